Background: an optimization exercise with open tools, aiming at small area, a short achievable clock period and few clock cycles per item. Do not read the settings as production practice. At most, simulation tests tie the RTL to the original design; equivalence was not proved. Order is by start time. A run may have started before the one above it ended, and the first run may already hold edits. The series may have gaps, and a smaller design here may also do less where the tests do not look. For runs 2 to 22, 29 to 42, 50 to 52, 54, 57, 58, 68, 71, 82 to 84, 87 to 89, 91, 93, 109, 111 to 117, 126 to 128, 136 and 137, only the layout was checked, not whether the RTL still works. In runs 101, 102, 104 to 108, 110 and 113 to 137 the design's own scripts or RTL, not TritonCTS, make the clock network. The clock port is modelled as an ideal driver, which makes a skipped or thinned clock tree look cheaper than it is; a real chip needs a root buffer or a tree. Power figures rest on the tool's default switching activity, not on a simulated workload.

### design.v
`timescale 1ns / 1ps
module prng (
	input clk,     
	input rst,   
	input [31:0] seed,  
	input start,
	input cont,
	output reg done,
	output reg [31:0] rand_num
);
reg [3:0] state; 
reg [15:0] param_a;
reg [31:0] param_m;
reg [31:0] quot;
reg [31:0] rem;
reg [31:0] y;
reg [31:0] z;
reg [31:0] q;
reg [31:0] r;
reg [31:0] m1;
reg [31:0] m2;
reg [31:0] sub_res;
reg [31:0] int_seed;  
reg [31:0] div_y;
reg [31:0] div_x;
wire [31:0] div_q;
wire [31:0] div_r;
reg div_start;
wire div_done;
reg [31:0] sub_a;
reg [31:0] sub_b;
reg [31:0] sub_out;
reg [31:0] mult_in_a;
reg [31:0] mult_in_b;
reg mult_enable;
wire mult_done;
wire [31:0] mult_out;
div div0 (
	.clk	(clk),
	.rst	(rst),
    .en	(div_start),
    .y	(div_y),
    .x	(div_x),
    .q	(div_q),
    .r	(div_r),
    .done	(div_done)
);
mult #(32) mult0 (
	.data_multiplicand(mult_in_a),
	.data_multiplier(mult_in_b),
	.data_result(mult_out),
	.ctrl_enable(mult_enable),
	.ctrl_done(mult_done),
	.rst(rst),
	.clk(clk)
	);
always @(posedge clk) begin
	if(rst) begin
		q <= 0;
		r <= 0;
		y <= 0;
		z <= 0;
		state <= 0;
		done <= 0;
		int_seed <= 0;
		param_a <= 16'h41a7;  
		param_m <= {{1'b0},{31{1'b1}}};  
		quot <= 127773;
		rem <= 2836;
		div_start <= 0;
		mult_enable <= 0;
	end else begin
		if (div_start == 1) div_start <= 0;
		 if (state == 0) begin   
		 	if (start == 1 && done == 0) begin
		 	  int_seed <= seed;
				div_start <= 1;  
				div_y <= param_m;
				div_x <= param_a;
		 		state <=1;
		 	end 
      else if (start == 0) done <= 0;
		 end
		 if (state == 1) begin 
		 	if (div_done == 1) begin
				q <= div_q;
				r <= div_r;
		 		state <= 2;
		 		div_start <= 1;
				div_y <= int_seed;  
				div_x <= div_q;  
		 	end
		 end
		 if (state == 2) begin 
		 	if (div_done == 1) begin
		 		state <= 3;
				z <= div_q;
				y <= div_r;
				mult_in_a <= param_a;
				mult_in_b <= div_r;
				mult_enable <= 1;
		 	end
		 end
		 if (state == 3) begin
		 	if (mult_done == 1) begin
			 	state <= 4;
			 	mult_enable <= 0;
				m1 <= mult_out;
			end
		 end
		 if (state == 4) begin
				state <= 5;
				mult_enable <= 1;
				mult_in_a <= div_q;
				mult_in_b <= r;
		 end
		 if (state == 5) begin 
		 	if (mult_done == 1) begin
				m2 <= mult_out;
				state <= 6;
				mult_enable <= 0;
			end
		 end
		 if (state == 6) begin 
			state <= 7;
			sub_res <= $signed(m1) - $signed(m2);
		 end
		 if (state == 7) begin 
			state <= 8;
			div_y <= sub_res;
			div_x <= param_m;
	 		div_start <= 1;
		 end
		 if (state == 8) begin 
		 	if (div_done == 1) begin
				rand_num <= div_r;
		 		state <= 0;
        	done <= 1;
		 	end
		 end
	end
end
endmodule
`timescale 1ns / 1ps
module div(
    input clk,
    input rst,
    input en,
    input [31:0] y,
    input [31:0] x,
    output reg [31:0] q,
    output reg [31:0] r,
    output reg done
    );
reg [31:0] orig_x;  
reg [2:0]  state;  
reg [31:0] dividend;  
reg [31:0] divisor;  
reg [5:0] m;  
reg [5:0] n;  
reg [4:0] i;  
reg [4:0] i2;  
reg [31:0] tmp_q;
reg [31:0] tmp2;
reg [4:0] tmp3;
reg trivial;
always @(posedge clk) begin : proc_divide
	if(rst) begin
		state <= 3;
		tmp2 <= 1;
		done <= 0;
	end else if(en) begin  
		state <= 0;
		done <= 0;
		dividend <= y;
		divisor <= x;
		orig_x <= x;
		tmp_q <= 0;
		r <= 0;
		trivial <= 0;
    i <= 0;
		for (i2 = 0; i2 < 31; i2 = i2 +1) begin
		  	if (y[i2] == 1) begin
		  		m <= i2;
		  	end
		  	if (x[i2] == 1) begin
		  		n <= i2;
		  	end
		end
	end else begin
		if (state == 0) begin 
			done <= 0;
			tmp3 <= $signed(m) - $signed(n);
			if ($signed($signed(m) - $signed(n)) < 0) begin
				state <= 3;
			end
			else state <= 1;
			tmp2 <= 0;
		end
		if (state == 1) begin 
			i <= i + 1;
			if (i >= (m - n)) begin
				state <= 2;
			end
			if ($signed(dividend) > 0) begin
				dividend <= dividend - (divisor << (m - n - i));
				tmp_q <= tmp_q + (1 << (m - n - i));
			end else begin
				dividend <= dividend + (divisor << (m - n - i));
				tmp_q <= tmp_q - (1 << (m - n - i));
			end
		end
		if (state == 2) begin 
			if ($signed(dividend) >= $signed(divisor)) begin
				dividend <= ($signed(dividend) - $signed(divisor));
				tmp_q <= ($signed(tmp_q) + 1);
			end
			if ($signed(dividend) < 0) begin
				dividend <= ($signed(dividend) + $signed(divisor));
				tmp_q <= ($signed(tmp_q) - 1);
			end
			state <= 3;
		end
		if (state == 3) begin 
			r <= dividend;
			q <= tmp_q;
			if (tmp2 == 0) begin
				done <= 1;
				tmp2 <= 1;
			end
			else done <= 0;
			state <= 3;  
		end
	end
end
endmodule
`timescale 1ns / 1ps
module mult#(
	parameter in_width = 4,
	parameter out_width = in_width*2)
	(
    input [in_width-1:0] data_multiplicand,
    input [in_width-1:0] data_multiplier,
    output reg [in_width-1:0] data_result,
    input ctrl_enable,
    output reg ctrl_done,
    input rst,
    input clk
    );
	reg [in_width-1:0] a;
	reg [in_width-1:0] b;
	reg [1:0] state;
	integer accum,i,j;
	reg[out_width-1:0] pp;
always @(posedge clk) begin : proc_mult
	if (rst == 1) begin
		state <= 0;
		ctrl_done <= 0;
	end else begin
		if (state == 0) begin
			if(ctrl_enable == 1) begin 
				state <= 1;
			end
		end
		if (state == 1) begin
			a <= data_multiplicand;
			b <= data_multiplier;
			ctrl_done <= 0;
			state <= 2;
			i <= 0;
			accum <= 0;
		end
		if(state == 2) begin
			if (i > 31) begin
				state <= 3;
			end else begin
				if (a[i] != 0) begin
					accum <= accum + (b<<i);
				end
				i <= i + 1;
			end
		end
		if(state == 3) begin
			data_result <= accum[31:0];
			if (ctrl_enable == 0) begin
				state <= 0;
				ctrl_done <= 0;
			end else begin
				ctrl_done <= 1;
			end
		end
	end
end
endmodule
### run.sh
#!/bin/bash
# synth_recipe.tcl (not shown) runs the flow's synth.tcl, then flattens the netlist and writes it again
# the make line also repeats each setting of config.mk as NAME=value (left out here)
make -C /OpenROAD-flow-scripts/flow DESIGN_CONFIG=/design/flow/config.mk WORK_HOME=/design/flow/orfs CLKGATE_MAP_FILE= SYNTH_SCRIPT=/design/flow/synth_recipe.tcl finish
### config.mk
export PLATFORM = sky130hd
export DESIGN_NAME = prng
export DESIGN_NICKNAME = prng
export VERILOG_FILES = /design/flow/design.v
export SDC_FILE = /design/flow/constraint.sdc
export NUM_CORES = 8
export LEC_CHECK = 0
export CAP_MARGIN = 20
export CORE_MARGIN = 2
export CORE_UTILIZATION = 40
export SLEW_MARGIN = 20
### constraint.sdc
create_clock -name core_clock -period 9.0 [get_ports {clk}]
set_input_delay 1.8000 -clock core_clock [delete_from_list [all_inputs] [get_ports {clk}]]
set_output_delay 1.8000 -clock core_clock [all_outputs]
set_load 0.01 [all_outputs]
==> summary.txt, run 1 <==
Run status
  • Outcome: complete, no violations

Clock network
  • Clock tree buffer depth: 3
  • Post-CTS Hold Buffers: 0
  • Worst-path clk slew: around 60 ps
  • Number of H-tree levels: 3
  • Count of buffers added by post-CTS timing repair for setup: 0
  • TritonCTS clock tree: done
  • CTS Buf Count: 80
  • Library cell used as clock root buffer: sky130_fd_sc_hd__clkbuf_16
  • Sinks on the clock net: 701
  • Number of gates resized after cts: 0
  • Later-pin clock latency in the skew report: about 670 ps

Global routing
  • Initial antenna violation count: 7
  • Total routing usage reported by global routing: 23.9%
  • Total congestion overflow: 0
  • Maximum number of pins on one net before global-route repair: 77
  • Wire length of the first global-routing pass: between 200000 and 250000 um
  • Via count of the first global-routing pass: about 32000

Critical path
  • Critical-path maximum fanout: 15
  • Crit path kind: reg2reg
  • Data arrival at the endpoint of the critical path: approximately 8500 ps
  • Peak per-stage delay on the critical path: about 500 ps
  • Worst reg2reg path startpoint: div0.n[0]
  • Critical Path Slowest Stage Cell: sky130_fd_sc_hd__o21ai_0
  • Critical path required time: between 9000 and 10000 ps
  • Critical Path Source Type: flop
  • Startpoint of the worst setup timing path: div0.n[0]
  • Sort of element at the end of the critical path: flop

Floorplan
  • Floorplan row count: 120
  • Full die area: around 110000 sq um
  • Die Span Y: between 300 and 400 um
  • Starting density of the core: just over 40%
  • Core Region: about 110000 sq um
  • Die width: 334 um
  • Count of boundary I/O pins: between 60 and 70

Cells and area
  • Core occupancy in the finished layout: 44.8%
  • Area Overhead vs Synth: 10.6%
  • Share of final-layout standard cells stronger than drive strength 1: around 8%
  • Layout net count: roughly 4600

Placed design
  • GPL Wtd Cong: approximately 0.96
  • Count of buffers inserted at the top-level ports: 67
  • HPWL after detailed placement: around 97000 um

Yosys
  • Share of the yosys chip area belonging to registers: 45.9%
  • Most used standard cell by instance count after synthesis: sky130_fd_sc_hd__edfxtp_1
  • Post-synth top cells: sky130_fd_sc_hd__edfxtp_1, sky130_fd_sc_hd__nand2_1, sky130_fd_sc_hd__a21oi_1, sky130_fd_sc_hd__nor2_1, sky130_fd_sc_hd__o21ai_0
  • Cells taking the most area after synthesis: sky130_fd_sc_hd__edfxtp_1, sky130_fd_sc_hd__ha_1, sky130_fd_sc_hd__dfxtp_1
  • Synth Area per Inst: about 9.9 sq um
  • Flops & latches, synth: 701
  • Top cell type by total area after synthesis: sky130_fd_sc_hd__edfxtp_1
  • Post-synth net total: about 4700
  • Synthesized instance count: ~4400
  • Count of synthesis-stage warnings from yosys: 3
  • Synth top area share: between 40% and 50%
  • Proportion of register bits with asynchronous set or reset after synthesis: 0%
  • Synthesized area: roughly 43000 sq um
  • Number of flops mapped to enable cells by yosys: ~590
  • Unique masters post-synth: 98
  • Dominant synthesized flop cell: sky130_fd_sc_hd__edfxtp_1

Detailed routing
  • Avg WL per Cell: about 23 um
  • Antenna-violating nets left: 0
  • Number of DRC markers in iteration 0: between 3000 and 4000
  • Drt drc: 0
  • Detailed-route wire length: 136000 um
  • Detailed-route vias per instance: between 5 and 6
  • Via count: approximately 35000
  • Initial DRT Pass Iterations: 5

Min path
  • Startpoint of the most critical hold path: mult_in_b[11]
  • Type of the most critical hold path: reg2reg

Pwr
  • Peak ir drop on the vdd network: about 120 uV
  • Power density normalized to cell area: 211 nW/um^2
  • Leak Pwr: about 17 nW

Timing
  • Final setup fails: 0
  • Final count of hold timing violations: 0
  • Final period utilization: between 90 and 100%
  • Maximum operating frequency: approximately 120 MHz
  • Worst max-slew margin expressed relative to the limit: between 20% and 30%
  • Max-slew violation total from the final report: 0
  • Final critical path time including I/O delays and setup: ~8100 ps
  • Total negative slack for setup checks: 0 ps
  • Worst clock skew on the final layout: roughly 44 ps
  • RSZ-0062 raised after global routing: no
  • Transition at the pin with the smallest max-transition slack: between 1000 and 1500 ps

Run
  • Count of max-cap constraint violations: 0
## worst max-delay path, delay by kind of cell (launching register included)
family / cells / cell delay [ps]
adders and majority gates: 5 / 1660
muxes: 1 / 350
AOI/OAI and AO/OA: 13 / 3360
DFF: 1 / 370
and+or+nand+nor: 9 / 1320
xor gates and xnor gates: 3 / 460
buffers and inverters: 2 / 320
## final cells by class
type,instances,area (sq um)
antenna,1,2.50
clock inverter,43,339
tap,1403,1760
fill,10056,59300
multi-input combinational,3272,21900
timing repair buffer,137,1200
sequential,701,20000
clock buffer,105,2200
inverter,180,683
## power by group
part           total (mW)  switching, mW  leakage (nW)  internal [mW]
clock network        3.18           1.39          1.24           1.80
logic                2.98           1.81          9.78           1.17
registers            3.99          0.293          6.36           3.70
## routing by layer
| layer | wire [um] | track usage (%) |
|---|---|---|
| met5 | 13 | 0 |
| met4 | 4920 | 8.72 |
| met3 | 10500 | 3.54 |
| met2 | 58700 | 35.6 |
| met1 | 61600 | 35.0 |
## final timing paths
path / depth (start not counted) / slack (ps) / to
max: 33 / 870 / div0.dividend[29]
min: 0 / 400 / mult0.b[11]
max reg2reg: 33 / 870 / div0.dividend[29]
min reg2reg: 0 / 400 / mult0.b[11]
## cells by family (layout without fill, tap and decap cells)
logic type / count (synthesis) / count (layout) / share of synthesized area (%)
AO/OA/AOI/OAI: 1226 / 1226 / 17.7
XOR/XNOR: 241 / 241 / 4.86
adder cells (fa/ha/maj): 218 / 218 / 6.41
buffers and inverters: 432 / 465 / 3.90
flip-flops: 701 / 701 / 45.9
multiplexers: 155 / 155 / 5.66
other: 0 / 1 / 0
AND/OR/NAND/NOR: 1432 / 1432 / 15.6
## through the flow
stage	area (sq um)	cells	hold slack (ps)	power (mW)	setup WS [ps]
floorplan	43500	4405	400	6.12	1720
global placement	45500	5692	402	6.94	1080
detailed placement	45500	5692	405	6.95	999
CTS	48100	5840	405	10.2	950
global route	48100	5841	415	10.6	234
finish	48100	5842	404	10.2	873
## layout by cell type (no fill, tap or decap), drive strengths merged, types with 58 or more instances in the layout
| master | instances |
|---|---|
| nor2b | 58 |
| dfxtp | 110 |
| and2 | 72 |
| nand3 | 128 |
| xor2 | 95 |
| clkbuf | 105 |
| ha | 210 |
| o21ai | 280 |
| edfxtp | 591 |
| a21o | 62 |
| buf | 71 |
| clkdlybuf4s50 | 66 |
| nand2 | 468 |
| nor2 | 342 |
| nor3 | 109 |
| o22ai | 81 |
| xnor2 | 146 |
| mux4 | 65 |
| inv | 187 |
| a21oi | 373 |
Testbench counts, summed over its fixed seeds: cycles 259,963, items 2,048.
==> run 2, diff against run 1 <==
==> design.v (replaced) <==
`timescale 1ns / 1ps
module prng (
	input clk,     
	input rst,   
	input [31:0] seed,
	input start,
	input cont,
	output reg done,
	output [31:0] rand_num
);
reg        busy;       
reg  [2:0] cnt;        
reg [30:0] acc;        
wire [30:0] acc8 = {acc[27:0], acc[30:28]};
wire [31:0] sum  = {1'b0, acc8} + {1'b0, ~acc};
wire [30:0] acc7 = sum[30:0] + {30'd0, sum[31]};
assign rand_num = {1'b0, acc};
always @(posedge clk) begin
	if (rst) begin
		busy <= 1'b0;
		done <= 1'b0;
		cnt  <= 3'd0;
	end else if (busy) begin
		cnt <= cnt + 3'd1;
		if (cnt == 3'd4) begin
			busy <= 1'b0;
			done <= 1'b1;
		end
	end else if (done) begin
		if (!start) done <= 1'b0;
	end else if (start) begin
		busy <= 1'b1;
		cnt  <= 3'd0;
	end
end
always @(posedge clk) begin
	if (busy)
		acc <= acc7;
	else if (!done)
		acc <= seed[30:0];
end
endmodule
==> summary.txt, run 2 <==
Timing
  • Worst clock skew on the final layout: 6.41 ps (was 43.7 ps)
  • Hold slack: 526 ps (was 404 ps)
  • Worst setup slack after layout: 3760 ps (was 873 ps)

Run status
  • Outcome: complete, no violations (unchanged)

Yosys
  • Post-synth top cells: sky130_fd_sc_hd__nor2_1, sky130_fd_sc_hd__a21oi_1, sky130_fd_sc_hd__nand2_1, sky130_fd_sc_hd__inv_1, sky130_fd_sc_hd__ha_1 (was sky130_fd_sc_hd__edfxtp_1, sky130_fd_sc_hd__nand2_1, sky130_fd_sc_hd__a21oi_1, sky130_fd_sc_hd__nor2_1, sky130_fd_sc_hd__o21ai_0)
  • Synth top area share: 22.0% (was 40.8%)
  • Post-synthesis mux area share: 1.80% (was 5.66%)
  • Flops & latches, synth: 36 (was 701)
  • Complex-gate fraction of the synthesized area: 23.9% (was 17.7%)

Placed design
  • GPL Wtd Cong: 0.895 (was 0.959)

Global routing
  • Wire length of the first global-routing pass: 19600 um (was 204000 um)
  • Initial antenna violation count: 0 (was 7)
  • Maximum number of pins on one net before global-route repair: 60 (was 77)

Critical path
  • Count of cells along the worst register-to-register path: 19 (was 33)
  • Worst reg2reg path startpoint: acc[1] (was div0.n[0])
  • Destination of the critical timing path: acc[28] (was div0.dividend[29])
  • Peak per-stage delay on the critical path: 700 ps (was 500 ps)

Clock network
  • Number of H-tree levels: 2 (was 3)

Cells and area
  • Layout net count: 663 (was 4626)
  • Area Overhead vs Synth: 19.9% (was 10.6%)
  • Post-route cell area: 5080 sq um (was 48100 sq um)
  • Commonest non-fill, non-tap cell in the layout: sky130_fd_sc_hd__clkdlybuf4s50_1 (was sky130_fd_sc_hd__edfxtp_1)

Floorplan
  • Die width: 107 um (was 334 um)
run 2: cell count changes after synthesis, sizes merged, moves of 136 or more:
cell    before  now
a21oi      373   51
o21ai      280   23
clkbuf     194   17
edfxtp     591   31
nor2       342   57
inv        180   44
nand2      468   45
ha         210   36
run 2: critical path: cells and delay by family, from the launching register on:
kind	cells	cell delay [ps]
adders and majority gates	3	850
AOI/OAI and AO/OA	9	1530
and+or+nand+nor	7	2220
DFF	1	490
run 2: cell type report:
class / count / area [sq um] / share of cell area, %
Tap cell: 136 / 170 / 3.35
Inverter: 44 / 165 / 3.25
Clock inverter: 2 / 12.5 / 0.246
Sequential cell: 36 / 1030 / 20.3
Multi-Input combinational cell: 436 / 2940 / 57.9
Timing Repair Buffer: 67 / 666 / 13.1
Clock buffer: 6 / 93.8 / 1.85
run 2: metal layers:
metal  up-vias  wire length, um  track usage [%]
li1       2081                -                -
met1      1894             5670             28.4
met2       101             5500             35.7
met3        20              456             3.22
met4         0              223             5.57
met5         -                0                0
Power of run 2 is not shown: the default activity estimate is doubtful for this run.
--- run 3: outline of the changes from run 2 ---
design.v: 42 -> 87 lines; modules unchanged: 0
  prng: edited, 41 -> 86 lines, not shown
==> summary.txt, run 3 <==
Run status
  • Outcome: complete, no violations (unchanged)

Detailed routing
  • Avg WL per Cell: 12.6 um (was 16.3 um)
  • Via count: 2763 (was 4096)
  • Number of DRC markers in iteration 0: 97 (was 205)
  • Drt drc: 0 (unchanged)

Cells and area
  • Number of inserted diodes: 0 (unchanged)
  • Layout net count: 501 (was 663)
  • Area Overhead vs Synth: 28.4% (was 19.9%)
  • Share of final-layout standard cells stronger than drive strength 1: 3.94% (was 4.91%)

Timing
  • Final setup fails: 0 (unchanged)
  • Maximum operating frequency: 297 MHz (was 191 MHz)
  • Total negative slack for setup checks: 0 ps (unchanged)

Global routing
  • Total routing usage reported by global routing: 17.5% (was 21.2%)
  • Maximum number of pins on one net before global-route repair: 64 (was 60)
  • Global-route track usage on met2: 29.6% (was 35.7%)

Clock network
  • Library cell used as clock root buffer: sky130_fd_sc_hd__clkbuf_8 (unchanged)
  • Later-pin clock latency in the skew report: 290 ps (was 300 ps)
  • Sinks on the clock net: 36 (unchanged)

Yosys
  • Unique masters post-synth: 56 (was 74)
  • Synthesized area: 2920 sq um (was 4240 sq um)
  • Synth Area per Inst: 7.89 sq um (was 7.88 sq um)
  • Cells taking the most area after synthesis: sky130_fd_sc_hd__dfxtp_1, sky130_fd_sc_hd__ha_1, sky130_fd_sc_hd__nor2b_1 (was sky130_fd_sc_hd__edfxtp_1, sky130_fd_sc_hd__ha_1, sky130_fd_sc_hd__a21oi_1)
  • Proportion of register bits with asynchronous set or reset after synthesis: 0% (unchanged)
  • Count of synthesis-stage warnings from yosys: 1 (unchanged)

Pwr
  • Combinational-cell power consumption: between 0.3 and 0.4 mW
  • Sequential group power: approximately 0.22 mW
  • Switching part of the total power: between 30 and 40%
  • Leak Pwr: roughly 1.5 nW
  • Power consumption: roughly 0.68 mW

Placed design
  • DP Area: 3660 sq um (was 4970 sq um)

Floorplan
  • Full die area: 8000 sq um (was 11400 sq um)
  • Starting density of the core: 40.7% (was 41.1%)

Min path
  • Type of the most critical hold path: reg2reg (unchanged)

Critical path
  • Crit path kind: reg2reg (unchanged)
run 3: layout make-up:
cell class	count	area (sq um)
fill	695	3420
multi-input combinational	311	2120
sequential	36	722
timing repair buffer	66	658
tap	99	124
clock buffer	8	90.1
inverter	11	41.3
run 3: logic make-up (layout without fill, tap and decap cells):
| kind of cell | after synthesis | count (layout) | synth area share (%) |
|---|---|---|---|
| compound gates | 107 | 107 | 22.9 |
| xor+xnor | 27 | 27 | 8.10 |
| fa+ha+maj | 34 | 34 | 14.8 |
| buf+inv | 23 | 85 | 3.13 |
| flops | 36 | 36 | 24.7 |
| mux | 3 | 3 | 1.11 |
| other cells | 1 | 1 | 0.128 |
| simple gates | 139 | 139 | 25.1 |
run 3: worst max-delay path: cells and delay by family (launching register included):
kind / cells / cell delay, ps
compound gates: 5 / 1290
fa+ha+maj: 1 / 300
flops: 1 / 740
simple gates: 4 / 920
==> run 4, diff against run 3 <==
--- a/config.mk
+++ b/config.mk
@@ -10,2 +10,2 @@
 export CORE_UTILIZATION = 40
-export SLEW_MARGIN = 20
+export SLEW_MARGIN = 70
==> summary.txt, run 4 <==
Yosys
  • Count of synthesis-stage warnings from yosys: 1 (unchanged)
  • Number of flops mapped to enable cells by yosys: 0 (unchanged)
  • Synthesized area: 2920 sq um (unchanged)
  • Xor and xnor fraction of the mapped netlist area: 8.10% (unchanged)
  • Post-synth net total: 440 (unchanged)
  • Simple-gate share of the synthesized area: 25.1% (unchanged)
  • Share of the yosys chip area belonging to registers: 24.7% (unchanged)

Floorplan
  • Full die area: 8000 sq um (unchanged)
  • Count of boundary I/O pins: 69 (unchanged)

Cells and area
  • Non-filler instance count after layout: 531 (unchanged)
  • Area Overhead vs Synth: 30.3% (was 28.4%)
  • Layout net count: 501 (unchanged)
  • Multi-input combinational cell area: 2160 sq um (was 2120 sq um)
  • Commonest non-fill, non-tap cell in the layout: sky130_fd_sc_hd__clkdlybuf4s50_1 (unchanged)

Detailed routing
  • Antenna-violating nets left: 0 (unchanged)
  • Met1 Routed Length: 3510 um (was 3400 um)
  • Detailed-route wire length: 6870 um (was 6710 um)

Timing
  • Final setup fails: 0 (unchanged)

Pwr
  • Power Internal: 0.428 mW (was 0.424 mW)
  • Combinational-cell power consumption: 0.351 mW (was 0.342 mW)
  • Comb power frac: 50.9% (was 50.1%)
  • Switching power of the nets: 0.262 mW (was 0.258 mW)

Run status
  • Outcome: complete, no violations (unchanged)

Critical path
  • Peak per-stage delay on the critical path: 580 ps (was 740 ps)
  • Worst reg2reg endpoint: acc[19] (was acc[15])
  • Crit path kind: reg2reg (unchanged)
  • Worst reg2reg setup slack: 5830 ps (was 5630 ps)
  • Critical-path maximum fanout: 40 (unchanged)

Clock network
  • Count of buffers added by post-CTS timing repair for setup: 0 (unchanged)
  • Sinks on the clock net: 36 (unchanged)

Min path
  • Worst hold endpoint: cnt[2] (unchanged)
  • Hold Path Stages: 2 (unchanged)

Placed design
  • Count of buffers inserted at the top-level ports: 65 (unchanged)
  • Post-placement worst setup slack: 5870 ps (was 5680 ps)
==> run 4: cell types whose count changed in the layout (fill, tap and decap cells not counted), sizes merged <==
cell,before,now
buf,1,0
clkbuf,8,9
==> run 4: worst min-delay path, delay by kind of cell, from the launching register on <==
| family | cells | cell delay [ps] |
|---|---|---|
| compound gates | 2 | 130 |
| flops | 1 | 320 |
==> run 4: final cells by class <==
type                            count  area share, %
Clock buffer                        8           2.37
Multi-Input combinational cell    311           56.8
Timing Repair Buffer               66           17.5
Tap cell                           99           3.26
Sequential cell                    36           19.0
Inverter                           11           1.09
==> run 4: worst max path at each step <==
stage | start | to | slack (ps) | cells after the start
2_1_floorplan | busy | acc[19] | 5910 | 12
3_3_place_gp | busy | acc[30] | 5270 | 10
3_5_place_dp | busy | acc[19] | 5870 | 10
4_1_cts | busy | acc[19] | 5860 | 10
5_1_grt | busy | acc[19] | 5570 | 10
6_report | busy | acc[19] | 5830 | 10
==> run 5, diff against run 4 <==
--- a/design.v
+++ b/design.v
@@ -14,3 +14,3 @@
 wire [30:0] a = acc;
-wire [30:0] b = ~{acc[2:0], acc[30:3]} & {31{busy}};
+wire [30:0] b = ~{acc[2:0], acc[30:3]};
 wire [30:0] g0 = a & b;
@@ -81,5 +81,5 @@
 always @(posedge clk) begin
-	if (busy || done)
+	if (busy)
 		acc <= sum;
-	else
+	else if (!done)
 		acc <= {seed[15:0], seed[30:16]};
--- a/config.mk
+++ b/config.mk
@@ -10,2 +10,2 @@
 export CORE_UTILIZATION = 40
-export SLEW_MARGIN = 70
+export SLEW_MARGIN = 20
==> summary.txt, run 5 <==
Run status
  • Outcome: complete, no violations (unchanged)

Detailed routing
  • Avg WL per Cell: 14.2 um (was 12.9 um)
  • Met2 WL: 3400 um (was 3090 um)
  • Max Used Layer: met4 (unchanged)

Placed design
  • HPWL after detailed placement: 5570 um (was 5170 um)
  • Number of cells in the design after placement: 507 (was 523)

Yosys
  • Cells taking the most area after synthesis: sky130_fd_sc_hd__edfxtp_1, sky130_fd_sc_hd__ha_1, sky130_fd_sc_hd__inv_1 (was sky130_fd_sc_hd__dfxtp_1, sky130_fd_sc_hd__ha_1, sky130_fd_sc_hd__nor2b_1)
  • Synth top area share: 28.7% (was 24.7%)
  • Share of the yosys chip area belonging to registers: 31.8% (was 24.7%)
  • Proportion of register bits with asynchronous set or reset after synthesis: 0% (unchanged)
  • Post-synth net total: 416 (was 440)

Cells and area
  • Register Area: 1030 sq um (was 724 sq um)
  • Area Overhead vs Synth: 26.2% (was 30.3%)
  • Layout net count: 482 (was 501)
  • Post-route cell area: 4090 sq um (was 3800 sq um)

Critical path
  • Critical Path Source Type: flop (unchanged)
  • Worst path buffer plus inverter count: 1 (was 0)
  • Kind of cell with the highest combined delay on the critical path: buffers and inverters (was compound AO/OA/AOI/OAI gates)
  • Worst reg2reg setup slack: 5930 ps (was 5830 ps)

Global routing
  • Global-route track usage on met2: 29.3% (was 29.8%)

Floorplan
  • Full die area: 8840 sq um (was 8000 sq um)
  • Tap cell count: 102 (was 99)

Clock network
  • TritonCTS clock tree: done (unchanged)
==> run 5: cell count changes after synthesis, moves of 8 or more <==
cell / delta
sky130_fd_sc_hd__dfxtp_1: -31
sky130_fd_sc_hd__edfxtp_1: +31
sky130_fd_sc_hd__inv_1: +37
sky130_fd_sc_hd__mux2_2: +13
sky130_fd_sc_hd__nand2_1: -22
sky130_fd_sc_hd__nor2_1: +8
sky130_fd_sc_hd__nor2b_1: -31
sky130_fd_sc_hd__o21ai_0: -15
sky130_fd_sc_hd__xor2_1: -8
==> run 5: logic make-up after synthesis <==
kind of cell	share of synthesized area (%)
buffers and inverters	6.64
DFF	31.8
muxes	5.83
other	0.116
xor gates and xnor gates	4.86
AOI/OAI and AO/OA	22.4
and+or+nand+nor	15.0
adders and majority gates	13.3
==> run 5: path summary, 6_finish.rpt <==
path,endpoint,start
min reg2reg,cnt[2],cnt[2]
min,cnt[2],cnt[2]
max reg2reg,acc[1],acc[3]
max,rand_num[3],acc[3]
Power of run 5 is not shown: the default activity estimate is doubtful for this run.
==> run 6, diff against run 5 <==
--- a/design.v
+++ b/design.v
@@ -14,3 +14,5 @@
 wire [30:0] a = acc;
-wire [30:0] b = ~{acc[2:0], acc[30:3]};
+reg [3:0] en;
+wire [30:0] en_bits = {{7{en[3]}}, {8{en[2]}}, {8{en[1]}}, {8{en[0]}}};
+wire [30:0] b = ~{acc[2:0], acc[30:3]} & en_bits;
 wire [30:0] g0 = a & b;
@@ -64,2 +66,3 @@
 	if (rst) begin
+		en   <= 4'd0;
 		busy <= 1'b0;
@@ -70,2 +73,3 @@
 		if (cnt == 3'd4) begin
+			en   <= 4'd0;
 			busy <= 1'b0;
@@ -76,2 +80,3 @@
 	end else if (start) begin
+		en   <= 4'hf;
 		busy <= 1'b1;
@@ -81,5 +86,5 @@
 always @(posedge clk) begin
-	if (busy)
+	if (busy || done)
 		acc <= sum;
-	else if (!done)
+	else
 		acc <= {seed[15:0], seed[30:16]};
==> summary.txt, run 6 <==
Floorplan
  • Die Span Y: 90.0 um (was 94.0 um)
  • Tap cell count: 99 (was 102)
  • Floorplan row count: 31 (was 32)
  • Full die area: 8100 sq um (was 8840 sq um)

Timing
  • Final critical path time including I/O delays and setup: 3490 ps (was 3090 ps)
  • Hold slack: 498 ps (was 507 ps)
  • Worst max-slew margin expressed relative to the limit: 43.8% (was 45.8%)
  • Final count of hold timing violations: 0 (unchanged)

Pwr
  • Leak Pwr: 1.56 nW
  • Sequential group power: about 0.22 mW
  • Power consumption: about 0.66 mW
  • Combinational-cell power consumption: around 0.3 mW

Clock network
  • CTS Buf Count: 5 (unchanged)
  • Library cell used as clock root buffer: sky130_fd_sc_hd__clkbuf_8 (unchanged)
  • Worst-path clk slew: 80 ps (was 70 ps)

Detailed routing
  • Sum of met3 wire segment lengths after detailed routing: 343 um (was 315 um)
  • Avg WL per Cell: 13.1 um (was 14.2 um)

Yosys
  • Synthesized instance count: 375 (was 346)
  • Post-synth net total: 445 (was 416)
  • Adder-cell share of the synthesized area: 14.6% (was 13.3%)

Min path
  • Type of the most critical hold path: reg2reg (unchanged)
  • Worst hold endpoint: cnt[2] (unchanged)

Run status
  • Outcome: complete, no violations (unchanged)

Critical path
  • Critical Path Source Type: flop (unchanged)
  • Count of cells along the worst register-to-register path: 10 (unchanged)
  • Critical path required time: 9180 ps (was 7200 ps)
  • Data arrival at the endpoint of the critical path: 3680 ps (was 1290 ps)

Cells and area
  • Non-filler instance count after layout: 536 (was 515)
  • Number of sequential storage elements: 37 (was 36)
  • Relative area of non-clock buffer cells in the final design: 17.3% (was 16.3%)
  • Register Area: 741 sq um (was 1030 sq um)

Global routing
  • Global-route track usage on met2: 27.6% (was 29.3%)
  • Total congestion overflow: 0 (unchanged)
  • Initial antenna violation count: 0 (unchanged)
run 6: cell count changes in the layout (fill, tap and decap cells not counted), sizes merged, moves of 8 or more:
cell	delta
inv	-38
dfxtp	+32
nor2b	+32
edfxtp	-31
nand2	+22
o21ai	+21
mux2	-13
xor2	+8
run 6: worst max-delay path by stage:
stage / endpoint / slack (ps)
2_1_floorplan: acc[19] / 6170
3_3_place_gp: acc[30] / 5510
3_5_place_dp: acc[30] / 5500
4_1_cts: acc[30] / 5490
5_1_grt: acc[15] / 5220
6_report: acc[19] / 5510
run 6: worst max-delay path: cells and delay by family, from the launching register on:
| family | cells | cell delay (ps) |
|---|---|---|
| AND/OR/NAND/NOR | 1 | 220 |
| flip-flops | 1 | 870 |
| XOR/XNOR | 1 | 140 |
| multiplexers | 1 | 250 |
| AO/OA/AOI/OAI | 6 | 1590 |
| adder cells (fa/ha/maj) | 1 | 300 |
==> run 7, diff against run 6 <==
--- a/design.v
+++ b/design.v
@@ -14,5 +14,3 @@
 wire [30:0] a = acc;
-reg [3:0] en;
-wire [30:0] en_bits = {{7{en[3]}}, {8{en[2]}}, {8{en[1]}}, {8{en[0]}}};
-wire [30:0] b = ~{acc[2:0], acc[30:3]} & en_bits;
+wire [30:0] b = ~{acc[2:0], acc[30:3]} & {31{busy}};
 wire [30:0] g0 = a & b;
@@ -66,3 +64,2 @@
 	if (rst) begin
-		en   <= 4'd0;
 		busy <= 1'b0;
@@ -73,3 +70,2 @@
 		if (cnt == 3'd4) begin
-			en   <= 4'd0;
 			busy <= 1'b0;
@@ -80,3 +76,2 @@
 	end else if (start) begin
-		en   <= 4'hf;
 		busy <= 1'b1;
--- a/config.mk
+++ b/config.mk
@@ -7,2 +7,3 @@
 export LEC_CHECK = 0
+export ABC_AREA = 1
 export CAP_MARGIN = 20
==> summary.txt, run 7 <==
Cells and area
  • Highest-count cells in the layout ignoring fill and taps: sky130_fd_sc_hd__nand2_1, sky130_fd_sc_hd__inv_1, sky130_fd_sc_hd__nor2_1 (was sky130_fd_sc_hd__clkdlybuf4s50_1, sky130_fd_sc_hd__nand2_1, sky130_fd_sc_hd__dfxtp_1)
  • Number of inserted diodes: 0 (unchanged)

Placed design
  • GPL Wtd Cong: 0.845 (was 0.791)
  • DP Area: 4180 sq um (was 3700 sq um)

Clock network
  • CTS Buf Count: 5 (unchanged)
  • Sinks on the clock net: 36 (was 37)

Yosys
  • Cells taking the most area after synthesis: sky130_fd_sc_hd__nand2_1, sky130_fd_sc_hd__dfxtp_1, sky130_fd_sc_hd__ha_1 (was sky130_fd_sc_hd__dfxtp_1, sky130_fd_sc_hd__ha_1, sky130_fd_sc_hd__nor2b_1)
  • Simple-gate share of the synthesized area: 45.5% (was 25.7%)
  • Number of flops mapped to enable cells by yosys: 0 (unchanged)
  • Unique masters post-synth: 35 (was 56)
  • Post-synth net total: 661 (was 445)

Critical path
  • Worst path buffer plus inverter count: 4 (was 0)
  • Sort of element at the end of the critical path: flop (unchanged)

Detailed routing
  • Max Used Layer: met4 (unchanged)
  • Drt drc: 0 (unchanged)

Global routing
  • GR Util met3: 3.24% (was 4.19%)

Run status
  • Outcome: complete, no violations (unchanged)

Floorplan
  • Full die area: 9450 sq um (was 8100 sq um)
  • Count of boundary I/O pins: 69 (unchanged)

Timing
  • Final period utilization: 42.1% (was 38.8%)

Pwr
  • Comb power frac: 46.2% (was 46.8%)
  • Largest power group: combinational cells (unchanged)
  • Power density normalized to cell area: 179 nW/um^2 (was 173 nW/um^2)
-- run 7: through the flow --
stage / hold slack [ps] / worst slack (ps)
global route: 532 / 4810
global placement: 469 / 5030
floorplan: 450 / 6210
CTS: 489 / 5010
finish: 488 / 5210
detailed placement: 477 / 5030
-- run 7: cell type report --
type	count	area [sq um]
clock buffer	5	68.8
clock inverter	3	90.1
fill	874	4190
inverter	75	282
multi-input combinational	467	2390
sequential	36	721
tap	108	135
timing repair buffer	67	673
-- run 7: path summary, 6_finish.rpt --
| path | startpoint | endpoint | slack [ps] | depth (start not counted) |
|---|---|---|---|---|
| worst min register to register | cnt[1] | cnt[1] | 490 | 2 |
| worst max-delay path | busy | acc[1] | 5210 | 16 |
| worst max register to register | busy | acc[1] | 5210 | 16 |
| worst min-delay path | cnt[1] | cnt[1] | 490 | 2 |
-- run 7: logic make-up after synthesis --
logic type      after synthesis
compound gates               63
buf+inv                      88
fa+ha+maj                    34
flops                        36
other cells                   1
simple gates                367
xor+xnor                      2
==> run 8, diff against run 7 <==
--- a/config.mk
+++ b/config.mk
@@ -11,2 +11,2 @@
 export CORE_UTILIZATION = 40
-export SLEW_MARGIN = 20
+export SLEW_MARGIN = 70
==> summary.txt, run 8 <==
Cells and area
  • Relative area of non-clock buffer cells in the final design: 15.4% (about the same)
  • Number of clock buffers in the layout: 6 (was 5)
  • Cell group occupying the most layout area: multi-input gates (unchanged)
  • Post-route cell area: 4310 sq um (was 4360 sq um)
  • Number of multi-input logic gates: 467 (unchanged)
  • Number of signal-net buffers in the layout: 66 (was 67)

Timing
  • Final critical path time including I/O delays and setup: 3240 ps (was 3790 ps)
  • RSZ-0062 raised after global routing: no (unchanged)
  • Maximum operating frequency: 308 MHz (was 264 MHz)
  • Worst setup slack after layout: 5760 ps (was 5210 ps)
  • Max-slew violation total from the final report: 0 (unchanged)
  • Worst clock skew on the final layout: 6.54 ps (was 9.35 ps)

Critical path
  • Startpoint of the worst setup timing path: busy (unchanged)
  • Count of cells along the worst register-to-register path: 15 (was 16)
  • Crit. path cell count: 15 (was 16)
  • Sort of element at the end of the critical path: flop (unchanged)

Global routing
  • Total routing usage reported by global routing: 19.2% (was 19.4%)
  • GRT met1 Usage: 24.2% (was 24.6%)
  • Via count of the first global-routing pass: 3556 (was 3585)

Yosys
  • Most used standard cell by instance count after synthesis: sky130_fd_sc_hd__nand2_1 (unchanged)
  • Synth top area share: 21.6% (unchanged)
  • Flops & latches, synth: 36 (unchanged)

Run status
  • Outcome: complete, no violations (unchanged)

Pwr
  • Power density normalized to cell area: 166 nW/um^2 (was 179 nW/um^2)
  • Power Internal: 0.418 mW (was 0.474 mW)
  • Clock group share of total power: 20.3% (was 26.9%)
  • Leak Pwr: 2.31 nW (was 2.33 nW)

Floorplan
  • Core Region: 8550 sq um (unchanged)
  • Starting density of the core: 40.6% (unchanged)
  • Die width: 97.2 um (unchanged)

Placed design
  • Number of cells in the design after placement: 752 (unchanged)
  • DP Area: 4190 sq um (was 4180 sq um)

Clock network
  • Number of H-tree levels: 2 (unchanged)

Detailed routing
  • Detailed-route vias per instance: 4.88 (was 4.93)
[run 8: cell types whose count changed in the layout (fill, tap and decap cells not counted)]
| cell | delta |
|---|---|
| sky130_fd_sc_hd__clkinv_4 | +1 |
| sky130_fd_sc_hd__buf_8 | -1 |
| sky130_fd_sc_hd__bufinv_16 | -2 |
| sky130_fd_sc_hd__clkbuf_1 | +1 |
| sky130_fd_sc_hd__buf_6 | +1 |
| sky130_fd_sc_hd__nand2_8 | +1 |
| sky130_fd_sc_hd__inv_4 | +1 |
| sky130_fd_sc_hd__clkinv_1 | -2 |
| sky130_fd_sc_hd__clkinv_2 | +1 |
| sky130_fd_sc_hd__buf_4 | -1 |
| sky130_fd_sc_hd__nand2_4 | -1 |
[run 8: kinds of logic (layout without fill, tap and decap cells)]
group	Yosys count	count (layout)	share of synthesized area, %
other cells	1	1	0.108
compound gates	63	63	10.0
buf+inv	88	149	10.6
flops	36	36	20.7
fa+ha+maj	34	34	12.5
xor+xnor	2	2	0.504
simple gates	367	367	45.5
==> run 9, diff against run 8 <==
--- a/config.mk
+++ b/config.mk
@@ -7,3 +7,2 @@
 export LEC_CHECK = 0
-export ABC_AREA = 1
 export CAP_MARGIN = 20
@@ -11,2 +10,2 @@
 export CORE_UTILIZATION = 40
-export SLEW_MARGIN = 70
+export SLEW_MARGIN = 85
==> summary.txt, run 9 <==
Yosys
  • Synth Area per Inst: 7.89 sq um (was 5.88 sq um)
  • Cells taking the most area after synthesis: sky130_fd_sc_hd__dfxtp_1, sky130_fd_sc_hd__ha_1, sky130_fd_sc_hd__nor2b_1 (was sky130_fd_sc_hd__nand2_1, sky130_fd_sc_hd__dfxtp_1, sky130_fd_sc_hd__ha_1)
  • Top cell type by total area after synthesis: sky130_fd_sc_hd__dfxtp_1 (was sky130_fd_sc_hd__nand2_1)
  • Most used standard cell by instance count after synthesis: sky130_fd_sc_hd__nand2_1 (unchanged)

Global routing
  • Via count of the first global-routing pass: 2836 (was 3556)

Run status
  • Outcome: complete, no violations (unchanged)

Floorplan
  • Full die area: 8000 sq um (was 9450 sq um)
  • Floorplan row count: 31 (was 34)
  • Tap cell count: 99 (was 108)

Pwr
  • Power density normalized to cell area: 179 nW/um^2 (was 166 nW/um^2)
  • Leak Pwr: 1.74 nW (was 2.31 nW)

Timing
  • Total negative slack for setup checks: 0 ps (unchanged)
  • Worst setup slack after layout: 1710 ps (was 5760 ps)
  • RSZ-0062 raised after global routing: no (unchanged)

Critical path
  • Peak per-stage delay on the critical path: 560 ps (was 410 ps)
  • Worst reg2reg setup slack: 1710 ps (was 5760 ps)
  • Critical Path Source Type: flop (unchanged)

Cells and area
  • Flip-flop and latch share of the layout cell area: 16.2% (was 16.7%)
  • Proportion of cell area spent on the clock network: 1.62% (was 2.50%)

Placed design
  • HPWL after detailed placement: 5890 um (was 6620 um)

Detailed routing
  • Max Used Layer: met4 (unchanged)

Min path
  • Startpoint of the most critical hold path: cnt[2] (was cnt[1])
  • Worst hold endpoint: cnt[2] (was cnt[1])
[run 9: cell count changes in the layout (fill, tap and decap cells not counted), sizes merged, moves of 13 or more]
cell	change
a21oi	-20
nand3	-43
nor2b	+33
o21ai	+34
inv	-63
clkdlybuf4s50	+27
nor2	-63
nand2	-177
xor2	+13
[run 9: layer usage]
metal | vias up | global-route usage, %
met1 | 1395 | 25.9
li1 | 1527 | -
met5 | - | 0
met2 | 63 | 33.3
met4 | 0 | 5.02
met3 | 10 | 3.60
[run 9: worst min-delay path: cells and delay by family, from the launching register on]
family	cells	cell delay (ps)
compound gates	2	130
flops	1	320
[run 9: kinds of logic (layout without fill, tap and decap cells)]
group                    Yosys count  in the layout  share of synthesized area (%)
multiplexers                       3              3                           1.11
other                              1              1                          0.128
adder cells (fa/ha/maj)           34             34                           14.8
AND/OR/NAND/NOR                  139            139                           25.1
AO/OA/AOI/OAI                    107            107                           22.9
flip-flops                        36             36                           24.7
XOR/XNOR                          27             27                           8.10
buffers and inverters             23            122                           3.13
==> run 10, diff against run 9 <==
--- a/design.v
+++ b/design.v
@@ -14,3 +14,3 @@
 wire [30:0] a = acc;
-wire [30:0] b = ~{acc[2:0], acc[30:3]} & {31{busy}};
+wire [30:0] b = ~{acc[2:0], acc[30:3]};
 wire [30:0] g0 = a & b;
@@ -81,5 +81,5 @@
 always @(posedge clk) begin
-	if (busy || done)
+	if (busy)
 		acc <= sum;
-	else
+	else if (!done)
 		acc <= {seed[15:0], seed[30:16]};
--- a/config.mk
+++ b/config.mk
@@ -7,2 +7,3 @@
 export LEC_CHECK = 0
+export ABC_AREA = 1
 export CAP_MARGIN = 20
@@ -10,2 +11,2 @@
 export CORE_UTILIZATION = 40
-export SLEW_MARGIN = 85
+export SLEW_MARGIN = 20
==> summary.txt, run 10 <==
Run status
  • Outcome: complete, no violations (unchanged)

Yosys
  • Dominant combinational cell family by area after synthesis: simple AND/OR/NAND/NOR gates (unchanged)
  • Synthesized instance count: 587 (was 370)
  • Synth Area per Inst: 6.31 sq um (was 7.89 sq um)
  • Count of synthesis-stage warnings from yosys: 1 (unchanged)
  • Post-synth top cells: sky130_fd_sc_hd__nand2_1, sky130_fd_sc_hd__inv_1, sky130_fd_sc_hd__nand3_1, sky130_fd_sc_hd__a21oi_1, sky130_fd_sc_hd__nor2_1 (was sky130_fd_sc_hd__nand2_1, sky130_fd_sc_hd__dfxtp_1, sky130_fd_sc_hd__ha_1, sky130_fd_sc_hd__nor2b_1, sky130_fd_sc_hd__o21ai_0)
  • Flops & latches, synth: 36 (unchanged)

Timing
  • Max-slew violation total from the final report: 0 (unchanged)
  • Hold slack: 494 ps (was 502 ps)
  • RSZ-0062 raised after global routing: no (unchanged)
  • Final count of hold timing violations: 0 (unchanged)

Run
  • Count of max-cap constraint violations: 0 (unchanged)

Clock network
  • Library cell used as clock root buffer: sky130_fd_sc_hd__clkbuf_8 (unchanged)
  • Count of buffers added by post-CTS timing repair for setup: 0 (unchanged)
  • CTS Buf Count: 5 (unchanged)

Critical path
  • Critical Path Source Type: flop (unchanged)
  • Data arrival at the endpoint of the critical path: 1300 ps (was 7480 ps)
  • Destination of the critical timing path: rand_num[3] (was acc[29])
  • Critical path required time: 7200 ps (was 9190 ps)

Detailed routing
  • Drt drc: 0 (unchanged)
  • Initial DRT Pass Iterations: 5 (was 4)

Floorplan
  • Core Region: 9110 sq um (was 7180 sq um)
  • Die width: 100 um (was 89.4 um)
run 10: cell types whose count changed after synthesis, moves of 20 or more:
cell,previous run,this run
sky130_fd_sc_hd__nand2_1,46,209
sky130_fd_sc_hd__inv_1,11,93
sky130_fd_sc_hd__nand3_1,10,56
sky130_fd_sc_hd__nor2b_1,33,0
sky130_fd_sc_hd__dfxtp_1,36,5
sky130_fd_sc_hd__edfxtp_1,0,31
sky130_fd_sc_hd__nor2_1,13,41
sky130_fd_sc_hd__o21ai_0,30,3
sky130_fd_sc_hd__a21oi_1,26,46
run 10: cell type report:
class | instances | area [sq um]
Multi-Input combinational cell | 435 | 2210
Clock buffer | 8 | 90.1
Inverter | 104 | 390
Fill cell | 959 | 4570
Tap cell | 111 | 139
Sequential cell | 36 | 1030
Timing Repair Buffer | 68 | 673
run 10: per-layer routing:
metal  share of wire [%]  track usage [%]
met5                   0                0
met3                 4.1             2.99
met2                  45             32.7
met4                 1.1             4.43
met1                  49             26.5
Power of run 10 is not shown: the default activity estimate is doubtful for this run.
==> run 11, diff against run 10 <==
--- a/design.v
+++ b/design.v
@@ -14,3 +14,3 @@
 wire [30:0] a = acc;
-wire [30:0] b = ~{acc[2:0], acc[30:3]};
+wire [30:0] b = ~{acc[2:0], acc[30:3]} & {31{busy}};
 wire [30:0] g0 = a & b;
@@ -81,5 +81,5 @@
 always @(posedge clk) begin
-	if (busy)
+	if (busy || done)
 		acc <= sum;
-	else if (!done)
+	else
 		acc <= {seed[15:0], seed[30:16]};
==> flow/run.sh (new file) <==
#!/bin/bash
# The standard layout, with the port buffers made of plain buffers
# (sky130_fd_sc_hd__buf_2) instead of the cell buffer_ports picks by itself.
set -euo pipefail
export BUFFER_PORTS_ARGS="-buffer_cell sky130_fd_sc_hd__buf_2"
bash standard.sh > standard.log 2>&1
==> standard.sh (new file) <==
#!/bin/bash
# synth_recipe.tcl (not shown) runs the flow's synth.tcl, then flattens the netlist and writes it again
# the make line also repeats each setting of config.mk as NAME=value (left out here)
make -C /OpenROAD-flow-scripts/flow DESIGN_CONFIG=/design/flow/config.mk WORK_HOME=/design/flow/orfs CLKGATE_MAP_FILE= SYNTH_SCRIPT=/design/flow/synth_recipe.tcl "${@:-finish}"
--- a/config.mk
+++ b/config.mk
@@ -7,3 +7,2 @@
 export LEC_CHECK = 0
-export ABC_AREA = 1
 export CAP_MARGIN = 20
@@ -11,2 +10,2 @@
 export CORE_UTILIZATION = 40
-export SLEW_MARGIN = 20
+export SLEW_MARGIN = 70
removed: run.sh
==> summary.txt, run 11 <==
Run status
  • Outcome: complete, no violations (unchanged)

Yosys
  • Xor and xnor fraction of the mapped netlist area: 8.10% (was 0.236%)
  • Synth Area per Inst: 7.89 sq um (was 6.31 sq um)
  • Cells taking the most area after synthesis: sky130_fd_sc_hd__dfxtp_1, sky130_fd_sc_hd__ha_1, sky130_fd_sc_hd__nor2b_1 (was sky130_fd_sc_hd__edfxtp_1, sky130_fd_sc_hd__nand2_1, sky130_fd_sc_hd__ha_1)
  • Synth top area share: 24.7% (was 25.1%)
  • Unique masters post-synth: 56 (was 34)
  • Synthesized instance count: 370 (was 587)

Cells and area
  • Core occupancy in the finished layout: 48.5% (was 49.8%)
  • Commonest non-fill, non-tap cell in the layout: sky130_fd_sc_hd__buf_2 (was sky130_fd_sc_hd__nand2_1)
  • Highest-count cells in the layout ignoring fill and taps: sky130_fd_sc_hd__buf_2, sky130_fd_sc_hd__nand2_1, sky130_fd_sc_hd__dfxtp_1 (was sky130_fd_sc_hd__nand2_1, sky130_fd_sc_hd__inv_1, sky130_fd_sc_hd__clkdlybuf4s50_1)

Detailed routing
  • Drt drc: 0 (unchanged)
  • Met2 WL: 2920 um (was 4260 um)

Timing
  • Maximum operating frequency: 318 MHz (was 322 MHz)

Pwr
  • Power density normalized to cell area: around 190 nW/um^2

Critical path
  • Sort of element at the end of the critical path: flop (was output pin)
  • Critical-path maximum fanout: 40 (was 4)
  • Worst path buffer plus inverter count: 0 (was 1)

Floorplan
  • Count of boundary I/O pins: 69 (unchanged)

Placed design
  • GPL Wtd Cong: 0.840 (was 0.854)
  • Count of buffers inserted at the top-level ports: 65 (unchanged)

Global routing
  • Total congestion overflow: 0 (unchanged)

Clock network
  • Later-pin clock latency in the skew report: 300 ps (about the same)
  • Post-CTS Hold Buffers: 0 (unchanged)
==> run 11: metrics by stage <==
step                      setup WS (ps)  total power, mW  hold slack (ps)
after global placement             5280            0.527              471
after detailed placement           5870            0.532              486
after CTS                          5840            0.680              500
after floorplan                    5910            0.447              451
after global routing               5680            0.731              522
final                              5860            0.674              502
==> run 11: path summary, 6_finish.rpt <==
check	to	slack, ps	cells after the start
worst max-delay path	acc[19]	5860	10
worst min-delay path	cnt[2]	500	2
worst max register to register	acc[19]	5860	10
worst min register to register	cnt[2]	500	2
==> run 11: area by class of cell <==
cell class,count,area (sq um)
Fill cell,706,3690
Tap cell,99,124
Inverter,11,41.3
Sequential cell,36,724
Multi-Input combinational cell,311,2140
Clock inverter,3,42.5
Timing Repair Buffer,66,337
Clock buffer,5,68.8
==> run 11: power breakdown <==
part	internal (mW)	total [mW]	switching, mW
combinational	0.141	0.312	0.170
clock	0.0820	0.145	0.0630
sequential	0.188	0.218	0.0296
total	0.411	0.674	0.263
==> run 12, diff against run 11 <==
--- a/flow/run.sh
+++ b/flow/run.sh
@@ -5,2 +5,3 @@
 export BUFFER_PORTS_ARGS="-buffer_cell sky130_fd_sc_hd__buf_2"
+export SETUP_SLACK_MARGIN=6.4
 bash standard.sh > standard.log 2>&1
==> summary.txt, run 12 <==
Clock network
  • Post-CTS Hold Buffers: 0 (unchanged)

Critical path
  • Critical-path maximum fanout: 10 (was 40)
  • Kind of cell with the highest combined delay on the critical path: compound AO/OA/AOI/OAI gates (unchanged)
  • Sort of element at the end of the critical path: flop (unchanged)
  • Worst reg2reg path startpoint: busy (unchanged)
  • Worst path buffer plus inverter count: 2 (was 0)

Pwr
  • Power Internal: 0.577 mW (was 0.411 mW)
  • Share of total power in sequential cells: 25.2% (was 32.3%)
  • Leak Pwr: 2.09 nW (was 1.56 nW)

Yosys
  • Share of the yosys chip area belonging to registers: 24.7% (unchanged)
  • Proportion of register bits with asynchronous set or reset after synthesis: 0% (unchanged)
  • Unique masters post-synth: 56 (unchanged)

Timing
  • Maximum operating frequency: 349 MHz (was 318 MHz)
  • Final critical path time including I/O delays and setup: 2870 ps (was 3140 ps)

Run status
  • Outcome: complete, no violations (unchanged)

Placed design
  • Count of buffers inserted at the top-level ports: 65 (unchanged)
  • GPL Wtd Cong: 0.834 (was 0.840)

Cells and area
  • Layout net count: 571 (was 501)
  • Share of final-layout standard cells stronger than drive strength 1: 55.4% (was 20.1%)
  • Highest-count cells in the layout ignoring fill and taps: sky130_fd_sc_hd__buf_4, sky130_fd_sc_hd__nand2_1, sky130_fd_sc_hd__buf_2 (was sky130_fd_sc_hd__buf_2, sky130_fd_sc_hd__nand2_1, sky130_fd_sc_hd__dfxtp_1)

Floorplan
  • Core Region: 7180 sq um (unchanged)

Detailed routing
  • Antenna-violating nets left: 0 (unchanged)

Global routing
  • Total congestion overflow: 0 (unchanged)
==> run 12: power groups by stage <==
stage               logic (mW)  clock network, mW  registers, mW
floorplan                0.229                  0          0.225
global placement         0.310                  0          0.222
detailed placement       0.319                  0          0.222
CTS                      0.439              0.150          0.224
global route             0.597              0.159          0.240
finish                   0.552              0.147          0.236
==> run 12: cell type report <==
class	instances	area, sq um	share of cell area [%]
multi-input combinational	311	2760	55.8
sequential	36	800	16.2
clock inverter	3	42.5	0.861
timing repair buffer	136	1110	22.4
tap	99	124	2.51
clock buffer	5	68.8	1.39
inverter	11	41.3	0.836
==> run 12: cells by family after synthesis <==
kind of cell,after synthesis,share of synthesized area (%)
fa+ha+maj,34,14.8
xor+xnor,27,8.10
mux,3,1.11
buf+inv,23,3.13
simple gates,139,25.1
compound gates,107,22.9
flops,36,24.7
other cells,1,0.128
==> run 12: stage by stage <==
step	setup WS [ps]	hold slack, ps
after floorplan	6140	451
after global placement	5690	471
after detailed placement	5950	477
after CTS	6150	494
after global routing	5980	521
final	6130	495
==> run 13, diff against run 12 <==
--- a/flow/run.sh
+++ b/flow/run.sh
@@ -5,3 +5,3 @@
 export BUFFER_PORTS_ARGS="-buffer_cell sky130_fd_sc_hd__buf_2"
-export SETUP_SLACK_MARGIN=6.4
+export SETUP_SLACK_MARGIN=6.0
 bash standard.sh > standard.log 2>&1
==> summary.txt, run 13 <==
Run status
  • Outcome: complete, no violations (unchanged)

Pwr
  • Power consumption: 0.690 mW (was 0.935 mW)

Floorplan
  • Floorplan row count: 31 (unchanged)
  • Starting density of the core: 40.7% (unchanged)

Yosys
  • Proportion of register bits with asynchronous set or reset after synthesis: 0% (unchanged)
  • Xor and xnor fraction of the mapped netlist area: 8.10% (unchanged)
  • Top cell type by total area after synthesis: sky130_fd_sc_hd__dfxtp_1 (unchanged)
  • Synth Area per Inst: 7.89 sq um (unchanged)

Critical path
  • Critical path required time: 9180 ps (was 9170 ps)
  • Crit path kind: reg2reg (unchanged)
  • Destination of the critical timing path: acc[19] (was acc[3])
  • Critical-path maximum fanout: 6 (was 10)
  • Worst reg2reg endpoint: acc[19] (was acc[3])

Timing
  • Worst clock skew on the final layout: 2.40 ps (was 9.57 ps)
  • Final setup fails: 0 (unchanged)
  • Total negative slack for setup checks: 0 ps (unchanged)
  • Final count of hold timing violations: 0 (unchanged)
  • Final period utilization: 32.4% (was 31.8%)

Cells and area
  • Highest-count cells in the layout ignoring fill and taps: sky130_fd_sc_hd__buf_2, sky130_fd_sc_hd__nand2_1, sky130_fd_sc_hd__dfxtp_1 (was sky130_fd_sc_hd__buf_4, sky130_fd_sc_hd__nand2_1, sky130_fd_sc_hd__buf_2)
  • Non-filler instance count after layout: 544 (was 601)

Detailed routing
  • Detailed-route wire length: 7260 um (was 9210 um)
  • Max Used Layer: met4 (unchanged)

Placed design
  • Post-placement worst setup slack: 5870 ps (was 5950 ps)
[run 13: changes by cell type in the layout (fill, tap and decap cells not counted), sizes merged]
cell      delta
buf         -56
clkbuf       +2
bufinv       -1
clkinv       -1
clkinvlp     -1
[run 13: final cells by class]
type | instances | area, sq um
Clock buffer | 8 | 90.1
Fill cell | 719 | 3470
Inverter | 11 | 41.3
Multi-Input combinational cell | 311 | 2270
Sequential cell | 36 | 724
Tap cell | 99 | 124
Timing Repair Buffer | 79 | 454
[run 13: report_power, final]
part | internal [mW] | switching, mW | leakage, nW | total [mW]
Combinational | 0.163 | 0.190 | 1.29 | 0.353
Sequential | 0.188 | 0.0282 | 0.303 | 0.216
Clock | 0.0625 | 0.0588 | 0.0455 | 0.121
[run 13: what timing repair did]
| action | in CTS | in global routing |
|---|---|---|
| gates resized for setup | 7 | 26 |
| setup buffers | 5 | 8 |
| gates cloned | 0 | 0 |
| pin swaps | 2 | 14 |
| endpoints found under the setup margin | 9 | 11 |
==> run 14, diff against run 13 <==
--- a/design.v
+++ b/design.v
@@ -14,3 +14,3 @@
 wire [30:0] a = acc;
-wire [30:0] b = ~{acc[2:0], acc[30:3]} & {31{busy}};
+wire [30:0] b = ~{acc[2:0], acc[30:3]};
 wire [30:0] g0 = a & b;
@@ -81,5 +81,5 @@
 always @(posedge clk) begin
-	if (busy || done)
+	if (busy)
 		acc <= sum;
-	else
+	else if (!done)
 		acc <= {seed[15:0], seed[30:16]};
--- a/flow/run.sh
+++ b/flow/run.sh
@@ -5,3 +5,3 @@
 export BUFFER_PORTS_ARGS="-buffer_cell sky130_fd_sc_hd__buf_2"
-export SETUP_SLACK_MARGIN=6.0
+
 bash standard.sh > standard.log 2>&1
==> summary.txt, run 14 <==
Yosys
  • Simple-gate share of the synthesized area: 15.0% (was 25.1%)
  • Share of the yosys chip area belonging to registers: 31.8% (was 24.7%)
  • Unique masters post-synth: 66 (was 56)

Floorplan
  • Starting density of the core: 41.5% (was 40.7%)
  • Core Region: 7810 sq um (was 7180 sq um)

Critical path
  • Peak per-stage delay on the critical path: 480 ps (was 380 ps)
  • Critical Path Slowest Stage Cell: sky130_fd_sc_hd__edfxtp_1 (was sky130_fd_sc_hd__dfxtp_4)
  • Worst path buffer plus inverter count: 1 (unchanged)
  • Critical Path Source Type: flop (unchanged)
  • Data arrival at the endpoint of the critical path: 3120 ps (was 3100 ps)
  • Worst reg2reg setup slack: 5920 ps (was 6080 ps)

Timing
  • Final period utilization: 34.2% (was 32.4%)
  • Final critical path time including I/O delays and setup: 3080 ps (was 2920 ps)
  • Maximum operating frequency: 325 MHz (was 343 MHz)
  • Final setup fails: 0 (unchanged)

Placed design
  • GPL Wtd Cong: 0.860 (was 0.839)
  • Count of buffers inserted at the top-level ports: 65 (unchanged)

Detailed routing
  • Avg WL per Cell: 14.1 um (was 13.3 um)

Global routing
  • Global-route track usage on met2: 28.3% (was 29.5%)
  • Total routing usage reported by global routing: 16.6% (was 17.9%)

Clock network
  • CTS Buf Count: 5 (unchanged)
  • Count of buffers added by post-CTS timing repair for setup: 0 (was 5)

Run status
  • Outcome: complete, no violations (unchanged)
-- run 14: per-stage QoR --
stage | instance area, sq um | cells | setup WS, ps | utilization (%) | hold WS, ps
final | 3800 | 515 | 5920 | 48.6 | 491
after global routing | 3800 | 515 | 5720 | 48.6 | 530
after CTS | 3780 | 515 | 5910 | 48.5 | 497
after detailed placement | 3690 | 507 | 5930 | 47.3 | 483
after global placement | 3680 | 507 | 5940 | 47.1 | 476
after floorplan | 3240 | 346 | 6180 | - | 451
-- run 14: layout make-up --
cell class	count	area (sq um)	share of cell area (%)
timing repair buffer	67	344	9.06
tap	102	128	3.36
clock buffer	8	90.1	2.37
inverter	48	183	4.81
sequential	36	1030	27.2
multi-input combinational	254	2020	53.2
-- run 14: worst min-delay path by stage --
stage                  end  slack, ps  cells after the start
finish              cnt[2]        490                      2
global route          done        530                      2
CTS                 cnt[2]        500                      2
detailed placement  cnt[2]        480                      2
global placement    cnt[2]        480                      2
floorplan           cnt[2]        450                      2
Power of run 14 is not shown: the default activity estimate is doubtful for this run.
==> run 15, diff against run 14 <==
--- a/flow/run.sh
+++ b/flow/run.sh
@@ -5,3 +5,3 @@
 export BUFFER_PORTS_ARGS="-buffer_cell sky130_fd_sc_hd__buf_2"
-
+export SETUP_SLACK_MARGIN=6.4
 bash standard.sh > standard.log 2>&1
==> summary.txt, run 15 <==
Run status
  • Outcome: complete, no violations (unchanged)

Clock network
  • Later-pin clock latency in the skew report: 290 ps (about the same)
  • Clock tree buffer depth: 2 (unchanged)

Cells and area
  • Highest-count cells in the layout ignoring fill and taps: sky130_fd_sc_hd__buf_2, sky130_fd_sc_hd__buf_4, sky130_fd_sc_hd__inv_1 (was sky130_fd_sc_hd__buf_2, sky130_fd_sc_hd__inv_1, sky130_fd_sc_hd__ha_1)
  • Number of inserted diodes: 0 (unchanged)
  • Relative area of non-clock buffer cells in the final design: 15.7% (was 9.06%)
  • Non-filler instance count after layout: 561 (was 515)
  • Share of cell area taken by multi-input logic gates: 54.1% (was 53.2%)
  • Number of fill cells in the layout: 687 (was 784)

Global routing
  • GR Util met3: 3.05% (was 2.89%)
  • Total congestion overflow: 0 (unchanged)
  • Global-route track usage on met2: 32.8% (was 28.3%)

Yosys
  • Synth Area per Inst: 9.37 sq um (unchanged)
  • Synthesized area: 3240 sq um (unchanged)
  • Post-synth net total: 416 (unchanged)
  • Top cell type by total area after synthesis: sky130_fd_sc_hd__edfxtp_1 (unchanged)

Critical path
  • Critical Path Source Type: flop (unchanged)
  • Critical-path maximum fanout: 3 (was 8)
  • Kind of cell with the highest combined delay on the critical path: flip-flops (was compound AO/OA/AOI/OAI gates)

Timing
  • RSZ-0062 raised after global routing: yes (was no)

Floorplan
  • Count of boundary I/O pins: 69 (unchanged)
  • Starting density of the core: 41.5% (unchanged)
  • Floorplan row count: 32 (unchanged)
## run 15: cell count changes in the layout (fill, tap and decap cells not counted), moves of 4 or more
cell,before,now
sky130_fd_sc_hd__o21ai_0,15,7
sky130_fd_sc_hd__o21ai_2,2,7
sky130_fd_sc_hd__buf_4,1,38
sky130_fd_sc_hd__a21oi_4,0,6
sky130_fd_sc_hd__inv_1,47,37
sky130_fd_sc_hd__buf_2,65,61
sky130_fd_sc_hd__ha_1,33,8
sky130_fd_sc_hd__buf_6,1,14
sky130_fd_sc_hd__inv_2,0,10
sky130_fd_sc_hd__ha_4,0,22
sky130_fd_sc_hd__a21oi_1,20,15
## run 15: kinds of logic after synthesis
| family | count (synthesis) | share of synthesized area [%] |
|---|---|---|
| AOI/OAI and AO/OA | 93 | 22.4 |
| and+or+nand+nor | 91 | 15.0 |
| buffers and inverters | 56 | 6.64 |
| DFF | 36 | 31.8 |
| adders and majority gates | 34 | 13.3 |
| xor gates and xnor gates | 18 | 4.86 |
| muxes | 17 | 5.83 |
| other | 1 | 0.116 |
Power of run 15 is not shown: the default activity estimate is doubtful for this run.
--- run 16: outline of the changes from run 15 ---
design.v: 87 -> 227 lines; modules unchanged: 0
  prng: edited, 86 -> 226 lines, shown in part
==> module prng, changes in run 16, first 19 of 241 lines <==
@@ -13,48 +13,188 @@
 wire [30:0] a = acc;
-wire [30:0] b = ~{acc[2:0], acc[30:3]};
+wire [30:0] b = ~{acc[2:0], acc[30:3]} & {31{busy}};
 wire [30:0] g0 = a & b;
 wire [30:0] p0 = a ^ b;
-wire [30:0] g1, p1, g2, p2, g3, p3, g4, p4, g5, p5;
-genvar i;
-generate
-	for (i = 0; i < 31; i = i + 1) begin : pfx
-		if (i & 1) begin
-			assign g1[i] = g0[i] | p0[i] & g0[i-1];
-			assign p1[i] = p0[i] & p0[i-1];
-		end else begin
-			assign g1[i] = g0[i];
-			assign p1[i] = p0[i];
-		end
-		if (i & 2) begin
-			assign g2[i] = g1[i] | p1[i] & g1[(i & ~3) + 1];
--- a/flow/run.sh
+++ b/flow/run.sh
@@ -5,3 +5,3 @@
 export BUFFER_PORTS_ARGS="-buffer_cell sky130_fd_sc_hd__buf_2"
-export SETUP_SLACK_MARGIN=6.4
+
 bash standard.sh > standard.log 2>&1
==> summary.txt, run 16 <==
Critical path
  • Critical Path Source Type: flop (unchanged)
  • Worst reg2reg endpoint: acc[19] (was acc[28])
  • Crit. path cell count: 11 (was 2)
  • Critical Path Slowest Stage Cell: sky130_fd_sc_hd__dfxtp_2 (was sky130_fd_sc_hd__edfxtp_1)

Clock network
  • Worst-path clk slew: 80 ps (about the same)
  • CTS Buf Count: 5 (unchanged)

Yosys
  • Number of flops mapped to enable cells by yosys: 0 (was 31)

Cells and area
  • Non-filler instance count after layout: 534 (was 561)
  • Commonest non-fill, non-tap cell in the layout: sky130_fd_sc_hd__buf_2 (unchanged)
  • Number of sequential storage elements: 36 (unchanged)
  • Number of inverters outside the clock class in the layout: 11 (was 48)
  • Relative area of non-clock buffer cells in the final design: 10.2% (was 15.7%)

Timing
  • Worst setup slack after layout: 5760 ps (was 6200 ps)

Floorplan
  • Floorplan row count: 31 (was 32)
  • Count of boundary I/O pins: 69 (unchanged)

Pwr
  • Switching power of the nets: 0.261 mW
  • Sequential group power: around 0.22 mW

Run status
  • Outcome: complete, no violations (unchanged)

Placed design
  • Count of buffers inserted at the top-level ports: 65 (unchanged)

Global routing
  • Wire length of the first global-routing pass: 10800 um (was 13500 um)

Min path
  • Hold Path Stages: 2 (unchanged)
  • Type of the most critical hold path: reg2reg (unchanged)

Run
  • Count of max-cap constraint violations: 0 (unchanged)
run 16: cell types whose count changed after synthesis, moves of 13 or more:
cell	change
sky130_fd_sc_hd__dfxtp_1	+31
sky130_fd_sc_hd__edfxtp_1	-31
sky130_fd_sc_hd__inv_1	-37
sky130_fd_sc_hd__mux2_2	-13
sky130_fd_sc_hd__nand2_1	+22
sky130_fd_sc_hd__nor2b_1	+31
sky130_fd_sc_hd__o21ai_0	+15
run 16: kinds of logic (layout without fill, tap and decap cells):
logic type / Yosys count / in the layout / synth area share (%)
compound gates: 107 / 107 / 22.9
xor+xnor: 27 / 27 / 8.10
fa+ha+maj: 34 / 34 / 14.8
buf+inv: 23 / 88 / 3.13
flops: 36 / 36 / 24.7
mux: 3 / 3 / 1.11
other cells: 1 / 1 / 0.128
simple gates: 139 / 139 / 25.1
run 16: tightest hold or removal path: cells and delay by family (launching register included):
| family | cells | cell delay, ps |
|---|---|---|
| DFF | 1 | 320 |
| AOI/OAI and AO/OA | 2 | 130 |
--- run 17: outline of the changes from run 16 ---
design.v: 227 -> 186 lines; modules unchanged: 0
  prng: edited, 226 -> 185 lines, not shown
==> summary.txt, run 17 <==
Yosys
  • Proportion of register bits with asynchronous set or reset after synthesis: 0% (unchanged)
  • Synthesized area: 2780 sq um (was 2920 sq um)
  • Synth top area share: 26.0% (was 24.7%)
  • Post-synth net total: 406 (was 440)
  • Most used standard cell by instance count after synthesis: sky130_fd_sc_hd__nand2_1 (unchanged)
  • Flops & latches, synth: 36 (unchanged)

Pwr
  • Power consumption: 0.635 mW (was 0.656 mW)
  • Combinational-cell power consumption: 0.290 mW (was 0.318 mW)
  • Switching power of the nets: 0.242 mW (was 0.261 mW)
  • Leak Pwr: 1.56 nW (about the same)

Floorplan
  • Die Span Y: 87.3 um (was 89.4 um)

Placed design
  • Count of buffers inserted at the top-level ports: 65 (unchanged)
  • Number of cells in the design after placement: 469 (was 526)

Cells and area
  • Number of inserted diodes: 0 (unchanged)
  • Register Area: 722 sq um (unchanged)
  • Number of sequential storage elements: 36 (unchanged)

Detailed routing
  • Via count: 2461 (was 2748)
  • Antenna-violating nets left: 0 (unchanged)

Timing
  • Maximum operating frequency: 262 MHz (was 308 MHz)
  • Final count of hold timing violations: 0 (unchanged)

Critical path
  • Worst reg2reg endpoint: acc[8] (was acc[19])
  • Worst reg2reg path startpoint: busy (unchanged)
  • Startpoint of the worst setup timing path: busy (unchanged)
  • Critical-path maximum fanout: 27 (was 23)

Clock network
  • CTS Buf Count: 5 (unchanged)
  • Count of buffers added by post-CTS timing repair for setup: 0 (unchanged)
  • Clock tree buffer depth: 2 (unchanged)

Min path
  • Hold Path Stages: 2 (unchanged)
  • Startpoint of the most critical hold path: cnt[2] (unchanged)

Global routing
  • Total congestion overflow: 0 (unchanged)
  • Maximum number of pins on one net before global-route repair: 30 (unchanged)
  • Total routing usage reported by global routing: 16.0% (was 16.9%)

Run
  • Count of max-cap constraint violations: 0 (unchanged)

Run status
  • Outcome: complete, no violations (unchanged)
## run 17: cell count changes in the layout (fill, tap and decap cells not counted), sizes merged, moves of 3 or more
cell	previous run	this run
o21ai	42	36
fa	1	4
nand2	46	39
mux2	2	5
a31o	0	3
nor2	14	8
nor3	8	0
o2111ai	0	3
xor2	15	12
a21oi	26	23
## run 17: stage by stage
stage,hold WS [ps],cell area (sq um)
CTS,498,3270
global route,531,3300
finish,499,3300
detailed placement,487,3180
global placement,470,3160
floorplan,451,2780
## run 17: cells by family (layout without fill, tap and decap cells)
family,after synthesis,count (layout),synth area share [%]
AO/OA/AOI/OAI,95,95,21.4
XOR/XNOR,25,25,7.89
adder cells (fa/ha/maj),37,37,17.8
buffers and inverters,22,86,3.43
flip-flops,36,36,26.0
multiplexers,6,6,2.39
other,1,1,0.135
AND/OR/NAND/NOR,111,111,21.1
## run 17: layer usage
metal | track usage, % | share of wire [%]
met1 | 21.7 | 50
met3 | 2.84 | 3.5
met2 | 26.0 | 46
met4 | 4.20 | 0.63
met5 | 0 | 0
--- run 18: outline of the changes from run 17 ---
design.v: 186 -> 236 lines; modules unchanged: 0
  prng: edited, 185 -> 235 lines, shown in part
==> module prng as of run 18, first 29 of 235 lines <==
module prng (
	input clk,     
	input rst,   
	input [31:0] seed,
	input start,
	input cont,
	output reg done,
	output [31:0] rand_num
);
reg        busy;       
reg  [2:0] cnt;        
reg [30:0] acc;        
reg        nd;         
wire [30:0] a = acc;
wire [30:0] b = ~{acc[2:0], acc[30:3]} & {{15{nd}}, {16{busy}}};
wire [30:0] g0 = a & b;
wire [30:0] p0 = a ^ b;
wire sg0_1 = g0[1] | p0[1] & g0[0];
wire sp0_1 = p0[1] & p0[0];
wire sg0_3 = g0[3] | p0[3] & g0[2];
wire sp0_3 = p0[3] & p0[2];
wire sg0_5 = g0[5] | p0[5] & g0[4];
wire sp0_5 = p0[5] & p0[4];
wire sg0_7 = g0[7] | p0[7] & g0[6];
wire sp0_7 = p0[7] & p0[6];
wire sg0_9 = g0[9] | p0[9] & g0[8];
wire sp0_9 = p0[9] & p0[8];
wire sg0_11 = g0[11] | p0[11] & g0[10];
wire sp0_11 = p0[11] & p0[10];
==> summary.txt, run 18 <==
Detailed routing
  • Detailed-route vias per instance: 5.38 (was 5.16)
  • Drt drc: 0 (unchanged)

Critical path
  • Destination of the critical timing path: acc[14] (was acc[8])
  • Critical path required time: 9180 ps (about the same)
  • Count of cells along the worst register-to-register path: 10 (was 13)
  • Critical-path maximum fanout: 26 (was 27)

Min path
  • Type of the most critical hold path: reg2reg (unchanged)
  • Startpoint of the most critical hold path: cnt[2] (unchanged)

Pwr
  • Switching power of the nets: 0.509 mW (was 0.242 mW)
  • Power consumption: 1.12 mW (was 0.635 mW)
  • Power density normalized to cell area: 314 nW/um^2 (was 193 nW/um^2)

Yosys
  • Cells taking the most area after synthesis: sky130_fd_sc_hd__dfxtp_1, sky130_fd_sc_hd__ha_1, sky130_fd_sc_hd__nor2b_1 (unchanged)
  • Post-synth net total: 453 (was 406)
  • Simple-gate share of the synthesized area: 27.5% (was 21.1%)

Clock network
  • Count of buffers added by post-CTS timing repair for setup: 0 (unchanged)
  • Library cell used as clock root buffer: sky130_fd_sc_hd__clkbuf_8 (unchanged)
  • Clock tree buffer depth: 2 (unchanged)
  • Sinks on the clock net: 37 (was 36)

Global routing
  • Layer carrying the most global-route usage: met2 (unchanged)

Floorplan
  • Count of boundary I/O pins: 69 (unchanged)

Timing
  • Total negative slack for setup checks: 0 ps (unchanged)
  • Final setup fails: 0 (unchanged)

Run status
  • Outcome: complete, no violations (unchanged)
## run 18: changes by cell type after synthesis, moves of 4 or more
cell	delta
sky130_fd_sc_hd__a21oi_1	+17
sky130_fd_sc_hd__mux2_2	-5
sky130_fd_sc_hd__nand2_1	-7
sky130_fd_sc_hd__nand4_1	+9
sky130_fd_sc_hd__nor2_1	+30
sky130_fd_sc_hd__nor3_1	+10
sky130_fd_sc_hd__o211ai_1	+6
sky130_fd_sc_hd__o21ai_0	-9
sky130_fd_sc_hd__o21ai_1	-4
sky130_fd_sc_hd__o31ai_1	+8
sky130_fd_sc_hd__xor2_1	-10
## run 18: final cells by class
| class | count | area [sq um] |
|---|---|---|
| Tap cell | 99 | 124 |
| Fill cell | 754 | 3670 |
| Multi-Input combinational cell | 323 | 2210 |
| Clock buffer | 5 | 68.8 |
| Inverter | 9 | 33.8 |
| Timing Repair Buffer | 67 | 337 |
| Clock inverter | 3 | 65.1 |
| Sequential cell | 37 | 746 |
==> run 19, diff against run 18 <==
--- a/design.v
+++ b/design.v
@@ -13,5 +13,4 @@
 reg [30:0] acc;        
-reg        nd;         
 wire [30:0] a = acc;
-wire [30:0] b = ~{acc[2:0], acc[30:3]} & {{15{nd}}, {16{busy}}};
+wire [30:0] b = ~{acc[2:0], acc[30:3]};
 wire [30:0] g0 = a & b;
@@ -222,13 +221,5 @@
 always @(posedge clk) begin
-	if (rst)
-		nd <= 1'b1;
-	else if (busy && cnt == 3'd4)
-		nd <= 1'b0;
-	else if (done && !start)
-		nd <= 1'b1;
-end
-always @(posedge clk) begin
-	if (busy || done)
+	if (busy)
 		acc <= sum;
-	else
+	else if (!done)
 		acc <= {seed[15:0], seed[30:16]};
==> summary.txt, run 19 <==
Cells and area
  • Number of inverters outside the clock class in the layout: 48 (was 9)
  • Share of cell area taken by multi-input logic gates: 53.2% (was 61.7%)
  • Highest-count cells in the layout ignoring fill and taps: sky130_fd_sc_hd__buf_2, sky130_fd_sc_hd__inv_1, sky130_fd_sc_hd__ha_1 (was sky130_fd_sc_hd__buf_2, sky130_fd_sc_hd__a21oi_1, sky130_fd_sc_hd__nor2_1)

Placed design
  • Count of buffers inserted at the top-level ports: 65 (unchanged)
  • Post-placement worst setup slack: 5930 ps (was 5680 ps)
  • HPWL after detailed placement: 5520 um (was 5720 um)

Yosys
  • Simple-gate share of the synthesized area: 15.0% (was 27.5%)
  • Dominant synthesized flop cell: sky130_fd_sc_hd__edfxtp_1 (was sky130_fd_sc_hd__dfxtp_1)
  • Proportion of register bits with asynchronous set or reset after synthesis: 0% (unchanged)
  • Count of synthesis-stage warnings from yosys: 1 (unchanged)
  • Complex-gate fraction of the synthesized area: 22.4% (was 25.8%)
  • Post-synth net total: 416 (was 453)

Run status
  • Outcome: complete, no violations (unchanged)

Global routing
  • Initial antenna violation count: 0 (unchanged)
  • Maximum number of pins on one net before global-route repair: 43 (was 35)
  • GRT met1 Usage: 22.3% (was 24.6%)

Detailed routing
  • Avg WL per Cell: 14.1 um (was 13.7 um)
  • Detailed-route vias per instance: 5.29 (was 5.38)
  • Met2 WL: 3470 um (was 3430 um)

Floorplan
  • Starting density of the core: 41.5% (about the same)
  • Core Region: 7810 sq um (was 7250 sq um)

Clock network
  • Clock tree buffer depth: 2 (unchanged)
  • Number of H-tree levels: 2 (unchanged)
==> run 19: cell families after synthesis <==
| logic type | Yosys count |
|---|---|
| flops | 36 |
| fa+ha+maj | 34 |
| buf+inv | 56 |
| compound gates | 93 |
| simple gates | 91 |
| xor+xnor | 18 |
| mux | 17 |
| other cells | 1 |
==> run 19: worst max-delay path by stage <==
stage | from | to | slack, ps
after detailed placement | acc[3] | acc[1] | 5930
after floorplan | acc[3] | acc[15] | 6180
final | acc[3] | acc[1] | 5920
after global placement | acc[3] | acc[1] | 5940
after CTS | acc[3] | acc[1] | 5910
after global routing | acc[3] | acc[1] | 5720
==> run 19: stage by stage <==
| stage | area (sq um) | hold WS (ps) |
|---|---|---|
| floorplan | 3240 | 451 |
| global placement | 3680 | 476 |
| detailed placement | 3690 | 483 |
| CTS | 3780 | 497 |
| global route | 3800 | 530 |
| finish | 3800 | 491 |
Power of run 19 is not shown: the default activity estimate is doubtful for this run.
--- run 20: outline of the changes from run 19 ---
design.v: 227 -> 195 lines; modules unchanged: 0
  prng: edited, 226 -> 194 lines, not shown
==> summary.txt, run 20 <==
Cells and area
  • Share of cell area taken by multi-input logic gates: 59.7% (was 53.2%)
  • Layout net count: 473 (was 482)
  • Number of fill cells in the layout: 709 (was 784)
  • Core occupancy in the finished layout: 49.0% (was 48.6%)

Yosys
  • Synth top area share: 26.3% (was 28.7%)
  • Proportion of register bits with asynchronous set or reset after synthesis: 0% (unchanged)
  • Most used standard cell by instance count after synthesis: sky130_fd_sc_hd__nand2_1 (was sky130_fd_sc_hd__inv_1)
  • Top cell type by total area after synthesis: sky130_fd_sc_hd__dfxtp_1 (was sky130_fd_sc_hd__edfxtp_1)
  • Count of synthesis-stage warnings from yosys: 1 (unchanged)
  • Number of flops mapped to enable cells by yosys: 0 (was 31)
  • Synthesized area: 2810 sq um (was 3240 sq um)

Detailed routing
  • Antenna-violating nets left: 0 (unchanged)
  • Detailed-route wire length: 6080 um (was 7270 um)
  • Met2 WL: 2810 um (was 3470 um)
  • Met1 Routed Length: 2950 um (was 3420 um)

Clock network
  • TritonCTS clock tree: done (unchanged)
  • Count of buffers added by post-CTS timing repair for setup: 0 (unchanged)
  • Number of gates resized after cts: 0 (unchanged)

Critical path
  • Worst path buffer plus inverter count: 2 (was 1)
  • Critical-path maximum fanout: 26 (was 8)
  • Critical Path Slowest Stage Cell: sky130_fd_sc_hd__dfxtp_4 (was sky130_fd_sc_hd__edfxtp_1)
  • Worst reg2reg path startpoint: busy (was acc[3])
  • Worst reg2reg endpoint: acc[8] (was acc[1])

Global routing
  • Wire length of the first global-routing pass: 10600 um (was 11900 um)
  • Layer carrying the most global-route usage: met2 (unchanged)
  • Initial antenna violation count: 0 (unchanged)
  • GR Util met3: 3.39% (was 2.89%)

Timing
  • Final critical path time including I/O delays and setup: 3610 ps (was 3080 ps)
  • Final setup fails: 0 (unchanged)

Run status
  • Outcome: complete, no violations (unchanged)

Floorplan
  • Floorplan row count: 30 (was 32)
  • Starting density of the core: 41.4% (was 41.5%)

Pwr
  • Clock group share of total power: roughly 10%
  • Comb power frac: 65.4%
-- run 20: kinds of logic (layout without fill, tap and decap cells) --
family                   Yosys count  after routing  synth area share [%]
other                              1              1                 0.133
XOR/XNOR                          25             25                  7.79
flip-flops                        37             37                  26.3
multiplexers                       6              6                  2.36
buffers and inverters             22             86                  3.38
adder cells (fa/ha/maj)           37             37                  17.5
AO/OA/AOI/OAI                     97             97                  21.5
AND/OR/NAND/NOR                  112            112                  20.9
-- run 20: power groups by stage --
stage	combinational (mW)	clock, mW	sequential, mW
after floorplan	0.543	0	0.292
after global placement	0.716	0	0.283
after detailed placement	0.728	0	0.283
after CTS	0.732	0.118	0.280
after global routing	0.855	0.125	0.287
final	0.736	0.112	0.277
-- run 20: through the flow --
stage | instances | cell area [sq um]
final | 497 | 3330
after global routing | 497 | 3330
after CTS | 495 | 3300
after detailed placement | 487 | 3220
after global placement | 487 | 3210
after floorplan | 337 | 2810
--- run 21: outline of the changes from run 20 ---
design.v: 195 -> 205 lines; modules unchanged: 0
  prng: edited, 194 -> 204 lines, not shown
==> summary.txt, run 21 <==
Run status
  • Outcome: complete, no violations (unchanged)

Yosys
  • Most used standard cell by instance count after synthesis: sky130_fd_sc_hd__nand2_1 (unchanged)
  • Share of the yosys chip area belonging to registers: 26.3% (about the same)
  • Dominant synthesized flop cell: sky130_fd_sc_hd__dfxtp_1 (unchanged)
  • Synth Area per Inst: 8.19 sq um (was 8.34 sq um)
  • Top cell type by total area after synthesis: sky130_fd_sc_hd__dfxtp_1 (unchanged)

Pwr
  • Leak Pwr: 1.61 nW (was 1.53 nW)
  • Power consumption: 0.694 mW (was 1.12 mW)
  • Largest power group: combinational cells (unchanged)

Clock network
  • CTS Buf Count: 5 (unchanged)
  • Count of buffers added by post-CTS timing repair for setup: 0 (unchanged)
  • Number of gates resized after cts: 0 (unchanged)
  • Post-CTS Hold Buffers: 0 (unchanged)
  • Library cell used as clock root buffer: sky130_fd_sc_hd__clkbuf_8 (unchanged)

Detailed routing
  • Max Used Layer: met4 (unchanged)
  • Initial DRT Pass Iterations: 4 (unchanged)
  • Antenna-violating nets left: 0 (unchanged)

Floorplan
  • Count of boundary I/O pins: 69 (unchanged)
  • Die width: 91.3 um (was 87.8 um)
  • Tap cell count: 99 (was 96)

Global routing
  • Total congestion overflow: 0 (unchanged)
  • Maximum number of pins on one net before global-route repair: 30 (was 58)
  • Total routing usage reported by global routing: 17.0% (was 16.8%)

Critical path
  • Critical-path maximum fanout: 9 (was 26)
  • Peak per-stage delay on the critical path: 430 ps (was 490 ps)

Cells and area
  • Number of signal-net buffers in the layout: 68 (unchanged)
  • Number of sequential storage elements: 40 (was 37)
  • Relative area of non-clock buffer cells in the final design: 9.68% (was 10.8%)
  • Number of clock buffers in the layout: 5 (was 8)
  • Number of fill cells in the layout: 732 (was 709)

Timing
  • Total negative slack for setup checks: 0 ps (unchanged)
  • Maximum operating frequency: 325 MHz (was 277 MHz)

Placed design
  • HPWL after detailed placement: 5740 um (was 4790 um)
  • Number of cells in the design after placement: 530 (was 487)
-- run 21: changes by cell type in the layout (fill, tap and decap cells not counted), moves of 4 or more --
cell                      before  now
sky130_fd_sc_hd__o21ai_0      29   34
sky130_fd_sc_hd__a21oi_1      22   32
sky130_fd_sc_hd__mux2_2        5    9
sky130_fd_sc_hd__or2_2         4    0
sky130_fd_sc_hd__nor2_1        7   22
sky130_fd_sc_hd__nor3_1        1    5
sky130_fd_sc_hd__nand2_1      39   49
sky130_fd_sc_hd__dfxtp_1      35   40
sky130_fd_sc_hd__fa_1          4    8
sky130_fd_sc_hd__xor2_1       12    7
-- run 21: worst paths after layout --
kind	startpoint	to	cells past startpoint	slack, ps
max	en[1]	acc[28]	11	5920
min	cnt[2]	cnt[2]	2	530
max reg2reg	en[1]	acc[28]	11	5920
min reg2reg	cnt[2]	cnt[2]	2	530
-- run 21: metal layers --
layer,vias up,track usage (%)
met2,53,28.6
met4,0,4.17
li1,1442,-
met5,-,0
met3,7,2.74
met1,1248,22.8
--- run 22: outline of the changes from run 21 ---
design.v: 205 -> 240 lines; modules unchanged: 0
  prng: edited, 204 -> 239 lines, not shown
==> summary.txt, run 22 <==
Cells and area
  • Highest-count cells in the layout ignoring fill and taps: sky130_fd_sc_hd__buf_2, sky130_fd_sc_hd__nand2_1, sky130_fd_sc_hd__dfxtp_1 (unchanged)
  • Commonest non-fill, non-tap cell in the layout: sky130_fd_sc_hd__buf_2 (unchanged)

Timing
  • Final count of hold timing violations: 0 (unchanged)
  • Hold slack: 526 ps (about the same)
  • Max-slew violation total from the final report: 0 (unchanged)
  • Final critical path time including I/O delays and setup: 3070 ps (was 3080 ps)

Pwr
  • Clock group share of total power: 19.5% (was 22.4%)
  • Sequential group power: 0.233 mW (was 0.242 mW)
  • Power Internal: 0.394 mW (was 0.428 mW)
  • Comb power frac: 44.4% (was 42.7%)
  • Switching part of the total power: 39.0% (was 38.4%)
  • Power density normalized to cell area: 177 nW/um^2 (was 193 nW/um^2)

Critical path
  • Worst reg2reg setup slack: 5930 ps (was 5920 ps)
  • Critical path required time: 9190 ps (was 9200 ps)

Min path
  • Worst hold endpoint: cnt[2] (unchanged)
  • Hold Path Stages: 2 (unchanged)

Placed design
  • GPL Wtd Cong: 0.789 (was 0.859)

Run status
  • Outcome: complete, no violations (unchanged)

Clock network
  • Later-pin clock latency in the skew report: 290 ps (was 310 ps)

Yosys
  • Post-synth net total: 461 (was 449)
  • Number of flops mapped to enable cells by yosys: 0 (unchanged)

Global routing
  • Via count of the first global-routing pass: 2724 (was 2546)

Detailed routing
  • Drt drc: 0 (unchanged)
-- run 22: kinds of logic (layout without fill, tap and decap cells) --
logic type	after synthesis	after routing	share of synthesized area, %
and+or+nand+nor	151	151	24.6
AOI/OAI and AO/OA	115	115	24.7
DFF	40	40	25.8
adders and majority gates	34	34	13.9
buffers and inverters	24	87	3.30
xor gates and xnor gates	23	23	6.49
muxes	3	3	1.05
other	1	1	0.121
-- run 22: final cells by class --
type	count	area, sq um
fillers	819	3960
multi-input cells	327	2240
flip-flops and latches	40	802
repair buffers	66	339
well taps	102	128
clock buffers	6	82.6
inverters	13	48.8
clock inverters	2	10.0
-- run 22: routing by layer --
metal  global-route usage (%)  wire length [um]
met3                     3.53               256
met1                     24.6              3660
met5                        0                 0
met4                     4.73                82
met2                     30.0              3380
-- run 22: through the flow --
step | setup WS (ps) | cell area, sq um
floorplan | 6340 | 3110
global placement | 5980 | 3520
detailed placement | 5980 | 3520
CTS | 5970 | 3610
global route | 5710 | 3650
finish | 5930 | 3650
--- run 23: outline of the changes from run 22 ---
design.v: 240 -> 192 lines; modules unchanged: 0
  prng: edited, 239 -> 191 lines, not shown
==> summary.txt, run 23 <==
Critical path
  • Sort of element at the end of the critical path: flop (unchanged)
  • Kind of cell with the highest combined delay on the critical path: compound AO/OA/AOI/OAI gates (unchanged)

Clock network
  • Post-CTS Hold Buffers: 0 (unchanged)
  • Worst-path clk slew: 70 ps (was 80 ps)

Global routing
  • Global-route track usage on met2: 27.1% (was 30.0%)
  • Layer carrying the most global-route usage: met2 (unchanged)
  • GRT met1 Usage: 23.9% (was 24.6%)

Run status
  • Outcome: complete, no violations (unchanged)

Yosys
  • Synth top area share: 24.6% (was 25.8%)
  • Complex-gate fraction of the synthesized area: 20.9% (was 24.7%)
  • Dominant synthesized flop cell: sky130_fd_sc_hd__dfxtp_1 (unchanged)
  • Dominant combinational cell family by area after synthesis: simple AND/OR/NAND/NOR gates (was compound AO/OA/AOI/OAI gates)
  • Simple-gate share of the synthesized area: 21.5% (was 24.6%)

Pwr
  • Peak ir drop on the vdd network: 120 uV (was 63.6 uV)
  • Leak Pwr: 1.56 nW (about the same)

Cells and area
  • Non-filler instance count after layout: 519 (was 556)
  • Core occupancy in the finished layout: 48.4% (was 47.9%)
  • Area Overhead vs Synth: 18.7% (was 17.4%)

Detailed routing
  • Max Used Layer: met4 (unchanged)
  • Detailed-route vias per instance: 5.11 (was 5.24)

Timing
  • Worst clock skew on the final layout: 1.15 ps (was 3.93 ps)
  • Hold slack: 497 ps (was 526 ps)

Floorplan
  • Die Span Y: 89.5 um (was 92.1 um)
[run 23: layout make-up]
class                           instances  share of cell area (%)
Sequential cell                        36                    20.9
Clock buffer                            5                    1.98
Inverter                               12                    1.30
Tap cell                               99                    3.57
Timing Repair Buffer                   66                    9.69
Clock inverter                          3                    1.23
Multi-Input combinational cell        298                    61.4
[run 23: worst paths after layout]
path / from / endpoint / cells after the start
worst max register to register: busy / acc[20] / 9
worst max-delay path: busy / acc[20] / 9
worst min register to register: cnt[2] / cnt[2] / 2
worst min-delay path: cnt[2] / cnt[2] / 2
[run 23: tightest hold or removal path, cell delays in order, from the launching register on]
cell	delay [ps]
sky130_fd_sc_hd__dfxtp_1	320
sky130_fd_sc_hd__o21ai_0	70
sky130_fd_sc_hd__a21oi_1	60
[run 23: power breakdown]
part | internal (mW) | total (mW) | switching, mW
Clock | 0.0820 | 0.144 | 0.0624
Combinational | 0.157 | 0.350 | 0.193
Sequential | 0.191 | 0.228 | 0.0362
Total | 0.430 | 0.721 | 0.291
Testbench counts for the RTL of run 23, summed over its fixed seeds: cycles 18,432, items 2,048.
==> run 24, diff against run 23 <==
==> run.sh (new file) <==
#!/bin/bash
# synth_recipe.tcl (not shown) runs the flow's synth.tcl, then flattens the netlist and writes it again
# the make line also repeats each setting of config.mk as NAME=value (left out here)
make -C /OpenROAD-flow-scripts/flow DESIGN_CONFIG=/design/flow/config.mk WORK_HOME=/design/flow/orfs CLKGATE_MAP_FILE= SYNTH_SCRIPT=/design/flow/synth_recipe.tcl finish
removed: flow/run.sh
removed: standard.sh
==> summary.txt, run 24 <==
Cells and area
  • Commonest non-fill, non-tap cell in the layout: sky130_fd_sc_hd__clkdlybuf4s50_1 (was sky130_fd_sc_hd__buf_2)
  • Number of fill cells in the layout: 703 (was 743)
  • Layout net count: 496 (unchanged)
  • Core occupancy in the finished layout: 52.6% (was 48.4%)

Floorplan
  • Die width: 89.5 um (unchanged)

Critical path
  • Critical path required time: 7200 ps (was 9190 ps)
  • Worst reg2reg setup slack: 5960 ps (was 5950 ps)
  • Peak per-stage delay on the critical path: 570 ps (about the same)

Detailed routing
  • Detailed-route vias per instance: 5.17 (was 5.11)
  • Detailed-route wire length: 6770 um (was 6550 um)

Yosys
  • Share of the yosys chip area belonging to registers: 24.6% (unchanged)
  • Adder-cell share of the synthesized area: 19.6% (unchanged)
  • Dominant combinational cell family by area after synthesis: simple AND/OR/NAND/NOR gates (unchanged)
  • Complex-gate fraction of the synthesized area: 20.9% (unchanged)

Clock network
  • Sinks on the clock net: 36 (unchanged)
  • Post-CTS Hold Buffers: 0 (unchanged)
  • Number of gates resized after cts: 0 (unchanged)

Pwr
  • Power density normalized to cell area: 194 nW/um^2 (was 208 nW/um^2)
  • Power Internal: 0.437 mW (was 0.430 mW)
  • Power consumption: 0.732 mW (was 0.721 mW)

Timing
  • Maximum operating frequency: 323 MHz (was 328 MHz)

Run status
  • Outcome: complete, no violations (unchanged)

Placed design
  • Post-placement worst setup slack: 5960 ps (about the same)
run 24: metal layers:
| metal | vias up | global-route usage, % |
|---|---|---|
| met5 | - | 0 |
| met4 | 0 | 4.34 |
| met3 | 5 | 4.34 |
| met2 | 64 | 28.7 |
| met1 | 1240 | 23.4 |
| li1 | 1374 | - |
run 24: cells by family after synthesis:
| logic type | Yosys count |
|---|---|
| AOI/OAI and AO/OA | 94 |
| buffers and inverters | 22 |
| DFF | 36 |
| other | 1 |
| muxes | 9 |
| xor gates and xnor gates | 23 |
| and+or+nand+nor | 130 |
| adders and majority gates | 41 |
run 24: final cells by class:
class                           count  area [sq um]  share of cell area, %
Sequential cell                    36           724                   19.2
Tap cell                           99           124                   3.28
Multi-Input combinational cell    298          2130                   56.5
Clock buffer                        5          68.8                   1.82
Clock inverter                      3          18.8                  0.498
Inverter                           12          45.0                   1.19
Timing Repair Buffer               66           662                   17.5
==> run 25, diff against run 24 <==
==> flow/run.sh (new file) <==
#!/bin/bash
# The standard layout, with the port buffers made of plain buffers
# (sky130_fd_sc_hd__buf_1) instead of the cell buffer_ports picks by itself.
set -euo pipefail
export BUFFER_PORTS_ARGS="-buffer_cell sky130_fd_sc_hd__buf_1"

bash standard.sh > standard.log 2>&1
==> standard.sh (new file) <==
#!/bin/bash
# synth_recipe.tcl (not shown) runs the flow's synth.tcl, then flattens the netlist and writes it again
# the make line also repeats each setting of config.mk as NAME=value (left out here)
make -C /OpenROAD-flow-scripts/flow DESIGN_CONFIG=/design/flow/config.mk WORK_HOME=/design/flow/orfs CLKGATE_MAP_FILE= SYNTH_SCRIPT=/design/flow/synth_recipe.tcl "${@:-finish}"
removed: run.sh
==> summary.txt, run 25 <==
Yosys
  • Synth top area share: 24.6% (unchanged)
  • Count of synthesis-stage warnings from yosys: 1 (unchanged)
  • Dominant synthesized flop cell: sky130_fd_sc_hd__dfxtp_1 (unchanged)
  • Dominant combinational cell family by area after synthesis: simple AND/OR/NAND/NOR gates (unchanged)
  • Proportion of register bits with asynchronous set or reset after synthesis: 0% (unchanged)
  • Number of flops mapped to enable cells by yosys: 0 (unchanged)
  • Complex-gate fraction of the synthesized area: 20.9% (unchanged)
  • Post-synth net total: 433 (unchanged)

Detailed routing
  • Initial DRT Pass Iterations: 4 (unchanged)
  • Drt drc: 0 (unchanged)

Timing
  • Maximum operating frequency: 328 MHz (was 323 MHz)
  • Total negative slack for setup checks: 0 ps (unchanged)
  • Final period utilization: 33.8% (was 34.4%)

Floorplan
  • Die width: 89.5 um (unchanged)
  • Die Span Y: 89.5 um (unchanged)

Run status
  • Outcome: complete, no violations (unchanged)

Pwr
  • Power density normalized to cell area: 223 nW/um^2 (was 194 nW/um^2)
  • Comb power frac: 44.1% (was 52.9%)
  • Largest power group: combinational cells (unchanged)

Global routing
  • Via count of the first global-routing pass: 2467 (was 2459)
  • Layer carrying the most global-route usage: met2 (unchanged)

Run
  • Count of max-cap constraint violations: 0 (unchanged)

Critical path
  • Sort of element at the end of the critical path: flop (was output pin)
[run 25: cell counts after synthesis]
Identical to the previous run, type by type.
[run 25: per-stage QoR]
step                instances  power, mW  hold WS, ps  setup WS [ps]  util [%]
floorplan                 356      0.484          451           6060         -
global placement          511      0.568          473           5420      45.5
detailed placement        511      0.570          489           5970      45.6
CTS                       519      0.775          499           5940      47.8
global route              519      0.838          515           5730      47.9
finish                    519      0.767          494           5960      47.9
[run 25: area by class of cell]
cell class / count / share of cell area [%]
Tap cell: 99 / 3.60
Sequential cell: 36 / 21.1
Clock inverter: 3 / 2.62
Inverter: 12 / 1.31
Timing Repair Buffer: 66 / 7.43
Clock buffer: 5 / 2.00
Multi-Input combinational cell: 298 / 62.0
[run 25: path summary, 6_finish.rpt]
check | from | end | slack [ps] | cells after the start
min | cnt[2] | cnt[2] | 490 | 2
max reg2reg | busy | acc[20] | 5960 | 9
min reg2reg | cnt[2] | cnt[2] | 490 | 2
max | busy | acc[20] | 5960 | 9
==> run 26, diff against run 25 <==
==> flow/run.sh (replaced) <==
#!/bin/bash
# The standard layout, with the port buffers made of plain buffers
# (sky130_fd_sc_hd__buf_2) instead of the cell buffer_ports picks by itself.
set -euo pipefail
export BUFFER_PORTS_ARGS="-buffer_cell sky130_fd_sc_hd__buf_2"

bash standard.sh > standard.log 2>&1
--- a/config.mk
+++ b/config.mk
@@ -9,3 +9,3 @@
 export CORE_MARGIN = 2
-export CORE_UTILIZATION = 40
+export CORE_UTILIZATION = 65
 export SLEW_MARGIN = 70
==> summary.txt, run 26 <==
Global routing
  • GR Util met3: 5.56% (was 2.95%)
  • Via count of the first global-routing pass: 2577 (was 2467)
  • GRT met1 Usage: 34.0% (was 23.6%)
  • Initial antenna violation count: 0 (unchanged)
  • Total congestion overflow: 0 (unchanged)
  • Maximum number of pins on one net before global-route repair: 55 (unchanged)

Critical path
  • Critical Path Slowest Stage Cell: sky130_fd_sc_hd__dfxtp_4 (unchanged)
  • Data arrival at the endpoint of the critical path: 3260 ps (was 3230 ps)
  • Crit path kind: reg2reg (unchanged)
  • Critical Path Source Type: flop (unchanged)

Clock network
  • Clock tree buffer depth: 2 (unchanged)
  • Worst-path clk slew: 70 ps (was 80 ps)
  • Post-CTS Hold Buffers: 0 (unchanged)
  • Number of gates resized after cts: 0 (unchanged)
  • Count of buffers added by post-CTS timing repair for setup: 0 (unchanged)

Yosys
  • Top cell type by total area after synthesis: sky130_fd_sc_hd__dfxtp_1 (unchanged)
  • Post-synthesis mux area share: 3.42% (unchanged)
  • Unique masters post-synth: 49 (unchanged)
  • Most used standard cell by instance count after synthesis: sky130_fd_sc_hd__nand2_1 (unchanged)
  • Synth Area per Inst: 8.22 sq um (unchanged)
  • Adder-cell share of the synthesized area: 19.6% (unchanged)
  • Number of flops mapped to enable cells by yosys: 0 (unchanged)

Detailed routing
  • Drt drc: 0 (unchanged)
  • Initial DRT Pass Iterations: 4 (unchanged)
  • Number of DRC markers in iteration 0: 117 (was 42)

Cells and area
  • Number of inserted diodes: 0 (unchanged)
  • Share of final-layout standard cells stronger than drive strength 1: 22.4% (was 6.90%)
  • Layout net count: 496 (unchanged)

Pwr
  • Leak Pwr: 1.55 nW (was 1.40 nW)

Timing
  • Final critical path time including I/O delays and setup: 3080 ps (was 3040 ps)
  • Hold slack: 497 ps (was 494 ps)
  • Final period utilization: 34.2% (was 33.8%)
  • Max-slew violation total from the final report: 0 (unchanged)

Run status
  • Outcome: complete, no violations (unchanged)
## run 26: final timing paths
check	startpoint	endpoint	slack [ps]
max	busy	acc[20]	5920
min	cnt[2]	cnt[2]	500
max reg2reg	busy	acc[20]	5920
min reg2reg	cnt[2]	cnt[2]	500
## run 26: final cells by class
type	instances	area, sq um
inverter	12	45.0
multi-input combinational	298	2130
timing repair buffer	66	337
fill	346	961
sequential	36	724
tap	52	65.1
clock inverter	2	10.0
clock buffer	6	82.6
## run 26: through the flow
step	std cells	util [%]	total power [mW]	setup slack (ps)	area, sq um
after floorplan	356	-	0.484	6060	2930
after global placement	464	75.5	0.567	5410	3290
after detailed placement	464	75.7	0.578	5980	3300
after CTS	472	77.8	0.702	5950	3390
after global routing	472	77.9	0.757	5780	3390
final	472	77.9	0.699	5920	3390
## run 26: report_power, final
part,total (mW),internal (mW),switching (mW),leakage [nW]
Clock,0.122,0.0611,0.0608,0.0510
Combinational,0.351,0.156,0.195,1.20
Sequential,0.226,0.191,0.0349,0.303
==> run 27, diff against run 26 <==
--- a/config.mk
+++ b/config.mk
@@ -9,3 +9,3 @@
 export CORE_MARGIN = 2
-export CORE_UTILIZATION = 65
-export SLEW_MARGIN = 70
+export CORE_UTILIZATION = 40
+export SLEW_MARGIN = 50
==> summary.txt, run 27 <==
Pwr
  • Sequential group power: 0.227 mW (was 0.226 mW)
  • Largest power group: combinational cells (unchanged)
  • Peak ir drop on the vdd network: 80.0 uV (was 138 uV)
  • Switching part of the total power: 40.4% (was 41.6%)
  • Switching power of the nets: 0.291 mW (was 0.290 mW)

Global routing
  • GRT met1 Usage: 24.0% (was 34.0%)
  • GR Util met3: 3.69% (was 5.56%)
  • Total congestion overflow: 0 (unchanged)

Critical path
  • Critical path required time: 9190 ps (about the same)
  • Crit. path cell count: 9 (unchanged)
  • Worst path buffer plus inverter count: 0 (unchanged)
  • Critical-path maximum fanout: 40 (unchanged)
  • Worst reg2reg path startpoint: busy (unchanged)
  • Critical Path Source Type: flop (unchanged)

Run status
  • Outcome: complete, no violations (unchanged)

Cells and area
  • Share of final-layout standard cells stronger than drive strength 1: 22.1% (was 22.4%)
  • Area Overhead vs Synth: 18.3% (was 16.0%)
  • Multi-input combinational cell area: 2130 sq um (about the same)

Detailed routing
  • Met1 Routed Length: 3270 um (was 2930 um)
  • Sum of met3 wire segment lengths after detailed routing: 268 um (was 304 um)
  • Via count: 2636 (was 2688)
  • Number of DRC markers in iteration 0: 59 (was 117)

Floorplan
  • Count of boundary I/O pins: 69 (unchanged)
  • Floorplan row count: 31 (was 24)

Placed design
  • HPWL after detailed placement: 5240 um (was 4970 um)
  • Post-placement worst setup slack: 5790 ps (was 5980 ps)

Timing
  • Final setup fails: 0 (unchanged)
  • Final critical path time including I/O delays and setup: 3230 ps (was 3080 ps)
  • Hold slack: 497 ps (about the same)
  • Final period utilization: 35.9% (was 34.2%)
  • RSZ-0062 raised after global routing: no (unchanged)

Clock network
  • Number of gates resized after cts: 0 (unchanged)
  • Count of buffers added by post-CTS timing repair for setup: 0 (unchanged)

Yosys
  • Post-synth top cells: sky130_fd_sc_hd__nand2_1, sky130_fd_sc_hd__dfxtp_1, sky130_fd_sc_hd__ha_1, sky130_fd_sc_hd__nor2b_1, sky130_fd_sc_hd__a21oi_1 (unchanged)
## run 27: cell count changes in the layout (fill, tap and decap cells not counted), sizes merged
cell	delta
clkbuf	-1
bufinv	+1
clkinvlp	+1
clkinv	-1
## run 27: area by class of cell
| cell class | instances | share of cell area (%) |
|---|---|---|
| Multi-Input combinational cell | 298 | 61.4 |
| Sequential cell | 36 | 20.9 |
| Timing Repair Buffer | 66 | 9.62 |
| Tap cell | 99 | 3.58 |
| Clock buffer | 5 | 1.99 |
| Inverter | 12 | 1.30 |
| Clock inverter | 3 | 1.23 |
## run 27: kinds of logic after synthesis
family	count (synthesis)	share of synthesized area [%]
and+or+nand+nor	130	21.5
DFF	36	24.6
adders and majority gates	41	19.6
AOI/OAI and AO/OA	94	20.9
muxes	9	3.42
other	1	0.128
buffers and inverters	22	2.95
xor gates and xnor gates	23	6.89
==> run 28, diff against run 27 <==
--- a/config.mk
+++ b/config.mk
@@ -10,2 +10,3 @@
 export CORE_UTILIZATION = 40
-export SLEW_MARGIN = 50
+export PLACE_DENSITY = 0.85
+export SLEW_MARGIN = 70
==> summary.txt, run 28 <==
Run status
  • Outcome: complete, no violations (unchanged)

Cells and area
  • Relative area of non-clock buffer cells in the final design: 9.76% (was 9.62%)
  • Number of multi-input logic gates: 298 (unchanged)
  • Non-filler instance count after layout: 519 (unchanged)
  • Core occupancy in the finished layout: 48.1% (was 48.2%)
  • Highest-count cells in the layout ignoring fill and taps: sky130_fd_sc_hd__buf_2, sky130_fd_sc_hd__nand2_1, sky130_fd_sc_hd__dfxtp_1 (unchanged)

Global routing
  • GRT met1 Usage: 22.1% (was 24.0%)

Critical path
  • Sort of element at the end of the critical path: flop (unchanged)
  • Critical-path maximum fanout: 40 (unchanged)

Pwr
  • Combinational-cell power consumption: 0.353 mW (was 0.348 mW)
  • Power consumption: 0.703 mW (was 0.720 mW)
  • Switching part of the total power: 41.8% (was 40.4%)

Yosys
  • Post-synth top cells: sky130_fd_sc_hd__nand2_1, sky130_fd_sc_hd__dfxtp_1, sky130_fd_sc_hd__ha_1, sky130_fd_sc_hd__nor2b_1, sky130_fd_sc_hd__a21oi_1 (unchanged)
  • Top cell type by total area after synthesis: sky130_fd_sc_hd__dfxtp_1 (unchanged)
  • Unique masters post-synth: 49 (unchanged)
  • Cells taking the most area after synthesis: sky130_fd_sc_hd__dfxtp_1, sky130_fd_sc_hd__ha_1, sky130_fd_sc_hd__nor2b_1 (unchanged)

Timing
  • Hold slack: 501 ps (was 497 ps)
  • Maximum operating frequency: 326 MHz (was 309 MHz)
  • Total negative slack for setup checks: 0 ps (unchanged)

Detailed routing
  • Antenna-violating nets left: 0 (unchanged)

Placed design
  • HPWL after detailed placement: 5520 um (was 5240 um)

Clock network
  • Count of buffers added by post-CTS timing repair for setup: 0 (unchanged)
  • Number of H-tree levels: 2 (unchanged)
-- run 28: kinds of logic after synthesis --
| group | after synthesis | share of synthesized area (%) |
|---|---|---|
| AND/OR/NAND/NOR | 130 | 21.5 |
| AO/OA/AOI/OAI | 94 | 20.9 |
| adder cells (fa/ha/maj) | 41 | 19.6 |
| flip-flops | 36 | 24.6 |
| XOR/XNOR | 23 | 6.89 |
| buffers and inverters | 22 | 2.95 |
| multiplexers | 9 | 3.42 |
| other | 1 | 0.128 |
-- run 28: worst paths after layout --
| kind | startpoint | to | slack (ps) | depth (start not counted) |
|---|---|---|---|---|
| setup / recovery | busy | acc[20] | 5940 | 9 |
| hold / removal | cnt[2] | cnt[2] | 500 | 2 |
| setup reg to reg | busy | acc[20] | 5940 | 9 |
| hold reg to reg | cnt[2] | cnt[2] | 500 | 2 |
==> run 29, diff against run 28 <==
--- a/design.v
+++ b/design.v
@@ -165,3 +165,4 @@
 assign c[30] = b7g0_29 | b7p0_29 & cin7;
-wire [30:0] sum = p0 ^ c;
+wire [30:0] x = (busy || done) ? p0 : {seed[15:0], seed[30:16]};
+wire [30:0] d = x ^ c;
 assign rand_num = {1'b0, acc};
@@ -185,8 +186,4 @@
 end
-always @(posedge clk) begin
-	if (busy || done)
-		acc <= sum;
-	else
-		acc <= {seed[15:0], seed[30:16]};
-end
+always @(posedge clk)
+	acc <= d;
 endmodule
==> flow/run.sh (replaced) <==
#!/bin/bash
# The standard layout, with the port buffers made of plain buffers
# (sky130_fd_sc_hd__buf_1) instead of the cell buffer_ports picks by itself.
set -euo pipefail
export BUFFER_PORTS_ARGS="-buffer_cell sky130_fd_sc_hd__buf_1"

bash standard.sh > standard.log 2>&1
--- a/config.mk
+++ b/config.mk
@@ -10,3 +10,2 @@
 export CORE_UTILIZATION = 40
-export PLACE_DENSITY = 0.85
 export SLEW_MARGIN = 70
==> summary.txt, run 29 <==
Detailed routing
  • Avg WL per Cell: 14.1 um (was 13.4 um)
  • Antenna-violating nets left: 0 (unchanged)
  • Number of DRC markers in iteration 0: 124 (was 120)

Yosys
  • Share of the yosys chip area belonging to registers: 23.9% (was 24.6%)
  • Most used standard cell by instance count after synthesis: sky130_fd_sc_hd__dfxtp_1 (was sky130_fd_sc_hd__nand2_1)
  • Proportion of register bits with asynchronous set or reset after synthesis: 0% (unchanged)
  • Xor and xnor fraction of the mapped netlist area: 7.56% (was 6.89%)
  • Flops & latches, synth: 36 (unchanged)

Timing
  • Final period utilization: 32.4% (was 34.0%)
  • Worst clock skew on the final layout: 8.59 ps (was 6.10 ps)
  • Worst setup slack after layout: 6080 ps (was 5940 ps)
  • Final count of hold timing violations: 0 (unchanged)

Cells and area
  • Number of sequential storage elements: 36 (unchanged)
  • Share of final-layout standard cells stronger than drive strength 1: 9.49% (was 21.9%)
  • Share of cell area taken by multi-input logic gates: 64.3% (was 61.7%)
  • Layout net count: 479 (was 496)

Clock network
  • Worst-path clk slew: 80 ps (was 70 ps)
  • Sinks on the clock net: 36 (unchanged)
  • Later-pin clock latency in the skew report: 290 ps (about the same)

Pwr
  • Peak ir drop on the vdd network: 130 uV (was 74.7 uV)

Critical path
  • Worst reg2reg endpoint: acc[11] (was acc[20])

Placed design
  • Post-placement worst setup slack: 6030 ps (was 5960 ps)
  • HPWL after detailed placement: 5620 um (was 5520 um)

Floorplan
  • Die width: 90.8 um (was 89.5 um)
  • Floorplan row count: 31 (unchanged)
  • Tap cell count: 99 (unchanged)
  • Full die area: 8240 sq um (was 8010 sq um)
  • Count of boundary I/O pins: 69 (unchanged)

Global routing
  • Wire length of the first global-routing pass: 12000 um (was 11500 um)
  • Total congestion overflow: 0 (unchanged)
  • Layer carrying the most global-route usage: met2 (unchanged)
  • Global-route track usage on met2: 28.8% (was 32.5%)

Run
  • Count of max-cap constraint violations: 0 (unchanged)

Run status
  • Outcome: complete, no violations (unchanged)
run 29: through the flow:
step / cells / cell area, sq um / utilization, %
floorplan: 343 / 3010 / -
global placement: 500 / 3360 / 46.3
detailed placement: 501 / 3380 / 46.6
CTS: 509 / 3470 / 47.9
global route: 510 / 3500 / 48.2
finish: 510 / 3500 / 48.2
run 29: where the power goes:
part | switching [mW] | internal (mW)
combinational | 0.425 | 0.299
sequential | 0.0710 | 0.239
clock | 0.0621 | 0.0612
total | 0.558 | 0.599
run 29: cells by family (layout without fill, tap and decap cells):
logic type	count (synthesis)	after routing
adders and majority gates	33	33
DFF	36	36
xor gates and xnor gates	26	26
buffers and inverters	19	87
and+or+nand+nor	107	107
muxes	33	33
AOI/OAI and AO/OA	88	88
other	1	1
run 29: worst max-delay path by stage:
stage,start,end,depth (start not counted)
CTS,busy,acc[3],10
finish,busy,acc[11],10
global placement,busy,acc[11],10
detailed placement,busy,acc[3],10
global route,busy,acc[11],10
floorplan,seed[12],acc[27],4
--- run 30: outline of the changes from run 29 ---
design.v: 189 -> 224 lines; modules unchanged: 0
  prng: edited, 188 -> 223 lines, shown in part
==> module prng as of run 30, first 29 of 223 lines <==
module prng (
	input clk,     
	input rst,   
	input [31:0] seed,
	input start,
	input cont,
	output reg done,
	output [31:0] rand_num
);
reg        busy;       
reg  [2:0] cnt;        
reg [30:0] acc;        
wire [30:0] a = acc;
wire [30:0] b = ~{acc[2:0], acc[30:3]} & {31{busy}};
wire [30:0] g0 = a & b;
wire [30:0] p0 = a ^ b;
wire sg0_1 = g0[1] | p0[1] & g0[0];
wire sp0_1 = p0[1] & p0[0];
wire sg0_3 = g0[3] | p0[3] & g0[2];
wire sp0_3 = p0[3] & p0[2];
wire sg0_5 = g0[5] | p0[5] & g0[4];
wire sp0_5 = p0[5] & p0[4];
wire sg0_7 = g0[7] | p0[7] & g0[6];
wire sp0_7 = p0[7] & p0[6];
wire sg0_9 = g0[9] | p0[9] & g0[8];
wire sp0_9 = p0[9] & p0[8];
wire sg0_11 = g0[11] | p0[11] & g0[10];
wire sp0_11 = p0[11] & p0[10];
wire sg0_13 = g0[13] | p0[13] & g0[12];
==> summary.txt, run 30 <==
Run status
  • Outcome: complete, no violations (unchanged)

Critical path
  • Worst reg2reg setup slack: 5780 ps (was 6080 ps)
  • Worst reg2reg endpoint: acc[23] (was acc[11])
  • Worst reg2reg path startpoint: busy (unchanged)

Min path
  • Hold Path Stages: 2 (unchanged)
  • Startpoint of the most critical hold path: cnt[2] (unchanged)
  • Type of the most critical hold path: reg2reg (unchanged)

Clock network
  • Library cell used as clock root buffer: sky130_fd_sc_hd__clkbuf_8 (unchanged)
  • Number of H-tree levels: 2 (unchanged)
  • Sinks on the clock net: 36 (unchanged)
  • Count of buffers added by post-CTS timing repair for setup: 0 (unchanged)

Timing
  • Final critical path time including I/O delays and setup: 3220 ps (was 2920 ps)
  • Final setup fails: 0 (unchanged)

Cells and area
  • Number of fill cells in the layout: 703 (was 738)
  • Commonest non-fill, non-tap cell in the layout: sky130_fd_sc_hd__buf_1 (unchanged)
  • Highest-count cells in the layout ignoring fill and taps: sky130_fd_sc_hd__buf_1, sky130_fd_sc_hd__dfxtp_1, sky130_fd_sc_hd__nor2b_1 (was sky130_fd_sc_hd__buf_1, sky130_fd_sc_hd__dfxtp_1, sky130_fd_sc_hd__ha_1)

Yosys
  • Flops & latches, synth: 36 (unchanged)
  • Post-synth top cells: sky130_fd_sc_hd__dfxtp_1, sky130_fd_sc_hd__nor2b_1, sky130_fd_sc_hd__ha_1, sky130_fd_sc_hd__mux2i_1, sky130_fd_sc_hd__a21oi_1 (was sky130_fd_sc_hd__dfxtp_1, sky130_fd_sc_hd__ha_1, sky130_fd_sc_hd__nor2b_1, sky130_fd_sc_hd__a21oi_1, sky130_fd_sc_hd__mux2i_1)

Floorplan
  • Starting density of the core: 40.9% (was 41.5%)

Global routing
  • GRT met1 Usage: 22.3% (was 23.3%)

Pwr
  • Comb power frac: 58.1% (was 62.6%)
  • Share of total power in sequential cells: 28.3% (was 26.8%)

Detailed routing
  • Detailed-route wire length: 6050 um (was 7200 um)
run 30: cell count changes in the layout (fill, tap and decap cells not counted), moves of 5 or more:
cell,delta
sky130_fd_sc_hd__and2_1,-6
sky130_fd_sc_hd__mux2_2,-5
sky130_fd_sc_hd__o21ai_0,-6
sky130_fd_sc_hd__xnor2_1,+5
sky130_fd_sc_hd__nor2_1,-10
sky130_fd_sc_hd__a21o_1,+6
run 30: logic make-up (layout without fill, tap and decap cells):
group	count (synthesis)	count (layout)
xor gates and xnor gates	31	31
AOI/OAI and AO/OA	68	68
muxes	32	32
adders and majority gates	33	33
DFF	36	36
and+or+nand+nor	77	77
other	1	1
buffers and inverters	16	83
run 30: cell type report:
cell class	count	share of cell area [%]
well taps	80	3.14
repair buffers	67	8.25
flip-flops and latches	36	22.6
multi-input cells	242	61.5
clock inverters	3	1.34
clock buffers	5	2.16
inverters	8	0.943
--- run 31: outline of the changes from run 30 ---
design.v: 224 -> 183 lines; modules unchanged: 0
  prng: edited, 223 -> 182 lines, not shown
==> summary.txt, run 31 <==
Run status
  • Outcome: complete, no violations (unchanged)

Cells and area
  • Register Area: 721 sq um (unchanged)
  • Commonest non-fill, non-tap cell in the layout: sky130_fd_sc_hd__buf_1 (unchanged)
  • Layout net count: 449 (was 429)
  • Highest-count cells in the layout ignoring fill and taps: sky130_fd_sc_hd__buf_1, sky130_fd_sc_hd__dfxtp_1, sky130_fd_sc_hd__ha_1 (was sky130_fd_sc_hd__buf_1, sky130_fd_sc_hd__dfxtp_1, sky130_fd_sc_hd__nor2b_1)

Detailed routing
  • Number of DRC markers in iteration 0: 57 (was 60)

Placed design
  • Count of buffers inserted at the top-level ports: 65 (unchanged)
  • GPL Wtd Cong: 0.811 (was 0.808)

Yosys
  • Synth Area per Inst: 9.00 sq um (was 9.29 sq um)
  • Synthesized area: 2800 sq um (was 2730 sq um)
  • Unique masters post-synth: 48 (was 44)

Floorplan
  • Die Span Y: 87.6 um (was 86.6 um)

Critical path
  • Data arrival at the endpoint of the critical path: 3690 ps (was 3450 ps)
  • Critical Path Source Type: flop (unchanged)
  • Count of cells along the worst register-to-register path: 12 (unchanged)
  • Crit path kind: reg2reg (unchanged)
  • Worst reg2reg endpoint: acc[6] (was acc[23])

Global routing
  • Total routing usage reported by global routing: 17.1% (was 16.8%)
  • Via count of the first global-routing pass: 2332 (was 2300)

Clock network
  • Sinks on the clock net: 36 (unchanged)

Min path
  • Worst hold endpoint: cnt[2] (was done)
  • Hold Path Stages: 2 (unchanged)

Timing
  • Maximum operating frequency: 289 MHz (was 311 MHz)
[run 31: power by group]
part,internal (mW),leakage [nW],switching (mW)
Clock,0.0527,0.0410,0.0584
Sequential,0.241,0.302,0.0680
Combinational,0.291,1.07,0.378
[run 31: area by class of cell]
class,instances,area share (%)
Clock buffer,6,2.23
Clock inverter,1,0.154
Inverter,8,0.922
Multi-Input combinational cell,259,62.5
Sequential cell,36,22.1
Tap cell,96,3.69
Timing Repair Buffer,70,8.41
[run 31: routing by layer]
metal / track usage (%) / wire length, um / up-vias
met5: 0 / 0 / -
li1: - / - / 1285
met2: 27.4 / 2840 / 48
met4: 5.87 / 127 / 0
met3: 3.39 / 234 / 11
met1: 22.9 / 3070 / 1093
[run 31: worst register-to-register path: cells and delay by family, from the launching register on]
family | cells | cell delay, ps
xor gates and xnor gates | 1 | 150
AOI/OAI and AO/OA | 4 | 1180
DFF | 1 | 530
adders and majority gates | 1 | 300
buffers and inverters | 2 | 510
and+or+nand+nor | 4 | 720
--- run 32: outline of the changes from run 31 ---
design.v: 183 -> 202 lines; modules unchanged: 0
  prng: edited, 182 -> 201 lines, not shown
==> summary.txt, run 32 <==
Yosys
  • Post-synth net total: 419 (was 380)
  • Most used standard cell by instance count after synthesis: sky130_fd_sc_hd__dfxtp_1 (unchanged)
  • Dominant combinational cell family by area after synthesis: compound AO/OA/AOI/OAI gates (unchanged)
  • Unique masters post-synth: 54 (was 48)
  • Synth Area per Inst: 8.90 sq um (was 9.00 sq um)
  • Simple-gate share of the synthesized area: 20.1% (was 17.3%)
  • Dominant synthesized flop cell: sky130_fd_sc_hd__dfxtp_1 (unchanged)

Global routing
  • Maximum number of pins on one net before global-route repair: 33 (was 32)
  • Total routing usage reported by global routing: 17.6% (was 17.1%)
  • Via count of the first global-routing pass: 2606 (was 2332)

Critical path
  • Worst path buffer plus inverter count: 1 (was 2)
  • Critical Path Slowest Stage Cell: sky130_fd_sc_hd__dfxtp_1 (unchanged)
  • Worst reg2reg setup slack: 6370 ps (was 5540 ps)

Timing
  • Max-slew violation total from the final report: 0 (unchanged)
  • Final count of hold timing violations: 0 (unchanged)

Run status
  • Outcome: complete, no violations (unchanged)

Clock network
  • Count of buffers added by post-CTS timing repair for setup: 0 (unchanged)
  • Sinks on the clock net: 40 (was 36)

Floorplan
  • Core Region: 7650 sq um (was 6790 sq um)

Detailed routing
  • Number of DRC markers in iteration 0: 119 (was 57)
  • Via count: 2791 (was 2437)

Cells and area
  • Number of fill cells in the layout: 783 (was 694)

Placed design
  • HPWL after detailed placement: 5780 um (was 5030 um)
[run 32: worst max-delay path by stage]
stage | from | end | slack (ps)
floorplan | seed[12] | acc[27] | 6240
global placement | seed[12] | acc[27] | 6120
detailed placement | seed[12] | acc[27] | 6110
CTS | done | done | 6290
global route | en[2] | acc[30] | 6140
finish | done | done | 6310
[run 32: cell type report]
type,count,area share [%]
Multi-Input combinational cell,297,63.2
Sequential cell,40,22.0
Timing Repair Buffer,68,7.34
Tap cell,102,3.51
Clock buffer,5,1.89
Clock inverter,3,1.31
Inverter,7,0.723
[run 32: power breakdown]
group / switching (mW) / internal (mW)
logic: 0.377 / 0.267
clock network: 0.0712 / 0.0837
registers: 0.0747 / 0.257
total: 0.523 / 0.607
[run 32: routing by layer]
metal	wire length (um)	global-route usage, %	vias up
met5	0	0	-
met4	29	2.61	0
met3	375	5.09	2
met2	3230	27.0	58
met1	3750	25.1	1289
li1	-	-	1442
--- run 33: outline of the changes from run 32 ---
design.v: 202 -> 237 lines; modules unchanged: 0
  prng: edited, 201 -> 236 lines, not shown
==> summary.txt, run 33 <==
Timing
  • Final critical path time including I/O delays and setup: 2970 ps (was 2690 ps)

Pwr
  • Share of total power in sequential cells: 31.5% (was 29.3%)
  • Largest power group: combinational cells (unchanged)

Yosys
  • Proportion of register bits with asynchronous set or reset after synthesis: 0% (unchanged)
  • Dominant synthesized flop cell: sky130_fd_sc_hd__dfxtp_1 (unchanged)
  • Adder-cell share of the synthesized area: 14.0% (was 13.2%)
  • Synth top area share: 27.1% (was 25.7%)

Global routing
  • GRT met1 Usage: 22.9% (was 25.1%)
  • GR Util met3: 3.44% (was 5.09%)
  • Initial antenna violation count: 0 (unchanged)

Detailed routing
  • Max Used Layer: met4 (unchanged)

Cells and area
  • Layout net count: 469 (was 488)
  • Area Overhead vs Synth: 16.0% (was 16.5%)
  • Commonest non-fill, non-tap cell in the layout: sky130_fd_sc_hd__buf_1 (unchanged)

Critical path
  • Critical path required time: 9190 ps (was 7200 ps)
  • Peak per-stage delay on the critical path: 450 ps (was 420 ps)
  • Critical-path maximum fanout: 9 (was 4)

Placed design
  • HPWL after detailed placement: 5410 um (was 5780 um)
  • Count of buffers inserted at the top-level ports: 65 (unchanged)

Floorplan
  • Full die area: 8090 sq um (was 8510 sq um)
  • Core Region: 7210 sq um (was 7650 sq um)

Clock network
  • Number of gates resized after cts: 0 (unchanged)

Run status
  • Outcome: complete, no violations (unchanged)
-- run 33: cell types whose count changed after synthesis, moves of 5 or more --
cell	previous run	this run
sky130_fd_sc_hd__and2_1	7	1
sky130_fd_sc_hd__nand3_1	9	4
sky130_fd_sc_hd__nor2_1	14	9
sky130_fd_sc_hd__o21ai_1	7	1
-- run 33: worst paths after layout --
check	slack, ps	endpoint	from	cells after the start
setup / recovery	6030	acc[11]	en[1]	10
hold / removal	520	en[1]	cnt[2]	1
setup reg to reg	6030	acc[11]	en[1]	10
hold reg to reg	520	en[1]	cnt[2]	1
-- run 33: layout make-up --
cell class | instances | area, sq um
Fill cell | 758 | 3790
Multi-Input combinational cell | 276 | 2120
Sequential cell | 40 | 801
Timing Repair Buffer | 66 | 251
Tap cell | 99 | 124
Clock buffer | 6 | 82.6
Inverter | 11 | 41.3
Clock inverter | 2 | 10.0
--- run 34: outline of the changes from run 33 ---
design.v: 237 -> 164 lines; modules unchanged: 0
  prng: edited, 236 -> 163 lines, not shown
==> summary.txt, run 34 <==
Global routing
  • Initial antenna violation count: 0 (unchanged)
  • Layer carrying the most global-route usage: met2 (unchanged)
  • GR Util met3: 3.14% (was 3.44%)
  • Total congestion overflow: 0 (unchanged)
  • GRT met1 Usage: 22.0% (was 22.9%)
  • Global-route track usage on met2: 28.6% (was 29.0%)

Placed design
  • Number of cells in the design after placement: 481 (was 492)

Cells and area
  • Number of inverters outside the clock class in the layout: 9 (was 11)
  • Area Overhead vs Synth: 19.3% (was 16.0%)
  • Register Area: 722 sq um (was 801 sq um)

Yosys
  • Adder-cell share of the synthesized area: 14.3% (was 14.0%)
  • Post-synth top cells: sky130_fd_sc_hd__dfxtp_1, sky130_fd_sc_hd__ha_1, sky130_fd_sc_hd__nor2b_1, sky130_fd_sc_hd__mux2i_1, sky130_fd_sc_hd__a21oi_1 (was sky130_fd_sc_hd__dfxtp_1, sky130_fd_sc_hd__nor2b_1, sky130_fd_sc_hd__ha_1, sky130_fd_sc_hd__a21oi_1, sky130_fd_sc_hd__mux2i_1)
  • Unique masters post-synth: 54 (was 53)
  • Post-synthesis mux area share: 11.6% (was 10.9%)

Timing
  • Final critical path time including I/O delays and setup: 3390 ps (was 2970 ps)
  • Worst clock skew on the final layout: 2.72 ps (was 7.98 ps)
  • Total negative slack for setup checks: 0 ps (unchanged)

Critical path
  • Critical Path Source Type: flop (unchanged)
  • Critical-path maximum fanout: 27 (was 9)

Detailed routing
  • Detailed-route wire length: 6700 um (was 7010 um)
  • Detailed-route vias per instance: 5.35 (was 5.25)

Clock network
  • Later-pin clock latency in the skew report: 290 ps (was 300 ps)

Run status
  • Outcome: complete, no violations (unchanged)
-- run 34: cell count changes in the layout (fill, tap and decap cells not counted), sizes merged, moves of 4 or more --
cell,before,now
nand2,18,7
a211o,0,5
o21a,1,5
and3,6,1
o21ai,14,10
nand3,4,8
dfxtp,40,36
xnor2,14,10
a21oi,35,27
-- run 34: critical path, stage by stage (launching register included) --
cell	delay, ps
sky130_fd_sc_hd__dfxtp_2	490
sky130_fd_sc_hd__buf_4	320
sky130_fd_sc_hd__nor2b_1	170
sky130_fd_sc_hd__ha_1	280
sky130_fd_sc_hd__a211o_1	290
sky130_fd_sc_hd__a21oi_2	280
sky130_fd_sc_hd__a211o_1	210
sky130_fd_sc_hd__nand3b_1	130
sky130_fd_sc_hd__a21oi_2	280
sky130_fd_sc_hd__o221ai_1	260
sky130_fd_sc_hd__a2111oi_0	470
sky130_fd_sc_hd__nor3_1	90
==> run 35, diff against run 34 <==
==> design.v: back to that of run 32 <==
--- a/config.mk
+++ b/config.mk
@@ -10,2 +10,4 @@
 export CORE_UTILIZATION = 40
+export CTS_CLUSTER_DIAMETER = 200
+export CTS_CLUSTER_SIZE = 50
 export SLEW_MARGIN = 70
==> summary.txt, run 35 <==
Cells and area
  • Core occupancy in the finished layout: 47.5% (was 48.4%)
  • Cell group occupying the most layout area: multi-input gates (unchanged)
  • Highest-count cells in the layout ignoring fill and taps: sky130_fd_sc_hd__buf_1, sky130_fd_sc_hd__dfxtp_1, sky130_fd_sc_hd__a21oi_1, sky130_fd_sc_hd__ha_1, sky130_fd_sc_hd__nor2b_1 (was sky130_fd_sc_hd__buf_1, sky130_fd_sc_hd__dfxtp_1, sky130_fd_sc_hd__nor2b_1, sky130_fd_sc_hd__ha_1, sky130_fd_sc_hd__mux2i_1)
  • Share of cell area taken by multi-input logic gates: 63.2% (was 62.3%)
  • Number of multi-input logic gates: 297 (was 270)
  • Number of clock buffers in the layout: 5 (unchanged)

Timing
  • RSZ-0062 raised after global routing: no (unchanged)

Yosys
  • Post-synth net total: 419 (was 392)
  • Number of flops mapped to enable cells by yosys: 0 (unchanged)
  • Synthesized instance count: 350 (was 323)
  • Synth Area per Inst: 8.90 sq um (was 8.96 sq um)
  • Share of the yosys chip area belonging to registers: 25.7% (was 24.9%)

Pwr
  • Power Internal: 0.607 mW (was 0.664 mW)
  • Switching power of the nets: 0.523 mW (was 0.519 mW)

Placed design
  • Number of cells in the design after placement: 512 (was 481)

Global routing
  • Global-route track usage on met2: 27.0% (was 28.6%)
  • Wire length of the first global-routing pass: 12200 um (was 10700 um)

Floorplan
  • Die Span Y: 92.3 um (was 89.0 um)
  • Floorplan row count: 32 (was 31)

Detailed routing
  • Detailed-route vias per instance: 5.35 (about the same)

Min path
  • Type of the most critical hold path: reg2reg (unchanged)

Clock network
  • Library cell used as clock root buffer: sky130_fd_sc_hd__clkbuf_8 (unchanged)

Run status
  • Outcome: complete, no violations (unchanged)
==> run 35: power groups by stage <==
stage / Clock [mW] / Combinational [mW] / Sequential (mW)
final: 0.155 / 0.644 / 0.331
after global routing: 0.170 / 0.723 / 0.342
after CTS: 0.161 / 0.630 / 0.332
after detailed placement: 0 / 0.627 / 0.337
after global placement: 0 / 0.614 / 0.337
after floorplan: 0 / 0.442 / 0.349
==> run 35: per-layer routing <==
layer / vias to the layer above / wire length (um)
li1: 1442 / -
met1: 1289 / 3750
met2: 58 / 3230
met3: 2 / 375
met4: 0 / 29
met5: - / 0
==> run 35: cell families after synthesis <==
| group | share of synthesized area (%) |
|---|---|
| fa+ha+maj | 13.2 |
| buf+inv | 2.01 |
| flops | 25.7 |
| simple gates | 20.1 |
| mux | 10.4 |
| other cells | 0.120 |
| compound gates | 20.8 |
| xor+xnor | 7.59 |
==> run 36, diff against run 35 <==
--- a/config.mk
+++ b/config.mk
@@ -10,2 +10,3 @@
 export CORE_UTILIZATION = 40
+export CTS_BUF_LIST = sky130_fd_sc_hd__clkbuf_16
 export CTS_CLUSTER_DIAMETER = 200
==> summary.txt, run 36 <==
Detailed routing
  • Met2 WL: 3190 um (was 3230 um)
  • Detailed-route vias per instance: 5.36 (was 5.35)
  • Antenna-violating nets left: 0 (unchanged)

Timing
  • Maximum operating frequency: 374 MHz (was 371 MHz)
  • Final period utilization: 29.7% (was 29.9%)
  • Worst setup slack after layout: 6320 ps (was 6310 ps)

Floorplan
  • Full die area: 8510 sq um (unchanged)

Critical path
  • Peak per-stage delay on the critical path: 410 ps (was 420 ps)
  • Startpoint of the worst setup timing path: done (unchanged)
  • Worst reg2reg path startpoint: en[2] (was en[0])
  • Count of cells along the worst register-to-register path: 9 (unchanged)

Yosys
  • Synth Area per Inst: 8.90 sq um (unchanged)
  • Number of flops mapped to enable cells by yosys: 0 (unchanged)
  • Unique masters post-synth: 54 (unchanged)

Cells and area
  • Number of signal-net buffers in the layout: 68 (unchanged)
  • Share of final-layout standard cells stronger than drive strength 1: 10.7% (unchanged)
  • Relative area of non-clock buffer cells in the final design: 7.23% (was 7.34%)
  • Post-route cell area: 3690 sq um (was 3630 sq um)
  • Commonest non-fill, non-tap cell in the layout: sky130_fd_sc_hd__buf_1 (unchanged)

Pwr
  • Power density normalized to cell area: 322 nW/um^2 (was 311 nW/um^2)

Run status
  • Outcome: complete, no violations (unchanged)

Clock network
  • Post-CTS Hold Buffers: 0 (unchanged)
  • Clock tree buffer depth: 2 (unchanged)
==> run 36: cell counts after synthesis <==
No cell type changed its count.
==> run 36: power groups by stage <==
stage / logic (mW) / clock network (mW) / registers, mW
after detailed placement: 0.627 / 0 / 0.337
after floorplan: 0.442 / 0 / 0.349
after CTS: 0.633 / 0.217 / 0.332
after global placement: 0.614 / 0 / 0.337
final: 0.645 / 0.211 / 0.332
after global routing: 0.724 / 0.225 / 0.342
==> run 36: worst min-delay path by stage <==
stage | startpoint | endpoint | slack, ps | depth (start not counted)
6_report | cnt[2] | cnt[2] | 500 | 2
2_1_floorplan | cnt[2] | cnt[2] | 470 | 2
4_1_cts | cnt[2] | cnt[2] | 510 | 2
3_3_place_gp | cnt[2] | cnt[2] | 490 | 2
5_1_grt | cnt[2] | cnt[2] | 530 | 2
3_5_place_dp | cnt[2] | cnt[2] | 500 | 2
==> run 37, diff against run 36 <==
--- a/config.mk
+++ b/config.mk
@@ -11,4 +11,2 @@
 export CTS_BUF_LIST = sky130_fd_sc_hd__clkbuf_16
-export CTS_CLUSTER_DIAMETER = 200
-export CTS_CLUSTER_SIZE = 50
 export SLEW_MARGIN = 70
==> summary.txt, run 37 <==
Run status
  • Outcome: complete, no violations (unchanged)

Yosys
  • Xor and xnor fraction of the mapped netlist area: 7.59% (unchanged)
  • Share of the yosys chip area belonging to registers: 25.7% (unchanged)
  • Simple-gate share of the synthesized area: 20.1% (unchanged)
  • Count of synthesis-stage warnings from yosys: 1 (unchanged)
  • Proportion of register bits with asynchronous set or reset after synthesis: 0% (unchanged)
  • Unique masters post-synth: 54 (unchanged)
  • Dominant combinational cell family by area after synthesis: compound AO/OA/AOI/OAI gates (unchanged)

Clock network
  • TritonCTS clock tree: done (unchanged)
  • Count of buffers added by post-CTS timing repair for setup: 0 (unchanged)

Cells and area
  • Core occupancy in the finished layout: 48.2% (unchanged)
  • Flip-flop and latch share of the layout cell area: 21.7% (unchanged)
  • Number of clock buffers in the layout: 5 (unchanged)
  • Number of inserted diodes: 0 (unchanged)
  • Share of cell area taken by multi-input logic gates: 62.2% (unchanged)
  • Share of final-layout standard cells stronger than drive strength 1: 10.7% (unchanged)

Detailed routing
  • Drt drc: 0 (unchanged)
  • Avg WL per Cell: 14.4 um (unchanged)
  • Antenna-violating nets left: 0 (unchanged)
  • Detailed-route wire length: 7500 um (unchanged)
  • Initial DRT Pass Iterations: 4 (unchanged)

Floorplan
  • Full die area: 8510 sq um (unchanged)
  • Starting density of the core: 40.8% (unchanged)
  • Floorplan row count: 32 (unchanged)

Pwr
  • Clock group share of total power: 17.8% (about the same)
  • Power Internal: 0.656 mW (unchanged)
  • Power consumption: 1.19 mW (unchanged)
  • Power density normalized to cell area: 322 nW/um^2 (unchanged)
  • Leak Pwr: 1.52 nW (unchanged)

Critical path
  • Worst path buffer plus inverter count: 1 (unchanged)
  • Data arrival at the endpoint of the critical path: 880 ps (about the same)

Timing
  • Final critical path time including I/O delays and setup: 2680 ps (unchanged)
  • Hold slack: 502 ps (unchanged)

Global routing
  • GRT met1 Usage: 25.0% (unchanged)
==> run 37: cells by family (layout without fill, tap and decap cells) <==
family                     Yosys count  in the layout
and+or+nand+nor                    111            111
AOI/OAI and AO/OA                   93             93
DFF                                 40             40
buffers and inverters               13             83
xor gates and xnor gates            27             27
adders and majority gates           33             33
other                                1              1
muxes                               32             32
==> run 37: worst min-delay path by stage <==
stage | cells past startpoint | endpoint | slack, ps | from
6_report | 2 | cnt[2] | 500 | cnt[2]
3_5_place_dp | 2 | cnt[2] | 500 | cnt[2]
2_1_floorplan | 2 | cnt[2] | 470 | cnt[2]
5_1_grt | 2 | cnt[2] | 530 | cnt[2]
4_1_cts | 2 | cnt[2] | 510 | cnt[2]
3_3_place_gp | 2 | cnt[2] | 490 | cnt[2]
==> run 37: power groups by stage <==
stage	clock, mW	sequential [mW]	combinational (mW)
final	0.211	0.332	0.645
after global routing	0.225	0.342	0.724
after CTS	0.217	0.332	0.633
after detailed placement	0	0.337	0.627
after global placement	0	0.337	0.614
after floorplan	0	0.349	0.442
==> run 38, diff against run 37 <==
--- a/config.mk
+++ b/config.mk
@@ -10,3 +10,5 @@
 export CORE_UTILIZATION = 40
-export CTS_BUF_LIST = sky130_fd_sc_hd__clkbuf_16
+export CTS_BUF_LIST = sky130_fd_sc_hd__clkbuf_8
+export CTS_CLUSTER_DIAMETER = 100
+export CTS_CLUSTER_SIZE = 30
 export SLEW_MARGIN = 70
==> summary.txt, run 38 <==
Placed design
  • HPWL after detailed placement: 5780 um (unchanged)
  • Number of cells in the design after placement: 512 (unchanged)

Global routing
  • Total congestion overflow: 0 (unchanged)
  • Maximum number of pins on one net before global-route repair: 33 (unchanged)
  • Initial antenna violation count: 0 (unchanged)

Pwr
  • Leak Pwr: 1.49 nW (was 1.52 nW)

Min path
  • Type of the most critical hold path: reg2reg (unchanged)

Critical path
  • Kind of cell with the highest combined delay on the critical path: flip-flops (unchanged)
  • Critical-path maximum fanout: 4 (unchanged)
  • Startpoint of the worst setup timing path: done (unchanged)
  • Destination of the critical timing path: done (unchanged)

Cells and area
  • Proportion of cell area spent on the clock network: 3.20% (was 4.68%)
  • Number of sequential storage elements: 40 (unchanged)
  • Share of final-layout standard cells stronger than drive strength 1: 10.7% (unchanged)
  • Number of clock buffers in the layout: 5 (unchanged)
  • Number of signal-net buffers in the layout: 68 (unchanged)
  • Number of multi-input logic gates: 297 (unchanged)
  • Non-filler instance count after layout: 522 (unchanged)

Timing
  • Max-slew violation total from the final report: 0 (unchanged)
  • Final count of hold timing violations: 0 (unchanged)
  • Maximum operating frequency: 371 MHz (was 374 MHz)
  • Hold slack: 506 ps (was 502 ps)
  • Worst clock skew on the final layout: 11.6 ps (was 5.98 ps)

Detailed routing
  • Initial DRT Pass Iterations: 4 (unchanged)
  • Detailed-route vias per instance: 5.35 (was 5.36)

Floorplan
  • Full die area: 8510 sq um (unchanged)

Clock network
  • Sinks on the clock net: 40 (unchanged)
  • Clock tree buffer depth: 2 (unchanged)
  • CTS Buf Count: 5 (unchanged)
  • Worst-path clk slew: 90 ps (was 70 ps)

Yosys
  • Unique masters post-synth: 54 (unchanged)
  • Top cell type by total area after synthesis: sky130_fd_sc_hd__dfxtp_1 (unchanged)
  • Share of the yosys chip area belonging to registers: 25.7% (unchanged)

Run status
  • Outcome: complete, no violations (unchanged)
==> run 38: power breakdown <==
part / internal (mW) / switching, mW / leakage [nW] / total (mW)
sequential: 0.257 / 0.0747 / 0.336 / 0.331
clock: 0.0837 / 0.0712 / 0.0583 / 0.155
combinational: 0.267 / 0.377 / 1.10 / 0.644
total: 0.607 / 0.523 / 1.49 / 1.13
==> run 38: metal layers <==
| layer | track usage, % | wire length [um] |
|---|---|---|
| met2 | 27.0 | 3230 |
| met3 | 5.09 | 375 |
| met4 | 2.61 | 29 |
| met5 | 0 | 0 |
| met1 | 25.1 | 3750 |
==> run 38: logic make-up after synthesis <==
family | Yosys count | synth area share (%)
xor+xnor | 27 | 7.59
fa+ha+maj | 33 | 13.2
other cells | 1 | 0.120
compound gates | 93 | 20.8
mux | 32 | 10.4
simple gates | 111 | 20.1
buf+inv | 13 | 2.01
flops | 40 | 25.7
--- run 39: outline of the changes from run 38 ---
design.v: 202 -> 98 lines; modules unchanged: 0
  prng: edited, 201 -> 97 lines, shown in part
==> module prng as of run 39, first 22 of 97 lines <==
module prng (
	input clk,     
	input rst,   
	input [31:0] seed,
	input start,
	input cont,
	output reg done,
	output [31:0] rand_num
);
localparam B  = 4;                 
localparam NB = (31 + B - 1) / B;  
reg [30:0] acc;    
reg  [2:0] cnt;    
reg  [3:0] en;     
wire busy = en[0];
assign rand_num = {1'b0, acc};
wire [30:0] en_bits = {{7{en[3]}}, {8{en[2]}}, {8{en[1]}}, {8{en[0]}}};
wire [30:0] b = ~{acc[2:0], acc[30:3]} & en_bits;
wire [30:0] g = acc & b;    
wire [30:0] p = acc ^ b;    
localparam LB = $clog2(B);
wire [30:0] lg [0:LB];
--- a/config.mk
+++ b/config.mk
@@ -10,5 +10,2 @@
 export CORE_UTILIZATION = 40
-export CTS_BUF_LIST = sky130_fd_sc_hd__clkbuf_8
-export CTS_CLUSTER_DIAMETER = 100
-export CTS_CLUSTER_SIZE = 30
 export SLEW_MARGIN = 70
==> summary.txt, run 39 <==
Cells and area
  • Number of signal-net buffers in the layout: 67 (was 68)
  • Share of cell area taken by multi-input logic gates: 63.2% (about the same)
  • Number of inverters outside the clock class in the layout: 10 (was 7)
  • Multi-input combinational cell area: 2270 sq um (was 2290 sq um)
  • Relative area of non-clock buffer cells in the final design: 7.23% (was 7.34%)
  • Core occupancy in the finished layout: 47.3% (was 47.5%)

Min path
  • Type of the most critical hold path: reg2reg (unchanged)

Timing
  • Max-slew violation total from the final report: 0 (unchanged)
  • Worst clock skew on the final layout: 1.82 ps (was 11.6 ps)
  • Hold slack: 507 ps (was 506 ps)

Pwr
  • Switching part of the total power: 46.2% (about the same)
  • Share of total power in sequential cells: 28.7% (was 29.3%)
  • Combinational-cell power consumption: 0.658 mW (was 0.644 mW)

Yosys
  • Unique masters post-synth: 54 (unchanged)
  • Share of the yosys chip area belonging to registers: 25.1% (was 25.7%)
  • Cells taking the most area after synthesis: sky130_fd_sc_hd__dfxtp_1, sky130_fd_sc_hd__ha_1, sky130_fd_sc_hd__mux2i_1 (unchanged)
  • Dominant combinational cell family by area after synthesis: compound AO/OA/AOI/OAI gates (unchanged)
  • Proportion of register bits with asynchronous set or reset after synthesis: 0% (unchanged)
  • Adder-cell share of the synthesized area: 13.3% (was 13.2%)
  • Post-synth net total: 422 (was 419)

Global routing
  • GR Util met3: 3.62% (was 5.09%)
  • Total congestion overflow: 0 (unchanged)

Floorplan
  • Tap cell count: 102 (unchanged)
  • Die width: 92.1 um (was 92.3 um)
  • Starting density of the core: 40.9% (was 40.8%)

Detailed routing
  • Max Used Layer: met4 (unchanged)
  • Via count: 2814 (was 2791)

Critical path
  • Sort of element at the end of the critical path: output pin (unchanged)

Clock network
  • Number of H-tree levels: 2 (unchanged)
  • Post-CTS Hold Buffers: 0 (unchanged)

Placed design
  • HPWL after detailed placement: 5820 um (was 5780 um)
  • Post-placement worst setup slack: 6090 ps (was 6110 ps)

Run status
  • Outcome: complete, no violations (unchanged)

Run
  • Count of max-cap constraint violations: 0 (unchanged)
[run 39: cell count changes in the layout (fill, tap and decap cells not counted), moves of 2 or more]
cell,delta
sky130_fd_sc_hd__nor2_1,+6
sky130_fd_sc_hd__nor2_2,-2
sky130_fd_sc_hd__dfxtp_1,-2
sky130_fd_sc_hd__a21oi_2,-2
sky130_fd_sc_hd__nand3_1,-2
sky130_fd_sc_hd__or2_2,-4
sky130_fd_sc_hd__clkinv_4,-2
sky130_fd_sc_hd__a21o_1,+2
sky130_fd_sc_hd__inv_1,+3
sky130_fd_sc_hd__clkbuf_2,-2
[run 39: worst paths after layout]
check | cells past startpoint | slack, ps | to | start
hold / removal | 2 | 510 | cnt[2] | cnt[2]
setup reg to reg | 8 | 6370 | acc[11] | en[0]
setup / recovery | 1 | 6320 | done | done
hold reg to reg | 2 | 510 | cnt[2] | cnt[2]
==> run 40, diff against run 39 <==
--- a/design.v
+++ b/design.v
@@ -10,3 +10,3 @@
 );
-localparam B  = 4;                 
+localparam B  = 5;                 
 localparam NB = (31 + B - 1) / B;  
==> summary.txt, run 40 <==
Pwr
  • Comb power frac: 60.5% (was 57.7%)

Run status
  • Outcome: complete, no violations (unchanged)

Clock network
  • Count of buffers added by post-CTS timing repair for setup: 0 (unchanged)
  • Clock tree buffer depth: 2 (unchanged)
  • Sinks on the clock net: 39 (unchanged)
  • Post-CTS Hold Buffers: 0 (unchanged)
  • TritonCTS clock tree: done (unchanged)

Cells and area
  • Number of inserted diodes: 0 (unchanged)

Global routing
  • Global-route track usage on met2: 30.7% (was 29.5%)
  • Via count of the first global-routing pass: 2908 (was 2641)
  • Initial antenna violation count: 0 (unchanged)

Detailed routing
  • Max Used Layer: met4 (unchanged)
  • Detailed-route wire length: 7910 um (was 7430 um)
  • Sum of met3 wire segment lengths after detailed routing: 316 um (was 352 um)

Yosys
  • Dominant combinational cell family by area after synthesis: compound AO/OA/AOI/OAI gates (unchanged)
  • Cells taking the most area after synthesis: sky130_fd_sc_hd__dfxtp_1, sky130_fd_sc_hd__ha_1, sky130_fd_sc_hd__mux2i_1 (unchanged)
  • Synth top area share: 24.3% (was 25.1%)
  • Simple-gate share of the synthesized area: 19.9% (was 19.7%)

Critical path
  • Worst reg2reg path startpoint: en[3] (was en[0])
  • Worst reg2reg endpoint: acc[28] (was acc[11])
  • Crit. path cell count: 10 (was 1)

Timing
  • Maximum operating frequency: 328 MHz (was 373 MHz)

Min path
  • Hold Path Stages: 2 (unchanged)
[run 40: changes by cell type in the layout (fill, tap and decap cells not counted), moves of 4 or more]
cell / delta
sky130_fd_sc_hd__or2_2: +4
sky130_fd_sc_hd__o211ai_1: +4
sky130_fd_sc_hd__and2_1: -4
sky130_fd_sc_hd__a211oi_2: +4
[run 40: metrics by stage]
step	area [sq um]	utilization, %	total power [mW]
2_1_floorplan	3210	-	0.819
3_3_place_gp	3560	45.9	0.982
3_5_place_dp	3600	46.3	1.00
4_1_cts	3680	47.4	1.13
5_1_grt	3700	47.7	1.23
6_report	3700	47.7	1.13
[run 40: final cells by class]
cell class,count,area (sq um)
clock buffers,5,68.8
inverters,10,37.5
flip-flops and latches,39,782
repair buffers,68,267
clock inverters,3,15.0
well taps,102,128
fillers,835,4070
multi-input cells,312,2400
==> run 41, diff against run 40 <==
--- a/design.v
+++ b/design.v
@@ -10,3 +10,3 @@
 );
-localparam B  = 5;                 
+localparam B  = 6;                 
 localparam NB = (31 + B - 1) / B;  
==> summary.txt, run 41 <==
Critical path
  • Critical-path maximum fanout: 9 (was 8)
  • Peak per-stage delay on the critical path: 450 ps (was 420 ps)
  • Critical Path Source Type: flop (unchanged)
  • Crit path kind: reg2reg (unchanged)

Placed design
  • GPL Wtd Cong: 0.804 (was 0.819)
  • HPWL after detailed placement: 5690 um (was 6270 um)
  • Post-placement worst setup slack: 5850 ps (was 5950 ps)
  • Count of buffers inserted at the top-level ports: 65 (unchanged)

Floorplan
  • Die Span Y: 91.4 um (was 93.6 um)
  • Tap cell count: 99 (was 102)
  • Floorplan row count: 31 (was 32)
  • Die width: 91.4 um (was 93.6 um)

Yosys
  • Dominant synthesized flop cell: sky130_fd_sc_hd__dfxtp_1 (unchanged)
  • Proportion of register bits with asynchronous set or reset after synthesis: 0% (unchanged)

Run status
  • Outcome: complete, no violations (unchanged)

Pwr
  • Leak Pwr: 1.57 nW (was 1.55 nW)

Global routing
  • Maximum number of pins on one net before global-route repair: 19 (unchanged)
  • Wire length of the first global-routing pass: 12100 um (was 13300 um)

Clock network
  • Library cell used as clock root buffer: sky130_fd_sc_hd__clkbuf_8 (unchanged)
  • Number of H-tree levels: 2 (unchanged)

Detailed routing
  • Max Used Layer: met4 (unchanged)

Timing
  • Final critical path time including I/O delays and setup: 3020 ps (was 3050 ps)

Cells and area
  • Number of fill cells in the layout: 744 (was 835)
[run 41: cell types whose count changed after synthesis, moves of 3 or more]
cell | previous run | this run
sky130_fd_sc_hd__a211oi_2 | 3 | 0
sky130_fd_sc_hd__a21oi_1 | 31 | 23
sky130_fd_sc_hd__and3_1 | 4 | 8
sky130_fd_sc_hd__and4_1 | 1 | 4
sky130_fd_sc_hd__nand3_1 | 9 | 5
sky130_fd_sc_hd__nand4_1 | 1 | 5
sky130_fd_sc_hd__nor3_1 | 10 | 15
sky130_fd_sc_hd__o211ai_1 | 4 | 1
sky130_fd_sc_hd__o21ai_0 | 15 | 11
sky130_fd_sc_hd__o21bai_1 | 5 | 2
sky130_fd_sc_hd__or2_2 | 4 | 1
sky130_fd_sc_hd__xnor2_1 | 8 | 11
[run 41: power breakdown]
| part | internal [mW] | switching (mW) |
|---|---|---|
| Combinational | 0.278 | 0.376 |
| Clock | 0.0701 | 0.0639 |
| Sequential | 0.251 | 0.0769 |
| Total | 0.599 | 0.517 |
==> run 42, diff against run 41 <==
--- a/design.v
+++ b/design.v
@@ -10,3 +10,3 @@
 );
-localparam B  = 6;                 
+localparam B  = 8;                 
 localparam NB = (31 + B - 1) / B;  
==> summary.txt, run 42 <==
Floorplan
  • Die width: 89.0 um (was 91.4 um)
  • Tap cell count: 96 (was 99)
  • Starting density of the core: 41.9% (was 41.7%)
  • Die Span Y: 89.0 um (was 91.4 um)

Clock network
  • Number of H-tree levels: 2 (unchanged)
  • Later-pin clock latency in the skew report: 290 ps (about the same)
  • Sinks on the clock net: 39 (unchanged)
  • Library cell used as clock root buffer: sky130_fd_sc_hd__clkbuf_8 (unchanged)

Yosys
  • Flops & latches, synth: 39 (unchanged)
  • Synthesized area: 2890 sq um (was 3050 sq um)
  • Synth top area share: 27.0% (was 25.6%)
  • Proportion of register bits with asynchronous set or reset after synthesis: 0% (unchanged)

Detailed routing
  • Antenna-violating nets left: 0 (unchanged)
  • Avg WL per Cell: 13.9 um (was 14.2 um)

Cells and area
  • Number of inserted diodes: 0 (unchanged)
  • Number of inverters outside the clock class in the layout: 8 (unchanged)
  • Area Overhead vs Synth: 16.8% (was 17.2%)
  • Layout net count: 461 (was 480)
  • Core occupancy in the finished layout: 48.9% (was 48.8%)
  • Number of clock buffers in the layout: 8 (unchanged)
  • Share of final-layout standard cells stronger than drive strength 1: 6.11% (was 8.50%)

Pwr
  • Total clock network power: 0.135 mW (was 0.134 mW)

Min path
  • Type of the most critical hold path: reg2reg (unchanged)
  • Startpoint of the most critical hold path: cnt[2] (unchanged)
  • Hold Path Stages: 2 (unchanged)

Placed design
  • Count of buffers inserted at the top-level ports: 65 (unchanged)
  • DP Area: 3270 sq um (was 3430 sq um)

Timing
  • RSZ-0062 raised after global routing: no (unchanged)
  • Final critical path time including I/O delays and setup: 2990 ps (was 3020 ps)
  • Max-slew violation total from the final report: 0 (unchanged)

Global routing
  • Total routing usage reported by global routing: 17.7% (about the same)
  • Global-route track usage on met2: 30.7% (was 29.5%)

Critical path
  • Critical path required time: 9180 ps (about the same)

Run status
  • Outcome: complete, no violations (unchanged)
[run 42: cell count changes after synthesis, moves of 4 or more]
cell and delta:
sky130_fd_sc_hd__a21oi_1 +9, sky130_fd_sc_hd__xnor2_1 +8, sky130_fd_sc_hd__nor3_1 -7, sky130_fd_sc_hd__nor2_1 -6, sky130_fd_sc_hd__a21o_1 +4, sky130_fd_sc_hd__and3_1 -4, sky130_fd_sc_hd__mux2_2 -4, sky130_fd_sc_hd__xor2_1 -4
[run 42: metal layers]
layer,wire (um),up-vias
met5,0,-
li1,-,1325
met1,3200,1167
met4,50,0
met2,3220,55
met3,330,4
[run 42: logic make-up after synthesis]
| group | after synthesis | share of synthesized area (%) |
|---|---|---|
| compound gates | 82 | 18.9 |
| xor+xnor | 31 | 9.39 |
| fa+ha+maj | 33 | 14.3 |
| buf+inv | 15 | 2.08 |
| flops | 39 | 27.0 |
| mux | 32 | 11.1 |
| other cells | 1 | 0.130 |
| simple gates | 90 | 17.2 |
==> run 43, diff against run 42 <==
--- a/design.v
+++ b/design.v
@@ -10,3 +10,3 @@
 );
-localparam B  = 8;                 
+localparam B  = 4;                 
 localparam NB = (31 + B - 1) / B;  
@@ -21,3 +21,3 @@
 wire [30:0] p = acc ^ b;    
-localparam LB = $clog2(B);
+localparam LB = (B > 8) ? 4 : (B > 4) ? 3 : (B > 2) ? 2 : (B > 1) ? 1 : 0;   
 wire [30:0] lg [0:LB];
@@ -52,3 +52,3 @@
 endgenerate
-localparam L = $clog2(NB);
+localparam L = (NB > 16) ? 5 : (NB > 8) ? 4 : (NB > 4) ? 3 : (NB > 2) ? 2 : 1;   
 wire [NB-1:0] cg [0:L];
==> summary.txt, run 43 <==
Timing
  • Max-slew violation total from the final report: 0 (unchanged)
  • Maximum operating frequency: 373 MHz (was 335 MHz)
  • Final count of hold timing violations: 0 (unchanged)

Pwr
  • Switching power of the nets: 0.527 mW (was 0.489 mW)
  • Sequential group power: 0.328 mW (about the same)
  • Combinational-cell power consumption: 0.658 mW (was 0.617 mW)
  • Power consumption: 1.14 mW (was 1.08 mW)
  • Leak Pwr: 1.49 nW (was 1.48 nW)
  • Comb power frac: 57.7% (was 57.1%)

Clock network
  • TritonCTS clock tree: done (unchanged)
  • Later-pin clock latency in the skew report: 290 ps (about the same)
  • Library cell used as clock root buffer: sky130_fd_sc_hd__clkbuf_8 (unchanged)
  • Number of H-tree levels: 2 (unchanged)

Yosys
  • Count of synthesis-stage warnings from yosys: 1 (unchanged)
  • Most used standard cell by instance count after synthesis: sky130_fd_sc_hd__dfxtp_1 (unchanged)
  • Flops & latches, synth: 39 (unchanged)
  • Dominant synthesized flop cell: sky130_fd_sc_hd__dfxtp_1 (unchanged)

Placed design
  • DP Area: 3470 sq um (was 3270 sq um)
  • HPWL after detailed placement: 5820 um (was 5380 um)

Critical path
  • Critical-path maximum fanout: 4 (was 9)
  • Data arrival at the endpoint of the critical path: 880 ps (was 3170 ps)
  • Peak per-stage delay on the critical path: 420 ps (was 470 ps)
  • Crit path kind: reg2out (was reg2reg)

Detailed routing
  • Met1 Routed Length: 3550 um (was 3200 um)
  • Max Used Layer: met4 (unchanged)
  • Detailed-route vias per instance: 5.39 (was 5.22)
  • Detailed-route wire length: 7430 um (was 6800 um)

Cells and area
  • Layout net count: 488 (was 461)
  • Share of final-layout standard cells stronger than drive strength 1: 8.81% (was 6.11%)

Floorplan
  • Die Span Y: 92.1 um (was 89.0 um)

Global routing
  • Initial antenna violation count: 0 (unchanged)
  • Wire length of the first global-routing pass: 12400 um (was 11100 um)
  • Global-route track usage on met2: 29.5% (was 30.7%)

Run status
  • Outcome: complete, no violations (unchanged)
[run 43: area by class of cell]
class | instances | area, sq um
clock inverters | 2 | 35.0
multi-input cells | 296 | 2270
flip-flops and latches | 39 | 782
fillers | 811 | 4010
clock buffers | 6 | 82.6
inverters | 10 | 37.5
repair buffers | 67 | 260
well taps | 102 | 128
[run 43: logic make-up (layout without fill, tap and decap cells)]
| family | Yosys count | after routing |
|---|---|---|
| flip-flops | 39 | 39 |
| AND/OR/NAND/NOR | 110 | 110 |
| XOR/XNOR | 26 | 26 |
| AO/OA/AOI/OAI | 93 | 93 |
| multiplexers | 33 | 33 |
| adder cells (fa/ha/maj) | 33 | 33 |
| buffers and inverters | 18 | 85 |
| other | 1 | 1 |
[run 43: path summary, 6_finish.rpt]
check,startpoint,endpoint,slack [ps],cells past startpoint
max,done,done,6320,1
min,cnt[2],cnt[2],510,2
max reg2reg,en[0],acc[11],6370,8
min reg2reg,cnt[2],cnt[2],510,2
Testbench counts for the RTL of run 43, summed over its fixed seeds: cycles 18,432, items 2,048.
==> run 44, diff against run 43 <==
--- a/design.v
+++ b/design.v
@@ -14,7 +14,7 @@
 reg  [2:0] cnt;    
-reg  [3:0] en;     
-wire busy = en[0];
+reg  [3:0] nen;    
+wire busy = !nen[0];
 assign rand_num = {1'b0, acc};
-wire [30:0] en_bits = {{7{en[3]}}, {8{en[2]}}, {8{en[1]}}, {8{en[0]}}};
-wire [30:0] b = ~{acc[2:0], acc[30:3]} & en_bits;
+wire [30:0] nen_bits = {{7{nen[3]}}, {8{nen[2]}}, {8{nen[1]}}, {8{nen[0]}}};
+wire [30:0] b = ~({acc[2:0], acc[30:3]} | nen_bits);
 wire [30:0] g = acc & b;    
@@ -80,3 +80,3 @@
 	if (rst) begin
-		en   <= 4'd0;
+		nen  <= 4'hf;
 		done <= 1'b0;
@@ -85,6 +85,6 @@
 		cnt <= cnt + 3'd1;
-		if (cnt == 3'd4)        en[0] <= 1'b0;
-		if (cnt[2])             en[1] <= 1'b0;
-		if (cnt[2] && !cnt[1])  en[2] <= 1'b0;
-		if (cnt[2] && !cnt[0])  en[3] <= 1'b0;
+		if (cnt == 3'd4)        nen[0] <= 1'b1;
+		if (cnt[2])             nen[1] <= 1'b1;
+		if (cnt[2] && !cnt[1])  nen[2] <= 1'b1;
+		if (cnt[2] && !cnt[0])  nen[3] <= 1'b1;
 		if (cnt == 3'd4)        done  <= 1'b1;
@@ -93,3 +93,3 @@
 	end else if (start) begin
-		en  <= 4'hf;
+		nen <= 4'd0;
 		cnt <= 3'd0;
==> summary.txt, run 44 <==
Clock network
  • Sinks on the clock net: 39 (unchanged)
  • Post-CTS Hold Buffers: 0 (unchanged)
  • TritonCTS clock tree: done (unchanged)

Min path
  • Type of the most critical hold path: reg2reg (unchanged)

Critical path
  • Crit. path cell count: 1 (unchanged)
  • Critical Path Slowest Stage Cell: sky130_fd_sc_hd__dfxtp_1 (unchanged)
  • Critical Path Source Type: flop (unchanged)
  • Count of cells along the worst register-to-register path: 10 (was 8)
  • Cell chain of the critical path: buf_1 (unchanged)

Detailed routing
  • Antenna-violating nets left: 0 (unchanged)
  • Via count: 2768 (was 2814)

Yosys
  • Adder-cell share of the synthesized area: 13.7% (was 13.3%)
  • Post-synth net total: 434 (was 422)
  • Flops & latches, synth: 39 (unchanged)
  • Share of the yosys chip area belonging to registers: 26.0% (was 25.1%)

Placed design
  • HPWL after detailed placement: 5850 um (was 5820 um)
  • GPL Wtd Cong: 0.873 (was 0.860)

Timing
  • Final setup fails: 0 (unchanged)
  • Maximum operating frequency: 373 MHz (about the same)

Floorplan
  • Die width: 90.7 um (was 92.1 um)

Pwr
  • Leak Pwr: 1.43 nW (was 1.49 nW)

Run status
  • Outcome: complete, no violations (unchanged)

Cells and area
  • Relative area of non-clock buffer cells in the final design: 7.70% (was 7.23%)
-- run 44: changes by cell type after synthesis, sizes merged, moves of 3 or more --
cell and change:
a21oi +3, nor2b -31, xnor2 +6, nor2 +39
mux2i -5, clkbuf +3, xor2 -3, nand2 +6
mux2 -3
-- run 44: where the power goes --
group | total, mW | switching, mW | internal, mW | leakage (nW)
combinational | 0.649 | 0.381 | 0.268 | 1.07
clock | 0.124 | 0.0703 | 0.0540 | 0.0402
sequential | 0.329 | 0.0763 | 0.253 | 0.327
total | 1.10 | 0.528 | 0.574 | 1.43
-- run 44: logic make-up (layout without fill, tap and decap cells) --
group,Yosys count,count (layout)
adders and majority gates,33,33
and+or+nand+nor,121,121
xor gates and xnor gates,29,29
DFF,39,39
buffers and inverters,22,86
other,1,1
muxes,25,25
AOI/OAI and AO/OA,95,95
-- run 44: per-layer routing --
metal	share of wire [%]	GRT usage (%)	vias to the layer above
met5	0	0	-
met4	1.2	7.05	0
met3	4.7	2.92	6
met2	45	29.4	70
met1	49	24.9	1251
li1	-	-	1441
Testbench counts for the RTL of run 44, summed over its fixed seeds: cycles 18,432, items 2,048.
==> run 45, diff against run 44 <==
==> flow/run.sh (replaced) <==
#!/bin/bash
# The standard layout with two changes:
#  - the port buffers are plain buffers (sky130_fd_sc_hd__buf_1) instead of the
#    cell buffer_ports picks by itself;
#  - in synthesis, ABC's technology mapping (&nf) may relax delay for area
#    (-R 100). Everything else in the synthesis, registers included, is as in
#    the standard flow.
set -euo pipefail
export BUFFER_PORTS_ARGS="-buffer_cell sky130_fd_sc_hd__buf_1"
cp -r "$FLOW_HOME/scripts" scripts
sed -i 's/^&nf$/\&nf -R 100/' scripts/abc_speed.script
export SCRIPTS_DIR="$PWD/scripts"
bash standard.sh > standard.log 2>&1
==> summary.txt, run 45 <==
Placed design
  • Count of buffers inserted at the top-level ports: 65 (unchanged)
  • Post-placement worst setup slack: 6070 ps (was 6110 ps)
  • Number of cells in the design after placement: 448 (was 518)

Floorplan
  • Count of boundary I/O pins: 69 (unchanged)
  • Core Region: 6390 sq um (was 7250 sq um)

Cells and area
  • Area Overhead vs Synth: 16.4% (was 14.2%)
  • Highest-count cells in the layout ignoring fill and taps: sky130_fd_sc_hd__buf_1, sky130_fd_sc_hd__nor2_1, sky130_fd_sc_hd__dfxtp_1 (unchanged)
  • Layout net count: 447 (was 497)

Run
  • Count of max-cap constraint violations: 0 (unchanged)

Clock network
  • Count of buffers added by post-CTS timing repair for setup: 0 (unchanged)
  • Post-CTS Hold Buffers: 0 (unchanged)

Detailed routing
  • Initial DRT Pass Iterations: 4 (unchanged)
  • Via count: 2415 (was 2768)
  • Drt drc: 0 (unchanged)
  • Number of DRC markers in iteration 0: 96 (was 144)

Pwr
  • Leak Pwr: 1.49 nW (was 1.43 nW)

Yosys
  • Number of flops mapped to enable cells by yosys: 0 (unchanged)
  • Simple-gate share of the synthesized area: 13.5% (was 18.7%)
  • Most used standard cell by instance count after synthesis: sky130_fd_sc_hd__nor2_1 (unchanged)

Run status
  • Outcome: complete, no violations (unchanged)

Global routing
  • Initial antenna violation count: 0 (unchanged)
  • Via count of the first global-routing pass: 2317 (was 2634)

Timing
  • Hold slack: 521 ps (was 502 ps)
## run 45: layer usage
metal / part of all wire, % / vias up / GRT usage, % / routed length, um
met4: 1.3 / 0 / 5.19 / 79
met3: 4.9 / 9 / 2.98 / 306
met2: 44 / 67 / 29.0 / 2760
li1: - / 1234 / - / -
met5: 0 / - / 0 / 0
met1: 50 / 1105 / 23.8 / 3110
## run 45: cells by family after synthesis
group	count (synthesis)
simple gates	85
compound gates	77
flops	39
fa+ha+maj	33
xor+xnor	31
mux	31
buf+inv	14
other cells	1
## run 45: metrics by stage
step	util (%)	cell area, sq um
after floorplan	-	2670
after global placement	46.8	2990
after detailed placement	47.2	3010
after CTS	48.6	3100
after global routing	48.6	3110
final	48.6	3110
## run 45: where the power goes
part	switching, mW	internal [mW]
Combinational	0.323	0.246
Clock	0.0684	0.0540
Sequential	0.0744	0.254
Total	0.465	0.554
==> run 46, diff against run 45 <==
--- a/flow/run.sh
+++ b/flow/run.sh
@@ -5,3 +5,3 @@
 #  - in synthesis, ABC's technology mapping (&nf) may relax delay for area
-#    (-R 100). Everything else in the synthesis, registers included, is as in
+#    (-R 50). Everything else in the synthesis, registers included, is as in
 #    the standard flow.
@@ -10,3 +10,3 @@
 cp -r "$FLOW_HOME/scripts" scripts
-sed -i 's/^&nf$/\&nf -R 100/' scripts/abc_speed.script
+sed -i 's/^&nf$/\&nf -R 50/' scripts/abc_speed.script
 export SCRIPTS_DIR="$PWD/scripts"
==> summary.txt, run 46 <==
Critical path
  • Critical path required time: 9220 ps (was 9240 ps)

Pwr
  • Power consumption: 1.04 mW (was 1.02 mW)
  • Total clock network power: 0.117 mW (was 0.122 mW)
  • Peak ir drop on the vdd network: 136 uV (was 139 uV)
  • Switching power of the nets: 0.481 mW (was 0.465 mW)
  • Comb power frac: 57.3% (was 55.8%)
  • Combinational-cell power consumption: 0.599 mW (was 0.568 mW)

Yosys
  • Unique masters post-synth: 43 (was 32)
  • Proportion of register bits with asynchronous set or reset after synthesis: 0% (unchanged)
  • Top cell type by total area after synthesis: sky130_fd_sc_hd__dfxtp_1 (unchanged)
  • Adder-cell share of the synthesized area: 15.1% (was 15.5%)
  • Post-synth top cells: sky130_fd_sc_hd__dfxtp_1, sky130_fd_sc_hd__nor2_1, sky130_fd_sc_hd__ha_1, sky130_fd_sc_hd__a21oi_1, sky130_fd_sc_hd__mux2i_1 (was sky130_fd_sc_hd__nor2_1, sky130_fd_sc_hd__dfxtp_1, sky130_fd_sc_hd__ha_1, sky130_fd_sc_hd__a21oi_1, sky130_fd_sc_hd__mux2i_1)
  • Synthesized area: 2730 sq um (was 2670 sq um)

Floorplan
  • Core Region: 6680 sq um (was 6390 sq um)
  • Floorplan row count: 30 (was 29)
  • Count of boundary I/O pins: 69 (unchanged)

Detailed routing
  • Initial DRT Pass Iterations: 4 (unchanged)
  • Drt drc: 0 (unchanged)
  • Detailed-route vias per instance: 5.27 (was 5.30)
  • Antenna-violating nets left: 0 (unchanged)

Run status
  • Outcome: complete, no violations (unchanged)

Clock network
  • Number of H-tree levels: 2 (unchanged)

Timing
  • Hold slack: 503 ps (was 521 ps)
## run 46: changes by cell type in the layout (fill, tap and decap cells not counted), sizes merged, moves of 3 or more
| cell | previous run | this run |
|---|---|---|
| nor2 | 46 | 41 |
| o21ai | 18 | 14 |
| a21o | 17 | 14 |
| a21oi | 32 | 35 |
| and4 | 0 | 3 |
| o21bai | 0 | 3 |
## run 46: worst min-delay path, cell delays in order, from the launching register on
cell	delay, ps
sky130_fd_sc_hd__dfxtp_1	330
sky130_fd_sc_hd__nand3_1	70
sky130_fd_sc_hd__a21oi_1	60
## run 46: layer usage
layer	routed length, um	share of wire [%]	global-route usage, %	up-vias
met5	0	0	0	-
li1	-	-	-	1236
met1	3010	48	23.0	1107
met3	276	4.4	3.71	6
met2	2950	47	28.7	53
met4	85	1.3	4.83	0
## run 46: cell type report
class	instances	share of cell area, %
Clock buffer	7	2.43
Clock inverter	1	0.159
Inverter	6	0.716
Multi-Input combinational cell	257	60.6
Sequential cell	39	24.9
Tap cell	80	3.18
Timing Repair Buffer	66	8.11
==> run 47, diff against run 46 <==
--- a/flow/run.sh
+++ b/flow/run.sh
@@ -5,3 +5,3 @@
 #  - in synthesis, ABC's technology mapping (&nf) may relax delay for area
-#    (-R 50). Everything else in the synthesis, registers included, is as in
+#    (-R 15). Everything else in the synthesis, registers included, is as in
 #    the standard flow.
@@ -10,3 +10,3 @@
 cp -r "$FLOW_HOME/scripts" scripts
-sed -i 's/^&nf$/\&nf -R 50/' scripts/abc_speed.script
+sed -i 's/^&nf$/\&nf -R 15/' scripts/abc_speed.script
 export SCRIPTS_DIR="$PWD/scripts"
==> summary.txt, run 47 <==
Pwr
  • Power density normalized to cell area: 324 nW/um^2 (was 332 nW/um^2)

Cells and area
  • Share of cell area taken by multi-input logic gates: 60.7% (was 60.6%)
  • Number of sequential storage elements: 39 (unchanged)
  • Cell group occupying the most layout area: multi-input gates (unchanged)
  • Number of clock buffers in the layout: 6 (was 7)
  • Post-route cell area: 3290 sq um (was 3150 sq um)

Yosys
  • Simple-gate share of the synthesized area: 17.2% (was 14.0%)
  • Number of flops mapped to enable cells by yosys: 0 (unchanged)

Clock network
  • CTS Buf Count: 5 (unchanged)
  • Number of H-tree levels: 2 (unchanged)

Critical path
  • Critical Path Source Type: flop (unchanged)
  • Most frequent cell on the critical path: sky130_fd_sc_hd__a21oi_1

Timing
  • Final setup fails: 0 (unchanged)
  • Worst setup slack after layout: 6320 ps (was 6190 ps)
  • Maximum operating frequency: 373 MHz (was 355 MHz)
  • Worst clock skew on the final layout: 10.9 ps (was 3.94 ps)

Global routing
  • Wire length of the first global-routing pass: 10700 um (was 10600 um)

Run status
  • Outcome: complete, no violations (unchanged)

Placed design
  • HPWL after detailed placement: 5420 um (was 5030 um)
  • Post-placement worst setup slack: 6220 ps (was 6200 ps)

Floorplan
  • Core Region: 6830 sq um (was 6680 sq um)

Detailed routing
  • Avg WL per Cell: 13.5 um (was 13.9 um)
  • Antenna-violating nets left: 0 (unchanged)
[run 47: cell types whose count changed in the layout (fill, tap and decap cells not counted), sizes merged, moves of 4 or more]
| cell | change |
|---|---|
| nor3 | +4 |
| a21oi | +6 |
| nor2 | +6 |
| o21ai | +7 |
| a21o | -10 |
[run 47: path summary, 6_finish.rpt]
| check | start | to | slack [ps] | cells after the start |
|---|---|---|---|---|
| min reg2reg | cnt[1] | cnt[1] | 500 | 2 |
| min | cnt[1] | cnt[1] | 500 | 2 |
| max reg2reg | nen[0] | acc[19] | 6320 | 10 |
| max | nen[0] | acc[19] | 6320 | 10 |
[run 47: per-layer routing]
layer	wire (um)	vias up
met5	0	-
met4	50	0
met3	335	4
met2	3110	61
met1	3230	1153
li1	-	1329
[run 47: report_power, final]
part,internal (mW),switching [mW],total [mW]
sequential,0.254,0.0730,0.327
clock,0.0627,0.0674,0.130
combinational,0.254,0.354,0.608
==> run 48, diff against run 47 <==
--- a/flow/run.sh
+++ b/flow/run.sh
@@ -5,3 +5,3 @@
 #  - in synthesis, ABC's technology mapping (&nf) may relax delay for area
-#    (-R 15). Everything else in the synthesis, registers included, is as in
+#    (-R 25). Everything else in the synthesis, registers included, is as in
 #    the standard flow.
@@ -10,3 +10,3 @@
 cp -r "$FLOW_HOME/scripts" scripts
-sed -i 's/^&nf$/\&nf -R 15/' scripts/abc_speed.script
+sed -i 's/^&nf$/\&nf -R 25/' scripts/abc_speed.script
 export SCRIPTS_DIR="$PWD/scripts"
==> summary.txt, run 48 <==
Run status
  • Outcome: complete, no violations (unchanged)

Detailed routing
  • Detailed-route wire length: 6730 um (unchanged)
  • Avg WL per Cell: 13.5 um (unchanged)
  • Detailed-route vias per instance: 5.11 (unchanged)

Placed design
  • GPL Wtd Cong: 0.820 (unchanged)
  • Number of cells in the design after placement: 490 (unchanged)
  • HPWL after detailed placement: 5420 um (unchanged)
  • DP Area: 3180 sq um (unchanged)
  • Count of buffers inserted at the top-level ports: 65 (unchanged)

Clock network
  • Number of H-tree levels: 2 (unchanged)
  • Count of buffers added by post-CTS timing repair for setup: 0 (unchanged)

Cells and area
  • Number of inverters outside the clock class in the layout: 9 (unchanged)
  • Commonest non-fill, non-tap cell in the layout: sky130_fd_sc_hd__buf_1 (unchanged)
  • Flip-flop and latch share of the layout cell area: 23.8% (unchanged)
  • Register Area: 782 sq um (unchanged)
  • Number of signal-net buffers in the layout: 67 (unchanged)
  • Number of inserted diodes: 0 (unchanged)

Yosys
  • Proportion of register bits with asynchronous set or reset after synthesis: 0% (unchanged)
  • Synth top area share: 27.5% (unchanged)
  • Adder-cell share of the synthesized area: 14.5% (unchanged)
  • Complex-gate fraction of the synthesized area: 18.4% (unchanged)
  • Flops & latches, synth: 39 (unchanged)
  • Post-synthesis mux area share: 9.86% (unchanged)

Critical path
  • Worst reg2reg setup slack: 6320 ps (about the same)
  • Crit path kind: reg2reg (unchanged)
  • Data arrival at the endpoint of the critical path: 2860 ps (about the same)
  • Critical-path maximum fanout: 16 (unchanged)

Timing
  • Final critical path time including I/O delays and setup: 2680 ps (unchanged)

Min path
  • Type of the most critical hold path: reg2reg (unchanged)

Pwr
  • Clock group share of total power: 12.2% (about the same)
  • Peak ir drop on the vdd network: 128 uV (unchanged)
  • Largest power group: combinational cells (unchanged)

Floorplan
  • Starting density of the core: 41.6% (unchanged)
  • Die width: 88.3 um (unchanged)
-- run 48: cell counts after synthesis --
No cell type changed its count.
-- run 48: critical path, delay by kind of cell, from the launching register on --
family	cells	cell delay [ps]
flip-flops	1	500
AO/OA/AOI/OAI	4	770
adder cells (fa/ha/maj)	1	310
AND/OR/NAND/NOR	4	830
XOR/XNOR	1	150
-- run 48: worst paths after layout --
path	to	depth (start not counted)
min reg2reg	cnt[1]	2
max	acc[19]	10
max reg2reg	acc[19]	10
min	cnt[1]	2
-- run 48: cell families after synthesis --
group,after synthesis
AOI/OAI and AO/OA,84
buffers and inverters,18
xor gates and xnor gates,31
DFF,39
other,1
adders and majority gates,33
muxes,28
and+or+nand+nor,102
-- run 48: routing by layer --
metal | part of all wire (%) | global-route usage, % | vias to the layer above
li1 | - | - | 1329
met1 | 48 | 23.3 | 1153
met2 | 46 | 28.4 | 61
met3 | 5.0 | 4.01 | 4
met4 | 0.74 | 4.27 | 0
met5 | 0 | 0 | -
==> run 49, diff against run 48 <==
--- a/flow/run.sh
+++ b/flow/run.sh
@@ -5,3 +5,3 @@
 #  - in synthesis, ABC's technology mapping (&nf) may relax delay for area
-#    (-R 25). Everything else in the synthesis, registers included, is as in
+#    (-R 35). Everything else in the synthesis, registers included, is as in
 #    the standard flow.
@@ -10,3 +10,3 @@
 cp -r "$FLOW_HOME/scripts" scripts
-sed -i 's/^&nf$/\&nf -R 25/' scripts/abc_speed.script
+sed -i 's/^&nf$/\&nf -R 35/' scripts/abc_speed.script
 export SCRIPTS_DIR="$PWD/scripts"
==> summary.txt, run 49 <==
Yosys
  • Number of flops mapped to enable cells by yosys: 0 (unchanged)
  • Top cell type by total area after synthesis: sky130_fd_sc_hd__dfxtp_1 (unchanged)
  • Dominant synthesized flop cell: sky130_fd_sc_hd__dfxtp_1 (unchanged)
  • Synthesized instance count: 310 (was 336)

Cells and area
  • Post-route cell area: 3250 sq um (was 3290 sq um)
  • Non-filler instance count after layout: 456 (was 498)

Critical path
  • Data arrival at the endpoint of the critical path: 3040 ps (was 2860 ps)
  • Kind of cell with the highest combined delay on the critical path: compound AO/OA/AOI/OAI gates (was simple AND/OR/NAND/NOR gates)
  • Critical Path Slowest Stage Cell: sky130_fd_sc_hd__dfxtp_1 (was sky130_fd_sc_hd__dfxtp_2)
  • Peak per-stage delay on the critical path: 550 ps (was 500 ps)

Clock network
  • Worst-path clk slew: 90 ps (was 80 ps)
  • Number of gates resized after cts: 0 (unchanged)
  • Sinks on the clock net: 39 (unchanged)

Pwr
  • Power consumption: 1.13 mW (was 1.06 mW)
  • Power density normalized to cell area: 347 nW/um^2 (was 324 nW/um^2)
  • Peak ir drop on the vdd network: 159 uV (was 128 uV)

Detailed routing
  • Via count: 2435 (was 2547)
  • Detailed-route wire length: 6400 um (was 6730 um)

Floorplan
  • Starting density of the core: 41.1% (was 41.6%)
  • Full die area: 7620 sq um (was 7790 sq um)

Placed design
  • Number of cells in the design after placement: 448 (was 490)
  • Count of buffers inserted at the top-level ports: 65 (unchanged)

Run status
  • Outcome: complete, no violations (unchanged)
[run 49: cell count changes in the layout (fill, tap and decap cells not counted), sizes merged, moves of 4 or more]
cell and change:
a21o +7, nand4 +4, nor3 -4, a21oi -7, o21ai -7, nand2 -6
[run 49: worst max-delay path by stage]
stage	from	endpoint	slack, ps	depth (start not counted)
global placement	nen[2]	acc[11]	6120	11
finish	nen[2]	acc[11]	6150	11
floorplan	nen[0]	acc[19]	6350	12
CTS	nen[1]	acc[11]	6150	11
global route	nen[1]	acc[15]	5920	11
detailed placement	nen[1]	acc[11]	6190	11
[run 49: area by class of cell]
class	count	area, sq um	share of cell area (%)
Tap cell	80	100	3.08
Inverter	8	30.0	0.923
Timing Repair Buffer	66	255	7.84
Clock inverter	3	67.6	2.08
Sequential cell	39	782	24.0
Multi-Input combinational cell	255	1950	59.9
Clock buffer	5	68.8	2.11
==> run 50, diff against run 49 <==
--- a/design.v
+++ b/design.v
@@ -10,3 +10,3 @@
 );
-localparam B  = 4;                 
+localparam B  = 2;                 
 localparam NB = (31 + B - 1) / B;  
--- a/flow/run.sh
+++ b/flow/run.sh
@@ -5,3 +5,3 @@
 #  - in synthesis, ABC's technology mapping (&nf) may relax delay for area
-#    (-R 35). Everything else in the synthesis, registers included, is as in
+#    (-R 20). Everything else in the synthesis, registers included, is as in
 #    the standard flow.
@@ -10,3 +10,3 @@
 cp -r "$FLOW_HOME/scripts" scripts
-sed -i 's/^&nf$/\&nf -R 35/' scripts/abc_speed.script
+sed -i 's/^&nf$/\&nf -R 20/' scripts/abc_speed.script
 export SCRIPTS_DIR="$PWD/scripts"
==> summary.txt, run 50 <==
Timing
  • Hold slack: 497 ps (about the same)
  • Worst clock skew on the final layout: 5.86 ps (was 7.08 ps)
  • Final count of hold timing violations: 0 (unchanged)
  • Max-slew violation total from the final report: 0 (unchanged)

Min path
  • Hold Path Stages: 2 (unchanged)

Cells and area
  • Number of inverters outside the clock class in the layout: 4 (was 8)
  • Number of signal-net buffers in the layout: 69 (was 66)

Global routing
  • Total congestion overflow: 0 (unchanged)
  • Maximum number of pins on one net before global-route repair: 17 (was 34)

Yosys
  • Most used standard cell by instance count after synthesis: sky130_fd_sc_hd__nor2_1 (unchanged)
  • Top cell type by total area after synthesis: sky130_fd_sc_hd__dfxtp_1 (unchanged)
  • Synthesized area: 3140 sq um (was 2780 sq um)
  • Post-synthesis mux area share: 9.89% (was 10.8%)

Clock network
  • Post-CTS Hold Buffers: 0 (unchanged)
  • Count of buffers added by post-CTS timing repair for setup: 0 (unchanged)

Critical path
  • Count of cells along the worst register-to-register path: 9 (was 11)
  • Critical path required time: 7200 ps (was 9190 ps)
  • Cell chain of the critical path: buf_1 (was nor2_1, ha_1, nand4_2, nor2_1, and3_1, a211oi_2, o41ai_4, a21oi_2, o21bai_2, a21oi_1, xor2_1)

Run
  • Count of max-cap constraint violations: 0 (unchanged)

Detailed routing
  • Detailed-route vias per instance: 5.39 (was 5.34)
  • Max Used Layer: met4 (unchanged)

Run status
  • Outcome: complete, no violations (unchanged)

Floorplan
  • Die width: 92.6 um (was 87.3 um)
-- run 50: cell types whose count changed in the layout (fill, tap and decap cells not counted), moves of 4 or more --
| cell | delta |
|---|---|
| sky130_fd_sc_hd__nand2_2 | +5 |
| sky130_fd_sc_hd__inv_1 | -4 |
| sky130_fd_sc_hd__a31o_2 | +8 |
| sky130_fd_sc_hd__nor2_1 | +8 |
| sky130_fd_sc_hd__a21o_1 | -8 |
| sky130_fd_sc_hd__a21oi_2 | +17 |
| sky130_fd_sc_hd__buf_4 | +4 |
| sky130_fd_sc_hd__nand3_1 | +4 |
| sky130_fd_sc_hd__o21ai_1 | +4 |
| sky130_fd_sc_hd__o21ai_2 | +7 |
| sky130_fd_sc_hd__nand2_1 | +10 |
-- run 50: worst max path at each step --
stage | to | cells after the start
floorplan | cnt[2] | 5
global route | done | 1
global placement | cnt[2] | 6
CTS | done | 1
finish | done | 1
detailed placement | cnt[2] | 6
==> run 51, diff against run 50 <==
--- a/design.v
+++ b/design.v
@@ -10,3 +10,3 @@
 );
-localparam B  = 2;                 
+localparam B  = 3;                 
 localparam NB = (31 + B - 1) / B;  
==> summary.txt, run 51 <==
Cells and area
  • Number of multi-input logic gates: 313 (was 309)
  • Proportion of cell area spent on the clock network: 2.60% (was 2.56%)
  • Multi-input combinational cell area: 2250 sq um (was 2330 sq um)
  • Layout net count: 508 (was 497)
  • Number of sequential storage elements: 39 (unchanged)

Timing
  • Worst setup slack after layout: 6030 ps (was 6300 ps)
  • Total negative slack for setup checks: 0 ps (unchanged)
  • RSZ-0062 raised after global routing: no (unchanged)

Pwr
  • Power density normalized to cell area: 322 nW/um^2 (was 346 nW/um^2)
  • Power Internal: 0.591 mW (was 0.611 mW)
  • Largest power group: combinational cells (unchanged)

Detailed routing
  • Detailed-route wire length: 7690 um (was 7940 um)
  • Number of DRC markers in iteration 0: 193 (was 149)

Critical path
  • Critical-path maximum fanout: 9 (was 4)
  • Most frequent cell on the critical path: sky130_fd_sc_hd__a31o_2
  • Cell chain of the critical path: nor2_1, ha_1, nand3_1, nor4_4, o21ai_0, a31o_2, nand2_1, a31o_2, o31ai_1, xor2_1 (was buf_1)
  • Kind of cell with the highest combined delay on the critical path: simple AND/OR/NAND/NOR gates (was flip-flops)
  • Worst reg2reg endpoint: acc[23] (was acc[7])
  • Crit. path cell count: 10 (was 1)
  • Worst reg2reg path startpoint: nen[2] (unchanged)
  • Critical Path Source Type: flop (unchanged)
  • Startpoint of the worst setup timing path: nen[2] (was done)

Global routing
  • Total routing usage reported by global routing: 18.9% (was 19.5%)
  • Maximum number of pins on one net before global-route repair: 17 (unchanged)

Min path
  • Type of the most critical hold path: reg2reg (unchanged)

Clock network
  • Count of buffers added by post-CTS timing repair for setup: 0 (unchanged)
  • TritonCTS clock tree: done (unchanged)
  • Worst-path clk slew: 90 ps (about the same)
  • Sinks on the clock net: 39 (unchanged)

Run status
  • Outcome: complete, no violations (unchanged)

Floorplan
  • Tap cell count: 99 (was 102)

Yosys
  • Complex-gate fraction of the synthesized area: 22.0% (was 25.2%)
  • Count of synthesis-stage warnings from yosys: 1 (unchanged)
  • Synthesized area: 3070 sq um (was 3140 sq um)
-- run 51: cell families (layout without fill, tap and decap cells) --
logic type,after synthesis,after routing
other cells,1,1
mux,27,27
xor+xnor,31,31
fa+ha+maj,33,33
compound gates,100,100
flops,39,39
buf+inv,20,88
simple gates,121,121
-- run 51: how the worst min path moves through the flow --
| stage | from | to | slack (ps) | cells after the start |
|---|---|---|---|---|
| after floorplan | cnt[1] | cnt[1] | 460 | 2 |
| after global placement | cnt[1] | cnt[1] | 490 | 2 |
| after detailed placement | cnt[1] | cnt[1] | 510 | 2 |
| after CTS | cnt[1] | cnt[1] | 520 | 2 |
| after global routing | cnt[1] | cnt[1] | 550 | 2 |
| final | cnt[1] | cnt[1] | 510 | 2 |
-- run 51: metal layers --
metal / global-route usage [%] / vias to the layer above
met3: 3.07 / 11
met4: 5.05 / 0
li1: - / 1482
met1: 25.6 / 1330
met5: 0 / -
met2: 31.0 / 65
==> run 52, diff against run 51 <==
--- a/design.v
+++ b/design.v
@@ -10,3 +10,3 @@
 );
-localparam B  = 3;                 
+localparam B  = 6;                 
 localparam NB = (31 + B - 1) / B;  
==> summary.txt, run 52 <==
Run status
  • Outcome: complete, no violations (unchanged)

Timing
  • Hold slack: 499 ps (was 514 ps)
  • Maximum operating frequency: 333 MHz (was 337 MHz)

Critical path
  • Count of cells along the worst register-to-register path: 11 (was 10)

Yosys
  • Proportion of register bits with asynchronous set or reset after synthesis: 0% (unchanged)
  • Flops & latches, synth: 39 (unchanged)
  • Simple-gate share of the synthesized area: 13.7% (was 18.3%)
  • Post-synthesis mux area share: 10.1% (was 8.81%)
  • Post-synth net total: 386 (was 441)

Min path
  • Hold Path Stages: 2 (unchanged)
  • Type of the most critical hold path: reg2reg (unchanged)

Placed design
  • HPWL after detailed placement: 4910 um (was 6220 um)

Pwr
  • Switching part of the total power: 45.8% (was 48.6%)
  • Power density normalized to cell area: 321 nW/um^2 (was 322 nW/um^2)
  • Combinational-cell power consumption: 0.585 mW (was 0.690 mW)

Cells and area
  • Number of inserted diodes: 0 (unchanged)
  • Highest-count cells in the layout ignoring fill and taps: sky130_fd_sc_hd__buf_1, sky130_fd_sc_hd__nor2_1, sky130_fd_sc_hd__dfxtp_1 (unchanged)
  • Non-filler instance count after layout: 463 (was 539)

Global routing
  • Wire length of the first global-routing pass: 10500 um (was 13000 um)

Clock network
  • Number of gates resized after cts: 0 (unchanged)
  • TritonCTS clock tree: done (unchanged)
  • Post-CTS Hold Buffers: 0 (unchanged)

Detailed routing
  • Via count: 2453 (was 2888)
-- run 52: tightest hold or removal path, stage by stage (launching register included) --
cell and delay (ps):
sky130_fd_sc_hd__dfxtp_1 330, sky130_fd_sc_hd__nand3_1 70, sky130_fd_sc_hd__a21oi_1 60
-- run 52: final cells by class --
class | count | area share [%]
tap | 80 | 3.12
clock buffer | 5 | 2.14
inverter | 10 | 1.17
sequential | 39 | 24.4
timing repair buffer | 66 | 7.95
multi-input combinational | 260 | 60.8
clock inverter | 3 | 0.468
-- run 52: cell families after synthesis --
group	after synthesis
and+or+nand+nor	85
AOI/OAI and AO/OA	82
DFF	39
adders and majority gates	33
xor gates and xnor gates	31
muxes	28
buffers and inverters	18
other	1
-- run 52: routing by layer --
layer	wire [um]	vias to the layer above	share of wire, %
met2	2770	54	45
li1	-	1283	-
met3	276	4	4.5
met1	3070	1112	50
met5	0	-	0
met4	30	0	0.49
==> run 53, diff against run 52 <==
--- a/design.v
+++ b/design.v
@@ -10,3 +10,3 @@
 );
-localparam B  = 6;                 
+localparam B  = 4;                 
 localparam NB = (31 + B - 1) / B;  
==> summary.txt, run 53 <==
Run status
  • Outcome: complete, no violations (unchanged)

Critical path
  • Data arrival at the endpoint of the critical path: 2860 ps (was 3180 ps)
  • Crit path kind: reg2reg (unchanged)
  • Peak per-stage delay on the critical path: 500 ps (was 480 ps)
  • Kind of cell with the highest combined delay on the critical path: simple AND/OR/NAND/NOR gates (was compound AO/OA/AOI/OAI gates)
  • Critical-path maximum fanout: 16 (was 8)

Cells and area
  • Area Overhead vs Synth: 15.8% (was 15.6%)
  • Multi-input combinational cell area: 2000 sq um (was 1950 sq um)
  • Core occupancy in the finished layout: 48.2% (was 47.5%)
  • Non-filler instance count after layout: 498 (was 463)
  • Number of inserted diodes: 0 (unchanged)
  • Number of sequential storage elements: 39 (unchanged)
  • Number of signal-net buffers in the layout: 67 (was 66)
  • Number of multi-input logic gates: 279 (was 260)

Timing
  • Max-slew violation total from the final report: 0 (unchanged)
  • Worst setup slack after layout: 6320 ps (was 6000 ps)
  • RSZ-0062 raised after global routing: no (unchanged)
  • Total negative slack for setup checks: 0 ps (unchanged)
  • Final setup fails: 0 (unchanged)

Yosys
  • Post-synthesis mux area share: 9.86% (was 10.1%)
  • Dominant combinational cell family by area after synthesis: compound AO/OA/AOI/OAI gates (unchanged)
  • Synth top area share: 27.5% (was 28.1%)
  • Count of synthesis-stage warnings from yosys: 1 (unchanged)
  • Dominant synthesized flop cell: sky130_fd_sc_hd__dfxtp_1 (unchanged)
  • Proportion of register bits with asynchronous set or reset after synthesis: 0% (unchanged)
  • Number of flops mapped to enable cells by yosys: 0 (unchanged)

Floorplan
  • Count of boundary I/O pins: 69 (unchanged)
  • Die width: 88.3 um (was 87.3 um)

Clock network
  • Worst-path clk slew: 80 ps (about the same)

Placed design
  • Number of cells in the design after placement: 490 (was 455)

Min path
  • Type of the most critical hold path: reg2reg (unchanged)

Detailed routing
  • Max Used Layer: met4 (unchanged)
  • Drt drc: 0 (unchanged)

Global routing
  • Maximum number of pins on one net before global-route repair: 21 (was 36)
## run 53: metal layers
metal | global-route usage (%) | up-vias
met2 | 28.4 | 61
met5 | 0 | -
met4 | 4.27 | 0
li1 | - | 1329
met3 | 4.01 | 4
met1 | 23.3 | 1153
## run 53: power by group
group | total (mW) | switching [mW] | leakage (nW) | internal (mW)
Sequential | 0.327 | 0.0730 | 0.327 | 0.254
Combinational | 0.608 | 0.354 | 1.05 | 0.254
Clock | 0.130 | 0.0674 | 0.0474 | 0.0627
Total | 1.06 | 0.494 | 1.42 | 0.570
## run 53: worst paths after layout
kind,startpoint,end,slack (ps),cells after the start
worst max register to register,nen[0],acc[19],6320,10
worst min-delay path,cnt[1],cnt[1],500,2
worst max-delay path,nen[0],acc[19],6320,10
worst min register to register,cnt[1],cnt[1],500,2
Testbench counts for the RTL of run 53, summed over its fixed seeds: cycles 18,432, items 2,048.
==> run 54, diff against run 53 <==
--- a/design.v
+++ b/design.v
@@ -10,3 +10,3 @@
 );
-localparam B  = 4;                 
+localparam B  = 8;                 
 localparam NB = (31 + B - 1) / B;  
==> summary.txt, run 54 <==
Yosys
  • Complex-gate fraction of the synthesized area: 18.8% (was 18.4%)
  • Top cell type by total area after synthesis: sky130_fd_sc_hd__dfxtp_1 (unchanged)
  • Post-synth net total: 377 (was 405)
  • Synth top area share: 28.7% (was 27.5%)

Critical path
  • Critical-path maximum fanout: 9 (was 16)
  • Count of cells along the worst register-to-register path: 11 (was 10)
  • Data arrival at the endpoint of the critical path: 3150 ps (was 2860 ps)
  • Critical Path Source Type: flop (unchanged)
  • Worst reg2reg path startpoint: nen[2] (was nen[0])

Cells and area
  • Core occupancy in the finished layout: 46.9% (was 48.2%)
  • Non-filler instance count after layout: 453 (was 498)
  • Commonest non-fill, non-tap cell in the layout: sky130_fd_sc_hd__buf_1 (unchanged)
  • Number of inserted diodes: 0 (unchanged)

Pwr
  • Sequential group power: 0.328 mW (was 0.327 mW)
  • Power density normalized to cell area: 327 nW/um^2 (was 324 nW/um^2)
  • Clock group share of total power: 12.0% (was 12.2%)
  • Power consumption: 1.03 mW (was 1.06 mW)
  • Comb power frac: 56.0% (was 57.1%)
  • Power Internal: 0.561 mW (was 0.570 mW)

Clock network
  • Post-CTS Hold Buffers: 0 (unchanged)

Placed design
  • Post-placement worst setup slack: 6060 ps (was 6220 ps)
  • Number of cells in the design after placement: 446 (was 490)
  • Count of buffers inserted at the top-level ports: 65 (unchanged)

Global routing
  • Initial antenna violation count: 0 (unchanged)
  • Wire length of the first global-routing pass: 10200 um (was 10700 um)

Timing
  • Final critical path time including I/O delays and setup: 2930 ps (was 2680 ps)
  • Worst clock skew on the final layout: 9.74 ps (was 10.9 ps)
  • Hold slack: 502 ps (was 505 ps)

Floorplan
  • Floorplan row count: 30 (unchanged)

Run status
  • Outcome: complete, no violations (unchanged)

Detailed routing
  • Number of DRC markers in iteration 0: 57 (was 58)
  • Detailed-route wire length: 6020 um (was 6730 um)

Min path
  • Startpoint of the most critical hold path: cnt[1] (unchanged)

Run
  • Count of max-cap constraint violations: 0 (unchanged)
run 54: cell type report:
class | instances | area (sq um) | area share (%)
Sequential cell | 39 | 782 | 24.9
Clock inverter | 1 | 5.00 | 0.160
Tap cell | 80 | 100 | 3.19
Clock buffer | 6 | 82.6 | 2.63
Timing Repair Buffer | 66 | 255 | 8.14
Inverter | 8 | 30.0 | 0.958
Multi-Input combinational cell | 253 | 1880 | 60.0
run 54: worst max-delay path, cell delays in order (launching register included):
cell,delay (ps)
sky130_fd_sc_hd__dfxtp_1,540
sky130_fd_sc_hd__nor2_1,110
sky130_fd_sc_hd__ha_1,340
sky130_fd_sc_hd__a21oi_2,200
sky130_fd_sc_hd__o21ai_2,120
sky130_fd_sc_hd__a221oi_4,310
sky130_fd_sc_hd__o21ai_1,120
sky130_fd_sc_hd__a41o_1,330
sky130_fd_sc_hd__a21o_1,230
sky130_fd_sc_hd__a21o_1,210
sky130_fd_sc_hd__a21oi_1,170
sky130_fd_sc_hd__xor2_1,170
==> run 55, diff against run 54 <==
--- a/design.v
+++ b/design.v
@@ -10,3 +10,3 @@
 );
-localparam B  = 8;                 
+localparam B  = 4;                 
 localparam NB = (31 + B - 1) / B;  
--- a/config.mk
+++ b/config.mk
@@ -10,2 +10,2 @@
 export CORE_UTILIZATION = 40
-export SLEW_MARGIN = 70
+export SLEW_MARGIN = 20
==> summary.txt, run 55 <==
Run status
  • Outcome: complete, no violations (unchanged)

Timing
  • Transition at the pin with the smallest max-transition slack: 608 ps
  • Final setup fails: 0 (unchanged)

Pwr
  • Power Internal: 0.569 mW (was 0.561 mW)
  • Power consumption: 1.06 mW (was 1.03 mW)
  • Combinational-cell power consumption: 0.606 mW (was 0.574 mW)

Global routing
  • Via count of the first global-routing pass: 2356 (was 2230)
  • Wire length of the first global-routing pass: 10700 um (was 10200 um)
  • Maximum number of pins on one net before global-route repair: 21 (was 25)

Critical path
  • Count of cells along the worst register-to-register path: 10 (was 11)

Cells and area
  • Commonest non-fill, non-tap cell in the layout: sky130_fd_sc_hd__buf_1 (unchanged)
  • Number of clock buffers in the layout: 6 (unchanged)
  • Core occupancy in the finished layout: 47.9% (was 46.9%)
  • Number of inverters outside the clock class in the layout: 9 (was 8)

Clock network
  • CTS Buf Count: 5 (unchanged)
  • TritonCTS clock tree: done (unchanged)
  • Count of buffers added by post-CTS timing repair for setup: 0 (unchanged)

Min path
  • Type of the most critical hold path: reg2reg (unchanged)

Yosys
  • Dominant combinational cell family by area after synthesis: compound AO/OA/AOI/OAI gates (unchanged)
  • Dominant synthesized flop cell: sky130_fd_sc_hd__dfxtp_1 (unchanged)

Detailed routing
  • Number of DRC markers in iteration 0: 62 (was 57)

Floorplan
  • Die width: 88.3 um (was 86.4 um)
  • Tap cell count: 96 (was 80)
==> run 55: cell types whose count changed after synthesis, sizes merged, moves of 4 or more <==
| cell | previous run | this run |
|---|---|---|
| nor2 | 41 | 47 |
| a21o | 9 | 4 |
| a21oi | 32 | 41 |
| buf | 1 | 5 |
==> run 55: cell families (layout without fill, tap and decap cells) <==
kind of cell / count (synthesis) / after routing
buf+inv: 18 / 83
fa+ha+maj: 33 / 33
simple gates: 102 / 102
compound gates: 84 / 84
xor+xnor: 31 / 31
flops: 39 / 39
mux: 28 / 28
other cells: 1 / 1
==> run 55: worst min path at each step <==
stage	start	to	depth (start not counted)	slack [ps]
finish	cnt[1]	cnt[1]	2	500
global route	cnt[1]	cnt[1]	2	530
CTS	cnt[1]	cnt[1]	2	500
detailed placement	cnt[1]	cnt[1]	2	490
global placement	cnt[1]	cnt[1]	2	480
floorplan	cnt[1]	cnt[1]	2	460
Testbench counts for the RTL of run 55, summed over its fixed seeds: cycles 18,432, items 2,048.
==> run 56, diff against run 55 <==
--- a/config.mk
+++ b/config.mk
@@ -10,2 +10,2 @@
 export CORE_UTILIZATION = 40
-export SLEW_MARGIN = 20
+export SLEW_MARGIN = 50
==> summary.txt, run 56 <==
Yosys
  • Cells taking the most area after synthesis: sky130_fd_sc_hd__dfxtp_1, sky130_fd_sc_hd__ha_1, sky130_fd_sc_hd__mux2i_1 (unchanged)
  • Synthesized instance count: 336 (unchanged)
  • Post-synth net total: 405 (unchanged)
  • Synth top area share: 27.5% (unchanged)

Pwr
  • Clock group share of total power: 12.0% (about the same)
  • Power Internal: 0.569 mW (unchanged)
  • Total clock network power: 0.127 mW (about the same)
  • Share of total power in sequential cells: 30.8% (about the same)

Timing
  • Final count of hold timing violations: 0 (unchanged)
  • Total negative slack for setup checks: 0 ps (unchanged)
  • Maximum operating frequency: 328 MHz (unchanged)
  • Final critical path time including I/O delays and setup: 3050 ps (unchanged)
  • RSZ-0062 raised after global routing: no (unchanged)

Cells and area
  • Number of inserted diodes: 0 (unchanged)
  • Share of cell area taken by multi-input logic gates: 60.7% (unchanged)
  • Flip-flop and latch share of the layout cell area: 23.9% (unchanged)
  • Number of signal-net buffers in the layout: 66 (unchanged)
  • Number of inverters outside the clock class in the layout: 9 (unchanged)

Clock network
  • CTS Buf Count: 5 (unchanged)
  • TritonCTS clock tree: done (unchanged)
  • Clock tree buffer depth: 2 (unchanged)
  • Later-pin clock latency in the skew report: 290 ps (about the same)

Critical path
  • Critical Path Slowest Stage Cell: sky130_fd_sc_hd__dfxtp_1 (unchanged)
  • Kind of cell with the highest combined delay on the critical path: simple AND/OR/NAND/NOR gates (unchanged)
  • Worst reg2reg setup slack: 5950 ps (about the same)
  • Crit path kind: reg2reg (unchanged)
  • Startpoint of the worst setup timing path: nen[0] (unchanged)
  • Cell chain of the critical path: nor2_1, ha_1, nand2_1, nor2_1, a21oi_1, o21ai_1, a2111oi_0, nor3_1, a21oi_1, xor2_1 (unchanged)

Run status
  • Outcome: complete, no violations (unchanged)

Detailed routing
  • Initial DRT Pass Iterations: 6 (unchanged)
  • Detailed-route vias per instance: 5.10 (unchanged)
  • Via count: 2533 (unchanged)

Run
  • Count of max-cap constraint violations: 0 (unchanged)

Floorplan
  • Full die area: 7790 sq um (unchanged)
## run 56: through the flow
stage / utilization [%] / worst slack, ps / area [sq um] / hold WS (ps)
global placement: 46.4 / 6100 / 3170 / 483
finish: 47.9 / 5950 / 3270 / 503
floorplan: - / 6530 / 2840 / 458
detailed placement: 46.4 / 6040 / 3170 / 489
global route: 47.9 / 5740 / 3270 / 532
CTS: 47.9 / 6020 / 3270 / 503
## run 56: logic make-up (layout without fill, tap and decap cells)
| family | Yosys count | in the layout | synth area share (%) |
|---|---|---|---|
| flip-flops | 39 | 39 | 27.5 |
| XOR/XNOR | 31 | 31 | 9.56 |
| other | 1 | 1 | 0.132 |
| AO/OA/AOI/OAI | 84 | 84 | 18.4 |
| multiplexers | 28 | 28 | 9.86 |
| AND/OR/NAND/NOR | 102 | 102 | 17.2 |
| adder cells (fa/ha/maj) | 33 | 33 | 14.5 |
| buffers and inverters | 18 | 83 | 2.91 |
==> run 57, diff against run 56 <==
--- a/design.v
+++ b/design.v
@@ -14,7 +14,6 @@
 reg  [2:0] cnt;    
-reg  [3:0] nen;    
-wire busy = !nen[0];
+reg        nbusy;  
+wire busy = !nbusy;
 assign rand_num = {1'b0, acc};
-wire [30:0] nen_bits = {{7{nen[3]}}, {8{nen[2]}}, {8{nen[1]}}, {8{nen[0]}}};
-wire [30:0] b = ~({acc[2:0], acc[30:3]} | nen_bits);
+wire [30:0] b = ~({acc[2:0], acc[30:3]} | {31{nbusy}});
 wire [30:0] g = acc & b;    
@@ -80,3 +79,3 @@
 	if (rst) begin
-		nen  <= 4'hf;
+		nbusy <= 1'b1;
 		done <= 1'b0;
@@ -85,7 +84,6 @@
 		cnt <= cnt + 3'd1;
-		if (cnt == 3'd4)        nen[0] <= 1'b1;
-		if (cnt[2])             nen[1] <= 1'b1;
-		if (cnt[2] && !cnt[1])  nen[2] <= 1'b1;
-		if (cnt[2] && !cnt[0])  nen[3] <= 1'b1;
-		if (cnt == 3'd4)        done  <= 1'b1;
+		if (cnt == 3'd4) begin
+			nbusy <= 1'b1;
+			done  <= 1'b1;
+		end
 	end else if (done) begin
@@ -93,3 +91,3 @@
 	end else if (start) begin
-		nen <= 4'd0;
+		nbusy <= 1'b0;
 		cnt <= 3'd0;
--- a/config.mk
+++ b/config.mk
@@ -10,2 +10,2 @@
 export CORE_UTILIZATION = 40
-export SLEW_MARGIN = 50
+export SLEW_MARGIN = 70
==> summary.txt, run 57 <==
Run status
  • Outcome: complete, no violations (unchanged)

Critical path
  • Peak per-stage delay on the critical path: 390 ps (was 650 ps)
  • Startpoint of the worst setup timing path: nbusy (was nen[0])

Detailed routing
  • Initial DRT Pass Iterations: 5 (was 6)
  • Met2 WL: 2920 um (was 3060 um)
  • Drt drc: 0 (unchanged)

Yosys
  • Synth Area per Inst: 8.45 sq um (was 8.46 sq um)
  • Number of flops mapped to enable cells by yosys: 0 (unchanged)
  • Top cell type by total area after synthesis: sky130_fd_sc_hd__dfxtp_1 (unchanged)

Placed design
  • DP Area: 3050 sq um (was 3170 sq um)

Clock network
  • Number of H-tree levels: 2 (unchanged)
  • Worst-path clk slew: 80 ps (about the same)

Floorplan
  • Die width: 86.4 um (was 88.3 um)
  • Starting density of the core: 40.6% (was 41.6%)
  • Full die area: 7460 sq um (was 7790 sq um)

Cells and area
  • Post-route cell area: 3160 sq um (was 3270 sq um)
  • Highest-count cells in the layout ignoring fill and taps: sky130_fd_sc_hd__buf_1, sky130_fd_sc_hd__nor2_1, sky130_fd_sc_hd__a21oi_1 (was sky130_fd_sc_hd__buf_1, sky130_fd_sc_hd__nor2_1, sky130_fd_sc_hd__dfxtp_1)
  • Non-filler instance count after layout: 468 (was 497)

Global routing
  • Wire length of the first global-routing pass: 10800 um (was 10700 um)
  • Global-route track usage on met2: 27.6% (was 29.1%)

Pwr
  • Switching power of the nets: 0.515 mW (was 0.491 mW)
  • Power consumption: 1.11 mW (was 1.06 mW)

Min path
  • Hold Path Stages: 2 (unchanged)
[run 57: kinds of logic after synthesis]
logic type               after synthesis  share of synthesized area, %
XOR/XNOR                              30                          9.69
other                                  1                         0.138
multiplexers                          29                          10.8
buffers and inverters                 14                          2.17
AND/OR/NAND/NOR                       99                          17.4
adder cells (fa/ha/maj)               33                          15.2
flip-flops                            36                          26.6
AO/OA/AOI/OAI                         79                          18.0
[run 57: area by class of cell]
| type | instances | share of cell area, % |
|---|---|---|
| Sequential cell | 36 | 22.8 |
| Timing Repair Buffer | 68 | 8.44 |
| Inverter | 6 | 0.713 |
| Tap cell | 80 | 3.17 |
| Multi-Input combinational cell | 271 | 61.8 |
| Clock buffer | 7 | 3.05 |
[run 57: power by group through the flow]
stage | sequential (mW) | combinational, mW | clock, mW
CTS | 0.312 | 0.665 | 0.130
finish | 0.310 | 0.670 | 0.126
detailed placement | 0.316 | 0.663 | 0
floorplan | 0.332 | 0.468 | 0
global route | 0.320 | 0.756 | 0.137
global placement | 0.315 | 0.648 | 0
==> run 58, diff against run 57 <==
--- a/design.v
+++ b/design.v
@@ -14,6 +14,7 @@
 reg  [2:0] cnt;    
-reg        nbusy;  
-wire busy = !nbusy;
+reg  [1:0] nen;    
+wire busy = !nen[0];
 assign rand_num = {1'b0, acc};
-wire [30:0] b = ~({acc[2:0], acc[30:3]} | {31{nbusy}});
+wire [30:0] nen_bits = {{15{nen[1]}}, {16{nen[0]}}};
+wire [30:0] b = ~({acc[2:0], acc[30:3]} | nen_bits);
 wire [30:0] g = acc & b;    
@@ -79,3 +80,3 @@
 	if (rst) begin
-		nbusy <= 1'b1;
+		nen  <= 2'b11;
 		done <= 1'b0;
@@ -84,6 +85,5 @@
 		cnt <= cnt + 3'd1;
-		if (cnt == 3'd4) begin
-			nbusy <= 1'b1;
-			done  <= 1'b1;
-		end
+		if (cnt == 3'd4)        nen[0] <= 1'b1;
+		if (cnt[2])             nen[1] <= 1'b1;
+		if (cnt == 3'd4)        done  <= 1'b1;
 	end else if (done) begin
@@ -91,3 +91,3 @@
 	end else if (start) begin
-		nbusy <= 1'b0;
+		nen <= 2'b00;
 		cnt <= 3'd0;
==> summary.txt, run 58 <==
Run status
  • Outcome: complete, no violations (unchanged)

Timing
  • RSZ-0062 raised after global routing: no (unchanged)
  • Max-slew violation total from the final report: 0 (unchanged)
  • Total negative slack for setup checks: 0 ps (unchanged)

Global routing
  • Wire length of the first global-routing pass: 11600 um (was 10800 um)
  • Maximum number of pins on one net before global-route repair: 35 (was 38)

Cells and area
  • Core occupancy in the finished layout: 48.2% (was 47.3%)
  • Register Area: 746 sq um (was 721 sq um)
  • Number of fill cells in the layout: 693 (was 721)
  • Number of sequential storage elements: 37 (was 36)
  • Number of inverters outside the clock class in the layout: 7 (was 6)
  • Number of multi-input logic gates: 265 (was 271)

Yosys
  • Xor and xnor fraction of the mapped netlist area: 9.27% (was 9.69%)
  • Simple-gate share of the synthesized area: 15.8% (was 17.4%)
  • Adder-cell share of the synthesized area: 15.1% (was 15.2%)
  • Dominant combinational cell family by area after synthesis: compound AO/OA/AOI/OAI gates (unchanged)

Critical path
  • Startpoint of the worst setup timing path: nen[1] (was nbusy)
  • Sort of element at the end of the critical path: flop (unchanged)
  • Worst path buffer plus inverter count: 1 (unchanged)

Floorplan
  • Die Span Y: 86.8 um (was 86.4 um)
  • Starting density of the core: 40.8% (was 40.6%)

Clock network
  • Sinks on the clock net: 37 (was 36)

Detailed routing
  • Avg WL per Cell: 15.4 um (was 14.0 um)
run 58: cell count changes after synthesis, sizes merged, moves of 2 or more:
cell / previous run / this run
nor2: 49 / 41
nand2: 15 / 19
xnor2: 20 / 17
a21oi: 38 / 36
a221o: 1 / 3
and4: 6 / 4
nand4: 5 / 7
xor2: 10 / 12
run 58: power breakdown:
group          leakage (nW)  switching [mW]  internal (mW)
clock                0.0681          0.0635          0.110
sequential            0.311          0.0764          0.245
combinational          1.05           0.390          0.266
run 58: worst max-delay path by stage:
stage,slack [ps],cells after the start,endpoint
detailed placement,6120,10,acc[7]
global placement,5730,9,acc[7]
CTS,6080,10,acc[7]
floorplan,6260,12,acc[19]
finish,6050,10,acc[7]
global route,5890,10,acc[7]
run 58: through the flow:
step	setup WS, ps	area [sq um]	hold slack (ps)	std cells
floorplan	6260	2740	458	317
global placement	5730	3060	482	455
detailed placement	6120	3090	500	455
CTS	6080	3220	517	463
global route	5890	3240	553	464
finish	6050	3240	517	464
==> run 59, diff against run 58 <==
--- a/design.v
+++ b/design.v
@@ -14,6 +14,6 @@
 reg  [2:0] cnt;    
-reg  [1:0] nen;    
+reg  [3:0] nen;    
 wire busy = !nen[0];
 assign rand_num = {1'b0, acc};
-wire [30:0] nen_bits = {{15{nen[1]}}, {16{nen[0]}}};
+wire [30:0] nen_bits = {{7{nen[3]}}, {8{nen[2]}}, {8{nen[1]}}, {8{nen[0]}}};
 wire [30:0] b = ~({acc[2:0], acc[30:3]} | nen_bits);
@@ -80,3 +80,3 @@
 	if (rst) begin
-		nen  <= 2'b11;
+		nen  <= 4'hf;
 		done <= 1'b0;
@@ -87,2 +87,4 @@
 		if (cnt[2])             nen[1] <= 1'b1;
+		if (cnt[2] && !cnt[1])  nen[2] <= 1'b1;
+		if (cnt[2] && !cnt[0])  nen[3] <= 1'b1;
 		if (cnt == 3'd4)        done  <= 1'b1;
@@ -91,3 +93,3 @@
 	end else if (start) begin
-		nen <= 2'b00;
+		nen <= 4'd0;
 		cnt <= 3'd0;
--- a/flow/run.sh
+++ b/flow/run.sh
@@ -5,3 +5,3 @@
 #  - in synthesis, ABC's technology mapping (&nf) may relax delay for area
-#    (-R 20). Everything else in the synthesis, registers included, is as in
+#    (-R 20 -p). Everything else in the synthesis, registers included, is as in
 #    the standard flow.
@@ -10,3 +10,3 @@
 cp -r "$FLOW_HOME/scripts" scripts
-sed -i 's/^&nf$/\&nf -R 20/' scripts/abc_speed.script
+sed -i 's/^&nf$/\&nf -R 20 -p/' scripts/abc_speed.script
 export SCRIPTS_DIR="$PWD/scripts"
==> summary.txt, run 59 <==
Timing
  • Final setup fails: 0 (unchanged)
  • Worst setup slack after layout: 6320 ps (was 6050 ps)

Yosys
  • Number of flops mapped to enable cells by yosys: 0 (unchanged)
  • Synthesized area: 2840 sq um (was 2740 sq um)
  • Flops & latches, synth: 39 (was 37)

Cells and area
  • Share of final-layout standard cells stronger than drive strength 1: 7.71% (was 7.81%)
  • Number of inverters outside the clock class in the layout: 9 (was 7)
  • Area Overhead vs Synth: 15.8% (was 18.0%)
  • Number of signal-net buffers in the layout: 67 (unchanged)
  • Share of cell area taken by multi-input logic gates: 60.7% (was 60.9%)
  • Number of inserted diodes: 0 (unchanged)

Critical path
  • Worst reg2reg path startpoint: nen[0] (was nen[1])
  • Startpoint of the worst setup timing path: nen[0] (was nen[1])
  • Worst reg2reg setup slack: 6320 ps (was 6050 ps)

Placed design
  • Number of cells in the design after placement: 490 (was 455)

Global routing
  • Global-route track usage on met2: 28.4% (was 31.6%)
  • Via count of the first global-routing pass: 2346 (was 2419)

Run status
  • Outcome: complete, no violations (unchanged)

Floorplan
  • Tap cell count: 96 (was 80)

Detailed routing
  • Sum of met3 wire segment lengths after detailed routing: 335 um (was 393 um)
  • Max Used Layer: met4 (unchanged)
  • Drt drc: 0 (unchanged)

Clock network
  • Later-pin clock latency in the skew report: 290 ps (about the same)
-- run 59: changes by cell type in the layout (fill, tap and decap cells not counted), moves of 3 or more --
cell                       previous run  this run
sky130_fd_sc_hd__a21o_1               8         4
sky130_fd_sc_hd__a21oi_1             32        36
sky130_fd_sc_hd__dfxtp_1             35        38
sky130_fd_sc_hd__nand2b_1             2         6
sky130_fd_sc_hd__nand4_1              7         2
sky130_fd_sc_hd__nor2_1              40        44
sky130_fd_sc_hd__nor3_1               1         4
sky130_fd_sc_hd__o21ai_0              3        11
-- run 59: kinds of logic (layout without fill, tap and decap cells) --
| family | count (synthesis) | count (layout) | share of synthesized area, % |
|---|---|---|---|
| and+or+nand+nor | 102 | 102 | 17.2 |
| DFF | 39 | 39 | 27.5 |
| muxes | 28 | 28 | 9.86 |
| other | 1 | 1 | 0.132 |
| xor gates and xnor gates | 31 | 31 | 9.56 |
| buffers and inverters | 18 | 84 | 2.91 |
| adders and majority gates | 33 | 33 | 14.5 |
| AOI/OAI and AO/OA | 84 | 84 | 18.4 |
Testbench counts for the RTL of run 59, summed over its fixed seeds: cycles 18,432, items 2,048.
==> run 60, diff against run 59 <==
--- a/flow/run.sh
+++ b/flow/run.sh
@@ -5,3 +5,3 @@
 #  - in synthesis, ABC's technology mapping (&nf) may relax delay for area
-#    (-R 20 -p). Everything else in the synthesis, registers included, is as in
+#    (-R 20). Everything else in the synthesis, registers included, is as in
 #    the standard flow.
@@ -10,3 +10,4 @@
 cp -r "$FLOW_HOME/scripts" scripts
-sed -i 's/^&nf$/\&nf -R 20 -p/' scripts/abc_speed.script
+sed -i 's/^&nf$/\&nf -R 20/' scripts/abc_speed.script
+sed -i "/^upsize -c$/d" scripts/abc_speed.script
 export SCRIPTS_DIR="$PWD/scripts"
==> summary.txt, run 60 <==
Critical path
  • Sort of element at the end of the critical path: flop (unchanged)
  • Worst reg2reg setup slack: 6030 ps (was 6320 ps)
  • Kind of cell with the highest combined delay on the critical path: compound AO/OA/AOI/OAI gates (was simple AND/OR/NAND/NOR gates)
  • Critical-path maximum fanout: 9 (was 16)
  • Worst reg2reg endpoint: acc[23] (was acc[19])

Placed design
  • Post-placement worst setup slack: 6220 ps (about the same)
  • HPWL after detailed placement: 5280 um (was 5420 um)

Run status
  • Outcome: complete, no violations (unchanged)

Yosys
  • Count of synthesis-stage warnings from yosys: 1 (unchanged)
  • Synth top area share: 28.1% (was 27.5%)
  • Synthesized area: 2780 sq um (was 2840 sq um)
  • Dominant synthesized flop cell: sky130_fd_sc_hd__dfxtp_1 (unchanged)

Clock network
  • Number of H-tree levels: 2 (unchanged)
  • Count of buffers added by post-CTS timing repair for setup: 0 (unchanged)
  • Worst-path clk slew: 90 ps (was 80 ps)
  • Post-CTS Hold Buffers: 0 (unchanged)
  • TritonCTS clock tree: done (unchanged)
  • Clock tree buffer depth: 2 (unchanged)

Pwr
  • Power Internal: 0.555 mW (was 0.570 mW)
  • Power consumption: 1.04 mW (was 1.06 mW)
  • Peak ir drop on the vdd network: 153 uV (was 128 uV)

Cells and area
  • Area Overhead vs Synth: 16.0% (was 15.8%)
  • Core occupancy in the finished layout: 47.6% (was 48.2%)
  • Layout net count: 471 (was 470)

Global routing
  • Layer carrying the most global-route usage: met2 (unchanged)
  • Total congestion overflow: 0 (unchanged)
  • GRT met1 Usage: 24.3% (was 23.3%)

Detailed routing
  • Detailed-route wire length: 6660 um (was 6730 um)
  • Antenna-violating nets left: 0 (unchanged)

Timing
  • Total negative slack for setup checks: 0 ps (unchanged)
  • Final period utilization: 33.1% (was 29.8%)
  • Worst setup slack after layout: 6030 ps (was 6320 ps)

Floorplan
  • Floorplan row count: 30 (unchanged)

Min path
  • Type of the most critical hold path: reg2reg (unchanged)
-- run 60: cell types whose count changed after synthesis, sizes merged --
cell	previous run	this run
buf	5	3
clkbuf	4	6
-- run 60: cells by family after synthesis --
family          count (synthesis)  share of synthesized area [%]
simple gates                  102                           16.9
xor+xnor                       31                           9.78
fa+ha+maj                      33                           14.9
mux                            28                           10.1
flops                          39                           28.1
compound gates                 84                           17.5
buf+inv                        18                           2.66
other cells                     1                          0.135
-- run 60: cell type report --
class                           instances  area (sq um)
Fill cell                             711          3540
Multi-Input combinational cell        279          1940
Sequential cell                        39           782
Timing Repair Buffer                   68           269
Tap cell                               80           100
Clock buffer                            5          68.8
Inverter                                9          33.8
Clock inverter                          3          25.0
-- run 60: per-layer routing --
metal	wire length, um	up-vias
met1	3290	1167
li1	-	1338
met3	255	7
met4	66	0
met5	0	-
met2	3050	51
==> run 61, diff against run 60 <==
--- a/flow/run.sh
+++ b/flow/run.sh
@@ -11,3 +11,3 @@
 sed -i 's/^&nf$/\&nf -R 20/' scripts/abc_speed.script
-sed -i "/^upsize -c$/d" scripts/abc_speed.script
+export SETUP_SLACK_MARGIN=6.45
 export SCRIPTS_DIR="$PWD/scripts"
==> summary.txt, run 61 <==
Critical path
  • Critical path required time: 7200 ps (was 9230 ps)
  • Crit path kind: reg2out (was reg2reg)
  • Count of cells along the worst register-to-register path: 11 (unchanged)
  • Cell chain of the critical path: buf_6 (was nor2_1, ha_1, a21oi_1, o21ai_1, o2bb2ai_1, o31a_1, a221oi_1, clkdlybuf4s25_1, o21bai_1, a21oi_1, xor2_1)

Placed design
  • Post-placement worst setup slack: 6220 ps (about the same)

Pwr
  • Share of total power in sequential cells: 24.1% (was 31.5%)
  • Power density normalized to cell area: 346 nW/um^2 (was 324 nW/um^2)
  • Combinational-cell power consumption: 0.915 mW (was 0.589 mW)
  • Peak ir drop on the vdd network: 158 uV (was 153 uV)

Cells and area
  • Share of final-layout standard cells stronger than drive strength 1: 36.2% (was 3.97%)
  • Number of inserted diodes: 0 (unchanged)

Detailed routing
  • Initial DRT Pass Iterations: 4 (unchanged)

Clock network
  • Later-pin clock latency in the skew report: 300 ps (about the same)
  • Post-CTS Hold Buffers: 0 (unchanged)

Yosys
  • Synth Area per Inst: 8.46 sq um (was 8.26 sq um)
  • Top cell type by total area after synthesis: sky130_fd_sc_hd__dfxtp_1 (unchanged)

Min path
  • Type of the most critical hold path: reg2reg (unchanged)
  • Startpoint of the most critical hold path: cnt[1] (unchanged)

Global routing
  • Layer carrying the most global-route usage: met2 (unchanged)
  • GRT met1 Usage: 24.6% (was 24.3%)
  • Total congestion overflow: 0 (unchanged)

Timing
  • Max-slew violation total from the final report: 0 (unchanged)

Run status
  • Outcome: complete, no violations (unchanged)
## run 61: changes by cell type after synthesis, sizes merged
cell,previous run,this run
buf,3,5
clkbuf,6,4
## run 61: cell type report
| class | count | area, sq um |
|---|---|---|
| Sequential cell | 39 | 836 |
| Tap cell | 96 | 120 |
| Fill cell | 656 | 2850 |
| Clock buffer | 6 | 82.6 |
| Clock inverter | 2 | 16.3 |
| Multi-Input combinational cell | 279 | 2090 |
| Inverter | 9 | 33.8 |
| Timing Repair Buffer | 107 | 800 |
## run 61: cells by family (layout without fill, tap and decap cells)
logic type / count (synthesis) / count (layout) / synth area share [%]
and+or+nand+nor: 102 / 102 / 17.2
other: 1 / 1 / 0.132
adders and majority gates: 33 / 33 / 14.5
AOI/OAI and AO/OA: 84 / 84 / 18.4
muxes: 28 / 28 / 9.86
buffers and inverters: 18 / 124 / 2.91
DFF: 39 / 39 / 27.5
xor gates and xnor gates: 31 / 31 / 9.56
==> run 62, diff against run 61 <==
--- a/flow/run.sh
+++ b/flow/run.sh
@@ -11,3 +11,4 @@
 sed -i 's/^&nf$/\&nf -R 20/' scripts/abc_speed.script
-export SETUP_SLACK_MARGIN=6.45
+export SETUP_SLACK_MARGIN=6.3
+export SETUP_MOVE_SEQUENCE=sizeup,swap
 export SCRIPTS_DIR="$PWD/scripts"
==> summary.txt, run 62 <==
Cells and area
  • Commonest non-fill, non-tap cell in the layout: sky130_fd_sc_hd__buf_1 (was sky130_fd_sc_hd__nor2_1)
  • Register Area: 793 sq um (was 836 sq um)

Yosys
  • Xor and xnor fraction of the mapped netlist area: 9.56% (unchanged)
  • Post-synth top cells: sky130_fd_sc_hd__nor2_1, sky130_fd_sc_hd__dfxtp_1, sky130_fd_sc_hd__a21oi_1, sky130_fd_sc_hd__ha_1, sky130_fd_sc_hd__mux2i_1 (unchanged)
  • Share of the yosys chip area belonging to registers: 27.5% (unchanged)
  • Complex-gate fraction of the synthesized area: 18.4% (unchanged)

Clock network
  • CTS Buf Count: 5 (unchanged)
  • TritonCTS clock tree: done (unchanged)
  • Clock tree buffer depth: 2 (unchanged)
  • Later-pin clock latency in the skew report: 300 ps (about the same)

Pwr
  • Peak ir drop on the vdd network: 130 uV (was 158 uV)

Global routing
  • Total congestion overflow: 0 (unchanged)
  • Maximum number of pins on one net before global-route repair: 21 (unchanged)

Detailed routing
  • Number of DRC markers in iteration 0: 60 (was 62)
  • Antenna-violating nets left: 0 (unchanged)

Timing
  • Final count of hold timing violations: 0 (unchanged)

Floorplan
  • Floorplan row count: 30 (unchanged)
  • Count of boundary I/O pins: 69 (unchanged)
  • Core Region: 6830 sq um (unchanged)

Critical path
  • Critical-path maximum fanout: 3 (was 2)
  • Critical Path Source Type: flop (unchanged)

Run status
  • Outcome: complete, no violations (unchanged)

Placed design
  • DP Area: 3180 sq um (unchanged)
-- run 62: where the power goes --
group	switching, mW	internal, mW	total [mW]
registers	0.0731	0.255	0.328
logic	0.357	0.257	0.614
clock network	0.0687	0.0626	0.131
total	0.499	0.574	1.07
-- run 62: final timing paths --
check,to,from
worst max-delay path,rand_num[22],acc[22]
worst min register to register,cnt[1],cnt[1]
worst min-delay path,cnt[1],cnt[1]
worst max register to register,acc[19],nen[0]
-- run 62: repair_timing --
action,4_1_cts,5_1_grt
endpoints found under the setup margin,2,14
pin swaps,0,1
gates resized for setup,2,12
-- run 62: per-layer routing --
metal  vias up  GRT usage, %  share of wire (%)
met1      1163          23.3                 48
li1       1329             -                  -
met5         -             0                  0
met3         6          4.01                4.8
met4         0          4.27               0.80
met2        53          28.4                 46
-- run 62: area by class of cell --
cell class	instances	area share (%)
clock buffer	6	2.49
sequential	39	23.9
tap	96	3.63
timing repair buffer	67	7.93
multi-input combinational	279	60.5
clock inverter	2	0.491
inverter	9	1.02
==> run 63, diff against run 62 <==
--- a/flow/run.sh
+++ b/flow/run.sh
@@ -11,3 +11,3 @@
 sed -i 's/^&nf$/\&nf -R 20/' scripts/abc_speed.script
-export SETUP_SLACK_MARGIN=6.3
+export SETUP_SLACK_MARGIN=6.45
 export SETUP_MOVE_SEQUENCE=sizeup,swap
==> summary.txt, run 63 <==
Run status
  • Outcome: complete, no violations (unchanged)

Clock network
  • Number of H-tree levels: 2 (unchanged)
  • TritonCTS clock tree: done (unchanged)
  • Post-CTS Hold Buffers: 0 (unchanged)
  • Sinks on the clock net: 39 (unchanged)

Global routing
  • Initial antenna violation count: 0 (unchanged)
  • Total routing usage reported by global routing: 17.8% (was 17.4%)

Pwr
  • Total clock network power: 0.131 mW (about the same)
  • Combinational-cell power consumption: 0.740 mW (was 0.614 mW)
  • Power density normalized to cell area: 336 nW/um^2 (was 324 nW/um^2)
  • Leak Pwr: 1.60 nW (was 1.44 nW)

Detailed routing
  • Detailed-route wire length: 6820 um (was 6730 um)
  • Antenna-violating nets left: 0 (unchanged)

Yosys
  • Top cell type by total area after synthesis: sky130_fd_sc_hd__dfxtp_1 (unchanged)
  • Synthesized instance count: 336 (unchanged)
  • Flops & latches, synth: 39 (unchanged)

Min path
  • Type of the most critical hold path: reg2reg (unchanged)
  • Hold Path Stages: 2 (unchanged)

Cells and area
  • Proportion of cell area spent on the clock network: 2.69% (was 2.98%)
  • Number of multi-input logic gates: 279 (unchanged)
  • Post-route cell area: 3670 sq um (was 3310 sq um)

Critical path
  • Peak per-stage delay on the critical path: 370 ps (was 380 ps)
  • Crit. path cell count: 1 (unchanged)

Floorplan
  • Die width: 88.3 um (unchanged)
  • Starting density of the core: 41.6% (unchanged)
  • Die Span Y: 88.3 um (unchanged)
  • Tap cell count: 96 (unchanged)

Placed design
  • Count of buffers inserted at the top-level ports: 65 (unchanged)
  • Post-placement worst setup slack: 6220 ps (unchanged)
  • DP Area: 3180 sq um (unchanged)

Timing
  • Maximum operating frequency: 387 MHz (was 377 MHz)
  • Max-slew violation total from the final report: 0 (unchanged)
  • Final setup fails: 0 (unchanged)
  • Worst clock skew on the final layout: 9.12 ps (was 12.1 ps)
-- run 63: cell counts after synthesis --
No cell type changed its count.
-- run 63: cells by family (layout without fill, tap and decap cells) --
family          count (synthesis)  count (layout)  synth area share (%)
mux                            28              28                  9.86
xor+xnor                       31              31                  9.56
buf+inv                        18              84                  2.91
flops                          39              39                  27.5
simple gates                  102             102                  17.2
other cells                     1               1                 0.132
fa+ha+maj                      33              33                  14.5
compound gates                 84              84                  18.4
-- run 63: worst max-delay path by stage --
stage / from / to / slack [ps]
after global routing: acc[23] / rand_num[23] / 6390
after detailed placement: nen[0] / acc[19] / 6220
after floorplan: nen[0] / acc[23] / 6530
after CTS: acc[30] / rand_num[30] / 6410
after global placement: nen[0] / acc[19] / 6100
final: acc[30] / rand_num[30] / 6420
-- run 63: metal layers --
metal | GRT usage (%) | part of all wire, %
met1 | 23.7 | 47
met2 | 29.0 | 47
met3 | 4.20 | 5.1
met4 | 4.68 | 1.1
met5 | 0 | 0
==> run 64, diff against run 63 <==
==> flow/run.sh (replaced) <==
#!/bin/bash
# The standard layout (standard.sh) with these changes:
#  - synthesis: ABC's technology mapping (&nf) may relax delay for area
#    (-R 20); everything else, registers included, is as in the standard flow;
#  - the port buffers are plain buffers (buf_1 on inputs, buf_2 on outputs),
#    placed by flow/buffer_ports.tcl instead of ORFS's own buffer_ports call;
#  - timing repair aims for 6.3 ns of setup slack.
set -euo pipefail
cp -r "$FLOW_HOME/scripts" scripts
sed -i 's/^&nf$/\&nf -R 20/' scripts/abc_speed.script
export SCRIPTS_DIR="$PWD/scripts"
export DONT_BUFFER_PORTS=1
export PRE_GLOBAL_PLACE_TCL="$PWD/flow/buffer_ports.tcl"
export SETUP_SLACK_MARGIN=6.3
bash standard.sh > standard.log 2>&1
==> flow/buffer_ports.tcl (new file) <==
# Port buffers: every input and output port gets one, as in the standard flow,
# but of a chosen plain buffer cell rather than the one buffer_ports picks.
buffer_ports -inputs -buffer_cell sky130_fd_sc_hd__buf_1
buffer_ports -outputs -buffer_cell sky130_fd_sc_hd__buf_2
==> summary.txt, run 64 <==
Run status
  • Outcome: complete, no violations (unchanged)

Clock network
  • Post-CTS Hold Buffers: 0 (unchanged)
  • Count of buffers added by post-CTS timing repair for setup: 0 (unchanged)
  • CTS Buf Count: 5 (unchanged)
  • Sinks on the clock net: 39 (unchanged)

Critical path
  • Critical-path maximum fanout: 4 (was 3)
  • Data arrival at the endpoint of the critical path: 760 ps (was 780 ps)
  • Worst reg2reg endpoint: acc[3] (was acc[30])

Floorplan
  • Core Region: 6830 sq um (unchanged)
  • Count of boundary I/O pins: 69 (unchanged)
  • Full die area: 7790 sq um (unchanged)
  • Floorplan row count: 30 (unchanged)
  • Die width: 88.3 um (unchanged)

Yosys
  • Dominant synthesized flop cell: sky130_fd_sc_hd__dfxtp_1 (unchanged)
  • Simple-gate share of the synthesized area: 17.2% (unchanged)
  • Xor and xnor fraction of the mapped netlist area: 9.56% (unchanged)
  • Number of flops mapped to enable cells by yosys: 0 (unchanged)
  • Synth top area share: 27.5% (unchanged)
  • Unique masters post-synth: 47 (unchanged)

Pwr
  • Total clock network power: 0.126 mW (was 0.131 mW)
  • Peak ir drop on the vdd network: 149 uV (was 157 uV)
  • Combinational-cell power consumption: 0.525 mW (was 0.740 mW)
  • Power Internal: 0.537 mW (was 0.702 mW)
  • Largest power group: combinational cells (unchanged)

Global routing
  • Initial antenna violation count: 0 (unchanged)
  • Total routing usage reported by global routing: 17.6% (was 17.8%)

Timing
  • RSZ-0062 raised after global routing: no (was yes)
  • Hold slack: 489 ps (was 501 ps)
  • Worst setup slack after layout: 6440 ps (was 6420 ps)
  • Maximum operating frequency: 391 MHz (was 387 MHz)
  • Final period utilization: 28.4% (was 28.7%)

Placed design
  • HPWL after detailed placement: 5280 um (was 5420 um)

Detailed routing
  • Detailed-route vias per instance: 5.44 (was 5.17)
  • Antenna-violating nets left: 0 (unchanged)
run 64: cell counts after synthesis:
No cell type changed its count.
run 64: logic make-up (layout without fill, tap and decap cells):
group / after synthesis / in the layout
muxes: 28 / 28
DFF: 39 / 39
other: 1 / 1
and+or+nand+nor: 102 / 102
xor gates and xnor gates: 31 / 31
AOI/OAI and AO/OA: 84 / 84
buffers and inverters: 18 / 20
adders and majority gates: 33 / 33
run 64: cell type report:
| class | instances | area (sq um) | share of cell area, % |
|---|---|---|---|
| inverters | 9 | 33.8 | 1.10 |
| multi-input cells | 279 | 2010 | 65.4 |
| well taps | 96 | 120 | 3.91 |
| repair buffers | 3 | 22.5 | 0.733 |
| clock inverters | 3 | 25.0 | 0.815 |
| flip-flops and latches | 39 | 792 | 25.8 |
| clock buffers | 5 | 68.8 | 2.24 |
run 64: routing by layer:
metal | wire [um] | track usage [%]
met5 | 0 | 0
met4 | 57 | 3.99
met3 | 509 | 5.69
met2 | 3090 | 28.2
met1 | 2970 | 23.1
==> run 65, diff against run 64 <==
--- a/flow/run.sh
+++ b/flow/run.sh
@@ -6,3 +6,3 @@
 #    placed by flow/buffer_ports.tcl instead of ORFS's own buffer_ports call;
-#  - timing repair aims for 6.3 ns of setup slack.
+#  - timing repair aims for 6.4 ns of setup slack.
 set -euo pipefail
@@ -13,3 +13,3 @@
 export PRE_GLOBAL_PLACE_TCL="$PWD/flow/buffer_ports.tcl"
-export SETUP_SLACK_MARGIN=6.3
+export SETUP_SLACK_MARGIN=6.4
 bash standard.sh > standard.log 2>&1
==> summary.txt, run 65 <==
Run status
  • Outcome: complete, no violations (unchanged)

Floorplan
  • Full die area: 7790 sq um (unchanged)
  • Die Span Y: 88.3 um (unchanged)
  • Count of boundary I/O pins: 69 (unchanged)
  • Tap cell count: 96 (unchanged)

Placed design
  • Number of cells in the design after placement: 425 (unchanged)
  • HPWL after detailed placement: 5280 um (unchanged)
  • Count of buffers inserted at the top-level ports: 65 (unchanged)

Timing
  • Max-slew violation total from the final report: 0 (unchanged)
  • Maximum operating frequency: 393 MHz (was 391 MHz)
  • Final critical path time including I/O delays and setup: 2540 ps (was 2560 ps)
  • Hold slack: 489 ps (about the same)

Yosys
  • Flops & latches, synth: 39 (unchanged)
  • Most used standard cell by instance count after synthesis: sky130_fd_sc_hd__nor2_1 (unchanged)
  • Count of synthesis-stage warnings from yosys: 1 (unchanged)

Min path
  • Type of the most critical hold path: reg2reg (unchanged)
  • Worst hold endpoint: cnt[1] (unchanged)

Critical path
  • Sort of element at the end of the critical path: output pin (unchanged)
  • Crit path kind: reg2out (unchanged)
  • Critical path required time: 7200 ps (about the same)
  • Worst reg2reg path startpoint: acc[26] (was acc[10])

Detailed routing
  • Detailed-route wire length: 6710 um (was 6630 um)
  • Initial DRT Pass Iterations: 4 (unchanged)

Pwr
  • Comb power frac: 51.6% (was 51.1%)
  • Power consumption: 1.04 mW (was 1.03 mW)
  • Total clock network power: 0.125 mW (was 0.126 mW)
  • Combinational-cell power consumption: 0.536 mW (was 0.525 mW)

Clock network
  • Worst-path clk slew: 90 ps (about the same)

Cells and area
  • Commonest non-fill, non-tap cell in the layout: sky130_fd_sc_hd__nor2_1 (unchanged)
  • Number of sequential storage elements: 39 (unchanged)
  • Cell group occupying the most layout area: multi-input gates (unchanged)
  • Share of cell area taken by multi-input logic gates: 64.9% (was 65.4%)

Run
  • Count of max-cap constraint violations: 0 (unchanged)

Global routing
  • Total routing usage reported by global routing: 17.6% (about the same)
[run 65: what timing repair did]
action	4_1_cts	5_1_grt
setup endpoints to repair	3	8
buffers inserted	0	4
pin swaps	1	5
cloned	0	0
endpoints found under the hold margin	0	0
gates resized for setup	4	17
[run 65: per-layer routing]
layer	global-route usage (%)	routed length, um
met4	3.99	57
met3	5.69	511
met2	28.2	3180
met5	0	0
met1	23.2	2960
[run 65: cells by family (layout without fill, tap and decap cells)]
| family | count (synthesis) | after routing | share of synthesized area, % |
|---|---|---|---|
| flip-flops | 39 | 39 | 27.5 |
| buffers and inverters | 18 | 23 | 2.91 |
| AND/OR/NAND/NOR | 102 | 102 | 17.2 |
| other | 1 | 1 | 0.132 |
| XOR/XNOR | 31 | 31 | 9.56 |
| adder cells (fa/ha/maj) | 33 | 33 | 14.5 |
| multiplexers | 28 | 28 | 9.86 |
| AO/OA/AOI/OAI | 84 | 84 | 18.4 |
==> run 66, diff against run 65 <==
--- a/flow/run.sh
+++ b/flow/run.sh
@@ -4,5 +4,5 @@
 #    (-R 20); everything else, registers included, is as in the standard flow;
-#  - the port buffers are plain buffers (buf_1 on inputs, buf_2 on outputs),
+#  - the port buffers are plain buffers (buf_1 on inputs, buf_1 on outputs),
 #    placed by flow/buffer_ports.tcl instead of ORFS's own buffer_ports call;
-#  - timing repair aims for 6.4 ns of setup slack.
+#  - timing repair aims for 6.3 ns of setup slack.
 set -euo pipefail
@@ -13,3 +13,3 @@
 export PRE_GLOBAL_PLACE_TCL="$PWD/flow/buffer_ports.tcl"
-export SETUP_SLACK_MARGIN=6.4
+export SETUP_SLACK_MARGIN=6.3
 bash standard.sh > standard.log 2>&1
--- a/flow/buffer_ports.tcl
+++ b/flow/buffer_ports.tcl
@@ -3,2 +3,2 @@
 buffer_ports -inputs -buffer_cell sky130_fd_sc_hd__buf_1
-buffer_ports -outputs -buffer_cell sky130_fd_sc_hd__buf_2
+buffer_ports -outputs -buffer_cell sky130_fd_sc_hd__buf_1
==> summary.txt, run 66 <==
Critical path
  • Critical Path Source Type: flop (unchanged)
  • Data arrival at the endpoint of the critical path: 760 ps (was 740 ps)
  • Crit path kind: reg2out (unchanged)

Yosys
  • Post-synth top cells: sky130_fd_sc_hd__nor2_1, sky130_fd_sc_hd__dfxtp_1, sky130_fd_sc_hd__a21oi_1, sky130_fd_sc_hd__ha_1, sky130_fd_sc_hd__mux2i_1 (unchanged)
  • Number of flops mapped to enable cells by yosys: 0 (unchanged)
  • Share of the yosys chip area belonging to registers: 27.5% (unchanged)
  • Count of synthesis-stage warnings from yosys: 1 (unchanged)
  • Synth Area per Inst: 8.46 sq um (unchanged)
  • Proportion of register bits with asynchronous set or reset after synthesis: 0% (unchanged)
  • Flops & latches, synth: 39 (unchanged)

Min path
  • Worst hold endpoint: cnt[1] (unchanged)
  • Type of the most critical hold path: reg2reg (unchanged)

Cells and area
  • Commonest non-fill, non-tap cell in the layout: sky130_fd_sc_hd__nor2_1 (unchanged)

Detailed routing
  • Number of DRC markers in iteration 0: 86 (was 72)
  • Via count: 2359 (was 2391)
  • Antenna-violating nets left: 0 (unchanged)

Run status
  • Outcome: complete, no violations (unchanged)

Timing
  • Worst setup slack after layout: 6440 ps (was 6460 ps)

Global routing
  • Wire length of the first global-routing pass: 10900 um (about the same)

Pwr
  • Largest power group: combinational cells (unchanged)

Placed design
  • Post-placement worst setup slack: 6240 ps (unchanged)
  • Count of buffers inserted at the top-level ports: 65 (unchanged)

Floorplan
  • Floorplan row count: 30 (unchanged)
==> run 66: cell counts after synthesis <==
No cell type changed its count.
==> run 66: cell type report <==
class,count,area share [%]
well taps,96,3.91
multi-input cells,279,65.4
repair buffers,3,0.733
inverters,9,1.10
flip-flops and latches,39,25.8
clock buffers,5,2.24
clock inverters,3,0.815
==> run 66: how the worst max path moves through the flow <==
| stage | end | start | slack [ps] | cells after the start |
|---|---|---|---|---|
| finish | done | done | 6440 | 0 |
| detailed placement | acc[19] | nen[0] | 6240 | 10 |
| global route | acc[23] | nen[0] | 6300 | 10 |
| floorplan | acc[23] | nen[0] | 6530 | 11 |
| global placement | acc[19] | nen[0] | 6110 | 10 |
| CTS | acc[19] | nen[0] | 6330 | 10 |
==> run 66: repair_timing <==
item,4_1_cts,5_1_grt
hold buffers,0,0
resized for setup,1,9
setup endpoints to repair,1,8
pin swaps,0,3
buffers inserted,0,1
==> run 67, diff against run 66 <==
--- a/flow/run.sh
+++ b/flow/run.sh
@@ -4,5 +4,5 @@
 #    (-R 20); everything else, registers included, is as in the standard flow;
-#  - the port buffers are plain buffers (buf_1 on inputs, buf_1 on outputs),
+#  - the port buffers are plain buffers (buf_1 on inputs, buf_2 on outputs),
 #    placed by flow/buffer_ports.tcl instead of ORFS's own buffer_ports call;
-#  - timing repair aims for 6.3 ns of setup slack.
+#  - timing repair aims for 6.35 ns of setup slack.
 set -euo pipefail
@@ -13,3 +13,3 @@
 export PRE_GLOBAL_PLACE_TCL="$PWD/flow/buffer_ports.tcl"
-export SETUP_SLACK_MARGIN=6.3
+export SETUP_SLACK_MARGIN=6.35
 bash standard.sh > standard.log 2>&1
--- a/flow/buffer_ports.tcl
+++ b/flow/buffer_ports.tcl
@@ -3,2 +3,2 @@
 buffer_ports -inputs -buffer_cell sky130_fd_sc_hd__buf_1
-buffer_ports -outputs -buffer_cell sky130_fd_sc_hd__buf_1
+buffer_ports -outputs -buffer_cell sky130_fd_sc_hd__buf_2
==> summary.txt, run 67 <==
Run status
  • Outcome: complete, no violations (unchanged)

Cells and area
  • Core occupancy in the finished layout: 45.3% (was 45.0%)
  • Register Area: 798 sq um (was 792 sq um)
  • Highest-count cells in the layout ignoring fill and taps: sky130_fd_sc_hd__nor2_1, sky130_fd_sc_hd__a21oi_1, sky130_fd_sc_hd__ha_1 (was sky130_fd_sc_hd__nor2_1, sky130_fd_sc_hd__a21oi_1, sky130_fd_sc_hd__dfxtp_1)
  • Multi-input combinational cell area: 2010 sq um (about the same)

Clock network
  • Number of H-tree levels: 2 (unchanged)
  • Later-pin clock latency in the skew report: 300 ps (about the same)

Timing
  • Max-slew violation total from the final report: 0 (unchanged)
  • Final setup fails: 0 (unchanged)
  • Maximum operating frequency: 391 MHz (about the same)
  • Hold slack: 489 ps (about the same)

Global routing
  • Total routing usage reported by global routing: 17.6% (about the same)
  • Initial antenna violation count: 0 (unchanged)
  • Via count of the first global-routing pass: 2290 (was 2289)

Detailed routing
  • Initial DRT Pass Iterations: 6 (was 4)
  • Max Used Layer: met4 (unchanged)
  • Drt drc: 0 (unchanged)
  • Met1 Routed Length: 2970 um (about the same)
  • Antenna-violating nets left: 0 (unchanged)
  • Met2 WL: 3130 um (was 3090 um)

Critical path
  • Crit. path cell count: 0 (unchanged)

Pwr
  • Power Internal: 0.540 mW (was 0.537 mW)
  • Total clock network power: 0.126 mW (about the same)
  • Power consumption: 1.03 mW (about the same)
  • Sequential group power: 0.377 mW (was 0.376 mW)
  • Combinational-cell power consumption: 0.528 mW (was 0.525 mW)

Yosys
  • Flops & latches, synth: 39 (unchanged)
  • Most used standard cell by instance count after synthesis: sky130_fd_sc_hd__nor2_1 (unchanged)
  • Synthesized area: 2840 sq um (unchanged)
  • Dominant synthesized flop cell: sky130_fd_sc_hd__dfxtp_1 (unchanged)
  • Count of synthesis-stage warnings from yosys: 1 (unchanged)
  • Dominant combinational cell family by area after synthesis: compound AO/OA/AOI/OAI gates (unchanged)
  • Synth top area share: 27.5% (unchanged)

Placed design
  • DP Area: 2940 sq um (unchanged)
-- run 67: worst paths after layout --
| check | startpoint | endpoint | slack, ps |
|---|---|---|---|
| worst max-delay path | done | done | 6440 |
| worst min-delay path | cnt[1] | cnt[1] | 490 |
| worst max register to register | acc[30] | acc[15] | 6460 |
| worst min register to register | cnt[1] | cnt[1] | 490 |
-- run 67: repair_timing --
action,CTS,global route
hold endpoints to repair,0,0
gates cloned,0,0
buffers inserted,0,3
gates resized for setup,3,12
pin swaps,1,4
setup endpoints to repair,1,10
-- run 67: final cells by class --
| type | instances | share of cell area, % |
|---|---|---|
| repair buffers | 5 | 1.21 |
| well taps | 96 | 3.88 |
| clock inverters | 3 | 0.808 |
| clock buffers | 5 | 2.22 |
| flip-flops and latches | 39 | 25.8 |
| multi-input cells | 279 | 65.0 |
| inverters | 9 | 1.09 |
==> run 68, diff against run 67 <==
--- a/design.v
+++ b/design.v
@@ -84,8 +84,8 @@
 	end else if (busy) begin
-		cnt <= cnt + 3'd1;
-		if (cnt == 3'd4)        nen[0] <= 1'b1;
-		if (cnt[2])             nen[1] <= 1'b1;
-		if (cnt[2] && !cnt[1])  nen[2] <= 1'b1;
-		if (cnt[2] && !cnt[0])  nen[3] <= 1'b1;
-		if (cnt == 3'd4)        done  <= 1'b1;
+		cnt <= {cnt[1:0], !cnt[2]};
+		if (cnt == 3'b110)                nen[0] <= 1'b1;
+		if (cnt[2] && !cnt[0])            nen[1] <= 1'b1;
+		if (cnt[1] && !cnt[0])            nen[2] <= 1'b1;
+		if (cnt[2] && (cnt[1] ^ cnt[0]))   nen[3] <= 1'b1;
+		if (cnt == 3'b110)                done   <= 1'b1;
 	end else if (done) begin
==> flow/run.sh (replaced) <==
#!/bin/bash
# The standard layout (standard.sh) with these changes:
#  - synthesis: ABC's technology mapping (&nf) may relax delay for area
#    (-R 20); everything else, registers included, is as in the standard flow;
#  - the port buffers are plain buffers (sky130_fd_sc_hd__buf_1) instead of
#    the cell buffer_ports picks by itself;
#  - timing repair aims for 6.3 ns of setup slack.
set -euo pipefail
cp -r "$FLOW_HOME/scripts" scripts
sed -i 's/^&nf$/\&nf -R 20/' scripts/abc_speed.script
export SCRIPTS_DIR="$PWD/scripts"
export BUFFER_PORTS_ARGS="-buffer_cell sky130_fd_sc_hd__buf_1"
export SETUP_SLACK_MARGIN=6.3
bash standard.sh > standard.log 2>&1
removed: flow/buffer_ports.tcl
==> summary.txt, run 68 <==
Timing
  • Final setup fails: 0 (unchanged)
  • Total negative slack for setup checks: 0 ps (unchanged)

Yosys
  • Synthesized instance count: 330 (was 336)
  • Flops & latches, synth: 39 (unchanged)
  • Share of the yosys chip area belonging to registers: 27.9% (was 27.5%)
  • Top cell type by total area after synthesis: sky130_fd_sc_hd__dfxtp_1 (unchanged)
  • Most used standard cell by instance count after synthesis: sky130_fd_sc_hd__nor2_1 (unchanged)
  • Post-synth net total: 398 (was 405)

Floorplan
  • Die Span Y: 87.6 um (was 88.3 um)
  • Core Region: 6790 sq um (was 6830 sq um)
  • Full die area: 7670 sq um (was 7790 sq um)

Clock network
  • Post-CTS Hold Buffers: 0 (unchanged)
  • TritonCTS clock tree: done (unchanged)
  • Number of gates resized after cts: 3 (unchanged)

Global routing
  • Wire length of the first global-routing pass: 11500 um (was 10900 um)

Cells and area
  • Share of final-layout standard cells stronger than drive strength 1: 18.7% (was 13.2%)
  • Commonest non-fill, non-tap cell in the layout: sky130_fd_sc_hd__buf_1 (was sky130_fd_sc_hd__nor2_1)

Critical path
  • Critical path required time: 7200 ps (about the same)
  • Data arrival at the endpoint of the critical path: 890 ps (was 760 ps)
  • Sort of element at the end of the critical path: output pin (unchanged)

Run status
  • Outcome: complete, no violations (unchanged)

Detailed routing
  • Detailed-route wire length: 7390 um (was 6670 um)
  • Detailed-route vias per instance: 5.28 (was 5.40)
[run 68: path summary, 6_finish.rpt]
path                  endpoint    start  slack (ps)  depth (start not counted)
hold / removal          cnt[2]   cnt[1]         490                          2
setup reg to reg        acc[6]   nen[0]        6370                         10
setup / recovery  rand_num[16]  acc[16]        6310                          1
hold reg to reg         cnt[2]   cnt[1]         490                          2
[run 68: cell families after synthesis]
| family | count (synthesis) |
|---|---|
| muxes | 29 |
| and+or+nand+nor | 104 |
| adders and majority gates | 32 |
| xor gates and xnor gates | 30 |
| other | 1 |
| buffers and inverters | 13 |
| AOI/OAI and AO/OA | 82 |
| DFF | 39 |
[run 68: final cells by class]
type	instances	area (sq um)
Fill cell	688	3220
Multi-Input combinational cell	278	2150
Sequential cell	39	806
Timing Repair Buffer	82	393
Tap cell	96	120
Clock buffer	6	82.6
Inverter	5	18.8
Clock inverter	1	5.00
==> run 69, diff against run 68 <==
--- a/design.v
+++ b/design.v
@@ -84,8 +84,8 @@
 	end else if (busy) begin
-		cnt <= {cnt[1:0], !cnt[2]};
-		if (cnt == 3'b110)                nen[0] <= 1'b1;
-		if (cnt[2] && !cnt[0])            nen[1] <= 1'b1;
-		if (cnt[1] && !cnt[0])            nen[2] <= 1'b1;
-		if (cnt[2] && (cnt[1] ^ cnt[0]))   nen[3] <= 1'b1;
-		if (cnt == 3'b110)                done   <= 1'b1;
+		cnt <= cnt + 3'd1;
+		if (cnt == 3'd4)        nen[0] <= 1'b1;
+		if (cnt[2])             nen[1] <= 1'b1;
+		if (cnt[2] && !cnt[1])  nen[2] <= 1'b1;
+		if (cnt[2] && !cnt[0])  nen[3] <= 1'b1;
+		if (cnt == 3'd4)        done  <= 1'b1;
 	end else if (done) begin
--- a/flow/run.sh
+++ b/flow/run.sh
@@ -6,3 +6,3 @@
 #    the cell buffer_ports picks by itself;
-#  - timing repair aims for 6.3 ns of setup slack.
+#  - timing repair aims for 6.2 ns of setup slack.
 set -euo pipefail
@@ -12,3 +12,3 @@
 export BUFFER_PORTS_ARGS="-buffer_cell sky130_fd_sc_hd__buf_1"
-export SETUP_SLACK_MARGIN=6.3
+export SETUP_SLACK_MARGIN=6.2
 bash standard.sh > standard.log 2>&1
==> summary.txt, run 69 <==
Detailed routing
  • Avg WL per Cell: 13.6 um (was 14.6 um)
  • Detailed-route wire length: 6750 um (was 7390 um)
  • Met2 WL: 3130 um (was 3520 um)
  • Detailed-route vias per instance: 5.12 (was 5.28)
  • Met1 Routed Length: 3250 um (was 3500 um)
  • Via count: 2549 (was 2679)

Floorplan
  • Full die area: 7790 sq um (was 7670 sq um)
  • Die width: 88.3 um (was 87.6 um)

Placed design
  • HPWL after detailed placement: 5420 um (was 5400 um)

Yosys
  • Unique masters post-synth: 47 (unchanged)
  • Synthesized instance count: 336 (was 330)
  • Most used standard cell by instance count after synthesis: sky130_fd_sc_hd__nor2_1 (unchanged)
  • Share of the yosys chip area belonging to registers: 27.5% (was 27.9%)

Cells and area
  • Commonest non-fill, non-tap cell in the layout: sky130_fd_sc_hd__buf_1 (unchanged)
  • Highest-count cells in the layout ignoring fill and taps: sky130_fd_sc_hd__buf_1, sky130_fd_sc_hd__nor2_1, sky130_fd_sc_hd__a21oi_1, sky130_fd_sc_hd__dfxtp_1, sky130_fd_sc_hd__ha_1 (was sky130_fd_sc_hd__buf_1, sky130_fd_sc_hd__nor2_1, sky130_fd_sc_hd__a21oi_1)

Clock network
  • Worst-path clk slew: 80 ps (about the same)
  • CTS Buf Count: 5 (unchanged)

Timing
  • Worst clock skew on the final layout: 12.1 ps (was 4.49 ps)
  • Final setup fails: 0 (unchanged)
  • Final critical path time including I/O delays and setup: 2680 ps (was 2690 ps)

Critical path
  • Critical Path Slowest Stage Cell: sky130_fd_sc_hd__dfxtp_1 (unchanged)

Run status
  • Outcome: complete, no violations (unchanged)

Global routing
  • GR Util met3: 4.01% (was 3.49%)
run 69: cells by family after synthesis:
group	count (synthesis)	synth area share, %
flip-flops	39	27.5
multiplexers	28	9.86
AND/OR/NAND/NOR	102	17.2
buffers and inverters	18	2.91
adder cells (fa/ha/maj)	33	14.5
AO/OA/AOI/OAI	84	18.4
other	1	0.132
XOR/XNOR	31	9.56
run 69: area by class of cell:
class	instances	area, sq um	area share [%]
inverters	9	33.8	1.03
clock buffers	6	82.6	2.51
clock inverters	2	16.3	0.494
repair buffers	67	259	7.86
multi-input cells	279	2000	60.6
well taps	96	120	3.65
flip-flops and latches	39	785	23.8
run 69: final timing paths:
check	from	endpoint	slack [ps]	cells past startpoint
max	done	done	6320	1
min	cnt[1]	cnt[1]	500	2
max reg2reg	nen[0]	acc[19]	6380	10
min reg2reg	cnt[1]	cnt[1]	500	2
run 69: timing repair:
action | 4_1_cts | 5_1_grt
resized for setup | 0 | 3
endpoints found under the setup margin | 0 | 3
setup buffers | 0 | 0
Testbench counts for the RTL of run 69, summed over its fixed seeds: cycles 18,432, items 2,048.
==> run 70, diff against run 69 <==
--- a/flow/run.sh
+++ b/flow/run.sh
@@ -6,3 +6,3 @@
 #    the cell buffer_ports picks by itself;
-#  - timing repair aims for 6.2 ns of setup slack.
+#  - timing repair aims for 6.35 ns of setup slack.
 set -euo pipefail
@@ -12,3 +12,3 @@
 export BUFFER_PORTS_ARGS="-buffer_cell sky130_fd_sc_hd__buf_1"
-export SETUP_SLACK_MARGIN=6.2
+export SETUP_SLACK_MARGIN=6.35
 bash standard.sh > standard.log 2>&1
==> summary.txt, run 70 <==
Run status
  • Outcome: complete, no violations (unchanged)

Detailed routing
  • Antenna-violating nets left: 0 (unchanged)
  • Via count: 2559 (was 2549)
  • Number of DRC markers in iteration 0: 64 (was 59)
  • Max Used Layer: met4 (unchanged)
  • Sum of met3 wire segment lengths after detailed routing: 334 um (was 325 um)
  • Initial DRT Pass Iterations: 4 (unchanged)

Pwr
  • Power density normalized to cell area: 325 nW/um^2 (was 324 nW/um^2)

Floorplan
  • Full die area: 7790 sq um (unchanged)
  • Core Region: 6830 sq um (unchanged)
  • Die width: 88.3 um (unchanged)

Cells and area
  • Share of final-layout standard cells stronger than drive strength 1: 23.6% (was 8.21%)
  • Area Overhead vs Synth: 19.3% (was 15.9%)
  • Highest-count cells in the layout ignoring fill and taps: sky130_fd_sc_hd__nor2_1, sky130_fd_sc_hd__buf_1, sky130_fd_sc_hd__a21oi_1 (was sky130_fd_sc_hd__buf_1, sky130_fd_sc_hd__nor2_1, sky130_fd_sc_hd__a21oi_1, sky130_fd_sc_hd__dfxtp_1, sky130_fd_sc_hd__ha_1)

Clock network
  • TritonCTS clock tree: done (unchanged)

Timing
  • Worst clock skew on the final layout: 12.7 ps (was 12.1 ps)

Global routing
  • Layer carrying the most global-route usage: met2 (unchanged)
  • GR Util met3: 4.01% (unchanged)
  • Wire length of the first global-routing pass: 10700 um (unchanged)

Critical path
  • Kind of cell with the highest combined delay on the critical path: flip-flops (unchanged)
  • Worst reg2reg setup slack: 6490 ps (was 6380 ps)
  • Sort of element at the end of the critical path: output pin (unchanged)

Yosys
  • Synthesized instance count: 336 (unchanged)
[run 70: cell counts after synthesis]
No cell type changed its count.
[run 70: worst reg2reg max path, delay by kind of cell (launching register included)]
| family | cells | cell delay [ps] |
|---|---|---|
| fa+ha+maj | 1 | 300 |
| compound gates | 6 | 1360 |
| flops | 1 | 420 |
| xor+xnor | 1 | 150 |
| simple gates | 2 | 220 |
[run 70: cells by family (layout without fill, tap and decap cells)]
family / count (synthesis) / in the layout / share of synthesized area (%)
xor+xnor: 31 / 31 / 9.56
mux: 28 / 28 / 9.86
flops: 39 / 39 / 27.5
fa+ha+maj: 33 / 33 / 14.5
buf+inv: 18 / 85 / 2.91
other cells: 1 / 1 / 0.132
compound gates: 84 / 84 / 18.4
simple gates: 102 / 102 / 17.2
[run 70: power breakdown]
part           switching (mW)  internal (mW)  leakage [nW]
Combinational           0.358          0.273          1.14
Clock                  0.0682         0.0626        0.0474
Sequential             0.0721          0.269         0.329
==> run 71, diff against run 70 <==
--- a/design.v
+++ b/design.v
@@ -84,8 +84,8 @@
 	end else if (busy) begin
-		cnt <= cnt + 3'd1;
-		if (cnt == 3'd4)        nen[0] <= 1'b1;
-		if (cnt[2])             nen[1] <= 1'b1;
-		if (cnt[2] && !cnt[1])  nen[2] <= 1'b1;
-		if (cnt[2] && !cnt[0])  nen[3] <= 1'b1;
-		if (cnt == 3'd4)        done  <= 1'b1;
+		cnt <= {cnt[1:0], !cnt[2]};
+		if (cnt == 3'b110)                nen[0] <= 1'b1;
+		if (cnt[2] && !cnt[0])            nen[1] <= 1'b1;
+		if (cnt[1] && !cnt[0])            nen[2] <= 1'b1;
+		if (cnt[2] && (cnt[1] ^ cnt[0]))   nen[3] <= 1'b1;
+		if (cnt == 3'b110)                done   <= 1'b1;
 	end else if (done) begin
==> summary.txt, run 71 <==
Timing
  • Hold slack: 495 ps (was 501 ps)
  • Final critical path time including I/O delays and setup: 2640 ps (was 2630 ps)

Detailed routing
  • Drt drc: 0 (unchanged)
  • Detailed-route vias per instance: 5.30 (was 5.13)
  • Max Used Layer: met4 (unchanged)
  • Avg WL per Cell: 14.8 um (was 13.5 um)

Run status
  • Outcome: complete, no violations (unchanged)

Pwr
  • Comb power frac: 61.4% (was 57.2%)
  • Largest power group: combinational cells (unchanged)
  • Power density normalized to cell area: 338 nW/um^2 (was 325 nW/um^2)
  • Power consumption: 1.24 mW (was 1.10 mW)
  • Sequential group power: 0.353 mW (was 0.341 mW)

Clock network
  • Clock tree buffer depth: 2 (unchanged)

Critical path
  • Sort of element at the end of the critical path: flop (was output pin)

Yosys
  • Number of flops mapped to enable cells by yosys: 0 (unchanged)
  • Complex-gate fraction of the synthesized area: 18.4% (about the same)

Placed design
  • DP Area: 3140 sq um (was 3180 sq um)
  • Number of cells in the design after placement: 484 (was 490)
  • GPL Wtd Cong: 0.823 (was 0.820)

Global routing
  • Via count of the first global-routing pass: 2418 (was 2348)

Floorplan
  • Die width: 87.6 um (was 88.3 um)
  • Core Region: 6790 sq um (was 6830 sq um)

Cells and area
  • Area Overhead vs Synth: 31.7% (was 19.3%)
## run 71: cell types whose count changed after synthesis, sizes merged, moves of 4 or more
| cell | delta |
|---|---|
| a21o | +4 |
| o21ai | -7 |
| xor2 | -4 |
| a21oi | -4 |
| inv | -4 |
## run 71: layout make-up
cell class,count,area [sq um],area share (%)
clock buffer,6,82.6,2.24
sequential,39,840,22.8
inverter,5,18.8,0.510
tap,96,120,3.27
multi-input combinational,278,2170,58.9
timing repair buffer,84,444,12.1
clock inverter,1,5.00,0.136
## run 71: worst min-delay path by stage
stage	startpoint	end	slack, ps
floorplan	cnt[1]	cnt[2]	440
global placement	cnt[0]	cnt[1]	480
detailed placement	cnt[1]	cnt[2]	490
CTS	cnt[1]	cnt[2]	500
global route	cnt[0]	cnt[1]	530
finish	cnt[0]	cnt[1]	490
## run 71: per-layer routing
metal | GRT usage (%) | up-vias
met5 | 0 | -
met2 | 30.1 | 54
met4 | 4.48 | 0
li1 | - | 1368
met1 | 26.2 | 1266
met3 | 3.49 | 10
==> run 72, diff against run 71 <==
--- a/design.v
+++ b/design.v
@@ -84,8 +84,8 @@
 	end else if (busy) begin
-		cnt <= {cnt[1:0], !cnt[2]};
-		if (cnt == 3'b110)                nen[0] <= 1'b1;
-		if (cnt[2] && !cnt[0])            nen[1] <= 1'b1;
-		if (cnt[1] && !cnt[0])            nen[2] <= 1'b1;
-		if (cnt[2] && (cnt[1] ^ cnt[0]))   nen[3] <= 1'b1;
-		if (cnt == 3'b110)                done   <= 1'b1;
+		cnt <= cnt + 3'd1;
+		if (cnt == 3'd4)        nen[0] <= 1'b1;
+		if (cnt[2])             nen[1] <= 1'b1;
+		if (cnt[2] && !cnt[1])  nen[2] <= 1'b1;
+		if (cnt[2] && !cnt[0])  nen[3] <= 1'b1;
+		if (cnt == 3'd4)        done  <= 1'b1;
 	end else if (done) begin
==> flow/run.sh (replaced) <==
#!/bin/bash
# The standard layout with two changes:
#  - the port buffers are plain buffers (sky130_fd_sc_hd__buf_1) instead of the
#    cell buffer_ports picks by itself;
#  - in synthesis, ABC's technology mapping (&nf) may relax delay for area
#    (-R 20). Everything else in the synthesis, registers included, is as in
#    the standard flow.
set -euo pipefail
export BUFFER_PORTS_ARGS="-buffer_cell sky130_fd_sc_hd__buf_1"
cp -r "$FLOW_HOME/scripts" scripts
sed -i 's/^&nf$/\&nf -R 20/' scripts/abc_speed.script
export SETUP_SLACK_MARGIN=6.3
export SCRIPTS_DIR="$PWD/scripts"
bash standard.sh > standard.log 2>&1
==> summary.txt, run 72 <==
Pwr
  • Share of total power in sequential cells: 30.5% (was 28.4%)
  • Power Internal: 0.574 mW (was 0.688 mW)
  • Power consumption: 1.07 mW (was 1.24 mW)

Yosys
  • Synth Area per Inst: 8.46 sq um (was 8.47 sq um)
  • Dominant synthesized flop cell: sky130_fd_sc_hd__dfxtp_1 (unchanged)
  • Post-synth net total: 405 (was 398)

Cells and area
  • Flip-flop and latch share of the layout cell area: 23.9% (was 22.8%)
  • Number of inverters outside the clock class in the layout: 9 (was 5)
  • Multi-input combinational cell area: 2000 sq um (was 2170 sq um)
  • Number of multi-input logic gates: 279 (was 278)
  • Non-filler instance count after layout: 498 (was 509)
  • Share of final-layout standard cells stronger than drive strength 1: 10.2% (was 30.3%)
  • Number of inserted diodes: 0 (unchanged)
  • Layout net count: 470 (was 481)
  • Number of fill cells in the layout: 713 (was 673)
  • Number of signal-net buffers in the layout: 67 (was 84)

Run status
  • Outcome: complete, no violations (unchanged)

Detailed routing
  • Via count: 2551 (was 2698)
  • Avg WL per Cell: 13.5 um (was 14.8 um)

Clock network
  • CTS Buf Count: 5 (unchanged)
  • Count of buffers added by post-CTS timing repair for setup: 0 (unchanged)
  • Library cell used as clock root buffer: sky130_fd_sc_hd__clkbuf_8 (unchanged)

Timing
  • Final period utilization: 29.4% (was 29.3%)

Placed design
  • DP Area: 3180 sq um (was 3140 sq um)
  • Number of cells in the design after placement: 490 (was 484)

Critical path
  • Critical path required time: 7200 ps (was 9190 ps)
  • Worst path buffer plus inverter count: 1 (was 2)
  • Sort of element at the end of the critical path: output pin (was flop)

Global routing
  • GR Util met3: 4.01% (was 3.49%)
  • Maximum number of pins on one net before global-route repair: 21 (was 35)
  • Via count of the first global-routing pass: 2348 (was 2418)

Min path
  • Type of the most critical hold path: reg2reg (unchanged)

Floorplan
  • Floorplan row count: 30 (unchanged)
  • Full die area: 7790 sq um (was 7670 sq um)
-- run 72: path summary, 6_finish.rpt --
kind              cells after the start      endpoint  startpoint  slack (ps)
hold reg to reg                       2        cnt[1]      cnt[1]         500
hold / removal                        2        cnt[1]      cnt[1]         500
setup / recovery                      1  rand_num[22]     acc[22]        6350
setup reg to reg                     10       acc[19]      nen[0]        6450
-- run 72: cell families (layout without fill, tap and decap cells) --
kind of cell             after synthesis  in the layout  share of synthesized area (%)
XOR/XNOR                              31             31                           9.56
multiplexers                          28             28                           9.86
adder cells (fa/ha/maj)               33             33                           14.5
buffers and inverters                 18             84                           2.91
AO/OA/AOI/OAI                         84             84                           18.4
other                                  1              1                          0.132
flip-flops                            39             39                           27.5
AND/OR/NAND/NOR                      102            102                           17.2
-- run 72: repair_timing --
item | in CTS | in global routing
setup endpoints to repair | 2 | 14
pin swaps | 0 | 1
gates resized for setup | 2 | 12
Testbench counts for the RTL of run 72, summed over its fixed seeds: cycles 18,432, items 2,048.
==> run 73, diff against run 72 <==
==> flow/run.sh (replaced) <==
#!/bin/bash
# The standard layout (standard.sh) with these changes:
#  - synthesis: ABC's technology mapping (&nf) may relax delay for area
#    (-R 20); everything else, registers included, is as in the standard flow;
#  - the port buffers are plain buffers (sky130_fd_sc_hd__buf_1) instead of
#    the cell buffer_ports picks by itself;
#  - timing repair aims for 6.3 ns of setup slack.
set -euo pipefail
cp -r "$FLOW_HOME/scripts" scripts
sed -i 's/^&nf$/\&nf -R 20/' scripts/abc_speed.script
export SCRIPTS_DIR="$PWD/scripts"
export BUFFER_PORTS_ARGS="-buffer_cell sky130_fd_sc_hd__buf_1"
export SETUP_SLACK_MARGIN=6.3
bash standard.sh > standard.log 2>&1
--- a/config.mk
+++ b/config.mk
@@ -7,2 +7,3 @@
 export LEC_CHECK = 0
+export ABC_AREA = 1
 export CAP_MARGIN = 20
==> summary.txt, run 73 <==
Min path
  • Type of the most critical hold path: reg2reg (unchanged)

Critical path
  • Critical-path maximum fanout: 3 (unchanged)
  • Worst reg2reg setup slack: 6940 ps (was 6450 ps)
  • Data arrival at the endpoint of the critical path: 860 ps (was 850 ps)
  • Cell chain of the critical path: buf_1 (unchanged)
  • Sort of element at the end of the critical path: output pin (unchanged)
  • Count of cells along the worst register-to-register path: 15 (was 10)

Yosys
  • Unique masters post-synth: 20 (was 47)
  • Top cell type by total area after synthesis: sky130_fd_sc_hd__dfxtp_1 (unchanged)
  • Complex-gate fraction of the synthesized area: 6.76% (was 18.4%)
  • Synthesized instance count: 591 (was 336)
  • Most used standard cell by instance count after synthesis: sky130_fd_sc_hd__nand2_1 (was sky130_fd_sc_hd__nor2_1)
  • Dominant combinational cell family by area after synthesis: simple AND/OR/NAND/NOR gates (was compound AO/OA/AOI/OAI gates)

Floorplan
  • Die width: 96.7 um (was 88.3 um)

Global routing
  • Global-route track usage on met2: 27.8% (was 28.4%)

Timing
  • Worst clock skew on the final layout: 13.2 ps (was 12.1 ps)
  • Final critical path time including I/O delays and setup: 2660 ps (was 2650 ps)
  • Worst setup slack after layout: 6340 ps (was 6350 ps)

Cells and area
  • Number of inserted diodes: 0 (unchanged)

Placed design
  • Count of buffers inserted at the top-level ports: 65 (unchanged)
  • Post-placement worst setup slack: 6540 ps (was 6220 ps)

Pwr
  • Leak Pwr: 2.17 nW (was 1.44 nW)

Run status
  • Outcome: complete, no violations (unchanged)
run 73: final timing paths:
check	from	end
max	acc[9]	rand_num[9]
min reg2reg	cnt[2]	cnt[2]
max reg2reg	nen[2]	acc[15]
min	cnt[2]	cnt[2]
run 73: final cells by class:
| type | count | area, sq um | area share, % |
|---|---|---|---|
| timing repair buffer | 65 | 251 | 6.46 |
| sequential | 39 | 791 | 20.3 |
| clock inverter | 3 | 20.0 | 0.514 |
| tap | 105 | 131 | 3.37 |
| clock buffer | 5 | 68.8 | 1.77 |
| inverter | 134 | 503 | 12.9 |
| multi-input combinational | 408 | 2130 | 54.7 |
run 73: power by group through the flow:
stage                     Sequential (mW)  Clock, mW  Combinational (mW)
after floorplan                     0.342          0               0.489
after global placement              0.334          0               0.657
after detailed placement            0.333          0               0.671
after CTS                           0.329      0.132               0.674
after global routing                0.344      0.138               0.777
final                               0.332      0.126               0.671
run 73: timing repair:
action	CTS	global route
hold buffers	0	0
endpoints found under the setup margin	0	13
resized for setup	0	13
endpoints found under the hold margin	0	0
==> run 74, diff against run 73 <==
--- a/flow/run.sh
+++ b/flow/run.sh
@@ -6,3 +6,3 @@
 #    the cell buffer_ports picks by itself;
-#  - timing repair aims for 6.3 ns of setup slack.
+#  - timing repair aims for 6.0 ns of setup slack.
 set -euo pipefail
@@ -12,3 +12,3 @@
 export BUFFER_PORTS_ARGS="-buffer_cell sky130_fd_sc_hd__buf_1"
-export SETUP_SLACK_MARGIN=6.3
+export SETUP_SLACK_MARGIN=6.0
 bash standard.sh > standard.log 2>&1
==> summary.txt, run 74 <==
Yosys
  • Xor and xnor fraction of the mapped netlist area: 2.04% (unchanged)
  • Adder-cell share of the synthesized area: 12.0% (unchanged)
  • Synthesized area: 3440 sq um (unchanged)
  • Complex-gate fraction of the synthesized area: 6.76% (unchanged)
  • Post-synth net total: 660 (unchanged)
  • Simple-gate share of the synthesized area: 37.9% (unchanged)
  • Unique masters post-synth: 20 (unchanged)

Cells and area
  • Commonest non-fill, non-tap cell in the layout: sky130_fd_sc_hd__nand2_1 (unchanged)
  • Multi-input combinational cell area: 2130 sq um (unchanged)
  • Non-filler instance count after layout: 759 (unchanged)

Run status
  • Outcome: complete, no violations (unchanged)

Critical path
  • Crit path kind: reg2out (unchanged)

Timing
  • Worst setup slack after layout: 6330 ps (was 6340 ps)
  • Final count of hold timing violations: 0 (unchanged)

Detailed routing
  • Antenna-violating nets left: 0 (unchanged)
  • Initial DRT Pass Iterations: 4 (unchanged)

Global routing
  • GRT met1 Usage: 21.6% (unchanged)
  • GR Util met3: 3.18% (unchanged)
  • Via count of the first global-routing pass: 3111 (unchanged)
  • Total congestion overflow: 0 (unchanged)

Floorplan
  • Full die area: 9360 sq um (unchanged)
  • Die Span Y: 96.7 um (unchanged)

Min path
  • Hold Path Stages: 2 (unchanged)
==> run 74: cell count changes in the layout (fill, tap and decap cells not counted), sizes merged <==
cell | before | now
clkbuf | 11 | 5
buf | 59 | 65
==> run 74: layout make-up <==
type                    instances  share of cell area (%)
clock buffers                   5                    1.77
clock inverters                 3                   0.516
inverters                     134                    13.0
multi-input cells             408                    54.9
flip-flops and latches         39                    20.2
well taps                     105                    3.39
repair buffers                 65                    6.29
==> run 74: worst max-delay path by stage <==
stage	start	end	slack, ps	depth (start not counted)
finish	acc[14]	rand_num[14]	6330	1
global route	acc[14]	rand_num[14]	6280	1
CTS	acc[10]	rand_num[10]	6300	1
detailed placement	start	nen[3]	6540	6
global placement	start	nen[3]	6550	6
floorplan	seed[5]	acc[20]	6680	2
==> run 74: power by group <==
group	total (mW)	internal [mW]	switching, mW
Clock	0.125	0.0541	0.0714
Combinational	0.667	0.244	0.422
Sequential	0.327	0.251	0.0767
Total	1.12	0.549	0.570
==> run 75, diff against run 74 <==
--- a/flow/run.sh
+++ b/flow/run.sh
@@ -6,3 +6,3 @@
 #    the cell buffer_ports picks by itself;
-#  - timing repair aims for 6.0 ns of setup slack.
+#  - timing repair aims for 6.4 ns of setup slack.
 set -euo pipefail
@@ -12,3 +12,3 @@
 export BUFFER_PORTS_ARGS="-buffer_cell sky130_fd_sc_hd__buf_1"
-export SETUP_SLACK_MARGIN=6.0
+export SETUP_SLACK_MARGIN=6.4
 bash standard.sh > standard.log 2>&1
==> summary.txt, run 75 <==
Floorplan
  • Starting density of the core: 41.7% (unchanged)
  • Die Span Y: 96.7 um (unchanged)

Yosys
  • Count of synthesis-stage warnings from yosys: 1 (unchanged)
  • Number of flops mapped to enable cells by yosys: 0 (unchanged)
  • Post-synth top cells: sky130_fd_sc_hd__nand2_1, sky130_fd_sc_hd__inv_1, sky130_fd_sc_hd__nor2_1, sky130_fd_sc_hd__dfxtp_1, sky130_fd_sc_hd__ha_1 (unchanged)
  • Unique masters post-synth: 20 (unchanged)

Timing
  • Final critical path time including I/O delays and setup: 2560 ps (was 2670 ps)
  • Final setup fails: 0 (unchanged)

Critical path
  • Critical-path maximum fanout: 2 (was 3)
  • Kind of cell with the highest combined delay on the critical path: flip-flops (unchanged)
  • Worst reg2reg setup slack: 6900 ps (was 6910 ps)
  • Peak per-stage delay on the critical path: 340 ps (was 380 ps)

Run status
  • Outcome: complete, no violations (unchanged)

Clock network
  • TritonCTS clock tree: done (unchanged)
  • Worst-path clk slew: 90 ps (about the same)

Pwr
  • Leak Pwr: 2.41 nW (was 2.15 nW)
  • Power density normalized to cell area: 302 nW/um^2 (was 289 nW/um^2)

Global routing
  • Total congestion overflow: 0 (unchanged)
  • GR Util met3: 3.18% (unchanged)

Cells and area
  • Non-filler instance count after layout: 790 (was 759)
  • Number of fill cells in the layout: 892 (was 929)
  • Layout net count: 753 (was 722)

Detailed routing
  • Antenna-violating nets left: 0 (unchanged)
run 75: cell counts after synthesis:
No cell type changed its count.
run 75: power groups by stage:
| stage | Clock, mW | Sequential (mW) | Combinational [mW] |
|---|---|---|---|
| after floorplan | 0 | 0.342 | 0.489 |
| after global placement | 0 | 0.334 | 0.657 |
| after detailed placement | 0 | 0.333 | 0.671 |
| after CTS | 0.132 | 0.326 | 0.757 |
| after global routing | 0.139 | 0.325 | 0.957 |
| final | 0.125 | 0.315 | 0.842 |
run 75: final cells by class:
| cell class | instances | area share [%] |
|---|---|---|
| inverter | 134 | 11.8 |
| multi-input combinational | 408 | 50.1 |
| tap | 105 | 3.09 |
| clock inverter | 3 | 0.471 |
| sequential | 39 | 19.4 |
| clock buffer | 5 | 1.62 |
| timing repair buffer | 96 | 13.5 |
run 75: repair_timing:
item                       CTS  global route
resized for setup           64             9
setup endpoints to repair   32            23
setup buffers               14            17
==> run 76, diff against run 75 <==
==> flow/run.sh (replaced) <==
#!/bin/bash
# The standard layout (standard.sh) with these changes:
#  - synthesis: ABC maps the logic with flow/abc.script instead of ORFS's
#    abc_speed.script; everything else, registers included, is as in the
#    standard flow;
#  - the port buffers are plain buffers (sky130_fd_sc_hd__buf_1) instead of
#    the cell buffer_ports picks by itself;
#  - timing repair aims for 6.3 ns of setup slack.
set -euo pipefail
cp -r "$FLOW_HOME/scripts" scripts
cp flow/abc.script scripts/abc_speed.script
export SCRIPTS_DIR="$PWD/scripts"
export BUFFER_PORTS_ARGS="-buffer_cell sky130_fd_sc_hd__buf_1"
export SETUP_SLACK_MARGIN=6.3
bash standard.sh > standard.log 2>&1
==> flow/abc.script (new file) <==
strash
dch
amap
topo
stime -c
buffer -c
upsize -c
dnsize -c
--- a/config.mk
+++ b/config.mk
@@ -7,3 +7,2 @@
 export LEC_CHECK = 0
-export ABC_AREA = 1
 export CAP_MARGIN = 20
==> summary.txt, run 76 <==
Run status
  • Outcome: complete, no violations (unchanged)

Global routing
  • Maximum number of pins on one net before global-route repair: 33 (was 55)
  • GRT met1 Usage: 25.3% (was 22.2%)
  • GR Util met3: 3.51% (was 3.18%)

Cells and area
  • Commonest non-fill, non-tap cell in the layout: sky130_fd_sc_hd__nor2_1 (was sky130_fd_sc_hd__nand2_1)
  • Cell group occupying the most layout area: multi-input gates (unchanged)
  • Number of fill cells in the layout: 696 (was 892)
  • Register Area: 798 sq um (was 822 sq um)

Clock network
  • Post-CTS Hold Buffers: 0 (unchanged)
  • Clock tree buffer depth: 2 (unchanged)

Pwr
  • Total clock network power: 0.178 mW (was 0.125 mW)
  • Combinational-cell power consumption: 0.644 mW (was 0.842 mW)
  • Power consumption: 1.15 mW (was 1.28 mW)
  • Peak ir drop on the vdd network: 133 uV (was 132 uV)

Yosys
  • Synthesized area: 2770 sq um (was 3440 sq um)

Timing
  • Worst clock skew on the final layout: 7.99 ps (was 11.3 ps)
  • Final period utilization: 29.5% (was 28.5%)
  • RSZ-0062 raised after global routing: no (was yes)
  • Final critical path time including I/O delays and setup: 2650 ps (was 2560 ps)

Detailed routing
  • Antenna-violating nets left: 0 (unchanged)
  • Max Used Layer: met4 (unchanged)
  • Via count: 2752 (was 3536)

Placed design
  • DP Area: 3080 sq um (was 3790 sq um)
==> run 76: cell count changes in the layout (fill, tap and decap cells not counted), moves of 17 or more <==
cell                      change
sky130_fd_sc_hd__o22ai_1     +24
sky130_fd_sc_hd__buf_1       +30
sky130_fd_sc_hd__dfxtp_1     +27
sky130_fd_sc_hd__buf_4       -27
sky130_fd_sc_hd__dfxtp_2     -31
sky130_fd_sc_hd__nor2_1      +27
sky130_fd_sc_hd__buf_2       -23
sky130_fd_sc_hd__inv_1      -114
sky130_fd_sc_hd__nand2_1    -183
sky130_fd_sc_hd__o21ai_0     -17
==> run 76: logic make-up after synthesis <==
family	Yosys count	synth area share, %
flops	39	28.2
simple gates	119	17.6
buf+inv	35	4.88
fa+ha+maj	33	14.9
other cells	1	0.135
compound gates	134	34.4
==> run 76: worst paths after layout <==
kind                            startpoint          end
worst max-delay path                acc[4]  rand_num[4]
worst min-delay path                cnt[2]       nen[3]
worst max register to register      nen[2]      acc[27]
worst min register to register      cnt[2]       nen[3]
==> run 77, diff against run 76 <==
==> flow/abc.script (replaced) <==
&get -n
&st
&syn2
&dch
&nf -R 20
&put
buffer -c
topo
stime -c
upsize -c
dnsize -c
==> summary.txt, run 77 <==
Run status
  • Outcome: complete, no violations (unchanged)

Timing
  • Final period utilization: 29.7% (was 29.5%)
  • Hold slack: 525 ps (was 519 ps)
  • Total negative slack for setup checks: 0 ps (unchanged)

Global routing
  • Via count of the first global-routing pass: 2318 (was 2526)
  • GRT met1 Usage: 23.6% (was 25.3%)

Detailed routing
  • Detailed-route wire length: 6400 um (was 7120 um)
  • Avg WL per Cell: 13.7 um (was 14.0 um)

Critical path
  • Critical path required time: 7200 ps (about the same)

Clock network
  • Sinks on the clock net: 39 (unchanged)
  • Clock tree buffer depth: 2 (unchanged)

Placed design
  • Number of cells in the design after placement: 459 (was 496)
  • HPWL after detailed placement: 5110 um (was 5430 um)
  • DP Area: 3070 sq um (was 3080 sq um)

Pwr
  • Share of total power in sequential cells: 29.0% (was 28.3%)
  • Power consumption: 1.14 mW (was 1.15 mW)
  • Switching part of the total power: 45.2% (was 46.6%)
  • Power density normalized to cell area: 349 nW/um^2 (was 350 nW/um^2)
  • Sequential group power: 0.330 mW (was 0.325 mW)

Floorplan
  • Core Region: 6720 sq um (was 6760 sq um)

Yosys
  • Number of flops mapped to enable cells by yosys: 0 (unchanged)
  • Post-synth top cells: sky130_fd_sc_hd__nor2_1, sky130_fd_sc_hd__dfxtp_1, sky130_fd_sc_hd__ha_1, sky130_fd_sc_hd__a21oi_1, sky130_fd_sc_hd__mux2i_1 (was sky130_fd_sc_hd__nor2_1, sky130_fd_sc_hd__dfxtp_1, sky130_fd_sc_hd__a21oi_1, sky130_fd_sc_hd__ha_1)

Cells and area
  • Post-route cell area: 3250 sq um (was 3280 sq um)
-- run 77: cell types whose count changed after synthesis, sizes merged, moves of 9 or more --
cell,previous run,this run
mux2i,0,29
o22ai,24,0
nor2,78,55
xnor2,0,18
xor2,0,13
inv,17,8
o21a,9,0
-- run 77: worst paths after layout --
kind,from,to,slack [ps]
worst min-delay path,cnt[2],cnt[2],520
worst min register to register,cnt[2],cnt[2],520
worst max register to register,nen[2],acc[19],6520
worst max-delay path,acc[1],rand_num[1],6330
-- run 77: repair_timing --
item | in CTS | in global routing
gates resized for setup | 2 | 13
gates cloned | 0 | 0
setup endpoints to repair | 3 | 14
-- run 77: kinds of logic (layout without fill, tap and decap cells) --
kind of cell    after synthesis  count (layout)  synth area share (%)
compound gates               76              76                  18.1
other cells                   1               1                 0.137
fa+ha+maj                    33              33                  15.0
mux                          29              29                  10.6
xor+xnor                     31              31                  9.89
buf+inv                      16              82                  2.46
simple gates                 96              96                  15.4
flops                        39              39                  28.4
==> run 78, diff against run 77 <==
==> flow/abc.script (replaced) <==
&get -n
&st
&dch
&nf -R 20
&st
&syn2
&if -g -K 6
&synch2
&nf -R 20
&put
buffer -c
topo
stime -c
upsize -c
dnsize -c
==> summary.txt, run 78 <==
Min path
  • Startpoint of the most critical hold path: cnt[1] (was cnt[2])
  • Hold Path Stages: 2 (unchanged)

Yosys
  • Count of synthesis-stage warnings from yosys: 1 (unchanged)
  • Proportion of register bits with asynchronous set or reset after synthesis: 0% (unchanged)

Critical path
  • Sort of element at the end of the critical path: output pin (unchanged)
  • Critical Path Slowest Stage Cell: sky130_fd_sc_hd__dfxtp_1 (unchanged)

Pwr
  • Largest power group: combinational cells (unchanged)
  • Peak ir drop on the vdd network: 138 uV (was 136 uV)
  • Switching power of the nets: 0.527 mW (was 0.514 mW)
  • Leak Pwr: 1.51 nW (was 1.47 nW)

Cells and area
  • Non-filler instance count after layout: 503 (was 467)
  • Commonest non-fill, non-tap cell in the layout: sky130_fd_sc_hd__buf_1 (unchanged)
  • Core occupancy in the finished layout: 49.5% (was 48.4%)
  • Number of inverters outside the clock class in the layout: 11 (was 8)
  • Cell group occupying the most layout area: multi-input gates (unchanged)
  • Layout net count: 475 (was 455)
  • Flip-flop and latch share of the layout cell area: 23.6% (was 24.3%)

Global routing
  • Via count of the first global-routing pass: 2403 (was 2318)

Timing
  • Worst setup slack after layout: 6300 ps (was 6330 ps)
  • Maximum operating frequency: 370 MHz (was 374 MHz)
  • Final count of hold timing violations: 0 (unchanged)
  • Final critical path time including I/O delays and setup: 2700 ps (was 2670 ps)

Floorplan
  • Full die area: 7770 sq um (was 7540 sq um)
  • Die Span Y: 88.2 um (was 86.8 um)
  • Floorplan row count: 30 (unchanged)
  • Starting density of the core: 41.5% (was 40.9%)

Clock network
  • Number of H-tree levels: 2 (unchanged)
  • Worst-path clk slew: 80 ps (was 90 ps)
  • Library cell used as clock root buffer: sky130_fd_sc_hd__clkbuf_8 (unchanged)

Detailed routing
  • Avg WL per Cell: 13.8 um (was 13.7 um)
  • Antenna-violating nets left: 0 (unchanged)
  • Max Used Layer: met4 (unchanged)
  • Met2 WL: 3060 um (was 2980 um)

Run status
  • Outcome: complete, no violations (unchanged)
## run 78: changes by cell type in the layout (fill, tap and decap cells not counted), sizes merged, moves of 3 or more
cell / change
a221o: +3
nand2: -4
clkbuf: +3
nor2: +3
inv: +3
o21bai: +4
mux2i: -5
o31ai: -4
## run 78: worst paths after layout
| check | to |
|---|---|
| setup / recovery | rand_num[21] |
| hold / removal | cnt[1] |
| hold reg to reg | cnt[1] |
| setup reg to reg | acc[30] |
## run 78: repair_timing
action / CTS / global route
gates resized for setup: 3 / 15
pin swaps: 1 / 2
buffers inserted: 0 / 2
endpoints found under the setup margin: 5 / 27
## run 78: cells by family after synthesis
group / after synthesis / synth area share [%]
mux: 24 / 8.48
compound gates: 85 / 19.8
simple gates: 107 / 17.0
other cells: 1 / 0.132
xor+xnor: 31 / 9.58
flops: 39 / 27.6
buf+inv: 20 / 2.87
fa+ha+maj: 33 / 14.6
==> run 79, diff against run 78 <==
--- a/flow/run.sh
+++ b/flow/run.sh
@@ -7,3 +7,3 @@
 #    the cell buffer_ports picks by itself;
-#  - timing repair aims for 6.3 ns of setup slack.
+#  - timing repair aims for 0 ns of setup slack.
 set -euo pipefail
@@ -13,3 +13,3 @@
 export BUFFER_PORTS_ARGS="-buffer_cell sky130_fd_sc_hd__buf_1"
-export SETUP_SLACK_MARGIN=6.3
+export SETUP_SLACK_MARGIN=0
 bash standard.sh > standard.log 2>&1
==> flow/abc.script (replaced) <==
&get -n
&st
&syn2
&dch
&nf -R 20
&put
buffer -c
topo
stime -c
upsize -c
dnsize -c
==> summary.txt, run 79 <==
Clock network
  • Sinks on the clock net: 39 (unchanged)
  • CTS Buf Count: 5 (unchanged)
  • Number of H-tree levels: 2 (unchanged)

Pwr
  • Share of total power in sequential cells: 29.2% (was 30.1%)

Timing
  • Final setup fails: 0 (unchanged)
  • Total negative slack for setup checks: 0 ps (unchanged)
  • Worst clock skew on the final layout: 6.85 ps (was 6.06 ps)
  • Final period utilization: 30.0% (about the same)
  • Max-slew violation total from the final report: 0 (unchanged)

Floorplan
  • Die Span Y: 86.8 um (was 88.2 um)
  • Tap cell count: 80 (was 96)

Detailed routing
  • Sum of met3 wire segment lengths after detailed routing: 297 um (was 362 um)
  • Number of DRC markers in iteration 0: 60 (was 68)
  • Max Used Layer: met4 (unchanged)

Yosys
  • Post-synthesis mux area share: 10.6% (was 8.48%)
  • Synthesized instance count: 321 (was 340)
  • Adder-cell share of the synthesized area: 15.0% (was 14.6%)

Global routing
  • Via count of the first global-routing pass: 2318 (was 2403)

Placed design
  • Count of buffers inserted at the top-level ports: 65 (unchanged)
  • GPL Wtd Cong: 0.830 (was 0.865)

Critical path
  • Kind of cell with the highest combined delay on the critical path: flip-flops (unchanged)
  • Data arrival at the endpoint of the critical path: 900 ps (about the same)

Run status
  • Outcome: complete, no violations (unchanged)
run 79: changes by cell type after synthesis, sizes merged, moves of 3 or more:
cell and change:
nor2 -3, o31ai +4, o21bai -4, mux2i +5
a221o -3, inv -3, nand2 +4
run 79: tightest hold or removal path, cell delays in order (launching register included):
cell and delay, ps:
sky130_fd_sc_hd__dfxtp_1 330, sky130_fd_sc_hd__a21oi_1 110, sky130_fd_sc_hd__nor3_1 50
run 79: worst paths after layout:
check,startpoint,end,slack [ps],cells past startpoint
min reg2reg,cnt[2],cnt[2],520,2
min,cnt[2],cnt[2],520,2
max,done,done,6300,1
max reg2reg,nen[1],acc[11],6310,10
run 79: stage by stage:
stage	util [%]	setup slack, ps	std cells	area, sq um
final	47.8	6300	467	3210
after global routing	47.8	6070	467	3210
after CTS	47.7	6230	467	3210
after detailed placement	45.7	6280	459	3070
after global placement	45.6	6320	459	3070
after floorplan	-	6560	321	2750
==> run 80, diff against run 79 <==
--- a/design.v
+++ b/design.v
@@ -75,3 +75,5 @@
 endgenerate
-wire [30:0] x = (busy || done) ? p : {seed[15:0], seed[30:16]};
+wire [3:0]  keep = ~nen | {4{done}};
+wire [30:0] keep_bits = {{7{keep[3]}}, {8{keep[2]}}, {8{keep[1]}}, {8{keep[0]}}};
+wire [30:0] x = (p & keep_bits) | ({seed[15:0], seed[30:16]} & ~keep_bits);
 always @(posedge clk)
==> flow/run.sh (replaced) <==
#!/bin/bash
# The standard layout (standard.sh) with these changes:
#  - synthesis: ABC's technology mapping (&nf) may relax delay for area
#    (-R 20); everything else, registers included, is as in the standard flow;
#  - the port buffers are plain buffers (sky130_fd_sc_hd__buf_1) instead of
#    the cell buffer_ports picks by itself;
#  - timing repair aims for 6.3 ns of setup slack.
set -euo pipefail
cp -r "$FLOW_HOME/scripts" scripts
sed -i 's/^&nf$/\&nf -R 20/' scripts/abc_speed.script
export SCRIPTS_DIR="$PWD/scripts"
export BUFFER_PORTS_ARGS="-buffer_cell sky130_fd_sc_hd__buf_1"
export SETUP_SLACK_MARGIN=6.3
bash standard.sh > standard.log 2>&1
removed: flow/abc.script
==> summary.txt, run 80 <==
Run status
  • Outcome: complete, no violations (unchanged)

Pwr
  • Combinational-cell power consumption: 0.701 mW (was 0.617 mW)
  • Leak Pwr: 1.54 nW (was 1.46 nW)
  • Clock group share of total power: 10.6% (was 16.0%)
  • Switching power of the nets: 0.551 mW (was 0.509 mW)
  • Largest power group: combinational cells (unchanged)
  • Comb power frac: 60.9% (was 54.8%)
  • Switching part of the total power: 47.8% (was 45.2%)
  • Peak ir drop on the vdd network: 139 uV (was 135 uV)

Detailed routing
  • Detailed-route vias per instance: 5.32 (was 5.24)
  • Met2 WL: 3370 um (was 2970 um)
  • Met1 Routed Length: 3450 um (was 3050 um)

Yosys
  • Synth top area share: 27.6% (was 28.4%)
  • Adder-cell share of the synthesized area: 14.6% (was 15.0%)
  • Complex-gate fraction of the synthesized area: 20.4% (was 18.1%)
  • Proportion of register bits with asynchronous set or reset after synthesis: 0% (unchanged)

Floorplan
  • Floorplan row count: 30 (unchanged)
  • Full die area: 7760 sq um (was 7540 sq um)
  • Starting density of the core: 41.4% (was 40.9%)

Cells and area
  • Layout net count: 470 (was 455)
  • Number of inserted diodes: 0 (unchanged)

Clock network
  • TritonCTS clock tree: done (unchanged)
  • Library cell used as clock root buffer: sky130_fd_sc_hd__clkbuf_8 (unchanged)

Timing
  • Max-slew violation total from the final report: 0 (unchanged)
  • Final count of hold timing violations: 0 (unchanged)
  • Total negative slack for setup checks: 0 ps (unchanged)

Critical path
  • Peak per-stage delay on the critical path: 390 ps (was 430 ps)
  • Kind of cell with the highest combined delay on the critical path: flip-flops (unchanged)
  • Critical Path Slowest Stage Cell: sky130_fd_sc_hd__dfxtp_1 (unchanged)
  • Critical Path Source Type: flop (unchanged)

Global routing
  • Initial antenna violation count: 0 (unchanged)
  • Maximum number of pins on one net before global-route repair: 14 (was 35)

Placed design
  • Count of buffers inserted at the top-level ports: 65 (unchanged)
  • GPL Wtd Cong: 0.845 (was 0.830)
run 80: cell types whose count changed after synthesis, sizes merged, moves of 4 or more:
cell | previous run | this run
a31o | 6 | 2
o31ai | 8 | 3
nor2b | 0 | 4
nor2 | 55 | 40
and4 | 0 | 4
a221o | 0 | 5
run 80: final cells by class:
| type | count | area, sq um | area share [%] |
|---|---|---|---|
| repair buffers | 77 | 332 | 9.44 |
| inverters | 7 | 26.3 | 0.748 |
| multi-input cells | 271 | 2140 | 61.0 |
| flip-flops and latches | 39 | 805 | 22.9 |
| well taps | 96 | 120 | 3.42 |
| clock buffers | 5 | 68.8 | 1.96 |
| clock inverters | 3 | 20.0 | 0.570 |
run 80: final timing paths:
path / from / endpoint / cells after the start
worst min-delay path: cnt[1] / cnt[1] / 2
worst min register to register: cnt[1] / cnt[1] / 2
worst max register to register: nen[1] / acc[7] / 10
worst max-delay path: acc[22] / rand_num[22] / 1
Testbench counts for the RTL of run 80, summed over its fixed seeds: cycles 18,432, items 2,048.
==> run 81, diff against run 80 <==
==> flow/run.sh (replaced) <==
#!/bin/bash
# The standard layout (standard.sh) with these changes:
#  - synthesis: ABC maps the logic with flow/abc.script instead of ORFS's
#    abc_speed.script; everything else, registers included, is as in the
#    standard flow;
#  - the port buffers are plain buffers (sky130_fd_sc_hd__buf_1) instead of
#    the cell buffer_ports picks by itself;
#  - timing repair aims for 0 ns of setup slack.
set -euo pipefail
cp -r "$FLOW_HOME/scripts" scripts
cp flow/abc.script scripts/abc_speed.script
export SCRIPTS_DIR="$PWD/scripts"
export BUFFER_PORTS_ARGS="-buffer_cell sky130_fd_sc_hd__buf_1"
export SETUP_SLACK_MARGIN=0
bash standard.sh > standard.log 2>&1
==> flow/abc.script (new file) <==
&get -n
&st
&syn2
&dch
&nf -R 20
&put
buffer -c
topo
stime -c
upsize -c
dnsize -c
==> summary.txt, run 81 <==
Run status
  • Outcome: complete, no violations (unchanged)

Cells and area
  • Non-filler instance count after layout: 469 (was 498)
  • Area Overhead vs Synth: 16.1% (was 24.1%)
  • Commonest non-fill, non-tap cell in the layout: sky130_fd_sc_hd__buf_1 (unchanged)

Floorplan
  • Floorplan row count: 30 (unchanged)

Timing
  • Hold slack: 525 ps (was 507 ps)
  • Final count of hold timing violations: 0 (unchanged)

Clock network
  • Library cell used as clock root buffer: sky130_fd_sc_hd__clkbuf_8 (unchanged)
  • Number of H-tree levels: 2 (unchanged)
  • Count of buffers added by post-CTS timing repair for setup: 0 (was 2)
  • Post-CTS Hold Buffers: 0 (unchanged)

Detailed routing
  • Avg WL per Cell: 13.8 um (was 14.6 um)
  • Antenna-violating nets left: 0 (unchanged)

Yosys
  • Simple-gate share of the synthesized area: 15.9% (was 16.1%)
  • Synthesized instance count: 325 (unchanged)
  • Post-synthesis mux area share: 10.5% (was 10.0%)
  • Unique masters post-synth: 36 (was 46)
  • Synth Area per Inst: 8.50 sq um (was 8.70 sq um)
  • Proportion of register bits with asynchronous set or reset after synthesis: 0% (unchanged)

Pwr
  • Total clock network power: 0.134 mW (was 0.123 mW)
  • Share of total power in sequential cells: 30.4% (was 28.5%)
  • Leak Pwr: 1.49 nW (was 1.54 nW)
  • Comb power frac: 57.2% (was 60.9%)
  • Sequential group power: 0.326 mW (was 0.328 mW)
  • Power Internal: 0.574 mW (was 0.601 mW)

Global routing
  • Total congestion overflow: 0 (unchanged)
  • GRT met1 Usage: 23.4% (was 26.2%)
  • Wire length of the first global-routing pass: 10700 um (was 11400 um)

Critical path
  • Kind of cell with the highest combined delay on the critical path: flip-flops (unchanged)
  • Crit path kind: reg2out (unchanged)
  • Worst reg2reg setup slack: 6380 ps (was 6390 ps)
  • Critical path required time: 7200 ps (about the same)

Placed design
  • Count of buffers inserted at the top-level ports: 65 (unchanged)

Min path
  • Type of the most critical hold path: reg2reg (unchanged)
==> run 81: cell count changes after synthesis, moves of 3 or more <==
| cell | delta |
|---|---|
| sky130_fd_sc_hd__nor2_1 | +16 |
| sky130_fd_sc_hd__o31ai_1 | +6 |
| sky130_fd_sc_hd__a31o_2 | +3 |
| sky130_fd_sc_hd__a21oi_1 | -3 |
| sky130_fd_sc_hd__and4_1 | -3 |
| sky130_fd_sc_hd__nand3_2 | +3 |
| sky130_fd_sc_hd__nand3_1 | -3 |
| sky130_fd_sc_hd__a221o_1 | -5 |
| sky130_fd_sc_hd__and2_1 | -3 |
| sky130_fd_sc_hd__mux2i_1 | +3 |
==> run 81: cell type report <==
class | count | area (sq um)
tap | 80 | 100
multi-input combinational | 269 | 1950
inverter | 8 | 30.0
clock buffer | 8 | 100
fill | 704 | 3550
timing repair buffer | 65 | 244
sequential | 39 | 783
==> run 82, diff against run 81 <==
--- a/design.v
+++ b/design.v
@@ -80,2 +80,4 @@
 	acc <= x ^ c;
+always @(posedge clk)
+	cnt <= busy ? cnt + 3'd1 : 3'd0;
 always @(posedge clk) begin
@@ -84,5 +86,3 @@
 		done <= 1'b0;
-		cnt  <= 3'd0;
 	end else if (busy) begin
-		cnt <= cnt + 3'd1;
 		if (cnt == 3'd4)        nen[0] <= 1'b1;
@@ -91,3 +91,3 @@
 		if (cnt[2] && !cnt[0])  nen[3] <= 1'b1;
-		if (cnt == 3'd4)        done  <= 1'b1;
+		if (cnt == 3'd4)        done   <= 1'b1;
 	end else if (done) begin
@@ -96,3 +96,2 @@
 		nen <= 4'd0;
-		cnt <= 3'd0;
 	end
--- a/flow/run.sh
+++ b/flow/run.sh
@@ -7,3 +7,3 @@
 #    the cell buffer_ports picks by itself;
-#  - timing repair aims for 0 ns of setup slack.
+#  - timing repair aims for 6.3 ns of setup slack.
 set -euo pipefail
@@ -13,3 +13,3 @@
 export BUFFER_PORTS_ARGS="-buffer_cell sky130_fd_sc_hd__buf_1"
-export SETUP_SLACK_MARGIN=0
+export SETUP_SLACK_MARGIN=6.3
 bash standard.sh > standard.log 2>&1
==> summary.txt, run 82 <==
Cells and area
  • Layout net count: 457 (unchanged)
  • Core occupancy in the finished layout: 48.8% (was 47.5%)
  • Share of final-layout standard cells stronger than drive strength 1: 12.3% (was 7.97%)
  • Area Overhead vs Synth: 20.0% (was 16.1%)

Pwr
  • Power density normalized to cell area: 339 nW/um^2 (was 335 nW/um^2)
  • Power Internal: 0.592 mW (was 0.574 mW)

Yosys
  • Top cell type by total area after synthesis: sky130_fd_sc_hd__dfxtp_1 (unchanged)
  • Simple-gate share of the synthesized area: 15.7% (was 15.9%)
  • Number of flops mapped to enable cells by yosys: 0 (unchanged)
  • Proportion of register bits with asynchronous set or reset after synthesis: 0% (unchanged)
  • Dominant synthesized flop cell: sky130_fd_sc_hd__dfxtp_1 (unchanged)
  • Dominant combinational cell family by area after synthesis: compound AO/OA/AOI/OAI gates (unchanged)

Clock network
  • Clock tree buffer depth: 2 (unchanged)
  • TritonCTS clock tree: done (unchanged)
  • Post-CTS Hold Buffers: 0 (unchanged)
  • CTS Buf Count: 5 (unchanged)

Detailed routing
  • Via count: 2449 (was 2446)
  • Drt drc: 0 (unchanged)
  • Avg WL per Cell: 14.0 um (was 13.8 um)
  • Met2 WL: 3080 um (was 2980 um)

Timing
  • Final period utilization: 29.6% (was 31.0%)
  • Maximum operating frequency: 375 MHz (was 359 MHz)
  • Worst setup slack after layout: 6330 ps (was 6210 ps)

Run status
  • Outcome: complete, no violations (unchanged)

Critical path
  • Sort of element at the end of the critical path: output pin (unchanged)
  • Worst reg2reg endpoint: acc[11] (was acc[19])
  • Kind of cell with the highest combined delay on the critical path: flip-flops (unchanged)
  • Critical path required time: 7200 ps (about the same)
  • Count of cells along the worst register-to-register path: 11 (unchanged)

Min path
  • Startpoint of the most critical hold path: cnt[0] (was cnt[2])
  • Type of the most critical hold path: reg2reg (unchanged)

Placed design
  • HPWL after detailed placement: 5190 um (was 5220 um)

Global routing
  • Initial antenna violation count: 0 (unchanged)

Floorplan
  • Die width: 86.5 um (was 87.1 um)
## run 82: changes by cell type after synthesis, moves of 3 or more
cell and delta:
sky130_fd_sc_hd__clkbuf_1 -3, sky130_fd_sc_hd__o21ai_1 -5, sky130_fd_sc_hd__nand2_1 +3, sky130_fd_sc_hd__a21o_1 -3, sky130_fd_sc_hd__o21ai_0 +7
## run 82: metal layers
metal / vias to the layer above / track usage (%)
met1: 1124 / 23.6
met2: 50 / 29.0
li1: 1269 / -
met4: 0 / 4.97
met5: - / 0
met3: 6 / 3.90
## run 82: cell type report
type / count / area (sq um)
inverters: 9 / 33.8
repair buffers: 70 / 282
fillers: 686 / 3420
well taps: 80 / 100
clock buffers: 8 / 100
flip-flops and latches: 39 / 800
multi-input cells: 263 / 1950
## run 82: timing repair
item | in CTS | in global routing
setup endpoints to repair | 11 | 16
pin swaps | 0 | 3
gates resized for setup | 4 | 20
setup buffers | 1 | 4
endpoints found under the hold margin | 0 | 0
==> run 83, diff against run 82 <==
==> flow/abc.script (replaced) <==
strash
dch
amap
topo
stime -c
buffer -c
upsize -c
dnsize -c
==> summary.txt, run 83 <==
Run status
  • Outcome: complete, no violations (unchanged)

Critical path
  • Crit path kind: reg2out (unchanged)
  • Critical path required time: 7200 ps (about the same)
  • Data arrival at the endpoint of the critical path: 880 ps (was 870 ps)

Yosys
  • Synth top area share: 28.4% (was 28.7%)
  • Count of synthesis-stage warnings from yosys: 1 (unchanged)
  • Cells taking the most area after synthesis: sky130_fd_sc_hd__dfxtp_1, sky130_fd_sc_hd__ha_1, sky130_fd_sc_hd__nor2_1 (was sky130_fd_sc_hd__dfxtp_1, sky130_fd_sc_hd__ha_1, sky130_fd_sc_hd__mux2i_1)
  • Number of flops mapped to enable cells by yosys: 0 (unchanged)

Detailed routing
  • Max Used Layer: met4 (unchanged)
  • Sum of met3 wire segment lengths after detailed routing: 287 um (was 267 um)
  • Detailed-route vias per instance: 5.40 (was 5.22)

Timing
  • Total negative slack for setup checks: 0 ps (unchanged)
  • Maximum operating frequency: 373 MHz (was 375 MHz)

Floorplan
  • Count of boundary I/O pins: 69 (unchanged)
  • Starting density of the core: 40.9% (was 40.7%)

Clock network
  • TritonCTS clock tree: done (unchanged)
  • CTS Buf Count: 5 (unchanged)
  • Number of gates resized after cts: 3 (was 4)
  • Count of buffers added by post-CTS timing repair for setup: 0 (was 1)

Global routing
  • Global-route track usage on met2: 31.5% (was 29.0%)

Placed design
  • Count of buffers inserted at the top-level ports: 65 (unchanged)
  • DP Area: 3070 sq um (was 3060 sq um)

Cells and area
  • Commonest non-fill, non-tap cell in the layout: sky130_fd_sc_hd__nor2_1 (was sky130_fd_sc_hd__buf_1)
run 83: path summary, 6_finish.rpt:
| kind | start | endpoint | slack (ps) | depth (start not counted) |
|---|---|---|---|---|
| worst min-delay path | cnt[0] | cnt[0] | 480 | 1 |
| worst max register to register | nen[1] | acc[11] | 6460 | 12 |
| worst max-delay path | acc[5] | rand_num[5] | 6320 | 1 |
| worst min register to register | cnt[0] | cnt[0] | 480 | 1 |
run 83: worst register-to-register path, delay by kind of cell, from the launching register on:
family	cells	cell delay, ps
AO/OA/AOI/OAI	7	1410
flip-flops	1	430
adder cells (fa/ha/maj)	1	320
AND/OR/NAND/NOR	3	230
buffers and inverters	1	110
run 83: layout make-up:
type	count	area (sq um)	area share (%)
timing repair buffer	74	317	9.63
tap	80	100	3.05
clock inverter	1	5.00	0.152
clock buffer	7	76.3	2.32
inverter	25	93.8	2.86
sequential	39	798	24.3
multi-input combinational	285	1900	57.7
==> run 84, diff against run 83 <==
==> flow/run.sh (replaced) <==
#!/bin/bash
# The standard layout (standard.sh) with these changes:
#  - synthesis: ABC's technology mapping (&nf) may relax delay for area
#    (-R 20); everything else, registers included, is as in the standard flow;
#  - the port buffers are plain buffers (sky130_fd_sc_hd__buf_1) instead of
#    the cell buffer_ports picks by itself;
#  - timing repair aims for 6.3 ns of setup slack.
set -euo pipefail
cp -r "$FLOW_HOME/scripts" scripts
sed -i 's/^&nf$/\&nf -R 20/' scripts/abc_speed.script
export SCRIPTS_DIR="$PWD/scripts"
export BUFFER_PORTS_ARGS="-buffer_cell sky130_fd_sc_hd__buf_1"
export SETUP_SLACK_MARGIN=6.3
bash standard.sh > standard.log 2>&1
removed: flow/abc.script
==> summary.txt, run 84 <==
Timing
  • Final count of hold timing violations: 0 (unchanged)
  • Final setup fails: 0 (unchanged)
  • Final period utilization: 29.5% (was 29.8%)

Yosys
  • Flops & latches, synth: 39 (unchanged)
  • Most used standard cell by instance count after synthesis: sky130_fd_sc_hd__nor2_1 (unchanged)
  • Post-synth net total: 397 (was 423)

Detailed routing
  • Number of DRC markers in iteration 0: 93 (was 88)
  • Met1 Routed Length: 3380 um (was 3390 um)

Clock network
  • Worst-path clk slew: 90 ps (was 80 ps)

Floorplan
  • Core Region: 6790 sq um (was 6720 sq um)
  • Tap cell count: 96 (was 80)

Run status
  • Outcome: complete, no violations (unchanged)

Cells and area
  • Layout net count: 464 (was 499)
  • Number of inverters outside the clock class in the layout: 7 (was 25)
  • Highest-count cells in the layout ignoring fill and taps: sky130_fd_sc_hd__buf_1, sky130_fd_sc_hd__nor2_1, sky130_fd_sc_hd__ha_1 (was sky130_fd_sc_hd__nor2_1, sky130_fd_sc_hd__buf_1, sky130_fd_sc_hd__a21oi_1)
  • Cell group occupying the most layout area: multi-input gates (unchanged)
  • Area Overhead vs Synth: 21.8% (was 19.7%)

Pwr
  • Peak ir drop on the vdd network: 144 uV (was 165 uV)

Critical path
  • Crit path kind: reg2out (unchanged)
  • Peak per-stage delay on the critical path: 390 ps (was 410 ps)
  • Critical Path Slowest Stage Cell: sky130_fd_sc_hd__dfxtp_1 (unchanged)
  • Sort of element at the end of the critical path: output pin (unchanged)

Placed design
  • Post-placement worst setup slack: 6190 ps (about the same)
## run 84: changes by cell type in the layout (fill, tap and decap cells not counted), sizes merged, moves of 9 or more
cell / delta
clkinv: -9
inv: -10
mux2i: +30
nand3: -9
nor2: -34
o22ai: -23
xnor2: +17
xor2: +15
## run 84: metrics by stage
stage          total power, mW  cell area [sq um]  cells  util [%]
6_report                  1.14               3410    492      50.2
5_1_grt                   1.25               3410    492      50.2
4_1_cts                   1.12               3320    489      48.9
3_5_place_dp             0.937               3170    480      46.6
3_3_place_gp             0.921               3120    480      46.0
2_1_floorplan            0.766               2800    328         -
## run 84: worst paths after layout
| check | from | endpoint | slack (ps) | cells past startpoint |
|---|---|---|---|---|
| hold / removal | cnt[0] | cnt[0] | 450 | 1 |
| hold reg to reg | cnt[0] | cnt[0] | 450 | 1 |
| setup / recovery | acc[10] | rand_num[10] | 6340 | 1 |
| setup reg to reg | nen[0] | acc[3] | 6370 | 11 |
==> run 85, diff against run 84 <==
--- a/design.v
+++ b/design.v
@@ -80,4 +80,2 @@
 	acc <= x ^ c;
-always @(posedge clk)
-	cnt <= busy ? cnt + 3'd1 : 3'd0;
 always @(posedge clk) begin
@@ -86,3 +84,5 @@
 		done <= 1'b0;
+		cnt  <= 3'd0;
 	end else if (busy) begin
+		cnt <= cnt + 3'd1;
 		if (cnt == 3'd4)        nen[0] <= 1'b1;
@@ -91,3 +91,3 @@
 		if (cnt[2] && !cnt[0])  nen[3] <= 1'b1;
-		if (cnt == 3'd4)        done   <= 1'b1;
+		if (cnt == 3'd4)        done  <= 1'b1;
 	end else if (done) begin
@@ -96,2 +96,3 @@
 		nen <= 4'd0;
+		cnt <= 3'd0;
 	end
==> flow/run.sh (replaced) <==
#!/bin/bash
# The standard layout (standard.sh) with these changes:
#  - synthesis: ABC maps the logic with flow/abc.script instead of ORFS's
#    abc_speed.script; everything else, registers included, is as in the
#    standard flow;
#  - the port buffers are plain buffers (sky130_fd_sc_hd__buf_1) instead of
#    the cell buffer_ports picks by itself;
#  - timing repair aims for 6.3 ns of setup slack.
set -euo pipefail
cp -r "$FLOW_HOME/scripts" scripts
cp flow/abc.script scripts/abc_speed.script
export SCRIPTS_DIR="$PWD/scripts"
export BUFFER_PORTS_ARGS="-buffer_cell sky130_fd_sc_hd__buf_1"
export SETUP_SLACK_MARGIN=6.3
bash standard.sh > standard.log 2>&1
==> flow/abc.script (new file) <==
strash
dch
amap
topo
stime -c
buffer -c
upsize -c
dnsize -c
==> summary.txt, run 85 <==
Run status
  • Outcome: complete, no violations (unchanged)

Critical path
  • Worst reg2reg setup slack: 6400 ps (was 6370 ps)
  • Count of cells along the worst register-to-register path: 13 (was 11)
  • Peak per-stage delay on the critical path: 390 ps (about the same)

Pwr
  • Leak Pwr: 1.39 nW (was 1.56 nW)
  • Power Internal: 0.598 mW (was 0.636 mW)
  • Share of total power in sequential cells: 28.6% (was 28.7%)

Global routing
  • Total routing usage reported by global routing: 18.6% (was 17.8%)
  • Global-route track usage on met2: 29.4% (was 29.6%)
  • Total congestion overflow: 0 (unchanged)

Yosys
  • Number of flops mapped to enable cells by yosys: 0 (unchanged)
  • Unique masters post-synth: 30 (was 42)
  • Top cell type by total area after synthesis: sky130_fd_sc_hd__dfxtp_1 (unchanged)
  • Flops & latches, synth: 39 (unchanged)

Detailed routing
  • Max Used Layer: met4 (unchanged)
  • Met2 WL: 3330 um (was 3190 um)
  • Detailed-route wire length: 7180 um (was 6870 um)

Cells and area
  • Number of inserted diodes: 0 (unchanged)

Floorplan
  • Count of boundary I/O pins: 69 (unchanged)
  • Die width: 87.2 um (was 87.6 um)

Clock network
  • Count of buffers added by post-CTS timing repair for setup: 0 (was 1)
  • Number of H-tree levels: 2 (unchanged)

Timing
  • Total negative slack for setup checks: 0 ps (unchanged)
-- run 85: cell families (layout without fill, tap and decap cells) --
kind of cell / after synthesis / after routing / share of synthesized area, %
AOI/OAI and AO/OA: 134 / 134 / 34.4
and+or+nand+nor: 122 / 122 / 18.0
DFF: 39 / 39 / 28.2
adders and majority gates: 33 / 33 / 14.9
buffers and inverters: 32 / 114 / 4.47
other: 1 / 1 / 0.135
-- run 85: worst max path at each step --
stage / startpoint / endpoint / slack (ps)
2_1_floorplan: nen[0] / acc[23] / 6570
3_3_place_gp: nen[0] / acc[7] / 6220
3_5_place_dp: nen[0] / acc[7] / 6210
4_1_cts: acc[10] / rand_num[10] / 6310
5_1_grt: nen[0] / acc[7] / 6250
6_report: acc[24] / rand_num[24] / 6350
-- run 85: layout make-up --
type | count | area, sq um | area share (%)
clock buffers | 8 | 100 | 2.98
inverters | 27 | 101 | 3.02
multi-input cells | 290 | 1910 | 57.0
flip-flops and latches | 39 | 796 | 23.7
well taps | 80 | 100 | 2.98
repair buffers | 79 | 347 | 10.3
Testbench counts for the RTL of run 85, summed over its fixed seeds: cycles 18,432, items 2,048.
==> run 86, diff against run 85 <==
==> flow/abc.script (replaced) <==
&get -n
&st
&syn2
&dch
&nf -R 20
&put
buffer -c
topo
stime -c
upsize -c
dnsize -c
==> summary.txt, run 86 <==
Detailed routing
  • Sum of met3 wire segment lengths after detailed routing: 236 um (was 286 um)
  • Drt drc: 0 (unchanged)
  • Detailed-route wire length: 6450 um (was 7180 um)

Global routing
  • Maximum number of pins on one net before global-route repair: 14 (unchanged)
  • GRT met1 Usage: 23.4% (was 26.2%)
  • Initial antenna violation count: 0 (unchanged)

Yosys
  • Synth Area per Inst: 8.50 sq um (was 7.68 sq um)
  • Synthesized area: 2760 sq um (was 2770 sq um)
  • Number of flops mapped to enable cells by yosys: 0 (unchanged)
  • Unique masters post-synth: 36 (was 30)
  • Flops & latches, synth: 39 (unchanged)

Cells and area
  • Register Area: 796 sq um (unchanged)
  • Number of multi-input logic gates: 269 (was 290)
  • Number of signal-net buffers in the layout: 66 (was 79)

Clock network
  • Sinks on the clock net: 39 (unchanged)
  • Clock tree buffer depth: 2 (unchanged)

Critical path
  • Critical path required time: 7200 ps (about the same)
  • Critical Path Slowest Stage Cell: sky130_fd_sc_hd__dfxtp_1 (unchanged)

Pwr
  • Power consumption: 1.08 mW (was 1.15 mW)
  • Largest power group: combinational cells (unchanged)
  • Switching power of the nets: 0.501 mW (was 0.549 mW)

Run status
  • Outcome: complete, no violations (unchanged)

Floorplan
  • Starting density of the core: 40.9% (was 41.0%)
==> run 86: cell types whose count changed after synthesis, sizes merged, moves of 9 or more <==
cell | previous run | this run
xor2 | 0 | 13
mux2i | 0 | 29
nor2 | 79 | 55
o22ai | 24 | 0
xnor2 | 0 | 18
inv | 20 | 8
o21a | 9 | 0
==> run 86: tightest hold or removal path: cells and delay by family, from the launching register on <==
family	cells	cell delay, ps
DFF	1	330
and+or+nand+nor	1	50
AOI/OAI and AO/OA	1	110
==> run 86: kinds of logic (layout without fill, tap and decap cells) <==
family / count (synthesis) / after routing / synth area share, %
mux: 29 / 29 / 10.5
flops: 39 / 39 / 28.2
other cells: 1 / 1 / 0.136
buf+inv: 17 / 82 / 2.44
simple gates: 99 / 99 / 15.9
fa+ha+maj: 33 / 33 / 14.9
compound gates: 76 / 76 / 18.0
xor+xnor: 31 / 31 / 9.82
==> run 86: timing repair <==
item | in CTS | in global routing
setup buffers | 1 | 0
resized for setup | 1 | 7
endpoints found under the setup margin | 1 | 15
cloned | 0 | 0
==> run 87, diff against run 86 <==
--- a/design.v
+++ b/design.v
@@ -10,3 +10,3 @@
 );
-localparam B  = 4;                 
+localparam B  = 3;                 
 localparam NB = (31 + B - 1) / B;  
==> summary.txt, run 87 <==
Run status
  • Outcome: complete, no violations (unchanged)

Clock network
  • Later-pin clock latency in the skew report: 300 ps (about the same)

Timing
  • Hold slack: 542 ps (was 525 ps)
  • Final period utilization: 29.5% (about the same)
  • RSZ-0062 raised after global routing: yes (unchanged)

Pwr
  • Peak ir drop on the vdd network: 169 uV (was 135 uV)
  • Power Internal: 0.606 mW (was 0.576 mW)

Critical path
  • Sort of element at the end of the critical path: output pin (unchanged)
  • Destination of the critical timing path: rand_num[14] (was rand_num[28])
  • Worst reg2reg endpoint: acc[26] (was acc[15])
  • Critical Path Slowest Stage Cell: sky130_fd_sc_hd__dfxtp_1 (unchanged)

Yosys
  • Xor and xnor fraction of the mapped netlist area: 9.37% (was 9.82%)
  • Count of synthesis-stage warnings from yosys: 1 (unchanged)
  • Simple-gate share of the synthesized area: 14.9% (was 15.9%)
  • Most used standard cell by instance count after synthesis: sky130_fd_sc_hd__nor2_1 (unchanged)
  • Complex-gate fraction of the synthesized area: 21.0% (was 18.0%)
  • Cells taking the most area after synthesis: sky130_fd_sc_hd__dfxtp_1, sky130_fd_sc_hd__ha_1, sky130_fd_sc_hd__mux2i_1 (unchanged)

Cells and area
  • Core occupancy in the finished layout: 49.7% (was 47.8%)
  • Number of inserted diodes: 0 (unchanged)

Detailed routing
  • Via count: 2656 (was 2467)
  • Detailed-route vias per instance: 5.22 (was 5.25)

Global routing
  • Total routing usage reported by global routing: 19.0% (was 17.6%)

Placed design
  • GPL Wtd Cong: 0.909 (was 0.792)
run 87: cell count changes in the layout (fill, tap and decap cells not counted), sizes merged, moves of 7 or more:
cell   previous run  this run
o21ai            11        21
xor2             13        21
nand2            21        14
o31ai             8         0
xnor2            18        10
run 87: repair_timing:
item,in CTS,in global routing
pin swaps,0,5
buffers inserted,0,4
cloned,0,0
setup endpoints to repair,11,26
gates resized for setup,3,23
run 87: layout make-up:
type / count / area (sq um) / share of cell area [%]
repair buffers: 70 / 285 / 8.04
multi-input cells: 279 / 2170 / 61.1
well taps: 99 / 124 / 3.49
clock buffers: 6 / 82.6 / 2.33
inverters: 14 / 52.6 / 1.48
clock inverters: 2 / 35.0 / 0.987
flip-flops and latches: 39 / 801 / 22.6
run 87: cells by family (layout without fill, tap and decap cells):
kind of cell	count (synthesis)	count (layout)
AOI/OAI and AO/OA	90	90
xor gates and xnor gates	31	31
adders and majority gates	33	33
buffers and inverters	23	92
DFF	39	39
muxes	30	30
other	1	1
and+or+nand+nor	94	94
==> run 88, diff against run 87 <==
--- a/design.v
+++ b/design.v
@@ -10,3 +10,3 @@
 );
-localparam B  = 3;                 
+localparam B  = 6;                 
 localparam NB = (31 + B - 1) / B;  
==> summary.txt, run 88 <==
Timing
  • Final count of hold timing violations: 0 (unchanged)
  • Final period utilization: 29.9% (was 29.5%)
  • Worst setup slack after layout: 6310 ps (was 6350 ps)
  • Hold slack: 537 ps (was 542 ps)
  • Maximum operating frequency: 371 MHz (was 377 MHz)

Placed design
  • HPWL after detailed placement: 5140 um (was 5790 um)

Yosys
  • Synth Area per Inst: 8.77 sq um (was 8.50 sq um)
  • Post-synthesis mux area share: 11.3% (was 10.4%)
  • Simple-gate share of the synthesized area: 16.0% (was 14.9%)

Min path
  • Worst hold endpoint: cnt[2] (unchanged)

Critical path
  • Sort of element at the end of the critical path: output pin (unchanged)

Global routing
  • Via count of the first global-routing pass: 2341 (was 2544)
  • Total congestion overflow: 0 (unchanged)

Cells and area
  • Number of sequential storage elements: 39 (unchanged)
  • Non-filler instance count after layout: 469 (was 509)
  • Number of fill cells in the layout: 658 (was 747)
  • Area Overhead vs Synth: 26.0% (was 22.5%)
  • Proportion of cell area spent on the clock network: 2.89% (was 3.31%)

Pwr
  • Total clock network power: 0.135 mW (was 0.156 mW)

Floorplan
  • Floorplan row count: 30 (was 31)
  • Core Region: 6720 sq um (was 7140 sq um)

Run status
  • Outcome: complete, no violations (unchanged)

Clock network
  • Sinks on the clock net: 39 (unchanged)
## run 88: cell count changes after synthesis, moves of 4 or more
| cell | previous run | this run |
|---|---|---|
| sky130_fd_sc_hd__o21ai_1 | 17 | 2 |
| sky130_fd_sc_hd__a21oi_2 | 7 | 0 |
| sky130_fd_sc_hd__and2_1 | 0 | 7 |
| sky130_fd_sc_hd__nor2_1 | 52 | 45 |
| sky130_fd_sc_hd__a31o_1 | 6 | 0 |
| sky130_fd_sc_hd__nand2_1 | 14 | 20 |
| sky130_fd_sc_hd__o21ai_0 | 2 | 7 |
| sky130_fd_sc_hd__a21oi_1 | 25 | 21 |
| sky130_fd_sc_hd__inv_1 | 10 | 6 |
| sky130_fd_sc_hd__inv_2 | 4 | 0 |
| sky130_fd_sc_hd__nand3_1 | 9 | 5 |
| sky130_fd_sc_hd__nor4_1 | 4 | 0 |
==> run 89, diff against run 88 <==
--- a/design.v
+++ b/design.v
@@ -10,3 +10,3 @@
 );
-localparam B  = 6;                 
+localparam B  = 8;                 
 localparam NB = (31 + B - 1) / B;  
==> summary.txt, run 89 <==
Run status
  • Outcome: complete, no violations (unchanged)

Timing
  • Total negative slack for setup checks: 0 ps (unchanged)
  • Worst setup slack after layout: 6350 ps (was 6310 ps)
  • Hold slack: 543 ps (was 537 ps)
  • Final count of hold timing violations: 0 (unchanged)

Detailed routing
  • Detailed-route wire length: 6320 um (was 6770 um)
  • Initial DRT Pass Iterations: 4 (unchanged)

Global routing
  • Total congestion overflow: 0 (unchanged)
  • Via count of the first global-routing pass: 2239 (was 2341)

Clock network
  • Sinks on the clock net: 39 (unchanged)
  • Post-CTS Hold Buffers: 0 (unchanged)

Pwr
  • Switching part of the total power: 44.4% (was 45.7%)

Yosys
  • Most used standard cell by instance count after synthesis: sky130_fd_sc_hd__nor2_1 (unchanged)
  • Flops & latches, synth: 39 (unchanged)
  • Share of the yosys chip area belonging to registers: 29.2% (was 28.4%)
  • Unique masters post-synth: 40 (was 43)
  • Dominant synthesized flop cell: sky130_fd_sc_hd__dfxtp_1 (unchanged)

Critical path
  • Critical Path Source Type: flop (unchanged)
  • Crit path kind: reg2out (unchanged)

Cells and area
  • Non-filler instance count after layout: 457 (was 469)

Run
  • Count of max-cap constraint violations: 0 (unchanged)

Min path
  • Hold Path Stages: 2 (unchanged)

Floorplan
  • Die Span Y: 85.7 um (was 87.0 um)
==> run 89: how the worst max path moves through the flow <==
stage,startpoint,endpoint,slack (ps)
2_1_floorplan,nen[2],acc[7],6350
3_3_place_gp,nen[0],acc[30],5930
3_5_place_dp,nen[2],acc[23],6160
4_1_cts,nen[0],acc[30],6310
5_1_grt,nen[0],acc[30],6240
6_report,acc[18],rand_num[18],6350
==> run 89: routing by layer <==
layer	share of wire, %	global-route usage, %	vias up
li1	-	-	1229
met1	51	24.6	1089
met2	43	26.4	58
met3	5.2	4.14	5
met4	1.0	4.76	0
met5	0	0	-
==> run 89: worst min-delay path, delay by kind of cell (launching register included) <==
family             cells  cell delay, ps
AOI/OAI and AO/OA      1             120
and+or+nand+nor        1              50
DFF                    1             330
==> run 89: layout make-up <==
class	count	area, sq um
clock buffers	8	100
fillers	640	3160
inverters	8	30.0
multi-input cells	249	1870
flip-flops and latches	39	805
well taps	77	96.3
repair buffers	76	324
==> run 90, diff against run 89 <==
--- a/design.v
+++ b/design.v
@@ -10,3 +10,3 @@
 );
-localparam B  = 8;                 
+localparam B  = 4;                 
 localparam NB = (31 + B - 1) / B;  
@@ -14,6 +14,6 @@
 reg  [2:0] cnt;    
-reg  [3:0] nen;    
+reg  [1:0] nen;    
 wire busy = !nen[0];
 assign rand_num = {1'b0, acc};
-wire [30:0] nen_bits = {{7{nen[3]}}, {8{nen[2]}}, {8{nen[1]}}, {8{nen[0]}}};
+wire [30:0] nen_bits = {{15{nen[1]}}, {16{nen[0]}}};
 wire [30:0] b = ~({acc[2:0], acc[30:3]} | nen_bits);
@@ -75,4 +75,4 @@
 endgenerate
-wire [3:0]  keep = ~nen | {4{done}};
-wire [30:0] keep_bits = {{7{keep[3]}}, {8{keep[2]}}, {8{keep[1]}}, {8{keep[0]}}};
+wire [1:0]  keep = ~nen | {2{done}};
+wire [30:0] keep_bits = {{15{keep[1]}}, {16{keep[0]}}};
 wire [30:0] x = (p & keep_bits) | ({seed[15:0], seed[30:16]} & ~keep_bits);
@@ -82,3 +82,3 @@
 	if (rst) begin
-		nen  <= 4'hf;
+		nen  <= 2'b11;
 		done <= 1'b0;
@@ -89,4 +89,2 @@
 		if (cnt[2])             nen[1] <= 1'b1;
-		if (cnt[2] && !cnt[1])  nen[2] <= 1'b1;
-		if (cnt[2] && !cnt[0])  nen[3] <= 1'b1;
 		if (cnt == 3'd4)        done  <= 1'b1;
@@ -95,3 +93,3 @@
 	end else if (start) begin
-		nen <= 4'd0;
+		nen <= 2'b00;
 		cnt <= 3'd0;
==> summary.txt, run 90 <==
Run status
  • Outcome: complete, no violations (unchanged)

Cells and area
  • Area Overhead vs Synth: 20.4% (was 20.9%)
  • Register Area: 754 sq um (was 805 sq um)
  • Share of final-layout standard cells stronger than drive strength 1: 11.7% (was 12.6%)
  • Number of inserted diodes: 0 (unchanged)

Timing
  • Final count of hold timing violations: 0 (unchanged)
  • Final setup fails: 0 (unchanged)
  • Total negative slack for setup checks: 0 ps (unchanged)
  • Hold slack: 461 ps (was 543 ps)

Placed design
  • Count of buffers inserted at the top-level ports: 65 (unchanged)

Floorplan
  • Count of boundary I/O pins: 69 (unchanged)
  • Die width: 85.8 um (was 85.7 um)

Critical path
  • Worst reg2reg path startpoint: nen[0] (was nen[1])
  • Critical Path Slowest Stage Cell: sky130_fd_sc_hd__dfxtp_1 (unchanged)
  • Kind of cell with the highest combined delay on the critical path: flip-flops (unchanged)
  • Data arrival at the endpoint of the critical path: 850 ps (about the same)

Pwr
  • Total clock network power: 0.173 mW (was 0.136 mW)
  • Clock group share of total power: 15.2% (was 12.8%)
  • Share of total power in sequential cells: 28.0% (was 31.6%)
  • Power density normalized to cell area: 352 nW/um^2 (was 328 nW/um^2)

Global routing
  • GRT met1 Usage: 23.2% (was 24.6%)
  • Total congestion overflow: 0 (unchanged)
  • Wire length of the first global-routing pass: 10400 um (about the same)
  • Global-route track usage on met2: 28.9% (was 26.4%)
  • Initial antenna violation count: 0 (unchanged)

Clock network
  • TritonCTS clock tree: done (unchanged)
  • Later-pin clock latency in the skew report: 290 ps (was 300 ps)
  • Worst-path clk slew: 80 ps (about the same)

Yosys
  • Synth Area per Inst: 8.50 sq um (was 8.75 sq um)
  • Xor and xnor fraction of the mapped netlist area: 10.1% (was 10.2%)

Detailed routing
  • Detailed-route wire length: 6250 um (was 6320 um)
  • Met1 Routed Length: 3040 um (was 3210 um)
  • Antenna-violating nets left: 0 (unchanged)
  • Via count: 2400 (was 2381)
run 90: cell types whose count changed after synthesis, sizes merged, moves of 3 or more:
cell,change
a21o,-5
nand2b,-4
clkbuf,-3
nand2,+6
a21oi,+7
nor2,+8
a31o,+5
o31ai,+8
run 90: through the flow:
stage	cell area [sq um]	setup slack [ps]	utilization, %	std cells	power [mW]
CTS	3170	6310	49.4	461	1.13
floorplan	2680	6360	-	315	0.784
detailed placement	3040	6290	47.3	453	0.954
finish	3220	6350	50.2	463	1.14
global route	3220	6290	50.2	463	1.24
global placement	2980	6080	46.5	449	0.940
run 90: layout make-up:
class / instances / area share [%]
tap: 77 / 2.99
inverter: 8 / 0.931
sequential: 37 / 23.4
timing repair buffer: 71 / 9.08
clock buffer: 5 / 2.13
clock inverter: 3 / 2.02
multi-input combinational: 262 / 59.4
run 90: timing repair:
item	4_1_cts	5_1_grt
cloned	0	0
setup buffers	0	2
gates resized for setup	2	7
setup endpoints to repair	2	14
Testbench counts for the RTL of run 90, summed over its fixed seeds: cycles 18,432, items 2,048.
==> run 91, diff against run 90 <==
--- a/design.v
+++ b/design.v
@@ -14,6 +14,6 @@
 reg  [2:0] cnt;    
-reg  [1:0] nen;    
+reg  [2:0] nen;    
 wire busy = !nen[0];
 assign rand_num = {1'b0, acc};
-wire [30:0] nen_bits = {{15{nen[1]}}, {16{nen[0]}}};
+wire [30:0] nen_bits = {{10{nen[2]}}, {10{nen[1]}}, {11{nen[0]}}};
 wire [30:0] b = ~({acc[2:0], acc[30:3]} | nen_bits);
@@ -75,4 +75,4 @@
 endgenerate
-wire [1:0]  keep = ~nen | {2{done}};
-wire [30:0] keep_bits = {{15{keep[1]}}, {16{keep[0]}}};
+wire [2:0]  keep = ~nen | {3{done}};
+wire [30:0] keep_bits = {{10{keep[2]}}, {10{keep[1]}}, {11{keep[0]}}};
 wire [30:0] x = (p & keep_bits) | ({seed[15:0], seed[30:16]} & ~keep_bits);
@@ -82,3 +82,3 @@
 	if (rst) begin
-		nen  <= 2'b11;
+		nen  <= 3'b111;
 		done <= 1'b0;
@@ -89,2 +89,3 @@
 		if (cnt[2])             nen[1] <= 1'b1;
+		if (cnt[2] && !cnt[1])  nen[2] <= 1'b1;
 		if (cnt == 3'd4)        done  <= 1'b1;
@@ -93,3 +94,3 @@
 	end else if (start) begin
-		nen <= 2'b00;
+		nen <= 3'b000;
 		cnt <= 3'd0;
==> summary.txt, run 91 <==
Run status
  • Outcome: complete, no violations (unchanged)

Yosys
  • Post-synth net total: 391 (was 384)
  • Proportion of register bits with asynchronous set or reset after synthesis: 0% (unchanged)
  • Unique masters post-synth: 37 (was 34)

Min path
  • Type of the most critical hold path: reg2reg (unchanged)
  • Worst hold endpoint: cnt[1] (was cnt[2])

Floorplan
  • Count of boundary I/O pins: 69 (unchanged)
  • Floorplan row count: 30 (was 29)
  • Tap cell count: 80 (was 77)

Critical path
  • Destination of the critical timing path: rand_num[28] (was rand_num[1])
  • Worst reg2reg path startpoint: nen[1] (was nen[0])
  • Kind of cell with the highest combined delay on the critical path: flip-flops (unchanged)

Cells and area
  • Non-filler instance count after layout: 471 (was 463)
  • Multi-input combinational cell area: 1950 sq um (was 1920 sq um)

Placed design
  • HPWL after detailed placement: 5140 um (was 5070 um)
  • Number of cells in the design after placement: 460 (was 453)

Timing
  • Final critical path time including I/O delays and setup: 2670 ps (was 2650 ps)
  • Worst clock skew on the final layout: 5.58 ps (was 10.3 ps)

Detailed routing
  • Sum of met3 wire segment lengths after detailed routing: 235 um (was 230 um)
  • Detailed-route vias per instance: 5.22 (was 5.18)

Clock network
  • TritonCTS clock tree: done (unchanged)
  • Clock tree buffer depth: 2 (unchanged)

Global routing
  • Maximum number of pins on one net before global-route repair: 20 (was 21)
run 91: cell types whose count changed in the layout (fill, tap and decap cells not counted), moves of 2 or more:
| cell | change |
|---|---|
| sky130_fd_sc_hd__a21oi_1 | +3 |
| sky130_fd_sc_hd__nand2_1 | -2 |
| sky130_fd_sc_hd__bufinv_16 | -2 |
| sky130_fd_sc_hd__or2_2 | +2 |
run 91: where the power goes:
part | internal, mW | switching, mW
clock network | 0.0619 | 0.0639
registers | 0.249 | 0.0756
logic | 0.260 | 0.373
total | 0.571 | 0.513
run 91: cell families after synthesis:
logic type	synth area share, %
other	0.137
xor gates and xnor gates	9.93
DFF	27.8
AOI/OAI and AO/OA	18.3
and+or+nand+nor	15.7
buffers and inverters	2.38
adders and majority gates	15.1
muxes	10.6
run 91: what timing repair did:
item,in CTS,in global routing
cloned,0,0
hold endpoints to repair,0,0
endpoints found under the setup margin,2,20
gates resized for setup,2,9
buffers inserted,0,3
==> run 92, diff against run 91 <==
--- a/design.v
+++ b/design.v
@@ -14,6 +14,6 @@
 reg  [2:0] cnt;    
-reg  [2:0] nen;    
+reg  [1:0] nen;    
 wire busy = !nen[0];
 assign rand_num = {1'b0, acc};
-wire [30:0] nen_bits = {{10{nen[2]}}, {10{nen[1]}}, {11{nen[0]}}};
+wire [30:0] nen_bits = {{15{nen[1]}}, {16{nen[0]}}};
 wire [30:0] b = ~({acc[2:0], acc[30:3]} | nen_bits);
@@ -75,4 +75,4 @@
 endgenerate
-wire [2:0]  keep = ~nen | {3{done}};
-wire [30:0] keep_bits = {{10{keep[2]}}, {10{keep[1]}}, {11{keep[0]}}};
+wire [1:0]  keep = ~nen | {2{done}};
+wire [30:0] keep_bits = {{15{keep[1]}}, {16{keep[0]}}};
 wire [30:0] x = (p & keep_bits) | ({seed[15:0], seed[30:16]} & ~keep_bits);
@@ -82,3 +82,3 @@
 	if (rst) begin
-		nen  <= 3'b111;
+		nen  <= 2'b11;
 		done <= 1'b0;
@@ -89,3 +89,2 @@
 		if (cnt[2])             nen[1] <= 1'b1;
-		if (cnt[2] && !cnt[1])  nen[2] <= 1'b1;
 		if (cnt == 3'd4)        done  <= 1'b1;
@@ -94,3 +93,3 @@
 	end else if (start) begin
-		nen <= 3'b000;
+		nen <= 2'b00;
 		cnt <= 3'd0;
==> flow/abc.script (replaced) <==
strash
dch
amap
topo
stime -c
buffer -c
upsize -c
dnsize -c
==> summary.txt, run 92 <==
Clock network
  • Post-CTS Hold Buffers: 0 (unchanged)
  • Worst-path clk slew: 70 ps (was 80 ps)
  • Clock tree buffer depth: 2 (unchanged)
  • Sinks on the clock net: 37 (was 38)
  • Number of gates resized after cts: 1 (was 2)

Cells and area
  • Area Overhead vs Synth: 21.9% (was 17.8%)
  • Non-filler instance count after layout: 512 (was 471)

Pwr
  • Power density normalized to cell area: 345 nW/um^2 (was 336 nW/um^2)
  • Leak Pwr: 1.37 nW (was 1.46 nW)

Timing
  • Worst clock skew on the final layout: 8.08 ps (was 5.58 ps)
  • Worst setup slack after layout: 6300 ps (was 6330 ps)
  • Total negative slack for setup checks: 0 ps (unchanged)

Yosys
  • Top cell type by total area after synthesis: sky130_fd_sc_hd__dfxtp_1 (unchanged)
  • Cells taking the most area after synthesis: sky130_fd_sc_hd__dfxtp_1, sky130_fd_sc_hd__ha_1, sky130_fd_sc_hd__nor2_1 (was sky130_fd_sc_hd__dfxtp_1, sky130_fd_sc_hd__ha_1, sky130_fd_sc_hd__mux2i_1)
  • Count of synthesis-stage warnings from yosys: 1 (unchanged)
  • Synth top area share: 27.4% (was 27.8%)
  • Synth Area per Inst: 7.68 sq um (was 8.49 sq um)
  • Flops & latches, synth: 37 (was 38)
  • Post-synthesis mux area share: 0% (was 10.6%)
  • Dominant combinational cell family by area after synthesis: compound AO/OA/AOI/OAI gates (unchanged)

Floorplan
  • Full die area: 7440 sq um (was 7520 sq um)
  • Starting density of the core: 41.9% (was 40.7%)
  • Core Region: 6460 sq um (was 6720 sq um)

Global routing
  • GRT met1 Usage: 26.6% (was 24.0%)
  • Initial antenna violation count: 0 (unchanged)

Critical path
  • Kind of cell with the highest combined delay on the critical path: flip-flops (unchanged)
  • Crit path kind: reg2out (unchanged)
  • Cell chain of the critical path: buf_1 (unchanged)

Placed design
  • GPL Wtd Cong: 0.820 (was 0.821)

Min path
  • Hold Path Stages: 1 (was 2)
  • Type of the most critical hold path: reg2reg (unchanged)

Run status
  • Outcome: complete, no violations (unchanged)

Detailed routing
  • Initial DRT Pass Iterations: 4 (unchanged)
  • Via count: 2763 (was 2459)
[run 92: worst max path at each step]
stage,start,to,depth (start not counted)
after floorplan,nen[0],acc[3],14
after global placement,nen[0],acc[11],12
after detailed placement,nen[0],acc[11],12
after CTS,nen[1],acc[11],12
after global routing,nen[1],acc[19],13
final,acc[18],rand_num[18],1
[run 92: area by class of cell]
type / instances / area, sq um
sequential: 37 / 751
clock buffer: 7 / 86.3
tap: 77 / 96.3
fill: 683 / 3160
timing repair buffer: 85 / 408
inverter: 25 / 95.1
multi-input combinational: 281 / 1860
[run 92: report_power, final]
| part | leakage [nW] | total (mW) | switching (mW) | internal, mW |
|---|---|---|---|---|
| logic | 1.01 | 0.703 | 0.413 | 0.290 |
| registers | 0.312 | 0.315 | 0.0736 | 0.241 |
| clock network | 0.0443 | 0.120 | 0.0595 | 0.0608 |
Testbench counts for the RTL of run 92, summed over its fixed seeds: cycles 18,432, items 2,048.
==> run 93, diff against run 92 <==
--- a/design.v
+++ b/design.v
@@ -14,6 +14,6 @@
 reg  [2:0] cnt;    
-reg  [1:0] nen;    
+reg  [2:0] nen;    
 wire busy = !nen[0];
 assign rand_num = {1'b0, acc};
-wire [30:0] nen_bits = {{15{nen[1]}}, {16{nen[0]}}};
+wire [30:0] nen_bits = {{10{nen[2]}}, {10{nen[1]}}, {11{nen[0]}}};
 wire [30:0] b = ~({acc[2:0], acc[30:3]} | nen_bits);
@@ -75,4 +75,4 @@
 endgenerate
-wire [1:0]  keep = ~nen | {2{done}};
-wire [30:0] keep_bits = {{15{keep[1]}}, {16{keep[0]}}};
+wire [2:0]  keep = ~nen | {3{done}};
+wire [30:0] keep_bits = {{10{keep[2]}}, {10{keep[1]}}, {11{keep[0]}}};
 wire [30:0] x = (p & keep_bits) | ({seed[15:0], seed[30:16]} & ~keep_bits);
@@ -82,3 +82,3 @@
 	if (rst) begin
-		nen  <= 2'b11;
+		nen  <= 3'b111;
 		done <= 1'b0;
@@ -89,2 +89,3 @@
 		if (cnt[2])             nen[1] <= 1'b1;
+		if (cnt[2] && !cnt[1])  nen[2] <= 1'b1;
 		if (cnt == 3'd4)        done  <= 1'b1;
@@ -93,3 +94,3 @@
 	end else if (start) begin
-		nen <= 2'b00;
+		nen <= 3'b000;
 		cnt <= 3'd0;
==> summary.txt, run 93 <==
Run status
  • Outcome: complete, no violations (unchanged)

Yosys
  • Most used standard cell by instance count after synthesis: sky130_fd_sc_hd__nor2_1 (unchanged)
  • Dominant combinational cell family by area after synthesis: compound AO/OA/AOI/OAI gates (unchanged)
  • Simple-gate share of the synthesized area: 17.7% (was 17.4%)
  • Synthesized area: 2740 sq um (was 2710 sq um)
  • Dominant synthesized flop cell: sky130_fd_sc_hd__dfxtp_1 (unchanged)

Cells and area
  • Number of inverters outside the clock class in the layout: 24 (was 25)
  • Layout net count: 504 (unchanged)
  • Number of inserted diodes: 0 (unchanged)
  • Cell group occupying the most layout area: multi-input gates (unchanged)
  • Number of clock buffers in the layout: 6 (was 7)
  • Number of fill cells in the layout: 683 (unchanged)
  • Relative area of non-clock buffer cells in the final design: 10.7% (was 12.4%)

Floorplan
  • Full die area: 7520 sq um (was 7440 sq um)
  • Die Span Y: 86.7 um (was 86.2 um)
  • Tap cell count: 80 (was 77)

Timing
  • Final period utilization: 29.7% (was 30.0%)
  • Final critical path time including I/O delays and setup: 2680 ps (was 2700 ps)
  • Final count of hold timing violations: 0 (unchanged)

Detailed routing
  • Initial DRT Pass Iterations: 4 (unchanged)
  • Avg WL per Cell: 13.8 um (about the same)
  • Number of DRC markers in iteration 0: 113 (was 88)
  • Via count: 2791 (was 2763)
  • Antenna-violating nets left: 0 (unchanged)

Pwr
  • Total clock network power: 0.180 mW (was 0.120 mW)
  • Largest power group: combinational cells (unchanged)

Critical path
  • Peak per-stage delay on the critical path: 420 ps (was 430 ps)
  • Critical path required time: 7200 ps (about the same)

Clock network
  • CTS Buf Count: 5 (unchanged)
  • Post-CTS Hold Buffers: 0 (unchanged)
  • Number of H-tree levels: 2 (unchanged)

Placed design
  • Number of cells in the design after placement: 493 (was 487)
  • DP Area: 3060 sq um (was 3030 sq um)

Global routing
  • Total congestion overflow: 0 (unchanged)
==> run 93: path summary, 6_finish.rpt <==
path          start          end  slack [ps]  depth (start not counted)
max          acc[2]  rand_num[2]        6320                          1
min          cnt[0]       cnt[0]         500                          1
max reg2reg  nen[0]       acc[7]        6440                         13
min reg2reg  cnt[0]       cnt[0]         500                          1
==> run 93: cells by family (layout without fill, tap and decap cells) <==
| logic type | count (synthesis) | after routing |
|---|---|---|
| fa+ha+maj | 33 | 33 |
| other cells | 1 | 1 |
| compound gates | 133 | 133 |
| simple gates | 119 | 119 |
| buf+inv | 32 | 112 |
| flops | 38 | 38 |
==> run 93: routing by layer <==
metal	vias up	track usage, %	share of wire (%)
met3	6	3.90	4.2
li1	1463	-	-
met4	0	4.97	1.0
met1	1267	26.0	47
met5	-	0	0
met2	55	31.5	48
--- run 94: outline of the changes from run 93 ---
design.v: 99 -> 100 lines; modules unchanged: 0
  prng: edited, 98 -> 99 lines, not shown
--- a/flow/run.sh
+++ b/flow/run.sh
@@ -7,3 +7,3 @@
 #    the cell buffer_ports picks by itself;
-#  - timing repair aims for 6.3 ns of setup slack.
+#  - timing repair aims for 6.25 ns of setup slack.
 set -euo pipefail
@@ -13,3 +13,3 @@
 export BUFFER_PORTS_ARGS="-buffer_cell sky130_fd_sc_hd__buf_1"
-export SETUP_SLACK_MARGIN=6.3
+export SETUP_SLACK_MARGIN=6.25
 bash standard.sh > standard.log 2>&1
==> flow/abc.script (replaced) <==
&get -n
&st
&syn2
&dch
&nf -R 20
&put
buffer -c
topo
stime -c
upsize -c
dnsize -c
==> summary.txt, run 94 <==
Run status
  • Outcome: complete, no violations (unchanged)

Cells and area
  • Number of signal-net buffers in the layout: 65 (was 80)
  • Number of fill cells in the layout: 708 (was 683)
  • Number of sequential storage elements: 39 (was 38)
  • Cell group occupying the most layout area: multi-input gates (unchanged)
  • Flip-flop and latch share of the layout cell area: 24.6% (was 23.0%)

Detailed routing
  • Detailed-route vias per instance: 5.25 (was 5.41)
  • Drt drc: 0 (unchanged)

Clock network
  • Library cell used as clock root buffer: sky130_fd_sc_hd__clkbuf_8 (unchanged)
  • Worst-path clk slew: 80 ps (about the same)
  • Post-CTS Hold Buffers: 0 (unchanged)

Pwr
  • Power consumption: 1.07 mW (was 1.20 mW)
  • Sequential group power: 0.326 mW (was 0.321 mW)
  • Peak ir drop on the vdd network: 135 uV (was 143 uV)

Global routing
  • GR Util met3: 2.94% (was 3.90%)
  • Via count of the first global-routing pass: 2377 (was 2534)

Placed design
  • Count of buffers inserted at the top-level ports: 65 (unchanged)
  • Number of cells in the design after placement: 461 (was 493)

Timing
  • Max-slew violation total from the final report: 0 (unchanged)

Critical path
  • Peak per-stage delay on the critical path: 450 ps (was 420 ps)
  • Worst reg2reg path startpoint: nen[2] (was nen[0])
  • Cell chain of the critical path: buf_1 (unchanged)

Floorplan
  • Die width: 87.1 um (was 86.7 um)
==> run 94: changes by cell type in the layout (fill, tap and decap cells not counted), sizes merged, moves of 8 or more <==
cell	change
o22a	-8
buf	-15
nor2	-23
xor2	+13
o21a	-9
xnor2	+18
clkinv	-9
mux2i	+29
o22ai	-23
a21o	+8
==> run 94: stage by stage <==
step	utilization (%)	setup WS [ps]
2_1_floorplan	-	6560
3_5_place_dp	45.9	6360
3_3_place_gp	45.4	6310
6_report	47.6	6280
4_1_cts	47.4	6280
5_1_grt	47.6	6250
==> run 94: what timing repair did <==
item                                    CTS  global route
endpoints found under the setup margin    1             9
gates resized for setup                   1             4
gates cloned                              0             0
==> run 94: kinds of logic (layout without fill, tap and decap cells) <==
family          after synthesis  count (layout)  synth area share, %
compound gates               76              76                 18.0
other cells                   1               1                0.136
fa+ha+maj                    33              33                 14.9
buf+inv                      17              81                 2.44
simple gates                 99              99                 15.9
mux                          29              29                 10.5
flops                        39              39                 28.2
xor+xnor                     31              31                 9.82
Testbench counts for the RTL of run 94, summed over its fixed seeds: cycles 18,432, items 2,048.
==> run 95, diff against run 94 <==
--- a/flow/run.sh
+++ b/flow/run.sh
@@ -7,3 +7,3 @@
 #    the cell buffer_ports picks by itself;
-#  - timing repair aims for 6.25 ns of setup slack.
+#  - timing repair aims for 6.35 ns of setup slack.
 set -euo pipefail
@@ -13,3 +13,3 @@
 export BUFFER_PORTS_ARGS="-buffer_cell sky130_fd_sc_hd__buf_1"
-export SETUP_SLACK_MARGIN=6.25
+export SETUP_SLACK_MARGIN=6.35
 bash standard.sh > standard.log 2>&1
==> summary.txt, run 95 <==
Floorplan
  • Floorplan row count: 30 (unchanged)
  • Tap cell count: 80 (unchanged)
  • Starting density of the core: 40.9% (unchanged)

Clock network
  • Sinks on the clock net: 39 (unchanged)
  • Number of H-tree levels: 2 (unchanged)
  • Post-CTS Hold Buffers: 0 (unchanged)

Yosys
  • Proportion of register bits with asynchronous set or reset after synthesis: 0% (unchanged)
  • Number of flops mapped to enable cells by yosys: 0 (unchanged)
  • Top cell type by total area after synthesis: sky130_fd_sc_hd__dfxtp_1 (unchanged)
  • Synthesized area: 2760 sq um (unchanged)

Detailed routing
  • Initial DRT Pass Iterations: 4 (unchanged)
  • Number of DRC markers in iteration 0: 45 (was 39)
  • Via count: 2466 (was 2461)

Global routing
  • Wire length of the first global-routing pass: 10700 um (about the same)
  • Via count of the first global-routing pass: 2376 (was 2377)
  • GRT met1 Usage: 23.3% (was 23.4%)

Timing
  • Final setup fails: 0 (unchanged)
  • Final count of hold timing violations: 0 (unchanged)
  • Final period utilization: 29.1% (was 30.2%)

Critical path
  • Crit path kind: reg2out (unchanged)
  • Worst reg2reg path startpoint: nen[2] (unchanged)
  • Worst reg2reg endpoint: acc[15] (was acc[19])
  • Count of cells along the worst register-to-register path: 11 (unchanged)
  • Critical Path Source Type: flop (unchanged)
  • Worst path buffer plus inverter count: 1 (unchanged)
  • Peak per-stage delay on the critical path: 380 ps (was 450 ps)
  • Data arrival at the endpoint of the critical path: 820 ps (was 920 ps)

Cells and area
  • Non-filler instance count after layout: 470 (was 469)
  • Multi-input combinational cell area: 1970 sq um (was 1950 sq um)
  • Commonest non-fill, non-tap cell in the layout: sky130_fd_sc_hd__nor2_1 (was sky130_fd_sc_hd__buf_1)
  • Number of inverters outside the clock class in the layout: 8 (unchanged)

Min path
  • Startpoint of the most critical hold path: cnt[2] (unchanged)

Run
  • Count of max-cap constraint violations: 0 (unchanged)

Run status
  • Outcome: complete, no violations (unchanged)
==> run 95: cell counts after synthesis <==
No cell type changed its count.
==> run 95: worst max path at each step <==
stage	start	to	slack (ps)	depth (start not counted)
2_1_floorplan	start	nen[0]	6560	3
3_3_place_gp	nen[0]	acc[15]	6310	11
3_5_place_dp	start	nen[3]	6360	6
4_1_cts	acc[29]	rand_num[29]	6350	1
5_1_grt	nen[2]	acc[15]	6330	11
6_report	acc[15]	rand_num[15]	6380	1
==> run 95: cell families after synthesis <==
group,after synthesis,share of synthesized area [%]
other cells,1,0.136
fa+ha+maj,33,14.9
buf+inv,17,2.44
compound gates,76,18.0
mux,29,10.5
xor+xnor,31,9.82
simple gates,99,15.9
flops,39,28.2
==> run 95: power by group <==
part | leakage, nW | switching (mW) | internal [mW]
sequential | 0.329 | 0.0725 | 0.264
clock | 0.0515 | 0.0634 | 0.0700
combinational | 1.20 | 0.369 | 0.270
==> run 96, diff against run 95 <==
--- a/flow/run.sh
+++ b/flow/run.sh
@@ -7,3 +7,3 @@
 #    the cell buffer_ports picks by itself;
-#  - timing repair aims for 6.35 ns of setup slack.
+#  - timing repair aims for 6.3 ns of setup slack.
 set -euo pipefail
@@ -13,3 +13,3 @@
 export BUFFER_PORTS_ARGS="-buffer_cell sky130_fd_sc_hd__buf_1"
-export SETUP_SLACK_MARGIN=6.35
+export SETUP_SLACK_MARGIN=6.3
 bash standard.sh > standard.log 2>&1
--- a/config.mk
+++ b/config.mk
@@ -10,2 +10,2 @@
 export CORE_UTILIZATION = 40
-export SLEW_MARGIN = 70
+export SLEW_MARGIN = 50
==> summary.txt, run 96 <==
Global routing
  • Wire length of the first global-routing pass: 10800 um (was 10700 um)
  • Total routing usage reported by global routing: 17.8% (was 17.6%)

Floorplan
  • Tap cell count: 80 (unchanged)
  • Full die area: 7590 sq um (unchanged)

Yosys
  • Dominant combinational cell family by area after synthesis: compound AO/OA/AOI/OAI gates (unchanged)
  • Complex-gate fraction of the synthesized area: 18.0% (unchanged)

Critical path
  • Critical Path Slowest Stage Cell: sky130_fd_sc_hd__dfxtp_4 (was sky130_fd_sc_hd__dfxtp_1)
  • Worst path buffer plus inverter count: 1 (unchanged)
  • Data arrival at the endpoint of the critical path: 860 ps (was 820 ps)
  • Peak per-stage delay on the critical path: 420 ps (was 380 ps)
  • Kind of cell with the highest combined delay on the critical path: flip-flops (unchanged)

Run status
  • Outcome: complete, no violations (unchanged)

Timing
  • Final critical path time including I/O delays and setup: 2660 ps (was 2620 ps)
  • Worst clock skew on the final layout: 5.11 ps (was 5.03 ps)
  • Total negative slack for setup checks: 0 ps (unchanged)

Clock network
  • Number of H-tree levels: 2 (unchanged)

Placed design
  • HPWL after detailed placement: 5210 um (was 5220 um)

Run
  • Count of max-cap constraint violations: 0 (unchanged)

Cells and area
  • Flip-flop and latch share of the layout cell area: 24.9% (was 24.8%)
  • Register Area: 795 sq um (was 821 sq um)

Pwr
  • Switching power of the nets: 0.506 mW (was 0.505 mW)
  • Combinational-cell power consumption: 0.615 mW (was 0.640 mW)

Detailed routing
  • Number of DRC markers in iteration 0: 75 (was 45)
==> run 96: cell counts after synthesis <==
Identical to the previous run, type by type.
==> run 96: kinds of logic after synthesis <==
kind of cell,Yosys count
muxes,29
AOI/OAI and AO/OA,76
other,1
and+or+nand+nor,99
adders and majority gates,33
xor gates and xnor gates,31
DFF,39
buffers and inverters,17
==> run 96: worst max-delay path by stage <==
stage               slack, ps      end  startpoint
floorplan                6560   nen[0]       start
global placement         6310  acc[15]      nen[0]
detailed placement       6270  acc[15]      nen[0]
CTS                      6270     done        done
global route             6280  acc[27]      nen[2]
finish                   6340     done        done
==> run 96: metrics by stage <==
step	instance area, sq um	hold WS [ps]	util, %	worst slack, ps	instances
after detailed placement	3080	515	45.6	6270	461
after global routing	3190	572	47.2	6280	469
after CTS	3170	535	46.9	6270	469
after global placement	3070	512	45.4	6310	461
after floorplan	2760	491	-	6560	325
final	3190	536	47.2	6340	469
==> run 97, diff against run 96 <==
--- a/config.mk
+++ b/config.mk
@@ -10,2 +10,2 @@
 export CORE_UTILIZATION = 40
-export SLEW_MARGIN = 50
+export SLEW_MARGIN = 85
==> summary.txt, run 97 <==
Run status
  • Outcome: complete, no violations (unchanged)

Cells and area
  • Share of cell area taken by multi-input logic gates: 61.7% (was 60.7%)
  • Register Area: 806 sq um (was 795 sq um)
  • Number of inverters outside the clock class in the layout: 8 (unchanged)
  • Share of final-layout standard cells stronger than drive strength 1: 27.7% (was 10.0%)

Clock network
  • Library cell used as clock root buffer: sky130_fd_sc_hd__clkbuf_8 (unchanged)
  • Count of buffers added by post-CTS timing repair for setup: 2 (was 0)

Placed design
  • HPWL after detailed placement: 5720 um (was 5210 um)
  • Count of buffers inserted at the top-level ports: 65 (unchanged)

Global routing
  • GR Util met3: 4.08% (was 3.32%)
  • Wire length of the first global-routing pass: 11800 um (was 10800 um)
  • Total routing usage reported by global routing: 19.5% (was 17.8%)
  • Via count of the first global-routing pass: 2595 (was 2380)

Detailed routing
  • Met1 Routed Length: 3480 um (was 3170 um)
  • Detailed-route vias per instance: 5.24 (was 5.29)

Timing
  • Final setup fails: 0 (unchanged)
  • Max-slew violation total from the final report: 0 (unchanged)

Yosys
  • Top cell type by total area after synthesis: sky130_fd_sc_hd__dfxtp_1 (unchanged)

Floorplan
  • Die width: 87.1 um (unchanged)
  • Die Span Y: 87.1 um (unchanged)

Min path
  • Startpoint of the most critical hold path: cnt[0] (unchanged)
  • Type of the most critical hold path: reg2reg (unchanged)

Critical path
  • Worst path buffer plus inverter count: 1 (unchanged)
[run 97: logic make-up after synthesis]
kind of cell,count (synthesis),share of synthesized area (%)
AOI/OAI and AO/OA,76,18.0
xor gates and xnor gates,31,9.82
adders and majority gates,33,14.9
buffers and inverters,17,2.44
DFF,39,28.2
muxes,29,10.5
other,1,0.136
and+or+nand+nor,99,15.9
[run 97: metrics by stage]
stage / cells / utilization, % / power (mW) / hold WS [ps] / worst slack, ps
3_5_place_dp: 492 / 53.1 / 1.11 / 521 / 6190
5_1_grt: 509 / 57.6 / 1.44 / 573 / 6290
6_report: 509 / 57.6 / 1.34 / 535 / 6330
2_1_floorplan: 325 / - / 0.779 / 491 / 6560
4_1_cts: 502 / 55.0 / 1.27 / 534 / 6290
3_3_place_gp: 461 / 45.4 / 0.932 / 512 / 6310
[run 97: power breakdown]
part           internal, mW  total, mW  switching (mW)
clock network        0.0813      0.150          0.0683
registers             0.256      0.334          0.0777
logic                 0.360      0.860           0.499
total                 0.698       1.34           0.645
==> run 98, diff against run 97 <==
--- a/config.mk
+++ b/config.mk
@@ -10,2 +10,2 @@
 export CORE_UTILIZATION = 40
-export SLEW_MARGIN = 85
+export SLEW_MARGIN = 60
==> summary.txt, run 98 <==
Timing
  • Final setup fails: 0 (unchanged)
  • Transition at the pin with the smallest max-transition slack: ~540 ps
  • Final critical path time including I/O delays and setup: 2660 ps (was 2670 ps)
  • Hold slack: 537 ps (was 535 ps)

Pwr
  • Largest power group: combinational cells (unchanged)
  • Sequential group power: 0.330 mW (was 0.334 mW)
  • Power consumption: 1.07 mW (was 1.34 mW)
  • Power Internal: 0.559 mW (was 0.698 mW)
  • Peak ir drop on the vdd network: 140 uV (was 163 uV)

Critical path
  • Data arrival at the endpoint of the critical path: 860 ps (was 870 ps)
  • Crit path kind: reg2out (unchanged)
  • Worst reg2reg path startpoint: nen[2] (unchanged)
  • Cell chain of the critical path: buf_1 (unchanged)
  • Critical-path maximum fanout: 3 (unchanged)
  • Worst reg2reg endpoint: acc[15] (was acc[11])

Placed design
  • DP Area: 3090 sq um (was 3590 sq um)

Cells and area
  • Number of sequential storage elements: 39 (unchanged)
  • Number of multi-input logic gates: 269 (unchanged)
  • Number of signal-net buffers in the layout: 66 (was 105)
  • Post-route cell area: 3210 sq um (was 3890 sq um)
  • Cell group occupying the most layout area: multi-input gates (unchanged)

Yosys
  • Dominant synthesized flop cell: sky130_fd_sc_hd__dfxtp_1 (unchanged)
  • Flops & latches, synth: 39 (unchanged)
  • Xor and xnor fraction of the mapped netlist area: 9.82% (unchanged)
  • Top cell type by total area after synthesis: sky130_fd_sc_hd__dfxtp_1 (unchanged)
  • Post-synth net total: 394 (unchanged)
  • Adder-cell share of the synthesized area: 14.9% (unchanged)
  • Post-synthesis mux area share: 10.5% (unchanged)

Floorplan
  • Tap cell count: 80 (unchanged)
  • Count of boundary I/O pins: 69 (unchanged)

Global routing
  • Wire length of the first global-routing pass: 10800 um (was 11800 um)

Run status
  • Outcome: complete, no violations (unchanged)

Detailed routing
  • Number of DRC markers in iteration 0: 73 (was 85)

Clock network
  • Clock tree buffer depth: 2 (unchanged)
## run 98: cell counts after synthesis
Identical to the previous run, type by type.
## run 98: worst register-to-register path: stages, from the launching register on
cell and delay (ps):
sky130_fd_sc_hd__dfxtp_2 430, sky130_fd_sc_hd__nor2_1 70, sky130_fd_sc_hd__ha_1 340, sky130_fd_sc_hd__a21oi_1 210, sky130_fd_sc_hd__o21ai_1 130, sky130_fd_sc_hd__a21oi_1 270
sky130_fd_sc_hd__o31ai_1 150, sky130_fd_sc_hd__a31oi_1 260, sky130_fd_sc_hd__inv_1 90, sky130_fd_sc_hd__a21oi_2 220, sky130_fd_sc_hd__o21ai_1 110, sky130_fd_sc_hd__xnor2_1 120
## run 98: worst max path at each step
stage               startpoint           end  slack, ps  cells after the start
floorplan                start        nen[0]       6560                      3
global placement        nen[0]       acc[15]       6310                     11
detailed placement      nen[0]       acc[15]       6280                     11
CTS                       done          done       6250                      1
global route            nen[1]       acc[11]       6280                     10
finish                 acc[28]  rand_num[28]       6340                      1
==> run 99, diff against run 98 <==
--- a/config.mk
+++ b/config.mk
@@ -7,5 +7,5 @@
 export LEC_CHECK = 0
-export CAP_MARGIN = 20
+export CAP_MARGIN = 50
 export CORE_MARGIN = 2
 export CORE_UTILIZATION = 40
-export SLEW_MARGIN = 60
+export SLEW_MARGIN = 50
==> summary.txt, run 99 <==
Yosys
  • Complex-gate fraction of the synthesized area: 18.0% (unchanged)
  • Post-synth net total: 394 (unchanged)
  • Synth Area per Inst: 8.50 sq um (unchanged)
  • Cells taking the most area after synthesis: sky130_fd_sc_hd__dfxtp_1, sky130_fd_sc_hd__ha_1, sky130_fd_sc_hd__mux2i_1 (unchanged)
  • Adder-cell share of the synthesized area: 14.9% (unchanged)
  • Count of synthesis-stage warnings from yosys: 1 (unchanged)

Cells and area
  • Layout net count: 457 (was 458)
  • Number of inverters outside the clock class in the layout: 8 (unchanged)
  • Share of cell area taken by multi-input logic gates: 60.7% (about the same)
  • Core occupancy in the finished layout: 47.2% (was 47.5%)
  • Number of multi-input logic gates: 269 (unchanged)
  • Register Area: 795 sq um (was 796 sq um)

Critical path
  • Data arrival at the endpoint of the critical path: 860 ps (about the same)
  • Cell chain of the critical path: clkbuf_2 (was buf_1)
  • Worst reg2reg endpoint: acc[11] (was acc[15])

Timing
  • Hold slack: 536 ps (was 537 ps)
  • Max-slew violation total from the final report: 0 (unchanged)
  • Worst clock skew on the final layout: 5.11 ps (was 9.02 ps)
  • Maximum operating frequency: 375 MHz (was 376 MHz)
  • Transition at the pin with the smallest max-transition slack: 623 ps (was 540 ps)

Detailed routing
  • Antenna-violating nets left: 0 (unchanged)

Global routing
  • Layer carrying the most global-route usage: met2 (unchanged)
  • Wire length of the first global-routing pass: 10800 um (about the same)

Pwr
  • Peak ir drop on the vdd network: 142 uV (was 140 uV)
  • Power density normalized to cell area: 334 nW/um^2 (was 332 nW/um^2)
  • Switching part of the total power: 47.6% (was 47.5%)
  • Power consumption: 1.06 mW (was 1.07 mW)
  • Leak Pwr: 1.47 nW (was 1.48 nW)

Floorplan
  • Die Span Y: 87.1 um (unchanged)
  • Core Region: 6760 sq um (unchanged)
  • Floorplan row count: 30 (unchanged)

Run status
  • Outcome: complete, no violations (unchanged)

Min path
  • Startpoint of the most critical hold path: cnt[0] (unchanged)

Clock network
  • CTS Buf Count: 5 (unchanged)
run 99: cell counts after synthesis:
No cell type changed its count.
run 99: power by group through the flow:
stage	sequential (mW)	combinational (mW)	clock [mW]
floorplan	0.346	0.433	0
global placement	0.332	0.600	0
detailed placement	0.334	0.610	0
CTS	0.330	0.614	0.125
global route	0.342	0.692	0.130
finish	0.329	0.615	0.121
run 99: how the worst max path moves through the flow:
stage / endpoint / from / cells past startpoint
2_1_floorplan: nen[0] / start / 3
3_3_place_gp: acc[15] / nen[0] / 11
3_5_place_dp: acc[15] / nen[0] / 11
4_1_cts: done / done / 1
5_1_grt: acc[27] / nen[2] / 10
6_report: done / done / 1
run 99: what timing repair did:
item	CTS	global route
gates resized for setup	2	10
setup endpoints to repair	8	15
buffers inserted	0	0
hold endpoints to repair	0	0
run 99: layer usage:
metal / up-vias / wire, um
met3: 5 / 247
met2: 43 / 2990
met1: 1149 / 3170
met4: 0 / 59
met5: - / 0
li1: 1286 / -
==> run 100, diff against run 99 <==
--- a/flow/run.sh
+++ b/flow/run.sh
@@ -7,3 +7,3 @@
 #    the cell buffer_ports picks by itself;
-#  - timing repair aims for 6.3 ns of setup slack.
+#  - timing repair aims for 6.35 ns of setup slack.
 set -euo pipefail
@@ -13,3 +13,3 @@
 export BUFFER_PORTS_ARGS="-buffer_cell sky130_fd_sc_hd__buf_1"
-export SETUP_SLACK_MARGIN=6.3
+export SETUP_SLACK_MARGIN=6.35
 bash standard.sh > standard.log 2>&1
--- a/config.mk
+++ b/config.mk
@@ -7,3 +7,3 @@
 export LEC_CHECK = 0
-export CAP_MARGIN = 50
+export CAP_MARGIN = 20
 export CORE_MARGIN = 2
==> summary.txt, run 100 <==
Run status
  • Outcome: complete, no violations (unchanged)

Cells and area
  • Number of sequential storage elements: 39 (unchanged)
  • Layout net count: 458 (was 457)
  • Number of inserted diodes: 0 (unchanged)
  • Number of clock buffers in the layout: 5 (unchanged)
  • Commonest non-fill, non-tap cell in the layout: sky130_fd_sc_hd__nor2_1 (was sky130_fd_sc_hd__buf_1)
  • Flip-flop and latch share of the layout cell area: 25.1% (was 24.9%)
  • Share of final-layout standard cells stronger than drive strength 1: 21.8% (was 10.0%)

Critical path
  • Cell chain of the critical path: clkbuf_2 (unchanged)
  • Data arrival at the endpoint of the critical path: 830 ps (was 860 ps)
  • Count of cells along the worst register-to-register path: 11 (was 10)
  • Destination of the critical timing path: rand_num[4] (was done)
  • Peak per-stage delay on the critical path: 380 ps (was 420 ps)
  • Startpoint of the worst setup timing path: acc[4] (was done)

Yosys
  • Dominant combinational cell family by area after synthesis: compound AO/OA/AOI/OAI gates (unchanged)
  • Adder-cell share of the synthesized area: 14.9% (unchanged)
  • Number of flops mapped to enable cells by yosys: 0 (unchanged)
  • Synth Area per Inst: 8.50 sq um (unchanged)

Min path
  • Hold Path Stages: 2 (unchanged)

Timing
  • Hold slack: 536 ps (about the same)
  • RSZ-0062 raised after global routing: yes (unchanged)
  • Final critical path time including I/O delays and setup: 2630 ps (was 2660 ps)
  • Total negative slack for setup checks: 0 ps (unchanged)

Clock network
  • Later-pin clock latency in the skew report: 290 ps (about the same)

Detailed routing
  • Sum of met3 wire segment lengths after detailed routing: 240 um (was 247 um)
  • Met1 Routed Length: 3220 um (was 3170 um)

Placed design
  • Count of buffers inserted at the top-level ports: 65 (unchanged)

Floorplan
  • Tap cell count: 80 (unchanged)
  • Count of boundary I/O pins: 69 (unchanged)

Pwr
  • Clock group share of total power: 11.1% (was 11.3%)
  • Total clock network power: 0.121 mW (about the same)
  • Sequential group power: 0.337 mW (was 0.329 mW)
  • Combinational-cell power consumption: 0.637 mW (was 0.615 mW)

Global routing
  • Initial antenna violation count: 0 (unchanged)
==> run 100: cell count changes in the layout (fill, tap and decap cells not counted), moves of 2 or more <==
cell,previous run,this run
sky130_fd_sc_hd__dfxtp_1,32,16
sky130_fd_sc_hd__clkbuf_2,1,20
sky130_fd_sc_hd__buf_1,64,39
sky130_fd_sc_hd__buf_2,0,6
sky130_fd_sc_hd__dfxtp_2,5,19
sky130_fd_sc_hd__a21oi_2,4,7
sky130_fd_sc_hd__dfxtp_4,2,4
sky130_fd_sc_hd__a21oi_1,29,26
==> run 100: layer usage <==
metal	track usage [%]	up-vias
met5	0	-
met4	3.92	0
met3	3.32	2
met2	29.6	49
met1	23.9	1137
li1	-	1292
==> run 100: through the flow <==
step           total power, mW  cells
2_1_floorplan            0.779    325
3_3_place_gp             0.932    461
3_5_place_dp             0.944    461
4_1_cts                   1.07    469
5_1_grt                   1.19    470
6_report                  1.10    470
--- run 101: outline of the changes from run 100 ---
new, not shown: flow/clock_tree.tcl
--- a/flow/run.sh
+++ b/flow/run.sh
@@ -7,3 +7,5 @@
 #    the cell buffer_ports picks by itself;
-#  - timing repair aims for 6.35 ns of setup slack.
+#  - after clock tree synthesis, flow/clock_tree.tcl replaces the two-level
+#    clock tree with one level of clock buffers;
+#  - timing repair aims for 6.45 ns of setup slack.
 set -euo pipefail
@@ -13,3 +15,4 @@
 export BUFFER_PORTS_ARGS="-buffer_cell sky130_fd_sc_hd__buf_1"
-export SETUP_SLACK_MARGIN=6.35
+export POST_CTS_TCL="$PWD/flow/clock_tree.tcl"
+export SETUP_SLACK_MARGIN=6.45
 bash standard.sh > standard.log 2>&1
--- a/config.mk
+++ b/config.mk
@@ -10,2 +10,2 @@
 export CORE_UTILIZATION = 40
-export SLEW_MARGIN = 50
+export SLEW_MARGIN = 40
==> summary.txt, run 101 <==
Yosys
  • Unique masters post-synth: 36 (unchanged)
  • Xor and xnor fraction of the mapped netlist area: 9.82% (unchanged)
  • Synthesized instance count: 325 (unchanged)
  • Post-synth net total: 394 (unchanged)
  • Post-synthesis mux area share: 10.5% (unchanged)
  • Adder-cell share of the synthesized area: 14.9% (unchanged)
  • Synth Area per Inst: 8.50 sq um (unchanged)

Cells and area
  • Core occupancy in the finished layout: 56.5% (was 48.4%)
  • Area Overhead vs Synth: 38.2% (was 18.3%)
  • Flip-flop and latch share of the layout cell area: 22.0% (was 25.1%)

Timing
  • Final critical path time including I/O delays and setup: 2510 ps (was 2630 ps)
  • Worst setup slack after layout: 6490 ps (was 6370 ps)

Detailed routing
  • Avg WL per Cell: 14.6 um (was 13.8 um)
  • Number of DRC markers in iteration 0: 42 (was 72)

Placed design
  • GPL Wtd Cong: 0.792 (unchanged)

Floorplan
  • Starting density of the core: 40.9% (unchanged)
  • Tap cell count: 80 (unchanged)

Global routing
  • Total congestion overflow: 0 (unchanged)

Critical path
  • Worst path buffer plus inverter count: 1 (unchanged)
  • Data arrival at the endpoint of the critical path: 2520 ps (was 830 ps)
  • Critical-path maximum fanout: 3 (unchanged)

Pwr
  • Switching power of the nets: 0.566 mW (was 0.511 mW)

Run status
  • Outcome: complete, no violations (unchanged)
## run 101: cell counts after synthesis
No cell type changed its count.
## run 101: path summary, 6_finish.rpt
kind,from,to,slack (ps),depth (start not counted)
worst max-delay path,start,nen[0],6490,4
worst min register to register,cnt[0],cnt[0],550,2
worst min-delay path,cnt[0],cnt[0],550,2
worst max register to register,acc[1],acc[19],6550,12
## run 101: per-layer routing
layer	GRT usage, %	wire [um]	vias up	part of all wire, %
li1	-	-	1345	-
met1	24.9	3320	1236	45
met2	33.4	3660	47	50
met3	4.45	275	6	3.8
met4	3.50	58	0	0.79
met5	0	0	-	0
## run 101: power groups by stage
stage / sequential [mW] / clock, mW / combinational (mW)
3_3_place_gp: 0.332 / 0 / 0.600
2_1_floorplan: 0.346 / 0 / 0.433
6_report: 0.331 / 0.0924 / 0.913
5_1_grt: 0.340 / 0.102 / 1.00
3_5_place_dp: 0.333 / 0 / 0.610
==> run 102, diff against run 101 <==
--- a/flow/run.sh
+++ b/flow/run.sh
@@ -9,3 +9,3 @@
 #    clock tree with one level of clock buffers;
-#  - timing repair aims for 6.45 ns of setup slack.
+#  - timing repair aims for 6.5 ns of setup slack.
 set -euo pipefail
@@ -16,3 +16,3 @@
 export POST_CTS_TCL="$PWD/flow/clock_tree.tcl"
-export SETUP_SLACK_MARGIN=6.45
+export SETUP_SLACK_MARGIN=6.5
 bash standard.sh > standard.log 2>&1
==> summary.txt, run 102 <==
Run status
  • Outcome: complete, no violations (unchanged)

Timing
  • Transition at the pin with the smallest max-transition slack: 637 ps (was 640 ps)
  • Worst setup slack after layout: 6510 ps (was 6490 ps)
  • Final critical path time including I/O delays and setup: 2490 ps (was 2510 ps)
  • Final period utilization: 27.7% (was 27.9%)

Yosys
  • Count of synthesis-stage warnings from yosys: 1 (unchanged)
  • Xor and xnor fraction of the mapped netlist area: 9.82% (unchanged)
  • Most used standard cell by instance count after synthesis: sky130_fd_sc_hd__nor2_1 (unchanged)
  • Unique masters post-synth: 36 (unchanged)
  • Synth Area per Inst: 8.50 sq um (unchanged)
  • Complex-gate fraction of the synthesized area: 18.0% (unchanged)
  • Synthesized area: 2760 sq um (unchanged)

Cells and area
  • Layout net count: 495 (was 491)
  • Highest-count cells in the layout ignoring fill and taps: sky130_fd_sc_hd__nor2_1, sky130_fd_sc_hd__buf_4, sky130_fd_sc_hd__buf_1 (unchanged)
  • Number of sequential storage elements: 39 (unchanged)

Critical path
  • Worst reg2reg path startpoint: acc[28] (was acc[1])
  • Count of cells along the worst register-to-register path: 12 (unchanged)
  • Worst reg2reg setup slack: 6510 ps (was 6550 ps)
  • Peak per-stage delay on the critical path: 360 ps (was 350 ps)
  • Data arrival at the endpoint of the critical path: 2510 ps (was 2520 ps)
  • Worst path buffer plus inverter count: 2 (was 1)

Placed design
  • HPWL after detailed placement: 5210 um (unchanged)
  • GPL Wtd Cong: 0.792 (unchanged)
  • DP Area: 3080 sq um (unchanged)

Floorplan
  • Count of boundary I/O pins: 69 (unchanged)

Global routing
  • Maximum number of pins on one net before global-route repair: 14 (unchanged)
  • Global-route track usage on met2: 34.1% (was 33.4%)
  • GR Util met3: 4.36% (was 4.45%)

Detailed routing
  • Number of DRC markers in iteration 0: 83 (was 42)
  • Avg WL per Cell: 14.8 um (was 14.6 um)
  • Antenna-violating nets left: 0 (unchanged)
  • Sum of met3 wire segment lengths after detailed routing: 283 um (was 275 um)
  • Met2 WL: 3790 um (was 3660 um)

Pwr
  • Switching part of the total power: 42.6% (was 42.4%)
-- run 102: changes by cell type in the layout (fill, tap and decap cells not counted), moves of 2 or more --
cell                      previous run  this run
sky130_fd_sc_hd__buf_4              35        39
sky130_fd_sc_hd__a31oi_2             3         0
sky130_fd_sc_hd__o21ai_2             6         9
sky130_fd_sc_hd__a21oi_1            20        18
sky130_fd_sc_hd__a21oi_2            12        14
sky130_fd_sc_hd__a31oi_4             1         3
sky130_fd_sc_hd__buf_2               2         0
sky130_fd_sc_hd__buf_6              30        32
sky130_fd_sc_hd__nand2_1            19        17
sky130_fd_sc_hd__nand2_2             2         4
sky130_fd_sc_hd__o21ai_1             3         1
-- run 102: worst max-delay path by stage --
stage | from | end | cells after the start
after floorplan | start | nen[0] | 3
after global placement | nen[0] | acc[15] | 11
after detailed placement | nen[0] | acc[15] | 11
after global routing | nen[2] | acc[23] | 11
final | acc[28] | acc[27] | 12
==> run 103, diff against run 102 <==
--- a/flow/run.sh
+++ b/flow/run.sh
@@ -7,5 +7,3 @@
 #    the cell buffer_ports picks by itself;
-#  - after clock tree synthesis, flow/clock_tree.tcl replaces the two-level
-#    clock tree with one level of clock buffers;
-#  - timing repair aims for 6.5 ns of setup slack.
+#  - timing repair aims for 6.3 ns of setup slack.
 set -euo pipefail
@@ -15,4 +13,3 @@
 export BUFFER_PORTS_ARGS="-buffer_cell sky130_fd_sc_hd__buf_1"
-export POST_CTS_TCL="$PWD/flow/clock_tree.tcl"
-export SETUP_SLACK_MARGIN=6.5
+export SETUP_SLACK_MARGIN=6.3
 bash standard.sh > standard.log 2>&1
removed: flow/clock_tree.tcl
==> summary.txt, run 103 <==
Critical path
  • Count of cells along the worst register-to-register path: 11 (was 12)

Detailed routing
  • Antenna-violating nets left: 0 (unchanged)
  • Detailed-route wire length: 6460 um (was 7480 um)
  • Met2 WL: 3030 um (was 3790 um)
  • Initial DRT Pass Iterations: 4 (unchanged)
  • Met1 Routed Length: 3120 um (was 3340 um)
  • Detailed-route vias per instance: 5.28 (was 5.29)

Cells and area
  • Number of inverters outside the clock class in the layout: 8 (unchanged)
  • Relative area of non-clock buffer cells in the final design: 7.68%
  • Proportion of cell area spent on the clock network: under 10%
  • Commonest non-fill, non-tap cell in the layout: sky130_fd_sc_hd__buf_1 (was sky130_fd_sc_hd__nor2_1)

Floorplan
  • Starting density of the core: 40.9% (unchanged)
  • Tap cell count: 80 (unchanged)
  • Full die area: 7590 sq um (unchanged)
  • Die Span Y: 87.1 um (unchanged)

Pwr
  • Peak ir drop on the vdd network: 143 uV (was 197 uV)
  • Power density normalized to cell area: 333 nW/um^2 (was 351 nW/um^2)
  • Comb power frac: 57.8% (was 69.2%)
  • Combinational-cell power consumption: 0.614 mW (was 0.950 mW)

Placed design
  • GPL Wtd Cong: 0.792 (unchanged)

Timing
  • Total negative slack for setup checks: 0 ps (unchanged)
  • RSZ-0062 raised after global routing: yes (unchanged)
  • Max-slew violation total from the final report: 0 (unchanged)

Clock network
  • Library cell used as clock root buffer: sky130_fd_sc_hd__clkbuf_8
  • Clock tree buffer depth: 2
  • Sinks on the clock net: 39 (unchanged)
  • Count of buffers added by post-CTS timing repair for setup: 0

Run status
  • Outcome: complete, no violations (unchanged)

Yosys
  • Synth Area per Inst: 8.50 sq um (unchanged)
  • Synth top area share: 28.2% (unchanged)
  • Synthesized area: 2760 sq um (unchanged)
  • Adder-cell share of the synthesized area: 14.9% (unchanged)

Global routing
  • Total congestion overflow: 0 (unchanged)
  • Total routing usage reported by global routing: 17.6% (was 19.6%)
==> run 103: through the flow <==
stage          power, mW  cells  hold slack, ps  worst slack (ps)  utilization, %
6_report            1.06    469             543              6340            47.2
3_3_place_gp       0.932    461             512              6310            45.4
4_1_cts             1.07    469             536              6280            46.8
5_1_grt             1.16    469             576              6300            47.2
2_1_floorplan      0.779    325             491              6560               -
3_5_place_dp       0.943    461             519              6270            45.6
==> run 103: worst max path at each step <==
stage | from | endpoint | slack (ps) | cells past startpoint
after detailed placement | nen[0] | acc[15] | 6270 | 11
after global routing | nen[1] | acc[11] | 6300 | 10
after global placement | nen[0] | acc[15] | 6310 | 11
final | done | done | 6340 | 1
after floorplan | start | nen[0] | 6560 | 3
after CTS | done | done | 6280 | 1
==> run 103: cells by family after synthesis <==
logic type                 Yosys count
and+or+nand+nor                     99
AOI/OAI and AO/OA                   76
DFF                                 39
adders and majority gates           33
xor gates and xnor gates            31
muxes                               29
buffers and inverters               17
other                                1
==> run 104, diff against run 103 <==
--- a/flow/run.sh
+++ b/flow/run.sh
@@ -7,2 +7,4 @@
 #    the cell buffer_ports picks by itself;
+#  - after clock tree synthesis, flow/clock_tree.tcl replaces the two-level
+#    clock tree with one level of clock buffers;
 #  - timing repair aims for 6.3 ns of setup slack.
@@ -13,2 +15,3 @@
 export BUFFER_PORTS_ARGS="-buffer_cell sky130_fd_sc_hd__buf_1"
+export POST_CTS_TCL="$PWD/flow/clock_tree.tcl"
 export SETUP_SLACK_MARGIN=6.3
==> flow/clock_tree.tcl: back to that of run 101 <==
==> summary.txt, run 104 <==
Placed design
  • Post-placement worst setup slack: 6270 ps (unchanged)
  • Number of cells in the design after placement: 461 (unchanged)
  • HPWL after detailed placement: 5210 um (unchanged)

Detailed routing
  • Detailed-route wire length: 6490 um (was 6460 um)
  • Met1 Routed Length: 3160 um (was 3120 um)

Min path
  • Type of the most critical hold path: reg2reg (unchanged)

Yosys
  • Complex-gate fraction of the synthesized area: 18.0% (unchanged)
  • Most used standard cell by instance count after synthesis: sky130_fd_sc_hd__nor2_1 (unchanged)
  • Post-synth net total: 394 (unchanged)
  • Dominant combinational cell family by area after synthesis: compound AO/OA/AOI/OAI gates (unchanged)
  • Post-synthesis mux area share: 10.5% (unchanged)
  • Simple-gate share of the synthesized area: 15.9% (unchanged)
  • Adder-cell share of the synthesized area: 14.9% (unchanged)
  • Flops & latches, synth: 39 (unchanged)
  • Top cell type by total area after synthesis: sky130_fd_sc_hd__dfxtp_1 (unchanged)

Critical path
  • Data arrival at the endpoint of the critical path: 740 ps (was 860 ps)
  • Critical-path maximum fanout: 7 (unchanged)

Global routing
  • Initial antenna violation count: 0 (unchanged)
  • Total congestion overflow: 0 (unchanged)
  • GR Util met3: 3.98% (was 3.79%)
  • Wire length of the first global-routing pass: 10700 um (about the same)
  • Global-route track usage on met2: 29.1% (unchanged)

Timing
  • Final period utilization: 28.2% (was 29.5%)
  • Max-slew violation total from the final report: 0 (unchanged)
  • Final critical path time including I/O delays and setup: 2540 ps (was 2660 ps)
  • Worst clock skew on the final layout: 9.41 ps (was 9.37 ps)

Pwr
  • Switching power of the nets: 0.486 mW (was 0.502 mW)
  • Power density normalized to cell area: 327 nW/um^2 (was 333 nW/um^2)
  • Sequential group power: 0.327 mW (was 0.328 mW)
  • Clock group share of total power: 8.8% (was 11.3%)
  • Comb power frac: 59.5% (was 57.8%)

Clock network
  • Worst-path clk slew: 80 ps (was 90 ps)

Run status
  • Outcome: complete, no violations (unchanged)

Floorplan
  • Die Span Y: 87.1 um (unchanged)
run 104: worst register-to-register path: cells and delay by family, from the launching register on:
| family | cells | cell delay, ps |
|---|---|---|
| xor gates and xnor gates | 1 | 120 |
| AOI/OAI and AO/OA | 7 | 1340 |
| DFF | 1 | 430 |
| buffers and inverters | 1 | 90 |
| adders and majority gates | 1 | 350 |
| and+or+nand+nor | 1 | 90 |
run 104: area by class of cell:
| type | count | area, sq um |
|---|---|---|
| inverter | 8 | 30.0 |
| buffer | 4 | 55.1 |
| fill | 706 | 3600 |
| multi-input combinational | 269 | 1940 |
| timing repair buffer | 65 | 244 |
| sequential | 39 | 790 |
| tap | 80 | 100 |
run 104: worst paths after layout:
path | from | endpoint | slack (ps) | depth (start not counted)
worst max-delay path | done | done | 6460 | 1
worst min-delay path | cnt[2] | cnt[2] | 540 | 2
worst max register to register | nen[2] | acc[15] | 6470 | 11
worst min register to register | cnt[2] | cnt[2] | 540 | 2
==> run 105, diff against run 104 <==
--- a/flow/clock_tree.tcl
+++ b/flow/clock_tree.tcl
@@ -5,4 +5,4 @@
 # buffer, so the clock arrives at all of them at about the same time.
-set nbuf 4
-set cell sky130_fd_sc_hd__clkbuf_8
+set nbuf 2
+set cell sky130_fd_sc_hd__clkbuf_16
 
==> summary.txt, run 105 <==
Critical path
  • Sort of element at the end of the critical path: output pin (unchanged)
  • Kind of cell with the highest combined delay on the critical path: flip-flops (unchanged)

Timing
  • Total negative slack for setup checks: 0 ps (unchanged)
  • Worst max-slew margin expressed relative to the limit: 59.7% (was 59.8%)
  • Transition at the pin with the smallest max-transition slack: 604 ps (was 603 ps)

Global routing
  • GR Util met3: 2.18% (was 3.98%)
  • Global-route track usage on met2: 28.7% (was 29.1%)
  • Layer carrying the most global-route usage: met2 (unchanged)

Yosys
  • Proportion of register bits with asynchronous set or reset after synthesis: 0% (unchanged)
  • Flops & latches, synth: 39 (unchanged)
  • Cells taking the most area after synthesis: sky130_fd_sc_hd__dfxtp_1, sky130_fd_sc_hd__ha_1, sky130_fd_sc_hd__mux2i_1 (unchanged)
  • Unique masters post-synth: 36 (unchanged)
  • Share of the yosys chip area belonging to registers: 28.2% (unchanged)
  • Synth top area share: 28.2% (unchanged)
  • Synthesized instance count: 325 (unchanged)

Floorplan
  • Tap cell count: 80 (unchanged)
  • Die width: 87.1 um (unchanged)
  • Starting density of the core: 40.9% (unchanged)
  • Core Region: 6760 sq um (unchanged)

Detailed routing
  • Detailed-route vias per instance: 5.36 (was 5.31)
  • Met1 Routed Length: 3130 um (was 3160 um)
  • Drt drc: 0 (unchanged)
  • Sum of met3 wire segment lengths after detailed routing: 210 um (was 265 um)

Cells and area
  • Number of multi-input logic gates: 269 (unchanged)
  • Flip-flop and latch share of the layout cell area: 25.0% (about the same)
  • Area Overhead vs Synth: 14.3% (was 14.1%)
  • Number of inserted diodes: 0 (unchanged)

Pwr
  • Clock group share of total power: 8.6% (was 8.8%)
  • Total clock network power: 0.0887 mW (was 0.0905 mW)
  • Largest power group: combinational cells (unchanged)

Placed design
  • HPWL after detailed placement: 5210 um (unchanged)
  • GPL Wtd Cong: 0.792 (unchanged)
  • DP Area: 3080 sq um (unchanged)

Run status
  • Outcome: complete, no violations (unchanged)
-- run 105: cell counts after synthesis --
Identical to the previous run, type by type.
-- run 105: cells by family after synthesis --
| group | count (synthesis) | synth area share (%) |
|---|---|---|
| XOR/XNOR | 31 | 9.82 |
| AND/OR/NAND/NOR | 99 | 15.9 |
| buffers and inverters | 17 | 2.44 |
| AO/OA/AOI/OAI | 76 | 18.0 |
| multiplexers | 29 | 10.5 |
| other | 1 | 0.136 |
| flip-flops | 39 | 28.2 |
| adder cells (fa/ha/maj) | 33 | 14.9 |
-- run 105: path summary, 6_finish.rpt --
kind / from / endpoint / slack, ps / cells past startpoint
max: done / done / 6430 / 1
min: cnt[2] / cnt[2] / 540 / 2
max reg2reg: nen[1] / acc[15] / 6490 / 11
min reg2reg: cnt[2] / cnt[2] / 540 / 2
-- run 105: stage by stage --
step                utilization, %  worst slack [ps]  power (mW)
floorplan                        -              6560       0.779
global placement              45.4              6310       0.932
detailed placement            45.6              6270       0.943
global route                  46.7              6300        1.13
finish                        46.7              6430        1.03
==> run 106, diff against run 105 <==
--- a/flow/clock_tree.tcl
+++ b/flow/clock_tree.tcl
@@ -5,4 +5,4 @@
 # buffer, so the clock arrives at all of them at about the same time.
-set nbuf 2
-set cell sky130_fd_sc_hd__clkbuf_16
+set nbuf 4
+set cell sky130_fd_sc_hd__clkbuf_4
 
==> summary.txt, run 106 <==
Critical path
  • Worst path buffer plus inverter count: 1 (unchanged)
  • Critical path required time: 7200 ps (about the same)
  • Cell chain of the critical path: buf_1 (unchanged)
  • Critical-path maximum fanout: 7 (unchanged)

Clock network
  • Worst-path clk slew: 120 ps (was 90 ps)
  • Sinks on the clock net: 39 (unchanged)

Cells and area
  • Layout net count: 456 (was 454)

Detailed routing
  • Met2 WL: 3060 um (was 2980 um)
  • Sum of met3 wire segment lengths after detailed routing: 228 um (was 210 um)
  • Via count: 2462 (was 2482)

Timing
  • Final period utilization: 28.7% (was 28.5%)
  • Total negative slack for setup checks: 0 ps (unchanged)
  • Transition at the pin with the smallest max-transition slack: 605 ps (was 604 ps)

Placed design
  • GPL Wtd Cong: 0.792 (unchanged)
  • Post-placement worst setup slack: 6270 ps (unchanged)

Global routing
  • GRT met1 Usage: 23.7% (unchanged)
  • Total routing usage reported by global routing: 17.8% (was 17.1%)
  • Layer carrying the most global-route usage: met2 (unchanged)

Pwr
  • Leak Pwr: 1.43 nW (was 1.44 nW)

Yosys
  • Most used standard cell by instance count after synthesis: sky130_fd_sc_hd__nor2_1 (unchanged)
  • Proportion of register bits with asynchronous set or reset after synthesis: 0% (unchanged)

Run status
  • Outcome: complete, no violations (unchanged)

Floorplan
  • Starting density of the core: 40.9% (unchanged)
-- run 106: cell counts after synthesis --
No cell type changed its count.
-- run 106: cell type report --
cell class	count	area, sq um	area share [%]
buffer	4	30.0	0.956
inverter	8	30.0	0.956
multi-input combinational	269	1940	61.8
sequential	39	797	25.4
tap	80	100	3.19
timing repair buffer	65	244	7.77
-- run 106: stage by stage --
step | instance area [sq um] | power, mW | hold slack [ps] | instances
floorplan | 2760 | 0.779 | 491 | 325
global placement | 3070 | 0.932 | 512 | 461
detailed placement | 3080 | 0.943 | 519 | 461
global route | 3140 | 1.11 | 582 | 465
finish | 3140 | 1.01 | 543 | 465
-- run 106: final timing paths --
path,slack [ps],end,startpoint,depth (start not counted)
worst min register to register,540,cnt[2],cnt[2],2
worst min-delay path,540,cnt[2],cnt[2],2
worst max register to register,6470,acc[15],acc[18],11
worst max-delay path,6410,done,done,1
-- run 106: report_power, final --
group | internal (mW) | switching [mW]
logic | 0.251 | 0.365
registers | 0.253 | 0.0722
clock network | 0.0214 | 0.0499
==> run 107, diff against run 106 <==
--- a/flow/run.sh
+++ b/flow/run.sh
@@ -9,3 +9,3 @@
 #    clock tree with one level of clock buffers;
-#  - timing repair aims for 6.3 ns of setup slack.
+#  - timing repair aims for 6.35 ns of setup slack.
 set -euo pipefail
@@ -16,3 +16,3 @@
 export POST_CTS_TCL="$PWD/flow/clock_tree.tcl"
-export SETUP_SLACK_MARGIN=6.3
+export SETUP_SLACK_MARGIN=6.35
 bash standard.sh > standard.log 2>&1
--- a/flow/clock_tree.tcl
+++ b/flow/clock_tree.tcl
@@ -6,3 +6,3 @@
 set nbuf 4
-set cell sky130_fd_sc_hd__clkbuf_4
+set cell sky130_fd_sc_hd__clkbuf_8
 
==> summary.txt, run 107 <==
Run status
  • Outcome: complete, no violations (unchanged)

Critical path
  • Peak per-stage delay on the critical path: 440 ps (was 450 ps)
  • Critical path required time: 7200 ps (about the same)
  • Data arrival at the endpoint of the critical path: 740 ps (was 790 ps)
  • Critical-path maximum fanout: 7 (unchanged)
  • Worst path buffer plus inverter count: 1 (unchanged)

Pwr
  • Peak ir drop on the vdd network: 126 uV (was 127 uV)
  • Power density normalized to cell area: 327 nW/um^2 (was 322 nW/um^2)
  • Leak Pwr: 1.46 nW (was 1.43 nW)
  • Power consumption: 1.04 mW (was 1.01 mW)

Yosys
  • Simple-gate share of the synthesized area: 15.9% (unchanged)
  • Number of flops mapped to enable cells by yosys: 0 (unchanged)
  • Unique masters post-synth: 36 (unchanged)
  • Xor and xnor fraction of the mapped netlist area: 9.82% (unchanged)
  • Post-synth top cells: sky130_fd_sc_hd__nor2_1, sky130_fd_sc_hd__dfxtp_1, sky130_fd_sc_hd__ha_1, sky130_fd_sc_hd__a21oi_1, sky130_fd_sc_hd__mux2i_1 (unchanged)

Floorplan
  • Count of boundary I/O pins: 69 (unchanged)
  • Full die area: 7590 sq um (unchanged)

Timing
  • Maximum operating frequency: 393 MHz (was 387 MHz)
  • Final critical path time including I/O delays and setup: 2540 ps (was 2590 ps)

Global routing
  • Initial antenna violation count: 0 (unchanged)

Detailed routing
  • Number of DRC markers in iteration 0: 49 (was 44)
  • Detailed-route vias per instance: 5.29 (about the same)

Placed design
  • HPWL after detailed placement: 5210 um (unchanged)
-- run 107: cell counts after synthesis --
Identical to the previous run, type by type.
-- run 107: tightest hold or removal path, cell delays in order, from the launching register on --
cell and delay [ps]:
sky130_fd_sc_hd__dfxtp_1 330, sky130_fd_sc_hd__a21oi_1 120, sky130_fd_sc_hd__nor3_1 50
-- run 107: power by group --
part | internal (mW) | switching (mW)
registers | 0.256 | 0.0727
clock network | 0.0406 | 0.0508
logic | 0.254 | 0.365
total | 0.551 | 0.488
-- run 107: final timing paths --
| kind | startpoint | end | slack, ps |
|---|---|---|---|
| max | done | done | 6460 |
| min | cnt[2] | cnt[2] | 540 |
| max reg2reg | nen[2] | acc[15] | 6470 |
| min reg2reg | cnt[2] | cnt[2] | 540 |
-- run 107: layout make-up --
class | instances | share of cell area (%)
flip-flops and latches | 39 | 25.0
multi-input cells | 269 | 61.3
plain buffers | 4 | 1.73
well taps | 80 | 3.15
inverters | 8 | 0.945
repair buffers | 65 | 7.88
==> run 108, diff against run 107 <==
--- a/flow/run.sh
+++ b/flow/run.sh
@@ -9,3 +9,3 @@
 #    clock tree with one level of clock buffers;
-#  - timing repair aims for 6.35 ns of setup slack.
+#  - timing repair aims for 6.4 ns of setup slack.
 set -euo pipefail
@@ -16,3 +16,3 @@
 export POST_CTS_TCL="$PWD/flow/clock_tree.tcl"
-export SETUP_SLACK_MARGIN=6.35
+export SETUP_SLACK_MARGIN=6.4
 bash standard.sh > standard.log 2>&1
==> summary.txt, run 108 <==
Run status
  • Outcome: complete, no violations (unchanged)

Detailed routing
  • Number of DRC markers in iteration 0: 49 (unchanged)

Timing
  • Worst max-slew margin expressed relative to the limit: 58.9% (was 59.8%)
  • RSZ-0062 raised after global routing: yes (unchanged)
  • Final count of hold timing violations: 0 (unchanged)
  • Total negative slack for setup checks: 0 ps (unchanged)

Yosys
  • Share of the yosys chip area belonging to registers: 28.2% (unchanged)
  • Dominant synthesized flop cell: sky130_fd_sc_hd__dfxtp_1 (unchanged)
  • Synthesized area: 2760 sq um (unchanged)
  • Number of flops mapped to enable cells by yosys: 0 (unchanged)

Cells and area
  • Multi-input combinational cell area: 2020 sq um (was 1950 sq um)
  • Number of inserted diodes: 0 (unchanged)
  • Number of fill cells in the layout: 670 (was 701)

Floorplan
  • Floorplan row count: 30 (unchanged)

Min path
  • Startpoint of the most critical hold path: cnt[2] (unchanged)
  • Hold Path Stages: 2 (unchanged)

Pwr
  • Largest power group: combinational cells (unchanged)
  • Comb power frac: 61.6% (was 59.5%)
  • Peak ir drop on the vdd network: 162 uV (was 126 uV)

Clock network
  • Later-pin clock latency in the skew report: 140 ps (about the same)

Critical path
  • Critical Path Slowest Stage Cell: sky130_fd_sc_hd__dfxtp_2 (unchanged)
  • Crit. path cell count: 12 (was 1)

Run
  • Count of max-cap constraint violations: 0 (unchanged)
[run 108: logic make-up (layout without fill, tap and decap cells)]
group | count (synthesis) | after routing | synth area share (%)
flops | 39 | 39 | 28.2
xor+xnor | 31 | 31 | 9.82
buf+inv | 17 | 83 | 2.44
other cells | 1 | 1 | 0.136
compound gates | 76 | 76 | 18.0
fa+ha+maj | 33 | 33 | 14.9
mux | 29 | 29 | 10.5
simple gates | 99 | 99 | 15.9
[run 108: metal layers]
| layer | vias to the layer above | wire, um | global-route usage (%) |
|---|---|---|---|
| met1 | 1153 | 3200 | 23.7 |
| met3 | 4 | 263 | 3.98 |
| li1 | 1292 | - | - |
| met2 | 48 | 3140 | 29.4 |
| met4 | 0 | 59 | 3.36 |
| met5 | - | 0 | 0 |
[run 108: final cells by class]
cell class                 count  area share (%)
timing repair buffer          71            9.77
tap                           80            2.97
inverter                       8           0.892
buffer                         4            1.64
multi-input combinational    269            59.9
sequential                    39            24.8
==> run 109, diff against run 108 <==
--- a/design.v
+++ b/design.v
@@ -80,2 +80,4 @@
 	acc <= x ^ c;
+always @(posedge clk)
+	cnt <= busy ? cnt + 3'd1 : 3'd0;
 always @(posedge clk) begin
@@ -84,5 +86,3 @@
 		done <= 1'b0;
-		cnt  <= 3'd0;
 	end else if (busy) begin
-		cnt <= cnt + 3'd1;
 		if (cnt == 3'd4)        nen[0] <= 1'b1;
@@ -91,3 +91,3 @@
 		if (cnt[2] && !cnt[0])  nen[3] <= 1'b1;
-		if (cnt == 3'd4)        done  <= 1'b1;
+		if (cnt == 3'd4)        done   <= 1'b1;
 	end else if (done) begin
@@ -96,3 +96,2 @@
 		nen <= 4'd0;
-		cnt <= 3'd0;
 	end
--- a/flow/run.sh
+++ b/flow/run.sh
@@ -9,3 +9,3 @@
 #    clock tree with one level of clock buffers;
-#  - timing repair aims for 6.4 ns of setup slack.
+#  - timing repair aims for 6.3 ns of setup slack.
 set -euo pipefail
@@ -16,3 +16,3 @@
 export POST_CTS_TCL="$PWD/flow/clock_tree.tcl"
-export SETUP_SLACK_MARGIN=6.4
+export SETUP_SLACK_MARGIN=6.3
 bash standard.sh > standard.log 2>&1
==> summary.txt, run 109 <==
Yosys
  • Unique masters post-synth: 33 (was 36)
  • Post-synth net total: 388 (was 394)
  • Synthesized area: 2720 sq um (was 2760 sq um)
  • Share of the yosys chip area belonging to registers: 28.7% (was 28.2%)
  • Count of synthesis-stage warnings from yosys: 1 (unchanged)
  • Synth Area per Inst: 8.53 sq um (was 8.50 sq um)
  • Synth top area share: 28.7% (was 28.2%)
  • Top cell type by total area after synthesis: sky130_fd_sc_hd__dfxtp_1 (unchanged)
  • Most used standard cell by instance count after synthesis: sky130_fd_sc_hd__nor2_1 (unchanged)
  • Post-synth top cells: sky130_fd_sc_hd__nor2_1, sky130_fd_sc_hd__dfxtp_1, sky130_fd_sc_hd__ha_1, sky130_fd_sc_hd__mux2i_1, sky130_fd_sc_hd__a21oi_1 (was sky130_fd_sc_hd__nor2_1, sky130_fd_sc_hd__dfxtp_1, sky130_fd_sc_hd__ha_1, sky130_fd_sc_hd__a21oi_1, sky130_fd_sc_hd__mux2i_1)
  • Cells taking the most area after synthesis: sky130_fd_sc_hd__dfxtp_1, sky130_fd_sc_hd__ha_1, sky130_fd_sc_hd__mux2i_1 (unchanged)
  • Flops & latches, synth: 39 (unchanged)
  • Dominant synthesized flop cell: sky130_fd_sc_hd__dfxtp_1 (unchanged)
  • Synthesized instance count: 319 (was 325)
  • Number of flops mapped to enable cells by yosys: 0 (unchanged)
  • Proportion of register bits with asynchronous set or reset after synthesis: 0% (unchanged)

Run status
  • Outcome: stopped before the end (was complete, no violations)
  • Err: Error: cts.tcl, 90 invalid command name "NULL"
  • Last step reached: 4_1_cts

Floorplan
  • Die Span Y: 86.5 um (was 87.1 um)
  • Die width: 86.5 um (was 87.1 um)
  • Count of boundary I/O pins: 69 (unchanged)
  • Starting density of the core: 40.7% (was 40.9%)
  • Floorplan row count: 30 (unchanged)

Placed design
  • Count of buffers inserted at the top-level ports: 65 (unchanged)
  • HPWL after detailed placement: 5150 um (was 5210 um)
  • GPL Wtd Cong: 0.824 (was 0.792)

Clock network
  • Sinks on the clock net: 39 (unchanged)
run 109: cell types whose count changed after synthesis, sizes merged, moves of 2 or more:
cell    delta
a21oi      -2
buf        +2
nand2b     -2
clkbuf     -3
nand2      +2
a21o       -2
nor2       -2
nor2b      +2
run 109: worst max path at each step:
stage / from / endpoint / slack [ps]
floorplan: nen[1] / acc[3] / 6450
global placement: nen[0] / acc[11] / 6210
detailed placement: nen[0] / acc[11] / 6170
run 109: cells by family after synthesis:
kind of cell | after synthesis | synth area share, %
other | 1 | 0.138
buffers and inverters | 17 | 2.48
adders and majority gates | 33 | 15.2
xor gates and xnor gates | 32 | 10.3
and+or+nand+nor | 96 | 15.7
AOI/OAI and AO/OA | 72 | 16.8
DFF | 39 | 28.7
muxes | 29 | 10.7
run 109: through the flow:
stage	setup WS [ps]	area [sq um]	cells	hold slack, ps
after floorplan	6450	2720	319	430
after global placement	6210	3030	456	455
after detailed placement	6170	3040	456	477
==> run 110, diff against run 109 <==
--- a/design.v
+++ b/design.v
@@ -14,6 +14,6 @@
 reg  [2:0] cnt;    
-reg  [3:0] nen;    
+reg  [1:0] nen;    
 wire busy = !nen[0];
 assign rand_num = {1'b0, acc};
-wire [30:0] nen_bits = {{7{nen[3]}}, {8{nen[2]}}, {8{nen[1]}}, {8{nen[0]}}};
+wire [30:0] nen_bits = {{15{nen[1]}}, {16{nen[0]}}};
 wire [30:0] b = ~({acc[2:0], acc[30:3]} | nen_bits);
@@ -75,4 +75,4 @@
 endgenerate
-wire [3:0]  keep = ~nen | {4{done}};
-wire [30:0] keep_bits = {{7{keep[3]}}, {8{keep[2]}}, {8{keep[1]}}, {8{keep[0]}}};
+wire [1:0]  keep = ~nen | {2{done}};
+wire [30:0] keep_bits = {{15{keep[1]}}, {16{keep[0]}}};
 wire [30:0] x = (p & keep_bits) | ({seed[15:0], seed[30:16]} & ~keep_bits);
@@ -80,14 +80,12 @@
 	acc <= x ^ c;
-always @(posedge clk)
-	cnt <= busy ? cnt + 3'd1 : 3'd0;
 always @(posedge clk) begin
 	if (rst) begin
-		nen  <= 4'hf;
+		nen  <= 2'b11;
 		done <= 1'b0;
+		cnt  <= 3'd0;
 	end else if (busy) begin
+		cnt <= cnt + 3'd1;
 		if (cnt == 3'd4)        nen[0] <= 1'b1;
 		if (cnt[2])             nen[1] <= 1'b1;
-		if (cnt[2] && !cnt[1])  nen[2] <= 1'b1;
-		if (cnt[2] && !cnt[0])  nen[3] <= 1'b1;
-		if (cnt == 3'd4)        done   <= 1'b1;
+		if (cnt == 3'd4)        done  <= 1'b1;
 	end else if (done) begin
@@ -95,3 +93,4 @@
 	end else if (start) begin
-		nen <= 4'd0;
+		nen <= 2'b00;
+		cnt <= 3'd0;
 	end
==> summary.txt, run 110 <==
Cells and area
  • Flip-flop and latch share of the layout cell area: between 20% and 30%
  • Area Overhead vs Synth: 16.0%
  • Post-route cell area: 3110 sq um
  • Cell group occupying the most layout area: multi-input gates
  • Multi-input combinational cell area: ~1900 sq um
  • Share of cell area taken by multi-input logic gates: about three fifths
  • Number of fill cells in the layout: approximately 670

Timing
  • Total negative slack for setup checks: 0 ps
  • Final count of hold timing violations: 0
  • Maximum operating frequency: 397 MHz
  • Worst max-slew margin expressed relative to the limit: ~56%

Pwr
  • Power consumption: between 1 and 1.5 mW
  • Peak ir drop on the vdd network: approximately 130 uV
  • Power density normalized to cell area: about 340 nW/um^2

Detailed routing
  • Drt drc: 0
  • Max Used Layer: met4
  • Sum of met3 wire segment lengths after detailed routing: between 200 and 300 um

Critical path
  • Worst path buffer plus inverter count: 1
  • Crit path kind: reg2reg
  • Worst reg2reg setup slack: about 6500 ps
  • Critical Path Source Type: flop
  • Critical-path maximum fanout: 11

Min path
  • Hold Path Stages: 1
  • Startpoint of the most critical hold path: cnt[2]

Clock network
  • Sinks on the clock net: 37 (was 39)

Floorplan
  • Core Region: 6420 sq um

Placed design
  • HPWL after detailed placement: 5000 um (was 5150 um)

Yosys
  • Number of flops mapped to enable cells by yosys: 0 (unchanged)
  • Flops & latches, synth: 37 (was 39)
  • Dominant synthesized flop cell: sky130_fd_sc_hd__dfxtp_1 (unchanged)
  • Most used standard cell by instance count after synthesis: sky130_fd_sc_hd__nor2_1 (unchanged)

Run status
  • Outcome: complete, no violations (was stopped before the end)

Global routing
  • Initial antenna violation count: 0
  • Maximum number of pins on one net before global-route repair: 21
## run 110: cell types whose count changed after synthesis, sizes merged, moves of 2 or more
cell	previous run	this run
nand2b	2	0
o21ai	12	10
dfxtp	39	37
a21oi	31	34
## run 110: worst max path at each step
| stage | startpoint | end | slack, ps | cells after the start |
|---|---|---|---|---|
| after floorplan | nen[1] | acc[19] | 6360 | 13 |
| after global placement | nen[0] | acc[11] | 6080 | 10 |
| after detailed placement | nen[0] | acc[11] | 6050 | 10 |
| after global routing | nen[0] | acc[11] | 6300 | 10 |
| final | nen[0] | acc[11] | 6480 | 10 |
## run 110: report_power, final
part,leakage (nW),switching [mW],internal [mW]
registers,0.312,0.0739,0.245
clock network,0.0288,0.0469,0.0405
logic,1.06,0.378,0.265
total,1.40,0.498,0.550
Testbench counts for the RTL of run 110, summed over its fixed seeds: cycles 18,432, items 2,048.
==> run 111, diff against run 110 <==
--- a/design.v
+++ b/design.v
@@ -14,6 +14,6 @@
 reg  [2:0] cnt;    
-reg  [1:0] nen;    
+reg  [2:0] nen;    
 wire busy = !nen[0];
 assign rand_num = {1'b0, acc};
-wire [30:0] nen_bits = {{15{nen[1]}}, {16{nen[0]}}};
+wire [30:0] nen_bits = {{10{nen[2]}}, {10{nen[1]}}, {11{nen[0]}}};
 wire [30:0] b = ~({acc[2:0], acc[30:3]} | nen_bits);
@@ -75,4 +75,4 @@
 endgenerate
-wire [1:0]  keep = ~nen | {2{done}};
-wire [30:0] keep_bits = {{15{keep[1]}}, {16{keep[0]}}};
+wire [2:0]  keep = ~nen | {3{done}};
+wire [30:0] keep_bits = {{10{keep[2]}}, {10{keep[1]}}, {11{keep[0]}}};
 wire [30:0] x = (p & keep_bits) | ({seed[15:0], seed[30:16]} & ~keep_bits);
@@ -82,3 +82,3 @@
 	if (rst) begin
-		nen  <= 2'b11;
+		nen  <= 3'b111;
 		done <= 1'b0;
@@ -89,2 +89,3 @@
 		if (cnt[2])             nen[1] <= 1'b1;
+		if (cnt[2] && !cnt[1])  nen[2] <= 1'b1;
 		if (cnt == 3'd4)        done  <= 1'b1;
@@ -93,3 +94,3 @@
 	end else if (start) begin
-		nen <= 2'b00;
+		nen <= 3'b000;
 		cnt <= 3'd0;
==> summary.txt, run 111 <==
Yosys
  • Simple-gate share of the synthesized area: 15.7% (was 15.0%)
  • Number of flops mapped to enable cells by yosys: 0 (unchanged)
  • Post-synth top cells: sky130_fd_sc_hd__nor2_1, sky130_fd_sc_hd__dfxtp_1, sky130_fd_sc_hd__a21oi_1, sky130_fd_sc_hd__ha_1, sky130_fd_sc_hd__mux2i_1 (was sky130_fd_sc_hd__nor2_1, sky130_fd_sc_hd__dfxtp_1, sky130_fd_sc_hd__ha_1, sky130_fd_sc_hd__mux2i_1, sky130_fd_sc_hd__a21oi_1)
  • Synthesized instance count: 322 (was 315)
  • Share of the yosys chip area belonging to registers: 27.8% (was 27.7%)
  • Dominant combinational cell family by area after synthesis: compound AO/OA/AOI/OAI gates (unchanged)
  • Count of synthesis-stage warnings from yosys: 1 (unchanged)
  • Proportion of register bits with asynchronous set or reset after synthesis: 0% (unchanged)
  • Synthesized area: 2740 sq um (was 2680 sq um)
  • Flops & latches, synth: 38 (was 37)
  • Synth Area per Inst: 8.49 sq um (was 8.50 sq um)
  • Synth top area share: 27.8% (was 27.7%)
  • Post-synthesis mux area share: 10.6% (was 10.8%)
  • Post-synth net total: 391 (was 384)
  • Adder-cell share of the synthesized area: 15.1% (was 15.4%)

Floorplan
  • Floorplan row count: 30 (was 29)
  • Die width: 86.7 um (was 85.8 um)
  • Starting density of the core: 40.7% (was 41.7%)

Run status
  • Err: Error: cts.tcl, 90 invalid command name "NULL"
  • Last step reached: 4_1_cts
  • Outcome: stopped before the end (was complete, no violations)

Placed design
  • GPL Wtd Cong: 0.821 (was 0.818)
  • Count of buffers inserted at the top-level ports: 65 (unchanged)
run 111: cell count changes after synthesis, sizes merged, moves of 2 or more:
cell,before,now
a21oi,34,38
nand2,23,21
clkbuf,3,5
or2,0,2
run 111: cells by family after synthesis:
kind of cell               after synthesis
AOI/OAI and AO/OA                       78
xor gates and xnor gates                31
adders and majority gates               33
buffers and inverters                   16
DFF                                     38
muxes                                   29
other                                    1
and+or+nand+nor                         96
run 111: worst max-delay path by stage:
stage,from,endpoint,cells after the start
3_5_place_dp,nen[0],acc[27],10
2_1_floorplan,start,nen[2],5
3_3_place_gp,nen[0],acc[27],10
run 111: stage by stage:
stage	utilization, %	instances	setup slack (ps)	hold WS, ps	instance area, sq um
after detailed placement	45.5	460	6010	520	3060
after global placement	45.5	460	6080	501	3060
after floorplan	-	322	6320	481	2740
==> run 112, diff against run 111 <==
--- a/design.v
+++ b/design.v
@@ -10,3 +10,3 @@
 );
-localparam B  = 4;                 
+localparam B  = 8;                 
 localparam NB = (31 + B - 1) / B;  
@@ -14,6 +14,6 @@
 reg  [2:0] cnt;    
-reg  [2:0] nen;    
+reg  [3:0] nen;    
 wire busy = !nen[0];
 assign rand_num = {1'b0, acc};
-wire [30:0] nen_bits = {{10{nen[2]}}, {10{nen[1]}}, {11{nen[0]}}};
+wire [30:0] nen_bits = {{7{nen[3]}}, {8{nen[2]}}, {8{nen[1]}}, {8{nen[0]}}};
 wire [30:0] b = ~({acc[2:0], acc[30:3]} | nen_bits);
@@ -75,4 +75,4 @@
 endgenerate
-wire [2:0]  keep = ~nen | {3{done}};
-wire [30:0] keep_bits = {{10{keep[2]}}, {10{keep[1]}}, {11{keep[0]}}};
+wire [3:0]  keep = ~nen | {4{done}};
+wire [30:0] keep_bits = {{7{keep[3]}}, {8{keep[2]}}, {8{keep[1]}}, {8{keep[0]}}};
 wire [30:0] x = (p & keep_bits) | ({seed[15:0], seed[30:16]} & ~keep_bits);
@@ -82,3 +82,3 @@
 	if (rst) begin
-		nen  <= 3'b111;
+		nen  <= 4'hf;
 		done <= 1'b0;
@@ -90,2 +90,3 @@
 		if (cnt[2] && !cnt[1])  nen[2] <= 1'b1;
+		if (cnt[2] && !cnt[0])  nen[3] <= 1'b1;
 		if (cnt == 3'd4)        done  <= 1'b1;
@@ -94,3 +95,3 @@
 	end else if (start) begin
-		nen <= 3'b000;
+		nen <= 4'd0;
 		cnt <= 3'd0;
==> summary.txt, run 112 <==
Placed design
  • Count of buffers inserted at the top-level ports: 65 (unchanged)
  • GPL Wtd Cong: 0.816 (was 0.821)
  • HPWL after detailed placement: 4770 um (was 5170 um)
  • Number of cells in the design after placement: 438 (was 460)

Floorplan
  • Die Span Y: 85.7 um (was 86.7 um)
  • Count of boundary I/O pins: 69 (unchanged)
  • Floorplan row count: 29 (was 30)
  • Starting density of the core: 41.8% (was 40.7%)
  • Die width: 85.7 um (was 86.7 um)

Yosys
  • Flops & latches, synth: 39 (was 38)
  • Cells taking the most area after synthesis: sky130_fd_sc_hd__dfxtp_1, sky130_fd_sc_hd__ha_1, sky130_fd_sc_hd__mux2i_1 (unchanged)
  • Synth top area share: 29.2% (was 27.8%)
  • Proportion of register bits with asynchronous set or reset after synthesis: 0% (unchanged)
  • Post-synth net total: 374 (was 391)
  • Synth Area per Inst: 8.75 sq um (was 8.49 sq um)
  • Number of flops mapped to enable cells by yosys: 0 (unchanged)
  • Synthesized instance count: 305 (was 322)
  • Top cell type by total area after synthesis: sky130_fd_sc_hd__dfxtp_1 (unchanged)
  • Share of the yosys chip area belonging to registers: 29.2% (was 27.8%)
  • Most used standard cell by instance count after synthesis: sky130_fd_sc_hd__nor2_1 (unchanged)
  • Dominant synthesized flop cell: sky130_fd_sc_hd__dfxtp_1 (unchanged)
  • Synthesized area: 2670 sq um (was 2740 sq um)
  • Unique masters post-synth: 40 (was 37)
  • Post-synth top cells: sky130_fd_sc_hd__nor2_1, sky130_fd_sc_hd__dfxtp_1, sky130_fd_sc_hd__ha_1, sky130_fd_sc_hd__mux2i_1, sky130_fd_sc_hd__a21oi_1 (was sky130_fd_sc_hd__nor2_1, sky130_fd_sc_hd__dfxtp_1, sky130_fd_sc_hd__a21oi_1, sky130_fd_sc_hd__ha_1, sky130_fd_sc_hd__mux2i_1)
  • Count of synthesis-stage warnings from yosys: 1 (unchanged)

Run status
  • Outcome: stopped before the end (unchanged)
  • Last step reached: 4_1_cts (unchanged)
  • Err: Error: cts.tcl, 90 invalid command name "NULL" (unchanged)

Clock network
  • Sinks on the clock net: 39 (was 38)
==> run 112: how the worst max path moves through the flow <==
stage / to / cells after the start
3_3_place_gp: acc[30] / 10
3_5_place_dp: acc[30] / 10
2_1_floorplan: acc[7] / 12
==> run 112: kinds of logic after synthesis <==
family	synth area share, %
compound gates	16.8
mux	11.3
buf+inv	2.53
flops	29.2
xor+xnor	10.2
other cells	0.140
simple gates	14.3
fa+ha+maj	15.5
==> run 112: per-stage QoR <==
step | util, % | instance area [sq um] | setup slack (ps) | hold WS (ps)
after floorplan | - | 2670 | 6350 | 491
after global placement | 46.6 | 2970 | 5930 | 510
after detailed placement | 46.6 | 2980 | 5910 | 530
==> run 113, diff against run 112 <==
--- a/design.v
+++ b/design.v
@@ -10,3 +10,3 @@
 );
-localparam B  = 8;                 
+localparam B  = 4;                 
 localparam NB = (31 + B - 1) / B;  
@@ -80,2 +80,4 @@
 	acc <= x ^ c;
+always @(posedge clk)
+	cnt <= busy ? cnt + 3'd1 : 3'd0;
 always @(posedge clk) begin
@@ -84,5 +86,3 @@
 		done <= 1'b0;
-		cnt  <= 3'd0;
 	end else if (busy) begin
-		cnt <= cnt + 3'd1;
 		if (cnt == 3'd4)        nen[0] <= 1'b1;
@@ -91,3 +91,3 @@
 		if (cnt[2] && !cnt[0])  nen[3] <= 1'b1;
-		if (cnt == 3'd4)        done  <= 1'b1;
+		if (cnt == 3'd4)        done   <= 1'b1;
 	end else if (done) begin
@@ -96,3 +96,2 @@
 		nen <= 4'd0;
-		cnt <= 3'd0;
 	end
--- a/flow/clock_tree.tcl
+++ b/flow/clock_tree.tcl
@@ -25,8 +25,9 @@
     set m [[$inst getMaster] getName]
-    if {[string match "sky130_fd_sc_hd__clkbuf_*" $m] || [string match "sky130_fd_sc_hd__buf_*" $m]} {
-      lappend bufs $inst
-      lappend todo [[$inst findITerm X] getNet]
-    } elseif {[string match "clkload*" [$inst getName]]} {
+    if {[string match "clkload*" [$inst getName]]} {
       # a dummy load clock_tree_synthesis added to balance its tree
       lappend loads $inst
+    } elseif {[string match "sky130_fd_sc_hd__clkbuf_*" $m] || [string match "sky130_fd_sc_hd__buf_*" $m]} {
+      lappend bufs $inst
+      set onet [[$inst findITerm X] getNet]
+      if {$onet ne "NULL"} { lappend todo $onet }
     } else {
@@ -45,6 +46,8 @@
   set onet [[$inst findITerm X] getNet]
-  foreach it [$onet getITerms] { $it disconnect }
+  if {$onet ne "NULL"} {
+    foreach it [$onet getITerms] { $it disconnect }
+    odb::dbNet_destroy $onet
+  }
   [$inst findITerm A] disconnect
   odb::dbInst_destroy $inst
-  odb::dbNet_destroy $onet
 }
==> summary.txt, run 113 <==
Cells and area
  • Number of fill cells in the layout: roughly 690
  • Multi-input combinational cell area: ~1900 sq um
  • Area Overhead vs Synth: 16.8%
  • Highest-count cells in the layout ignoring fill and taps: sky130_fd_sc_hd__buf_1, sky130_fd_sc_hd__nor2_1, sky130_fd_sc_hd__dfxtp_1
  • Layout net count: around 460
  • Flip-flop and latch share of the layout cell area: between 20% and 30%
  • Register Area: 795 sq um

Min path
  • Worst hold endpoint: cnt[0]
  • Startpoint of the most critical hold path: cnt[0]

Yosys
  • Simple-gate share of the synthesized area: 15.7% (was 14.3%)
  • Dominant synthesized flop cell: sky130_fd_sc_hd__dfxtp_1 (unchanged)
  • Number of flops mapped to enable cells by yosys: 0 (unchanged)
  • Post-synthesis mux area share: 10.7% (was 11.3%)
  • Xor and xnor fraction of the mapped netlist area: 10.3% (was 10.2%)
  • Synthesized instance count: 319 (was 305)
  • Proportion of register bits with asynchronous set or reset after synthesis: 0% (unchanged)
  • Unique masters post-synth: 33 (was 40)

Detailed routing
  • Detailed-route wire length: around 6300 um
  • Via count: 2405

Run status
  • Outcome: complete, no violations (was stopped before the end)

Placed design
  • HPWL after detailed placement: 5150 um (was 4770 um)
  • Number of cells in the design after placement: 456 (was 438)

Timing
  • Total negative slack for setup checks: 0 ps
  • Maximum operating frequency: 394 MHz

Global routing
  • Initial antenna violation count: 0
  • Total congestion overflow: 0

Floorplan
  • Die width: 86.5 um (was 85.7 um)
  • Core Region: between 6000 and 7000 sq um
  • Starting density of the core: 40.7% (was 41.8%)

Clock network
  • Worst-path clk slew: 80 ps

Critical path
  • Crit path kind: reg2reg
  • Critical Path Source Type: flop
  • Peak per-stage delay on the critical path: approximately 390 ps
  • Worst reg2reg path startpoint: nen[1]
==> run 113: changes by cell type after synthesis, moves of 5 or more <==
cell                      delta
sky130_fd_sc_hd__a31o_2      +5
sky130_fd_sc_hd__nand2_1     +5
sky130_fd_sc_hd__a21o_1      -7
sky130_fd_sc_hd__nor2_1      +8
sky130_fd_sc_hd__o31ai_1     +8
==> run 113: cells by family after synthesis <==
group / count (synthesis)
AO/OA/AOI/OAI: 72
AND/OR/NAND/NOR: 96
XOR/XNOR: 32
flip-flops: 39
adder cells (fa/ha/maj): 33
buffers and inverters: 17
multiplexers: 29
other: 1
==> run 113: layer usage <==
layer  share of wire (%)  vias to the layer above  track usage (%)
met5                   0                        -                0
met4                 1.4                        0             5.68
met3                 3.1                        5             2.57
met2                  47                       46             29.3
met1                  49                     1091             23.7
li1                    -                     1263                -
==> run 114, diff against run 113 <==
--- a/design.v
+++ b/design.v
@@ -14,6 +14,6 @@
 reg  [2:0] cnt;    
-reg  [3:0] nen;    
+reg  [2:0] nen;    
 wire busy = !nen[0];
 assign rand_num = {1'b0, acc};
-wire [30:0] nen_bits = {{7{nen[3]}}, {8{nen[2]}}, {8{nen[1]}}, {8{nen[0]}}};
+wire [30:0] nen_bits = {{10{nen[2]}}, {10{nen[1]}}, {11{nen[0]}}};
 wire [30:0] b = ~({acc[2:0], acc[30:3]} | nen_bits);
@@ -75,4 +75,4 @@
 endgenerate
-wire [3:0]  keep = ~nen | {4{done}};
-wire [30:0] keep_bits = {{7{keep[3]}}, {8{keep[2]}}, {8{keep[1]}}, {8{keep[0]}}};
+wire [2:0]  keep = ~nen | {3{done}};
+wire [30:0] keep_bits = {{10{keep[2]}}, {10{keep[1]}}, {11{keep[0]}}};
 wire [30:0] x = (p & keep_bits) | ({seed[15:0], seed[30:16]} & ~keep_bits);
@@ -80,9 +80,9 @@
 	acc <= x ^ c;
-always @(posedge clk)
-	cnt <= busy ? cnt + 3'd1 : 3'd0;
 always @(posedge clk) begin
 	if (rst) begin
-		nen  <= 4'hf;
+		nen  <= 3'b111;
 		done <= 1'b0;
+		cnt  <= 3'd0;
 	end else if (busy) begin
+		cnt <= cnt + 3'd1;
 		if (cnt == 3'd4)        nen[0] <= 1'b1;
@@ -90,4 +90,3 @@
 		if (cnt[2] && !cnt[1])  nen[2] <= 1'b1;
-		if (cnt[2] && !cnt[0])  nen[3] <= 1'b1;
-		if (cnt == 3'd4)        done   <= 1'b1;
+		if (cnt == 3'd4)        done  <= 1'b1;
 	end else if (done) begin
@@ -95,3 +94,4 @@
 	end else if (start) begin
-		nen <= 4'd0;
+		nen <= 3'b000;
+		cnt <= 3'd0;
 	end
==> summary.txt, run 114 <==
Run status
  • Outcome: complete, no violations (unchanged)

Floorplan
  • Full die area: 7520 sq um (was 7480 sq um)
  • Tap cell count: 80 (unchanged)
  • Floorplan row count: 30 (unchanged)

Pwr
  • Switching power of the nets: 0.502 mW (was 0.491 mW)
  • Sequential group power: 0.326 mW (was 0.328 mW)
  • Total clock network power: 0.0869 mW (was 0.0881 mW)
  • Clock group share of total power: 8.2% (was 8.4%)
  • Peak ir drop on the vdd network: 129 uV (was 170 uV)
  • Power consumption: 1.06 mW (was 1.05 mW)

Cells and area
  • Flip-flop and latch share of the layout cell area: 23.8% (was 25.0%)
  • Number of fill cells in the layout: 683 (was 688)

Timing
  • Hold slack: 522 ps (was 495 ps)
  • Maximum operating frequency: 377 MHz (was 394 MHz)

Detailed routing
  • Via count: 2459 (was 2405)
  • Detailed-route wire length: 6470 um (was 6330 um)
  • Met2 WL: 2930 um (was 2950 um)

Global routing
  • Layer carrying the most global-route usage: met2 (unchanged)

Yosys
  • Cells taking the most area after synthesis: sky130_fd_sc_hd__dfxtp_1, sky130_fd_sc_hd__ha_1, sky130_fd_sc_hd__mux2i_1 (unchanged)
  • Proportion of register bits with asynchronous set or reset after synthesis: 0% (unchanged)
  • Synth Area per Inst: 8.49 sq um (was 8.53 sq um)
  • Post-synth net total: 391 (was 388)

Placed design
  • GPL Wtd Cong: 0.821 (was 0.824)
## run 114: cell types whose count changed after synthesis, moves of 2 or more
cell	previous run	this run
sky130_fd_sc_hd__a21o_1	6	8
sky130_fd_sc_hd__nand2_1	22	19
sky130_fd_sc_hd__inv_1	9	7
sky130_fd_sc_hd__a21oi_1	28	34
sky130_fd_sc_hd__o21ai_0	10	2
sky130_fd_sc_hd__or2_2	0	2
sky130_fd_sc_hd__o21ai_1	2	7
## run 114: path summary, 6_finish.rpt
check / depth (start not counted) / endpoint / slack (ps) / from
min: 2 / cnt[1] / 520 / cnt[1]
min reg2reg: 2 / cnt[1] / 520 / cnt[1]
max reg2reg: 10 / acc[27] / 6470 / nen[2]
max: 6 / nen[2] / 6350 / start
## run 114: tightest hold or removal path, delay by kind of cell, from the launching register on
| family | cells | cell delay [ps] |
|---|---|---|
| flip-flops | 1 | 350 |
| AO/OA/AOI/OAI | 1 | 70 |
| AND/OR/NAND/NOR | 1 | 70 |
==> run 115, diff against run 114 <==
--- a/design.v
+++ b/design.v
@@ -10,3 +10,3 @@
 );
-localparam B  = 4;                 
+localparam B  = 8;                 
 localparam NB = (31 + B - 1) / B;  
@@ -14,6 +14,6 @@
 reg  [2:0] cnt;    
-reg  [2:0] nen;    
+reg  [3:0] nen;    
 wire busy = !nen[0];
 assign rand_num = {1'b0, acc};
-wire [30:0] nen_bits = {{10{nen[2]}}, {10{nen[1]}}, {11{nen[0]}}};
+wire [30:0] nen_bits = {{7{nen[3]}}, {8{nen[2]}}, {8{nen[1]}}, {8{nen[0]}}};
 wire [30:0] b = ~({acc[2:0], acc[30:3]} | nen_bits);
@@ -75,4 +75,4 @@
 endgenerate
-wire [2:0]  keep = ~nen | {3{done}};
-wire [30:0] keep_bits = {{10{keep[2]}}, {10{keep[1]}}, {11{keep[0]}}};
+wire [3:0]  keep = ~nen | {4{done}};
+wire [30:0] keep_bits = {{7{keep[3]}}, {8{keep[2]}}, {8{keep[1]}}, {8{keep[0]}}};
 wire [30:0] x = (p & keep_bits) | ({seed[15:0], seed[30:16]} & ~keep_bits);
@@ -82,3 +82,3 @@
 	if (rst) begin
-		nen  <= 3'b111;
+		nen  <= 4'hf;
 		done <= 1'b0;
@@ -90,2 +90,3 @@
 		if (cnt[2] && !cnt[1])  nen[2] <= 1'b1;
+		if (cnt[2] && !cnt[0])  nen[3] <= 1'b1;
 		if (cnt == 3'd4)        done  <= 1'b1;
@@ -94,3 +95,3 @@
 	end else if (start) begin
-		nen <= 3'b000;
+		nen <= 4'd0;
 		cnt <= 3'd0;
==> summary.txt, run 115 <==
Cells and area
  • Number of inserted diodes: 0 (unchanged)
  • Number of multi-input logic gates: 249 (was 268)
  • Number of sequential storage elements: 39 (was 38)
  • Highest-count cells in the layout ignoring fill and taps: sky130_fd_sc_hd__buf_1, sky130_fd_sc_hd__nor2_1, sky130_fd_sc_hd__ha_1, sky130_fd_sc_hd__dfxtp_1, sky130_fd_sc_hd__mux2i_1 (was sky130_fd_sc_hd__buf_1, sky130_fd_sc_hd__nor2_1, sky130_fd_sc_hd__ha_1, sky130_fd_sc_hd__dfxtp_1, sky130_fd_sc_hd__a21oi_1)

Floorplan
  • Die Span Y: 85.7 um (was 86.7 um)
  • Floorplan row count: 29 (was 30)

Timing
  • Maximum operating frequency: 375 MHz (was 377 MHz)
  • Final critical path time including I/O delays and setup: 2660 ps (was 2650 ps)

Pwr
  • Peak ir drop on the vdd network: 130 uV (was 129 uV)
  • Share of total power in sequential cells: 32.8% (was 30.9%)
  • Power Internal: 0.550 mW (was 0.555 mW)

Detailed routing
  • Drt drc: 0 (unchanged)
  • Detailed-route wire length: 6330 um (was 6470 um)
  • Met1 Routed Length: 3150 um (was 3140 um)

Yosys
  • Synth Area per Inst: 8.75 sq um (was 8.49 sq um)
  • Dominant combinational cell family by area after synthesis: compound AO/OA/AOI/OAI gates (unchanged)
  • Number of flops mapped to enable cells by yosys: 0 (unchanged)

Critical path
  • Worst reg2reg path startpoint: nen[1] (was nen[2])
  • Crit. path cell count: 11 (was 6)

Run status
  • Outcome: complete, no violations (unchanged)

Min path
  • Startpoint of the most critical hold path: cnt[2] (was cnt[1])

Global routing
  • Total routing usage reported by global routing: 17.3% (was 18.1%)
  • GR Util met3: 5.10% (was 3.81%)
## run 115: changes by cell type in the layout (fill, tap and decap cells not counted), sizes merged, moves of 3 or more
| cell | before | now |
|---|---|---|
| a21o | 8 | 13 |
| nand2 | 21 | 17 |
| a21oi | 38 | 27 |
| a31o | 6 | 1 |
| nor2 | 53 | 46 |
| nand2b | 1 | 4 |
| o31ai | 8 | 0 |
## run 115: per-stage QoR
step	worst slack (ps)	instance area (sq um)	total power [mW]
final	6340	3120	1.00
after global routing	6240	3120	1.10
after detailed placement	5910	2980	0.885
after global placement	5930	2970	0.875
after floorplan	6350	2670	0.732
## run 115: logic make-up (layout without fill, tap and decap cells)
family          count (synthesis)  after routing
flops                          39             39
xor+xnor                       31             31
compound gates                 67             67
buf+inv                        17             84
mux                            30             30
other cells                     1              1
fa+ha+maj                      33             33
simple gates                   87             87
==> run 116, diff against run 115 <==
--- a/design.v
+++ b/design.v
@@ -10,3 +10,3 @@
 );
-localparam B  = 8;                 
+localparam B  = 4;                 
 localparam NB = (31 + B - 1) / B;  
@@ -14,6 +14,6 @@
 reg  [2:0] cnt;    
-reg  [3:0] nen;    
+reg  [1:0] nen;    
 wire busy = !nen[0];
 assign rand_num = {1'b0, acc};
-wire [30:0] nen_bits = {{7{nen[3]}}, {8{nen[2]}}, {8{nen[1]}}, {8{nen[0]}}};
+wire [30:0] nen_bits = {{15{nen[1]}}, {16{nen[0]}}};
 wire [30:0] b = ~({acc[2:0], acc[30:3]} | nen_bits);
@@ -75,4 +75,4 @@
 endgenerate
-wire [3:0]  keep = ~nen | {4{done}};
-wire [30:0] keep_bits = {{7{keep[3]}}, {8{keep[2]}}, {8{keep[1]}}, {8{keep[0]}}};
+wire [1:0]  keep = ~nen | {2{done}};
+wire [30:0] keep_bits = {{15{keep[1]}}, {16{keep[0]}}};
 wire [30:0] x = (p & keep_bits) | ({seed[15:0], seed[30:16]} & ~keep_bits);
@@ -80,14 +80,12 @@
 	acc <= x ^ c;
+always @(posedge clk)
+	cnt <= busy ? cnt + 3'd1 : 3'd0;
 always @(posedge clk) begin
 	if (rst) begin
-		nen  <= 4'hf;
+		nen  <= 2'b11;
 		done <= 1'b0;
-		cnt  <= 3'd0;
 	end else if (busy) begin
-		cnt <= cnt + 3'd1;
 		if (cnt == 3'd4)        nen[0] <= 1'b1;
 		if (cnt[2])             nen[1] <= 1'b1;
-		if (cnt[2] && !cnt[1])  nen[2] <= 1'b1;
-		if (cnt[2] && !cnt[0])  nen[3] <= 1'b1;
-		if (cnt == 3'd4)        done  <= 1'b1;
+		if (cnt == 3'd4)        done   <= 1'b1;
 	end else if (done) begin
@@ -95,4 +93,3 @@
 	end else if (start) begin
-		nen <= 4'd0;
-		cnt <= 3'd0;
+		nen <= 2'b00;
 	end
==> summary.txt, run 116 <==
Placed design
  • Number of cells in the design after placement: 440 (was 438)
  • GPL Wtd Cong: 0.853 (was 0.816)

Run status
  • Outcome: complete, no violations (unchanged)

Clock network
  • Sinks on the clock net: 37 (was 39)

Timing
  • Final count of hold timing violations: 0 (unchanged)
  • Worst clock skew on the final layout: 11.3 ps (was 10.5 ps)
  • Final critical path time including I/O delays and setup: 2570 ps (was 2660 ps)

Yosys
  • Synthesized area: 2640 sq um (was 2670 sq um)
  • Post-synthesis mux area share: 11.0% (was 11.3%)
  • Unique masters post-synth: 34 (was 40)
  • Post-synth net total: 375 (was 374)
  • Dominant synthesized flop cell: sky130_fd_sc_hd__dfxtp_1 (unchanged)

Critical path
  • Sort of element at the end of the critical path: flop (unchanged)
  • Worst path buffer plus inverter count: 0 (unchanged)
  • Count of cells along the worst register-to-register path: 11 (unchanged)

Detailed routing
  • Via count: 2391 (was 2333)
  • Detailed-route vias per instance: 5.34 (was 5.20)
  • Number of DRC markers in iteration 0: 73 (was 59)

Pwr
  • Power consumption: 1.06 mW (was 1.00 mW)

Global routing
  • Global-route track usage on met2: 27.6% (was 26.6%)
  • Maximum number of pins on one net before global-route repair: 23 (was 14)

Cells and area
  • Cell group occupying the most layout area: multi-input gates (unchanged)
  • Area Overhead vs Synth: 18.5% (was 17.0%)
## run 116: cell types whose count changed after synthesis, sizes merged, moves of 3 or more
cell	delta
a21o	-6
a21oi	+4
a31o	+4
nand2b	-3
nor2	+5
o31ai	+8
xnor2	+3
## run 116: worst max-delay path by stage
stage / depth (start not counted) / slack, ps / end / from
after floorplan: 13 / 6330 / acc[3] / nen[0]
after global placement: 11 / 5890 / acc[15] / nen[0]
after detailed placement: 11 / 5850 / acc[15] / nen[0]
after global routing: 10 / 6240 / acc[27] / nen[1]
final: 11 / 6430 / acc[19] / nen[0]
## run 116: power breakdown
part           switching, mW  internal, mW  leakage (nW)
registers             0.0723         0.245         0.312
logic                  0.385         0.272          1.05
clock network         0.0480        0.0406        0.0288
total                  0.506         0.558          1.40
## run 116: stage by stage
stage                     setup WS [ps]  util, %
after global placement             5890     46.4
after floorplan                    6330        -
after global routing               6240     49.2
after detailed placement           5850     46.6
final                              6430     49.2
==> run 117, diff against run 116 <==
--- a/design.v
+++ b/design.v
@@ -14,6 +14,6 @@
 reg  [2:0] cnt;    
-reg  [1:0] nen;    
-wire busy = !nen[0];
+reg        nen;    
+wire busy = !nen;
 assign rand_num = {1'b0, acc};
-wire [30:0] nen_bits = {{15{nen[1]}}, {16{nen[0]}}};
+wire [30:0] nen_bits = {31{nen}};
 wire [30:0] b = ~({acc[2:0], acc[30:3]} | nen_bits);
@@ -75,4 +75,4 @@
 endgenerate
-wire [1:0]  keep = ~nen | {2{done}};
-wire [30:0] keep_bits = {{15{keep[1]}}, {16{keep[0]}}};
+wire        keep = ~nen | done;
+wire [30:0] keep_bits = {31{keep}};
 wire [30:0] x = (p & keep_bits) | ({seed[15:0], seed[30:16]} & ~keep_bits);
@@ -80,12 +80,13 @@
 	acc <= x ^ c;
-always @(posedge clk)
-	cnt <= busy ? cnt + 3'd1 : 3'd0;
 always @(posedge clk) begin
 	if (rst) begin
-		nen  <= 2'b11;
+		nen  <= 1'b1;
 		done <= 1'b0;
+		cnt  <= 3'd0;
 	end else if (busy) begin
-		if (cnt == 3'd4)        nen[0] <= 1'b1;
-		if (cnt[2])             nen[1] <= 1'b1;
-		if (cnt == 3'd4)        done   <= 1'b1;
+		cnt <= cnt + 3'd1;
+		if (cnt == 3'd4) begin
+			nen  <= 1'b1;
+			done <= 1'b1;
+		end
 	end else if (done) begin
@@ -93,3 +94,4 @@
 	end else if (start) begin
-		nen <= 2'b00;
+		nen <= 1'b0;
+		cnt <= 3'd0;
 	end
==> summary.txt, run 117 <==
Run status
  • Outcome: complete, no violations (unchanged)

Detailed routing
  • Drt drc: 0 (unchanged)

Cells and area
  • Number of inserted diodes: 0 (unchanged)
  • Number of inverters outside the clock class in the layout: 7 (unchanged)

Yosys
  • Synthesized area: 2650 sq um (was 2640 sq um)
  • Count of synthesis-stage warnings from yosys: 1 (unchanged)
  • Synth Area per Inst: 8.70 sq um (was 8.62 sq um)

Pwr
  • Sequential group power: 0.312 mW (was 0.317 mW)
  • Peak ir drop on the vdd network: 144 uV (was 162 uV)
  • Switching part of the total power: 47.8% (was 47.6%)
  • Comb power frac: 64.4% (was 61.8%)
  • Largest power group: combinational cells (unchanged)

Global routing
  • GRT met1 Usage: 24.1% (was 24.4%)
  • Maximum number of pins on one net before global-route repair: 22 (was 23)

Floorplan
  • Die width: 85.4 um (was 85.2 um)
  • Full die area: 7300 sq um (was 7260 sq um)

Critical path
  • Worst reg2reg setup slack: 6440 ps (was 6430 ps)
  • Cell chain of the critical path: buf_12, nor2_1, ha_1, a21oi_2, o21ai_1, a21oi_2, o31ai_2, a31o_4, nand3_2, nand2_2, a21o_1, xnor2_1 (was nor2_2, ha_1, and3_4, a221o_1, a31oi_2, o31ai_2, a31o_2, nand3_2, nand2_1, a21o_1, xnor2_1)
  • Critical Path Slowest Stage Cell: sky130_fd_sc_hd__dfxtp_4 (was sky130_fd_sc_hd__a221o_1)
  • Critical path required time: 9030 ps (about the same)

Timing
  • Total negative slack for setup checks: 0 ps (unchanged)

Placed design
  • Count of buffers inserted at the top-level ports: 65 (unchanged)

Run
  • Count of max-cap constraint violations: 0 (unchanged)
-- run 117: cell count changes in the layout (fill, tap and decap cells not counted), sizes merged, moves of 2 or more --
cell | previous run | this run
a211oi | 0 | 2
o21bai | 3 | 1
nor2b | 5 | 3
a21oi | 31 | 34
buf | 68 | 75
-- run 117: through the flow --
stage	std cells	util, %	power [mW]	cell area, sq um	worst slack, ps
floorplan	305	-	0.810	2650	6340
global placement	439	46.5	0.967	2970	5870
detailed placement	441	47.4	0.986	3030	5820
global route	453	50.9	1.22	3250	6290
finish	453	50.9	1.12	3250	6440
-- run 117: cells by family (layout without fill, tap and decap cells) --
family	count (synthesis)	after routing	share of synthesized area, %
other	1	1	0.141
XOR/XNOR	32	32	10.6
AND/OR/NAND/NOR	86	86	14.1
buffers and inverters	16	87	2.41
AO/OA/AOI/OAI	71	71	18.7
multiplexers	30	30	11.3
flip-flops	36	36	27.2
adder cells (fa/ha/maj)	33	33	15.6
==> run 118, diff against run 117 <==
--- a/design.v
+++ b/design.v
@@ -14,6 +14,6 @@
 reg  [2:0] cnt;    
-reg        nen;    
-wire busy = !nen;
+reg  [1:0] nen;    
+wire busy = !nen[0];
 assign rand_num = {1'b0, acc};
-wire [30:0] nen_bits = {31{nen}};
+wire [30:0] nen_bits = {{15{nen[1]}}, {16{nen[0]}}};
 wire [30:0] b = ~({acc[2:0], acc[30:3]} | nen_bits);
@@ -75,4 +75,4 @@
 endgenerate
-wire        keep = ~nen | done;
-wire [30:0] keep_bits = {31{keep}};
+wire [1:0]  keep = ~nen | {2{done}};
+wire [30:0] keep_bits = {{15{keep[1]}}, {16{keep[0]}}};
 wire [30:0] x = (p & keep_bits) | ({seed[15:0], seed[30:16]} & ~keep_bits);
@@ -82,3 +82,3 @@
 	if (rst) begin
-		nen  <= 1'b1;
+		nen  <= 2'b11;
 		done <= 1'b0;
@@ -87,6 +87,5 @@
 		cnt <= cnt + 3'd1;
-		if (cnt == 3'd4) begin
-			nen  <= 1'b1;
-			done <= 1'b1;
-		end
+		if (cnt == 3'd4)        nen[0] <= 1'b1;
+		if (cnt[2])             nen[1] <= 1'b1;
+		if (cnt == 3'd4)        done  <= 1'b1;
 	end else if (done) begin
@@ -94,3 +93,3 @@
 	end else if (start) begin
-		nen <= 1'b0;
+		nen <= 2'b00;
 		cnt <= 3'd0;
--- a/config.mk
+++ b/config.mk
@@ -10,2 +10,2 @@
 export CORE_UTILIZATION = 40
-export SLEW_MARGIN = 40
+export SLEW_MARGIN = 70
==> summary.txt, run 118 <==
Yosys
  • Count of synthesis-stage warnings from yosys: 1 (unchanged)
  • Cells taking the most area after synthesis: sky130_fd_sc_hd__dfxtp_1, sky130_fd_sc_hd__ha_1, sky130_fd_sc_hd__mux2i_1 (unchanged)
  • Proportion of register bits with asynchronous set or reset after synthesis: 0% (unchanged)
  • Post-synth net total: 384 (was 374)

Timing
  • Final critical path time including I/O delays and setup: 2530 ps (was 2560 ps)

Floorplan
  • Count of boundary I/O pins: 69 (unchanged)
  • Starting density of the core: 41.7% (was 41.5%)
  • Tap cell count: 77 (unchanged)
  • Die width: 85.8 um (was 85.4 um)

Critical path
  • Most frequent cell on the critical path: sky130_fd_sc_hd__a21oi_1 (was sky130_fd_sc_hd__a21oi_2)

Cells and area
  • Number of inverters outside the clock class in the layout: 8 (was 7)
  • Core occupancy in the finished layout: 48.8% (was 50.9%)
  • Non-filler instance count after layout: 458 (was 453)
  • Number of sequential storage elements: 37 (was 36)

Pwr
  • Power consumption: 1.05 mW (was 1.12 mW)
  • Power density normalized to cell area: 335 nW/um^2 (was 345 nW/um^2)
  • Peak ir drop on the vdd network: 121 uV (was 144 uV)

Global routing
  • GRT met1 Usage: 23.2% (was 24.1%)
  • Global-route track usage on met2: 28.8% (was 29.1%)

Clock network
  • Later-pin clock latency in the skew report: 130 ps (about the same)

Placed design
  • HPWL after detailed placement: 5070 um (was 4990 um)
  • Number of cells in the design after placement: 453 (was 441)

Run status
  • Outcome: complete, no violations (unchanged)
==> run 118: changes by cell type after synthesis, moves of 2 or more <==
cell / change
sky130_fd_sc_hd__nand2_1: +4
sky130_fd_sc_hd__buf_2: +3
sky130_fd_sc_hd__o31ai_1: +2
sky130_fd_sc_hd__a31oi_1: +2
sky130_fd_sc_hd__nor2_1: +3
sky130_fd_sc_hd__clkbuf_1: -3
sky130_fd_sc_hd__o31ai_2: -2
==> run 118: how the worst max path moves through the flow <==
stage           start      end  slack [ps]  depth (start not counted)
6_report       nen[0]   acc[7]        6470                         11
5_1_grt        nen[0]  acc[14]        6260                         11
3_5_place_dp   nen[0]  acc[11]        6290                         10
3_3_place_gp   nen[0]  acc[11]        6080                         10
2_1_floorplan  nen[1]  acc[19]        6360                         13
==> run 118: where the power goes <==
group,switching [mW],total (mW),internal (mW)
Combinational,0.377,0.643,0.266
Sequential,0.0739,0.319,0.245
Clock,0.0461,0.0866,0.0405
Testbench counts for the RTL of run 118, summed over its fixed seeds: cycles 18,432, items 2,048.
==> run 119, diff against run 118 <==
--- a/config.mk
+++ b/config.mk
@@ -10,2 +10,2 @@
 export CORE_UTILIZATION = 40
-export SLEW_MARGIN = 70
+export SLEW_MARGIN = 40
==> summary.txt, run 119 <==
Run status
  • Outcome: complete, no violations (unchanged)

Yosys
  • Post-synth net total: 384 (unchanged)
  • Count of synthesis-stage warnings from yosys: 1 (unchanged)
  • Unique masters post-synth: 34 (unchanged)
  • Post-synth top cells: sky130_fd_sc_hd__nor2_1, sky130_fd_sc_hd__dfxtp_1, sky130_fd_sc_hd__ha_1, sky130_fd_sc_hd__mux2i_1, sky130_fd_sc_hd__a21oi_1 (unchanged)
  • Cells taking the most area after synthesis: sky130_fd_sc_hd__dfxtp_1, sky130_fd_sc_hd__ha_1, sky130_fd_sc_hd__mux2i_1 (unchanged)
  • Synthesized area: 2680 sq um (unchanged)
  • Synth Area per Inst: 8.50 sq um (unchanged)

Timing
  • Final period utilization: 28.0% (was 28.1%)
  • Final setup fails: 0 (unchanged)
  • Final critical path time including I/O delays and setup: 2520 ps (was 2530 ps)
  • Max-slew violation total from the final report: 0 (unchanged)

Detailed routing
  • Max Used Layer: met4 (unchanged)
  • Antenna-violating nets left: 0 (unchanged)

Cells and area
  • Share of final-layout standard cells stronger than drive strength 1: 9.26% (was 9.97%)

Critical path
  • Critical Path Source Type: flop (unchanged)
  • Worst reg2reg setup slack: 6480 ps (was 6470 ps)
  • Crit path kind: reg2reg (unchanged)
  • Crit. path cell count: 10 (was 11)

Min path
  • Hold Path Stages: 1 (unchanged)
  • Type of the most critical hold path: reg2reg (unchanged)

Global routing
  • Wire length of the first global-routing pass: 10200 um (was 10400 um)
  • Via count of the first global-routing pass: 2268 (was 2336)
## run 119: cell type report
class	instances	area share, %
Buffer	4	1.77
Multi-Input combinational cell	262	61.7
Timing Repair Buffer	67	8.34
Inverter	8	0.967
Tap cell	77	3.10
Sequential cell	37	24.1
## run 119: through the flow
stage	instance area (sq um)	cells	hold slack [ps]	utilization, %	worst slack, ps
after floorplan	2680	315	423	-	6360
after detailed placement	2990	449	449	46.6	6050
final	3110	455	460	48.4	6480
after global routing	3110	455	489	48.4	6300
after global placement	2980	449	441	46.5	6080
## run 119: cell families (layout without fill, tap and decap cells)
family,after synthesis,count (layout),share of synthesized area (%)
AOI/OAI and AO/OA,75,75,18.3
xor gates and xnor gates,31,31,10.1
adders and majority gates,33,33,15.4
buffers and inverters,16,79,2.52
DFF,37,37,27.7
muxes,29,29,10.8
other,1,1,0.140
and+or+nand+nor,93,93,15.0
## run 119: where the power goes
part / switching [mW] / internal (mW)
clock network: 0.0469 / 0.0405
logic: 0.378 / 0.265
registers: 0.0739 / 0.245
==> run 120, diff against run 119 <==
--- a/flow/run.sh
+++ b/flow/run.sh
@@ -9,3 +9,3 @@
 #    clock tree with one level of clock buffers;
-#  - timing repair aims for 6.3 ns of setup slack.
+#  - timing repair aims for 6.25 ns of setup slack.
 set -euo pipefail
@@ -16,3 +16,3 @@
 export POST_CTS_TCL="$PWD/flow/clock_tree.tcl"
-export SETUP_SLACK_MARGIN=6.3
+export SETUP_SLACK_MARGIN=6.25
 bash standard.sh > standard.log 2>&1
==> summary.txt, run 120 <==
Yosys
  • Most used standard cell by instance count after synthesis: sky130_fd_sc_hd__nor2_1 (unchanged)
  • Synth top area share: 27.7% (unchanged)
  • Post-synth top cells: sky130_fd_sc_hd__nor2_1, sky130_fd_sc_hd__dfxtp_1, sky130_fd_sc_hd__ha_1, sky130_fd_sc_hd__mux2i_1, sky130_fd_sc_hd__a21oi_1 (unchanged)
  • Synthesized instance count: 315 (unchanged)
  • Post-synth net total: 384 (unchanged)
  • Cells taking the most area after synthesis: sky130_fd_sc_hd__dfxtp_1, sky130_fd_sc_hd__ha_1, sky130_fd_sc_hd__mux2i_1 (unchanged)

Critical path
  • Cell chain of the critical path: nor2_1, ha_1, nand2_1, o21ai_1, a31oi_1, o31ai_1, a31oi_1, o21ai_1, a21oi_2, xor2_1 (was buf_4, nor2_1, ha_1, and3_2, a31oi_2, o31ai_2, a31oi_2, o21ai_1, a21oi_2, xor2_1)
  • Count of cells along the worst register-to-register path: 10 (unchanged)
  • Worst reg2reg setup slack: 6420 ps (was 6480 ps)

Pwr
  • Comb power frac: 60.8% (was 61.3%)
  • Power consumption: 1.04 mW (was 1.05 mW)

Timing
  • Max-slew violation total from the final report: 0 (unchanged)
  • Final period utilization: 28.6% (was 28.0%)
  • RSZ-0062 raised after global routing: yes (was no)

Cells and area
  • Area Overhead vs Synth: 14.5% (was 16.0%)
  • Non-filler instance count after layout: 454 (was 455)
  • Commonest non-fill, non-tap cell in the layout: sky130_fd_sc_hd__buf_1 (unchanged)
  • Number of inverters outside the clock class in the layout: 8 (unchanged)

Min path
  • Type of the most critical hold path: reg2reg (unchanged)
  • Worst hold endpoint: cnt[2] (unchanged)
  • Startpoint of the most critical hold path: cnt[2] (unchanged)

Global routing
  • Wire length of the first global-routing pass: 10200 um (about the same)

Run status
  • Outcome: complete, no violations (unchanged)
## run 120: cell counts after synthesis
No cell type changed its count.
## run 120: how the worst max path moves through the flow
stage | start | endpoint | cells after the start
floorplan | nen[0] | acc[3] | 13
global placement | nen[0] | acc[15] | 11
detailed placement | nen[0] | acc[14] | 11
global route | nen[0] | acc[11] | 10
finish | nen[0] | acc[11] | 10
## run 120: logic make-up after synthesis
| group | synth area share (%) |
|---|---|
| flops | 27.7 |
| other cells | 0.140 |
| compound gates | 18.3 |
| buf+inv | 2.52 |
| xor+xnor | 10.1 |
| simple gates | 15.0 |
| fa+ha+maj | 15.4 |
| mux | 10.8 |
## run 120: power by group through the flow
| stage | Combinational (mW) | Clock [mW] | Sequential, mW |
|---|---|---|---|
| after global placement | 0.617 | 0 | 0.322 |
| after global routing | 0.711 | 0.0979 | 0.331 |
| after floorplan | 0.448 | 0 | 0.336 |
| after detailed placement | 0.628 | 0 | 0.324 |
| final | 0.630 | 0.0874 | 0.319 |
==> run 121, diff against run 120 <==
--- a/flow/run.sh
+++ b/flow/run.sh
@@ -9,3 +9,3 @@
 #    clock tree with one level of clock buffers;
-#  - timing repair aims for 6.25 ns of setup slack.
+#  - timing repair aims for 6.3 ns of setup slack.
 set -euo pipefail
@@ -16,3 +16,3 @@
 export POST_CTS_TCL="$PWD/flow/clock_tree.tcl"
-export SETUP_SLACK_MARGIN=6.25
+export SETUP_SLACK_MARGIN=6.3
 bash standard.sh > standard.log 2>&1
==> flow/abc.script (replaced) <==
strash
dch
amap
topo
stime -c
buffer -c
upsize -c
dnsize -c
==> summary.txt, run 121 <==
Pwr
  • Comb power frac: 64.6% (was 60.8%)
  • Sequential group power: 0.317 mW (was 0.319 mW)
  • Power consumption: 1.14 mW (was 1.04 mW)
  • Power density normalized to cell area: 338 nW/um^2 (about the same)

Placed design
  • Number of cells in the design after placement: 487 (was 449)

Cells and area
  • Number of multi-input logic gates: 281 (was 262)
  • Number of fill cells in the layout: 663 (was 682)
  • Non-filler instance count after layout: 511 (was 454)
  • Share of final-layout standard cells stronger than drive strength 1: 18.2% (was 7.69%)
  • Share of cell area taken by multi-input logic gates: 57.9% (was 61.5%)

Critical path
  • Worst reg2reg setup slack: 6390 ps (was 6420 ps)
  • Startpoint of the worst setup timing path: nen[0] (unchanged)
  • Sort of element at the end of the critical path: flop (unchanged)
  • Peak per-stage delay on the critical path: 400 ps (was 470 ps)
  • Worst path buffer plus inverter count: 2 (was 0)

Run status
  • Outcome: complete, no violations (unchanged)

Detailed routing
  • Avg WL per Cell: 14.3 um (was 13.7 um)
  • Met1 Routed Length: 3540 um (was 3010 um)
  • Max Used Layer: met4 (unchanged)
  • Met2 WL: 3330 um (was 2910 um)

Timing
  • Final period utilization: 29.0% (was 28.6%)
  • Worst clock skew on the final layout: 8.62 ps (was 10.1 ps)

Yosys
  • Synthesized instance count: 352 (was 315)
  • Synthesized area: 2710 sq um (was 2680 sq um)
  • Number of flops mapped to enable cells by yosys: 0 (unchanged)
  • Count of synthesis-stage warnings from yosys: 1 (unchanged)
  • Dominant synthesized flop cell: sky130_fd_sc_hd__dfxtp_1 (unchanged)
  • Most used standard cell by instance count after synthesis: sky130_fd_sc_hd__nor2_1 (unchanged)

Min path
  • Startpoint of the most critical hold path: cnt[0] (was cnt[2])
  • Type of the most critical hold path: reg2reg (unchanged)

Global routing
  • Layer carrying the most global-route usage: met2 (unchanged)
  • Via count of the first global-routing pass: 2634 (was 2213)

Floorplan
  • Die width: 86.2 um (was 85.8 um)
  • Floorplan row count: 29 (unchanged)
[run 121: cell types whose count changed after synthesis, moves of 7 or more]
| cell | delta |
|---|---|
| sky130_fd_sc_hd__a211oi_2 | +7 |
| sky130_fd_sc_hd__o22a_1 | +8 |
| sky130_fd_sc_hd__a311oi_2 | +7 |
| sky130_fd_sc_hd__nand3_1 | +7 |
| sky130_fd_sc_hd__nor2_1 | +24 |
| sky130_fd_sc_hd__o21ai_0 | +8 |
| sky130_fd_sc_hd__a21o_1 | -7 |
| sky130_fd_sc_hd__xnor2_1 | -18 |
| sky130_fd_sc_hd__clkinv_1 | +8 |
| sky130_fd_sc_hd__o22ai_1 | +24 |
| sky130_fd_sc_hd__mux2i_1 | -29 |
| sky130_fd_sc_hd__xor2_1 | -13 |
[run 121: stage by stage]
stage	cell area (sq um)	worst slack, ps
floorplan	2710	6370
global placement	3020	6000
detailed placement	3020	5990
global route	3370	6240
finish	3370	6390
==> run 122, diff against run 121 <==
==> flow/abc.script (replaced) <==
&get -n
&st
&dch
&nf -R 20
&st
&syn2
&if -g -K 6
&synch2
&nf -R 20
&st
&syn2
&if -g -K 6
&synch2
&nf -R 20
&st
&syn2
&if -g -K 6
&synch2
&nf -R 20
&st
&syn2
&if -g -K 6
&synch2
&nf -R 20
&st
&syn2
&if -g -K 6
&synch2
&nf -R 20
&put
buffer -c
topo
stime -c
upsize -c
dnsize -c
==> summary.txt, run 122 <==
Critical path
  • Crit. path cell count: 11 (was 13)
  • Critical-path maximum fanout: 8 (was 6)
  • Critical Path Source Type: flop (unchanged)
  • Critical path required time: 9010 ps (was 9070 ps)
  • Cell chain of the critical path: buf_8, nor2_2, ha_1, nand2_2, nor3_4, a21oi_2, o31ai_2, a41o_1, a21o_1, a21o_1, a311oi_1 (was buf_6, nor2_2, ha_1, a21oi_2, nor2_1, a211oi_2, o21a_1, o31ai_1, a31oi_1, inv_2, a311oi_2, nor2_1, a21oi_1)

Yosys
  • Number of flops mapped to enable cells by yosys: 0 (unchanged)
  • Proportion of register bits with asynchronous set or reset after synthesis: 0% (unchanged)
  • Synth Area per Inst: 8.65 sq um (was 7.68 sq um)
  • Count of synthesis-stage warnings from yosys: 1 (unchanged)
  • Synthesized instance count: 318 (was 352)

Detailed routing
  • Detailed-route wire length: 7340 um (was 7300 um)
  • Antenna-violating nets left: 0 (unchanged)

Timing
  • Transition at the pin with the smallest max-transition slack: 603 ps (was 558 ps)
  • Maximum operating frequency: 379 MHz (was 383 MHz)

Run status
  • Outcome: complete, no violations (unchanged)

Cells and area
  • Number of inserted diodes: 0 (unchanged)
  • Area Overhead vs Synth: 26.4% (was 24.6%)

Placed design
  • DP Area: 3070 sq um (was 3020 sq um)
  • GPL Wtd Cong: 0.824 (was 0.820)
  • Count of buffers inserted at the top-level ports: 65 (unchanged)

Global routing
  • Total congestion overflow: 0 (unchanged)
  • GRT met1 Usage: 24.5% (was 26.6%)

Min path
  • Hold Path Stages: 2 (was 1)
run 122: cell count changes in the layout (fill, tap and decap cells not counted), moves of 8 or more:
cell                       delta
sky130_fd_sc_hd__xor2_1      +12
sky130_fd_sc_hd__clkinv_1     -8
sky130_fd_sc_hd__o22ai_1     -23
sky130_fd_sc_hd__a21oi_1      -9
sky130_fd_sc_hd__mux2i_1     +26
sky130_fd_sc_hd__xnor2_1     +17
sky130_fd_sc_hd__o22a_1       -8
sky130_fd_sc_hd__nor2_1      -38
run 122: worst min-delay path, delay by kind of cell, from the launching register on:
family           cells  cell delay (ps)
AO/OA/AOI/OAI        1               60
flip-flops           1              330
AND/OR/NAND/NOR      1               70
run 122: area by class of cell:
| type | instances | area, sq um | area share (%) |
|---|---|---|---|
| multi-input combinational | 266 | 2150 | 62.0 |
| sequential | 37 | 749 | 21.6 |
| timing repair buffer | 81 | 392 | 11.3 |
| tap | 80 | 100 | 2.88 |
| buffer | 4 | 55.1 | 1.58 |
| inverter | 7 | 26.3 | 0.756 |
==> run 123, diff against run 122 <==
--- a/flow/run.sh
+++ b/flow/run.sh
@@ -9,3 +9,3 @@
 #    clock tree with one level of clock buffers;
-#  - timing repair aims for 6.3 ns of setup slack.
+#  - timing repair aims for 6.35 ns of setup slack.
 set -euo pipefail
@@ -16,3 +16,3 @@
 export POST_CTS_TCL="$PWD/flow/clock_tree.tcl"
-export SETUP_SLACK_MARGIN=6.3
+export SETUP_SLACK_MARGIN=6.35
 bash standard.sh > standard.log 2>&1
==> flow/abc.script (replaced) <==
&get -n
&st
&syn2
&dch
&nf -R 20
&put
buffer -c
topo
stime -c
upsize -c
dnsize -c
==> summary.txt, run 123 <==
Cells and area
  • Multi-input combinational cell area: 1930 sq um (was 2150 sq um)
  • Share of final-layout standard cells stronger than drive strength 1: 13.2% (was 17.7%)
  • Commonest non-fill, non-tap cell in the layout: sky130_fd_sc_hd__buf_1 (unchanged)
  • Highest-count cells in the layout ignoring fill and taps: sky130_fd_sc_hd__buf_1, sky130_fd_sc_hd__nor2_1, sky130_fd_sc_hd__ha_1 (was sky130_fd_sc_hd__buf_1, sky130_fd_sc_hd__nor2_1, sky130_fd_sc_hd__dfxtp_1)
  • Number of fill cells in the layout: 670 (was 669)

Critical path
  • Cell chain of the critical path: buf_4, nor2_1, ha_1, a21o_1, a31o_1, a31oi_2, o31ai_2, a31o_2, nand3_2, nand2_2, a21o_1, xnor2_1 (was buf_8, nor2_2, ha_1, nand2_2, nor3_4, a21oi_2, o31ai_2, a41o_1, a21o_1, a21o_1, a311oi_1)

Yosys
  • Flops & latches, synth: 37 (unchanged)
  • Synth top area share: 27.7% (was 26.9%)
  • Post-synth net total: 384 (was 387)
  • Synthesized instance count: 315 (was 318)

Timing
  • Worst max-slew margin expressed relative to the limit: 56.0% (was 59.7%)
  • Final period utilization: 27.7% (was 29.3%)

Detailed routing
  • Antenna-violating nets left: 0 (unchanged)
  • Via count: 2409 (was 2590)
  • Detailed-route vias per instance: 5.29 (was 5.45)

Floorplan
  • Die width: 85.8 um (was 86.9 um)
  • Full die area: 7370 sq um (was 7560 sq um)
  • Starting density of the core: 41.7% (was 40.9%)

Clock network
  • Later-pin clock latency in the skew report: 130 ps (was 140 ps)

Run status
  • Outcome: complete, no violations (unchanged)

Min path
  • Startpoint of the most critical hold path: cnt[2] (was cnt[1])

Global routing
  • Wire length of the first global-routing pass: 10300 um (was 11100 um)

Pwr
  • Peak ir drop on the vdd network: 133 uV (was 134 uV)
## run 123: cell types whose count changed after synthesis, sizes merged, moves of 3 or more
cell / delta
a221oi: -3
a221o: -3
a31o: +4
nor3: -3
mux2i: +3
nor2: +13
and4: -4
o31ai: +5
nand2: +4
## run 123: power breakdown
group	switching, mW	internal, mW
clock network	0.0467	0.0405
logic	0.380	0.271
registers	0.0735	0.247
## run 123: path summary, 6_finish.rpt
check / to / slack, ps / depth (start not counted)
hold reg to reg: cnt[2] / 460 / 1
setup / recovery: acc[3] / 6500 / 12
hold / removal: cnt[2] / 460 / 1
setup reg to reg: acc[3] / 6500 / 12
## run 123: routing by layer
| layer | part of all wire [%] | wire length [um] | vias to the layer above |
|---|---|---|---|
| li1 | - | - | 1250 |
| met1 | 48 | 3050 | 1105 |
| met2 | 47 | 2950 | 51 |
| met3 | 4.5 | 286 | 3 |
| met4 | 0.80 | 51 | 0 |
| met5 | 0 | 0 | - |
==> run 124, diff against run 123 <==
--- a/flow/run.sh
+++ b/flow/run.sh
@@ -9,3 +9,3 @@
 #    clock tree with one level of clock buffers;
-#  - timing repair aims for 6.35 ns of setup slack.
+#  - timing repair aims for 6.3 ns of setup slack.
 set -euo pipefail
@@ -16,3 +16,3 @@
 export POST_CTS_TCL="$PWD/flow/clock_tree.tcl"
-export SETUP_SLACK_MARGIN=6.35
+export SETUP_SLACK_MARGIN=6.3
 bash standard.sh > standard.log 2>&1
--- a/config.mk
+++ b/config.mk
@@ -10,2 +10,2 @@
 export CORE_UTILIZATION = 40
-export SLEW_MARGIN = 40
+export SLEW_MARGIN = 50
==> summary.txt, run 124 <==
Run status
  • Outcome: complete, no violations (unchanged)

Cells and area
  • Flip-flop and latch share of the layout cell area: 24.1% (was 24.2%)
  • Number of multi-input logic gates: 262 (unchanged)
  • Area Overhead vs Synth: 16.0% (was 17.0%)

Timing
  • Final critical path time including I/O delays and setup: 2520 ps (was 2500 ps)
  • Max-slew violation total from the final report: 0 (unchanged)

Floorplan
  • Count of boundary I/O pins: 69 (unchanged)
  • Die Span Y: 85.8 um (unchanged)
  • Starting density of the core: 41.7% (unchanged)

Global routing
  • Via count of the first global-routing pass: 2268 (was 2281)
  • Initial antenna violation count: 0 (unchanged)

Clock network
  • Worst-path clk slew: 70 ps (about the same)
  • Sinks on the clock net: 37 (unchanged)

Placed design
  • GPL Wtd Cong: 0.818 (unchanged)

Run
  • Count of max-cap constraint violations: 0 (unchanged)

Critical path
  • Crit path kind: reg2reg (unchanged)
  • Worst reg2reg path startpoint: nen[0] (unchanged)

Detailed routing
  • Antenna-violating nets left: 0 (unchanged)
  • Detailed-route wire length: 6310 um (was 6340 um)

Pwr
  • Largest power group: combinational cells (unchanged)

Yosys
  • Post-synth top cells: sky130_fd_sc_hd__nor2_1, sky130_fd_sc_hd__dfxtp_1, sky130_fd_sc_hd__ha_1, sky130_fd_sc_hd__mux2i_1, sky130_fd_sc_hd__a21oi_1 (unchanged)
  • Number of flops mapped to enable cells by yosys: 0 (unchanged)
  • Synthesized area: 2680 sq um (unchanged)
-- run 124: cell families after synthesis --
group                    after synthesis  share of synthesized area [%]
XOR/XNOR                              31                           10.1
adder cells (fa/ha/maj)               33                           15.4
AND/OR/NAND/NOR                       93                           15.0
other                                  1                          0.140
AO/OA/AOI/OAI                         75                           18.3
flip-flops                            37                           27.7
buffers and inverters                 16                           2.52
multiplexers                          29                           10.8
-- run 124: layer usage --
metal | GRT usage [%] | share of wire, % | routed length, um | up-vias
met3 | 4.81 | 4.6 | 288 | 5
met2 | 28.8 | 46 | 2900 | 51
met1 | 22.2 | 48 | 3050 | 1094
met5 | 0 | 0 | 0 | -
met4 | 4.18 | 1.1 | 72 | 0
li1 | - | - | - | 1251
-- run 124: worst paths after layout --
kind / endpoint / slack (ps) / cells past startpoint
worst min register to register: cnt[2] / 460 / 1
worst max-delay path: acc[11] / 6480 / 10
worst max register to register: acc[11] / 6480 / 10
worst min-delay path: cnt[2] / 460 / 1
--- run 125: outline of the changes from run 124 ---
changed, not shown: flow/run.sh
--- a/design.v
+++ b/design.v
@@ -28,4 +28,4 @@
 assign lp[0] = p;
-wire [NB-1:0] bg, bp;
-wire [30:0] c;
+wire [NB-1:0] bg, bp;    
+wire [30:0] c;           
 genvar i, j, k;
@@ -89,3 +89,3 @@
 		if (cnt[2])             nen[1] <= 1'b1;
-		if (cnt == 3'd4)        done  <= 1'b1;
+		if (cnt == 3'd4)        done   <= 1'b1;
 	end else if (done) begin
--- a/flow/clock_tree.tcl
+++ b/flow/clock_tree.tcl
@@ -1,6 +1 @@
-# POST_CTS hook: replace the clock tree that clock_tree_synthesis built (a
-# root buffer feeding leaf buffers) with a single level of buffers: the clock
-# port drives NBUF clock buffers, each driving the clock pins of one group of
-# nearby flip-flops. Every flip-flop's clock passes through exactly one
-# buffer, so the clock arrives at all of them at about the same time.
 set nbuf 4
--- a/config.mk
+++ b/config.mk
@@ -10,2 +10,2 @@
 export CORE_UTILIZATION = 40
-export SLEW_MARGIN = 50
+export SLEW_MARGIN = 40
==> summary.txt, run 125 <==
Run status
  • Outcome: complete, no violations (unchanged)

Cells and area
  • Share of cell area taken by multi-input logic gates: 61.7% (unchanged)
  • Commonest non-fill, non-tap cell in the layout: sky130_fd_sc_hd__buf_1 (unchanged)
  • Area Overhead vs Synth: 16.0% (unchanged)
  • Cell group occupying the most layout area: multi-input gates (unchanged)
  • Number of multi-input logic gates: 262 (unchanged)

Timing
  • Maximum operating frequency: 397 MHz (unchanged)
  • Worst clock skew on the final layout: 7.03 ps (unchanged)
  • Final period utilization: 28.0% (unchanged)

Placed design
  • GPL Wtd Cong: 0.818 (unchanged)

Detailed routing
  • Antenna-violating nets left: 0 (unchanged)
  • Via count: 2401 (unchanged)
  • Avg WL per Cell: 13.9 um (unchanged)

Floorplan
  • Full die area: 7370 sq um (unchanged)
  • Die Span Y: 85.8 um (unchanged)

Critical path
  • Critical-path maximum fanout: 11 (unchanged)
  • Worst reg2reg setup slack: 6480 ps (about the same)
  • Kind of cell with the highest combined delay on the critical path: compound AO/OA/AOI/OAI gates (unchanged)
  • Critical Path Source Type: flop (unchanged)
  • Crit path kind: reg2reg (unchanged)
  • Count of cells along the worst register-to-register path: 10 (unchanged)
  • Startpoint of the worst setup timing path: nen[0] (unchanged)
  • Worst reg2reg endpoint: acc[11] (unchanged)

Yosys
  • Synthesized area: 2680 sq um (unchanged)
  • Top cell type by total area after synthesis: sky130_fd_sc_hd__dfxtp_1 (unchanged)
  • Number of flops mapped to enable cells by yosys: 0 (unchanged)
  • Share of the yosys chip area belonging to registers: 27.7% (unchanged)

Clock network
  • Worst-path clk slew: 70 ps (about the same)
  • Sinks on the clock net: 37 (unchanged)

Pwr
  • Peak ir drop on the vdd network: 133 uV (unchanged)
  • Comb power frac: 61.3% (about the same)
  • Power density normalized to cell area: 337 nW/um^2 (unchanged)

Global routing
  • Total congestion overflow: 0 (unchanged)

Min path
  • Type of the most critical hold path: reg2reg (unchanged)
## run 125: how the worst min path moves through the flow
stage | end | startpoint
global placement | cnt[2] | cnt[2]
global route | cnt[2] | cnt[2]
detailed placement | cnt[2] | cnt[2]
floorplan | cnt[2] | cnt[2]
finish | cnt[2] | cnt[2]
## run 125: per-layer routing
| layer | vias to the layer above | wire [um] | part of all wire (%) | track usage (%) |
|---|---|---|---|---|
| met1 | 1094 | 3050 | 48 | 22.2 |
| met5 | - | 0 | 0 | 0 |
| met2 | 51 | 2900 | 46 | 28.8 |
| met4 | 0 | 72 | 1.1 | 4.18 |
| li1 | 1251 | - | - | - |
| met3 | 5 | 288 | 4.6 | 4.81 |
## run 125: stage by stage
step | std cells | instance area, sq um | util [%] | hold WS [ps]
floorplan | 315 | 2680 | - | 423
global placement | 449 | 2980 | 46.5 | 441
detailed placement | 449 | 2990 | 46.6 | 449
global route | 455 | 3110 | 48.4 | 489
finish | 455 | 3110 | 48.4 | 460
Testbench counts for the RTL of run 125, summed over its fixed seeds: cycles 18,432, items 2,048.
==> run 126, diff against run 125 <==
--- a/design.v
+++ b/design.v
@@ -10,3 +10,3 @@
 );
-localparam B  = 4;                 
+localparam B  = 2;                 
 localparam NB = (31 + B - 1) / B;  
==> summary.txt, run 126 <==
Run status
  • Outcome: complete, no violations (unchanged)

Global routing
  • Via count of the first global-routing pass: 2645 (was 2268)
  • Layer carrying the most global-route usage: met2 (unchanged)
  • Initial antenna violation count: 0 (unchanged)

Floorplan
  • Starting density of the core: 40.7% (was 41.7%)
  • Full die area: 8010 sq um (was 7370 sq um)

Cells and area
  • Share of final-layout standard cells stronger than drive strength 1: 8.43% (was 9.26%)
  • Layout net count: 486 (was 449)
  • Multi-input combinational cell area: 2130 sq um (was 1920 sq um)

Detailed routing
  • Max Used Layer: met4 (unchanged)
  • Avg WL per Cell: 14.9 um (was 13.9 um)
  • Met1 Routed Length: 3840 um (was 3050 um)
  • Number of DRC markers in iteration 0: 84 (was 61)
  • Sum of met3 wire segment lengths after detailed routing: 301 um (was 288 um)

Pwr
  • Total clock network power: 0.0854 mW (was 0.0875 mW)

Timing
  • Worst clock skew on the final layout: 9.36 ps (was 7.03 ps)

Min path
  • Type of the most critical hold path: reg2reg (unchanged)

Yosys
  • Xor and xnor fraction of the mapped netlist area: 9.29% (was 10.1%)
  • Post-synthesis mux area share: 10.6% (was 10.8%)

Clock network
  • Worst-path clk slew: 70 ps (about the same)

Critical path
  • Worst reg2reg endpoint: acc[17] (was acc[11])
  • Peak per-stage delay on the critical path: 410 ps (was 420 ps)
  • Critical path required time: 7200 ps (was 9020 ps)
==> run 126: changes by cell type after synthesis, moves of 7 or more <==
| cell | delta |
|---|---|
| sky130_fd_sc_hd__nand4_1 | +8 |
| sky130_fd_sc_hd__a31o_2 | +8 |
| sky130_fd_sc_hd__o21ai_0 | +9 |
| sky130_fd_sc_hd__nor2_1 | +14 |
| sky130_fd_sc_hd__a21o_1 | -7 |
| sky130_fd_sc_hd__a21oi_1 | +9 |
| sky130_fd_sc_hd__o31ai_1 | +8 |
==> run 126: stage by stage <==
stage | cells | worst slack (ps) | util, % | hold slack, ps
after floorplan | 353 | 6510 | - | 423
after global placement | 510 | 6150 | 45.5 | 445
after detailed placement | 510 | 6160 | 45.5 | 452
after global routing | 514 | 6310 | 46.4 | 500
final | 514 | 6490 | 46.4 | 471
==> run 126: worst max path at each step <==
stage / end / slack [ps]
after floorplan: acc[19] / 6510
after global placement: acc[9] / 6150
after detailed placement: acc[9] / 6160
after global routing: acc[17] / 6310
final: rand_num[2] / 6490
==> run 127, diff against run 126 <==
--- a/design.v
+++ b/design.v
@@ -10,3 +10,3 @@
 );
-localparam B  = 2;                 
+localparam B  = 3;                 
 localparam NB = (31 + B - 1) / B;  
==> summary.txt, run 127 <==
Timing
  • Final period utilization: 28.6% (was 27.9%)

Global routing
  • GRT met1 Usage: 25.1% (was 28.0%)
  • Via count of the first global-routing pass: 2468 (was 2645)
  • Initial antenna violation count: 0 (unchanged)
  • Total congestion overflow: 0 (unchanged)

Yosys
  • Complex-gate fraction of the synthesized area: 21.5% (was 23.1%)
  • Dominant synthesized flop cell: sky130_fd_sc_hd__dfxtp_1 (unchanged)
  • Simple-gate share of the synthesized area: 13.7% (was 15.5%)
  • Adder-cell share of the synthesized area: 14.7% (was 14.1%)

Cells and area
  • Non-filler instance count after layout: 495 (was 514)
  • Post-route cell area: 3420 sq um (was 3330 sq um)

Pwr
  • Share of total power in sequential cells: 28.5% (was 27.6%)
  • Power consumption: 1.12 mW (was 1.16 mW)
  • Clock group share of total power: 7.7% (was 7.4%)

Detailed routing
  • Via count: 2613 (was 2749)
  • Detailed-route vias per instance: 5.28 (was 5.35)
  • Detailed-route wire length: 7120 um (was 7670 um)
  • Number of DRC markers in iteration 0: 73 (was 84)

Min path
  • Hold Path Stages: 1 (unchanged)

Critical path
  • Data arrival at the endpoint of the critical path: 2600 ps (was 710 ps)
  • Cell chain of the critical path: clkbuf_4, nor2_1, ha_1, a21o_1, a21oi_1, o21bai_1, a21oi_1, o21ai_1, a31oi_2, inv_1, a31o_1, xnor2_1 (was buf_1)

Run status
  • Outcome: complete, no violations (unchanged)

Floorplan
  • Die Span Y: 87.9 um (was 89.5 um)
-- run 127: cell types whose count changed in the layout (fill, tap and decap cells not counted), sizes merged, moves of 10 or more --
cell / delta
nor2: -18
o31ai: -16
nand4: -14
a21oi: -13
a21o: +10
inv: +10
-- run 127: power by group through the flow --
stage	Clock, mW	Sequential [mW]	Combinational (mW)
final	0.0864	0.318	0.712
after global routing	0.0938	0.329	0.793
after detailed placement	0	0.325	0.641
after floorplan	0	0.336	0.455
after global placement	0	0.324	0.631
-- run 127: cell type report --
class	count	area [sq um]
timing repair buffer	72	300
tap	96	120
multi-input combinational	271	2140
sequential	37	749
fill	701	3370
inverter	15	56.3
buffer	4	55.1
-- run 127: logic make-up after synthesis --
| group | Yosys count |
|---|---|
| XOR/XNOR | 31 |
| buffers and inverters | 23 |
| adder cells (fa/ha/maj) | 33 |
| AND/OR/NAND/NOR | 86 |
| other | 1 |
| flip-flops | 37 |
| multiplexers | 30 |
| AO/OA/AOI/OAI | 90 |
==> run 128, diff against run 127 <==
--- a/design.v
+++ b/design.v
@@ -10,3 +10,3 @@
 );
-localparam B  = 3;                 
+localparam B  = 8;                 
 localparam NB = (31 + B - 1) / B;  
==> summary.txt, run 128 <==
Run status
  • Outcome: complete, no violations (unchanged)

Yosys
  • Dominant combinational cell family by area after synthesis: compound AO/OA/AOI/OAI gates (unchanged)
  • Complex-gate fraction of the synthesized area: 18.5% (was 21.5%)
  • Post-synthesis mux area share: 11.8% (was 10.7%)
  • Share of the yosys chip area belonging to registers: 28.2% (was 26.3%)
  • Synth top area share: 28.2% (was 26.3%)
  • Cells taking the most area after synthesis: sky130_fd_sc_hd__dfxtp_1, sky130_fd_sc_hd__ha_1, sky130_fd_sc_hd__mux2i_1 (unchanged)
  • Most used standard cell by instance count after synthesis: sky130_fd_sc_hd__nor2_1 (unchanged)
  • Synthesized area: 2620 sq um (was 2810 sq um)
  • Number of flops mapped to enable cells by yosys: 0 (unchanged)

Cells and area
  • Area Overhead vs Synth: 31.2% (was 21.7%)
  • Layout net count: 452 (was 470)

Detailed routing
  • Met1 Routed Length: 3040 um (was 3390 um)
  • Number of DRC markers in iteration 0: 35 (was 73)
  • Detailed-route wire length: 6660 um (was 7120 um)
  • Detailed-route vias per instance: 5.16 (was 5.28)
  • Via count: 2365 (was 2613)

Global routing
  • Total congestion overflow: 0 (unchanged)
  • Via count of the first global-routing pass: 2171 (was 2468)
  • GR Util met3: 4.38% (was 3.20%)
  • Layer carrying the most global-route usage: met2 (unchanged)
  • Initial antenna violation count: 0 (unchanged)

Critical path
  • Critical path required time: 9030 ps (about the same)
  • Worst reg2reg path startpoint: nen[1] (unchanged)
  • Kind of cell with the highest combined delay on the critical path: compound AO/OA/AOI/OAI gates (unchanged)

Pwr
  • Power Internal: 0.626 mW (was 0.561 mW)
  • Share of total power in sequential cells: 27.6% (was 28.5%)
  • Largest power group: combinational cells (unchanged)

Clock network
  • Worst-path clk slew: 70 ps (about the same)

Placed design
  • Number of cells in the design after placement: 426 (was 484)
  • GPL Wtd Cong: 0.804 (was 0.972)

Floorplan
  • Count of boundary I/O pins: 69 (unchanged)

Timing
  • Final period utilization: 29.2% (was 28.6%)

Min path
  • Startpoint of the most critical hold path: cnt[2] (unchanged)
## run 128: cell count changes after synthesis, sizes merged, moves of 4 or more
| cell | change |
|---|---|
| a21oi | -9 |
| o21ai | -9 |
| nor2 | -8 |
| nand3 | -7 |
| nor4 | -6 |
| a31o | -5 |
| nand4 | +5 |
| xnor2 | +4 |
| xor2 | -4 |
## run 128: how the worst max path moves through the flow
stage,from,to,slack [ps],cells past startpoint
floorplan,nen[0],acc[5],6310,12
global placement,nen[0],acc[14],5870,10
detailed placement,nen[0],acc[14],5880,10
global route,nen[1],acc[7],6230,13
finish,nen[1],acc[5],6370,12
## run 128: cell type report
cell class	instances	area [sq um]	share of cell area, %
buffer	4	55.1	1.60
inverter	12	45.0	1.31
multi-input combinational	235	2030	59.0
sequential	37	749	21.8
tap	77	96.3	2.80
timing repair buffer	93	465	13.5
==> run 129, diff against run 128 <==
--- a/design.v
+++ b/design.v
@@ -10,3 +10,3 @@
 );
-localparam B  = 8;                 
+localparam B  = 4;                 
 localparam NB = (31 + B - 1) / B;  
--- a/flow/run.sh
+++ b/flow/run.sh
@@ -21,3 +21,3 @@
 export POST_CTS_TCL="$PWD/flow/clock_tree.tcl"
-export SETUP_SLACK_MARGIN=6.3
+export SETUP_SLACK_MARGIN=0
 bash standard.sh > standard.log 2>&1
==> summary.txt, run 129 <==
Floorplan
  • Starting density of the core: 41.7% (was 41.3%)
  • Count of boundary I/O pins: 69 (unchanged)

Global routing
  • Maximum number of pins on one net before global-route repair: 21 (was 18)
  • GRT met1 Usage: 22.9% (was 23.9%)
  • Via count of the first global-routing pass: 2212 (was 2171)

Detailed routing
  • Antenna-violating nets left: 0 (unchanged)
  • Max Used Layer: met4 (unchanged)

Cells and area
  • Post-route cell area: 3050 sq um (was 3440 sq um)
  • Number of fill cells in the layout: 688 (was 627)
  • Area Overhead vs Synth: 13.8% (was 31.2%)
  • Layout net count: 447 (was 452)
  • Number of inverters outside the clock class in the layout: 8 (was 12)

Critical path
  • Worst path buffer plus inverter count: 0 (was 2)
  • Cell chain of the critical path: nor2_1, ha_1, a21oi_1, o21ai_1, a21oi_1, o31ai_1, a31oi_1, nor2b_1, nor2_1, o21bai_1, xnor2_1 (was buf_4, nor2_1, ha_1, a21oi_2, o21ai_2, a221oi_2, buf_4, o21ai_2, a31o_4, a21o_1, a21o_1, xnor2_1)
  • Peak per-stage delay on the critical path: 750 ps (was 420 ps)
  • Critical-path maximum fanout: 20 (was 8)

Yosys
  • Number of flops mapped to enable cells by yosys: 0 (unchanged)
  • Synthesized instance count: 315 (was 292)
  • Synth top area share: 27.7% (was 28.2%)

Placed design
  • Post-placement worst setup slack: 6040 ps (was 5880 ps)
  • Number of cells in the design after placement: 449 (was 426)

Timing
  • Max-slew violation total from the final report: 0 (unchanged)

Run status
  • Outcome: complete, no violations (unchanged)
run 129: changes by cell type after synthesis, moves of 4 or more:
cell / change
sky130_fd_sc_hd__nor2_1: +11
sky130_fd_sc_hd__a31o_2: +5
sky130_fd_sc_hd__inv_1: -4
sky130_fd_sc_hd__a21oi_2: +4
sky130_fd_sc_hd__nand2_1: +7
sky130_fd_sc_hd__o21ai_0: -5
sky130_fd_sc_hd__xor2_1: -4
sky130_fd_sc_hd__a21oi_1: +5
sky130_fd_sc_hd__o21ai_1: +5
sky130_fd_sc_hd__o31ai_1: +7
sky130_fd_sc_hd__xnor2_1: +4
run 129: worst paths after layout:
| path | end | depth (start not counted) |
|---|---|---|
| hold reg to reg | cnt[2] | 1 |
| setup reg to reg | acc[14] | 11 |
| hold / removal | cnt[2] | 1 |
| setup / recovery | acc[14] | 11 |
run 129: where the power goes:
group	total [mW]	internal, mW	switching [mW]
combinational	0.625	0.257	0.368
sequential	0.319	0.245	0.0743
clock	0.0873	0.0405	0.0467
total	1.03	0.542	0.489
Testbench counts for the RTL of run 129, summed over its fixed seeds: cycles 18,432, items 2,048.
==> run 130, diff against run 129 <==
--- a/flow/run.sh
+++ b/flow/run.sh
@@ -21,3 +21,3 @@
 export POST_CTS_TCL="$PWD/flow/clock_tree.tcl"
-export SETUP_SLACK_MARGIN=0
+export SETUP_SLACK_MARGIN=6.0
 bash standard.sh > standard.log 2>&1
==> summary.txt, run 130 <==
Timing
  • Final period utilization: 30.2% (was 32.9%)
  • Transition at the pin with the smallest max-transition slack: 645 ps (was 678 ps)
  • Final setup fails: 0 (unchanged)
  • Total negative slack for setup checks: 0 ps (unchanged)

Detailed routing
  • Detailed-route vias per instance: 5.28 (unchanged)
  • Avg WL per Cell: 13.7 um (unchanged)
  • Sum of met3 wire segment lengths after detailed routing: 262 um (unchanged)

Global routing
  • GR Util met3: 4.52% (unchanged)

Critical path
  • Peak per-stage delay on the critical path: 550 ps (was 750 ps)

Yosys
  • Dominant combinational cell family by area after synthesis: compound AO/OA/AOI/OAI gates (unchanged)
  • Synthesized instance count: 315 (unchanged)
  • Cells taking the most area after synthesis: sky130_fd_sc_hd__dfxtp_1, sky130_fd_sc_hd__ha_1, sky130_fd_sc_hd__mux2i_1 (unchanged)
  • Synth Area per Inst: 8.50 sq um (unchanged)
  • Post-synth net total: 384 (unchanged)
  • Most used standard cell by instance count after synthesis: sky130_fd_sc_hd__nor2_1 (unchanged)

Cells and area
  • Commonest non-fill, non-tap cell in the layout: sky130_fd_sc_hd__buf_1 (unchanged)
  • Multi-input combinational cell area: 1880 sq um (unchanged)
  • Layout net count: 447 (unchanged)

Pwr
  • Power density normalized to cell area: 338 nW/um^2 (about the same)

Run status
  • Outcome: complete, no violations (unchanged)

Floorplan
  • Count of boundary I/O pins: 69 (unchanged)

Min path
  • Type of the most critical hold path: reg2reg (unchanged)

Clock network
  • Worst-path clk slew: 70 ps (about the same)
## run 130: final timing paths
check                  to  depth (start not counted)  slack (ps)   start
hold / removal     cnt[2]                          1         470  cnt[2]
setup reg to reg  acc[14]                         11        6290  nen[0]
hold reg to reg    cnt[2]                          1         470  cnt[2]
setup / recovery  acc[14]                         11        6290  nen[0]
## run 130: metrics by stage
stage	setup WS (ps)	power (mW)
3_5_place_dp	6040	0.952
3_3_place_gp	6080	0.939
2_1_floorplan	6270	0.784
5_1_grt	6060	1.14
6_report	6290	1.03
## run 130: critical path, delay by kind of cell (launching register included)
| family | cells | cell delay, ps |
|---|---|---|
| AO/OA/AOI/OAI | 6 | 1130 |
| XOR/XNOR | 1 | 130 |
| adder cells (fa/ha/maj) | 1 | 350 |
| flip-flops | 1 | 550 |
| AND/OR/NAND/NOR | 3 | 440 |
## run 130: power breakdown
part           internal (mW)  switching (mW)  total, mW
clock                 0.0405          0.0467     0.0873
combinational          0.257           0.368      0.625
sequential             0.245          0.0743      0.319
==> run 131, diff against run 130 <==
--- a/flow/run.sh
+++ b/flow/run.sh
@@ -21,3 +21,3 @@
 export POST_CTS_TCL="$PWD/flow/clock_tree.tcl"
-export SETUP_SLACK_MARGIN=6.0
+export SETUP_SLACK_MARGIN=6.2
 bash standard.sh > standard.log 2>&1
==> summary.txt, run 131 <==
Pwr
  • Sequential group power: 0.319 mW (about the same)
  • Clock group share of total power: 8.5% (about the same)
  • Combinational-cell power consumption: 0.626 mW (was 0.625 mW)
  • Power Internal: 0.542 mW (was 0.543 mW)
  • Power density normalized to cell area: 338 nW/um^2 (about the same)

Critical path
  • Critical Path Slowest Stage Cell: sky130_fd_sc_hd__dfxtp_1 (was sky130_fd_sc_hd__dfxtp_2)
  • Data arrival at the endpoint of the critical path: 800 ps (was 2740 ps)
  • Sort of element at the end of the critical path: output pin (was flop)
  • Worst path buffer plus inverter count: 1 (was 0)
  • Crit path kind: reg2out (was reg2reg)

Detailed routing
  • Detailed-route wire length: 6200 um (was 6190 um)

Yosys
  • Dominant synthesized flop cell: sky130_fd_sc_hd__dfxtp_1 (unchanged)
  • Post-synth top cells: sky130_fd_sc_hd__nor2_1, sky130_fd_sc_hd__dfxtp_1, sky130_fd_sc_hd__ha_1, sky130_fd_sc_hd__mux2i_1, sky130_fd_sc_hd__a21oi_1 (unchanged)
  • Count of synthesis-stage warnings from yosys: 1 (unchanged)

Global routing
  • Wire length of the first global-routing pass: 10200 um (unchanged)

Run status
  • Outcome: complete, no violations (unchanged)

Placed design
  • Post-placement worst setup slack: 6040 ps (unchanged)
  • HPWL after detailed placement: 5050 um (unchanged)

Floorplan
  • Core Region: 6420 sq um (unchanged)
  • Full die area: 7370 sq um (unchanged)

Cells and area
  • Share of final-layout standard cells stronger than drive strength 1: 6.91% (unchanged)
  • Commonest non-fill, non-tap cell in the layout: sky130_fd_sc_hd__buf_1 (unchanged)

Timing
  • Total negative slack for setup checks: 0 ps (unchanged)
-- run 131: worst paths after layout --
path	to	depth (start not counted)	from	slack, ps
max	done	1	done	6400
min	cnt[2]	1	cnt[2]	470
max reg2reg	acc[14]	11	nen[0]	6400
min reg2reg	cnt[2]	1	cnt[2]	470
-- run 131: cell families after synthesis --
family | share of synthesized area, %
AO/OA/AOI/OAI | 18.3
XOR/XNOR | 10.1
adder cells (fa/ha/maj) | 15.4
buffers and inverters | 2.52
flip-flops | 27.7
multiplexers | 10.8
other | 0.140
AND/OR/NAND/NOR | 15.0
-- run 131: routing by layer --
layer,part of all wire [%],global-route usage [%]
met4,0.71,3.75
met2,47,28.6
met1,48,22.9
met3,4.1,4.52
met5,0,0
-- run 131: layout make-up --
type / instances / area, sq um / area share (%)
buffer: 4 / 55.1 / 1.80
inverter: 8 / 30.0 / 0.982
multi-input combinational: 262 / 1880 / 61.6
sequential: 37 / 748 / 24.5
tap: 77 / 96.3 / 3.15
timing repair buffer: 65 / 244 / 7.98
==> run 132, diff against run 131 <==
--- a/flow/run.sh
+++ b/flow/run.sh
@@ -21,3 +21,3 @@
 export POST_CTS_TCL="$PWD/flow/clock_tree.tcl"
-export SETUP_SLACK_MARGIN=6.2
+export SETUP_SLACK_MARGIN=6.35
 bash standard.sh > standard.log 2>&1
--- a/config.mk
+++ b/config.mk
@@ -10,2 +10,2 @@
 export CORE_UTILIZATION = 40
-export SLEW_MARGIN = 40
+export SLEW_MARGIN = 20
==> summary.txt, run 132 <==
Pwr
  • Peak ir drop on the vdd network: 137 uV (was 145 uV)
  • Power consumption: 1.05 mW (was 1.03 mW)
  • Power density normalized to cell area: 339 nW/um^2 (was 338 nW/um^2)

Cells and area
  • Layout net count: 449 (was 447)
  • Core occupancy in the finished layout: 48.2% (was 47.6%)
  • Number of fill cells in the layout: 682 (was 686)
  • Highest-count cells in the layout ignoring fill and taps: sky130_fd_sc_hd__buf_1, sky130_fd_sc_hd__nor2_1, sky130_fd_sc_hd__ha_1 (was sky130_fd_sc_hd__buf_1, sky130_fd_sc_hd__nor2_1, sky130_fd_sc_hd__dfxtp_1)

Yosys
  • Adder-cell share of the synthesized area: 15.4% (unchanged)
  • Post-synth net total: 384 (unchanged)

Global routing
  • GRT met1 Usage: 23.2% (was 22.9%)
  • Initial antenna violation count: 0 (unchanged)

Placed design
  • HPWL after detailed placement: 4990 um (was 5050 um)

Min path
  • Type of the most critical hold path: reg2reg (unchanged)
  • Worst hold endpoint: cnt[2] (unchanged)

Detailed routing
  • Number of DRC markers in iteration 0: 63 (was 55)

Floorplan
  • Floorplan row count: 29 (unchanged)
  • Die width: 85.8 um (unchanged)

Critical path
  • Worst reg2reg path startpoint: nen[0] (unchanged)

Run status
  • Outcome: complete, no violations (unchanged)

Timing
  • Final setup fails: 0 (unchanged)
  • Final critical path time including I/O delays and setup: 2610 ps (was 2600 ps)
  • Worst max-slew margin expressed relative to the limit: 33.0% (was 56.9%)
  • Hold slack: 467 ps (was 471 ps)
-- run 132: where the power goes --
part	leakage (nW)	switching, mW	total (mW)	internal, mW
combinational	1.07	0.376	0.642	0.266
clock	0.0288	0.0481	0.0886	0.0406
sequential	0.312	0.0736	0.319	0.246
-- run 132: area by class of cell --
type / instances / share of cell area [%]
inverter: 8 / 0.971
multi-input combinational: 262 / 61.2
buffer: 4 / 1.78
sequential: 37 / 24.3
tap: 77 / 3.11
timing repair buffer: 67 / 8.62
-- run 132: how the worst max path moves through the flow --
stage	from	endpoint	slack, ps	depth (start not counted)
global placement	nen[0]	acc[11]	6080	10
floorplan	nen[1]	acc[19]	6360	13
finish	nen[0]	acc[3]	6390	12
detailed placement	nen[0]	acc[11]	6070	10
global route	nen[0]	acc[3]	6250	12
-- run 132: metrics by stage --
step,cells,setup slack (ps)
2_1_floorplan,315,6360
3_3_place_gp,449,6080
3_5_place_dp,449,6070
5_1_grt,455,6250
6_report,455,6390
==> run 133, diff against run 132 <==
--- a/flow/run.sh
+++ b/flow/run.sh
@@ -21,3 +21,3 @@
 export POST_CTS_TCL="$PWD/flow/clock_tree.tcl"
-export SETUP_SLACK_MARGIN=6.35
+export SETUP_SLACK_MARGIN=6.4
 bash standard.sh > standard.log 2>&1
==> summary.txt, run 133 <==
Timing
  • Worst max-slew margin expressed relative to the limit: 33.2% (was 33.0%)
  • Hold slack: 472 ps (was 467 ps)
  • Final setup fails: 0 (unchanged)

Placed design
  • Post-placement worst setup slack: 6120 ps (was 6070 ps)
  • DP Area: 2980 sq um (unchanged)

Cells and area
  • Number of inserted diodes: 0 (unchanged)
  • Number of sequential storage elements: 37 (unchanged)
  • Area Overhead vs Synth: 22.6% (was 15.5%)
  • Flip-flop and latch share of the layout cell area: 24.1% (was 24.3%)
  • Core occupancy in the finished layout: 51.1% (was 48.2%)
  • Register Area: 791 sq um (was 752 sq um)

Yosys
  • Count of synthesis-stage warnings from yosys: 1 (unchanged)
  • Number of flops mapped to enable cells by yosys: 0 (unchanged)
  • Complex-gate fraction of the synthesized area: 18.3% (unchanged)
  • Synth top area share: 27.7% (unchanged)
  • Adder-cell share of the synthesized area: 15.4% (unchanged)
  • Synthesized area: 2680 sq um (unchanged)

Run status
  • Outcome: complete, no violations (unchanged)

Clock network
  • Sinks on the clock net: 37 (unchanged)
  • Worst-path clk slew: 70 ps (about the same)

Global routing
  • Initial antenna violation count: 0 (unchanged)
  • Wire length of the first global-routing pass: 10600 um (was 10200 um)
  • Total routing usage reported by global routing: 17.7% (was 17.2%)

Critical path
  • Critical Path Slowest Stage Cell: sky130_fd_sc_hd__dfxtp_4 (unchanged)
  • Peak per-stage delay on the critical path: 400 ps (was 420 ps)
  • Critical Path Source Type: flop (unchanged)
  • Worst reg2reg path startpoint: nen[0] (unchanged)
  • Worst reg2reg endpoint: acc[11] (was acc[3])
  • Sort of element at the end of the critical path: flop (unchanged)

Floorplan
  • Starting density of the core: 41.7% (unchanged)

Detailed routing
  • Via count: 2478 (was 2415)
  • Detailed-route wire length: 6460 um (was 6290 um)

Pwr
  • Peak ir drop on the vdd network: 129 uV (was 137 uV)

Min path
  • Hold Path Stages: 1 (unchanged)
-- run 133: worst max-delay path by stage --
stage / cells past startpoint / to / start / slack [ps]
after floorplan: 13 / acc[19] / nen[1] / 6450
final: 11 / acc[11] / nen[0] / 6470
after detailed placement: 10 / acc[11] / nen[0] / 6120
after global placement: 10 / acc[27] / nen[0] / 6080
after global routing: 10 / acc[27] / nen[1] / 6340
-- run 133: metal layers --
layer / track usage [%] / wire length (um)
met3: 3.08 / 224
met2: 31.3 / 3170
met1: 22.0 / 2990
met4: 4.76 / 71
met5: 0 / 0
-- run 133: cells by family (layout without fill, tap and decap cells) --
kind of cell / count (synthesis) / in the layout
xor gates and xnor gates: 31 / 31
adders and majority gates: 33 / 33
DFF: 37 / 37
muxes: 29 / 29
other: 1 / 1
AOI/OAI and AO/OA: 75 / 75
and+or+nand+nor: 93 / 93
buffers and inverters: 16 / 85
-- run 133: power by group --
group	switching, mW	total [mW]	internal, mW
clock	0.0447	0.0852	0.0405
combinational	0.398	0.700	0.303
sequential	0.0675	0.329	0.261
==> run 134, diff against run 133 <==
--- a/flow/run.sh
+++ b/flow/run.sh
@@ -21,3 +21,3 @@
 export POST_CTS_TCL="$PWD/flow/clock_tree.tcl"
-export SETUP_SLACK_MARGIN=6.4
+export SETUP_SLACK_MARGIN=6.45
 bash standard.sh > standard.log 2>&1
==> summary.txt, run 134 <==
Floorplan
  • Count of boundary I/O pins: 69 (unchanged)
  • Die width: 85.8 um (unchanged)
  • Core Region: 6420 sq um (unchanged)

Placed design
  • GPL Wtd Cong: 0.788 (was 0.807)

Timing
  • Worst clock skew on the final layout: 9.97 ps (was 11.2 ps)
  • Final setup fails: 0 (unchanged)

Yosys
  • Synthesized instance count: 315 (unchanged)
  • Post-synth top cells: sky130_fd_sc_hd__nor2_1, sky130_fd_sc_hd__dfxtp_1, sky130_fd_sc_hd__ha_1, sky130_fd_sc_hd__mux2i_1, sky130_fd_sc_hd__a21oi_1 (unchanged)
  • Cells taking the most area after synthesis: sky130_fd_sc_hd__dfxtp_1, sky130_fd_sc_hd__ha_1, sky130_fd_sc_hd__mux2i_1 (unchanged)
  • Post-synthesis mux area share: 10.8% (unchanged)

Global routing
  • Total routing usage reported by global routing: 18.5% (was 17.7%)

Detailed routing
  • Drt drc: 0 (unchanged)
  • Number of DRC markers in iteration 0: 114 (was 85)

Cells and area
  • Highest-count cells in the layout ignoring fill and taps: sky130_fd_sc_hd__nor2_1, sky130_fd_sc_hd__buf_4, sky130_fd_sc_hd__buf_1 (was sky130_fd_sc_hd__nor2_1, sky130_fd_sc_hd__buf_1, sky130_fd_sc_hd__ha_1, sky130_fd_sc_hd__buf_2, sky130_fd_sc_hd__dfxtp_2)
  • Number of inserted diodes: 0 (unchanged)

Run status
  • Outcome: complete, no violations (unchanged)

Min path
  • Startpoint of the most critical hold path: cnt[2] (unchanged)

Critical path
  • Worst path buffer plus inverter count: 1 (unchanged)
  • Worst reg2reg path startpoint: nen[0] (unchanged)
  • Startpoint of the worst setup timing path: nen[0] (unchanged)
  • Critical-path maximum fanout: 7 (unchanged)

Pwr
  • Peak ir drop on the vdd network: 147 uV (was 129 uV)

Clock network
  • Later-pin clock latency in the skew report: 140 ps (about the same)
-- run 134: cell counts after synthesis --
No cell type changed its count.
-- run 134: cells by family after synthesis --
logic type	after synthesis
DFF	37
xor gates and xnor gates	31
muxes	29
adders and majority gates	33
buffers and inverters	16
and+or+nand+nor	93
AOI/OAI and AO/OA	75
other	1
-- run 134: where the power goes --
part / switching, mW / internal (mW)
registers: 0.0578 / 0.260
clock network: 0.0457 / 0.0405
logic: 0.469 / 0.475
total: 0.572 / 0.776
-- run 134: per-layer routing --
layer / GRT usage, % / share of wire [%] / vias up
met3: 2.69 / 2.8 / 8
met5: 0 / 0 / -
li1: - / - / 1338
met2: 31.5 / 49 / 46
met4: 6.20 / 1.3 / 0
met1: 23.8 / 47 / 1216
-- run 134: area by class of cell --
class | instances | area, sq um | share of cell area (%)
multi-input combinational | 262 | 2020 | 53.7
sequential | 37 | 791 | 21.0
timing repair buffer | 107 | 772 | 20.5
tap | 77 | 96.3 | 2.56
buffer | 4 | 55.1 | 1.46
inverter | 8 | 30.0 | 0.798
==> run 135, diff against run 134 <==
--- a/flow/run.sh
+++ b/flow/run.sh
@@ -21,3 +21,3 @@
 export POST_CTS_TCL="$PWD/flow/clock_tree.tcl"
-export SETUP_SLACK_MARGIN=6.45
+export SETUP_SLACK_MARGIN=6.3
 bash standard.sh > standard.log 2>&1
==> summary.txt, run 135 <==
Run status
  • Outcome: complete, no violations (unchanged)

Yosys
  • Most used standard cell by instance count after synthesis: sky130_fd_sc_hd__nor2_1 (unchanged)
  • Simple-gate share of the synthesized area: 15.0% (unchanged)
  • Xor and xnor fraction of the mapped netlist area: 10.1% (unchanged)
  • Number of flops mapped to enable cells by yosys: 0 (unchanged)
  • Dominant synthesized flop cell: sky130_fd_sc_hd__dfxtp_1 (unchanged)

Pwr
  • Switching power of the nets: 0.495 mW (was 0.572 mW)
  • Share of total power in sequential cells: 30.6% (was 23.6%)
  • Total clock network power: 0.0890 mW (was 0.0862 mW)
  • Largest power group: combinational cells (unchanged)

Global routing
  • GR Util met3: 2.60% (was 2.69%)

Timing
  • Total negative slack for setup checks: 0 ps (unchanged)
  • Final count of hold timing violations: 0 (unchanged)
  • Final critical path time including I/O delays and setup: 2540 ps (was 2500 ps)

Detailed routing
  • Detailed-route wire length: 6220 um (was 7040 um)
  • Number of DRC markers in iteration 0: 56 (was 114)

Cells and area
  • Number of inserted diodes: 0 (unchanged)
  • Multi-input combinational cell area: 1880 sq um (was 2020 sq um)
  • Cell group occupying the most layout area: multi-input gates (unchanged)
  • Flip-flop and latch share of the layout cell area: 24.5% (was 21.0%)
  • Highest-count cells in the layout ignoring fill and taps: sky130_fd_sc_hd__buf_1, sky130_fd_sc_hd__nor2_1, sky130_fd_sc_hd__dfxtp_1 (was sky130_fd_sc_hd__nor2_1, sky130_fd_sc_hd__buf_4, sky130_fd_sc_hd__buf_1)
  • Layout net count: 448 (was 489)

Min path
  • Startpoint of the most critical hold path: cnt[2] (unchanged)
-- run 135: cell counts after synthesis --
Identical to the previous run, type by type.
-- run 135: critical path, stage by stage, from the launching register on --
cell and delay, ps:
sky130_fd_sc_hd__dfxtp_4 470, sky130_fd_sc_hd__nor2_1 80, sky130_fd_sc_hd__ha_1 340, sky130_fd_sc_hd__a21o_1 200, sky130_fd_sc_hd__a31o_1 210, sky130_fd_sc_hd__a31oi_1 220, sky130_fd_sc_hd__o31ai_1 120, sky130_fd_sc_hd__a31oi_1 390
sky130_fd_sc_hd__o21ai_2 130, sky130_fd_sc_hd__a21oi_2 170, sky130_fd_sc_hd__xor2_1 150
-- run 135: kinds of logic (layout without fill, tap and decap cells) --
family	after synthesis	after routing
buffers and inverters	16	78
DFF	37	37
adders and majority gates	33	33
other	1	1
AOI/OAI and AO/OA	75	75
xor gates and xnor gates	31	31
and+or+nand+nor	93	93
muxes	29	29
==> run 136, diff against run 135 <==
--- a/design.v
+++ b/design.v
@@ -21,9 +21,3 @@
 wire [30:0] p = acc ^ b;    
-localparam LB = (B > 8) ? 4 : (B > 4) ? 3 : (B > 2) ? 2 : (B > 1) ? 1 : 0;   
-wire [30:0] lg [0:LB];
-wire [30:0] lp [0:LB];
-wire [30:0] gl = lg[LB];
-wire [30:0] pl = lp[LB];
-assign lg[0] = g;
-assign lp[0] = p;
+wire [30:0] gl, pl;
 wire [NB-1:0] bg, bp;    
@@ -32,14 +26,9 @@
 generate
-	for (k = 0; k < LB; k = k + 1) begin : local_level
-		for (i = 0; i < 31; i = i + 1) begin : local_bit
-			localparam LO = i - i % B;
-			localparam OFF = i % B;
-			localparam J = LO + (OFF & ~((2 << k) - 1)) + (1 << k) - 1;
-			if ((OFF >> k) & 1) begin : merge
-				assign lg[k+1][i] = lg[k][i] | lp[k][i] & lg[k][J];
-				assign lp[k+1][i] = lp[k][i] & lp[k][J];
-			end else begin : pass
-				assign lg[k+1][i] = lg[k][i];
-				assign lp[k+1][i] = lp[k][i];
-			end
+	for (i = 0; i < 31; i = i + 1) begin : local_bit
+		if (i % B == 0) begin : first
+			assign gl[i] = g[i];
+			assign pl[i] = p[i];
+		end else begin : next
+			assign gl[i] = g[i] | p[i] & gl[i-1];
+			assign pl[i] = p[i] & pl[i-1];
 		end
==> summary.txt, run 136 <==
Critical path
  • Critical Path Source Type: flop (unchanged)
  • Data arrival at the endpoint of the critical path: 2680 ps (was 2610 ps)
  • Peak per-stage delay on the critical path: 380 ps (was 470 ps)

Floorplan
  • Full die area: 7250 sq um (was 7370 sq um)

Detailed routing
  • Drt drc: 0 (unchanged)
  • Detailed-route vias per instance: 5.26 (was 5.33)

Global routing
  • GR Util met3: 4.47% (was 2.60%)
  • GRT met1 Usage: 22.9% (was 23.2%)
  • Total congestion overflow: 0 (unchanged)

Timing
  • Final critical path time including I/O delays and setup: 2610 ps (was 2540 ps)
  • Worst max-slew margin expressed relative to the limit: 32.5% (was 32.4%)
  • Transition at the pin with the smallest max-transition slack: 1010 ps (about the same)

Yosys
  • Most used standard cell by instance count after synthesis: sky130_fd_sc_hd__nor2_1 (unchanged)
  • Proportion of register bits with asynchronous set or reset after synthesis: 0% (unchanged)
  • Count of synthesis-stage warnings from yosys: 1 (unchanged)
  • Number of flops mapped to enable cells by yosys: 0 (unchanged)
  • Dominant synthesized flop cell: sky130_fd_sc_hd__dfxtp_1 (unchanged)

Pwr
  • Comb power frac: 62.9% (was 60.8%)

Cells and area
  • Cell group occupying the most layout area: multi-input gates (unchanged)
  • Number of sequential storage elements: 37 (unchanged)

Min path
  • Type of the most critical hold path: reg2reg (unchanged)

Run status
  • Outcome: complete, no violations (unchanged)

Placed design
  • Count of buffers inserted at the top-level ports: 65 (unchanged)
==> run 136: cells by family (layout without fill, tap and decap cells) <==
logic type / after synthesis / after routing / synth area share (%)
AOI/OAI and AO/OA: 75 / 75 / 20.4
and+or+nand+nor: 73 / 73 / 11.7
DFF: 37 / 37 / 28.1
adders and majority gates: 33 / 33 / 15.7
xor gates and xnor gates: 31 / 31 / 10.3
muxes: 30 / 30 / 11.4
buffers and inverters: 14 / 90 / 2.23
other: 1 / 1 / 0.142
==> run 136: how the worst max path moves through the flow <==
stage,endpoint,slack [ps],cells after the start
finish,acc[14],6390,12
global route,acc[14],6220,12
detailed placement,acc[7],5920,10
global placement,acc[7],5900,10
floorplan,acc[10],6340,13
==> run 136: layer usage <==
layer	share of wire [%]	wire, um
met5	0	0
met3	3.6	234
met1	47	3080
met4	0.92	60
met2	48	3160
==> run 136: through the flow <==
step	power [mW]	worst slack (ps)
floorplan	0.754	6340
global placement	0.903	5900
detailed placement	0.912	5920
global route	1.18	6220
finish	1.08	6390
--- run 137: outline of the changes from run 136 ---
design.v: 87 -> 107 lines; modules unchanged: 0
  prng: edited, 86 -> 106 lines, shown in part
==> module prng, changes in run 137, first 24 of 77 lines <==
@@ -20,3 +20,9 @@
 wire [30:0] p = acc ^ b;    
-wire [30:0] gl, pl;
+localparam LB = (B > 8) ? 4 : (B > 4) ? 3 : (B > 2) ? 2 : (B > 1) ? 1 : 0;   
+wire [30:0] lg [0:LB];
+wire [30:0] lp [0:LB];
+wire [30:0] gl = lg[LB];
+wire [30:0] pl = lp[LB];
+assign lg[0] = g;
+assign lp[0] = p;
 wire [NB-1:0] bg, bp;    
@@ -25,9 +31,14 @@
 generate
-	for (i = 0; i < 31; i = i + 1) begin : local_bit
-		if (i % B == 0) begin : first
-			assign gl[i] = g[i];
-			assign pl[i] = p[i];
-		end else begin : next
-			assign gl[i] = g[i] | p[i] & gl[i-1];
-			assign pl[i] = p[i] & pl[i-1];
+	for (k = 0; k < LB; k = k + 1) begin : local_level
+		for (i = 0; i < 31; i = i + 1) begin : local_bit
+			localparam LO = i - i % B;
+			localparam OFF = i % B;
==> summary.txt, run 137 <==
Global routing
  • Via count of the first global-routing pass: 2345 (was 2224)
  • GR Util met3: 4.97% (was 4.47%)

Pwr
  • Peak ir drop on the vdd network: 196 uV (was 160 uV)

Yosys
  • Post-synth top cells: sky130_fd_sc_hd__nor2_1, sky130_fd_sc_hd__dfxtp_1, sky130_fd_sc_hd__ha_1, sky130_fd_sc_hd__mux2i_1, sky130_fd_sc_hd__a21oi_1 (unchanged)
  • Synthesized instance count: 286 (was 294)

Detailed routing
  • Via count: 2488 (was 2353)

Run
  • Count of max-cap constraint violations: 0 (unchanged)

Cells and area
  • Area Overhead vs Synth: 49.5% (was 24.0%)
  • Commonest non-fill, non-tap cell in the layout: sky130_fd_sc_hd__buf_1 (unchanged)
  • Post-route cell area: 3760 sq um (was 3270 sq um)
  • Highest-count cells in the layout ignoring fill and taps: sky130_fd_sc_hd__buf_1, sky130_fd_sc_hd__dfxtp_1, sky130_fd_sc_hd__mux2i_1, sky130_fd_sc_hd__buf_4, sky130_fd_sc_hd__nor2_1 (was sky130_fd_sc_hd__buf_1, sky130_fd_sc_hd__nor2_1, sky130_fd_sc_hd__dfxtp_1)
  • Non-filler instance count after layout: 470 (was 447)
  • Core occupancy in the finished layout: 62.8% (was 51.5%)

Critical path
  • Startpoint of the worst setup timing path: nen[1] (unchanged)
  • Cell chain of the critical path: nor2_2, ha_4, a21o_4, a221oi_4, o221ai_2, nand3_1, nand2_2, a21oi_4, o21ai_4, a211o_1, buf_4, a21o_1, a21oi_2, xor2_1 (was buf_12, nor2_1, ha_1, a21o_1, a21o_1, a21oi_2, o21ai_1, a21o_1, a31o_4, a21o_1, a21oi_2, xor2_1)
  • Data arrival at the endpoint of the critical path: 2920 ps (was 2680 ps)

Clock network
  • Sinks on the clock net: 37 (unchanged)

Run status
  • Outcome: complete, no violations (unchanged)

Timing
  • Hold slack: 494 ps (was 459 ps)
  • Total negative slack for setup checks: 0 ps (unchanged)
  • Final period utilization: 31.7% (was 29.0%)

Floorplan
  • Starting density of the core: 42.0% (was 41.5%)

Placed design
  • Post-placement worst setup slack: 5680 ps (was 5920 ps)
## run 137: where the power goes
| part | total (mW) | switching, mW | internal, mW |
|---|---|---|---|
| Sequential | 0.335 | 0.0904 | 0.245 |
| Combinational | 0.889 | 0.443 | 0.446 |
| Clock | 0.0880 | 0.0475 | 0.0405 |
| Total | 1.31 | 0.581 | 0.731 |
## run 137: cell families after synthesis
group	after synthesis	synth area share, %
AOI/OAI and AO/OA	62	15.6
xor gates and xnor gates	31	10.8
adders and majority gates	33	16.4
buffers and inverters	16	2.53
DFF	37	29.4
muxes	30	11.9
other	1	0.149
and+or+nand+nor	76	13.2
## run 137: area by class of cell
cell class | instances | area [sq um]
Fill cell | 519 | 2230
Inverter | 8 | 30.0
Timing Repair Buffer | 113 | 688
Multi-Input combinational cell | 233 | 2150
Sequential cell | 37 | 749
Tap cell | 75 | 93.8
Buffer | 4 | 55.1

[port drivers added, routing unchanged]
The results above use ideal ports. As a check the final layouts listed here were re-extracted and re-timed, cells and wires unchanged. Step 1 (the two cells are an assumption about what drives the block):
set clk [get_ports {clk}]
set_driving_cell -lib_cell sky130_fd_sc_hd__clkbuf_16 $clk
set_driving_cell -lib_cell sky130_fd_sc_hd__buf_2 [delete_from_list [all_inputs] $clk]
Step 2 adds t to the input delays and takes it off the output delays; t is the mean of the earliest and latest rising clock arrival at the registers after step 1. Input paths then give back, and output paths get back, about the clock's delay inside the block. Slacks: no drivers / after step 1 / after step 2; pairs: no drivers / after step 1.
run | t (ns) | slack for setup (ns) | worst setup path after step 2 | cell pins on the clock port's net
run 1 | 0.722 | 0.873 / 0.873 / 0.873 | register to register | 1
run 2 | 0.328 | 3.764 / 3.764 / 3.764 | register to register | 1
run 3 | 0.316 | 5.634 / 5.634 / 5.634 | register to register | 1
run 4 | 0.315 | 5.833 / 5.833 / 5.833 | register to register | 1
run 5 | 0.311 | 5.907 / 5.879 / 5.889 | input to register | 1
run 6 | 0.320 | 5.506 / 5.506 / 5.506 | register to register | 1
run 7 | 0.328 | 5.209 / 5.209 / 5.209 | register to register | 1
run 8 | 0.318 | 5.756 / 5.756 / 5.756 | register to register | 1
run 9 | 0.318 | 1.711 / 1.711 / 1.711 | register to register | 1
run 10 | 0.322 | 5.896 / 5.864 / 5.980 | register to register | 1
run 11 | 0.321 | 5.857 / 5.857 / 5.857 | register to register | 1
run 12 | 0.326 | 6.134 / 6.134 / 6.134 | register to register | 1
run 13 | 0.318 | 6.081 / 6.081 / 6.081 | register to register | 1
run 14 | 0.311 | 5.919 / 5.919 / 5.919 | register to register | 1
run 15 | 0.324 | 6.196 / 6.162 / 6.209 | input to register | 1
run 16 | 0.316 | 5.757 / 5.757 / 5.757 | register to register | 1
run 17 | 0.308 | 5.189 / 5.189 / 5.189 | register to register | 1
run 18 | 0.324 | 5.760 / 5.760 / 5.760 | register to register | 1
run 19 | 0.311 | 5.919 / 5.919 / 5.919 | register to register | 1
run 20 | 0.310 | 5.387 / 5.387 / 5.387 | register to register | 1
run 21 | 0.332 | 5.921 / 5.921 / 5.921 | register to register | 1
run 22 | 0.322 | 5.932 / 5.932 / 5.932 | register to register | 1
run 23 | 0.326 | 5.954 / 5.954 / 5.954 | register to register | 1
run 24 | 0.319 | 5.902 / 5.873 / 5.960 | register to register | 1
run 25 | 0.316 | 5.956 / 5.956 / 5.956 | register to register | 1
run 26 | 0.319 | 5.924 / 5.924 / 5.924 | register to register | 1
run 27 | 0.324 | 5.769 / 5.769 / 5.769 | register to register | 1
run 28 | 0.317 | 5.936 / 5.936 / 5.936 | register to register | 1
run 29 | 0.315 | 6.084 / 6.084 / 6.061 | input to register | 1
run 30 | 0.320 | 5.783 / 5.783 / 5.783 | register to register | 1
run 31 | 0.316 | 5.543 / 5.543 / 5.543 | register to register | 1
run 32 | 0.323 | 6.305 / 6.276 / 6.092 | input to register | 1
run 33 | 0.322 | 6.026 / 6.026 / 5.896 | input to register | 1
run 34 | 0.320 | 5.609 / 5.609 / 5.609 | register to register | 1
run 35 | 0.323 | 6.305 / 6.276 / 6.092 | input to register | 1
run 36 | 0.325 | 6.324 / 6.287 / 6.085 | input to register | 1
run 37 | 0.325 | 6.324 / 6.287 / 6.085 | input to register | 1
run 38 | 0.323 | 6.305 / 6.276 / 6.092 | input to register | 1
run 39 | 0.323 | 6.321 / 6.289 / 6.086 | input to register | 1
run 40 | 0.327 | 5.953 / 5.953 / 5.953 | register to register | 1
run 41 | 0.324 | 5.983 / 5.983 / 5.952 | input to register | 1
run 42 | 0.322 | 6.011 / 6.011 / 6.011 | register to register | 1
run 43 | 0.323 | 6.321 / 6.289 / 6.086 | input to register | 1
run 44 | 0.329 | 6.318 / 6.286 / 6.123 | input to register | 1
run 45 | 0.323 | 6.049 / 6.049 / 6.049 | register to register | 1
run 46 | 0.320 | 6.186 / 6.186 / 6.186 | register to register | 1
run 47 | 0.319 | 6.322 / 6.297 / 6.322 | register to register | 1
run 48 | 0.319 | 6.322 / 6.297 / 6.322 | register to register | 1
run 49 | 0.328 | 6.151 / 6.151 / 6.151 | register to register | 1
run 50 | 0.334 | 6.298 / 6.268 / 6.436 | input to register | 1
run 51 | 0.327 | 6.033 / 6.033 / 6.033 | register to register | 1
run 52 | 0.316 | 5.998 / 5.998 / 5.998 | register to register | 1
run 53 | 0.319 | 6.322 / 6.297 / 6.322 | register to register | 1
run 54 | 0.318 | 6.069 / 6.069 / 6.069 | register to register | 1
run 55 | 0.320 | 5.952 / 5.952 / 5.952 | register to register | 1
run 56 | 0.320 | 5.952 / 5.952 / 5.952 | register to register | 1
run 57 | 0.310 | 5.983 / 5.983 / 5.983 | register to register | 1
run 58 | 0.319 | 6.052 / 6.052 / 6.052 | register to register | 1
run 59 | 0.319 | 6.322 / 6.297 / 6.322 | register to register | 1
run 60 | 0.327 | 6.025 / 6.025 / 6.025 | register to register | 1
run 61 | 0.328 | 6.437 / 6.406 / 6.406 | input to register | 1
run 62 | 0.327 | 6.350 / 6.319 / 6.413 | input to register | 1
run 63 | 0.326 | 6.418 / 6.388 / 6.413 | input to register | 1
run 64 | 0.324 | 6.443 / 6.413 / 6.495 | register to register | 1
run 65 | 0.321 | 6.455 / 6.425 / 6.525 | register to register | 1
run 66 | 0.324 | 6.443 / 6.413 / 6.495 | register to register | 1
run 67 | 0.322 | 6.444 / 6.414 / 6.462 | register to register | 1
run 68 | 0.324 | 6.311 / 6.282 / 6.246 | input to register | 1
run 69 | 0.323 | 6.323 / 6.293 / 6.380 | register to register | 1
run 70 | 0.327 | 6.370 / 6.340 / 6.410 | input to register | 1
run 71 | 0.323 | 6.359 / 6.343 / 6.247 | input to register | 1
run 72 | 0.327 | 6.350 / 6.319 / 6.413 | input to register | 1
run 73 | 0.331 | 6.336 / 6.302 / 6.529 | input to register | 1
run 74 | 0.331 | 6.330 / 6.297 / 6.533 | input to register | 1
run 75 | 0.330 | 6.436 / 6.403 / 6.520 | input to register | 1
run 76 | 0.316 | 6.349 / 6.322 / 6.448 | register to register | 1
run 77 | 0.324 | 6.328 / 6.298 / 6.325 | input to register | 1
run 78 | 0.327 | 6.298 / 6.272 / 6.395 | register to register | 1
run 79 | 0.325 | 6.299 / 6.270 / 6.314 | register to register | 1
run 80 | 0.327 | 6.349 / 6.317 / 6.219 | input to register | 1
run 81 | 0.325 | 6.214 / 6.184 / 6.344 | input to register | 1
run 82 | 0.326 | 6.334 / 6.305 / 6.405 | input to register | 1
run 83 | 0.326 | 6.318 / 6.288 / 6.459 | register to register | 1
run 84 | 0.323 | 6.342 / 6.315 / 6.371 | register to register | 1
run 85 | 0.322 | 6.346 / 6.316 / 6.402 | register to register | 1
run 86 | 0.324 | 6.345 / 6.315 / 6.344 | input to register | 1
run 87 | 0.323 | 6.348 / 6.321 / 6.339 | input to register | 1
run 88 | 0.323 | 6.307 / 6.277 / 6.344 | register to register | 1
run 89 | 0.323 | 6.346 / 6.316 / 6.337 | input to register | 1
run 90 | 0.311 | 6.349 / 6.318 / 6.468 | register to register | 1
run 91 | 0.324 | 6.326 / 6.293 / 6.121 | input to register | 1
run 92 | 0.319 | 6.303 / 6.274 / 6.373 | register to register | 1
run 93 | 0.318 | 6.323 / 6.292 / 6.356 | input to register | 1
run 94 | 0.324 | 6.285 / 6.255 / 6.351 | input to register | 1
run 95 | 0.325 | 6.380 / 6.350 / 6.350 | input to register | 1
run 96 | 0.323 | 6.336 / 6.305 / 6.355 | input to register | 1
run 97 | 0.324 | 6.331 / 6.303 / 6.312 | input to register | 1
run 98 | 0.323 | 6.340 / 6.308 / 6.361 | input to register | 1
run 99 | 0.323 | 6.336 / 6.305 / 6.355 | input to register | 1
run 100 | 0.322 | 6.375 / 6.344 / 6.360 | input to register | 1
run 101 | 0.195 | 6.492 / 6.517 / 6.322 | input to register | 4
run 102 | 0.194 | 6.510 / 6.510 / 6.365 | input to register | 4
run 103 | 0.322 | 6.341 / 6.312 / 6.347 | input to register | 1
run 104 | 0.194 | 6.462 / 6.402 / 6.355 | input to register | 4
run 105 | 0.195 | 6.431 / 6.384 / 6.351 | input to register | 2
run 106 | 0.220 | 6.414 / 6.362 / 6.358 | input to register | 4
run 107 | 0.194 | 6.458 / 6.398 / 6.352 | input to register | 4
run 108 | 0.192 | 6.505 / 6.483 / 6.343 | input to register | 4
run 110 | 0.191 | 6.479 / 6.433 / 6.479 | register to register | 4
run 113 | 0.193 | 6.462 / 6.440 / 6.411 | input to register | 4
run 114 | 0.194 | 6.348 / 6.389 / 6.195 | input to register | 4
run 115 | 0.196 | 6.335 / 6.335 / 6.335 | register to register | 4
run 116 | 0.194 | 6.431 / 6.428 / 6.431 | register to register | 4
run 117 | 0.194 | 6.439 / 6.413 / 6.432 | input to register | 4
run 118 | 0.189 | 6.469 / 6.435 / 6.469 | register to register | 4
run 119 | 0.191 | 6.479 / 6.433 / 6.479 | register to register | 4
run 120 | 0.191 | 6.423 / 6.423 / 6.423 | register to register | 4
run 121 | 0.197 | 6.392 / 6.392 / 6.392 | register to register | 4
run 122 | 0.195 | 6.359 / 6.359 / 6.244 | input to register | 4
run 123 | 0.190 | 6.504 / 6.462 / 6.504 | register to register | 4
run 124 | 0.191 | 6.479 / 6.433 / 6.479 | register to register | 4
run 125 | 0.191 | 6.479 / 6.433 / 6.479 | register to register | 4
run 126 | 0.195 | 6.488 / 6.424 / 6.489 | register to register | 4
run 127 | 0.194 | 6.429 / 6.429 / 6.429 | register to register | 4
run 128 | 0.193 | 6.371 / 6.371 / 6.371 | register to register | 4
run 129 | 0.191 | 6.035 / 6.035 / 6.035 | register to register | 4
run 130 | 0.191 | 6.286 / 6.286 / 6.286 | register to register | 4
run 131 | 0.190 | 6.396 / 6.338 / 6.402 | register to register | 4
run 132 | 0.190 | 6.394 / 6.394 / 6.394 | register to register | 4
run 133 | 0.188 | 6.473 / 6.473 / 6.473 | register to register | 4
run 134 | 0.191 | 6.496 / 6.496 / 6.496 | register to register | 4
run 135 | 0.190 | 6.463 / 6.429 / 6.463 | register to register | 4
run 136 | 0.194 | 6.388 / 6.388 / 6.388 | register to register | 4
run 137 | 0.195 | 6.147 / 6.147 / 6.147 | register to register | 4
After both steps every run listed still meets setup and hold.
